From an optimization exercise on the open Yosys and OpenROAD flow, aimed at small area; shortcuts taken in it are not production practice.
Where RTL was checked, it was by simulation tests only, not by an equivalence proof against the original.
Order is by start time. A run may have started before the one above it ended, and the first run may already hold edits.
Not every run is shown, and edits may drop behaviour that the tests do not exercise.
For runs 1 to 6, 8 to 10, 16, 17, 19 and 28, only the layout was checked, not whether the RTL still works.
The flow treats the clock pin as an ideal source, which a real chip does not have.
Power figures rest on the tool's default switching activity, not on a simulated workload.

`flow/design.v`:
```
module firFilter(dataOut1,r_out,dataIn1,rIn1, clk, rst, enable);
input clk,rst,enable;
output [16-1:0]dataOut1;
output r_out;
input [16-1:0]dataIn1;
input rIn1;
reg mR, rR, a2R, a1R, oR;
reg [15:0] x, a2, a1, o;
reg [13:0] d;                
always @(posedge clk) begin
  if (rst) begin
    mR <= 1'b0; rR <= 1'b0; a2R <= 1'b0; a1R <= 1'b0; oR <= 1'b0;
  end else if (enable) begin
    mR  <= rIn1;
    rR  <= mR;
    a2R <= rR & mR;
    a1R <= a2R & mR;
    oR  <= a1R & mR;
  end
end
always @(posedge clk) begin
  if (enable) begin
    x  <= dataIn1;
    d  <= x[13:0];
    a2 <= {d, 2'b00} + x + {x[14:0], 1'b0};
    a1 <= a2 + {x[14:0], 1'b0};
    o  <= a1 + x;
  end
end
assign r_out = oR;
assign dataOut1 = o;
endmodule
```
`flow/constraint.sdc`:
```
create_clock -name core_clock -period 4.0 [get_ports {clk}]
set_input_delay 0.8000 -clock core_clock [delete_from_list [all_inputs] [get_ports {clk}]]
set_output_delay 0.8000 -clock core_clock [all_outputs]
set_load 0.01 [all_outputs]
```
`flow/run.sh`:
```
#!/bin/bash
# synth_recipe.tcl (not shown) runs the flow's synth.tcl, then flattens the netlist and writes it again
# the make line also repeats each setting of config.mk as NAME=value (left out here)
make -C /OpenROAD-flow-scripts/flow DESIGN_CONFIG=/design/flow/config.mk WORK_HOME=/design/flow/orfs CLKGATE_MAP_FILE= SYNTH_SCRIPT=/design/flow/synth_recipe.tcl finish
```
`flow/config.mk`:
```
export PLATFORM = sky130hd
export DESIGN_NAME = firFilter
export DESIGN_NICKNAME = firFilter
export VERILOG_FILES = /design/flow/design.v
export SDC_FILE = /design/flow/constraint.sdc
export NUM_CORES = 4
export LEC_CHECK = 0
export CAP_MARGIN = 20
export CORE_MARGIN = 2
export CORE_UTILIZATION = 40
export SLEW_MARGIN = 20
```
==> load_flow_metrics.sql, run 1 <==
INSERT INTO impl_metrics (metric_group, metric, value, unit) VALUES
('cts', 'tritoncts_num_sinks', '82', ''),
('synth', 'synthArstFlopShare', '0', ''),
('drt', 'dr.first_iter.drc_count', '93', ''),
('cts', 'post_cts_buffers', '0', ''),
('drt', 'drt_wl_total', '8300', 'um'),
('floorplanning', 'placement_rows', '40', ''),
('cts', 'ctsRootBufferMaster', 'sky130_fd_sc_hd__clkbuf_16', ''),
('cts', 'cts_made_buffers', '9', ''),
('pwr', 'power.static_leakage', '0.00214', 'uW'),
('grt', 'antenna_found_initial', '0', ''),
('cts', 'cts-htree-levels', '3', ''),
('synth', 'synth_top_area_cell', 'sky130_fd_sc_hd__edfxtp_1', ''),
('cts', 'cts-root-to-sink-buffers', '2', ''),
('synth', 'synth_compound_gate_area_share', '0.157', ''),
('drt', 'avgRoutedWirePerCell', '14.1', 'um'),
('drt', 'firstDrtPassIters', '4', ''),
('cts', 'cts_repair_resize_count', '0', ''),
('cts', 'clk-insertion-delay-late', '0.34', 'ns'),
('place', 'dp_hpwl', '5990', 'um'),
('synth', 'synth-main-ff-cell', 'sky130_fd_sc_hd__edfxtp_1', ''),
('floorplanning', 'fp.coreArea', '12000', 'um^2'),
('sta', 'final.setup_skew', '0.00853', 'ns'),
('synth', 'mappedNetlistNets', '476', ''),
('pwr', 'clockPowerShare', '0.209', ''),
('grt', 'pin_count_of_the_biggest_net_entering_global_routing', '86', ''),
('drt', 'antenna_violating_nets_post_route', '0', ''),
('critical_path', 'worst_ep_required_time', '4.08', 'ns'),
('grt', 'vias_in_the_first_global_route', '3195', ''),
('pwr', 'swShare', '0.337', ''),
('cells_and_area', 'postLayoutCellArea', '5710', 'um^2'),
('drt', 'route.vias.total', '3220', ''),
('sta', 'setup_repair_after_global_routing_missed_its_margin', 'no', ''),
('synth', 'yosysWarningCount', '1', ''),
('drt', 'drc', '0', ''),
('pwr', 'combinationalPowerShare', '0.438', ''),
('sta', 'final_max_slew_viol_count', '0', ''),
('critical_path', 'setup.worst_path.end_class', 'register', ''),
('run', 'maxCapViolations', '0', ''),
('critical_path', 'worstPathArrival', '3.07', 'ns'),
('cts', 'path_clk_slew', '0.06', 'ns'),
('synth', 'syn_area_per_cell', '12.4', 'um^2'),
('cells_and_area', 'insertedDiodeCount', '0', ''),
('critical_path', 'critPathKind', 'register to register', ''),
('pwr', 'power.switching', '1300', 'uW'),
('synth', 'synthAdderAreaFrac', '0.175', ''),
('synth', 'synth_sequential_area_ratio', '0.492', ''),
('outcome', 'outcome', 'timing/DRC/antenna clean', ''),
('worst_hold_path', 'hp-class', 'register to register', ''),
('synth', 'synthXorXnorAreaFrac', '0.0643', ''),
('floorplanning', 'ioPinCount', '37', ''),
('drt', 'detail_route.vias_per_cell', '5.47', ''),
('sta', 'clock.fmax', '0.335', 'GHz'),
('floorplanning', 'fp.dieArea', '13200', 'um^2'),
('critical_path', 'start_kind', 'register', ''),
('cells_and_area', 'num-nets-final', '516', ''),
('synth', 'synth_top_family_by_area', 'adder cells', ''),
('synth', 'netlist.area_leader.share', '0.471', ''),
('sta', 'layout_worst_path_cycle_share', '0.745', ''),
('grt', 'global_route_wire_length_before_repair', '14000', 'um'),
('synth', 'muxShareOfSynthArea', '0.00408', ''),
('sta', 'setup_total_negative_slack', '0', 'ns'),
('sta', 'timing.max_slew.rel_slack', '0.316', ''),
('synth', 'synth.ff_latch_count', '82', ''),
('synth', 'synth_cell_type_count', '57', ''),
('cells_and_area', 'drive_gt1_frac', '0.0701', ''),
('pwr', 'cell_internal_pwr', '2550', 'uW'),
('synth', 'count_of_flip_flops_with_a_built_in_enable_after_synthesis', '77', ''),
('synth', 'post_synthesis_simple_gate_area_fraction', '0.0898', ''),
('pwr', 'max-vdd-ir-drop', '0.225', 'mV'),
('place', 'placed_cell_area', '5420', 'um^2'),
('grt', 'overflow', '0', '');
-- cells by family after synthesis --
group,count (synthesis)
AOI/OAI and AO/OA,105
muxes,2
adders and majority gates,59
xor gates and xnor gates,36
and+or+nand+nor,91
DFF,82
buffers and inverters,22
-- flip-flops by register name, indices dropped and copies added, names as in the netlist --
| register | flops |
|---|---|
| a2R | 1 |
| rR | 1 |
| a2 | 16 |
| o | 16 |
| x | 16 |
| a1R | 1 |
| oR | 1 |
| a1 | 16 |
| d | 13 |
| mR | 1 |
-- placed cells by master (no fill, tap or decap), types with 3 or more instances in the layout --
cell / count
sky130_fd_sc_hd__fa_1: 16
sky130_fd_sc_hd__a211o_1: 3
sky130_fd_sc_hd__a21o_1: 9
sky130_fd_sc_hd__a211oi_1: 5
sky130_fd_sc_hd__o21ai_0: 8
sky130_fd_sc_hd__dfxtp_1: 5
sky130_fd_sc_hd__o211ai_1: 3
sky130_fd_sc_hd__clkbuf_16: 10
sky130_fd_sc_hd__inv_1: 15
sky130_fd_sc_hd__ha_1: 43
sky130_fd_sc_hd__nor2_1: 23
sky130_fd_sc_hd__xor2_1: 13
sky130_fd_sc_hd__o21a_1: 4
sky130_fd_sc_hd__a31oi_1: 5
sky130_fd_sc_hd__a21oi_1: 30
sky130_fd_sc_hd__nand2b_1: 8
sky130_fd_sc_hd__o21ai_1: 4
sky130_fd_sc_hd__nor3_1: 12
sky130_fd_sc_hd__edfxtp_1: 77
sky130_fd_sc_hd__clkdlybuf4s50_1: 35
sky130_fd_sc_hd__nand2_1: 18
sky130_fd_sc_hd__o31ai_1: 3
sky130_fd_sc_hd__nand3_1: 15
sky130_fd_sc_hd__a21oi_2: 3
sky130_fd_sc_hd__xnor2_1: 23
sky130_fd_sc_hd__nand4_1: 3
-- stage by stage --
| stage | cells | setup slack [ns] | hold WS [ns] | util | total power, uW |
|---|---|---|---|---|---|
| 2_1_floorplan | 397 | 1.28 | 0.441 | - | 2640 |
| 3_3_place_gp | 573 | 1.10 | 0.458 | 0.451 | 3010 |
| 3_5_place_dp | 573 | 1.04 | 0.473 | 0.451 | 3050 |
| 4_1_cts | 589 | 1.02 | 0.483 | 0.475 | 3870 |
| 5_1_grt | 589 | 0.901 | 0.497 | 0.475 | 4140 |
| 6_report | 589 | 1.02 | 0.479 | 0.475 | 3850 |
-- power by group through the flow --
| stage | Sequential [uW] | Clock (uW) | Combinational (uW) |
|---|---|---|---|
| finish | 1360 | 806 | 1690 |
| global placement | 1380 | 0 | 1630 |
| detailed placement | 1380 | 0 | 1670 |
| global route | 1380 | 868 | 1890 |
| floorplan | 1400 | 0 | 1240 |
| CTS | 1360 | 829 | 1680 |
-- routing by layer --
layer / track usage / share of wire / up-vias
met5: 0 / 0 / -
li1: - / - / 1591
met2: 0.215 / 0.46 / 77
met3: 0.0337 / 0.041 / 25
met1: 0.173 / 0.47 / 1527
met4: 0.0755 / 0.033 / 0
-- cell usage after synthesis, types with 3 or more instances --
| cell | number |
|---|---|
| sky130_fd_sc_hd__a211oi_1 | 5 |
| sky130_fd_sc_hd__o21ai_0 | 8 |
| sky130_fd_sc_hd__o211ai_1 | 3 |
| sky130_fd_sc_hd__nor2_1 | 23 |
| sky130_fd_sc_hd__edfxtp_1 | 77 |
| sky130_fd_sc_hd__a21oi_2 | 3 |
| sky130_fd_sc_hd__nor3_1 | 12 |
| sky130_fd_sc_hd__fa_1 | 16 |
| sky130_fd_sc_hd__nand4_1 | 3 |
| sky130_fd_sc_hd__a21o_1 | 9 |
| sky130_fd_sc_hd__buf_2 | 4 |
| sky130_fd_sc_hd__ha_1 | 43 |
| sky130_fd_sc_hd__xor2_1 | 13 |
| sky130_fd_sc_hd__nand3_1 | 15 |
| sky130_fd_sc_hd__a31oi_1 | 5 |
| sky130_fd_sc_hd__inv_1 | 15 |
| sky130_fd_sc_hd__xnor2_1 | 23 |
| sky130_fd_sc_hd__nand2b_1 | 8 |
| sky130_fd_sc_hd__o31ai_1 | 3 |
| sky130_fd_sc_hd__a211o_1 | 3 |
| sky130_fd_sc_hd__clkbuf_1 | 3 |
| sky130_fd_sc_hd__o21ai_1 | 4 |
| sky130_fd_sc_hd__nand2_1 | 18 |
| sky130_fd_sc_hd__a21oi_1 | 30 |
| sky130_fd_sc_hd__dfxtp_1 | 5 |
| sky130_fd_sc_hd__o21a_1 | 4 |
-- path summary, 6_finish.rpt --
kind / from / slack, ns / endpoint / cells after the start
worst max-delay path: x[1] / 1.02 / a2[14] / 9
worst min-delay path: a1R / 0.48 / a1R / 2
worst max register to register: x[1] / 1.02 / a2[14] / 9
worst min register to register: a1R / 0.48 / a1R / 2
-- final cells by class --
class / count / area [um^2]
Timing Repair Buffer: 36 / 358
Tap cell: 147 / 184
Multi-Input combinational cell: 293 / 2400
Clock inverter: 2 / 10.0
Clock buffer: 14 / 285
Sequential cell: 82 / 2410
Inverter: 15 / 56.3
Fill cell: 1096 / 6300
-- worst max-delay path, cell delays in order, from the launching register on --
cell                       delay, ns
sky130_fd_sc_hd__edfxtp_1       0.54
sky130_fd_sc_hd__fa_1           0.59
sky130_fd_sc_hd__ha_1           0.21
sky130_fd_sc_hd__inv_1          0.07
sky130_fd_sc_hd__fa_1           0.40
sky130_fd_sc_hd__nand2b_1       0.19
sky130_fd_sc_hd__a21oi_1        0.29
sky130_fd_sc_hd__o41ai_2        0.14
sky130_fd_sc_hd__a31oi_1        0.21
sky130_fd_sc_hd__xor2_1         0.08
==> run 2: changes to the inputs <==
--- a/flow/config.mk
+++ b/flow/config.mk
@@ -5,6 +5,7 @@
 export SDC_FILE = /design/flow/constraint.sdc
 export NUM_CORES = 4
 export LEC_CHECK = 0
+export ABC_AREA = 1
 export CAP_MARGIN = 20
 export CORE_MARGIN = 2
 export CORE_UTILIZATION = 40
==> run 2 against run 1 <==
Compared with the run above: largest power group unchanged; routed wire length rose by 11%; power shrank 0.38%; critical path depth increased by 1; still clean.
==> load_flow_metrics.sql, run 2 <==
INSERT INTO impl_metrics (metric_group, metric, value, unit) VALUES
('floorplanning', 'die-width', '119', 'um'),
('sta', 'finalSetupViolCount', '0', ''),
('grt', 'global_route.usage.total', '0.148', ''),
('floorplanning', 'initial_utilization', '0.413', ''),
('synth', 'synthArstFlopShare', '0', ''),
('synth', 'mappedNetlistNets', '670', ''),
('critical_path', 'critPathMaxFanout', '7', ''),
('critical_path', 'worst_r2r_startpoint', 'x[1]', ''),
('synth', 'synth_cell_type_count', '24', ''),
('sta', 'final.min_clock_period', '2.59', 'ns'),
('place', 'placed_cell_area', '5830', 'um^2'),
('synth', 'synth_top_cells_by_area', 'sky130_fd_sc_hd__edfxtp_1 (44%), sky130_fd_sc_hd__nand2_1 (15%), sky130_fd_sc_hd__ha_1 (10%)', ''),
('synth', 'synth-main-ff-cell', 'sky130_fd_sc_hd__edfxtp_1', ''),
('critical_path', 'critPathBufInv', '2', ''),
('worst_hold_path', 'hp-class', 'register to register', ''),
('sta', 'setup_total_negative_slack', '0', 'ns'),
('critical_path', 'crit_path_max_incr_delay', '0.59', 'ns'),
('cts', 'hold_buffers', '0', ''),
('cts', 'ctsRootBufferMaster', 'sky130_fd_sc_hd__clkbuf_16', ''),
('run', 'maxCapViolations', '0', ''),
('drt', 'drc', '0', ''),
('synth', 'syn-cell-area', '5260', 'um^2'),
('synth', 'synth.ff_latch_count', '82', ''),
('floorplanning', 'ioPinCount', '37', ''),
('synth', 'netlist.area_leader.share', '0.440', ''),
('grt', 'pin_count_of_the_biggest_net_entering_global_routing', '84', ''),
('critical_path', 'reg2reg_depth', '10', ''),
('sta', 'final.setup_skew', '0.00335', 'ns'),
('synth', 'ys_top_cells_by_count', 'sky130_fd_sc_hd__nand2_1 (206), sky130_fd_sc_hd__inv_1 (100), sky130_fd_sc_hd__edfxtp_1 (77)', ''),
('cts', 'cts-root-to-sink-buffers', '2', ''),
('critical_path', 'setup.worst_path.end_class', 'register', ''),
('cells_and_area', 'syn_to_final_growth', '17.5', '%'),
('cells_and_area', 'final_common_cell', 'sky130_fd_sc_hd__nand2_1', ''),
('critical_path', 'cpMostUsedCell', 'sky130_fd_sc_hd__nand3_1', ''),
('place', 'dp_hpwl', '7130', 'um'),
('cts', 'tritoncts', 'done', ''),
('cts', 'tritoncts_num_sinks', '82', ''),
('synth', 'syn_area_per_cell', '8.89', 'um^2'),
('drt', 'route.vias.total', '3783', ''),
('sta', 'worstMarginPinSlew', '1.00', 'ns'),
('sta', 'final-hold-violation-count', '0', ''),
('grt', 'vias_in_the_first_global_route', '3846', ''),
('cts', 'post_cts_buffers', '0', ''),
('sta', 'final_max_slew_viol_count', '0', ''),
('drt', 'drt_wl_total', '9200', 'um'),
('synth', 'count_of_flip_flops_with_a_built_in_enable_after_synthesis', '77', ''),
('worst_hold_path', 'min-delay-start', 'rR', ''),
('drt', 'antenna_violating_nets_post_route', '0', ''),
('pwr', 'max-vdd-ir-drop', '0.231', 'mV'),
('critical_path', 'setup.reg_to_reg.worst_slack', '1.41', 'ns'),
('outcome', 'outcome', 'timing/DRC/antenna clean', ''),
('cells_and_area', 'insertedDiodeCount', '0', ''),
('cts', 'clk-insertion-delay-late', '0.34', 'ns'),
('cts', 'path_clk_slew', '0.06', 'ns'),
('critical_path', 'worst_ep_required_time', '4.10', 'ns'),
('floorplanning', 'fp.dieArea', '14100', 'um^2'),
('critical_path', 'capturing_point_of_the_worst_reg2reg_path', 'a2[14]', ''),
('drt', 'firstDrtPassIters', '4', ''),
('critical_path', 'cp_cell_sequence', 'fa_1 > ha_1 > inv_1 > fa_1 > inv_1 > nand3_1 > nand3_1 > nand3_1 > nand4_1 > nand2_1', ''),
('synth', 'synth_sequential_area_ratio', '0.459', ''),
('worst_hold_path', 'timing.hold.worst_path_depth', '2', ''),
('critical_path', 'start_kind', 'register', ''),
('grt', 'overflow', '0', ''),
('sta', 'setup_repair_after_global_routing_missed_its_margin', 'no', ''),
('cells_and_area', 'num-nets-final', '717', ''),
('cells_and_area', 'postLayoutCellArea', '6180', 'um^2'),
('floorplanning', 'fp.coreArea', '12700', 'um^2'),
('drt', 'avgRoutedWirePerCell', '11.3', 'um'),
('grt', 'global_route_wire_length_before_repair', '16500', 'um'),
('floorplanning', 'placement_rows', '41', ''),
('critical_path', 'critPathSlowestCell', 'sky130_fd_sc_hd__fa_1', ''),
('grt', 'antenna_found_initial', '0', ''),
('critical_path', 'critPathKind', 'register to register', ''),
('cells_and_area', 'drive_gt1_frac', '0.0435', ''),
('synth', 'synth.most_common_cell', 'sky130_fd_sc_hd__nand2_1', ''),
('sta', 'layout_worst_path_cycle_share', '0.647', ''),
('sta', 'timing.max_slew.rel_slack', '0.331', ''),
('cts', 'cts-htree-levels', '3', ''),
('worst_hold_path', 'hold-path-endpoint', 'rR', ''),
('critical_path', 'critPathTopFamily', 'adder cells', ''),
('critical_path', 'critical_path_cell_count', '10', ''),
('cells_and_area', 'final_cell_mix', 'sky130_fd_sc_hd__nand2_1 (206), sky130_fd_sc_hd__inv_1 (100), sky130_fd_sc_hd__edfxtp_1 (77), sky130_fd_sc_hd__ha_1 (43), sky130_fd_sc_hd__clkdlybuf4s50_1 (35)', ''),
('pwr', 'power.static_leakage', '0.00295', 'uW'),
('drt', 'detail_route.vias_per_cell', '4.64', ''),
('synth', 'synth_top_area_cell', 'sky130_fd_sc_hd__edfxtp_1', ''),
('cts', 'cts_made_buffers', '9', ''),
('synth', 'yosysWarningCount', '1', ''),
('synth', 'synthesis.instances', '591', ''),
('critical_path', 'worstPathArrival', '2.69', 'ns'),
('cts', 'cts_repair_resize_count', '0', ''),
('place', 'place.gp.congestion', '0.864', ''),
('floorplanning', 'die_h', '119', 'um'),
('place', 'buffer_ports.inserted', '36', ''),
('sta', 'clock.fmax', '0.386', 'GHz'),
('drt', 'dr.first_iter.drc_count', '124', ''),
('pwr', 'pwr_density_cell', '621', 'nW/um^2');
[run 2: cell types whose count changed in the layout (fill, tap and decap cells not counted), moves of 5 or more]
cell / before / now
sky130_fd_sc_hd__nand2_1: 18 / 206
sky130_fd_sc_hd__inv_1: 15 / 100
sky130_fd_sc_hd__nand3_1: 15 / 34
sky130_fd_sc_hd__xnor2_1: 23 / 8
sky130_fd_sc_hd__nor3_1: 12 / 3
sky130_fd_sc_hd__a21o_1: 9 / 1
sky130_fd_sc_hd__o21ai_0: 8 / 0
sky130_fd_sc_hd__nand2b_1: 8 / 1
sky130_fd_sc_hd__nor2_1: 23 / 30
sky130_fd_sc_hd__a211oi_1: 5 / 0
sky130_fd_sc_hd__a31oi_1: 5 / 0
[run 2: power by group]
| part | switching [uW] | internal, uW | total [uW] |
|---|---|---|---|
| Sequential | 83.2 | 1240 | 1330 |
| Clock | 326 | 588 | 914 |
| Combinational | 939 | 657 | 1600 |
| Total | 1350 | 2490 | 3840 |
[run 2: worst max path at each step]
stage	start	to	slack (ns)
2_1_floorplan	x[1]	a2[14]	1.61
6_report	x[1]	a2[14]	1.41
3_5_place_dp	x[1]	a2[14]	1.40
5_1_grt	x[1]	a2[14]	1.25
3_3_place_gp	x[1]	a2[14]	1.47
4_1_cts	x[1]	a2[14]	1.39
[run 2: final cells by class]
class | instances | area (um^2)
inverters | 101 | 379
repair buffers | 36 | 358
multi-input cells | 408 | 2460
well taps | 172 | 215
clock inverters | 1 | 5.00
clock buffers | 15 | 343
flip-flops and latches | 82 | 2410
fillers | 1251 | 6550
[run 2: cell families (layout without fill, tap and decap cells)]
logic type,Yosys count,in the layout,synth area share
AO/OA/AOI/OAI,32,32,0.0329
flip-flops,82,82,0.459
buffers and inverters,101,153,0.0721
adder cells (fa/ha/maj),59,59,0.163
XOR/XNOR,25,25,0.0417
AND/OR/NAND/NOR,292,292,0.231
[run 2: tightest hold or removal path, stage by stage (launching register included)]
cell	delay (ns)
sky130_fd_sc_hd__dfxtp_1	0.31
sky130_fd_sc_hd__nand2_1	0.06
sky130_fd_sc_hd__a21oi_1	0.05
[run 2: stage by stage]
step           setup slack, ns  hold slack (ns)  cells  utilization  total power, uW
2_1_floorplan             1.61            0.434    591            -             2520
3_3_place_gp              1.47            0.452    799        0.458             2920
3_5_place_dp              1.40            0.462    799        0.458             2950
4_1_cts                   1.39            0.472    815        0.485             3870
5_1_grt                   1.25            0.500    815        0.485             4190
6_report                  1.41            0.467    815        0.485             3840
[run 2: per-layer routing]
layer  up-vias  track usage  part of all wire
li1       1999            -                 -
met1      1703        0.171              0.45
met2        64        0.252              0.48
met3        17       0.0343             0.041
met4         0       0.0804             0.029
met5         -            0                 0
==> run 3: changes to the inputs <==
==> flow/design.v (replaced) <==
module FA (
  input a,
  input b,
  input ci,
  output s,
  output co
);
  assign s = a ^ b ^ ci;
  assign co = (a & b) | (a & ci) | (b & ci);
endmodule
module HA (
  input a,
  input b,
  output s,
  output co
);
  assign s = a ^ b;
  assign co = a & b;
endmodule
module firFilter(dataOut1,r_out,dataIn1,rIn1, clk, rst, enable);
input clk,rst,enable;
output [16-1:0]dataOut1;
output r_out;
input [16-1:0]dataIn1;
input rIn1;
localparam L = 8;
reg mR, rR, a2R, a1R, oR;
reg [15:0] x, a2, a1, o;     
reg [13:0] d;                
reg c2, c1, co;              
always @(posedge clk) begin
  if (rst) begin
    mR <= 1'b0; rR <= 1'b0; a2R <= 1'b0; a1R <= 1'b0; oR <= 1'b0;
  end else if (enable) begin
    mR  <= rIn1;
    rR  <= mR;
    a2R <= rR & mR;
    a1R <= a2R & mR;
    oR  <= a1R & mR;
  end
end
wire [15:0] s3;              
wire [15:0] k3;              
wire [15:0] a2n;
wire [15:0] a2c;             
genvar i;
generate
  for (i = 2; i <= 14; i = i + 1) begin : csa
    FA u (.a(d[i-2]), .b(x[i-1]), .ci(x[i]), .s(s3[i]), .co(k3[i+1]));
  end
endgenerate
assign s3[15] = d[13] ^ x[14] ^ x[15];
assign a2n[0] = x[0];
HA a2h1 (.a(x[1]), .b(x[0]), .s(a2n[1]), .co(a2c[1]));
HA a2h2 (.a(s3[2]), .b(a2c[1]), .s(a2n[2]), .co(a2c[2]));
generate
  for (i = 3; i < L; i = i + 1) begin : a2lo
    FA u (.a(s3[i]), .b(k3[i]), .ci(a2c[i-1]), .s(a2n[i]), .co(a2c[i]));
  end
endgenerate
HA a2hL (.a(s3[L]), .b(k3[L]), .s(a2n[L]), .co(a2c[L]));
generate
  for (i = L + 1; i <= 14; i = i + 1) begin : a2hi
    FA u (.a(s3[i]), .b(k3[i]), .ci(a2c[i-1]), .s(a2n[i]), .co(a2c[i]));
  end
endgenerate
assign a2n[15] = s3[15] ^ k3[15] ^ a2c[14];
wire [15:0] a1n;
wire [15:0] a1c;
assign a1n[0] = a2[0];
HA a1h1 (.a(a2[1]), .b(x[0]), .s(a1n[1]), .co(a1c[1]));
generate
  for (i = 2; i < L; i = i + 1) begin : a1lo
    FA u (.a(a2[i]), .b(x[i-1]), .ci(a1c[i-1]), .s(a1n[i]), .co(a1c[i]));
  end
endgenerate
FA a1fL (.a(a2[L]), .b(x[L-1]), .ci(c2), .s(a1n[L]), .co(a1c[L]));
generate
  for (i = L + 1; i <= 14; i = i + 1) begin : a1hi
    FA u (.a(a2[i]), .b(x[i-1]), .ci(a1c[i-1]), .s(a1n[i]), .co(a1c[i]));
  end
endgenerate
assign a1n[15] = a2[15] ^ x[14] ^ a1c[14];
wire [15:0] on;
wire [15:0] oc;
HA oh0 (.a(a1[0]), .b(x[0]), .s(on[0]), .co(oc[0]));
generate
  for (i = 1; i < L; i = i + 1) begin : olo
    FA u (.a(a1[i]), .b(x[i]), .ci(oc[i-1]), .s(on[i]), .co(oc[i]));
  end
endgenerate
FA ofL (.a(a1[L]), .b(x[L]), .ci(c1), .s(on[L]), .co(oc[L]));
generate
  for (i = L + 1; i <= 14; i = i + 1) begin : ohi
    FA u (.a(a1[i]), .b(x[i]), .ci(oc[i-1]), .s(on[i]), .co(oc[i]));
  end
endgenerate
assign on[15] = a1[15] ^ x[15] ^ oc[14];
always @(posedge clk) begin
  if (enable) begin
    x  <= dataIn1;
    d  <= x[13:0];
    a2 <= a2n;
    c2 <= a2c[L-1];
    a1 <= a1n;
    c1 <= a1c[L-1];
    o  <= on;
    co <= oc[L-1];
  end
end
wire [15:0] inc;             
assign inc[L] = co;
generate
  for (i = L; i <= 14; i = i + 1) begin : oinc
    HA u (.a(o[i]), .b(inc[i]), .s(dataOut1[i]), .co(inc[i+1]));
  end
endgenerate
assign dataOut1[15] = o[15] ^ inc[15];
assign dataOut1[L-1:0] = o[L-1:0];
assign r_out = oR;
endmodule
==> flow/flow/run.sh (new file) <==
#!/bin/bash
# The standard layout, with two changes: the smallest buffer (buf_1) on
# every input and output port, and no dummy loads in the clock tree.
set -euo pipefail
export BUFFER_PORTS_ARGS="-buffer_cell sky130_fd_sc_hd__buf_1"
export CTS_ARGS="-sink_clustering_enable -repair_clock_nets -dont_use_dummy_load"
bash standard.sh finish > standard_finish.log 2>&1
==> flow/standard.sh (new file) <==
#!/bin/bash
# synth_recipe.tcl (not shown) runs the flow's synth.tcl, then flattens the netlist and writes it again
# the make line also repeats each setting of config.mk as NAME=value (left out here)
make -C /OpenROAD-flow-scripts/flow DESIGN_CONFIG=/design/flow/config.mk WORK_HOME=/design/flow/orfs CLKGATE_MAP_FILE= SYNTH_SCRIPT=/design/flow/synth_recipe.tcl "${@:-finish}"
--- a/flow/config.mk
+++ b/flow/config.mk
@@ -5,8 +5,9 @@
 export SDC_FILE = /design/flow/constraint.sdc
 export NUM_CORES = 4
 export LEC_CHECK = 0
-export ABC_AREA = 1
 export CAP_MARGIN = 20
 export CORE_MARGIN = 2
 export CORE_UTILIZATION = 40
 export SLEW_MARGIN = 20
+export SYNTH_HIERARCHICAL = 1
+export SYNTH_MINIMUM_KEEP_SIZE = 0
removed: flow/run.sh
==> run 3 against run 2 <==
Compared with the run above: die area fell by 25%; final cell count fell by 57%; count of clock-buffer cells in the layout fell by 6; synthesized area fell by 26%; utilization fell by 3.3 points; worst setup slack got worse by 1.3 ns; synthesized cell count fell by 70%.
==> load_flow_metrics.sql, run 3 <==
INSERT INTO impl_metrics (metric_group, metric, value, unit) VALUES
('outcome', 'outcome', 'timing/DRC/antenna clean', ''),
('synth', 'synth_top_area_cell', 'sky130_fd_sc_hd__edfxtp_1', ''),
('cts', 'cts_made_buffers', '9', ''),
('floorplanning', 'die-width', '103', 'um'),
('synth', 'synthesis.instances', '178', ''),
('cts', 'clk-insertion-delay-late', '0.35', 'ns'),
('cells_and_area', 'ff_latch_area', '2500', 'um^2'),
('pwr', 'power.static_leakage', '0.00150', 'uW'),
('floorplanning', 'initial_utilization', '0.406', ''),
('sta', 'layout_worst_path_cycle_share', '0.968', ''),
('grt', 'vias_in_the_first_global_route', '1656', ''),
('synth', 'synth_cell_type_count', '14', ''),
('place', 'dp_hpwl', '3270', 'um'),
('synth', 'netlist.area_leader.share', '0.616', ''),
('synth', 'synth_sequential_area_ratio', '0.642', ''),
('sta', 'setup_repair_after_global_routing_missed_its_margin', 'yes', ''),
('synth', 'count_of_flip_flops_with_a_built_in_enable_after_synthesis', '80', ''),
('sta', 'final.setup_skew', '0.0166', 'ns'),
('cells_and_area', 'syn_to_final_growth', '11.2', '%'),
('cells_and_area', 'final_cell_mix', 'sky130_fd_sc_hd__edfxtp_1 (80), sky130_fd_sc_hd__fa_1 (44), sky130_fd_sc_hd__buf_1 (35), sky130_fd_sc_hd__ha_1 (12), sky130_fd_sc_hd__clkbuf_8 (9)', ''),
('cells_and_area', 'multi_input_comb_area', '1350', 'um^2'),
('synth', 'mappedNetlistNets', '261', ''),
('synth', 'synth_top_family_by_area', 'adder cells', ''),
('grt', 'global_route.usage.total', '0.103', ''),
('cts', 'cts-root-to-sink-buffers', '2', ''),
('synth', 'synthXorXnorAreaFrac', '0.0215', ''),
('floorplanning', 'die_h', '103', 'um'),
('critical_path', 'worstPathArrival', '3.97', 'ns'),
('drt', 'drt_wl_total', '4550', 'um'),
('synth', 'synth.most_common_cell', 'sky130_fd_sc_hd__edfxtp_1', ''),
('cells_and_area', 'drive_gt1_frac', '0.109', ''),
('critical_path', 'worst_ep_required_time', '4.10', 'ns'),
('cts', 'tritoncts', 'done', ''),
('synth', 'synth_top_cells_by_area', 'sky130_fd_sc_hd__edfxtp_1 (62%), sky130_fd_sc_hd__fa_1 (26%), sky130_fd_sc_hd__ha_1 (3.9%)', ''),
('place', 'place.gp.congestion', '0.716', ''),
('synth', 'synth.ff_latch_count', '85', ''),
('cells_and_area', 'final_common_cell', 'sky130_fd_sc_hd__edfxtp_1', ''),
('drt', 'dr.first_iter.drc_count', '28', ''),
('cts', 'tritoncts_num_sinks', '85', ''),
('floorplanning', 'fp.coreArea', '9590', 'um^2'),
('drt', 'firstDrtPassIters', '4', ''),
('critical_path', 'cp_cell_sequence', 'fa_1 > ha_1 > fa_2 > fa_1 > fa_2 > fa_2 > fa_1 > fa_1 > xor2_1 > xnor2_1', ''),
('synth', 'post_synthesis_simple_gate_area_fraction', '0.0106', ''),
('sta', 'final-hold-violation-count', '0', ''),
('critical_path', 'critPathMaxFanout', '3', ''),
('critical_path', 'start_kind', 'register', ''),
('synth', 'synthAdderAreaFrac', '0.300', ''),
('grt', 'overflow', '0', ''),
('critical_path', 'crit_path_max_incr_delay', '0.48', 'ns'),
('cells_and_area', 'postLayoutCellArea', '4340', 'um^2'),
('critical_path', 'critPathSlowestCell', 'sky130_fd_sc_hd__fa_1', ''),
('synth', 'syn_area_per_cell', '21.9', 'um^2'),
('cells_and_area', 'insertedDiodeCount', '0', ''),
('synth', 'synthArstFlopShare', '0', ''),
('synth', 'syn-cell-area', '3900', 'um^2'),
('drt', 'detail_route.vias_per_cell', '4.35', ''),
('critical_path', 'critPathKind', 'register to register', ''),
('sta', 'final_max_slew_viol_count', '0', ''),
('worst_hold_path', 'hp-class', 'register to register', ''),
('cells_and_area', 'n_fill_cell', '827', ''),
('pwr', 'pwr_density_cell', '541', 'nW/um^2'),
('sta', 'hold_slack', '0.478', 'ns'),
('drt', 'route.vias.total', '1540', ''),
('synth', 'yosysWarningCount', '7', ''),
('drt', 'avgRoutedWirePerCell', '12.9', 'um'),
('floorplanning', 'fp.dieArea', '10600', 'um^2'),
('synth', 'synth-main-ff-cell', 'sky130_fd_sc_hd__edfxtp_1', ''),
('cts', 'ctsRootBufferMaster', 'sky130_fd_sc_hd__clkbuf_8', ''),
('place', 'placed_cell_area', '4180', 'um^2'),
('cts', 'path_clk_slew', '0.07', 'ns'),
('run', 'maxCapViolations', '0', ''),
('floorplanning', 'placement_rows', '36', ''),
('sta', 'clock.fmax', '0.258', 'GHz'),
('grt', 'antenna_found_initial', '0', ''),
('cells_and_area', 'num-nets-final', '306', ''),
('critical_path', 'cpMostUsedCell', 'sky130_fd_sc_hd__fa_1', ''),
('synth', 'muxShareOfSynthArea', '0.00513', ''),
('cts', 'cts-htree-levels', '3', ''),
('grt', 'pin_count_of_the_biggest_net_entering_global_routing', '42', ''),
('sta', 'final.min_clock_period', '3.87', 'ns'),
('sta', 'finalSetupViolCount', '0', ''),
('pwr', 'max-vdd-ir-drop', '0.179', 'mV'),
('synth', 'synth_compound_gate_area_share', '0.00385', ''),
('synth', 'ys_top_cells_by_count', 'sky130_fd_sc_hd__edfxtp_1 (80), sky130_fd_sc_hd__fa_1 (51), sky130_fd_sc_hd__ha_1 (12)', ''),
('critical_path', 'setup.worst_path.end_class', 'register', ''),
('place', 'buffer_ports.inserted', '36', ''),
('grt', 'global_route_wire_length_before_repair', '7840', 'um'),
('floorplanning', 'ioPinCount', '37', ''),
('sta', 'worstMarginPinSlew', '0.525', 'ns'),
('drt', 'drc', '0', ''),
('drt', 'antenna_violating_nets_post_route', '0', ''),
('sta', 'timing.max_slew.rel_slack', '0.650', '');
[run 3: cell types whose count changed after synthesis, moves of 6 or more]
cell | previous run | this run
sky130_fd_sc_hd__nand3_1 | 34 | 3
sky130_fd_sc_hd__inv_1 | 100 | 0
sky130_fd_sc_hd__buf_4 | 0 | 8
sky130_fd_sc_hd__nand4_1 | 6 | 0
sky130_fd_sc_hd__xor2_1 | 17 | 2
sky130_fd_sc_hd__ha_1 | 43 | 12
sky130_fd_sc_hd__nor2_1 | 30 | 2
sky130_fd_sc_hd__nand2_1 | 206 | 0
sky130_fd_sc_hd__a21oi_1 | 28 | 3
sky130_fd_sc_hd__fa_1 | 16 | 51
[run 3: worst paths after layout]
| path | slack [ns] | end | start | cells past startpoint |
|---|---|---|---|---|
| worst min-delay path | 0.48 | oR | oR | 2 |
| worst min register to register | 0.48 | oR | oR | 2 |
| worst max register to register | 0.13 | a2[15] | x[7] | 10 |
| worst max-delay path | 0.13 | a2[15] | x[7] | 10 |
[run 3: area by class of cell]
cell class	count	share of cell area
Tap cell	133	0.0384
Timing Repair Buffer	43	0.0450
Sequential cell	85	0.577
Clock buffer	9	0.0286
Multi-Input combinational cell	84	0.311
[run 3: critical path: cells and delay by family, from the launching register on]
| kind | cells | cell delay [ns] |
|---|---|---|
| adders and majority gates | 8 | 2.89 |
| DFF | 1 | 0.45 |
| xor gates and xnor gates | 2 | 0.28 |
[run 3: Yosys stat by module (local to each module, per instance)]
| module | flops+latches | times used | area, um^2 | cells inside |
|---|---|---|---|---|
| FA | 0 | 51 | 20.0 | 1 |
| firFilter | 85 | 1 | 2730 | 115 |
| HA | 0 | 12 | 12.5 | 1 |
[run 3: kinds of logic (layout without fill, tap and decap cells)]
kind of cell / count (synthesis) / in the layout
mux: 2 / 2
simple gates: 8 / 8
compound gates: 3 / 3
xor+xnor: 8 / 8
fa+ha+maj: 63 / 63
buf+inv: 9 / 52
flops: 85 / 85
[run 3: routing by layer]
| metal | global-route usage | up-vias | wire (um) |
|---|---|---|---|
| li1 | - | 714 | - |
| met1 | 0.148 | 780 | 2310 |
| met2 | 0.136 | 34 | 1870 |
| met3 | 0.0332 | 12 | 245 |
| met4 | 0.0646 | 0 | 126 |
| met5 | 0 | - | 0 |
[run 3: report_power, final]
| group | switching [uW] | leakage (uW) | total, uW | internal, uW |
|---|---|---|---|---|
| sequential | 109 | 0.000824 | 1380 | 1270 |
| clock | 256 | 0.0000647 | 457 | 201 |
| combinational | 260 | 0.000613 | 507 | 247 |
| total | 625 | 0.00150 | 2350 | 1720 |
[run 3: metrics by stage]
stage                     setup slack (ns)  utilization  total power, uW  setup TNS [ns]  std cells
after floorplan                     0.0327            -             1780               0        178
after global placement              0.0264        0.436             1900               0        344
after global routing              -0.00905        0.452             2550        -0.00905        354
final                                0.126        0.452             2350               0        354
after CTS                           0.0312        0.450             2390               0        354
after detailed placement           -0.0186        0.436             1920         -0.0186        344
[run 3: repair_timing]
item	CTS	global route
buffers inserted	1	0
gates cloned	0	0
gates resized for setup	1	7
pin swaps	0	1
endpoints found under the hold margin	0	0
endpoints found under the setup margin	1	3
hold buffers	0	0
==> run 4: changes to the inputs <==
==> flow/run.sh (new file) <==
#!/bin/bash
# synth_recipe.tcl (not shown) runs the flow's synth.tcl, then flattens the netlist and writes it again
# the make line also repeats each setting of config.mk as NAME=value (left out here)
make -C /OpenROAD-flow-scripts/flow DESIGN_CONFIG=/design/flow/config.mk WORK_HOME=/design/flow/orfs CLKGATE_MAP_FILE= SYNTH_SCRIPT=/design/flow/synth_recipe.tcl finish
removed: flow/flow/run.sh
removed: flow/standard.sh
==> run 4 against run 3 <==
Compared with the run above: worst setup slack improved by 0.0016 ns; synthesized cell count did not move; design area rose by 7.4%; via count fell by 1.2%; clock power rose by 55%; fmax barely moved; routed wire length fell by 1.3%; worst hold slack improved by 0.0016 ns; count of clock-buffer cells in the layout did not move.
==> load_flow_metrics.sql, run 4 <==
INSERT INTO impl_metrics (metric_group, metric, value, unit) VALUES
('drt', 'avgRoutedWirePerCell', '12.6', 'um'),
('sta', 'setup_total_negative_slack', '0', 'ns'),
('place', 'dp.cells', '342', ''),
('place', 'dp_hpwl', '3050', 'um'),
('synth', 'synth_top_area_cell', 'sky130_fd_sc_hd__edfxtp_1', ''),
('critical_path', 'cpMostUsedCell', 'sky130_fd_sc_hd__fa_1', ''),
('synth', 'yosysWarningCount', '7', ''),
('synth', 'synth.most_common_cell', 'sky130_fd_sc_hd__edfxtp_1', ''),
('cells_and_area', 'multi_input_comb_area', '1360', 'um^2'),
('cts', 'ctsRootBufferMaster', 'sky130_fd_sc_hd__clkbuf_8', ''),
('grt', 'overflow', '0', ''),
('synth', 'synthArstFlopShare', '0', ''),
('critical_path', 'worstPathArrival', '3.98', 'ns'),
('critical_path', 'cp_cell_sequence', 'buf_4 > fa_1 > fa_1 > fa_1 > fa_1 > fa_1 > fa_2 > fa_2 > xnor2_2 > xnor2_1', ''),
('cts', 'hold_buffers', '0', ''),
('floorplanning', 'fp.coreArea', '9590', 'um^2'),
('critical_path', 'critPathMaxFanout', '4', ''),
('cells_and_area', 'insertedDiodeCount', '0', ''),
('worst_hold_path', 'min-delay-start', 'oR', ''),
('synth', 'synth_cell_type_count', '14', ''),
('critical_path', 'setup.reg_to_reg.worst_slack', '0.13', 'ns'),
('cells_and_area', 'final_cell_mix', 'sky130_fd_sc_hd__edfxtp_1 (80), sky130_fd_sc_hd__fa_1 (44), sky130_fd_sc_hd__clkdlybuf4s50_1 (35), sky130_fd_sc_hd__ha_1 (12), sky130_fd_sc_hd__clkbuf_8 (9)', ''),
('drt', 'dr.first_iter.drc_count', '65', ''),
('pwr', 'power.static_leakage', '0.00165', 'uW'),
('sta', 'final.setup_skew', '0.0146', 'ns'),
('critical_path', 'start_kind', 'register', ''),
('sta', 'timing.final.ws_setup', '0.128', 'ns'),
('place', 'place.gp.congestion', '0.714', ''),
('synth', 'syn_area_per_cell', '21.9', 'um^2'),
('synth', 'count_of_flip_flops_with_a_built_in_enable_after_synthesis', '80', ''),
('sta', 'setup_repair_after_global_routing_missed_its_margin', 'no', ''),
('synth', 'synth.ff_latch_count', '85', ''),
('grt', 'vias_in_the_first_global_route', '1551', ''),
('cells_and_area', 'syn_to_final_growth', '19.5', '%'),
('grt', 'antenna_found_initial', '0', ''),
('cells_and_area', 'drive_gt1_frac', '0.124', ''),
('sta', 'final-hold-violation-count', '0', ''),
('cells_and_area', 'ff_latch_area', '2500', 'um^2'),
('sta', 'layout_worst_path_cycle_share', '0.968', ''),
('cts', 'cts-root-to-sink-buffers', '2', ''),
('critical_path', 'worst_ep_required_time', '4.10', 'ns'),
('cells_and_area', 'final_common_cell', 'sky130_fd_sc_hd__edfxtp_1', ''),
('cells_and_area', 'finish.cell_count_without_fillers', '358', ''),
('grt', 'pin_count_of_the_biggest_net_entering_global_routing', '89', ''),
('place', 'buffer_ports.inserted', '36', ''),
('sta', 'timing.max_slew.rel_slack', '0.302', ''),
('synth', 'synth_sequential_area_ratio', '0.642', ''),
('critical_path', 'reg2reg_depth', '10', ''),
('place', 'placed_cell_area', '4390', 'um^2'),
('grt', 'global_route.usage.total', '0.101', ''),
('synth', 'synth-main-ff-cell', 'sky130_fd_sc_hd__edfxtp_1', ''),
('drt', 'firstDrtPassIters', '4', ''),
('cells_and_area', 'num-nets-final', '304', ''),
('pwr', 'pwr_density_cell', '581', 'nW/um^2'),
('drt', 'detail_route.vias_per_cell', '4.25', ''),
('synth', 'synthesis.instances', '178', ''),
('critical_path', 'crit_path_max_incr_delay', '0.45', 'ns'),
('outcome', 'outcome', 'timing/DRC/antenna clean', ''),
('critical_path', 'setup.worst_path.end_class', 'register', ''),
('cells_and_area', 'n_fill_cell', '812', ''),
('sta', 'final_max_slew_viol_count', '0', ''),
('synth', 'synth_top_cells_by_area', 'sky130_fd_sc_hd__edfxtp_1 (62%), sky130_fd_sc_hd__fa_1 (26%), sky130_fd_sc_hd__ha_1 (3.9%)', ''),
('grt', 'global_route_wire_length_before_repair', '7710', 'um'),
('critical_path', 'worst_r2r_startpoint', 'x[8]', ''),
('drt', 'antenna_violating_nets_post_route', '0', ''),
('cts', 'path_clk_slew', '0.08', 'ns'),
('run', 'maxCapViolations', '0', ''),
('drt', 'route.vias.total', '1521', ''),
('synth', 'netlist.area_leader.share', '0.616', ''),
('cts', 'clk-insertion-delay-late', '0.35', 'ns'),
('critical_path', 'critPathSlowestCell', 'sky130_fd_sc_hd__edfxtp_1', ''),
('sta', 'clock.fmax', '0.258', 'GHz'),
('floorplanning', 'initial_utilization', '0.406', ''),
('worst_hold_path', 'hp-class', 'register to register', ''),
('sta', 'finalSetupViolCount', '0', ''),
('worst_hold_path', 'timing.hold.worst_path_depth', '2', ''),
('sta', 'worstMarginPinSlew', '1.05', 'ns'),
('drt', 'drc', '0', ''),
('cts', 'cts-htree-levels', '3', ''),
('cts', 'tritoncts_num_sinks', '85', ''),
('cells_and_area', 'postLayoutCellArea', '4660', 'um^2'),
('floorplanning', 'die-width', '103', 'um'),
('cts', 'tritoncts', 'done', ''),
('pwr', 'max-vdd-ir-drop', '0.189', 'mV'),
('synth', 'mappedNetlistNets', '261', ''),
('floorplanning', 'ioPinCount', '37', ''),
('critical_path', 'capturing_point_of_the_worst_reg2reg_path', 'o[15]', ''),
('critical_path', 'timing.critical_path.from', 'x[8]', ''),
('worst_hold_path', 'hold-path-endpoint', 'oR', ''),
('place', 'placement.setup.worst_slack', '-0.00635', 'ns'),
('critical_path', 'critPathKind', 'register to register', ''),
('drt', 'drt_wl_total', '4500', 'um'),
('cts', 'cts_made_buffers', '9', ''),
('floorplanning', 'die_h', '103', 'um'),
('floorplanning', 'fp.dieArea', '10600', 'um^2'),
('sta', 'hold_slack', '0.480', 'ns'),
('synth', 'ys_top_cells_by_count', 'sky130_fd_sc_hd__edfxtp_1 (80), sky130_fd_sc_hd__fa_1 (51), sky130_fd_sc_hd__ha_1 (12)', ''),
('sta', 'final.min_clock_period', '3.87', 'ns'),
('floorplanning', 'placement_rows', '36', ''),
('synth', 'syn-cell-area', '3900', 'um^2');
[run 4: logic make-up (layout without fill, tap and decap cells)]
group,Yosys count,count (layout),share of synthesized area
AOI/OAI and AO/OA,3,3,0.00385
xor gates and xnor gates,8,8,0.0215
adders and majority gates,63,63,0.300
buffers and inverters,9,56,0.0167
DFF,85,85,0.642
muxes,2,2,0.00513
and+or+nand+nor,8,8,0.0106
[run 4: how the worst max path moves through the flow]
stage | end | cells past startpoint
after floorplan | a2[15] | 10
after global placement | a2[15] | 10
after detailed placement | a2[15] | 10
after CTS | o[15] | 10
after global routing | a1[15] | 10
final | o[15] | 10
[run 4: per-module statistics from Yosys, one instance, submodules excluded]
module     flip-flops and latches  cells
FA                              0      1
HA                              0      1
firFilter                      85    115
[run 4: area by class of cell]
class | instances | share of cell area
Sequential cell | 85 | 0.537
Multi-Input combinational cell | 84 | 0.291
Timing Repair Buffer | 41 | 0.0857
Tap cell | 133 | 0.0357
Clock buffer | 9 | 0.0266
Clock inverter | 6 | 0.0239
[run 4: what timing repair did]
action,4_1_cts,5_1_grt
resized for setup,1,8
buffers inserted,0,1
setup endpoints to repair,1,3
pin swaps,0,1
gates cloned,0,0
[run 4: power breakdown]
part / internal, uW / total [uW] / switching [uW]
Sequential: 1270 / 1380 / 108
Combinational: 354 / 614 / 260
Clock: 413 / 709 / 297
[run 4: worst max-delay path, delay by kind of cell, from the launching register on]
family / cells / cell delay, ns
adder cells (fa/ha/maj): 7 / 2.73
XOR/XNOR: 2 / 0.26
flip-flops: 1 / 0.45
buffers and inverters: 1 / 0.19
[run 4: metal layers]
| metal | global-route usage | up-vias | wire, um |
|---|---|---|---|
| met2 | 0.125 | 37 | 1860 |
| met5 | 0 | - | 0 |
| met3 | 0.0366 | 8 | 242 |
| met1 | 0.156 | 760 | 2300 |
| met4 | 0.0492 | 0 | 90 |
| li1 | - | 716 | - |
[run 4: metrics by stage]
stage	total power, uW	util
floorplan	1780	-
global placement	2010	0.457
detailed placement	2020	0.457
CTS	2730	0.482
global route	2920	0.486
finish	2710	0.486
==> run 5: changes to the inputs <==
==> flow/flow/run.sh (new file) <==
#!/bin/bash
# The standard layout, with two changes: the smallest buffer (buf_1) on
# every input and output port, and no dummy loads in the clock tree.
set -euo pipefail
export BUFFER_PORTS_ARGS="-buffer_cell sky130_fd_sc_hd__buf_1"
export CTS_ARGS="-sink_clustering_enable -repair_clock_nets -dont_use_dummy_load -sink_clustering_size 30 -sink_clustering_max_diameter 80"
bash standard.sh finish > standard_finish.log 2>&1
==> flow/standard.sh (new file) <==
#!/bin/bash
# synth_recipe.tcl (not shown) runs the flow's synth.tcl, then flattens the netlist and writes it again
# the make line also repeats each setting of config.mk as NAME=value (left out here)
make -C /OpenROAD-flow-scripts/flow DESIGN_CONFIG=/design/flow/config.mk WORK_HOME=/design/flow/orfs CLKGATE_MAP_FILE= SYNTH_SCRIPT=/design/flow/synth_recipe.tcl "${@:-finish}"
removed: flow/run.sh
==> run 5 against run 4 <==
Compared with the run above: clock power shrank 36%; clock skew grew 0.0020 ns; worst hold slack lost 0.0016 ns; via count grew 1.2%; count of clock-buffer cells in the layout is the same; non-clock buffer count grew 2; worst setup slack lost 0.0016 ns; routed wire length grew 1.3%; power shrank 13%; critical path type unchanged.
==> load_flow_metrics.sql, run 5 <==
INSERT INTO impl_metrics (metric_group, metric, value, unit) VALUES
('outcome', 'outcome', 'timing/DRC/antenna clean', ''),
('sta', 'setup_repair_after_global_routing_missed_its_margin', 'yes', ''),
('cts', 'cts_made_buffers', '9', ''),
('critical_path', 'cp_cell_sequence', 'fa_1 > ha_1 > fa_2 > fa_1 > fa_2 > fa_2 > fa_1 > fa_1 > xor2_1 > xnor2_1', ''),
('synth', 'count_of_flip_flops_with_a_built_in_enable_after_synthesis', '80', ''),
('floorplanning', 'fp.dieArea', '10600', 'um^2'),
('sta', 'timing.final.ws_setup', '0.126', 'ns'),
('synth', 'synth_top_area_cell', 'sky130_fd_sc_hd__edfxtp_1', ''),
('floorplanning', 'fp.coreArea', '9590', 'um^2'),
('critical_path', 'critPathKind', 'register to register', ''),
('cells_and_area', 'insertedDiodeCount', '0', ''),
('critical_path', 'critical_path_cell_count', '10', ''),
('cts', 'path_clk_slew', '0.07', 'ns'),
('cells_and_area', 'syn_to_final_growth', '11.2', '%'),
('place', 'place.gp.congestion', '0.716', ''),
('critical_path', 'crit_path_max_incr_delay', '0.48', 'ns'),
('floorplanning', 'die_h', '103', 'um'),
('synth', 'synthesis.instances', '178', ''),
('critical_path', 'setup.reg_to_reg.worst_slack', '0.13', 'ns'),
('grt', 'vias_in_the_first_global_route', '1656', ''),
('cts', 'tritoncts_num_sinks', '85', ''),
('synth', 'ys_top_cells_by_count', 'sky130_fd_sc_hd__edfxtp_1 (80), sky130_fd_sc_hd__fa_1 (51), sky130_fd_sc_hd__ha_1 (12)', ''),
('cells_and_area', 'n_fill_cell', '827', ''),
('floorplanning', 'die-width', '103', 'um'),
('synth', 'yosysWarningCount', '7', ''),
('critical_path', 'setup.worst_path.end_class', 'register', ''),
('synth', 'synthArstFlopShare', '0', ''),
('pwr', 'power.static_leakage', '0.00150', 'uW'),
('synth', 'netlist.area_leader.share', '0.616', ''),
('cells_and_area', 'final_common_cell', 'sky130_fd_sc_hd__edfxtp_1', ''),
('place', 'placement.setup.worst_slack', '-0.0186', 'ns'),
('cells_and_area', 'num-nets-final', '306', ''),
('synth', 'mappedNetlistNets', '261', ''),
('cells_and_area', 'final_cell_mix', 'sky130_fd_sc_hd__edfxtp_1 (80), sky130_fd_sc_hd__fa_1 (44), sky130_fd_sc_hd__buf_1 (35), sky130_fd_sc_hd__ha_1 (12), sky130_fd_sc_hd__clkbuf_8 (9)', ''),
('floorplanning', 'placement_rows', '36', ''),
('sta', 'final-hold-violation-count', '0', ''),
('synth', 'synth_sequential_area_ratio', '0.642', ''),
('critical_path', 'worst_r2r_startpoint', 'x[7]', ''),
('synth', 'synth-main-ff-cell', 'sky130_fd_sc_hd__edfxtp_1', ''),
('critical_path', 'crit_end', 'a2[15]', ''),
('sta', 'final.min_clock_period', '3.87', 'ns'),
('pwr', 'power.total', '2350', 'uW'),
('worst_hold_path', 'min-delay-start', 'oR', ''),
('critical_path', 'critPathMaxFanout', '3', ''),
('sta', 'finalSetupViolCount', '0', ''),
('drt', 'detail_route.vias_per_cell', '4.35', ''),
('synth', 'synth.most_common_cell', 'sky130_fd_sc_hd__edfxtp_1', ''),
('synth', 'synth.ff_latch_count', '85', ''),
('grt', 'global_route_wire_length_before_repair', '7840', 'um'),
('pwr', 'pwr_density_cell', '541', 'nW/um^2'),
('sta', 'timing.max_slew.rel_slack', '0.650', ''),
('synth', 'synth_cell_type_count', '14', ''),
('cts', 'cts-htree-levels', '3', ''),
('grt', 'pin_count_of_the_biggest_net_entering_global_routing', '42', ''),
('critical_path', 'capturing_point_of_the_worst_reg2reg_path', 'a2[15]', ''),
('critical_path', 'timing.critical_path.from', 'x[7]', ''),
('place', 'dp_hpwl', '3270', 'um'),
('critical_path', 'worstPathArrival', '3.97', 'ns'),
('drt', 'route.vias.total', '1540', ''),
('critical_path', 'worst_ep_required_time', '4.10', 'ns'),
('critical_path', 'reg2reg_depth', '10', ''),
('floorplanning', 'initial_utilization', '0.406', ''),
('cells_and_area', 'drive_gt1_frac', '0.109', ''),
('sta', 'clock.fmax', '0.258', 'GHz'),
('sta', 'setup_total_negative_slack', '0', 'ns'),
('cts', 'cts-root-to-sink-buffers', '2', ''),
('critical_path', 'cpMostUsedCell', 'sky130_fd_sc_hd__fa_1', ''),
('drt', 'antenna_violating_nets_post_route', '0', ''),
('synth', 'synth_top_cells_by_area', 'sky130_fd_sc_hd__edfxtp_1 (62%), sky130_fd_sc_hd__fa_1 (26%), sky130_fd_sc_hd__ha_1 (3.9%)', ''),
('grt', 'antenna_found_initial', '0', ''),
('grt', 'overflow', '0', ''),
('drt', 'drt_wl_total', '4550', 'um'),
('critical_path', 'start_kind', 'register', ''),
('synth', 'syn-cell-area', '3900', 'um^2'),
('sta', 'layout_worst_path_cycle_share', '0.968', ''),
('drt', 'avgRoutedWirePerCell', '12.9', 'um'),
('critical_path', 'critPathBufInv', '0', ''),
('drt', 'dr.first_iter.drc_count', '28', ''),
('synth', 'syn_area_per_cell', '21.9', 'um^2'),
('sta', 'final_max_slew_viol_count', '0', ''),
('worst_hold_path', 'hp-class', 'register to register', ''),
('pwr', 'max-vdd-ir-drop', '0.179', 'mV'),
('drt', 'firstDrtPassIters', '4', ''),
('cts', 'tritoncts', 'done', ''),
('critical_path', 'critPathSlowestCell', 'sky130_fd_sc_hd__fa_1', ''),
('floorplanning', 'ioPinCount', '37', ''),
('critical_path', 'critPathTopFamily', 'adder cells', ''),
('sta', 'final.setup_skew', '0.0166', 'ns'),
('grt', 'global_route.usage.total', '0.103', ''),
('drt', 'drc', '0', ''),
('sta', 'worstMarginPinSlew', '0.525', 'ns'),
('cts', 'ctsRootBufferMaster', 'sky130_fd_sc_hd__clkbuf_8', ''),
('place', 'buffer_ports.inserted', '36', ''),
('cts', 'hold_buffers', '0', ''),
('run', 'maxCapViolations', '0', ''),
('cts', 'clk-insertion-delay-late', '0.35', 'ns');
## run 5: cell counts after synthesis
Identical to the previous run, type by type.
## run 5: cell families after synthesis
group                      share of synthesized area
buffers and inverters                         0.0167
DFF                                            0.642
and+or+nand+nor                               0.0106
adders and majority gates                      0.300
xor gates and xnor gates                      0.0215
AOI/OAI and AO/OA                            0.00385
muxes                                        0.00513
## run 5: worst min-delay path, stage by stage (launching register included)
cell and delay [ns]:
sky130_fd_sc_hd__dfxtp_1 0.31, sky130_fd_sc_hd__nand2b_1 0.06, sky130_fd_sc_hd__a21oi_1 0.05
## run 5: cell type report
class | count | area, um^2 | area share
flip-flops and latches | 85 | 2500 | 0.577
multi-input cells | 84 | 1350 | 0.311
repair buffers | 43 | 195 | 0.0450
well taps | 133 | 166 | 0.0384
clock buffers | 9 | 124 | 0.0286
## run 5: per-module statistics from Yosys, one instance, submodules excluded
module	cells inside	cell area [um^2]	times used	flip-flops and latches
firFilter	115	2730	1	85
FA	1	20.0	51	0
HA	1	12.5	12	0
## run 5: repair_timing
| item | 4_1_cts | 5_1_grt |
|---|---|---|
| endpoints found under the setup margin | 1 | 3 |
| setup buffers | 1 | 0 |
| pin swaps | 0 | 1 |
| resized for setup | 1 | 7 |
## run 5: worst min-delay path by stage
stage	cells past startpoint	endpoint	slack, ns
3_3_place_gp	2	oR	0.46
2_1_floorplan	2	a1R	0.44
4_1_cts	2	a1R	0.49
3_5_place_dp	2	oR	0.47
6_report	2	oR	0.48
5_1_grt	2	oR	0.50
## run 5: layer usage
metal	track usage	vias up	wire length [um]
met5	0	-	0
met4	0.0646	0	126
met3	0.0332	12	245
met2	0.136	34	1870
met1	0.148	780	2310
li1	-	714	-
## run 5: report_power, final
group | internal [uW] | switching [uW] | leakage (uW) | total, uW
registers | 1270 | 109 | 0.000824 | 1380
logic | 247 | 260 | 0.000613 | 507
clock network | 201 | 256 | 0.0000647 | 457
## run 5: metrics by stage
stage / cells / instance area [um^2] / hold slack [ns] / utilization
3_3_place_gp: 344 / 4180 / 0.457 / 0.436
4_1_cts: 354 / 4320 / 0.485 / 0.450
2_1_floorplan: 178 / 3900 / 0.440 / -
5_1_grt: 354 / 4340 / 0.502 / 0.452
3_5_place_dp: 344 / 4180 / 0.472 / 0.436
6_report: 354 / 4340 / 0.478 / 0.452
==> run 6: changes to the inputs <==
==> flow/flow/run.sh (replaced) <==
#!/bin/bash
# The standard layout, with two changes: the smallest buffer (buf_1) on
# every input and output port, and no dummy loads in the clock tree.
set -euo pipefail
export BUFFER_PORTS_ARGS="-buffer_cell sky130_fd_sc_hd__buf_1"
export CTS_ARGS="-sink_clustering_enable -repair_clock_nets -dont_use_dummy_load -sink_clustering_size 45 -sink_clustering_max_diameter 200 -buf_list sky130_fd_sc_hd__clkbuf_16"
bash standard.sh finish > standard_finish.log 2>&1
==> run 6 against run 5 <==
Compared with the run above: still clean; first-iteration DRC count is 7.1% higher; worst hold slack got worse by 0.0022 ns; sequential share of layout area is 1.4 points lower; critical path depth stayed put; sequential power barely moved; worst setup slack better by 0.044 ns; synthesized area unchanged; fmax grew 1.1%; final cell count unchanged; non-clock buffer count stayed put; largest cell class unchanged.
==> load_flow_metrics.sql, run 6 <==
INSERT INTO impl_metrics (metric_group, metric, value, unit) VALUES
('synth', 'synth_sequential_area_ratio', '0.642', ''),
('floorplanning', 'die_h', '103', 'um'),
('critical_path', 'critPathMaxFanout', '4', ''),
('cts', 'tritoncts', 'done', ''),
('critical_path', 'cpMostUsedCell', 'sky130_fd_sc_hd__fa_2', ''),
('critical_path', 'setup.reg_to_reg.worst_slack', '0.17', 'ns'),
('sta', 'setup_repair_after_global_routing_missed_its_margin', 'no', ''),
('pwr', 'power.static_leakage', '0.00155', 'uW'),
('place', 'dp.cells', '344', ''),
('cells_and_area', 'multi_input_comb_area', '1350', 'um^2'),
('critical_path', 'worstPathArrival', '3.90', 'ns'),
('sta', 'final-hold-violation-count', '0', ''),
('critical_path', 'setup.worst_path.end_class', 'register', ''),
('synth', 'synth_top_family_by_area', 'adder cells', ''),
('synth', 'synth.most_common_cell', 'sky130_fd_sc_hd__edfxtp_1', ''),
('synth', 'syn-cell-area', '3900', 'um^2'),
('cells_and_area', 'final_util', '0.463', ''),
('grt', 'global_route.usage.total', '0.105', ''),
('synth', 'synth_top_area_cell', 'sky130_fd_sc_hd__edfxtp_1', ''),
('critical_path', 'capturing_point_of_the_worst_reg2reg_path', 'a2[15]', ''),
('critical_path', 'timing.critical_path.from', 'x[8]', ''),
('critical_path', 'cp_cell_sequence', 'fa_1 > ha_1 > fa_2 > fa_2 > fa_2 > fa_2 > fa_1 > fa_1 > xor2_1 > xnor2_1', ''),
('drt', 'drt_wl_total', '4570', 'um'),
('cts', 'hold_buffers', '0', ''),
('floorplanning', 'placement_rows', '36', ''),
('pwr', 'power.switching', '649', 'uW'),
('cells_and_area', 'num-nets-final', '306', ''),
('pwr', 'swShare', '0.253', ''),
('cts', 'cts_made_buffers', '9', ''),
('place', 'placement.setup.worst_slack', '-0.0186', 'ns'),
('pwr', 'cell_internal_pwr', '1920', 'uW'),
('cells_and_area', 'syn_to_final_growth', '14.0', '%'),
('place', 'place.gp.congestion', '0.716', ''),
('sta', 'layout_worst_path_cycle_share', '0.958', ''),
('cells_and_area', 'ff_latch_area', '2500', 'um^2'),
('cts', 'ctsRootBufferMaster', 'sky130_fd_sc_hd__clkbuf_16', ''),
('worst_hold_path', 'timing.hold.worst_path_depth', '2', ''),
('sta', 'final_max_slew_viol_count', '0', ''),
('synth', 'synth_cell_type_count', '14', ''),
('cts', 'clk-insertion-delay-late', '0.33', 'ns'),
('cts', 'tritoncts_num_sinks', '85', ''),
('drt', 'avgRoutedWirePerCell', '12.9', 'um'),
('cells_and_area', 'n_fill_cell', '819', ''),
('floorplanning', 'fp.coreArea', '9590', 'um^2'),
('floorplanning', 'initial_utilization', '0.406', ''),
('grt', 'pin_count_of_the_biggest_net_entering_global_routing', '42', ''),
('synth', 'synthesis.instances', '178', ''),
('grt', 'overflow', '0', ''),
('place', 'dp_hpwl', '3270', 'um'),
('sta', 'final.setup_skew', '0.0104', 'ns'),
('synth', 'post_synthesis_simple_gate_area_fraction', '0.0106', ''),
('drt', 'firstDrtPassIters', '4', ''),
('critical_path', 'start_kind', 'register', ''),
('synth', 'netlist.area_leader.share', '0.616', ''),
('critical_path', 'critPathKind', 'register to register', ''),
('pwr', 'combinationalPowerShare', '0.197', ''),
('sta', 'timing.final.ws_setup', '0.170', 'ns'),
('synth', 'syn_area_per_cell', '21.9', 'um^2'),
('synth', 'ys_top_cells_by_count', 'sky130_fd_sc_hd__edfxtp_1 (80), sky130_fd_sc_hd__fa_1 (51), sky130_fd_sc_hd__ha_1 (12)', ''),
('critical_path', 'reg2reg_depth', '10', ''),
('pwr', 'max-vdd-ir-drop', '0.196', 'mV'),
('synth', 'synthArstFlopShare', '0', ''),
('sta', 'clock.fmax', '0.261', 'GHz'),
('cells_and_area', 'final_common_cell', 'sky130_fd_sc_hd__edfxtp_1', ''),
('cells_and_area', 'finish.cell_count_without_fillers', '354', ''),
('cells_and_area', 'drive_gt1_frac', '0.113', ''),
('drt', 'route.vias.total', '1543', ''),
('worst_hold_path', 'hp-class', 'register to register', ''),
('synth', 'synth_top_cells_by_area', 'sky130_fd_sc_hd__edfxtp_1 (62%), sky130_fd_sc_hd__fa_1 (26%), sky130_fd_sc_hd__ha_1 (3.9%)', ''),
('critical_path', 'worst_r2r_startpoint', 'x[8]', ''),
('synth', 'synth_compound_gate_area_share', '0.00385', ''),
('drt', 'drc', '0', ''),
('worst_hold_path', 'hold-path-endpoint', 'oR', ''),
('synth', 'synth-main-ff-cell', 'sky130_fd_sc_hd__edfxtp_1', ''),
('critical_path', 'crit_path_max_incr_delay', '0.47', 'ns'),
('drt', 'detail_route.vias_per_cell', '4.36', ''),
('sta', 'final.min_clock_period', '3.83', 'ns'),
('cells_and_area', 'insertedDiodeCount', '0', ''),
('synth', 'muxShareOfSynthArea', '0.00513', ''),
('synth', 'yosysWarningCount', '7', ''),
('critical_path', 'critPathTopFamily', 'adder cells', ''),
('drt', 'antenna_violating_nets_post_route', '0', ''),
('sta', 'worstMarginPinSlew', '0.524', 'ns'),
('synth', 'synthXorXnorAreaFrac', '0.0215', ''),
('outcome', 'outcome', 'timing/DRC/antenna clean', ''),
('critical_path', 'critPathSlowestCell', 'sky130_fd_sc_hd__edfxtp_1', ''),
('cells_and_area', 'final_cell_mix', 'sky130_fd_sc_hd__edfxtp_1 (80), sky130_fd_sc_hd__fa_1 (43), sky130_fd_sc_hd__buf_1 (35), sky130_fd_sc_hd__ha_1 (12), sky130_fd_sc_hd__clkbuf_16 (9)', ''),
('cts', 'cts-root-to-sink-buffers', '2', ''),
('synth', 'synthAdderAreaFrac', '0.300', ''),
('sta', 'timing.max_slew.rel_slack', '0.651', ''),
('grt', 'global_route_wire_length_before_repair', '7960', 'um'),
('floorplanning', 'fp.dieArea', '10600', 'um^2'),
('floorplanning', 'die-width', '103', 'um'),
('place', 'buffer_ports.inserted', '36', ''),
('place', 'placed_cell_area', '4180', 'um^2'),
('critical_path', 'critPathBufInv', '0', ''),
('synth', 'mappedNetlistNets', '261', ''),
('worst_hold_path', 'min-delay-start', 'oR', ''),
('critical_path', 'worst_ep_required_time', '4.07', 'ns'),
('run', 'maxCapViolations', '0', ''),
('sta', 'finalSetupViolCount', '0', ''),
('pwr', 'power.sequential.fraction', '0.540', ''),
('cts', 'path_clk_slew', '0.05', 'ns'),
('grt', 'antenna_found_initial', '0', ''),
('floorplanning', 'ioPinCount', '37', ''),
('drt', 'dr.first_iter.drc_count', '30', ''),
('cts', 'cts-htree-levels', '3', ''),
('grt', 'vias_in_the_first_global_route', '1674', ''),
('synth', 'count_of_flip_flops_with_a_built_in_enable_after_synthesis', '80', ''),
('pwr', 'pwr_density_cell', '578', 'nW/um^2'),
('pwr', 'clockPowerShare', '0.263', ''),
('cells_and_area', 'postLayoutCellArea', '4440', 'um^2'),
('synth', 'synth.ff_latch_count', '85', '');
==> run 6: cells by family after synthesis <==
group / Yosys count
AO/OA/AOI/OAI: 3
XOR/XNOR: 8
adder cells (fa/ha/maj): 63
buffers and inverters: 9
flip-flops: 85
multiplexers: 2
AND/OR/NAND/NOR: 8
==> run 6: area by class of cell <==
class | count | share of cell area
Sequential cell | 85 | 0.563
Multi-Input combinational cell | 84 | 0.304
Timing Repair Buffer | 43 | 0.0448
Clock buffer | 9 | 0.0507
Tap cell | 133 | 0.0374
==> run 6: worst max path at each step <==
stage | to | slack [ns] | cells after the start
finish | a2[15] | 0.17 | 10
global route | o[15] | 0.03 | 10
CTS | a2[15] | 0.03 | 10
detailed placement | a2[15] | -0.02 | 10
global placement | a2[15] | 0.03 | 10
floorplan | a2[15] | 0.03 | 10
==> run 6: power groups by stage <==
stage / Sequential [uW] / Clock, uW / Combinational [uW]
final: 1390 / 675 / 507
after global routing: 1420 / 733 / 630
after CTS: 1390 / 697 / 516
after detailed placement: 1410 / 0 / 511
after global placement: 1400 / 0 / 500
after floorplan: 1390 / 0 / 392
==> run 6: stage by stage <==
stage	hold slack, ns	total power, uW	setup TNS (ns)
floorplan	0.440	1780	0
global placement	0.457	1900	0
detailed placement	0.472	1920	-0.0186
CTS	0.482	2600	0
global route	0.499	2780	0
finish	0.476	2570	0
==> run 6: modules after synthesis (local to each module, per instance) <==
module | cells | cell area [um^2] | times used
firFilter | 115 | 2730 | 1
FA | 1 | 20.0 | 51
HA | 1 | 12.5 | 12
==> run 6: timing repair <==
action	in CTS	in global routing
buffers inserted	1	0
setup endpoints to repair	1	3
gates resized for setup	1	9
pin swaps	0	1
==> run 6: layer usage <==
layer	GRT usage	routed length (um)	vias up	part of all wire
met2	0.140	1920	33	0.42
met5	0	0	-	0
met1	0.149	2320	779	0.51
met3	0.0271	202	10	0.044
met4	0.0738	124	0	0.027
li1	-	-	721	-
==> run 6: worst min-delay path: stages, from the launching register on <==
cell and delay (ns):
sky130_fd_sc_hd__dfxtp_1 0.31, sky130_fd_sc_hd__nand2b_1 0.06, sky130_fd_sc_hd__a21oi_1 0.05
==> run 7: changes to the inputs <==
--- a/flow/design.v
+++ b/flow/design.v
@@ -24,19 +24,18 @@
 input [16-1:0]dataIn1;
 input rIn1;
 localparam L = 8;
-reg mR, rR, a2R, a1R, oR;
+reg mR;                      
+reg [2:0] n;                 
 reg [15:0] x, a2, a1, o;     
 reg [13:0] d;                
 reg c2, c1, co;              
 always @(posedge clk) begin
   if (rst) begin
-    mR <= 1'b0; rR <= 1'b0; a2R <= 1'b0; a1R <= 1'b0; oR <= 1'b0;
+    mR <= 1'b0;
+    n  <= 3'd0;
   end else if (enable) begin
-    mR  <= rIn1;
-    rR  <= mR;
-    a2R <= rR & mR;
-    a1R <= a2R & mR;
-    oR  <= a1R & mR;
+    mR <= rIn1;
+    n  <= !mR ? 3'd0 : n[2] ? 3'd4 : n + 3'd1;
   end
 end
 wire [15:0] s3;              
@@ -117,5 +116,5 @@
 endgenerate
 assign dataOut1[15] = o[15] ^ inc[15];
 assign dataOut1[L-1:0] = o[L-1:0];
-assign r_out = oR;
+assign r_out = n[2];
 endmodule
==> flow/flow/run.sh (replaced) <==
#!/bin/bash
# The standard layout, with two changes: the smallest buffer (buf_1) on
# every input and output port, and no dummy loads in the clock tree.
set -euo pipefail
export BUFFER_PORTS_ARGS="-buffer_cell sky130_fd_sc_hd__buf_1"
export CTS_ARGS="-sink_clustering_enable -repair_clock_nets -dont_use_dummy_load"
bash standard.sh finish > standard_finish.log 2>&1
==> run 7 against run 6 <==
Compared with the run above: critical path type unchanged; synthesized area down 0.42%; routed wire length increased by 4.9%; power shrank 9.2%; fmax shrank 1.1%; clock skew increased by 0.0093 ns; via count shrank 2.5%; worst setup slack got worse by 0.043 ns; die area shrank 0.40%; flip-flop and latch count fell by 1; design area decreased by 2.7%.
==> load_flow_metrics.sql, run 7 <==
INSERT INTO impl_metrics (metric_group, metric, value, unit) VALUES
('floorplanning', 'fp.coreArea', '9330', 'um^2'),
('cts', 'tritoncts', 'done', ''),
('critical_path', 'setup.reg_to_reg.worst_slack', '0.13', 'ns'),
('sta', 'final.setup_skew', '0.0197', 'ns'),
('synth', 'synth_sequential_area_ratio', '0.639', ''),
('sta', 'worstMarginPinSlew', '0.850', 'ns'),
('outcome', 'outcome', 'timing/DRC/antenna clean', ''),
('sta', 'setup_repair_after_global_routing_missed_its_margin', 'yes', ''),
('cells_and_area', 'final_common_cell', 'sky130_fd_sc_hd__edfxtp_1', ''),
('critical_path', 'setup.worst_path.end_class', 'register', ''),
('drt', 'avgRoutedWirePerCell', '13.7', 'um'),
('grt', 'global_route.usage.total', '0.110', ''),
('grt', 'pin_count_of_the_biggest_net_entering_global_routing', '66', ''),
('pwr', 'max-vdd-ir-drop', '0.179', 'mV'),
('critical_path', 'critPathSlowestCell', 'sky130_fd_sc_hd__fa_1', ''),
('critical_path', 'worst_ep_required_time', '4.09', 'ns'),
('critical_path', 'critPathTopFamily', 'adder cells', ''),
('pwr', 'power.static_leakage', '0.00151', 'uW'),
('grt', 'overflow', '0', ''),
('synth', 'netlist.area_leader.share', '0.619', ''),
('floorplanning', 'die-width', '103', 'um'),
('place', 'buffer_ports.inserted', '36', ''),
('place', 'dp.cells', '340', ''),
('sta', 'final.min_clock_period', '3.87', 'ns'),
('cts', 'cts_made_buffers', '9', ''),
('drt', 'antenna_violating_nets_post_route', '0', ''),
('floorplanning', 'ioPinCount', '37', ''),
('synth', 'synth.ff_latch_count', '84', ''),
('sta', 'final-hold-violation-count', '0', ''),
('cts', 'hold_buffers', '0', ''),
('floorplanning', 'fp.dieArea', '10500', 'um^2'),
('cells_and_area', 'final_util', '0.464', ''),
('cts', 'ctsRootBufferMaster', 'sky130_fd_sc_hd__clkbuf_8', ''),
('floorplanning', 'initial_utilization', '0.416', ''),
('critical_path', 'cp_cell_sequence', 'fa_1 > ha_1 > fa_1 > fa_2 > fa_1 > fa_2 > fa_2 > fa_1 > xor2_1 > xnor2_1', ''),
('synth', 'synth_cell_type_count', '16', ''),
('critical_path', 'critPathMaxFanout', '4', ''),
('cells_and_area', 'syn_to_final_growth', '11.4', '%'),
('synth', 'ys_top_cells_by_count', 'sky130_fd_sc_hd__edfxtp_1 (80), sky130_fd_sc_hd__fa_1 (51), sky130_fd_sc_hd__ha_1 (13)', ''),
('run', 'maxCapViolations', '0', ''),
('synth', 'syn_area_per_cell', '22.2', 'um^2'),
('cts', 'tritoncts_num_sinks', '84', ''),
('critical_path', 'critPathKind', 'register to register', ''),
('synth', 'synth-main-ff-cell', 'sky130_fd_sc_hd__edfxtp_1', ''),
('cells_and_area', 'insertedDiodeCount', '0', ''),
('cts', 'clk-insertion-delay-late', '0.35', 'ns'),
('synth', 'synth.most_common_cell', 'sky130_fd_sc_hd__edfxtp_1', ''),
('floorplanning', 'placement_rows', '35', ''),
('drt', 'detail_route.vias_per_cell', '4.30', ''),
('grt', 'global_route_wire_length_before_repair', '8270', 'um'),
('synth', 'synthArstFlopShare', '0', ''),
('sta', 'final_max_slew_viol_count', '0', ''),
('critical_path', 'worstPathArrival', '3.97', 'ns'),
('critical_path', 'critPathBufInv', '0', ''),
('drt', 'firstDrtPassIters', '3', ''),
('floorplanning', 'die_h', '103', 'um'),
('synth', 'count_of_flip_flops_with_a_built_in_enable_after_synthesis', '80', ''),
('sta', 'timing.max_slew.rel_slack', '0.434', ''),
('synth', 'yosysWarningCount', '7', ''),
('drt', 'route.vias.total', '1505', ''),
('pwr', 'pwr_density_cell', '539', 'nW/um^2'),
('cts', 'cts-root-to-sink-buffers', '2', ''),
('sta', 'hold_slack', '0.488', 'ns'),
('cells_and_area', 'drive_gt1_frac', '0.104', ''),
('cells_and_area', 'finish.cell_count_without_fillers', '350', ''),
('place', 'place.gp.congestion', '0.689', ''),
('drt', 'drt_wl_total', '4800', 'um'),
('place', 'placed_cell_area', '4180', 'um^2'),
('drt', 'dr.first_iter.drc_count', '95', ''),
('sta', 'layout_worst_path_cycle_share', '0.968', ''),
('critical_path', 'cpMostUsedCell', 'sky130_fd_sc_hd__fa_1', ''),
('cells_and_area', 'postLayoutCellArea', '4320', 'um^2'),
('critical_path', 'start_kind', 'register', ''),
('drt', 'drc', '0', ''),
('place', 'dp_hpwl', '3490', 'um'),
('cells_and_area', 'num-nets-final', '307', ''),
('grt', 'vias_in_the_first_global_route', '1648', ''),
('worst_hold_path', 'hp-class', 'register to register', ''),
('synth', 'mappedNetlistNets', '259', ''),
('cells_and_area', 'final_cell_mix', 'sky130_fd_sc_hd__edfxtp_1 (80), sky130_fd_sc_hd__fa_1 (47), sky130_fd_sc_hd__buf_1 (35), sky130_fd_sc_hd__ha_1 (13)', ''),
('synth', 'synth_top_cells_by_area', 'sky130_fd_sc_hd__edfxtp_1 (62%), sky130_fd_sc_hd__fa_1 (26%), sky130_fd_sc_hd__ha_1 (4.2%)', ''),
('critical_path', 'crit_path_max_incr_delay', '0.48', 'ns'),
('sta', 'clock.fmax', '0.258', 'GHz'),
('synth', 'synth_top_area_cell', 'sky130_fd_sc_hd__edfxtp_1', ''),
('grt', 'antenna_found_initial', '0', ''),
('cts', 'cts-htree-levels', '3', ''),
('synth', 'syn-cell-area', '3880', 'um^2'),
('cts', 'path_clk_slew', '0.07', 'ns'),
('synth', 'synthesis.instances', '175', ''),
('sta', 'finalSetupViolCount', '0', '');
[run 7: per-stage QoR]
stage                     setup TNS [ns]  worst slack [ns]  total power [uW]
after floorplan                        0            0.0327              1770
after CTS                              0            0.0158              2380
after global routing             -0.0114           -0.0114              2550
after detailed placement         -0.0370           -0.0370              1920
after global placement                 0            0.0295              1880
final                                  0             0.127              2330
[run 7: cell type report]
cell class	count	area [um^2]
repair buffers	45	206
fillers	822	5000
well taps	129	161
multi-input cells	83	1350
clock buffers	9	124
flip-flops and latches	84	2480
[run 7: logic make-up (layout without fill, tap and decap cells)]
family,count (synthesis),in the layout,share of synthesized area
flops,84,84,0.639
xor+xnor,8,8,0.0216
simple gates,7,7,0.0122
compound gates,3,3,0.00387
mux,1,1,0.00258
fa+ha+maj,64,64,0.305
buf+inv,8,54,0.0155
[run 7: report_power, final]
group / switching [uW] / internal [uW]
clock: 252 / 201
sequential: 102 / 1260
combinational: 264 / 249
[run 7: final timing paths]
| path | from | to | cells past startpoint |
|---|---|---|---|
| setup / recovery | x[7] | a2[15] | 10 |
| hold reg to reg | n[1] | n[1] | 2 |
| setup reg to reg | x[7] | a2[15] | 10 |
| hold / removal | n[1] | n[1] | 2 |
[run 7: repair_timing]
item,in CTS,in global routing
endpoints found under the setup margin,1,3
setup buffers,0,1
resized for setup,1,3
[run 7: tightest hold or removal path, stage by stage, from the launching register on]
cell and delay [ns]:
sky130_fd_sc_hd__dfxtp_1 0.32, sky130_fd_sc_hd__nand2b_1 0.07, sky130_fd_sc_hd__a21oi_1 0.06
[run 7: per-layer routing]
| layer | GRT usage | share of wire |
|---|---|---|
| met2 | 0.145 | 0.43 |
| met3 | 0.0359 | 0.045 |
| met1 | 0.164 | 0.50 |
| met5 | 0 | 0 |
| met4 | 0.0585 | 0.023 |
[run 7: modules after synthesis, one instance, submodules excluded]
| module | times used | area, um^2 |
|---|---|---|
| FA | 51 | 20.0 |
| HA | 12 | 12.5 |
| firFilter | 1 | 2710 |
==> run 8: changes to the inputs <==
--- a/flow/design.v
+++ b/flow/design.v
@@ -26,7 +26,9 @@
 localparam L = 8;
 reg mR;                      
 reg [2:0] n;                 
-reg [15:0] x, a2, a1, o;     
+reg [15:0] x, a1, o;         
+reg [15:2] a2;               
+wire [1:0] a2l = {d[1] ^ d[0], d[0]};
 reg [13:0] d;                
 reg c2, c1, co;              
 always @(posedge clk) begin
@@ -40,7 +42,7 @@
 end
 wire [15:0] s3;              
 wire [15:0] k3;              
-wire [15:0] a2n;
+wire [15:2] a2n;
 wire [15:0] a2c;             
 genvar i;
 generate
@@ -49,8 +51,7 @@
   end
 endgenerate
 assign s3[15] = d[13] ^ x[14] ^ x[15];
-assign a2n[0] = x[0];
-HA a2h1 (.a(x[1]), .b(x[0]), .s(a2n[1]), .co(a2c[1]));
+assign a2c[1] = x[1] & x[0];
 HA a2h2 (.a(s3[2]), .b(a2c[1]), .s(a2n[2]), .co(a2c[2]));
 generate
   for (i = 3; i < L; i = i + 1) begin : a2lo
@@ -66,8 +67,8 @@
 assign a2n[15] = s3[15] ^ k3[15] ^ a2c[14];
 wire [15:0] a1n;
 wire [15:0] a1c;
-assign a1n[0] = a2[0];
-HA a1h1 (.a(a2[1]), .b(x[0]), .s(a1n[1]), .co(a1c[1]));
+assign a1n[0] = a2l[0];
+HA a1h1 (.a(a2l[1]), .b(x[0]), .s(a1n[1]), .co(a1c[1]));
 generate
   for (i = 2; i < L; i = i + 1) begin : a1lo
     FA u (.a(a2[i]), .b(x[i-1]), .ci(a1c[i-1]), .s(a1n[i]), .co(a1c[i]));
--- a/flow/config.mk
+++ b/flow/config.mk
@@ -7,7 +7,8 @@
 export LEC_CHECK = 0
 export CAP_MARGIN = 20
 export CORE_MARGIN = 2
-export CORE_UTILIZATION = 40
+export CORE_UTILIZATION = 70
+export PLACE_DENSITY = 0.85
 export SLEW_MARGIN = 20
 export SYNTH_HIERARCHICAL = 1
 export SYNTH_MINIMUM_KEEP_SIZE = 0
==> run 8 against run 7 <==
Compared with the run above: still clean on timing, DRC and antenna; worst hold slack improved by 0.011 ns; clock power fell by 1%; final cell count down 17%; design area is 2.1% lower; global-route usage rose by 8.6 points; first-iteration DRC count down 7.4%; combinational power rose by 6.3%; non-clock buffer count decreased by 2; clock skew decreased by 0.0018 ns; critical path type unchanged; critical endpoint unchanged.
==> load_flow_metrics.sql, run 8 <==
INSERT INTO impl_metrics (metric_group, metric, value, unit) VALUES
('pwr', 'combinationalPowerShare', '0.231', ''),
('pwr', 'max-vdd-ir-drop', '0.336', 'mV'),
('cts', 'cts-root-to-sink-buffers', '2', ''),
('pwr', 'cell_internal_pwr', '1720', 'uW'),
('synth', 'synth_top_cells_by_area', 'sky130_fd_sc_hd__edfxtp_1 (62%), sky130_fd_sc_hd__fa_1 (26%), sky130_fd_sc_hd__ha_1 (3.9%)', ''),
('place', 'buffer_ports.inserted', '36', ''),
('run', 'maxCapViolations', '0', ''),
('sta', 'hold_slack', '0.499', 'ns'),
('pwr', 'pwr_density_cell', '557', 'nW/um^2'),
('sta', 'setup_repair_after_global_routing_missed_its_margin', 'no', ''),
('place', 'dp_hpwl', '3750', 'um'),
('floorplanning', 'die_h', '78.2', 'um'),
('cts', 'tritoncts_num_sinks', '83', ''),
('grt', 'global_route.usage.total', '0.197', ''),
('synth', 'synthesis.instances', '175', ''),
('drt', 'route.vias.total', '1567', ''),
('cts', 'tritoncts', 'done', ''),
('sta', 'finalSetupViolCount', '0', ''),
('sta', 'layout_worst_path_cycle_share', '0.970', ''),
('grt', 'vias_in_the_first_global_route', '1781', ''),
('grt', 'pin_count_of_the_biggest_net_entering_global_routing', '87', ''),
('grt', 'global_route_wire_length_before_repair', '8420', 'um'),
('synth', 'synth.ff_latch_count', '83', ''),
('drt', 'drc', '0', ''),
('sta', 'final.setup_skew', '0.0179', 'ns'),
('critical_path', 'worst_ep_required_time', '4.11', 'ns'),
('synth', 'synth-main-ff-cell', 'sky130_fd_sc_hd__edfxtp_1', ''),
('synth', 'count_of_flip_flops_with_a_built_in_enable_after_synthesis', '79', ''),
('drt', 'avgRoutedWirePerCell', '17.5', 'um'),
('cells_and_area', 'final_util', '0.783', ''),
('floorplanning', 'fp.dieArea', '6120', 'um^2'),
('synth', 'syn_area_per_cell', '22.0', 'um^2'),
('pwr', 'power.switching', '638', 'uW'),
('critical_path', 'critPathKind', 'register to register', ''),
('cells_and_area', 'n_fill_cell', '298', ''),
('critical_path', 'setup.worst_path.end_class', 'register', ''),
('sta', 'final-hold-violation-count', '0', ''),
('critical_path', 'capturing_point_of_the_worst_reg2reg_path', 'a2[15]', ''),
('critical_path', 'critPathMaxFanout', '3', ''),
('cts', 'path_clk_slew', '0.08', 'ns'),
('critical_path', 'crit_end', 'a2[15]', ''),
('critical_path', 'worst_r2r_startpoint', 'x[8]', ''),
('sta', 'timing.max_slew.rel_slack', '0.328', ''),
('pwr', 'swShare', '0.271', ''),
('cells_and_area', 'multi_input_comb_area', '1370', 'um^2'),
('cts', 'cts_made_buffers', '9', ''),
('critical_path', 'setup.reg_to_reg.worst_slack', '0.12', 'ns'),
('cts', 'hold_buffers', '0', ''),
('place', 'place.gp.congestion', '0.764', ''),
('cells_and_area', 'final_common_cell', 'sky130_fd_sc_hd__edfxtp_1', ''),
('cells_and_area', 'syn_to_final_growth', '9.77', '%'),
('cts', 'cts-htree-levels', '3', ''),
('synth', 'mappedNetlistNets', '258', ''),
('place', 'dp.cells', '280', ''),
('drt', 'antenna_violating_nets_post_route', '0', ''),
('drt', 'drt_wl_total', '5110', 'um'),
('synth', 'synth_sequential_area_ratio', '0.636', ''),
('floorplanning', 'ioPinCount', '37', ''),
('cells_and_area', 'final_cell_mix', 'sky130_fd_sc_hd__edfxtp_1 (79), sky130_fd_sc_hd__fa_1 (43), sky130_fd_sc_hd__buf_1 (35), sky130_fd_sc_hd__ha_1 (12), sky130_fd_sc_hd__clkbuf_8 (9)', ''),
('synth', 'syn-cell-area', '3850', 'um^2'),
('drt', 'detail_route.vias_per_cell', '5.38', ''),
('critical_path', 'start_kind', 'register', ''),
('synth', 'synth.most_common_cell', 'sky130_fd_sc_hd__edfxtp_1', ''),
('sta', 'final.min_clock_period', '3.88', 'ns'),
('synth', 'yosysWarningCount', '7', ''),
('sta', 'worstMarginPinSlew', '1.01', 'ns'),
('floorplanning', 'initial_utilization', '0.713', ''),
('pwr', 'power.sequential.fraction', '0.579', ''),
('floorplanning', 'placement_rows', '27', ''),
('cells_and_area', 'drive_gt1_frac', '0.119', ''),
('cells_and_area', 'layout_top_registers', 'a1 x16, o x16, x x16', ''),
('critical_path', 'timing.critical_path.from', 'x[8]', ''),
('floorplanning', 'fp.coreArea', '5410', 'um^2'),
('outcome', 'outcome', 'timing/DRC/antenna clean', ''),
('pwr', 'clockPowerShare', '0.190', ''),
('grt', 'antenna_found_initial', '0', ''),
('drt', 'firstDrtPassIters', '4', ''),
('grt', 'overflow', '0', ''),
('pwr', 'power.static_leakage', '0.00149', 'uW'),
('sta', 'final_max_slew_viol_count', '0', ''),
('cells_and_area', 'insertedDiodeCount', '0', ''),
('cells_and_area', 'num-nets-final', '304', ''),
('sta', 'setup_total_negative_slack', '0', 'ns'),
('synth', 'synth_cell_type_count', '17', ''),
('critical_path', 'worstPathArrival', '3.99', 'ns'),
('cells_and_area', 'ff_latch_area', '2450', 'um^2'),
('cts', 'clk-insertion-delay-late', '0.35', 'ns'),
('critical_path', 'reg2reg_depth', '11', ''),
('sta', 'clock.fmax', '0.258', 'GHz'),
('drt', 'dr.first_iter.drc_count', '88', ''),
('worst_hold_path', 'hp-class', 'register to register', ''),
('synth', 'ys_top_cells_by_count', 'sky130_fd_sc_hd__edfxtp_1 (79), sky130_fd_sc_hd__fa_1 (51), sky130_fd_sc_hd__ha_1 (12)', ''),
('cts', 'ctsRootBufferMaster', 'sky130_fd_sc_hd__clkbuf_8', ''),
('synth', 'synthArstFlopShare', '0', ''),
('floorplanning', 'die-width', '78.2', 'um'),
('cells_and_area', 'finish.cell_count_without_fillers', '291', ''),
('synth', 'netlist.area_leader.share', '0.615', ''),
('synth', 'synth_top_area_cell', 'sky130_fd_sc_hd__edfxtp_1', '');
## run 8: cell count changes after synthesis, sizes merged
cell | before | now
and2 | 0 | 1
edfxtp | 80 | 79
ha | 13 | 12
xor2 | 2 | 3
## run 8: critical path, cell delays in order (launching register included)
cell	delay [ns]
sky130_fd_sc_hd__edfxtp_1	0.41
sky130_fd_sc_hd__buf_4	0.16
sky130_fd_sc_hd__fa_1	0.44
sky130_fd_sc_hd__ha_1	0.22
sky130_fd_sc_hd__fa_1	0.38
sky130_fd_sc_hd__fa_2	0.35
sky130_fd_sc_hd__fa_2	0.35
sky130_fd_sc_hd__fa_2	0.35
sky130_fd_sc_hd__fa_2	0.35
sky130_fd_sc_hd__fa_2	0.38
sky130_fd_sc_hd__xor2_2	0.16
sky130_fd_sc_hd__xnor2_1	0.12
## run 8: worst min-delay path by stage
stage          start    to  slack, ns  cells after the start
3_5_place_dp    n[0]  n[0]       0.49                      2
3_3_place_gp    n[1]  n[1]       0.46                      2
6_report        n[0]  n[0]       0.50                      2
4_1_cts         n[0]  n[0]       0.50                      2
5_1_grt         n[0]  n[0]       0.51                      2
2_1_floorplan   n[1]  n[1]       0.45                      2
## run 8: what timing repair did
item | CTS | global route
pin swaps | 1 | 3
resized for setup | 3 | 7
setup buffers | 1 | 1
endpoints found under the setup margin | 3 | 3
hold endpoints to repair | 0 | 0
## run 8: layout make-up
cell class	count	share of cell area
clock buffers	9	0.0293
multi-input cells	84	0.324
well taps	72	0.0213
flip-flops and latches	83	0.580
repair buffers	43	0.0461
## run 8: routing by layer
metal  share of wire  up-vias  wire length (um)  track usage
li1                -      707                 -            -
met1            0.43      804              2210        0.272
met2            0.51       45              2590        0.303
met3           0.041       11               210       0.0483
met4           0.018        0                94       0.0947
met5               0        -                 0            0
## run 8: kinds of logic (layout without fill, tap and decap cells)
family | count (synthesis) | after routing | synth area share
muxes | 1 | 1 | 0.00260
and+or+nand+nor | 8 | 8 | 0.0140
buffers and inverters | 8 | 52 | 0.0156
adders and majority gates | 63 | 63 | 0.304
AOI/OAI and AO/OA | 3 | 3 | 0.00389
DFF | 83 | 83 | 0.636
xor gates and xnor gates | 9 | 9 | 0.0240
## run 8: power groups by stage
| stage | logic, uW | registers (uW) | clock network (uW) |
|---|---|---|---|
| floorplan | 393 | 1370 | 0 |
| global placement | 482 | 1370 | 0 |
| detailed placement | 545 | 1390 | 0 |
| CTS | 553 | 1370 | 457 |
| global route | 648 | 1390 | 486 |
| finish | 544 | 1360 | 448 |
## run 8: modules after synthesis, one instance, submodules excluded
module	area (um^2)	cells	flip-flops and latches
FA	20.0	1	0
HA	12.5	1	0
firFilter	2700	113	83
## run 8: stage by stage
stage	setup slack, ns	total power, uW	area [um^2]
after global routing	0.00127	2530	4230
after CTS	0.00323	2380	4200
after global placement	0.0455	1860	4060
after detailed placement	-0.0873	1930	4060
final	0.119	2360	4230
after floorplan	0.0327	1760	3850
==> run 9: changes to the inputs <==
--- a/flow/config.mk
+++ b/flow/config.mk
@@ -7,8 +7,7 @@
 export LEC_CHECK = 0
 export CAP_MARGIN = 20
 export CORE_MARGIN = 2
-export CORE_UTILIZATION = 70
-export PLACE_DENSITY = 0.85
+export CORE_UTILIZATION = 40
 export SLEW_MARGIN = 20
 export SYNTH_HIERARCHICAL = 1
 export SYNTH_MINIMUM_KEEP_SIZE = 0
==> run 9 against run 8 <==
Compared with the run above: register-to-register slack improved by 0.04 ns; sequential power barely moved; sequential share of layout area fell by 0.76 points; flip-flop and latch count did not move; design area rose by 1.3%; die area rose by 71%; worst setup slack improved by 0.038 ns; synthesized cell count did not move; largest cell class unchanged.
==> load_flow_metrics.sql, run 9 <==
INSERT INTO impl_metrics (metric_group, metric, value, unit) VALUES
('outcome', 'outcome', 'timing/DRC/antenna clean', ''),
('critical_path', 'worst_r2r_startpoint', 'x[7]', ''),
('grt', 'vias_in_the_first_global_route', '1527', ''),
('sta', 'setup_repair_after_global_routing_missed_its_margin', 'no', ''),
('floorplanning', 'ioPinCount', '37', ''),
('cells_and_area', 'num-nets-final', '302', ''),
('synth', 'count_of_flip_flops_with_a_built_in_enable_after_synthesis', '79', ''),
('synth', 'syn-cell-area', '3850', 'um^2'),
('floorplanning', 'fp.coreArea', '9280', 'um^2'),
('drt', 'firstDrtPassIters', '3', ''),
('synth', 'synthArstFlopShare', '0', ''),
('synth', 'mappedNetlistNets', '258', ''),
('cells_and_area', 'final_common_cell', 'sky130_fd_sc_hd__edfxtp_1', ''),
('drt', 'drt_wl_total', '4450', 'um'),
('cts', 'path_clk_slew', '0.06', 'ns'),
('critical_path', 'critPathSlowestCell', 'sky130_fd_sc_hd__fa_1', ''),
('floorplanning', 'die-width', '102', 'um'),
('floorplanning', 'die_h', '102', 'um'),
('synth', 'synth-main-ff-cell', 'sky130_fd_sc_hd__edfxtp_1', ''),
('sta', 'finalSetupViolCount', '0', ''),
('synth', 'synth_top_area_cell', 'sky130_fd_sc_hd__edfxtp_1', ''),
('cts', 'tritoncts', 'done', ''),
('synth', 'synth_cell_type_count', '17', ''),
('cells_and_area', 'layout_top_registers', 'a1 x16, o x16, x x16', ''),
('critical_path', 'worstPathArrival', '3.93', 'ns'),
('place', 'dp_hpwl', '3120', 'um'),
('sta', 'timing.max_slew.rel_slack', '0.298', ''),
('cells_and_area', 'final_util', '0.462', ''),
('cts', 'tritoncts_num_sinks', '83', ''),
('cts', 'ctsRootBufferMaster', 'sky130_fd_sc_hd__clkbuf_8', ''),
('cells_and_area', 'final_cell_mix', 'sky130_fd_sc_hd__edfxtp_1 (79), sky130_fd_sc_hd__fa_1 (43), sky130_fd_sc_hd__buf_1 (35), sky130_fd_sc_hd__ha_1 (12), sky130_fd_sc_hd__clkbuf_8 (9)', ''),
('drt', 'antenna_violating_nets_post_route', '0', ''),
('pwr', 'power.static_leakage', '0.00149', 'uW'),
('place', 'place.gp.congestion', '0.691', ''),
('worst_hold_path', 'min-delay-start', 'n[1]', ''),
('cts', 'cts-htree-levels', '3', ''),
('synth', 'netlist.area_leader.share', '0.615', ''),
('cells_and_area', 'ff_latch_area', '2450', 'um^2'),
('sta', 'layout_worst_path_cycle_share', '0.961', ''),
('synth', 'synth_sequential_area_ratio', '0.636', ''),
('sta', 'hold_slack', '0.503', 'ns'),
('sta', 'final.min_clock_period', '3.84', 'ns'),
('sta', 'setup_total_negative_slack', '0', 'ns'),
('synth', 'synthesis.instances', '175', ''),
('cells_and_area', 'insertedDiodeCount', '0', ''),
('synth', 'yosysWarningCount', '7', ''),
('cells_and_area', 'drive_gt1_frac', '0.111', ''),
('synth', 'ys_top_cells_by_count', 'sky130_fd_sc_hd__edfxtp_1 (79), sky130_fd_sc_hd__fa_1 (51), sky130_fd_sc_hd__ha_1 (12)', ''),
('critical_path', 'cpMostUsedCell', 'sky130_fd_sc_hd__fa_2', ''),
('drt', 'route.vias.total', '1493', ''),
('synth', 'syn_area_per_cell', '22.0', 'um^2'),
('worst_hold_path', 'hp-class', 'register to register', ''),
('synth', 'synth_top_cells_by_area', 'sky130_fd_sc_hd__edfxtp_1 (62%), sky130_fd_sc_hd__fa_1 (26%), sky130_fd_sc_hd__ha_1 (3.9%)', ''),
('floorplanning', 'initial_utilization', '0.415', ''),
('grt', 'global_route_wire_length_before_repair', '7420', 'um'),
('sta', 'worstMarginPinSlew', '1.05', 'ns'),
('drt', 'detail_route.vias_per_cell', '4.32', ''),
('drt', 'avgRoutedWirePerCell', '12.9', 'um'),
('grt', 'global_route.usage.total', '0.0984', ''),
('pwr', 'max-vdd-ir-drop', '0.159', 'mV'),
('cts', 'hold_buffers', '0', ''),
('drt', 'drc', '0', ''),
('critical_path', 'setup.worst_path.end_class', 'register', ''),
('synth', 'synth.ff_latch_count', '83', ''),
('drt', 'dr.first_iter.drc_count', '55', ''),
('pwr', 'pwr_density_cell', '541', 'nW/um^2'),
('sta', 'final.setup_skew', '0.0268', 'ns'),
('floorplanning', 'fp.dieArea', '10400', 'um^2'),
('critical_path', 'critPathMaxFanout', '3', ''),
('cts', 'cts-root-to-sink-buffers', '2', ''),
('cells_and_area', 'syn_to_final_growth', '11.2', '%'),
('cts', 'cts_made_buffers', '9', ''),
('critical_path', 'cp_cell_sequence', 'fa_1 > ha_1 > fa_2 > fa_2 > fa_1 > fa_2 > fa_2 > fa_1 > xor2_1 > xnor2_1', ''),
('place', 'buffer_ports.inserted', '36', ''),
('grt', 'overflow', '0', ''),
('sta', 'clock.fmax', '0.260', 'GHz'),
('synth', 'synth.most_common_cell', 'sky130_fd_sc_hd__edfxtp_1', ''),
('critical_path', 'worst_ep_required_time', '4.08', 'ns'),
('critical_path', 'crit_path_max_incr_delay', '0.49', 'ns'),
('sta', 'final-hold-violation-count', '0', ''),
('run', 'maxCapViolations', '0', ''),
('cts', 'clk-insertion-delay-late', '0.35', 'ns'),
('cells_and_area', 'n_fill_cell', '821', ''),
('grt', 'antenna_found_initial', '0', ''),
('critical_path', 'start_kind', 'register', ''),
('critical_path', 'timing.critical_path.from', 'x[7]', ''),
('floorplanning', 'placement_rows', '35', ''),
('critical_path', 'critPathKind', 'register to register', ''),
('sta', 'final_max_slew_viol_count', '0', ''),
('cells_and_area', 'multi_input_comb_area', '1370', 'um^2'),
('grt', 'pin_count_of_the_biggest_net_entering_global_routing', '87', '');
run 9: worst paths after layout:
path / end / slack (ns) / cells past startpoint
setup reg to reg: a2[15] / 0.16 / 10
hold reg to reg: n[1] / 0.50 / 2
hold / removal: n[1] / 0.50 / 2
setup / recovery: a2[15] / 0.16 / 10
run 9: critical path, delay by kind of cell, from the launching register on:
| kind | cells | cell delay (ns) |
|---|---|---|
| adder cells (fa/ha/maj) | 8 | 2.84 |
| flip-flops | 1 | 0.47 |
| XOR/XNOR | 2 | 0.28 |
run 9: layer usage:
| metal | up-vias | GRT usage | share of wire |
|---|---|---|---|
| li1 | 703 | - | - |
| met1 | 746 | 0.144 | 0.51 |
| met2 | 36 | 0.130 | 0.43 |
| met3 | 8 | 0.0349 | 0.049 |
| met4 | 0 | 0.0523 | 0.017 |
| met5 | - | 0 | 0 |
run 9: layout make-up:
type / count / share of cell area
clock buffer: 9 / 0.0289
sequential: 83 / 0.572
multi-input combinational: 84 / 0.320
tap: 129 / 0.0376
timing repair buffer: 41 / 0.0420
run 9: power by group:
group	total [uW]	leakage (uW)	switching (uW)	internal (uW)
Combinational	508	0.000615	257	251
Sequential	1360	0.000806	108	1250
Clock	451	0.0000647	250	201
Total	2320	0.00149	615	1710
run 9: Yosys stat by module (local to each module, per instance):
module / cell area [um^2] / copies in the design / cells inside
firFilter: 2700 / 1 / 113
FA: 20.0 / 51 / 1
HA: 12.5 / 11 / 1
run 9: metrics by stage:
step | total power (uW) | setup slack, ns | std cells | cell area [um^2]
6_report | 2320 | 0.157 | 346 | 4290
5_1_grt | 2520 | 0.0149 | 346 | 4290
4_1_cts | 2350 | 0.0405 | 345 | 4250
3_5_place_dp | 1890 | -0.0331 | 336 | 4130
3_3_place_gp | 1880 | 0.0289 | 336 | 4130
2_1_floorplan | 1760 | 0.0327 | 175 | 3850
run 9: kinds of logic (layout without fill, tap and decap cells):
logic type / count (synthesis) / in the layout / share of synthesized area
AO/OA/AOI/OAI: 3 / 3 / 0.00389
XOR/XNOR: 9 / 9 / 0.0240
adder cells (fa/ha/maj): 63 / 63 / 0.304
buffers and inverters: 8 / 50 / 0.0156
flip-flops: 83 / 83 / 0.636
multiplexers: 1 / 1 / 0.00260
AND/OR/NAND/NOR: 8 / 8 / 0.0140
run 9: timing repair:
| action | 4_1_cts | 5_1_grt |
|---|---|---|
| setup buffers | 0 | 1 |
| pin swaps | 1 | 1 |
| gates resized for setup | 2 | 8 |
| setup endpoints to repair | 1 | 3 |
==> run 10: changes to the inputs <==
--- a/flow/config.mk
+++ b/flow/config.mk
@@ -8,6 +8,7 @@
 export CAP_MARGIN = 20
 export CORE_MARGIN = 2
 export CORE_UTILIZATION = 40
+export GPL_TIMING_DRIVEN = 0
 export SLEW_MARGIN = 20
 export SYNTH_HIERARCHICAL = 1
 export SYNTH_MINIMUM_KEEP_SIZE = 0
==> run 10 against run 9 <==
Compared with the run above: register-to-register slack got worse by 0.03 ns; clock skew decreased by 0.0016 ns; via count up 3.5%; routed wire length is 1.8% higher; non-clock buffer count grew 9; count of clock-buffer cells in the layout unchanged; still clean on timing, DRC and antenna; highest routed layer unchanged.
==> load_flow_metrics.sql, run 10 <==
INSERT INTO impl_metrics (metric_group, metric, value, unit) VALUES
('outcome', 'outcome', 'timing/DRC/antenna clean', ''),
('place', 'dp.cells', '342', ''),
('pwr', 'max-vdd-ir-drop', '0.144', 'mV'),
('drt', 'drt_wl_total', '4530', 'um'),
('sta', 'layout_worst_path_cycle_share', '0.970', ''),
('grt', 'grt.met1_usage', '0.152', ''),
('cts', 'path_clk_slew', '0.08', 'ns'),
('cts', 'ctsRootBufferMaster', 'sky130_fd_sc_hd__clkbuf_8', ''),
('sta', 'timing.final.ws_setup', '0.122', 'ns'),
('grt', 'top_usage_layer', 'met1', ''),
('pwr', 'pwr_density_cell', '541', 'nW/um^2'),
('drt', 'dr.first_iter.drc_count', '73', ''),
('grt', 'global_route.usage.total', '0.101', ''),
('synth', 'synth_top_area_cell', 'sky130_fd_sc_hd__edfxtp_1', ''),
('cts', 'cts-htree-levels', '3', ''),
('sta', 'clock.fmax', '0.258', 'GHz'),
('sta', 'final_max_slew_viol_count', '0', ''),
('drt', 'detail_route.vias_per_cell', '4.35', ''),
('pwr', 'power.static_leakage', '0.00153', 'uW'),
('floorplanning', 'die_h', '102', 'um'),
('run', 'maxCapViolations', '0', ''),
('critical_path', 'critPathKind', 'register to register', ''),
('cts', 'clk-insertion-delay-late', '0.35', 'ns'),
('synth', 'synth-main-ff-cell', 'sky130_fd_sc_hd__edfxtp_1', ''),
('synth', 'netlist.area_leader.share', '0.615', ''),
('cts', 'cts-root-to-sink-buffers', '2', ''),
('synth', 'mappedNetlistNets', '258', ''),
('sta', 'worstMarginPinSlew', '0.661', 'ns'),
('synth', 'syn_area_per_cell', '22.0', 'um^2'),
('synth', 'synth.most_common_cell', 'sky130_fd_sc_hd__edfxtp_1', ''),
('cts', 'tritoncts_num_sinks', '83', ''),
('critical_path', 'setup.worst_path.end_class', 'register', ''),
('floorplanning', 'initial_utilization', '0.415', ''),
('cells_and_area', 'syn_to_final_growth', '13.4', '%'),
('synth', 'synthesis.instances', '175', ''),
('floorplanning', 'die-width', '102', 'um'),
('drt', 'antenna_violating_nets_post_route', '0', ''),
('cells_and_area', 'final_cell_mix', 'sky130_fd_sc_hd__edfxtp_1 (79), sky130_fd_sc_hd__fa_1 (44), sky130_fd_sc_hd__buf_1 (35), sky130_fd_sc_hd__ha_1 (12), sky130_fd_sc_hd__buf_4 (12)', ''),
('sta', 'timing.max_slew.rel_slack', '0.559', ''),
('synth', 'ys_top_cells_by_count', 'sky130_fd_sc_hd__edfxtp_1 (79), sky130_fd_sc_hd__fa_1 (51), sky130_fd_sc_hd__ha_1 (12)', ''),
('synth', 'synthArstFlopShare', '0', ''),
('grt', 'overflow', '0', ''),
('sta', 'finalSetupViolCount', '0', ''),
('critical_path', 'worstPathArrival', '3.98', 'ns'),
('place', 'dp_hpwl', '3250', 'um'),
('cts', 'tritoncts', 'done', ''),
('grt', 'global_route_wire_length_before_repair', '7680', 'um'),
('cells_and_area', 'finish.cell_count_without_fillers', '355', ''),
('grt', 'grtUsageMet2', '0.129', ''),
('grt', 'antenna_found_initial', '0', ''),
('cells_and_area', 'final_common_cell', 'sky130_fd_sc_hd__edfxtp_1', ''),
('drt', 'firstDrtPassIters', '4', ''),
('critical_path', 'critPathMaxFanout', '4', ''),
('sta', 'final.min_clock_period', '3.88', 'ns'),
('critical_path', 'start_kind', 'register', ''),
('synth', 'count_of_flip_flops_with_a_built_in_enable_after_synthesis', '79', ''),
('drt', 'avgRoutedWirePerCell', '12.8', 'um'),
('sta', 'final-hold-violation-count', '0', ''),
('sta', 'final.setup_skew', '0.0253', 'ns'),
('sta', 'setup_repair_after_global_routing_missed_its_margin', 'no', ''),
('drt', 'route.vias.total', '1546', ''),
('floorplanning', 'fp.dieArea', '10400', 'um^2'),
('worst_hold_path', 'hp-class', 'register to register', ''),
('grt', 'vias_in_the_first_global_route', '1570', ''),
('floorplanning', 'ioPinCount', '37', ''),
('cells_and_area', 'num-nets-final', '311', ''),
('cells_and_area', 'drive_gt1_frac', '0.137', ''),
('synth', 'synth.ff_latch_count', '83', ''),
('drt', 'drc', '0', ''),
('synth', 'synth_cell_type_count', '17', ''),
('floorplanning', 'placement_rows', '35', ''),
('grt', 'pin_count_of_the_biggest_net_entering_global_routing', '35', ''),
('critical_path', 'worst_ep_required_time', '4.10', 'ns'),
('cts', 'cts_made_buffers', '9', ''),
('synth', 'yosysWarningCount', '7', ''),
('cells_and_area', 'insertedDiodeCount', '0', ''),
('grt', 'groute.layer.met3.usage', '0.0356', ''),
('place', 'placement.setup.worst_slack', '-0.187', 'ns'),
('cells_and_area', 'layout_top_registers', 'a1 x16, o x16, x x16', ''),
('cts', 'hold_buffers', '0', ''),
('synth', 'synth_sequential_area_ratio', '0.636', ''),
('pwr', 'power.total', '2360', 'uW'),
('place', 'place.gp.congestion', '0.684', ''),
('synth', 'synth_top_cells_by_area', 'sky130_fd_sc_hd__edfxtp_1 (62%), sky130_fd_sc_hd__fa_1 (26%), sky130_fd_sc_hd__ha_1 (3.9%)', ''),
('place', 'buffer_ports.inserted', '36', ''),
('synth', 'syn-cell-area', '3850', 'um^2'),
('floorplanning', 'fp.coreArea', '9280', 'um^2');
[run 10: per-module statistics from Yosys (local to each module, per instance)]
module	cell area, um^2	cells	flip-flops and latches	copies in the design
HA	12.5	1	0	11
firFilter	2700	113	83	1
FA	20.0	1	0	51
[run 10: worst paths after layout]
path         from  slack [ns]    end  cells past startpoint
max          x[8]        0.12  o[15]                     10
max reg2reg  x[8]        0.12  o[15]                     10
min          n[1]        0.48   n[1]                      2
min reg2reg  n[1]        0.48   n[1]                      2
[run 10: kinds of logic (layout without fill, tap and decap cells)]
logic type	Yosys count	in the layout	share of synthesized area
AOI/OAI and AO/OA	3	3	0.00389
adders and majority gates	63	63	0.304
muxes	1	1	0.00260
DFF	83	83	0.636
and+or+nand+nor	8	8	0.0140
xor gates and xnor gates	9	9	0.0240
buffers and inverters	8	59	0.0156
[run 10: power by group]
group / internal [uW] / switching [uW]
sequential: 1250 / 109
clock: 202 / 254
combinational: 281 / 267
[run 10: through the flow]
| step | cell area (um^2) | hold slack [ns] | TNS [ns] | util |
|---|---|---|---|---|
| after floorplan | 3850 | 0.447 | 0 | - |
| after global placement | 4150 | 0.471 | -36.87 | 0.447 |
| after detailed placement | 4200 | 0.477 | -0.187 | 0.452 |
| after CTS | 4350 | 0.488 | 0 | 0.469 |
| after global routing | 4370 | 0.515 | 0 | 0.471 |
| final | 4370 | 0.481 | 0 | 0.471 |
[run 10: layout make-up]
cell class	count	area (um^2)
fill	837	4910
sequential	83	2450
multi-input combinational	84	1360
timing repair buffer	42	214
tap	129	161
clock buffer	9	124
buffer	8	60.1
[run 10: metal layers]
| layer | vias to the layer above | part of all wire |
|---|---|---|
| li1 | 724 | - |
| met4 | 0 | 0.015 |
| met5 | - | 0 |
| met1 | 778 | 0.51 |
| met3 | 6 | 0.054 |
| met2 | 38 | 0.42 |
[run 10: repair_timing]
action / 4_1_cts / 5_1_grt
resized for setup: 2 / 5
setup endpoints to repair: 1 / 3
setup buffers: 3 / 1
pin swaps: 0 / 1
[run 10: critical path: stages (launching register included)]
cell                       delay, ns
sky130_fd_sc_hd__edfxtp_1       0.47
sky130_fd_sc_hd__buf_4          0.20
sky130_fd_sc_hd__fa_1           0.41
sky130_fd_sc_hd__fa_2           0.36
sky130_fd_sc_hd__fa_1           0.39
sky130_fd_sc_hd__fa_2           0.36
sky130_fd_sc_hd__fa_1           0.39
sky130_fd_sc_hd__fa_1           0.40
sky130_fd_sc_hd__fa_1           0.39
sky130_fd_sc_hd__xnor2_1        0.20
sky130_fd_sc_hd__xnor2_1        0.08
==> run 11: changes to the inputs <==
--- a/flow/design.v
+++ b/flow/design.v
@@ -23,7 +23,7 @@
 output r_out;
 input [16-1:0]dataIn1;
 input rIn1;
-localparam L = 8;
+localparam L = 9;
 reg mR;                      
 reg [2:0] n;                 
 reg [15:0] x, a1, o;         
--- a/flow/config.mk
+++ b/flow/config.mk
@@ -8,7 +8,6 @@
 export CAP_MARGIN = 20
 export CORE_MARGIN = 2
 export CORE_UTILIZATION = 40
-export GPL_TIMING_DRIVEN = 0
 export SLEW_MARGIN = 20
 export SYNTH_HIERARCHICAL = 1
 export SYNTH_MINIMUM_KEEP_SIZE = 0
==> run 11 against run 10 <==
Compared with the run above: design area shrank 2.2%; via count fell by 1.4%; sequential power about the same; still clean on timing, DRC and antenna.
==> load_flow_metrics.sql, run 11 <==
INSERT INTO impl_metrics (metric_group, metric, value, unit) VALUES
('cells_and_area', 'n_fill_cell', '817', ''),
('worst_hold_path', 'timing.hold.worst_path_depth', '2', ''),
('drt', 'antenna_violating_nets_post_route', '0', ''),
('synth', 'synthArstFlopShare', '0', ''),
('drt', 'route.vias.total', '1525', ''),
('run', 'maxCapViolations', '0', ''),
('synth', 'synthesis.instances', '175', ''),
('cells_and_area', 'ff_latch_area', '2450', 'um^2'),
('cells_and_area', 'drive_gt1_frac', '0.100', ''),
('synth', 'synth_cell_type_count', '17', ''),
('place', 'buffer_ports.inserted', '36', ''),
('critical_path', 'critPathKind', 'register to register', ''),
('synth', 'syn_area_per_cell', '22.0', 'um^2'),
('grt', 'vias_in_the_first_global_route', '1548', ''),
('floorplanning', 'initial_utilization', '0.415', ''),
('sta', 'layout_worst_path_cycle_share', '0.970', ''),
('worst_hold_path', 'min-delay-start', 'n[1]', ''),
('sta', 'final.setup_skew', '0.0378', 'ns'),
('cts', 'clk-insertion-delay-late', '0.35', 'ns'),
('floorplanning', 'placement_rows', '35', ''),
('synth', 'synth.ff_latch_count', '83', ''),
('critical_path', 'start_kind', 'register', ''),
('grt', 'antenna_found_initial', '0', ''),
('critical_path', 'setup.reg_to_reg.worst_slack', '0.12', 'ns'),
('cells_and_area', 'syn_to_final_growth', '11.1', '%'),
('synth', 'synth_top_cells_by_area', 'sky130_fd_sc_hd__edfxtp_1 (62%), sky130_fd_sc_hd__fa_1 (27%), sky130_fd_sc_hd__ha_1 (3.6%)', ''),
('grt', 'overflow', '0', ''),
('critical_path', 'setup.worst_path.end_class', 'register', ''),
('sta', 'final-hold-violation-count', '0', ''),
('synth', 'synth-main-ff-cell', 'sky130_fd_sc_hd__edfxtp_1', ''),
('synth', 'synth_top_area_cell', 'sky130_fd_sc_hd__edfxtp_1', ''),
('cells_and_area', 'final_cell_mix', 'sky130_fd_sc_hd__edfxtp_1 (79), sky130_fd_sc_hd__fa_1 (47), sky130_fd_sc_hd__buf_1 (35), sky130_fd_sc_hd__ha_1 (11), sky130_fd_sc_hd__clkbuf_8 (9)', ''),
('synth', 'synth_sequential_area_ratio', '0.637', ''),
('cells_and_area', 'final_common_cell', 'sky130_fd_sc_hd__edfxtp_1', ''),
('floorplanning', 'fp.coreArea', '9280', 'um^2'),
('cells_and_area', 'final_util', '0.461', ''),
('synth', 'mappedNetlistNets', '257', ''),
('place', 'dp_hpwl', '3210', 'um'),
('cts', 'cts-root-to-sink-buffers', '2', ''),
('grt', 'pin_count_of_the_biggest_net_entering_global_routing', '55', ''),
('floorplanning', 'die_h', '102', 'um'),
('place', 'placement.setup.worst_slack', '-0.0449', 'ns'),
('synth', 'count_of_flip_flops_with_a_built_in_enable_after_synthesis', '79', ''),
('cts', 'path_clk_slew', '0.09', 'ns'),
('sta', 'setup_total_negative_slack', '0', 'ns'),
('cts', 'ctsRootBufferMaster', 'sky130_fd_sc_hd__clkbuf_8', ''),
('sta', 'worstMarginPinSlew', '0.697', 'ns'),
('floorplanning', 'ioPinCount', '37', ''),
('worst_hold_path', 'hold-path-endpoint', 'n[1]', ''),
('drt', 'firstDrtPassIters', '2', ''),
('synth', 'synth.most_common_cell', 'sky130_fd_sc_hd__edfxtp_1', ''),
('critical_path', 'worstPathArrival', '3.96', 'ns'),
('critical_path', 'reg2reg_depth', '9', ''),
('cts', 'tritoncts', 'done', ''),
('synth', 'yosysWarningCount', '7', ''),
('synth', 'syn-cell-area', '3850', 'um^2'),
('cells_and_area', 'multi_input_comb_area', '1340', 'um^2'),
('synth', 'ys_top_cells_by_count', 'sky130_fd_sc_hd__edfxtp_1 (79), sky130_fd_sc_hd__fa_1 (51), sky130_fd_sc_hd__ha_1 (11)', ''),
('drt', 'dr.first_iter.drc_count', '23', ''),
('cells_and_area', 'insertedDiodeCount', '0', ''),
('grt', 'global_route.usage.total', '0.100', ''),
('cells_and_area', 'num-nets-final', '303', ''),
('worst_hold_path', 'hp-class', 'register to register', ''),
('cells_and_area', 'postLayoutCellArea', '4280', 'um^2'),
('pwr', 'power.static_leakage', '0.00149', 'uW'),
('sta', 'timing.final.ws_setup', '0.119', 'ns'),
('drt', 'drc', '0', ''),
('grt', 'global_route_wire_length_before_repair', '7620', 'um'),
('sta', 'timing.max_slew.rel_slack', '0.535', ''),
('sta', 'hold_slack', '0.479', 'ns'),
('cts', 'tritoncts_num_sinks', '83', ''),
('drt', 'detail_route.vias_per_cell', '4.38', ''),
('cts', 'cts_made_buffers', '9', ''),
('floorplanning', 'die-width', '102', 'um'),
('floorplanning', 'fp.dieArea', '10400', 'um^2'),
('sta', 'final.min_clock_period', '3.88', 'ns'),
('critical_path', 'capturing_point_of_the_worst_reg2reg_path', 'o[8]', ''),
('critical_path', 'worst_r2r_startpoint', 'x[0]', ''),
('critical_path', 'critPathMaxFanout', '2', ''),
('cells_and_area', 'layout_top_registers', 'a1 x16, o x16, x x16', ''),
('sta', 'clock.fmax', '0.258', 'GHz'),
('pwr', 'pwr_density_cell', '540', 'nW/um^2'),
('outcome', 'outcome', 'timing/DRC/antenna clean', ''),
('critical_path', 'worst_ep_required_time', '4.07', 'ns'),
('synth', 'netlist.area_leader.share', '0.616', ''),
('place', 'placed_cell_area', '4140', 'um^2'),
('pwr', 'max-vdd-ir-drop', '0.157', 'mV'),
('cts', 'cts-htree-levels', '3', ''),
('sta', 'finalSetupViolCount', '0', ''),
('sta', 'final_max_slew_viol_count', '0', ''),
('drt', 'drt_wl_total', '4440', 'um'),
('place', 'place.gp.congestion', '0.681', ''),
('drt', 'avgRoutedWirePerCell', '12.8', 'um'),
('sta', 'setup_repair_after_global_routing_missed_its_margin', 'no', '');
[run 11: worst max-delay path by stage]
stage	from	end	slack, ns
5_1_grt	d[0]	a1[8]	0.006
4_1_cts	x[0]	o[8]	0.04
2_1_floorplan	x[0]	o[8]	0.07
6_report	x[0]	o[8]	0.12
3_3_place_gp	x[0]	o[8]	0.03
3_5_place_dp	x[0]	o[8]	-0.04
[run 11: through the flow]
stage	power, uW	std cells
2_1_floorplan	1760	175
3_3_place_gp	1880	338
3_5_place_dp	1900	338
4_1_cts	2350	348
5_1_grt	2500	348
6_report	2310	348
[run 11: report_power, final]
group / total [uW] / internal (uW) / switching (uW)
Sequential: 1360 / 1250 / 106
Clock: 454 / 201 / 253
Combinational: 498 / 242 / 256
Total: 2310 / 1700 / 616
[run 11: what timing repair did]
action | 4_1_cts | 5_1_grt
setup endpoints to repair | 2 | 2
gates resized for setup | 2 | 2
hold buffers | 0 | 0
cloned | 0 | 0
setup buffers | 1 | 0
[run 11: cell type report]
| cell class | count | area share |
|---|---|---|
| clock buffer | 9 | 0.0290 |
| multi-input combinational | 83 | 0.313 |
| tap | 129 | 0.0377 |
| sequential | 83 | 0.573 |
| timing repair buffer | 44 | 0.0465 |
[run 11: per-layer routing]
| layer | global-route usage | up-vias | part of all wire |
|---|---|---|---|
| met5 | 0 | - | 0 |
| met4 | 0.0585 | 0 | 0.019 |
| met3 | 0.0321 | 8 | 0.051 |
| met2 | 0.133 | 33 | 0.43 |
| met1 | 0.145 | 779 | 0.50 |
| li1 | - | 705 | - |
[run 11: per-module statistics from Yosys (local to each module, per instance)]
module     cells  flip-flops and latches  area, um^2  copies in the design
firFilter    114                      83        2700                     1
FA             1                       0        20.0                    51
HA             1                       0        12.5                    10
[run 11: cells by family after synthesis]
family | Yosys count | synth area share
and+or+nand+nor | 8 | 0.0140
xor gates and xnor gates | 9 | 0.0240
DFF | 83 | 0.637
AOI/OAI and AO/OA | 3 | 0.00390
muxes | 1 | 0.00260
adders and majority gates | 62 | 0.301
buffers and inverters | 9 | 0.0175
[run 11: critical path: stages (launching register included)]
cell and delay (ns):
sky130_fd_sc_hd__edfxtp_1 0.40, sky130_fd_sc_hd__ha_1 0.21, sky130_fd_sc_hd__fa_2 0.34, sky130_fd_sc_hd__fa_2 0.35, sky130_fd_sc_hd__fa_2 0.34, sky130_fd_sc_hd__fa_1 0.38
sky130_fd_sc_hd__fa_1 0.39, sky130_fd_sc_hd__fa_1 0.39, sky130_fd_sc_hd__fa_2 0.36, sky130_fd_sc_hd__fa_1 0.45
==> run 12: changes to the inputs <==
--- a/flow/design.v
+++ b/flow/design.v
@@ -37,7 +37,7 @@
     n  <= 3'd0;
   end else if (enable) begin
     mR <= rIn1;
-    n  <= !mR ? 3'd0 : n[2] ? 3'd4 : n + 3'd1;
+    n  <= {mR & n[1] & ~n[0], mR & (n[1] | n[0]), mR & ~n[1]};
   end
 end
 wire [15:0] s3;              
==> run 12 against run 11 <==
Compared with the run above: sequential power is essentially flat; utilization shrank 0.067 points; first-iteration DRC count grew 100%; register-to-register slack lost 0.02 ns; power grew 1.0%; highest routed layer unchanged; critical path depth is the same; routed wire length grew 9.6%.
==> load_flow_metrics.sql, run 12 <==
INSERT INTO impl_metrics (metric_group, metric, value, unit) VALUES
('outcome', 'outcome', 'timing/DRC/antenna clean', ''),
('cts', 'tritoncts_num_sinks', '83', ''),
('cts', 'hold_buffers', '0', ''),
('synth', 'synth-main-ff-cell', 'sky130_fd_sc_hd__edfxtp_1', ''),
('grt', 'global_route.usage.total', '0.106', ''),
('critical_path', 'reg2reg_depth', '9', ''),
('synth', 'ys_top_cells_by_count', 'sky130_fd_sc_hd__edfxtp_1 (79), sky130_fd_sc_hd__fa_1 (51), sky130_fd_sc_hd__ha_1 (10)', ''),
('synth', 'synthesis.instances', '174', ''),
('grt', 'vias_in_the_first_global_route', '1638', ''),
('drt', 'antenna_violating_nets_post_route', '0', ''),
('worst_hold_path', 'timing.hold.worst_path_depth', '2', ''),
('cells_and_area', 'layout_top_registers', 'a1 x16, o x16, x x16', ''),
('cts', 'tritoncts', 'done', ''),
('grt', 'overflow', '0', ''),
('cells_and_area', 'final_common_cell', 'sky130_fd_sc_hd__edfxtp_1', ''),
('worst_hold_path', 'hold-path-endpoint', 'n[2]', ''),
('sta', 'setup_repair_after_global_routing_missed_its_margin', 'no', ''),
('critical_path', 'start_kind', 'register', ''),
('cells_and_area', 'final_cell_mix', 'sky130_fd_sc_hd__edfxtp_1 (79), sky130_fd_sc_hd__fa_1 (46), sky130_fd_sc_hd__buf_1 (35), sky130_fd_sc_hd__ha_1 (10)', ''),
('critical_path', 'critPathKind', 'register to register', ''),
('worst_hold_path', 'min-delay-start', 'n[2]', ''),
('place', 'buffer_ports.inserted', '36', ''),
('cells_and_area', 'drive_gt1_frac', '0.110', ''),
('pwr', 'power.static_leakage', '0.00148', 'uW'),
('drt', 'dr.first_iter.drc_count', '46', ''),
('drt', 'drt_wl_total', '4870', 'um'),
('pwr', 'max-vdd-ir-drop', '0.218', 'mV'),
('place', 'place.gp.congestion', '0.722', ''),
('floorplanning', 'fp.dieArea', '10400', 'um^2'),
('grt', 'antenna_found_initial', '0', ''),
('place', 'dp_hpwl', '3540', 'um'),
('cts', 'cts-root-to-sink-buffers', '2', ''),
('pwr', 'power.total', '2330', 'uW'),
('cts', 'clk-insertion-delay-late', '0.34', 'ns'),
('grt', 'global_route_wire_length_before_repair', '8080', 'um'),
('synth', 'count_of_flip_flops_with_a_built_in_enable_after_synthesis', '79', ''),
('cells_and_area', 'insertedDiodeCount', '0', ''),
('drt', 'avgRoutedWirePerCell', '14.0', 'um'),
('synth', 'synth_top_family_by_area', 'adder cells', ''),
('cts', 'cts-htree-levels', '3', ''),
('run', 'maxCapViolations', '0', ''),
('floorplanning', 'die_h', '102', 'um'),
('floorplanning', 'fp.coreArea', '9280', 'um^2'),
('place', 'placed_cell_area', '4130', 'um^2'),
('synth', 'netlist.area_leader.share', '0.619', ''),
('critical_path', 'capturing_point_of_the_worst_reg2reg_path', 'o[8]', ''),
('sta', 'setup_total_negative_slack', '0', 'ns'),
('floorplanning', 'initial_utilization', '0.413', ''),
('synth', 'yosysWarningCount', '7', ''),
('sta', 'final-hold-violation-count', '0', ''),
('synth', 'synth_sequential_area_ratio', '0.640', ''),
('cts', 'cts_made_buffers', '9', ''),
('cts', 'path_clk_slew', '0.09', 'ns'),
('sta', 'final.min_clock_period', '3.90', 'ns'),
('critical_path', 'worst_r2r_startpoint', 'x[0]', ''),
('worst_hold_path', 'hp-class', 'register to register', ''),
('grt', 'pin_count_of_the_biggest_net_entering_global_routing', '45', ''),
('sta', 'clock.fmax', '0.257', 'GHz'),
('synth', 'synth.most_common_cell', 'sky130_fd_sc_hd__edfxtp_1', ''),
('critical_path', 'setup.reg_to_reg.worst_slack', '0.10', 'ns'),
('cells_and_area', 'num-nets-final', '302', ''),
('sta', 'final_max_slew_viol_count', '0', ''),
('drt', 'detail_route.vias_per_cell', '4.40', ''),
('synth', 'post_synthesis_simple_gate_area_fraction', '0.0131', ''),
('floorplanning', 'ioPinCount', '37', ''),
('floorplanning', 'die-width', '102', 'um'),
('cts', 'ctsRootBufferMaster', 'sky130_fd_sc_hd__clkbuf_8', ''),
('critical_path', 'worst_ep_required_time', '4.09', 'ns'),
('synth', 'synthXorXnorAreaFrac', '0.0242', ''),
('drt', 'route.vias.total', '1532', ''),
('drt', 'firstDrtPassIters', '4', ''),
('synth', 'synth.ff_latch_count', '83', ''),
('floorplanning', 'placement_rows', '35', ''),
('synth', 'mappedNetlistNets', '255', ''),
('synth', 'synth_cell_type_count', '17', ''),
('critical_path', 'setup.worst_path.end_class', 'register', ''),
('synth', 'syn-cell-area', '3830', 'um^2'),
('synth', 'synth_top_cells_by_area', 'sky130_fd_sc_hd__edfxtp_1 (62%), sky130_fd_sc_hd__fa_1 (27%), sky130_fd_sc_hd__ha_1 (3.3%)', ''),
('sta', 'finalSetupViolCount', '0', ''),
('synth', 'muxShareOfSynthArea', '0.00261', ''),
('critical_path', 'critPathMaxFanout', '2', ''),
('synth', 'synth_compound_gate_area_share', '0.00392', ''),
('cells_and_area', 'postLayoutCellArea', '4270', 'um^2'),
('synth', 'syn_area_per_cell', '22.0', 'um^2'),
('synth', 'synthAdderAreaFrac', '0.299', ''),
('synth', 'synthArstFlopShare', '0', ''),
('sta', 'timing.max_slew.rel_slack', '0.623', ''),
('sta', 'final.setup_skew', '0.0219', 'ns'),
('sta', 'layout_worst_path_cycle_share', '0.974', ''),
('sta', 'worstMarginPinSlew', '0.566', 'ns'),
('pwr', 'pwr_density_cell', '547', 'nW/um^2'),
('synth', 'synth_top_area_cell', 'sky130_fd_sc_hd__edfxtp_1', ''),
('critical_path', 'worstPathArrival', '3.99', 'ns'),
('drt', 'drc', '0', ''),
('cells_and_area', 'syn_to_final_growth', '11.4', '%');
-- run 12: worst max-delay path by stage --
stage / end / depth (start not counted) / start / slack (ns)
after global routing: o[8] / 9 / x[0] / 0.02
after floorplan: o[8] / 9 / x[0] / 0.07
final: o[8] / 9 / x[0] / 0.10
after global placement: o[8] / 9 / x[0] / 0.05
after detailed placement: o[8] / 9 / x[0] / -0.03
after CTS: o[8] / 9 / x[0] / 0.01
-- run 12: critical path, cell delays in order (launching register included) --
cell	delay, ns
sky130_fd_sc_hd__edfxtp_1	0.41
sky130_fd_sc_hd__ha_1	0.21
sky130_fd_sc_hd__fa_2	0.34
sky130_fd_sc_hd__fa_2	0.34
sky130_fd_sc_hd__fa_1	0.38
sky130_fd_sc_hd__fa_1	0.38
sky130_fd_sc_hd__fa_1	0.40
sky130_fd_sc_hd__fa_2	0.36
sky130_fd_sc_hd__fa_1	0.39
sky130_fd_sc_hd__fa_1	0.43
-- run 12: per-stage QoR --
| stage | util | std cells | hold WS [ns] | worst slack [ns] |
|---|---|---|---|---|
| 3_5_place_dp | 0.444 | 338 | 0.479 | -0.0302 |
| 2_1_floorplan | - | 174 | 0.447 | 0.0684 |
| 3_3_place_gp | 0.444 | 338 | 0.465 | 0.0495 |
| 4_1_cts | 0.459 | 348 | 0.491 | 0.0116 |
| 5_1_grt | 0.460 | 348 | 0.511 | 0.0199 |
| 6_report | 0.460 | 348 | 0.484 | 0.103 |
-- run 12: final cells by class --
type / count / area (um^2)
multi-input combinational: 82 / 1330
clock buffer: 9 / 124
timing repair buffer: 45 / 206
sequential: 83 / 2450
fill: 823 / 5010
tap: 129 / 161
-- run 12: routing by layer --
layer	up-vias	global-route usage	wire length [um]
met2	38	0.150	2170
met1	781	0.150	2370
met4	0	0.0503	93
met5	-	0	0
li1	703	-	-
met3	10	0.0363	233
-- run 12: power breakdown --
group	internal, uW	switching [uW]	total, uW
registers	1250	107	1360
clock network	201	248	449
logic	255	271	526
total	1710	625	2330
-- run 12: cells by family after synthesis --
logic type | after synthesis
simple gates | 8
compound gates | 3
mux | 1
buf+inv | 9
fa+ha+maj | 61
xor+xnor | 9
flops | 83
-- run 12: per-module statistics from Yosys, one instance, submodules excluded --
| module | flops+latches | times used |
|---|---|---|
| firFilter | 83 | 1 |
| HA | 0 | 10 |
| FA | 0 | 51 |
-- run 12: what timing repair did --
action / CTS / global route
setup endpoints to repair: 2 / 4
endpoints found under the hold margin: 0 / 0
buffers inserted: 1 / 0
gates resized for setup: 1 / 4
==> run 13: changes to the inputs <==
--- a/flow/config.mk
+++ b/flow/config.mk
@@ -5,9 +5,9 @@
 export SDC_FILE = /design/flow/constraint.sdc
 export NUM_CORES = 4
 export LEC_CHECK = 0
-export CAP_MARGIN = 20
+export CAP_MARGIN = 5
 export CORE_MARGIN = 2
 export CORE_UTILIZATION = 40
-export SLEW_MARGIN = 20
+export SLEW_MARGIN = 5
 export SYNTH_HIERARCHICAL = 1
 export SYNTH_MINIMUM_KEEP_SIZE = 0
==> run 13 against run 12 <==
Compared with the run above: combinational power hardly changed; largest power group unchanged; design area unchanged; critical path type unchanged; register-to-register slack about the same; die area is the same; worst setup slack unchanged; synthesized area stayed put; highest routed layer unchanged; global-route usage stayed put; sequential power about the same; fmax unchanged; via count stayed put; final cell count unchanged.
==> load_flow_metrics.sql, run 13 <==
INSERT INTO impl_metrics (metric_group, metric, value, unit) VALUES
('sta', 'setup_repair_after_global_routing_missed_its_margin', 'no', ''),
('drt', 'detail_route.vias_per_cell', '4.40', ''),
('synth', 'synth_cell_type_count', '17', ''),
('synth', 'mappedNetlistNets', '255', ''),
('floorplanning', 'die-width', '102', 'um'),
('critical_path', 'worst_ep_required_time', '4.09', 'ns'),
('critical_path', 'cp_cell_sequence', 'ha_1 > fa_2 > fa_2 > fa_1 > fa_1 > fa_1 > fa_2 > fa_1 > fa_1', ''),
('cts', 'tritoncts', 'done', ''),
('pwr', 'power.static_leakage', '0.00148', 'uW'),
('cells_and_area', 'final_common_cell', 'sky130_fd_sc_hd__edfxtp_1', ''),
('synth', 'synth.ff_latch_count', '83', ''),
('grt', 'global_route.usage.total', '0.106', ''),
('sta', 'final_max_slew_viol_count', '0', ''),
('sta', 'finalSetupViolCount', '0', ''),
('critical_path', 'start_kind', 'register', ''),
('drt', 'avgRoutedWirePerCell', '14.0', 'um'),
('critical_path', 'critPathMaxFanout', '2', ''),
('synth', 'synth_top_area_cell', 'sky130_fd_sc_hd__edfxtp_1', ''),
('critical_path', 'cpMostUsedCell', 'sky130_fd_sc_hd__fa_1', ''),
('sta', 'clock.fmax', '0.257', 'GHz'),
('cts', 'hold_buffers', '0', ''),
('cells_and_area', 'insertedDiodeCount', '0', ''),
('synth', 'count_of_flip_flops_with_a_built_in_enable_after_synthesis', '79', ''),
('cts', 'cts_made_buffers', '9', ''),
('cells_and_area', 'final_cell_mix', 'sky130_fd_sc_hd__edfxtp_1 (79), sky130_fd_sc_hd__fa_1 (46), sky130_fd_sc_hd__buf_1 (35), sky130_fd_sc_hd__ha_1 (10)', ''),
('floorplanning', 'die_h', '102', 'um'),
('critical_path', 'crit_path_max_incr_delay', '0.43', 'ns'),
('pwr', 'pwr_density_cell', '547', 'nW/um^2'),
('cts', 'ctsRootBufferMaster', 'sky130_fd_sc_hd__clkbuf_8', ''),
('cells_and_area', 'layout_top_registers', 'a1 x16, o x16, x x16', ''),
('synth', 'synth_top_cells_by_area', 'sky130_fd_sc_hd__edfxtp_1 (62%), sky130_fd_sc_hd__fa_1 (27%), sky130_fd_sc_hd__ha_1 (3.3%)', ''),
('grt', 'overflow', '0', ''),
('synth', 'synthesis.instances', '174', ''),
('cells_and_area', 'num-nets-final', '302', ''),
('critical_path', 'worstPathArrival', '3.99', 'ns'),
('cells_and_area', 'drive_gt1_frac', '0.110', ''),
('grt', 'antenna_found_initial', '0', ''),
('drt', 'drc', '0', ''),
('floorplanning', 'fp.dieArea', '10400', 'um^2'),
('synth', 'syn-cell-area', '3830', 'um^2'),
('run', 'maxCapViolations', '0', ''),
('sta', 'layout_worst_path_cycle_share', '0.974', ''),
('cts', 'cts-root-to-sink-buffers', '2', ''),
('cts', 'path_clk_slew', '0.09', 'ns'),
('drt', 'drt_wl_total', '4870', 'um'),
('synth', 'ys_top_cells_by_count', 'sky130_fd_sc_hd__edfxtp_1 (79), sky130_fd_sc_hd__fa_1 (51), sky130_fd_sc_hd__ha_1 (10)', ''),
('sta', 'hold_slack', '0.484', 'ns'),
('critical_path', 'critPathKind', 'register to register', ''),
('synth', 'synthArstFlopShare', '0', ''),
('place', 'place.gp.congestion', '0.722', ''),
('cts', 'tritoncts_num_sinks', '83', ''),
('place', 'buffer_ports.inserted', '36', ''),
('synth', 'netlist.area_leader.share', '0.619', ''),
('cts', 'clk-insertion-delay-late', '0.34', 'ns'),
('sta', 'timing.max_slew.rel_slack', '0.623', ''),
('synth', 'yosysWarningCount', '7', ''),
('sta', 'final-hold-violation-count', '0', ''),
('floorplanning', 'fp.coreArea', '9280', 'um^2'),
('drt', 'dr.first_iter.drc_count', '46', ''),
('sta', 'setup_total_negative_slack', '0', 'ns'),
('drt', 'firstDrtPassIters', '4', ''),
('place', 'dp_hpwl', '3540', 'um'),
('sta', 'final.min_clock_period', '3.90', 'ns'),
('cts', 'cts-htree-levels', '3', ''),
('grt', 'global_route_wire_length_before_repair', '8080', 'um'),
('floorplanning', 'ioPinCount', '37', ''),
('grt', 'vias_in_the_first_global_route', '1638', ''),
('synth', 'synth_sequential_area_ratio', '0.640', ''),
('worst_hold_path', 'hp-class', 'register to register', ''),
('cells_and_area', 'syn_to_final_growth', '11.4', '%'),
('critical_path', 'setup.worst_path.end_class', 'register', ''),
('pwr', 'max-vdd-ir-drop', '0.218', 'mV'),
('critical_path', 'critPathSlowestCell', 'sky130_fd_sc_hd__fa_1', ''),
('sta', 'final.setup_skew', '0.0219', 'ns'),
('grt', 'pin_count_of_the_biggest_net_entering_global_routing', '45', ''),
('outcome', 'outcome', 'timing/DRC/antenna clean', ''),
('floorplanning', 'placement_rows', '35', ''),
('synth', 'syn_area_per_cell', '22.0', 'um^2'),
('synth', 'synth.most_common_cell', 'sky130_fd_sc_hd__edfxtp_1', ''),
('drt', 'antenna_violating_nets_post_route', '0', ''),
('drt', 'route.vias.total', '1532', ''),
('synth', 'synth-main-ff-cell', 'sky130_fd_sc_hd__edfxtp_1', ''),
('sta', 'worstMarginPinSlew', '0.566', 'ns'),
('floorplanning', 'initial_utilization', '0.413', '');
-- run 13: cell counts in the layout (fill, tap and decap cells not counted) --
No cell type changed its count.
-- run 13: timing repair --
action / CTS / global route
resized for setup: 1 / 4
buffers inserted: 1 / 0
gates cloned: 0 / 0
endpoints found under the setup margin: 2 / 4
-- run 13: per-module statistics from Yosys (local to each module, per instance) --
module,area [um^2],cells inside,flops+latches,copies in the design
HA,12.5,1,0,10
firFilter,2690,113,83,1
FA,20.0,1,0,51
-- run 13: cell type report --
cell class	count	area, um^2
Clock buffer	9	124
Fill cell	823	5010
Multi-Input combinational cell	82	1330
Sequential cell	83	2450
Tap cell	129	161
Timing Repair Buffer	45	206
-- run 13: per-stage QoR --
stage | worst slack (ns) | utilization | std cells | power (uW) | cell area, um^2
final | 0.103 | 0.460 | 348 | 2330 | 4270
after global routing | 0.0199 | 0.460 | 348 | 2530 | 4270
after CTS | 0.0116 | 0.459 | 348 | 2390 | 4260
after detailed placement | -0.0302 | 0.444 | 338 | 1920 | 4130
after global placement | 0.0495 | 0.444 | 338 | 1900 | 4130
after floorplan | 0.0684 | - | 174 | 1760 | 3830
-- run 13: final timing paths --
kind,from,endpoint,slack [ns],cells past startpoint
worst min register to register,n[2],n[2],0.48,2
worst min-delay path,n[2],n[2],0.48,2
worst max register to register,x[0],o[8],0.10,9
worst max-delay path,x[0],o[8],0.10,9
-- run 13: kinds of logic after synthesis --
family	count (synthesis)	synth area share
flops	83	0.640
buf+inv	9	0.0176
fa+ha+maj	61	0.299
compound gates	3	0.00392
xor+xnor	9	0.0242
mux	1	0.00261
simple gates	8	0.0131
-- run 13: metal layers --
metal | vias up | global-route usage | part of all wire
li1 | 703 | - | -
met1 | 781 | 0.150 | 0.49
met2 | 38 | 0.150 | 0.45
met3 | 10 | 0.0363 | 0.048
met4 | 0 | 0.0503 | 0.019
met5 | - | 0 | 0
-- run 13: worst max-delay path: cells and delay by family (launching register included) --
family	cells	cell delay (ns)
flip-flops	1	0.41
adder cells (fa/ha/maj)	9	3.23
-- run 13: power by group --
group / switching (uW) / leakage [uW] / internal [uW]
combinational: 271 / 0.000609 / 255
sequential: 107 / 0.000806 / 1250
clock: 248 / 0.0000647 / 201
==> run 14: changes to the inputs <==
--- a/flow/config.mk
+++ b/flow/config.mk
@@ -5,9 +5,9 @@
 export SDC_FILE = /design/flow/constraint.sdc
 export NUM_CORES = 4
 export LEC_CHECK = 0
-export CAP_MARGIN = 5
+export CAP_MARGIN = 0
 export CORE_MARGIN = 2
 export CORE_UTILIZATION = 40
-export SLEW_MARGIN = 5
+export SLEW_MARGIN = 0
 export SYNTH_HIERARCHICAL = 1
 export SYNTH_MINIMUM_KEEP_SIZE = 0
==> run 14 against run 13 <==
Compared with the run above: critical path depth unchanged; critical path type unchanged; power unchanged; global-route usage unchanged; flip-flop and latch count unchanged; still clean; design area stayed put; highest routed layer unchanged; sequential share of layout area unchanged.
==> load_flow_metrics.sql, run 14 <==
INSERT INTO impl_metrics (metric_group, metric, value, unit) VALUES
('grt', 'overflow', '0', ''),
('cells_and_area', 'layout_top_registers', 'a1 x16, o x16, x x16', ''),
('critical_path', 'setup.worst_path.end_class', 'register', ''),
('sta', 'setup_repair_after_global_routing_missed_its_margin', 'no', ''),
('place', 'placed_cell_area', '4130', 'um^2'),
('synth', 'netlist.area_leader.share', '0.619', ''),
('synth', 'synth.most_common_cell', 'sky130_fd_sc_hd__edfxtp_1', ''),
('cts', 'cts_made_buffers', '9', ''),
('place', 'buffer_ports.inserted', '36', ''),
('pwr', 'power.static_leakage', '0.00148', 'uW'),
('sta', 'final.setup_skew', '0.0219', 'ns'),
('place', 'place.gp.congestion', '0.722', ''),
('sta', 'final.min_clock_period', '3.90', 'ns'),
('sta', 'timing.max_slew.rel_slack', '0.623', ''),
('sta', 'setup_total_negative_slack', '0', 'ns'),
('drt', 'drc', '0', ''),
('synth', 'synth_top_cells_by_area', 'sky130_fd_sc_hd__edfxtp_1 (62%), sky130_fd_sc_hd__fa_1 (27%), sky130_fd_sc_hd__ha_1 (3.3%)', ''),
('sta', 'hold_slack', '0.484', 'ns'),
('grt', 'antenna_found_initial', '0', ''),
('synth', 'synth-main-ff-cell', 'sky130_fd_sc_hd__edfxtp_1', ''),
('synth', 'yosysWarningCount', '7', ''),
('run', 'maxCapViolations', '0', ''),
('grt', 'vias_in_the_first_global_route', '1638', ''),
('cts', 'cts-root-to-sink-buffers', '2', ''),
('critical_path', 'start_kind', 'register', ''),
('critical_path', 'critPathMaxFanout', '2', ''),
('cells_and_area', 'insertedDiodeCount', '0', ''),
('critical_path', 'cpMostUsedCell', 'sky130_fd_sc_hd__fa_1', ''),
('sta', 'worstMarginPinSlew', '0.566', 'ns'),
('sta', 'finalSetupViolCount', '0', ''),
('grt', 'global_route.usage.total', '0.106', ''),
('synth', 'synthArstFlopShare', '0', ''),
('floorplanning', 'placement_rows', '35', ''),
('cells_and_area', 'postLayoutCellArea', '4270', 'um^2'),
('floorplanning', 'fp.dieArea', '10400', 'um^2'),
('floorplanning', 'fp.coreArea', '9280', 'um^2'),
('cts', 'path_clk_slew', '0.09', 'ns'),
('cts', 'tritoncts_num_sinks', '83', ''),
('cells_and_area', 'syn_to_final_growth', '11.4', '%'),
('critical_path', 'critPathTopFamily', 'adder cells', ''),
('critical_path', 'cp_cell_sequence', 'ha_1 > fa_2 > fa_2 > fa_1 > fa_1 > fa_1 > fa_2 > fa_1 > fa_1', ''),
('pwr', 'max-vdd-ir-drop', '0.218', 'mV'),
('critical_path', 'worst_ep_required_time', '4.09', 'ns'),
('floorplanning', 'ioPinCount', '37', ''),
('worst_hold_path', 'hp-class', 'register to register', ''),
('drt', 'dr.first_iter.drc_count', '46', ''),
('critical_path', 'critPathKind', 'register to register', ''),
('floorplanning', 'die_h', '102', 'um'),
('floorplanning', 'die-width', '102', 'um'),
('drt', 'firstDrtPassIters', '4', ''),
('pwr', 'pwr_density_cell', '547', 'nW/um^2'),
('synth', 'count_of_flip_flops_with_a_built_in_enable_after_synthesis', '79', ''),
('cells_and_area', 'num-nets-final', '302', ''),
('drt', 'avgRoutedWirePerCell', '14.0', 'um'),
('cts', 'clk-insertion-delay-late', '0.34', 'ns'),
('cells_and_area', 'final_cell_mix', 'sky130_fd_sc_hd__edfxtp_1 (79), sky130_fd_sc_hd__fa_1 (46), sky130_fd_sc_hd__buf_1 (35), sky130_fd_sc_hd__ha_1 (10)', ''),
('drt', 'antenna_violating_nets_post_route', '0', ''),
('critical_path', 'worstPathArrival', '3.99', 'ns'),
('cts', 'cts-htree-levels', '3', ''),
('synth', 'syn_area_per_cell', '22.0', 'um^2'),
('synth', 'synthesis.instances', '174', ''),
('drt', 'drt_wl_total', '4870', 'um'),
('sta', 'clock.fmax', '0.257', 'GHz'),
('outcome', 'outcome', 'timing/DRC/antenna clean', ''),
('cts', 'tritoncts', 'done', ''),
('cts', 'ctsRootBufferMaster', 'sky130_fd_sc_hd__clkbuf_8', ''),
('sta', 'layout_worst_path_cycle_share', '0.974', ''),
('cells_and_area', 'drive_gt1_frac', '0.110', ''),
('place', 'dp_hpwl', '3540', 'um'),
('critical_path', 'critPathBufInv', '0', ''),
('cells_and_area', 'final_common_cell', 'sky130_fd_sc_hd__edfxtp_1', ''),
('critical_path', 'critPathSlowestCell', 'sky130_fd_sc_hd__fa_1', ''),
('critical_path', 'crit_path_max_incr_delay', '0.43', 'ns'),
('sta', 'final-hold-violation-count', '0', ''),
('grt', 'global_route_wire_length_before_repair', '8080', 'um'),
('synth', 'synth_cell_type_count', '17', ''),
('synth', 'synth_top_area_cell', 'sky130_fd_sc_hd__edfxtp_1', ''),
('sta', 'final_max_slew_viol_count', '0', ''),
('drt', 'detail_route.vias_per_cell', '4.40', ''),
('drt', 'route.vias.total', '1532', ''),
('synth', 'syn-cell-area', '3830', 'um^2'),
('grt', 'pin_count_of_the_biggest_net_entering_global_routing', '45', ''),
('floorplanning', 'initial_utilization', '0.413', ''),
('synth', 'ys_top_cells_by_count', 'sky130_fd_sc_hd__edfxtp_1 (79), sky130_fd_sc_hd__fa_1 (51), sky130_fd_sc_hd__ha_1 (10)', ''),
('synth', 'synth.ff_latch_count', '83', ''),
('synth', 'synth_sequential_area_ratio', '0.640', ''),
('synth', 'mappedNetlistNets', '255', '');
run 14: cell counts after synthesis:
No cell type changed its count.
run 14: final timing paths:
kind,from,endpoint,slack [ns],cells past startpoint
hold / removal,n[2],n[2],0.48,2
setup / recovery,x[0],o[8],0.10,9
hold reg to reg,n[2],n[2],0.48,2
setup reg to reg,x[0],o[8],0.10,9
run 14: cells by family after synthesis:
| logic type | share of synthesized area |
|---|---|
| AO/OA/AOI/OAI | 0.00392 |
| XOR/XNOR | 0.0242 |
| adder cells (fa/ha/maj) | 0.299 |
| buffers and inverters | 0.0176 |
| flip-flops | 0.640 |
| multiplexers | 0.00261 |
| AND/OR/NAND/NOR | 0.0131 |
run 14: worst reg2reg max path, cell delays in order, from the launching register on:
cell                       delay (ns)
sky130_fd_sc_hd__edfxtp_1        0.41
sky130_fd_sc_hd__ha_1            0.21
sky130_fd_sc_hd__fa_2            0.34
sky130_fd_sc_hd__fa_2            0.34
sky130_fd_sc_hd__fa_1            0.38
sky130_fd_sc_hd__fa_1            0.38
sky130_fd_sc_hd__fa_1            0.40
sky130_fd_sc_hd__fa_2            0.36
sky130_fd_sc_hd__fa_1            0.39
sky130_fd_sc_hd__fa_1            0.43
run 14: what timing repair did:
action / 4_1_cts / 5_1_grt
setup endpoints to repair: 2 / 4
resized for setup: 1 / 4
setup buffers: 1 / 0
hold buffers: 0 / 0
run 14: layer usage:
metal / vias to the layer above / wire length [um] / GRT usage
li1: 703 / - / -
met3: 10 / 233 / 0.0363
met4: 0 / 93 / 0.0503
met1: 781 / 2370 / 0.150
met5: - / 0 / 0
met2: 38 / 2170 / 0.150
run 14: modules after synthesis, one instance, submodules excluded:
| module | cell area, um^2 | copies in the design |
|---|---|---|
| firFilter | 2690 | 1 |
| FA | 20.0 | 51 |
| HA | 12.5 | 10 |
run 14: area by class of cell:
type	instances	area, um^2
clock buffer	9	124
fill	823	5010
tap	129	161
sequential	83	2450
timing repair buffer	45	206
multi-input combinational	82	1330
run 14: report_power, final:
group,total [uW],internal [uW],switching [uW]
clock network,449,201,248
registers,1360,1250,107
logic,526,255,271
total,2330,1710,625
run 14: metrics by stage:
stage | power (uW) | setup WS (ns) | utilization | std cells
final | 2330 | 0.103 | 0.460 | 348
after global routing | 2530 | 0.0199 | 0.460 | 348
after CTS | 2390 | 0.0116 | 0.459 | 348
after detailed placement | 1920 | -0.0302 | 0.444 | 338
after global placement | 1900 | 0.0495 | 0.444 | 338
after floorplan | 1760 | 0.0684 | - | 174
==> run 15: changes to the inputs <==
==> flow/flow/run.sh (replaced) <==
#!/bin/bash
# The standard layout, with three changes: the smallest buffer (buf_1) on
# every input and output port, no dummy loads in the clock tree, and the clock
# tree's leaf buffers downsized where the flip-flop clock-pin slew allows.
set -euo pipefail
export BUFFER_PORTS_ARGS="-buffer_cell sky130_fd_sc_hd__buf_1"
export CTS_ARGS="-sink_clustering_enable -repair_clock_nets -dont_use_dummy_load"
export POST_CTS_TCL="$(pwd)/flow/downsize_clk.tcl"
bash standard.sh finish > standard_finish.log 2>&1
==> flow/flow/downsize_clk.tcl (new file) <==
estimate_parasitics -placement
proc clk_pin_slew_max {} {
  set worst 0.0
  foreach p [get_pins -hierarchical */CLK] {
    foreach prop {slew_max_rise slew_max_fall} {
      set s [get_property $p $prop]
      if {$s > $worst} { set worst $s }
    }
  }
  return $worst
}
set slew_limit 0.112
set setup0 [sta::worst_slack_cmd max]
set hold0 [sta::worst_slack_cmd min]
puts "clock downsizing: start slew [clk_pin_slew_max] setup $setup0 hold $hold0"
set sizes {sky130_fd_sc_hd__clkbuf_1 sky130_fd_sc_hd__clkbuf_2 sky130_fd_sc_hd__clkbuf_4 sky130_fd_sc_hd__clkbuf_8 sky130_fd_sc_hd__clkbuf_16}
foreach inst [get_cells clkbuf_*_f_clk] {
  set name [get_full_name $inst]
  set orig [get_property $inst ref_name]
  set idx [lsearch $sizes $orig]
  if {$idx < 0} { continue }
  set best $orig
  for {set i [expr {$idx - 1}]} {$i >= 0} {incr i -1} {
    set cand [lindex $sizes $i]
    replace_cell $inst $cand
    estimate_parasitics -placement
    set sl [clk_pin_slew_max]
    set su [sta::worst_slack_cmd max]
    set ho [sta::worst_slack_cmd min]
    puts "clock downsizing: try $name $cand slew $sl setup $su hold $ho"
    if {$sl <= $slew_limit && $su >= -20e-12 && $ho >= 50e-12} {
      set best $cand
    } else {
      break
    }
  }
  replace_cell $inst $best
  estimate_parasitics -placement
  puts "clock downsizing: $name $orig -> $best"
}
puts "clock downsizing: end slew [clk_pin_slew_max] setup [sta::worst_slack_cmd max] hold [sta::worst_slack_cmd min]"
detailed_placement
check_placement
--- a/flow/config.mk
+++ b/flow/config.mk
@@ -5,9 +5,9 @@
 export SDC_FILE = /design/flow/constraint.sdc
 export NUM_CORES = 4
 export LEC_CHECK = 0
-export CAP_MARGIN = 0
+export CAP_MARGIN = 20
 export CORE_MARGIN = 2
 export CORE_UTILIZATION = 40
-export SLEW_MARGIN = 0
+export SLEW_MARGIN = 20
 export SYNTH_HIERARCHICAL = 1
 export SYNTH_MINIMUM_KEEP_SIZE = 0
==> run 15 against run 14 <==
Compared with the run above: still clean on timing, DRC and antenna; flip-flop and latch count unchanged; design area down 0.53%; critical path depth is 1 higher; synthesized area stayed put; worst hold slack improved by 0.0047 ns; sequential share of layout area grew 0.30 points; power shrank 2.1%; final cell count unchanged; sequential power about the same; critical path type unchanged; largest power group unchanged.
==> load_flow_metrics.sql, run 15 <==
INSERT INTO impl_metrics (metric_group, metric, value, unit) VALUES
('synth', 'synth.ff_latch_count', '83', ''),
('pwr', 'combinationalPowerShare', '0.230', ''),
('sta', 'timing.max_slew.rel_slack', '0.623', ''),
('sta', 'hold_slack', '0.489', 'ns'),
('drt', 'dr.first_iter.drc_count', '44', ''),
('synth', 'syn_area_per_cell', '22.0', 'um^2'),
('synth', 'synth_cell_type_count', '17', ''),
('cells_and_area', 'n_fill_cell', '827', ''),
('floorplanning', 'die_h', '102', 'um'),
('worst_hold_path', 'hp-class', 'register to register', ''),
('sta', 'finalSetupViolCount', '0', ''),
('cells_and_area', 'layout_top_registers', 'a1 x16, o x16, x x16', ''),
('critical_path', 'critPathBufInv', '2', ''),
('sta', 'setup_repair_after_global_routing_missed_its_margin', 'no', ''),
('synth', 'synthArstFlopShare', '0', ''),
('sta', 'layout_worst_path_cycle_share', '0.966', ''),
('grt', 'pin_count_of_the_biggest_net_entering_global_routing', '45', ''),
('synth', 'synth_top_cells_by_area', 'sky130_fd_sc_hd__edfxtp_1 (62%), sky130_fd_sc_hd__fa_1 (27%), sky130_fd_sc_hd__ha_1 (3.3%)', ''),
('cts', 'clk-insertion-delay-late', '0.35', 'ns'),
('place', 'placement.setup.worst_slack', '-0.0302', 'ns'),
('drt', 'avgRoutedWirePerCell', '13.9', 'um'),
('synth', 'ys_top_cells_by_count', 'sky130_fd_sc_hd__edfxtp_1 (79), sky130_fd_sc_hd__fa_1 (51), sky130_fd_sc_hd__ha_1 (10)', ''),
('pwr', 'power.total', '2280', 'uW'),
('cells_and_area', 'num-nets-final', '302', ''),
('drt', 'antenna_violating_nets_post_route', '0', ''),
('sta', 'clock.fmax', '0.259', 'GHz'),
('run', 'maxCapViolations', '0', ''),
('synth', 'synthesis.instances', '174', ''),
('drt', 'firstDrtPassIters', '3', ''),
('cts', 'path_clk_slew', '0.10', 'ns'),
('floorplanning', 'initial_utilization', '0.413', ''),
('grt', 'grtUsageMet2', '0.150', ''),
('place', 'dp_hpwl', '3540', 'um'),
('pwr', 'clockPowerShare', '0.175', ''),
('cts', 'tritoncts', 'done', ''),
('grt', 'global_route_wire_length_before_repair', '8080', 'um'),
('synth', 'synth.most_common_cell', 'sky130_fd_sc_hd__edfxtp_1', ''),
('grt', 'grt.met1_usage', '0.150', ''),
('synth', 'netlist.area_leader.share', '0.619', ''),
('cells_and_area', 'drive_gt1_frac', '0.114', ''),
('floorplanning', 'placement_rows', '35', ''),
('critical_path', 'worstPathArrival', '3.92', 'ns'),
('cells_and_area', 'final_util', '0.458', ''),
('sta', 'timing.final.ws_setup', '0.138', 'ns'),
('floorplanning', 'ioPinCount', '37', ''),
('sta', 'final.setup_skew', '0.0331', 'ns'),
('grt', 'antenna_found_initial', '0', ''),
('grt', 'vias_in_the_first_global_route', '1638', ''),
('place', 'dp.cells', '338', ''),
('synth', 'count_of_flip_flops_with_a_built_in_enable_after_synthesis', '79', ''),
('drt', 'drt_wl_total', '4850', 'um'),
('grt', 'overflow', '0', ''),
('critical_path', 'critPathTopFamily', 'adder cells', ''),
('drt', 'detail_route.vias_per_cell', '4.42', ''),
('critical_path', 'cpMostUsedCell', 'sky130_fd_sc_hd__fa_1', ''),
('critical_path', 'cp_cell_sequence', 'buf_4 > buf_4 > ha_1 > fa_1 > fa_1 > fa_1 > fa_2 > fa_1 > fa_2 > fa_1', ''),
('critical_path', 'critPathMaxFanout', '3', ''),
('synth', 'synth-main-ff-cell', 'sky130_fd_sc_hd__edfxtp_1', ''),
('pwr', 'swShare', '0.270', ''),
('pwr', 'pwr_density_cell', '538', 'nW/um^2'),
('sta', 'final_max_slew_viol_count', '0', ''),
('synth', 'synth_top_area_cell', 'sky130_fd_sc_hd__edfxtp_1', ''),
('sta', 'final.min_clock_period', '3.86', 'ns'),
('floorplanning', 'fp.coreArea', '9280', 'um^2'),
('drt', 'route.vias.total', '1537', ''),
('critical_path', 'start_kind', 'register', ''),
('cells_and_area', 'insertedDiodeCount', '0', ''),
('cells_and_area', 'syn_to_final_growth', '10.8', '%'),
('grt', 'top_usage_layer', 'met1', ''),
('grt', 'groute.layer.met3.usage', '0.0363', ''),
('floorplanning', 'fp.dieArea', '10400', 'um^2'),
('critical_path', 'worst_ep_required_time', '4.06', 'ns'),
('pwr', 'power.static_leakage', '0.00147', 'uW'),
('cells_and_area', 'final_common_cell', 'sky130_fd_sc_hd__edfxtp_1', ''),
('drt', 'drc', '0', ''),
('synth', 'synth_sequential_area_ratio', '0.640', ''),
('sta', 'worstMarginPinSlew', '0.565', 'ns'),
('synth', 'mappedNetlistNets', '255', ''),
('pwr', 'max-vdd-ir-drop', '0.217', 'mV'),
('synth', 'yosysWarningCount', '7', ''),
('floorplanning', 'die-width', '102', 'um'),
('place', 'buffer_ports.inserted', '36', ''),
('cts', 'tritoncts_num_sinks', '83', ''),
('pwr', 'power.switching', '618', 'uW'),
('pwr', 'power.sequential.fraction', '0.595', ''),
('synth', 'syn-cell-area', '3830', 'um^2'),
('sta', 'final-hold-violation-count', '0', ''),
('outcome', 'outcome', 'timing/DRC/antenna clean', ''),
('critical_path', 'setup.worst_path.end_class', 'register', ''),
('place', 'place.gp.congestion', '0.722', ''),
('critical_path', 'crit_path_max_incr_delay', '0.43', 'ns'),
('cells_and_area', 'finish.cell_count_without_fillers', '348', ''),
('cells_and_area', 'final_cell_mix', 'sky130_fd_sc_hd__edfxtp_1 (79), sky130_fd_sc_hd__fa_1 (45), sky130_fd_sc_hd__buf_1 (35), sky130_fd_sc_hd__ha_1 (10), sky130_fd_sc_hd__buf_4 (9)', ''),
('critical_path', 'critPathSlowestCell', 'sky130_fd_sc_hd__fa_1', ''),
('grt', 'global_route.usage.total', '0.106', ''),
('critical_path', 'critPathKind', 'register to register', ''),
('pwr', 'cell_internal_pwr', '1670', 'uW');
[run 15: logic make-up after synthesis]
kind of cell,Yosys count,synth area share
flops,83,0.640
simple gates,8,0.0131
xor+xnor,9,0.0242
fa+ha+maj,61,0.299
compound gates,3,0.00392
buf+inv,9,0.0176
mux,1,0.00261
[run 15: routing by layer]
| metal | share of wire | vias up | routed length, um |
|---|---|---|---|
| met4 | 0.022 | 0 | 105 |
| met5 | 0 | - | 0 |
| met2 | 0.45 | 38 | 2180 |
| li1 | - | 705 | - |
| met1 | 0.48 | 783 | 2330 |
| met3 | 0.048 | 11 | 232 |
[run 15: power groups by stage]
stage                     registers, uW  logic, uW  clock network [uW]
after detailed placement           1380        539                   0
after global placement             1380        517                   0
after global routing               1390        640                 451
final                              1360        527                 399
after floorplan                    1370        396                   0
[run 15: per-module statistics from Yosys, one instance, submodules excluded]
| module | flip-flops and latches | cell area [um^2] |
|---|---|---|
| FA | 0 | 20.0 |
| HA | 0 | 12.5 |
| firFilter | 83 | 2690 |
[run 15: final cells by class]
class	instances	area, um^2	area share
Sequential cell	83	2450	0.577
Timing Repair Buffer	45	206	0.0486
Multi-Input combinational cell	82	1330	0.313
Tap cell	129	161	0.0380
Clock buffer	9	98.8	0.0233
[run 15: worst paths after layout]
check / from / slack (ns) / to / cells past startpoint
hold reg to reg: n[2] / 0.49 / n[2] / 2
setup reg to reg: x[0] / 0.14 / a1[8] / 10
hold / removal: n[2] / 0.49 / n[2] / 2
setup / recovery: x[0] / 0.14 / a1[8] / 10
[run 15: metrics by stage]
stage               setup TNS (ns)  instance area (um^2)
floorplan                        0                  3830
global placement                 0                  4130
detailed placement         -0.0302                  4130
global route                     0                  4250
finish                           0                  4250
[run 15: worst reg2reg max path: stages (launching register included)]
cell	delay [ns]
sky130_fd_sc_hd__edfxtp_1	0.41
sky130_fd_sc_hd__buf_4	0.15
sky130_fd_sc_hd__buf_4	0.13
sky130_fd_sc_hd__ha_1	0.18
sky130_fd_sc_hd__fa_1	0.40
sky130_fd_sc_hd__fa_1	0.39
sky130_fd_sc_hd__fa_1	0.39
sky130_fd_sc_hd__fa_2	0.35
sky130_fd_sc_hd__fa_1	0.40
sky130_fd_sc_hd__fa_2	0.36
sky130_fd_sc_hd__fa_1	0.43
==> run 16: changes to the inputs <==
--- a/flow/design.v
+++ b/flow/design.v
@@ -23,7 +23,7 @@
 output r_out;
 input [16-1:0]dataIn1;
 input rIn1;
-localparam L = 9;
+localparam L = 8;
 reg mR;                      
 reg [2:0] n;                 
 reg [15:0] x, a1, o;         
==> run 16 against run 15 <==
Compared with the run above: design area grew 0.68%; utilization grew 0.31 points; synthesized cell count is the same; highest routed layer unchanged.
==> load_flow_metrics.sql, run 16 <==
INSERT INTO impl_metrics (metric_group, metric, value, unit) VALUES
('outcome', 'outcome', 'timing/DRC/antenna clean', ''),
('critical_path', 'worstPathArrival', '3.99', 'ns'),
('synth', 'synth_cell_type_count', '17', ''),
('sta', 'final_max_slew_viol_count', '0', ''),
('place', 'buffer_ports.inserted', '36', ''),
('cells_and_area', 'postLayoutCellArea', '4280', 'um^2'),
('synth', 'mappedNetlistNets', '256', ''),
('drt', 'dr.first_iter.drc_count', '48', ''),
('critical_path', 'critPathSlowestCell', 'sky130_fd_sc_hd__edfxtp_1', ''),
('sta', 'timing.max_slew.rel_slack', '0.745', ''),
('critical_path', 'setup.worst_path.end_class', 'register', ''),
('sta', 'setup_total_negative_slack', '0', 'ns'),
('critical_path', 'critPathKind', 'register to register', ''),
('cts', 'tritoncts', 'done', ''),
('grt', 'overflow', '0', ''),
('pwr', 'power.total', '2270', 'uW'),
('cells_and_area', 'multi_input_comb_area', '1360', 'um^2'),
('critical_path', 'cpMostUsedCell', 'sky130_fd_sc_hd__fa_2', ''),
('floorplanning', 'fp.dieArea', '10400', 'um^2'),
('drt', 'antenna_violating_nets_post_route', '0', ''),
('sta', 'finalSetupViolCount', '0', ''),
('pwr', 'pwr_density_cell', '532', 'nW/um^2'),
('floorplanning', 'placement_rows', '35', ''),
('cts', 'path_clk_slew', '0.10', 'ns'),
('place', 'dp_hpwl', '3220', 'um'),
('synth', 'synthArstFlopShare', '0', ''),
('grt', 'antenna_found_initial', '0', ''),
('place', 'dp.cells', '337', ''),
('critical_path', 'crit_path_max_incr_delay', '0.44', 'ns'),
('sta', 'worstMarginPinSlew', '0.383', 'ns'),
('sta', 'clock.fmax', '0.257', 'GHz'),
('sta', 'final.min_clock_period', '3.89', 'ns'),
('synth', 'synth_top_area_cell', 'sky130_fd_sc_hd__edfxtp_1', ''),
('sta', 'final.setup_skew', '0.0291', 'ns'),
('cells_and_area', 'num-nets-final', '304', ''),
('drt', 'firstDrtPassIters', '3', ''),
('sta', 'final-hold-violation-count', '0', ''),
('sta', 'layout_worst_path_cycle_share', '0.971', ''),
('cells_and_area', 'finish.cell_count_without_fillers', '349', ''),
('critical_path', 'critPathMaxFanout', '4', ''),
('synth', 'yosysWarningCount', '7', ''),
('critical_path', 'setup.reg_to_reg.worst_slack', '0.11', 'ns'),
('synth', 'syn-cell-area', '3840', 'um^2'),
('cells_and_area', 'insertedDiodeCount', '0', ''),
('floorplanning', 'fp.coreArea', '9280', 'um^2'),
('critical_path', 'worst_ep_required_time', '4.10', 'ns'),
('grt', 'vias_in_the_first_global_route', '1576', ''),
('synth', 'synth.most_common_cell', 'sky130_fd_sc_hd__edfxtp_1', ''),
('cells_and_area', 'ff_latch_area', '2450', 'um^2'),
('critical_path', 'worst_r2r_startpoint', 'x[8]', ''),
('cells_and_area', 'drive_gt1_frac', '0.136', ''),
('synth', 'syn_area_per_cell', '22.1', 'um^2'),
('worst_hold_path', 'hp-class', 'register to register', ''),
('synth', 'synth_top_cells_by_area', 'sky130_fd_sc_hd__edfxtp_1 (62%), sky130_fd_sc_hd__fa_1 (27%), sky130_fd_sc_hd__ha_1 (3.6%)', ''),
('synth', 'netlist.area_leader.share', '0.618', ''),
('synth', 'synth-main-ff-cell', 'sky130_fd_sc_hd__edfxtp_1', ''),
('synth', 'count_of_flip_flops_with_a_built_in_enable_after_synthesis', '79', ''),
('synth', 'synth.ff_latch_count', '83', ''),
('floorplanning', 'die-width', '102', 'um'),
('drt', 'drc', '0', ''),
('grt', 'pin_count_of_the_biggest_net_entering_global_routing', '32', ''),
('critical_path', 'crit_end', 'a2[15]', ''),
('critical_path', 'start_kind', 'register', ''),
('cts', 'tritoncts_num_sinks', '83', ''),
('place', 'place.gp.congestion', '0.663', ''),
('pwr', 'power.static_leakage', '0.00148', 'uW'),
('grt', 'global_route_wire_length_before_repair', '7490', 'um'),
('drt', 'route.vias.total', '1510', ''),
('place', 'placed_cell_area', '4120', 'um^2'),
('cells_and_area', 'final_cell_mix', 'sky130_fd_sc_hd__edfxtp_1 (79), sky130_fd_sc_hd__fa_1 (42), sky130_fd_sc_hd__buf_1 (35), sky130_fd_sc_hd__ha_1 (11)', ''),
('grt', 'global_route.usage.total', '0.0994', ''),
('synth', 'synth_sequential_area_ratio', '0.639', ''),
('cts', 'clk-insertion-delay-late', '0.34', 'ns'),
('floorplanning', 'die_h', '102', 'um'),
('run', 'maxCapViolations', '0', ''),
('drt', 'detail_route.vias_per_cell', '4.33', ''),
('critical_path', 'cp_cell_sequence', 'buf_4 > fa_1 > ha_1 > fa_1 > fa_2 > fa_2 > fa_2 > fa_2 > fa_2 > xor2_1 > xnor2_1', ''),
('critical_path', 'reg2reg_depth', '11', ''),
('critical_path', 'timing.critical_path.from', 'x[8]', ''),
('drt', 'drt_wl_total', '4420', 'um'),
('cells_and_area', 'layout_top_registers', 'a1 x16, o x16, x x16', ''),
('floorplanning', 'initial_utilization', '0.413', ''),
('cells_and_area', 'final_util', '0.461', ''),
('critical_path', 'capturing_point_of_the_worst_reg2reg_path', 'a2[15]', ''),
('cells_and_area', 'final_common_cell', 'sky130_fd_sc_hd__edfxtp_1', ''),
('pwr', 'max-vdd-ir-drop', '0.155', 'mV'),
('synth', 'synthesis.instances', '174', ''),
('synth', 'ys_top_cells_by_count', 'sky130_fd_sc_hd__edfxtp_1 (79), sky130_fd_sc_hd__fa_1 (51), sky130_fd_sc_hd__ha_1 (11)', ''),
('cells_and_area', 'n_fill_cell', '823', ''),
('drt', 'avgRoutedWirePerCell', '12.7', 'um'),
('floorplanning', 'ioPinCount', '37', ''),
('cells_and_area', 'syn_to_final_growth', '11.4', '%');
==> run 16: cell count changes after synthesis <==
cell / delta
sky130_fd_sc_hd__buf_4: -1
sky130_fd_sc_hd__ha_1: +1
==> run 16: cell families after synthesis <==
| group | synth area share |
|---|---|
| flops | 0.639 |
| compound gates | 0.00391 |
| simple gates | 0.0130 |
| xor+xnor | 0.0241 |
| mux | 0.00261 |
| fa+ha+maj | 0.302 |
| buf+inv | 0.0156 |
==> run 16: critical path, delay by kind of cell, from the launching register on <==
family / cells / cell delay [ns]
XOR/XNOR: 2 / 0.28
adder cells (fa/ha/maj): 8 / 2.77
buffers and inverters: 1 / 0.16
flip-flops: 1 / 0.44
==> run 16: metal layers <==
metal  track usage  part of all wire  up-vias
met5             0                 0        -
met4        0.0492             0.015        0
met3        0.0349             0.050        6
met2         0.136              0.43       33
met1         0.142              0.51      763
li1              -                 -      708
==> run 16: area by class of cell <==
cell class	count	share of cell area
flip-flops and latches	83	0.573
clock buffers	9	0.0217
multi-input cells	83	0.319
well taps	129	0.0377
repair buffers	45	0.0483
==> run 16: modules after synthesis (local to each module, per instance) <==
module / flops+latches / cells / times used / area (um^2)
firFilter: 83 / 112 / 1 / 2680
HA: 0 / 1 / 11 / 12.5
FA: 0 / 1 / 51 / 20.0
==> run 16: worst min-delay path by stage <==
stage / cells past startpoint / from / end
5_1_grt: 2 / n[0] / n[0]
3_5_place_dp: 2 / n[0] / n[0]
2_1_floorplan: 2 / n[0] / n[0]
6_report: 2 / n[1] / n[2]
3_3_place_gp: 2 / n[2] / n[2]
==> run 16: power by group <==
| part | total (uW) | internal [uW] | switching, uW |
|---|---|---|---|
| clock | 391 | 149 | 242 |
| sequential | 1360 | 1250 | 108 |
| combinational | 523 | 262 | 261 |
==> run 16: through the flow <==
stage | hold slack (ns) | setup slack, ns
6_report | 0.490 | 0.115
3_5_place_dp | 0.482 | -0.0474
3_3_place_gp | 0.462 | 0.0197
5_1_grt | 0.516 | -0.00164
2_1_floorplan | 0.447 | 0.0327
==> run 17: changes to the inputs <==
--- a/flow/design.v
+++ b/flow/design.v
@@ -23,7 +23,7 @@
 output r_out;
 input [16-1:0]dataIn1;
 input rIn1;
-localparam L = 8;
+localparam L = 10;
 reg mR;                      
 reg [2:0] n;                 
 reg [15:0] x, a1, o;         
==> run 17 against run 16 <==
Compared with the run above: now fails the layout checks on negative setup slack; design area grew 0.56%; synthesized area shrank 0.26%; routed wire length grew 7.0%.
==> load_flow_metrics.sql, run 17 <==
INSERT INTO impl_metrics (metric_group, metric, value, unit) VALUES
('synth', 'synthesis.instances', '174', ''),
('synth', 'synth_cell_type_count', '17', ''),
('drt', 'dr.first_iter.drc_count', '50', ''),
('cells_and_area', 'insertedDiodeCount', '0', ''),
('place', 'place.gp.congestion', '0.718', ''),
('cells_and_area', 'syn_to_final_growth', '12.3', '%'),
('grt', 'pin_count_of_the_biggest_net_entering_global_routing', '68', ''),
('sta', 'worstMarginPinSlew', '0.873', 'ns'),
('sta', 'final-hold-violation-count', '0', ''),
('cells_and_area', 'final_common_cell', 'sky130_fd_sc_hd__edfxtp_1', ''),
('place', 'buffer_ports.inserted', '36', ''),
('critical_path', 'setup.reg_to_reg.worst_slack', '-0.05', 'ns'),
('floorplanning', 'ioPinCount', '37', ''),
('drt', 'drc', '0', ''),
('floorplanning', 'fp.coreArea', '9280', 'um^2'),
('floorplanning', 'initial_utilization', '0.412', ''),
('grt', 'global_route_wire_length_before_repair', '7940', 'um'),
('drt', 'route.vias.total', '1524', ''),
('drt', 'detail_route.vias_per_cell', '4.40', ''),
('synth', 'syn-cell-area', '3830', 'um^2'),
('synth', 'yosysWarningCount', '7', ''),
('outcome', 'outcome', 'complete, but fails checks', ''),
('floorplanning', 'placement_rows', '35', ''),
('drt', 'avgRoutedWirePerCell', '13.7', 'um'),
('critical_path', 'worst_ep_required_time', '4.08', 'ns'),
('critical_path', 'worstPathArrival', '4.13', 'ns'),
('sta', 'final.min_clock_period', '4.05', 'ns'),
('synth', 'synthArstFlopShare', '0', ''),
('critical_path', 'setup.worst_path.end_class', 'register', ''),
('synth', 'synth-main-ff-cell', 'sky130_fd_sc_hd__edfxtp_1', ''),
('sta', 'final.setup_skew', '0.0281', 'ns'),
('sta', 'timing.final.ws_setup', '-0.0549', 'ns'),
('synth', 'synth_sequential_area_ratio', '0.641', ''),
('sta', 'timing.max_slew.rel_slack', '0.418', ''),
('grt', 'overflow', '0', ''),
('sta', 'setup_repair_after_global_routing_missed_its_margin', 'yes', ''),
('pwr', 'max-vdd-ir-drop', '0.190', 'mV'),
('synth', 'synth_top_area_cell', 'sky130_fd_sc_hd__edfxtp_1', ''),
('cts', 'tritoncts', 'done', ''),
('run', 'maxCapViolations', '0', ''),
('drt', 'firstDrtPassIters', '4', ''),
('floorplanning', 'die_h', '102', 'um'),
('drt', 'antenna_violating_nets_post_route', '0', ''),
('cts', 'clk-insertion-delay-late', '0.35', 'ns'),
('critical_path', 'critPathMaxFanout', '2', ''),
('cts', 'path_clk_slew', '0.09', 'ns'),
('synth', 'syn_area_per_cell', '22.0', 'um^2'),
('cells_and_area', 'num-nets-final', '299', ''),
('cts', 'tritoncts_num_sinks', '83', ''),
('synth', 'netlist.area_leader.share', '0.620', ''),
('sta', 'setup_total_negative_slack', '-0.0549', 'ns'),
('pwr', 'power.static_leakage', '0.00144', 'uW'),
('synth', 'synth_top_cells_by_area', 'sky130_fd_sc_hd__edfxtp_1 (62%), sky130_fd_sc_hd__fa_1 (27%), sky130_fd_sc_hd__ha_1 (2.9%)', ''),
('outcome', 'check-failures', 'negative setup slack', ''),
('floorplanning', 'fp.dieArea', '10400', 'um^2'),
('synth', 'ys_top_cells_by_count', 'sky130_fd_sc_hd__edfxtp_1 (79), sky130_fd_sc_hd__fa_1 (51), sky130_fd_sc_hd__buf_4 (10)', ''),
('drt', 'drt_wl_total', '4720', 'um'),
('cells_and_area', 'drive_gt1_frac', '0.198', ''),
('worst_hold_path', 'hp-class', 'register to register', ''),
('critical_path', 'start_kind', 'register', ''),
('grt', 'antenna_found_initial', '0', ''),
('place', 'dp_hpwl', '3450', 'um'),
('synth', 'count_of_flip_flops_with_a_built_in_enable_after_synthesis', '79', ''),
('floorplanning', 'die-width', '102', 'um'),
('sta', 'final_max_slew_viol_count', '0', ''),
('cells_and_area', 'final_cell_mix', 'sky130_fd_sc_hd__edfxtp_1 (79), sky130_fd_sc_hd__buf_1 (35), sky130_fd_sc_hd__fa_1 (29), sky130_fd_sc_hd__fa_2 (22), sky130_fd_sc_hd__clkbuf_8 (9)', ''),
('critical_path', 'critPathKind', 'register to register', ''),
('synth', 'synth.most_common_cell', 'sky130_fd_sc_hd__edfxtp_1', ''),
('sta', 'hold_slack', '0.479', 'ns'),
('sta', 'clock.fmax', '0.247', 'GHz'),
('sta', 'finalSetupViolCount', '1', ''),
('synth', 'mappedNetlistNets', '254', ''),
('grt', 'vias_in_the_first_global_route', '1592', ''),
('cells_and_area', 'layout_top_registers', 'a1 x16, o x16, x x16', ''),
('synth', 'synth.ff_latch_count', '83', ''),
('sta', 'layout_worst_path_cycle_share', '1.01', ''),
('grt', 'global_route.usage.total', '0.105', ''),
('place', 'dp.cells', '337', ''),
('pwr', 'pwr_density_cell', '546', 'nW/um^2'),
('cells_and_area', 'finish.cell_count_without_fillers', '346', '');
## run 17: cell count changes after synthesis
cell and delta:
sky130_fd_sc_hd__buf_4 +2, sky130_fd_sc_hd__ha_1 -2
## run 17: per-module statistics from Yosys, one instance, submodules excluded
| module | flops+latches | cells inside |
|---|---|---|
| HA | 0 | 1 |
| FA | 0 | 1 |
| firFilter | 83 | 114 |
## run 17: kinds of logic after synthesis
family,after synthesis,synth area share
fa+ha+maj,60,0.296
simple gates,8,0.0131
mux,1,0.00261
buf+inv,10,0.0196
compound gates,3,0.00392
xor+xnor,9,0.0242
flops,83,0.641
## run 17: layout make-up
type,count,area [um^2]
fillers,818,4980
flip-flops and latches,83,2450
multi-input cells,81,1360
repair buffers,44,199
well taps,129,161
clock buffers,9,124
## run 17: power breakdown
group	switching [uW]	total, uW	internal [uW]
registers	112	1370	1250
clock network	255	456	201
logic	267	526	260
total	633	2350	1710
## run 17: worst paths after layout
kind	cells after the start	startpoint	end
max	10	x[0]	o[9]
min	2	n[2]	n[2]
max reg2reg	10	x[0]	o[9]
min reg2reg	2	n[2]	n[2]
## run 17: critical path, cell delays in order, from the launching register on
cell                       delay, ns
sky130_fd_sc_hd__edfxtp_1       0.40
sky130_fd_sc_hd__ha_2           0.19
sky130_fd_sc_hd__fa_2           0.34
sky130_fd_sc_hd__fa_2           0.35
sky130_fd_sc_hd__fa_2           0.35
sky130_fd_sc_hd__fa_2           0.35
sky130_fd_sc_hd__fa_2           0.35
sky130_fd_sc_hd__fa_2           0.35
sky130_fd_sc_hd__fa_2           0.36
sky130_fd_sc_hd__fa_2           0.35
sky130_fd_sc_hd__fa_2           0.40
## run 17: stage by stage
stage	cell area [um^2]	setup slack (ns)	utilization	power (uW)
global route	4300	-0.164	0.463	2540
floorplan	3870	0.0136	-	1780
global placement	4160	-0.0611	0.448	1900
detailed placement	4160	-0.0871	0.448	1930
finish	4300	-0.0549	0.463	2350
## run 17: routing by layer
| metal | wire length (um) | up-vias | global-route usage |
|---|---|---|---|
| li1 | - | 695 | - |
| met1 | 2230 | 772 | 0.154 |
| met2 | 2100 | 45 | 0.143 |
| met3 | 264 | 12 | 0.0294 |
| met4 | 128 | 0 | 0.0585 |
| met5 | 0 | - | 0 |
==> run 18: changes to the inputs <==
--- a/flow/design.v
+++ b/flow/design.v
@@ -23,7 +23,7 @@
 output r_out;
 input [16-1:0]dataIn1;
 input rIn1;
-localparam L = 10;
+localparam L = 9;
 reg mR;                      
 reg [2:0] n;                 
 reg [15:0] x, a1, o;         
==> run 18 against run 17 <==
Compared with the run above: the run now finishes clean; first-iteration DRC count decreased by 12%; clock skew increased by 0.0050 ns; non-clock buffer count increased by 1; sequential power about the same; flip-flop and latch count unchanged; sequential share of layout area increased by 0.71 points; global-route usage increased by 0.11 points.
==> load_flow_metrics.sql, run 18 <==
INSERT INTO impl_metrics (metric_group, metric, value, unit) VALUES
('critical_path', 'worst_ep_required_time', '4.06', 'ns'),
('place', 'place.gp.congestion', '0.722', ''),
('pwr', 'power.switching', '618', 'uW'),
('grt', 'antenna_found_initial', '0', ''),
('pwr', 'power.sequential.fraction', '0.595', ''),
('synth', 'synth.most_common_cell', 'sky130_fd_sc_hd__edfxtp_1', ''),
('pwr', 'cell_internal_pwr', '1670', 'uW'),
('synth', 'syn-cell-area', '3830', 'um^2'),
('cells_and_area', 'layout_top_registers', 'a1 x16, o x16, x x16', ''),
('cts', 'clk-insertion-delay-late', '0.35', 'ns'),
('critical_path', 'worst_r2r_startpoint', 'x[0]', ''),
('sta', 'timing.max_slew.rel_slack', '0.623', ''),
('drt', 'avgRoutedWirePerCell', '13.9', 'um'),
('place', 'dp_hpwl', '3540', 'um'),
('critical_path', 'capturing_point_of_the_worst_reg2reg_path', 'a1[8]', ''),
('pwr', 'max-vdd-ir-drop', '0.217', 'mV'),
('synth', 'synthesis.instances', '174', ''),
('cts', 'path_clk_slew', '0.10', 'ns'),
('cts', 'tritoncts_num_sinks', '83', ''),
('synth', 'synth_cell_type_count', '17', ''),
('drt', 'antenna_violating_nets_post_route', '0', ''),
('synth', 'synthArstFlopShare', '0', ''),
('pwr', 'power.static_leakage', '0.00147', 'uW'),
('synth', 'synth.ff_latch_count', '83', ''),
('place', 'placed_cell_area', '4130', 'um^2'),
('floorplanning', 'fp.dieArea', '10400', 'um^2'),
('synth', 'mappedNetlistNets', '255', ''),
('critical_path', 'critPathMaxFanout', '3', ''),
('outcome', 'outcome', 'timing/DRC/antenna clean', ''),
('place', 'placement.setup.worst_slack', '-0.0302', 'ns'),
('cts', 'tritoncts', 'done', ''),
('sta', 'final.setup_skew', '0.0331', 'ns'),
('cells_and_area', 'final_cell_mix', 'sky130_fd_sc_hd__edfxtp_1 (79), sky130_fd_sc_hd__fa_1 (45), sky130_fd_sc_hd__buf_1 (35), sky130_fd_sc_hd__ha_1 (10), sky130_fd_sc_hd__buf_4 (9)', ''),
('drt', 'firstDrtPassIters', '3', ''),
('drt', 'drt_wl_total', '4850', 'um'),
('critical_path', 'reg2reg_depth', '10', ''),
('sta', 'clock.fmax', '0.259', 'GHz'),
('critical_path', 'setup.reg_to_reg.worst_slack', '0.14', 'ns'),
('grt', 'global_route.usage.total', '0.106', ''),
('cells_and_area', 'num-nets-final', '302', ''),
('cells_and_area', 'insertedDiodeCount', '0', ''),
('grt', 'global_route_wire_length_before_repair', '8080', 'um'),
('sta', 'final-hold-violation-count', '0', ''),
('sta', 'layout_worst_path_cycle_share', '0.966', ''),
('worst_hold_path', 'min-delay-start', 'n[2]', ''),
('cells_and_area', 'drive_gt1_frac', '0.114', ''),
('sta', 'setup_repair_after_global_routing_missed_its_margin', 'no', ''),
('critical_path', 'setup.worst_path.end_class', 'register', ''),
('synth', 'yosysWarningCount', '7', ''),
('worst_hold_path', 'hp-class', 'register to register', ''),
('pwr', 'clockPowerShare', '0.175', ''),
('worst_hold_path', 'hold-path-endpoint', 'n[2]', ''),
('floorplanning', 'die-width', '102', 'um'),
('grt', 'vias_in_the_first_global_route', '1638', ''),
('grt', 'overflow', '0', ''),
('floorplanning', 'initial_utilization', '0.413', ''),
('pwr', 'power.total', '2280', 'uW'),
('sta', 'final.min_clock_period', '3.86', 'ns'),
('critical_path', 'start_kind', 'register', ''),
('sta', 'timing.final.ws_setup', '0.138', 'ns'),
('synth', 'ys_top_cells_by_count', 'sky130_fd_sc_hd__edfxtp_1 (79), sky130_fd_sc_hd__fa_1 (51), sky130_fd_sc_hd__ha_1 (10)', ''),
('cells_and_area', 'final_common_cell', 'sky130_fd_sc_hd__edfxtp_1', ''),
('drt', 'route.vias.total', '1537', ''),
('synth', 'synth-main-ff-cell', 'sky130_fd_sc_hd__edfxtp_1', ''),
('place', 'buffer_ports.inserted', '36', ''),
('sta', 'finalSetupViolCount', '0', ''),
('sta', 'final_max_slew_viol_count', '0', ''),
('drt', 'drc', '0', ''),
('synth', 'count_of_flip_flops_with_a_built_in_enable_after_synthesis', '79', ''),
('synth', 'synth_top_area_cell', 'sky130_fd_sc_hd__edfxtp_1', ''),
('cells_and_area', 'syn_to_final_growth', '10.8', '%'),
('synth', 'syn_area_per_cell', '22.0', 'um^2'),
('floorplanning', 'die_h', '102', 'um'),
('run', 'maxCapViolations', '0', ''),
('drt', 'dr.first_iter.drc_count', '44', ''),
('cells_and_area', 'postLayoutCellArea', '4250', 'um^2'),
('sta', 'hold_slack', '0.489', 'ns'),
('sta', 'worstMarginPinSlew', '0.565', 'ns'),
('floorplanning', 'fp.coreArea', '9280', 'um^2'),
('pwr', 'combinationalPowerShare', '0.230', ''),
('floorplanning', 'placement_rows', '35', ''),
('worst_hold_path', 'timing.hold.worst_path_depth', '2', ''),
('pwr', 'swShare', '0.270', ''),
('synth', 'netlist.area_leader.share', '0.619', ''),
('drt', 'detail_route.vias_per_cell', '4.42', ''),
('floorplanning', 'ioPinCount', '37', ''),
('pwr', 'pwr_density_cell', '538', 'nW/um^2'),
('critical_path', 'worstPathArrival', '3.92', 'ns'),
('grt', 'pin_count_of_the_biggest_net_entering_global_routing', '45', ''),
('synth', 'synth_top_cells_by_area', 'sky130_fd_sc_hd__edfxtp_1 (62%), sky130_fd_sc_hd__fa_1 (27%), sky130_fd_sc_hd__ha_1 (3.3%)', ''),
('synth', 'synth_sequential_area_ratio', '0.640', ''),
('critical_path', 'critPathKind', 'register to register', '');
[run 18: changes by cell type after synthesis]
cell and change:
sky130_fd_sc_hd__ha_1 +1, sky130_fd_sc_hd__buf_4 -1
[run 18: power groups by stage]
| stage | logic [uW] | registers, uW | clock network (uW) |
|---|---|---|---|
| 6_report | 527 | 1360 | 399 |
| 5_1_grt | 640 | 1390 | 451 |
| 3_5_place_dp | 539 | 1380 | 0 |
| 3_3_place_gp | 517 | 1380 | 0 |
| 2_1_floorplan | 396 | 1370 | 0 |
[run 18: modules after synthesis, one instance, submodules excluded]
module,times used,flops+latches,cells,cell area [um^2]
firFilter,1,83,113,2690
HA,10,0,1,12.5
FA,51,0,1,20.0
[run 18: per-layer routing]
layer / up-vias / global-route usage / wire, um
met5: - / 0 / 0
met4: 0 / 0.0503 / 105
met3: 11 / 0.0363 / 232
met2: 38 / 0.150 / 2180
met1: 783 / 0.150 / 2330
li1: 705 / - / -
[run 18: area by class of cell]
| class | count | area (um^2) |
|---|---|---|
| fill | 827 | 5040 |
| sequential | 83 | 2450 |
| multi-input combinational | 82 | 1330 |
| timing repair buffer | 45 | 206 |
| tap | 129 | 161 |
| clock buffer | 9 | 98.8 |
[run 18: worst max path at each step]
stage	from	endpoint	slack (ns)	depth (start not counted)
2_1_floorplan	x[0]	o[8]	0.07	9
3_3_place_gp	x[0]	o[8]	0.05	9
3_5_place_dp	x[0]	o[8]	-0.03	9
5_1_grt	d[0]	a1[8]	0.02	9
6_report	x[0]	a1[8]	0.14	10
[run 18: per-stage QoR]
stage,TNS [ns],cells,util
finish,0,348,0.458
detailed placement,-0.0302,338,0.444
global placement,0,338,0.444
floorplan,0,174,-
global route,0,348,0.458
[run 18: critical path, cell delays in order (launching register included)]
cell and delay, ns:
sky130_fd_sc_hd__edfxtp_1 0.41, sky130_fd_sc_hd__buf_4 0.15, sky130_fd_sc_hd__buf_4 0.13, sky130_fd_sc_hd__ha_1 0.18, sky130_fd_sc_hd__fa_1 0.40, sky130_fd_sc_hd__fa_1 0.39
sky130_fd_sc_hd__fa_1 0.39, sky130_fd_sc_hd__fa_2 0.35, sky130_fd_sc_hd__fa_1 0.40, sky130_fd_sc_hd__fa_2 0.36, sky130_fd_sc_hd__fa_1 0.43
[run 18: cell families after synthesis]
group / count (synthesis) / synth area share
flops: 83 / 0.640
simple gates: 8 / 0.0131
buf+inv: 9 / 0.0176
xor+xnor: 9 / 0.0242
mux: 1 / 0.00261
compound gates: 3 / 0.00392
fa+ha+maj: 61 / 0.299
==> run 19: changes to the inputs <==
--- a/flow/design.v
+++ b/flow/design.v
@@ -55,13 +55,13 @@
 HA a2h2 (.a(s3[2]), .b(a2c[1]), .s(a2n[2]), .co(a2c[2]));
 generate
   for (i = 3; i < L; i = i + 1) begin : a2lo
-    FA u (.a(s3[i]), .b(k3[i]), .ci(a2c[i-1]), .s(a2n[i]), .co(a2c[i]));
+    FA u (.a(s3[i]), .b(a2c[i-1]), .ci(k3[i]), .s(a2n[i]), .co(a2c[i]));
   end
 endgenerate
 HA a2hL (.a(s3[L]), .b(k3[L]), .s(a2n[L]), .co(a2c[L]));
 generate
   for (i = L + 1; i <= 14; i = i + 1) begin : a2hi
-    FA u (.a(s3[i]), .b(k3[i]), .ci(a2c[i-1]), .s(a2n[i]), .co(a2c[i]));
+    FA u (.a(s3[i]), .b(a2c[i-1]), .ci(k3[i]), .s(a2n[i]), .co(a2c[i]));
   end
 endgenerate
 assign a2n[15] = s3[15] ^ k3[15] ^ a2c[14];
@@ -71,13 +71,13 @@
 HA a1h1 (.a(a2l[1]), .b(x[0]), .s(a1n[1]), .co(a1c[1]));
 generate
   for (i = 2; i < L; i = i + 1) begin : a1lo
-    FA u (.a(a2[i]), .b(x[i-1]), .ci(a1c[i-1]), .s(a1n[i]), .co(a1c[i]));
+    FA u (.a(a2[i]), .b(a1c[i-1]), .ci(x[i-1]), .s(a1n[i]), .co(a1c[i]));
   end
 endgenerate
-FA a1fL (.a(a2[L]), .b(x[L-1]), .ci(c2), .s(a1n[L]), .co(a1c[L]));
+FA a1fL (.a(a2[L]), .b(c2), .ci(x[L-1]), .s(a1n[L]), .co(a1c[L]));
 generate
   for (i = L + 1; i <= 14; i = i + 1) begin : a1hi
-    FA u (.a(a2[i]), .b(x[i-1]), .ci(a1c[i-1]), .s(a1n[i]), .co(a1c[i]));
+    FA u (.a(a2[i]), .b(a1c[i-1]), .ci(x[i-1]), .s(a1n[i]), .co(a1c[i]));
   end
 endgenerate
 assign a1n[15] = a2[15] ^ x[14] ^ a1c[14];
@@ -86,13 +86,13 @@
 HA oh0 (.a(a1[0]), .b(x[0]), .s(on[0]), .co(oc[0]));
 generate
   for (i = 1; i < L; i = i + 1) begin : olo
-    FA u (.a(a1[i]), .b(x[i]), .ci(oc[i-1]), .s(on[i]), .co(oc[i]));
+    FA u (.a(a1[i]), .b(oc[i-1]), .ci(x[i]), .s(on[i]), .co(oc[i]));
   end
 endgenerate
-FA ofL (.a(a1[L]), .b(x[L]), .ci(c1), .s(on[L]), .co(oc[L]));
+FA ofL (.a(a1[L]), .b(c1), .ci(x[L]), .s(on[L]), .co(oc[L]));
 generate
   for (i = L + 1; i <= 14; i = i + 1) begin : ohi
-    FA u (.a(a1[i]), .b(x[i]), .ci(oc[i-1]), .s(on[i]), .co(oc[i]));
+    FA u (.a(a1[i]), .b(oc[i-1]), .ci(x[i]), .s(on[i]), .co(oc[i]));
   end
 endgenerate
 assign on[15] = a1[15] ^ x[15] ^ oc[14];
==> run 19 against run 18 <==
Compared with the run above: clock power increased by 5%; fmax down 1.9%; first-iteration DRC count decreased by 4.5%; register-to-register slack worse by 0.08 ns; critical path type unchanged; worst setup slack got worse by 0.076 ns; utilization increased by 0.58 points; power grew 2.2%; synthesized area unchanged; clock skew down 0.0081 ns; count of clock-buffer cells in the layout did not move; die area unchanged.
==> load_flow_metrics.sql, run 19 <==
INSERT INTO impl_metrics (metric_group, metric, value, unit) VALUES
('floorplanning', 'fp.coreArea', '9280', 'um^2'),
('sta', 'timing.max_slew.rel_slack', '0.299', ''),
('grt', 'grtUsageMet2', '0.158', ''),
('pwr', 'pwr_density_cell', '543', 'nW/um^2'),
('drt', 'drt_wl_total', '4920', 'um'),
('cts', 'tritoncts_num_sinks', '83', ''),
('pwr', 'clockPowerShare', '0.179', ''),
('floorplanning', 'die_h', '102', 'um'),
('synth', 'synthArstFlopShare', '0', ''),
('grt', 'top_usage_layer', 'met2', ''),
('floorplanning', 'ioPinCount', '37', ''),
('pwr', 'power.switching', '639', 'uW'),
('critical_path', 'crit_path_max_incr_delay', '0.45', 'ns'),
('synth', 'yosysWarningCount', '7', ''),
('drt', 'antenna_violating_nets_post_route', '0', ''),
('critical_path', 'capturing_point_of_the_worst_reg2reg_path', 'o[8]', ''),
('sta', 'clock.fmax', '0.254', 'GHz'),
('critical_path', 'critPathKind', 'register to register', ''),
('grt', 'pin_count_of_the_biggest_net_entering_global_routing', '87', ''),
('cts', 'tritoncts', 'done', ''),
('synth', 'synth_top_area_cell', 'sky130_fd_sc_hd__edfxtp_1', ''),
('critical_path', 'start_kind', 'register', ''),
('drt', 'route.vias.total', '1550', ''),
('drt', 'avgRoutedWirePerCell', '14.0', 'um'),
('worst_hold_path', 'hp-class', 'register to register', ''),
('place', 'placement.setup.worst_slack', '-0.127', 'ns'),
('synth', 'netlist.area_leader.share', '0.619', ''),
('grt', 'groute.layer.met3.usage', '0.0445', ''),
('critical_path', 'setup.worst_path.end_class', 'register', ''),
('pwr', 'cell_internal_pwr', '1700', 'uW'),
('grt', 'overflow', '0', ''),
('sta', 'final_max_slew_viol_count', '0', ''),
('pwr', 'power.sequential.fraction', '0.581', ''),
('cells_and_area', 'layout_top_registers', 'a1 x16, o x16, x x16', ''),
('place', 'buffer_ports.inserted', '36', ''),
('synth', 'post_synthesis_simple_gate_area_fraction', '0.0131', ''),
('pwr', 'power.static_leakage', '0.00147', 'uW'),
('worst_hold_path', 'timing.hold.worst_path_depth', '2', ''),
('critical_path', 'worst_r2r_startpoint', 'x[0]', ''),
('cells_and_area', 'n_fill_cell', '802', ''),
('worst_hold_path', 'min-delay-start', 'n[2]', ''),
('cells_and_area', 'final_common_cell', 'sky130_fd_sc_hd__edfxtp_1', ''),
('critical_path', 'reg2reg_depth', '9', ''),
('critical_path', 'cp_cell_sequence', 'ha_2 > fa_2 > fa_2 > fa_2 > fa_2 > fa_2 > fa_2 > fa_2 > fa_1', ''),
('grt', 'global_route.usage.total', '0.111', ''),
('place', 'dp_hpwl', '3400', 'um'),
('grt', 'grt.met1_usage', '0.150', ''),
('floorplanning', 'initial_utilization', '0.413', ''),
('cells_and_area', 'finish.cell_count_without_fillers', '351', ''),
('synth', 'synthesis.instances', '174', ''),
('drt', 'dr.first_iter.drc_count', '42', ''),
('floorplanning', 'fp.dieArea', '10400', 'um^2'),
('cts', 'path_clk_slew', '0.08', 'ns'),
('critical_path', 'cpMostUsedCell', 'sky130_fd_sc_hd__fa_2', ''),
('critical_path', 'critPathSlowestCell', 'sky130_fd_sc_hd__fa_1', ''),
('synth', 'synth.ff_latch_count', '83', ''),
('drt', 'detail_route.vias_per_cell', '4.42', ''),
('sta', 'layout_worst_path_cycle_share', '0.984', ''),
('synth', 'synthAdderAreaFrac', '0.299', ''),
('sta', 'worstMarginPinSlew', '1.05', 'ns'),
('critical_path', 'worst_ep_required_time', '4.08', 'ns'),
('floorplanning', 'placement_rows', '35', ''),
('critical_path', 'worstPathArrival', '4.02', 'ns'),
('critical_path', 'critPathMaxFanout', '2', ''),
('cells_and_area', 'drive_gt1_frac', '0.171', ''),
('place', 'dp.cells', '341', ''),
('synth', 'synth_top_cells_by_area', 'sky130_fd_sc_hd__edfxtp_1 (62%), sky130_fd_sc_hd__fa_1 (27%), sky130_fd_sc_hd__ha_1 (3.3%)', ''),
('synth', 'synth.most_common_cell', 'sky130_fd_sc_hd__edfxtp_1', ''),
('sta', 'setup_repair_after_global_routing_missed_its_margin', 'yes', ''),
('sta', 'timing.final.ws_setup', '0.0620', 'ns'),
('worst_hold_path', 'hold-path-endpoint', 'n[2]', ''),
('synth', 'syn-cell-area', '3830', 'um^2'),
('floorplanning', 'die-width', '102', 'um'),
('drt', 'firstDrtPassIters', '4', ''),
('cells_and_area', 'final_cell_mix', 'sky130_fd_sc_hd__edfxtp_1 (79), sky130_fd_sc_hd__fa_1 (36), sky130_fd_sc_hd__buf_1 (35), sky130_fd_sc_hd__fa_2 (15), sky130_fd_sc_hd__buf_4 (13)', ''),
('cts', 'clk-insertion-delay-late', '0.35', 'ns'),
('synth', 'synth_cell_type_count', '17', ''),
('run', 'maxCapViolations', '0', ''),
('pwr', 'combinationalPowerShare', '0.240', ''),
('pwr', 'swShare', '0.274', ''),
('synth', 'synth_top_family_by_area', 'adder cells', ''),
('cells_and_area', 'num-nets-final', '305', ''),
('grt', 'global_route_wire_length_before_repair', '8270', 'um'),
('critical_path', 'setup.reg_to_reg.worst_slack', '0.06', 'ns'),
('sta', 'final.min_clock_period', '3.94', 'ns'),
('outcome', 'outcome', 'timing/DRC/antenna clean', ''),
('grt', 'vias_in_the_first_global_route', '1662', ''),
('sta', 'final.setup_skew', '0.0250', 'ns'),
('place', 'place.gp.congestion', '0.696', ''),
('pwr', 'max-vdd-ir-drop', '0.181', 'mV'),
('synth', 'synth-main-ff-cell', 'sky130_fd_sc_hd__edfxtp_1', ''),
('sta', 'final-hold-violation-count', '0', ''),
('cells_and_area', 'insertedDiodeCount', '0', ''),
('synth', 'muxShareOfSynthArea', '0.00261', ''),
('synth', 'synthXorXnorAreaFrac', '0.0242', ''),
('synth', 'count_of_flip_flops_with_a_built_in_enable_after_synthesis', '79', ''),
('drt', 'drc', '0', ''),
('synth', 'mappedNetlistNets', '255', ''),
('synth', 'synth_compound_gate_area_share', '0.00392', ''),
('cells_and_area', 'syn_to_final_growth', '12.2', '%'),
('synth', 'ys_top_cells_by_count', 'sky130_fd_sc_hd__edfxtp_1 (79), sky130_fd_sc_hd__fa_1 (51), sky130_fd_sc_hd__ha_1 (10)', ''),
('synth', 'syn_area_per_cell', '22.0', 'um^2'),
('sta', 'finalSetupViolCount', '0', ''),
('synth', 'synth_sequential_area_ratio', '0.640', ''),
('grt', 'antenna_found_initial', '0', '');
run 19: cell counts after synthesis:
No cell type changed its count.
run 19: per-stage QoR:
step	utilization	instance area [um^2]	hold slack [ns]	setup TNS, ns	total power, uW
detailed placement	0.449	4160	0.469	-0.309	1960
global route	0.463	4300	0.508	-0.0385	2530
floorplan	-	3850	0.447	0	1790
global placement	0.449	4160	0.465	-0.180	1930
finish	0.463	4300	0.479	0	2330
run 19: worst max-delay path: cells and delay by family, from the launching register on:
family	cells	cell delay [ns]
DFF	1	0.43
adders and majority gates	9	3.25
run 19: cell families (layout without fill, tap and decap cells):
| kind of cell | after synthesis | count (layout) |
|---|---|---|
| flops | 83 | 83 |
| fa+ha+maj | 61 | 61 |
| xor+xnor | 9 | 9 |
| buf+inv | 9 | 57 |
| simple gates | 8 | 8 |
| compound gates | 3 | 3 |
| mux | 1 | 1 |
run 19: worst max path at each step:
stage | startpoint | to | slack [ns] | depth (start not counted)
floorplan | x[0] | o[8] | 0.008 | 9
global placement | x[0] | o[8] | -0.11 | 9
detailed placement | x[0] | o[8] | -0.13 | 9
global route | x[0] | o[8] | -0.04 | 9
finish | x[0] | o[8] | 0.06 | 9
run 19: routing by layer:
layer	wire (um)	vias to the layer above
met5	0	-
met4	103	0
met3	264	9
met2	2250	35
met1	2300	797
li1	-	709
run 19: layout make-up:
| cell class | instances | area [um^2] | area share |
|---|---|---|---|
| Tap cell | 129 | 161 | 0.0375 |
| Clock buffer | 9 | 105 | 0.0244 |
| Multi-Input combinational cell | 82 | 1350 | 0.315 |
| Timing Repair Buffer | 48 | 229 | 0.0532 |
| Sequential cell | 83 | 2450 | 0.570 |
run 19: power groups by stage:
| stage | logic [uW] | clock network [uW] | registers, uW |
|---|---|---|---|
| after floorplan | 421 | 0 | 1370 |
| after global placement | 558 | 0 | 1380 |
| after detailed placement | 575 | 0 | 1380 |
| after global routing | 678 | 466 | 1390 |
| final | 561 | 418 | 1360 |
run 19: Yosys stat by module, one instance, submodules excluded:
module / times used / area, um^2
firFilter: 1 / 2690
HA: 10 / 12.5
FA: 51 / 20.0
==> run 20: changes to the inputs <==
--- a/flow/design.v
+++ b/flow/design.v
@@ -55,13 +55,13 @@
 HA a2h2 (.a(s3[2]), .b(a2c[1]), .s(a2n[2]), .co(a2c[2]));
 generate
   for (i = 3; i < L; i = i + 1) begin : a2lo
-    FA u (.a(s3[i]), .b(a2c[i-1]), .ci(k3[i]), .s(a2n[i]), .co(a2c[i]));
+    FA u (.a(s3[i]), .b(k3[i]), .ci(a2c[i-1]), .s(a2n[i]), .co(a2c[i]));
   end
 endgenerate
 HA a2hL (.a(s3[L]), .b(k3[L]), .s(a2n[L]), .co(a2c[L]));
 generate
   for (i = L + 1; i <= 14; i = i + 1) begin : a2hi
-    FA u (.a(s3[i]), .b(a2c[i-1]), .ci(k3[i]), .s(a2n[i]), .co(a2c[i]));
+    FA u (.a(s3[i]), .b(k3[i]), .ci(a2c[i-1]), .s(a2n[i]), .co(a2c[i]));
   end
 endgenerate
 assign a2n[15] = s3[15] ^ k3[15] ^ a2c[14];
@@ -71,13 +71,13 @@
 HA a1h1 (.a(a2l[1]), .b(x[0]), .s(a1n[1]), .co(a1c[1]));
 generate
   for (i = 2; i < L; i = i + 1) begin : a1lo
-    FA u (.a(a2[i]), .b(a1c[i-1]), .ci(x[i-1]), .s(a1n[i]), .co(a1c[i]));
+    FA u (.a(a2[i]), .b(x[i-1]), .ci(a1c[i-1]), .s(a1n[i]), .co(a1c[i]));
   end
 endgenerate
-FA a1fL (.a(a2[L]), .b(c2), .ci(x[L-1]), .s(a1n[L]), .co(a1c[L]));
+FA a1fL (.a(a2[L]), .b(x[L-1]), .ci(c2), .s(a1n[L]), .co(a1c[L]));
 generate
   for (i = L + 1; i <= 14; i = i + 1) begin : a1hi
-    FA u (.a(a2[i]), .b(a1c[i-1]), .ci(x[i-1]), .s(a1n[i]), .co(a1c[i]));
+    FA u (.a(a2[i]), .b(x[i-1]), .ci(a1c[i-1]), .s(a1n[i]), .co(a1c[i]));
   end
 endgenerate
 assign a1n[15] = a2[15] ^ x[14] ^ a1c[14];
@@ -86,13 +86,13 @@
 HA oh0 (.a(a1[0]), .b(x[0]), .s(on[0]), .co(oc[0]));
 generate
   for (i = 1; i < L; i = i + 1) begin : olo
-    FA u (.a(a1[i]), .b(oc[i-1]), .ci(x[i]), .s(on[i]), .co(oc[i]));
+    FA u (.a(a1[i]), .b(x[i]), .ci(oc[i-1]), .s(on[i]), .co(oc[i]));
   end
 endgenerate
-FA ofL (.a(a1[L]), .b(c1), .ci(x[L]), .s(on[L]), .co(oc[L]));
+FA ofL (.a(a1[L]), .b(x[L]), .ci(c1), .s(on[L]), .co(oc[L]));
 generate
   for (i = L + 1; i <= 14; i = i + 1) begin : ohi
-    FA u (.a(a1[i]), .b(oc[i-1]), .ci(x[i]), .s(on[i]), .co(oc[i]));
+    FA u (.a(a1[i]), .b(x[i]), .ci(oc[i-1]), .s(on[i]), .co(oc[i]));
   end
 endgenerate
 assign on[15] = a1[15] ^ x[15] ^ oc[14];
--- a/flow/config.mk
+++ b/flow/config.mk
@@ -8,6 +8,7 @@
 export CAP_MARGIN = 20
 export CORE_MARGIN = 2
 export CORE_UTILIZATION = 40
+export PLACE_DENSITY = 0.45
 export SLEW_MARGIN = 20
 export SYNTH_HIERARCHICAL = 1
 export SYNTH_MINIMUM_KEEP_SIZE = 0
==> run 20 against run 19 <==
Compared with the run above: combinational power is 4.3% lower; synthesized cell count unchanged; global-route usage grew 0.88 points; fmax up 1.4%; clock skew is 0.00092 ns lower; largest cell class unchanged.
==> load_flow_metrics.sql, run 20 <==
INSERT INTO impl_metrics (metric_group, metric, value, unit) VALUES
('drt', 'dr_wl_met2', '2520', 'um'),
('sta', 'final_max_slew_viol_count', '0', ''),
('synth', 'mappedNetlistNets', '255', ''),
('place', 'buffer_ports.inserted', '36', ''),
('pwr', 'power.static_leakage', '0.00147', 'uW'),
('synth', 'post_synthesis_simple_gate_area_fraction', '0.0131', ''),
('sta', 'setup_repair_after_global_routing_missed_its_margin', 'no', ''),
('floorplanning', 'fp.dieArea', '10400', 'um^2'),
('pwr', 'max-vdd-ir-drop', '0.160', 'mV'),
('synth', 'synthAdderAreaFrac', '0.299', ''),
('floorplanning', 'placement_rows', '35', ''),
('grt', 'antenna_found_initial', '0', ''),
('cts', 'tritoncts', 'done', ''),
('critical_path', 'worst_r2r_startpoint', 'x[1]', ''),
('critical_path', 'worstPathArrival', '3.98', 'ns'),
('cells_and_area', 'ff_latch_area', '2450', 'um^2'),
('synth', 'muxShareOfSynthArea', '0.00261', ''),
('place', 'place.gp.congestion', '0.710', ''),
('sta', 'worstMarginPinSlew', '1.08', 'ns'),
('floorplanning', 'die-width', '102', 'um'),
('worst_hold_path', 'timing.hold.worst_path_depth', '2', ''),
('synth', 'synth.ff_latch_count', '83', ''),
('drt', 'antenna_violating_nets_post_route', '0', ''),
('drt', 'firstDrtPassIters', '4', ''),
('critical_path', 'setup.reg_to_reg.worst_slack', '0.12', 'ns'),
('drt', 'drc', '0', ''),
('critical_path', 'worst_ep_required_time', '4.09', 'ns'),
('sta', 'setup_total_negative_slack', '0', 'ns'),
('worst_hold_path', 'min-delay-start', 'n[2]', ''),
('worst_hold_path', 'hp-class', 'register to register', ''),
('cells_and_area', 'drive_gt1_frac', '0.105', ''),
('synth', 'synth_top_cells_by_area', 'sky130_fd_sc_hd__edfxtp_1 (62%), sky130_fd_sc_hd__fa_1 (27%), sky130_fd_sc_hd__ha_1 (3.3%)', ''),
('critical_path', 'capturing_point_of_the_worst_reg2reg_path', 'a2[8]', ''),
('drt', 'detail_route.vias_per_cell', '4.48', ''),
('grt', 'global_route_wire_length_before_repair', '8990', 'um'),
('floorplanning', 'ioPinCount', '37', ''),
('synth', 'synthesis.instances', '174', ''),
('drt', 'drt_wl_total', '5290', 'um'),
('synth', 'ys_top_cells_by_count', 'sky130_fd_sc_hd__edfxtp_1 (79), sky130_fd_sc_hd__fa_1 (51), sky130_fd_sc_hd__ha_1 (10)', ''),
('cts', 'clk-insertion-delay-late', '0.34', 'ns'),
('cts', 'path_clk_slew', '0.10', 'ns'),
('synth', 'synth_top_area_cell', 'sky130_fd_sc_hd__edfxtp_1', ''),
('synth', 'syn-cell-area', '3830', 'um^2'),
('synth', 'synth.most_common_cell', 'sky130_fd_sc_hd__edfxtp_1', ''),
('critical_path', 'critPathMaxFanout', '3', ''),
('floorplanning', 'initial_utilization', '0.413', ''),
('sta', 'timing.max_slew.rel_slack', '0.278', ''),
('synth', 'synth_sequential_area_ratio', '0.640', ''),
('grt', 'global_route.usage.total', '0.119', ''),
('cells_and_area', 'syn_to_final_growth', '10.7', '%'),
('cells_and_area', 'n_fill_cell', '827', ''),
('drt', 'avgRoutedWirePerCell', '15.2', 'um'),
('floorplanning', 'fp.coreArea', '9280', 'um^2'),
('drt', 'detail_route.wirelength.met1', '2460', 'um'),
('critical_path', 'setup.worst_path.end_class', 'register', ''),
('synth', 'synth_top_family_by_area', 'adder cells', ''),
('floorplanning', 'die_h', '102', 'um'),
('cells_and_area', 'num-nets-final', '302', ''),
('synth', 'count_of_flip_flops_with_a_built_in_enable_after_synthesis', '79', ''),
('sta', 'final.setup_skew', '0.0241', 'ns'),
('cts', 'tritoncts_num_sinks', '83', ''),
('worst_hold_path', 'hold-path-endpoint', 'n[2]', ''),
('grt', 'overflow', '0', ''),
('critical_path', 'start_kind', 'register', ''),
('cells_and_area', 'multi_input_comb_area', '1320', 'um^2'),
('synth', 'synthXorXnorAreaFrac', '0.0242', ''),
('cells_and_area', 'final_common_cell', 'sky130_fd_sc_hd__edfxtp_1', ''),
('pwr', 'pwr_density_cell', '544', 'nW/um^2'),
('place', 'dp_hpwl', '3770', 'um'),
('sta', 'clock.fmax', '0.257', 'GHz'),
('synth', 'yosysWarningCount', '7', ''),
('grt', 'pin_count_of_the_biggest_net_entering_global_routing', '87', ''),
('cells_and_area', 'final_cell_mix', 'sky130_fd_sc_hd__edfxtp_1 (79), sky130_fd_sc_hd__fa_1 (47), sky130_fd_sc_hd__buf_1 (35), sky130_fd_sc_hd__ha_1 (10), sky130_fd_sc_hd__buf_4 (10)', ''),
('drt', 'dr.first_iter.drc_count', '73', ''),
('cells_and_area', 'insertedDiodeCount', '0', ''),
('synth', 'synthArstFlopShare', '0', ''),
('critical_path', 'reg2reg_depth', '8', ''),
('synth', 'synth-main-ff-cell', 'sky130_fd_sc_hd__edfxtp_1', ''),
('critical_path', 'critPathKind', 'register to register', ''),
('sta', 'finalSetupViolCount', '0', ''),
('cells_and_area', 'layout_top_registers', 'a1 x16, o x16, x x16', ''),
('drt', 'route.top_layer_used', 'met4', ''),
('synth', 'syn_area_per_cell', '22.0', 'um^2'),
('outcome', 'outcome', 'timing/DRC/antenna clean', ''),
('synth', 'netlist.area_leader.share', '0.619', ''),
('sta', 'hold_slack', '0.487', 'ns'),
('synth', 'synth_compound_gate_area_share', '0.00392', ''),
('synth', 'synth_cell_type_count', '17', ''),
('sta', 'final-hold-violation-count', '0', ''),
('drt', 'amount_of_wire_on_met3_after_detailed_routing', '219', 'um'),
('drt', 'route.vias.total', '1560', ''),
('grt', 'vias_in_the_first_global_route', '1743', ''),
('sta', 'layout_worst_path_cycle_share', '0.971', ''),
('sta', 'final.min_clock_period', '3.88', 'ns'),
('run', 'maxCapViolations', '0', '');
==> run 20: cell counts after synthesis <==
No cell type changed its count.
==> run 20: critical path, stage by stage (launching register included) <==
cell and delay [ns]:
sky130_fd_sc_hd__edfxtp_1 0.49, sky130_fd_sc_hd__fa_1 0.50, sky130_fd_sc_hd__ha_1 0.23, sky130_fd_sc_hd__fa_1 0.41, sky130_fd_sc_hd__fa_1 0.40, sky130_fd_sc_hd__fa_1 0.39, sky130_fd_sc_hd__fa_1 0.40, sky130_fd_sc_hd__fa_1 0.39
sky130_fd_sc_hd__fa_1 0.43
==> run 20: logic make-up (layout without fill, tap and decap cells) <==
kind of cell,after synthesis,after routing
AND/OR/NAND/NOR,8,8
adder cells (fa/ha/maj),61,61
XOR/XNOR,9,9
AO/OA/AOI/OAI,3,3
multiplexers,1,1
buffers and inverters,9,54
flip-flops,83,83
==> run 20: per-module statistics from Yosys, one instance, submodules excluded <==
| module | cells inside | copies in the design | flip-flops and latches |
|---|---|---|---|
| FA | 1 | 51 | 0 |
| HA | 1 | 10 | 0 |
| firFilter | 113 | 1 | 83 |
==> run 20: layer usage <==
metal  up-vias  GRT usage
li1        704          -
met1       812      0.169
met2        35      0.172
met3         9     0.0308
met4         0     0.0615
met5         -          0
==> run 20: through the flow <==
step | total power [uW] | instance area [um^2] | cells | utilization | setup WS [ns]
after detailed placement | 1950 | 4120 | 337 | 0.444 | -0.0316
final | 2310 | 4240 | 348 | 0.457 | 0.116
after floorplan | 1760 | 3830 | 174 | - | 0.0684
after global routing | 2500 | 4240 | 348 | 0.457 | 0.0133
after global placement | 1930 | 4120 | 337 | 0.444 | 0.00252
==> run 20: power by group <==
group	internal (uW)	switching (uW)
Combinational	256	280
Clock	160	250
Sequential	1250	110
==> run 20: layout make-up <==
| type | instances | area share |
|---|---|---|
| multi-input combinational | 82 | 0.312 |
| tap | 129 | 0.0380 |
| timing repair buffer | 45 | 0.0487 |
| clock buffer | 9 | 0.0233 |
| sequential | 83 | 0.578 |
==> run 20: worst max path at each step <==
stage          depth (start not counted)  from  endpoint  slack, ns
2_1_floorplan                          9  x[0]      o[8]       0.07
3_3_place_gp                           9  x[0]      o[8]      0.003
3_5_place_dp                           9  x[0]      o[8]      -0.03
5_1_grt                                9  x[0]      o[8]       0.01
6_report                               8  x[1]     a2[8]       0.12
==> run 21: changes to the inputs <==
--- a/flow/config.mk
+++ b/flow/config.mk
@@ -8,7 +8,7 @@
 export CAP_MARGIN = 20
 export CORE_MARGIN = 2
 export CORE_UTILIZATION = 40
-export PLACE_DENSITY = 0.45
+export PLACE_DENSITY = 0.9
 export SLEW_MARGIN = 20
 export SYNTH_HIERARCHICAL = 1
 export SYNTH_MINIMUM_KEEP_SIZE = 0
==> run 21 against run 20 <==
Compared with the run above: via count fell by 0.90%; non-clock buffer count unchanged; fmax fell by 0.12%; flip-flop and latch count unchanged; clock power is 5.4% lower; utilization is essentially flat; final cell count stayed put; global-route usage decreased by 1.0 points; routed wire length shrank 6.4%; count of clock-buffer cells in the layout is the same; sequential power about the same; critical endpoint unchanged; largest cell class unchanged; largest power group unchanged.
==> load_flow_metrics.sql, run 21 <==
INSERT INTO impl_metrics (metric_group, metric, value, unit) VALUES
('outcome', 'outcome', 'timing/DRC/antenna clean', ''),
('synth', 'synth_sequential_area_ratio', '0.640', ''),
('sta', 'clock.fmax', '0.257', 'GHz'),
('grt', 'pin_count_of_the_biggest_net_entering_global_routing', '87', ''),
('critical_path', 'critPathBufInv', '1', ''),
('sta', 'timing.max_slew.rel_slack', '0.303', ''),
('drt', 'firstDrtPassIters', '4', ''),
('sta', 'final.min_clock_period', '3.89', 'ns'),
('sta', 'worstMarginPinSlew', '1.05', 'ns'),
('cells_and_area', 'finish.cell_count_without_fillers', '348', ''),
('critical_path', 'worst_ep_required_time', '4.07', 'ns'),
('cells_and_area', 'final_common_cell', 'sky130_fd_sc_hd__edfxtp_1', ''),
('worst_hold_path', 'timing.hold.worst_path_depth', '2', ''),
('synth', 'yosysWarningCount', '7', ''),
('cells_and_area', 'drive_gt1_frac', '0.123', ''),
('grt', 'overflow', '0', ''),
('cells_and_area', 'n_fill_cell', '818', ''),
('floorplanning', 'placement_rows', '35', ''),
('grt', 'global_route_wire_length_before_repair', '8300', 'um'),
('critical_path', 'cpMostUsedCell', 'sky130_fd_sc_hd__fa_1', ''),
('cells_and_area', 'syn_to_final_growth', '10.8', '%'),
('critical_path', 'reg2reg_depth', '9', ''),
('pwr', 'power.total', '2290', 'uW'),
('drt', 'avgRoutedWirePerCell', '14.2', 'um'),
('synth', 'synth.most_common_cell', 'sky130_fd_sc_hd__edfxtp_1', ''),
('cells_and_area', 'ff_latch_area', '2450', 'um^2'),
('pwr', 'power.static_leakage', '0.00146', 'uW'),
('drt', 'drc', '0', ''),
('sta', 'final-hold-violation-count', '0', ''),
('cts', 'clk-insertion-delay-late', '0.34', 'ns'),
('grt', 'antenna_found_initial', '0', ''),
('worst_hold_path', 'min-delay-start', 'n[2]', ''),
('synth', 'synth.ff_latch_count', '83', ''),
('cells_and_area', 'layout_top_registers', 'a1 x16, o x16, x x16', ''),
('place', 'dp_hpwl', '3600', 'um'),
('critical_path', 'start_kind', 'register', ''),
('cts', 'tritoncts', 'done', ''),
('floorplanning', 'fp.dieArea', '10400', 'um^2'),
('synth', 'synth_cell_type_count', '17', ''),
('drt', 'drt_wl_total', '4950', 'um'),
('synth', 'mappedNetlistNets', '255', ''),
('critical_path', 'cp_cell_sequence', 'buf_4 > fa_1 > ha_1 > fa_1 > fa_2 > fa_1 > fa_1 > fa_1 > fa_1', ''),
('cts', 'path_clk_slew', '0.10', 'ns'),
('synth', 'syn_area_per_cell', '22.0', 'um^2'),
('critical_path', 'critPathKind', 'register to register', ''),
('pwr', 'pwr_density_cell', '538', 'nW/um^2'),
('sta', 'final_max_slew_viol_count', '0', ''),
('synth', 'synth_top_cells_by_area', 'sky130_fd_sc_hd__edfxtp_1 (62%), sky130_fd_sc_hd__fa_1 (27%), sky130_fd_sc_hd__ha_1 (3.3%)', ''),
('grt', 'vias_in_the_first_global_route', '1718', ''),
('synth', 'count_of_flip_flops_with_a_built_in_enable_after_synthesis', '79', ''),
('pwr', 'max-vdd-ir-drop', '0.211', 'mV'),
('synth', 'syn-cell-area', '3830', 'um^2'),
('synth', 'synth_top_area_cell', 'sky130_fd_sc_hd__edfxtp_1', ''),
('critical_path', 'crit_path_max_incr_delay', '0.45', 'ns'),
('sta', 'finalSetupViolCount', '0', ''),
('place', 'place.gp.congestion', '0.739', ''),
('drt', 'route.vias.total', '1546', ''),
('place', 'buffer_ports.inserted', '36', ''),
('critical_path', 'setup.worst_path.end_class', 'register', ''),
('critical_path', 'critPathMaxFanout', '2', ''),
('drt', 'antenna_violating_nets_post_route', '0', ''),
('cells_and_area', 'final_cell_mix', 'sky130_fd_sc_hd__edfxtp_1 (79), sky130_fd_sc_hd__fa_1 (43), sky130_fd_sc_hd__buf_1 (35), sky130_fd_sc_hd__ha_1 (10), sky130_fd_sc_hd__buf_4 (10)', ''),
('synth', 'ys_top_cells_by_count', 'sky130_fd_sc_hd__edfxtp_1 (79), sky130_fd_sc_hd__fa_1 (51), sky130_fd_sc_hd__ha_1 (10)', ''),
('sta', 'layout_worst_path_cycle_share', '0.972', ''),
('synth', 'synthesis.instances', '174', ''),
('floorplanning', 'ioPinCount', '37', ''),
('floorplanning', 'die-width', '102', 'um'),
('floorplanning', 'initial_utilization', '0.413', ''),
('cts', 'tritoncts_num_sinks', '83', ''),
('cells_and_area', 'multi_input_comb_area', '1330', 'um^2'),
('grt', 'global_route.usage.total', '0.109', ''),
('critical_path', 'critPathSlowestCell', 'sky130_fd_sc_hd__fa_1', ''),
('critical_path', 'setup.reg_to_reg.worst_slack', '0.11', 'ns'),
('synth', 'netlist.area_leader.share', '0.619', ''),
('run', 'maxCapViolations', '0', ''),
('critical_path', 'worst_r2r_startpoint', 'x[1]', ''),
('sta', 'final.setup_skew', '0.0324', 'ns'),
('critical_path', 'capturing_point_of_the_worst_reg2reg_path', 'a2[8]', ''),
('synth', 'synth-main-ff-cell', 'sky130_fd_sc_hd__edfxtp_1', ''),
('drt', 'detail_route.vias_per_cell', '4.44', ''),
('cells_and_area', 'insertedDiodeCount', '0', ''),
('place', 'dp.cells', '335', ''),
('critical_path', 'worstPathArrival', '3.96', 'ns'),
('floorplanning', 'fp.coreArea', '9280', 'um^2'),
('sta', 'setup_repair_after_global_routing_missed_its_margin', 'no', ''),
('cells_and_area', 'num-nets-final', '302', ''),
('worst_hold_path', 'hold-path-endpoint', 'n[2]', ''),
('worst_hold_path', 'hp-class', 'register to register', ''),
('drt', 'dr.first_iter.drc_count', '102', ''),
('critical_path', 'critPathTopFamily', 'adder cells', ''),
('synth', 'synthArstFlopShare', '0', ''),
('floorplanning', 'die_h', '102', 'um');
-- run 21: area by class of cell --
type,count,area share
sequential,83,0.577
multi-input combinational,82,0.314
tap,129,0.0380
timing repair buffer,45,0.0486
clock buffer,9,0.0218
-- run 21: cells by family (layout without fill, tap and decap cells) --
logic type,Yosys count,after routing,share of synthesized area
buf+inv,9,54,0.0176
simple gates,8,8,0.0131
compound gates,3,3,0.00392
mux,1,1,0.00261
fa+ha+maj,61,61,0.299
xor+xnor,9,9,0.0242
flops,83,83,0.640
-- run 21: stage by stage --
step                      setup slack (ns)  area (um^2)  hold WS [ns]  TNS (ns)   util
after floorplan                     0.0684         3830         0.447         0      -
after global routing                0.0269         4250         0.534         0  0.457
after detailed placement           -0.0759         4100         0.478    -0.122  0.442
final                                0.111         4250         0.485         0  0.457
after global placement              0.0478         4100         0.462         0  0.442
-- run 21: tightest hold or removal path, cell delays in order (launching register included) --
cell and delay, ns:
sky130_fd_sc_hd__dfxtp_1 0.33, sky130_fd_sc_hd__nand2b_1 0.06, sky130_fd_sc_hd__a21oi_1 0.06
-- run 21: modules after synthesis, one instance, submodules excluded --
| module | area, um^2 | flip-flops and latches | cells inside | copies in the design |
|---|---|---|---|---|
| firFilter | 2690 | 83 | 113 | 1 |
| FA | 20.0 | 0 | 1 | 51 |
| HA | 12.5 | 0 | 1 | 10 |
-- run 21: metal layers --
| metal | part of all wire | track usage | routed length [um] |
|---|---|---|---|
| met3 | 0.033 | 0.0246 | 165 |
| met5 | 0 | 0 | 0 |
| met1 | 0.45 | 0.151 | 2230 |
| met2 | 0.50 | 0.168 | 2490 |
| met4 | 0.014 | 0.0492 | 70 |
-- run 21: worst max path at each step --
stage | startpoint | endpoint | slack (ns) | cells past startpoint
global route | x[1] | a2[8] | 0.03 | 9
finish | x[1] | a2[8] | 0.11 | 9
floorplan | x[0] | o[8] | 0.07 | 9
detailed placement | x[0] | o[8] | -0.08 | 9
global placement | x[0] | o[8] | 0.05 | 9
-- run 21: where the power goes --
part / internal (uW) / switching, uW / leakage, uW
sequential: 1250 / 111 / 0.000806
combinational: 257 / 277 / 0.000606
clock: 149 / 239 / 0.0000518
==> run 22: changes to the inputs <==
--- a/flow/config.mk
+++ b/flow/config.mk
@@ -7,8 +7,8 @@
 export LEC_CHECK = 0
 export CAP_MARGIN = 20
 export CORE_MARGIN = 2
-export CORE_UTILIZATION = 40
-export PLACE_DENSITY = 0.9
+export CORE_UTILIZATION = 60
+export PLACE_DENSITY = 0.75
 export SLEW_MARGIN = 20
 export SYNTH_HIERARCHICAL = 1
 export SYNTH_MINIMUM_KEEP_SIZE = 0
==> run 22 against run 21 <==
Compared with the run above: count of clock-buffer cells in the layout stayed put; still clean on timing, DRC and antenna; die area is 32% lower; largest power group unchanged; routed wire length is 2.4% higher; clock skew is 0.0080 ns higher; global-route usage is 6.6 points higher.
==> load_flow_metrics.sql, run 22 <==
INSERT INTO impl_metrics (metric_group, metric, value, unit) VALUES
('synth', 'synth.most_common_cell', 'sky130_fd_sc_hd__edfxtp_1', ''),
('sta', 'layout_worst_path_cycle_share', '0.966', ''),
('worst_hold_path', 'timing.hold.worst_path_depth', '2', ''),
('place', 'dp.cells', '286', ''),
('floorplanning', 'fp.dieArea', '7050', 'um^2'),
('sta', 'final.min_clock_period', '3.86', 'ns'),
('cells_and_area', 'n_fill_cell', '437', ''),
('synth', 'netlist.area_leader.share', '0.619', ''),
('pwr', 'power.sequential.fraction', '0.594', ''),
('synth', 'synth_top_area_cell', 'sky130_fd_sc_hd__edfxtp_1', ''),
('pwr', 'cell_internal_pwr', '1660', 'uW'),
('critical_path', 'critPathSlowestCell', 'sky130_fd_sc_hd__fa_1', ''),
('critical_path', 'start_kind', 'register', ''),
('pwr', 'swShare', '0.277', ''),
('sta', 'final-hold-violation-count', '0', ''),
('pwr', 'pwr_density_cell', '551', 'nW/um^2'),
('drt', 'dr.first_iter.drc_count', '57', ''),
('drt', 'drc', '0', ''),
('grt', 'global_route.usage.total', '0.175', ''),
('critical_path', 'worstPathArrival', '3.96', 'ns'),
('floorplanning', 'die-width', '83.9', 'um'),
('run', 'maxCapViolations', '0', ''),
('cells_and_area', 'multi_input_comb_area', '1330', 'um^2'),
('cells_and_area', 'finish.cell_count_without_fillers', '295', ''),
('sta', 'worstMarginPinSlew', '0.426', 'ns'),
('sta', 'timing.final.ws_setup', '0.137', 'ns'),
('drt', 'avgRoutedWirePerCell', '17.2', 'um'),
('pwr', 'clockPowerShare', '0.169', ''),
('drt', 'detail_route.vias_per_cell', '5.30', ''),
('pwr', 'power.switching', '635', 'uW'),
('place', 'buffer_ports.inserted', '36', ''),
('grt', 'antenna_found_initial', '0', ''),
('floorplanning', 'die_h', '83.9', 'um'),
('synth', 'count_of_flip_flops_with_a_built_in_enable_after_synthesis', '79', ''),
('critical_path', 'cp_cell_sequence', 'ha_1 > fa_2 > fa_2 > fa_2 > fa_1 > fa_1 > fa_1 > fa_1 > fa_1', ''),
('sta', 'hold_slack', '0.509', 'ns'),
('critical_path', 'cpMostUsedCell', 'sky130_fd_sc_hd__fa_1', ''),
('drt', 'antenna_violating_nets_post_route', '0', ''),
('critical_path', 'worst_r2r_startpoint', 'x[0]', ''),
('critical_path', 'worst_ep_required_time', '4.09', 'ns'),
('cts', 'tritoncts', 'done', ''),
('place', 'dp_hpwl', '3820', 'um'),
('synth', 'synthArstFlopShare', '0', ''),
('synth', 'ys_top_cells_by_count', 'sky130_fd_sc_hd__edfxtp_1 (79), sky130_fd_sc_hd__fa_1 (51), sky130_fd_sc_hd__ha_1 (10)', ''),
('sta', 'setup_total_negative_slack', '0', 'ns'),
('grt', 'overflow', '0', ''),
('sta', 'final_max_slew_viol_count', '0', ''),
('critical_path', 'setup.worst_path.end_class', 'register', ''),
('synth', 'synth.ff_latch_count', '83', ''),
('drt', 'firstDrtPassIters', '4', ''),
('critical_path', 'critical_path_cell_count', '9', ''),
('floorplanning', 'ioPinCount', '37', ''),
('synth', 'synth_sequential_area_ratio', '0.640', ''),
('critical_path', 'setup.reg_to_reg.worst_slack', '0.14', 'ns'),
('critical_path', 'capturing_point_of_the_worst_reg2reg_path', 'o[8]', ''),
('synth', 'synth_cell_type_count', '17', ''),
('synth', 'syn_area_per_cell', '22.0', 'um^2'),
('cells_and_area', 'syn_to_final_growth', '8.68', '%'),
('critical_path', 'critPathKind', 'register to register', ''),
('cells_and_area', 'final_common_cell', 'sky130_fd_sc_hd__edfxtp_1', ''),
('cells_and_area', 'insertedDiodeCount', '0', ''),
('cts', 'tritoncts_num_sinks', '83', ''),
('cells_and_area', 'drive_gt1_frac', '0.106', ''),
('cts', 'clk-insertion-delay-late', '0.35', 'ns'),
('grt', 'vias_in_the_first_global_route', '1836', ''),
('pwr', 'combinationalPowerShare', '0.237', ''),
('critical_path', 'critPathTopFamily', 'adder cells', ''),
('synth', 'mappedNetlistNets', '255', ''),
('cells_and_area', 'ff_latch_area', '2450', 'um^2'),
('drt', 'drt_wl_total', '5070', 'um'),
('sta', 'timing.max_slew.rel_slack', '0.716', ''),
('worst_hold_path', 'hp-class', 'register to register', ''),
('critical_path', 'timing.critical_path.from', 'x[0]', ''),
('critical_path', 'critPathMaxFanout', '2', ''),
('critical_path', 'critPathBufInv', '0', ''),
('place', 'place.gp.congestion', '0.730', ''),
('floorplanning', 'initial_utilization', '0.611', ''),
('drt', 'route.vias.total', '1564', ''),
('sta', 'final.setup_skew', '0.0404', 'ns'),
('grt', 'global_route_wire_length_before_repair', '8960', 'um'),
('critical_path', 'crit_path_max_incr_delay', '0.44', 'ns'),
('cells_and_area', 'final_cell_mix', 'sky130_fd_sc_hd__edfxtp_1 (79), sky130_fd_sc_hd__fa_1 (46), sky130_fd_sc_hd__buf_1 (35), sky130_fd_sc_hd__ha_1 (10), sky130_fd_sc_hd__buf_4 (8)', ''),
('synth', 'synthesis.instances', '174', ''),
('pwr', 'power.static_leakage', '0.00146', 'uW'),
('synth', 'synth-main-ff-cell', 'sky130_fd_sc_hd__edfxtp_1', ''),
('cts', 'path_clk_slew', '0.10', 'ns'),
('floorplanning', 'placement_rows', '29', ''),
('critical_path', 'reg2reg_depth', '9', ''),
('cells_and_area', 'layout_top_registers', 'a1 x16, o x16, x x16', ''),
('sta', 'finalSetupViolCount', '0', ''),
('cells_and_area', 'num-nets-final', '301', ''),
('place', 'placement.setup.worst_slack', '-0.0965', 'ns'),
('grt', 'pin_count_of_the_biggest_net_entering_global_routing', '35', ''),
('synth', 'syn-cell-area', '3830', 'um^2'),
('outcome', 'outcome', 'timing/DRC/antenna clean', ''),
('floorplanning', 'fp.coreArea', '6280', 'um^2'),
('pwr', 'max-vdd-ir-drop', '0.310', 'mV'),
('sta', 'setup_repair_after_global_routing_missed_its_margin', 'no', ''),
('critical_path', 'crit_end', 'o[8]', ''),
('synth', 'synth_top_cells_by_area', 'sky130_fd_sc_hd__edfxtp_1 (62%), sky130_fd_sc_hd__fa_1 (27%), sky130_fd_sc_hd__ha_1 (3.3%)', ''),
('synth', 'yosysWarningCount', '7', ''),
('sta', 'clock.fmax', '0.259', 'GHz');
[run 22: cell count changes in the layout (fill, tap and decap cells not counted), sizes merged]
cell    before  now
buf         45   43
clkbuf       9   10
[run 22: modules after synthesis, one instance, submodules excluded]
module,times used,flops+latches,area [um^2]
firFilter,1,83,2690
FA,51,0,20.0
HA,10,0,12.5
[run 22: worst min path at each step]
stage / start / end
floorplan: n[0] / n[0]
global placement: n[2] / n[2]
detailed placement: n[1] / n[2]
global route: n[0] / n[0]
finish: n[0] / n[0]
[run 22: kinds of logic (layout without fill, tap and decap cells)]
group,count (synthesis),after routing,share of synthesized area
xor+xnor,9,9,0.0242
fa+ha+maj,61,61,0.299
buf+inv,9,53,0.0176
compound gates,3,3,0.00392
mux,1,1,0.00261
flops,83,83,0.640
simple gates,8,8,0.0131
[run 22: power groups by stage]
| stage | Sequential (uW) | Clock (uW) | Combinational, uW |
|---|---|---|---|
| 2_1_floorplan | 1370 | 0 | 396 |
| 3_3_place_gp | 1380 | 0 | 509 |
| 5_1_grt | 1400 | 438 | 642 |
| 3_5_place_dp | 1390 | 0 | 556 |
| 6_report | 1360 | 387 | 545 |
[run 22: layout make-up]
type                       instances  share of cell area
tap                               77              0.0231
clock buffer                       9              0.0222
timing repair buffer              44              0.0477
sequential                        83               0.589
multi-input combinational         82               0.318
[run 22: worst min-delay path, stage by stage (launching register included)]
cell and delay (ns):
sky130_fd_sc_hd__dfxtp_1 0.33, sky130_fd_sc_hd__nand2b_1 0.07, sky130_fd_sc_hd__a21oi_1 0.06
[run 22: per-layer routing]
metal  vias to the layer above  share of wire  GRT usage
met1                       824           0.39      0.217
li1                        704              -          -
met2                        30           0.56      0.290
met4                         0          0.013     0.0528
met3                         6          0.038     0.0653
met5                         -              0          0
[run 22: stage by stage]
step                      power (uW)  cell area, um^2   util
after global placement          1890             4060  0.647
final                           2300             4170  0.664
after detailed placement        1950             4060  0.647
after floorplan                 1760             3830      -
after global routing            2480             4170  0.664
==> run 23: changes to the inputs <==
--- a/flow/config.mk
+++ b/flow/config.mk
@@ -7,7 +7,7 @@
 export LEC_CHECK = 0
 export CAP_MARGIN = 20
 export CORE_MARGIN = 2
-export CORE_UTILIZATION = 60
+export CORE_UTILIZATION = 40
 export PLACE_DENSITY = 0.75
 export SLEW_MARGIN = 20
 export SYNTH_HIERARCHICAL = 1
==> run 23 against run 22 <==
Compared with the run above: register-to-register slack lost 0.03 ns; routed wire length decreased by 8.7%; still clean on timing, DRC and antenna; global-route usage shrank 7.1 points; largest cell class unchanged; sequential power is essentially flat; critical path depth unchanged; die area is 47% higher; worst setup slack got worse by 0.033 ns; utilization decreased by 21 points.
==> load_flow_metrics.sql, run 23 <==
INSERT INTO impl_metrics (metric_group, metric, value, unit) VALUES
('outcome', 'outcome', 'timing/DRC/antenna clean', ''),
('cells_and_area', 'drive_gt1_frac', '0.0917', ''),
('critical_path', 'start_kind', 'register', ''),
('sta', 'final-hold-violation-count', '0', ''),
('synth', 'synthArstFlopShare', '0', ''),
('synth', 'synth_cell_type_count', '17', ''),
('critical_path', 'worst_ep_required_time', '4.11', 'ns'),
('sta', 'final.setup_skew', '0.0347', 'ns'),
('synth', 'netlist.area_leader.share', '0.619', ''),
('floorplanning', 'die_h', '102', 'um'),
('synth', 'syn-cell-area', '3830', 'um^2'),
('cts', 'clk-insertion-delay-late', '0.35', 'ns'),
('sta', 'timing.max_slew.rel_slack', '0.302', ''),
('floorplanning', 'die-width', '102', 'um'),
('synth', 'synth-main-ff-cell', 'sky130_fd_sc_hd__edfxtp_1', ''),
('cts', 'tritoncts_num_sinks', '83', ''),
('cells_and_area', 'syn_to_final_growth', '10.3', '%'),
('critical_path', 'worstPathArrival', '4.01', 'ns'),
('grt', 'grt.met1_usage', '0.141', ''),
('sta', 'finalSetupViolCount', '0', ''),
('grt', 'overflow', '0', ''),
('place', 'buffer_ports.inserted', '36', ''),
('drt', 'route.vias.total', '1554', ''),
('cells_and_area', 'n_fill_cell', '844', ''),
('synth', 'synthXorXnorAreaFrac', '0.0242', ''),
('sta', 'final_max_slew_viol_count', '0', ''),
('synth', 'synth.most_common_cell', 'sky130_fd_sc_hd__edfxtp_1', ''),
('worst_hold_path', 'hp-class', 'register to register', ''),
('floorplanning', 'ioPinCount', '37', ''),
('synth', 'synth_top_area_cell', 'sky130_fd_sc_hd__edfxtp_1', ''),
('cells_and_area', 'ff_latch_area', '2450', 'um^2'),
('cells_and_area', 'final_cell_mix', 'sky130_fd_sc_hd__edfxtp_1 (79), sky130_fd_sc_hd__fa_1 (49), sky130_fd_sc_hd__buf_1 (35), sky130_fd_sc_hd__ha_1 (10), sky130_fd_sc_hd__buf_4 (9)', ''),
('sta', 'worstMarginPinSlew', '1.05', 'ns'),
('grt', 'global_route.usage.total', '0.104', ''),
('sta', 'layout_worst_path_cycle_share', '0.974', ''),
('run', 'maxCapViolations', '0', ''),
('sta', 'setup_repair_after_global_routing_missed_its_margin', 'no', ''),
('drt', 'firstDrtPassIters', '4', ''),
('sta', 'clock.fmax', '0.257', 'GHz'),
('grt', 'antenna_found_initial', '0', ''),
('grt', 'top_usage_layer', 'met2', ''),
('floorplanning', 'placement_rows', '35', ''),
('critical_path', 'critPathMaxFanout', '2', ''),
('place', 'place.gp.congestion', '0.713', ''),
('synth', 'count_of_flip_flops_with_a_built_in_enable_after_synthesis', '79', ''),
('drt', 'detail_route.vias_per_cell', '4.48', ''),
('synth', 'synthesis.instances', '174', ''),
('synth', 'syn_area_per_cell', '22.0', 'um^2'),
('synth', 'synth_sequential_area_ratio', '0.640', ''),
('place', 'dp.cells', '335', ''),
('drt', 'drt_wl_total', '4630', 'um'),
('place', 'dp_hpwl', '3300', 'um'),
('floorplanning', 'fp.dieArea', '10400', 'um^2'),
('cells_and_area', 'layout_top_registers', 'a1 x16, o x16, x x16', ''),
('cts', 'path_clk_slew', '0.11', 'ns'),
('drt', 'dr.first_iter.drc_count', '82', ''),
('cells_and_area', 'num-nets-final', '301', ''),
('cells_and_area', 'multi_input_comb_area', '1320', 'um^2'),
('cells_and_area', 'final_common_cell', 'sky130_fd_sc_hd__edfxtp_1', ''),
('drt', 'drc', '0', ''),
('critical_path', 'critPathKind', 'register to register', ''),
('sta', 'setup_total_negative_slack', '0', 'ns'),
('synth', 'yosysWarningCount', '7', ''),
('cells_and_area', 'finish.cell_count_without_fillers', '347', ''),
('critical_path', 'setup.worst_path.end_class', 'register', ''),
('drt', 'avgRoutedWirePerCell', '13.4', 'um'),
('floorplanning', 'fp.coreArea', '9280', 'um^2'),
('synth', 'mappedNetlistNets', '255', ''),
('synth', 'synthAdderAreaFrac', '0.299', ''),
('critical_path', 'setup.reg_to_reg.worst_slack', '0.10', 'ns'),
('pwr', 'pwr_density_cell', '539', 'nW/um^2'),
('pwr', 'power.static_leakage', '0.00147', 'uW'),
('synth', 'muxShareOfSynthArea', '0.00261', ''),
('grt', 'pin_count_of_the_biggest_net_entering_global_routing', '87', ''),
('place', 'placement.setup.worst_slack', '-0.00872', 'ns'),
('floorplanning', 'initial_utilization', '0.413', ''),
('drt', 'antenna_violating_nets_post_route', '0', ''),
('cts', 'tritoncts', 'done', ''),
('grt', 'vias_in_the_first_global_route', '1663', ''),
('grt', 'global_route_wire_length_before_repair', '7850', 'um'),
('grt', 'groute.layer.met3.usage', '0.0267', ''),
('synth', 'post_synthesis_simple_gate_area_fraction', '0.0131', ''),
('grt', 'grtUsageMet2', '0.152', ''),
('synth', 'synth_compound_gate_area_share', '0.00392', ''),
('synth', 'synth_top_family_by_area', 'adder cells', ''),
('cells_and_area', 'insertedDiodeCount', '0', ''),
('synth', 'synth_top_cells_by_area', 'sky130_fd_sc_hd__edfxtp_1 (62%), sky130_fd_sc_hd__fa_1 (27%), sky130_fd_sc_hd__ha_1 (3.3%)', ''),
('sta', 'final.min_clock_period', '3.90', 'ns'),
('pwr', 'max-vdd-ir-drop', '0.180', 'mV'),
('synth', 'synth.ff_latch_count', '83', ''),
('sta', 'timing.final.ws_setup', '0.104', 'ns'),
('synth', 'ys_top_cells_by_count', 'sky130_fd_sc_hd__edfxtp_1 (79), sky130_fd_sc_hd__fa_1 (51), sky130_fd_sc_hd__ha_1 (10)', '');
[run 23: cell counts after synthesis]
Identical to the previous run, type by type.
[run 23: cells by family (layout without fill, tap and decap cells)]
group | Yosys count | in the layout
multiplexers | 1 | 1
XOR/XNOR | 9 | 9
AND/OR/NAND/NOR | 8 | 8
flip-flops | 83 | 83
AO/OA/AOI/OAI | 3 | 3
buffers and inverters | 9 | 53
adder cells (fa/ha/maj) | 61 | 61
[run 23: per-module statistics from Yosys (local to each module, per instance)]
module     copies in the design  cells  flip-flops and latches  cell area, um^2
HA                           10      1                       0             12.5
FA                           51      1                       0             20.0
firFilter                     1    113                      83             2690
[run 23: per-layer routing]
| metal | routed length, um | share of wire | vias up |
|---|---|---|---|
| met5 | 0 | 0 | - |
| met4 | 127 | 0.027 | 0 |
| met3 | 187 | 0.040 | 10 |
| met2 | 2180 | 0.47 | 33 |
| met1 | 2130 | 0.46 | 811 |
| li1 | - | - | 700 |
[run 23: path summary, 6_finish.rpt]
kind,from,end,cells after the start
worst min register to register,n[2],n[2],2
worst min-delay path,n[2],n[2],2
worst max-delay path,x[0],o[8],9
worst max register to register,x[0],o[8],9
[run 23: final cells by class]
cell class / count / share of cell area
Clock buffer: 9 / 0.0228
Multi-Input combinational cell: 82 / 0.312
Timing Repair Buffer: 44 / 0.0471
Sequential cell: 83 / 0.580
Tap cell: 129 / 0.0382
[run 23: through the flow]
| step | power [uW] | util | cell area, um^2 | hold slack [ns] |
|---|---|---|---|---|
| after floorplan | 1760 | - | 3830 | 0.447 |
| after global placement | 1860 | 0.442 | 4100 | 0.463 |
| after detailed placement | 1920 | 0.442 | 4100 | 0.476 |
| after global routing | 2460 | 0.455 | 4230 | 0.505 |
| final | 2280 | 0.455 | 4230 | 0.486 |
[run 23: power by group]
part / switching (uW) / total, uW / internal, uW
clock: 244 / 398 / 154
combinational: 272 / 521 / 249
sequential: 106 / 1360 / 1250
total: 622 / 2280 / 1660
[run 23: worst max-delay path, stage by stage, from the launching register on]
cell and delay (ns):
sky130_fd_sc_hd__edfxtp_1 0.40, sky130_fd_sc_hd__ha_1 0.21, sky130_fd_sc_hd__fa_1 0.38, sky130_fd_sc_hd__fa_1 0.40
sky130_fd_sc_hd__fa_2 0.36, sky130_fd_sc_hd__fa_2 0.34, sky130_fd_sc_hd__fa_1 0.39, sky130_fd_sc_hd__fa_1 0.39
sky130_fd_sc_hd__fa_1 0.39, sky130_fd_sc_hd__fa_1 0.42
==> run 24: changes to the inputs <==
--- a/flow/flow/run.sh
+++ b/flow/flow/run.sh
@@ -6,4 +6,5 @@
 export BUFFER_PORTS_ARGS="-buffer_cell sky130_fd_sc_hd__buf_1"
 export CTS_ARGS="-sink_clustering_enable -repair_clock_nets -dont_use_dummy_load"
 export POST_CTS_TCL="$(pwd)/flow/downsize_clk.tcl"
+export SETUP_MOVE_SEQUENCE="unbuffer,sizeup,swap"
 bash standard.sh finish > standard_finish.log 2>&1
==> run 24 against run 23 <==
Compared with the run above: die area is the same; design area shrank 0.36%; worst hold slack is essentially flat; combinational power is essentially flat; clock skew grew 0.0025 ns; sequential share of layout area grew 0.21 points; synthesized area is the same; synthesized cell count is the same; clock power is essentially flat; power shrank 0.12%; critical endpoint unchanged; largest cell class unchanged; highest routed layer unchanged.
==> load_flow_metrics.sql, run 24 <==
INSERT INTO impl_metrics (metric_group, metric, value, unit) VALUES
('pwr', 'power.switching', '620', 'uW'),
('sta', 'hold_slack', '0.485', 'ns'),
('cells_and_area', 'layout_top_registers', 'a1 x16, o x16, x x16', ''),
('floorplanning', 'die-width', '102', 'um'),
('grt', 'global_route_wire_length_before_repair', '7830', 'um'),
('pwr', 'pwr_density_cell', '540', 'nW/um^2'),
('sta', 'final_max_slew_viol_count', '0', ''),
('synth', 'synth.ff_latch_count', '83', ''),
('synth', 'syn-cell-area', '3830', 'um^2'),
('cells_and_area', 'final_util', '0.454', ''),
('critical_path', 'critPathSlowestCell', 'sky130_fd_sc_hd__fa_1', ''),
('critical_path', 'critPathBufInv', '0', ''),
('pwr', 'combinationalPowerShare', '0.228', ''),
('grt', 'global_route.usage.total', '0.103', ''),
('place', 'buffer_ports.inserted', '36', ''),
('synth', 'count_of_flip_flops_with_a_built_in_enable_after_synthesis', '79', ''),
('place', 'place.gp.congestion', '0.713', ''),
('synth', 'synthesis.instances', '174', ''),
('sta', 'finalSetupViolCount', '0', ''),
('synth', 'yosysWarningCount', '7', ''),
('synth', 'synthArstFlopShare', '0', ''),
('drt', 'dr_wl_met2', '2180', 'um'),
('critical_path', 'cp_cell_sequence', 'ha_1 > fa_1 > fa_2 > fa_2 > fa_2 > fa_1 > fa_1 > fa_1 > fa_1', ''),
('floorplanning', 'fp.coreArea', '9280', 'um^2'),
('drt', 'route.top_layer_used', 'met4', ''),
('critical_path', 'critPathKind', 'register to register', ''),
('pwr', 'max-vdd-ir-drop', '0.178', 'mV'),
('sta', 'setup_repair_after_global_routing_missed_its_margin', 'no', ''),
('pwr', 'power.static_leakage', '0.00145', 'uW'),
('critical_path', 'start_kind', 'register', ''),
('synth', 'synth_cell_type_count', '17', ''),
('critical_path', 'critPathTopFamily', 'adder cells', ''),
('drt', 'avgRoutedWirePerCell', '13.3', 'um'),
('synth', 'synth-main-ff-cell', 'sky130_fd_sc_hd__edfxtp_1', ''),
('drt', 'amount_of_wire_on_met3_after_detailed_routing', '162', 'um'),
('synth', 'mappedNetlistNets', '255', ''),
('sta', 'layout_worst_path_cycle_share', '0.967', ''),
('synth', 'synth_sequential_area_ratio', '0.640', ''),
('floorplanning', 'ioPinCount', '37', ''),
('cells_and_area', 'syn_to_final_growth', '9.89', '%'),
('cts', 'tritoncts', 'done', ''),
('floorplanning', 'fp.dieArea', '10400', 'um^2'),
('sta', 'setup_total_negative_slack', '0', 'ns'),
('pwr', 'swShare', '0.272', ''),
('drt', 'detail_route.vias_per_cell', '4.46', ''),
('place', 'placed_cell_area', '4100', 'um^2'),
('sta', 'final-hold-violation-count', '0', ''),
('cells_and_area', 'drive_gt1_frac', '0.0930', ''),
('critical_path', 'worst_ep_required_time', '4.11', 'ns'),
('outcome', 'outcome', 'timing/DRC/antenna clean', ''),
('critical_path', 'critPathMaxFanout', '2', ''),
('floorplanning', 'placement_rows', '35', ''),
('drt', 'detail_route.wirelength.met1', '2110', 'um'),
('drt', 'firstDrtPassIters', '4', ''),
('synth', 'synth.most_common_cell', 'sky130_fd_sc_hd__edfxtp_1', ''),
('synth', 'syn_area_per_cell', '22.0', 'um^2'),
('critical_path', 'cpMostUsedCell', 'sky130_fd_sc_hd__fa_1', ''),
('critical_path', 'reg2reg_depth', '9', ''),
('synth', 'netlist.area_leader.share', '0.619', ''),
('drt', 'dr.first_iter.drc_count', '67', ''),
('critical_path', 'worstPathArrival', '3.98', 'ns'),
('synth', 'synth_top_cells_by_area', 'sky130_fd_sc_hd__edfxtp_1 (62%), sky130_fd_sc_hd__fa_1 (27%), sky130_fd_sc_hd__ha_1 (3.3%)', ''),
('cells_and_area', 'final_cell_mix', 'sky130_fd_sc_hd__edfxtp_1 (79), sky130_fd_sc_hd__fa_1 (46), sky130_fd_sc_hd__buf_1 (35), sky130_fd_sc_hd__ha_1 (10), sky130_fd_sc_hd__buf_4 (6)', ''),
('worst_hold_path', 'hp-class', 'register to register', ''),
('critical_path', 'critical_path_cell_count', '9', ''),
('floorplanning', 'die_h', '102', 'um'),
('synth', 'synth_top_area_cell', 'sky130_fd_sc_hd__edfxtp_1', ''),
('cts', 'tritoncts_num_sinks', '83', ''),
('grt', 'overflow', '0', ''),
('cts', 'clk-insertion-delay-late', '0.35', 'ns'),
('sta', 'final.setup_skew', '0.0372', 'ns'),
('pwr', 'power.sequential.fraction', '0.598', ''),
('pwr', 'cell_internal_pwr', '1660', 'uW'),
('cts', 'path_clk_slew', '0.10', 'ns'),
('sta', 'timing.max_slew.rel_slack', '0.297', ''),
('drt', 'route.vias.total', '1534', ''),
('drt', 'drc', '0', ''),
('cells_and_area', 'final_common_cell', 'sky130_fd_sc_hd__edfxtp_1', ''),
('place', 'dp_hpwl', '3300', 'um'),
('sta', 'clock.fmax', '0.259', 'GHz'),
('grt', 'vias_in_the_first_global_route', '1658', ''),
('pwr', 'clockPowerShare', '0.174', ''),
('critical_path', 'setup.reg_to_reg.worst_slack', '0.13', 'ns'),
('drt', 'antenna_violating_nets_post_route', '0', ''),
('sta', 'final.min_clock_period', '3.87', 'ns'),
('cells_and_area', 'postLayoutCellArea', '4210', 'um^2'),
('worst_hold_path', 'timing.hold.worst_path_depth', '2', ''),
('synth', 'ys_top_cells_by_count', 'sky130_fd_sc_hd__edfxtp_1 (79), sky130_fd_sc_hd__fa_1 (51), sky130_fd_sc_hd__ha_1 (10)', ''),
('critical_path', 'crit_path_max_incr_delay', '0.42', 'ns'),
('cells_and_area', 'num-nets-final', '298', ''),
('sta', 'worstMarginPinSlew', '1.05', 'ns'),
('drt', 'drt_wl_total', '4570', 'um'),
('floorplanning', 'initial_utilization', '0.413', ''),
('critical_path', 'setup.worst_path.end_class', 'register', ''),
('run', 'maxCapViolations', '0', ''),
('grt', 'pin_count_of_the_biggest_net_entering_global_routing', '87', ''),
('grt', 'antenna_found_initial', '0', ''),
('cells_and_area', 'insertedDiodeCount', '0', '');
run 24: worst paths after layout:
| check | startpoint | to |
|---|---|---|
| setup / recovery | x[0] | o[8] |
| hold / removal | n[2] | n[2] |
| setup reg to reg | x[0] | o[8] |
| hold reg to reg | n[2] | n[2] |
run 24: modules after synthesis, one instance, submodules excluded:
module / flip-flops and latches / cell area (um^2) / times used
firFilter: 83 / 2690 / 1
FA: 0 / 20.0 / 51
HA: 0 / 12.5 / 10
run 24: power groups by stage:
stage | clock, uW | combinational (uW) | sequential (uW)
6_report | 396 | 519 | 1360
5_1_grt | 452 | 616 | 1390
3_5_place_dp | 0 | 535 | 1390
3_3_place_gp | 0 | 485 | 1380
2_1_floorplan | 0 | 396 | 1370
run 24: worst min-delay path, delay by kind of cell (launching register included):
kind,cells,cell delay (ns)
compound gates,1,0.06
flops,1,0.31
simple gates,1,0.07
run 24: cells by family after synthesis:
kind of cell | synth area share
multiplexers | 0.00261
adder cells (fa/ha/maj) | 0.299
buffers and inverters | 0.0176
AND/OR/NAND/NOR | 0.0131
AO/OA/AOI/OAI | 0.00392
XOR/XNOR | 0.0242
flip-flops | 0.640
run 24: layout make-up:
cell class	instances	area, um^2
clock buffers	9	96.3
fillers	845	5070
multi-input cells	82	1330
flip-flops and latches	83	2450
well taps	129	161
repair buffers	41	176
run 24: metrics by stage:
step                      power [uW]  instances  setup slack [ns]
after global routing            2460        344            0.0253
after floorplan                 1760        174            0.0684
final                           2270        344             0.132
after global placement          1860        335            0.0308
after detailed placement        1920        335          -0.00872
run 24: routing by layer:
metal	global-route usage	vias up
met5	0	-
met4	0.0615	0
met3	0.0267	8
met2	0.152	33
met1	0.141	800
li1	-	693
==> run 25: changes to the inputs <==
--- a/flow/flow/run.sh
+++ b/flow/flow/run.sh
@@ -6,5 +6,5 @@
 export BUFFER_PORTS_ARGS="-buffer_cell sky130_fd_sc_hd__buf_1"
 export CTS_ARGS="-sink_clustering_enable -repair_clock_nets -dont_use_dummy_load"
 export POST_CTS_TCL="$(pwd)/flow/downsize_clk.tcl"
-export SETUP_MOVE_SEQUENCE="unbuffer,sizeup,swap"
+export RECOVER_POWER=100
 bash standard.sh finish > standard_finish.log 2>&1
==> run 25 against run 24 <==
Compared with the run above: now fails the layout checks on max-capacitance violations, max-slew violations; count of clock-buffer cells in the layout unchanged; design area about the same; clock skew about the same; via count up 0.78%; flip-flop and latch count unchanged; worst hold slack about the same; routed wire length up 0.94%; final cell count up 0.87%; die area unchanged; largest cell class unchanged.
==> load_flow_metrics.sql, run 25 <==
INSERT INTO impl_metrics (metric_group, metric, value, unit) VALUES
('outcome', 'outcome', 'complete, but fails checks', ''),
('outcome', 'check-failures', 'max-capacitance violations, max-slew violations', ''),
('drt', 'drt_wl_total', '4610', 'um'),
('floorplanning', 'fp.dieArea', '10400', 'um^2'),
('cells_and_area', 'layout_top_registers', 'a1 x16, o x16, x x16', ''),
('drt', 'avgRoutedWirePerCell', '13.3', 'um'),
('drt', 'antenna_violating_nets_post_route', '0', ''),
('pwr', 'max-vdd-ir-drop', '0.179', 'mV'),
('critical_path', 'setup.worst_path.end_class', 'register', ''),
('critical_path', 'setup.reg_to_reg.worst_slack', '0.10', 'ns'),
('drt', 'dr.first_iter.drc_count', '83', ''),
('synth', 'synth.ff_latch_count', '83', ''),
('drt', 'drc', '0', ''),
('critical_path', 'critPathMaxFanout', '2', ''),
('synth', 'syn-cell-area', '3830', 'um^2'),
('cells_and_area', 'syn_to_final_growth', '9.82', '%'),
('grt', 'antenna_found_initial', '0', ''),
('cells_and_area', 'n_fill_cell', '850', ''),
('place', 'place.gp.congestion', '0.713', ''),
('grt', 'pin_count_of_the_biggest_net_entering_global_routing', '87', ''),
('cts', 'path_clk_slew', '0.10', 'ns'),
('floorplanning', 'initial_utilization', '0.413', ''),
('sta', 'layout_worst_path_cycle_share', '0.974', ''),
('place', 'dp.cells', '335', ''),
('cells_and_area', 'insertedDiodeCount', '0', ''),
('sta', 'setup_total_negative_slack', '0', 'ns'),
('sta', 'final-hold-violation-count', '0', ''),
('floorplanning', 'die_h', '102', 'um'),
('grt', 'vias_in_the_first_global_route', '1663', ''),
('synth', 'synth_top_area_cell', 'sky130_fd_sc_hd__edfxtp_1', ''),
('synth', 'synth.most_common_cell', 'sky130_fd_sc_hd__edfxtp_1', ''),
('cells_and_area', 'drive_gt1_frac', '0.0734', ''),
('drt', 'route.vias.total', '1546', ''),
('cells_and_area', 'postLayoutCellArea', '4210', 'um^2'),
('cells_and_area', 'num-nets-final', '301', ''),
('critical_path', 'reg2reg_depth', '9', ''),
('grt', 'global_route.usage.total', '0.104', ''),
('cells_and_area', 'final_common_cell', 'sky130_fd_sc_hd__edfxtp_1', ''),
('place', 'buffer_ports.inserted', '36', ''),
('synth', 'yosysWarningCount', '7', ''),
('floorplanning', 'ioPinCount', '37', ''),
('worst_hold_path', 'hp-class', 'register to register', ''),
('synth', 'synthArstFlopShare', '0', ''),
('synth', 'synth_sequential_area_ratio', '0.640', ''),
('synth', 'synth-main-ff-cell', 'sky130_fd_sc_hd__edfxtp_1', ''),
('floorplanning', 'fp.coreArea', '9280', 'um^2'),
('synth', 'syn_area_per_cell', '22.0', 'um^2'),
('cts', 'tritoncts', 'done', ''),
('cells_and_area', 'finish.cell_count_without_fillers', '347', ''),
('critical_path', 'worst_ep_required_time', '4.11', 'ns'),
('synth', 'synth_cell_type_count', '17', ''),
('sta', 'worstMarginPinSlew', '2.05', 'ns'),
('sta', 'final.min_clock_period', '3.90', 'ns'),
('critical_path', 'start_kind', 'register', ''),
('pwr', 'pwr_density_cell', '540', 'nW/um^2'),
('cts', 'tritoncts_num_sinks', '83', ''),
('critical_path', 'critPathKind', 'register to register', ''),
('worst_hold_path', 'min-delay-start', 'n[2]', ''),
('floorplanning', 'die-width', '102', 'um'),
('synth', 'synthesis.instances', '174', ''),
('synth', 'mappedNetlistNets', '255', ''),
('pwr', 'power.static_leakage', '0.00145', 'uW'),
('grt', 'overflow', '0', ''),
('sta', 'finalSetupViolCount', '0', ''),
('sta', 'final_max_slew_viol_count', '87', ''),
('drt', 'firstDrtPassIters', '4', ''),
('pwr', 'power.total', '2270', 'uW'),
('floorplanning', 'placement_rows', '35', ''),
('critical_path', 'worstPathArrival', '4.00', 'ns'),
('synth', 'count_of_flip_flops_with_a_built_in_enable_after_synthesis', '79', ''),
('critical_path', 'capturing_point_of_the_worst_reg2reg_path', 'o[8]', ''),
('critical_path', 'timing.critical_path.from', 'x[0]', ''),
('synth', 'synth_top_cells_by_area', 'sky130_fd_sc_hd__edfxtp_1 (62%), sky130_fd_sc_hd__fa_1 (27%), sky130_fd_sc_hd__ha_1 (3.3%)', ''),
('grt', 'global_route_wire_length_before_repair', '7850', 'um'),
('drt', 'detail_route.vias_per_cell', '4.46', ''),
('cells_and_area', 'final_cell_mix', 'sky130_fd_sc_hd__edfxtp_1 (79), sky130_fd_sc_hd__fa_1 (49), sky130_fd_sc_hd__buf_1 (35), sky130_fd_sc_hd__ha_1 (10)', ''),
('cts', 'clk-insertion-delay-late', '0.35', 'ns'),
('sta', 'setup_repair_after_global_routing_missed_its_margin', 'no', ''),
('synth', 'netlist.area_leader.share', '0.619', ''),
('sta', 'final.setup_skew', '0.0371', 'ns'),
('synth', 'ys_top_cells_by_count', 'sky130_fd_sc_hd__edfxtp_1 (79), sky130_fd_sc_hd__fa_1 (51), sky130_fd_sc_hd__ha_1 (10)', ''),
('critical_path', 'worst_r2r_startpoint', 'x[0]', ''),
('sta', 'timing.max_slew.rel_slack', '-0.369', ''),
('worst_hold_path', 'hold-path-endpoint', 'n[2]', ''),
('sta', 'hold_slack', '0.486', 'ns'),
('sta', 'clock.fmax', '0.257', 'GHz'),
('place', 'dp_hpwl', '3300', 'um'),
('run', 'maxCapViolations', '1', ''),
('worst_hold_path', 'timing.hold.worst_path_depth', '2', ''),
('place', 'placed_cell_area', '4100', 'um^2');
run 25: cell counts after synthesis:
Identical to the previous run, type by type.
run 25: worst max path at each step:
stage | end | cells after the start
finish | o[8] | 9
global route | o[8] | 9
detailed placement | o[8] | 9
global placement | o[8] | 9
floorplan | o[8] | 9
run 25: cell families after synthesis:
family                     Yosys count  synth area share
AOI/OAI and AO/OA                    3           0.00392
DFF                                 83             0.640
xor gates and xnor gates             9            0.0242
adders and majority gates           61             0.299
and+or+nand+nor                      8            0.0131
buffers and inverters                9            0.0176
muxes                                1           0.00261
run 25: critical path, stage by stage (launching register included):
cell                       delay, ns
sky130_fd_sc_hd__edfxtp_1       0.40
sky130_fd_sc_hd__ha_1           0.21
sky130_fd_sc_hd__fa_1           0.38
sky130_fd_sc_hd__fa_1           0.40
sky130_fd_sc_hd__fa_2           0.36
sky130_fd_sc_hd__fa_2           0.34
sky130_fd_sc_hd__fa_1           0.39
sky130_fd_sc_hd__fa_1           0.39
sky130_fd_sc_hd__fa_1           0.39
sky130_fd_sc_hd__fa_1           0.42
run 25: report_power, final:
group | switching (uW) | internal (uW)
registers | 106 | 1250
logic | 271 | 246
clock network | 242 | 154
total | 619 | 1650
run 25: metal layers:
layer / part of all wire / vias up / wire (um) / GRT usage
li1: - / 699 / - / -
met4: 0.025 / 0 / 117 / 0.0615
met5: 0 / - / 0 / 0
met3: 0.035 / 8 / 162 / 0.0267
met1: 0.47 / 806 / 2160 / 0.141
met2: 0.47 / 33 / 2170 / 0.152
run 25: per-stage QoR:
| step | setup slack [ns] | util |
|---|---|---|
| 2_1_floorplan | 0.0684 | - |
| 3_3_place_gp | 0.0308 | 0.442 |
| 3_5_place_dp | -0.00872 | 0.442 |
| 5_1_grt | 0.0118 | 0.454 |
| 6_report | 0.103 | 0.454 |
run 25: Yosys stat by module, one instance, submodules excluded:
module	times used	cell area, um^2	flops+latches	cells
firFilter	1	2690	83	113
FA	51	20.0	0	1
HA	10	12.5	0	1
run 25: final cells by class:
type | instances | area [um^2] | area share
sequential | 83 | 2450 | 0.582
tap | 129 | 161 | 0.0383
clock buffer | 9 | 96.3 | 0.0229
multi-input combinational | 82 | 1320 | 0.313
timing repair buffer | 44 | 181 | 0.0431
==> run 26: changes to the inputs <==
--- a/flow/flow/run.sh
+++ b/flow/flow/run.sh
@@ -6,5 +6,6 @@
 export BUFFER_PORTS_ARGS="-buffer_cell sky130_fd_sc_hd__buf_1"
 export CTS_ARGS="-sink_clustering_enable -repair_clock_nets -dont_use_dummy_load"
 export POST_CTS_TCL="$(pwd)/flow/downsize_clk.tcl"
-export RECOVER_POWER=100
+export SETUP_MOVE_SEQUENCE="unbuffer,sizeup,swap"
+export GPL_KEEP_OVERFLOW=0
 bash standard.sh finish > standard_finish.log 2>&1
==> run 26 against run 25 <==
Compared with the run above: the run now finishes clean; via count down 1.6%; count of clock-buffer cells in the layout unchanged; combinational power up 2%; critical path depth unchanged; clock skew fell by 0.0091 ns; largest power group unchanged; clock power grew 2%; fmax shrank 0.26%; synthesized cell count unchanged; power rose by 1.0%; largest cell class unchanged; first-iteration DRC count fell by 51%.
==> load_flow_metrics.sql, run 26 <==
INSERT INTO impl_metrics (metric_group, metric, value, unit) VALUES
('critical_path', 'critPathKind', 'register to register', ''),
('floorplanning', 'die_h', '102', 'um'),
('pwr', 'combinationalPowerShare', '0.229', ''),
('grt', 'grtUsageMet2', '0.170', ''),
('sta', 'final.setup_skew', '0.0280', 'ns'),
('critical_path', 'setup.worst_path.end_class', 'register', ''),
('place', 'buffer_ports.inserted', '36', ''),
('cts', 'path_clk_slew', '0.10', 'ns'),
('drt', 'detail_route.vias_per_cell', '4.46', ''),
('sta', 'worstMarginPinSlew', '0.478', 'ns'),
('floorplanning', 'placement_rows', '35', ''),
('cells_and_area', 'multi_input_comb_area', '1330', 'um^2'),
('cells_and_area', 'insertedDiodeCount', '0', ''),
('pwr', 'max-vdd-ir-drop', '0.184', 'mV'),
('critical_path', 'worst_r2r_startpoint', 'x[0]', ''),
('grt', 'global_route_wire_length_before_repair', '8330', 'um'),
('pwr', 'power.sequential.fraction', '0.596', ''),
('grt', 'overflow', '0', ''),
('synth', 'synth_sequential_area_ratio', '0.640', ''),
('floorplanning', 'fp.dieArea', '10400', 'um^2'),
('outcome', 'outcome', 'timing/DRC/antenna clean', ''),
('synth', 'synthArstFlopShare', '0', ''),
('grt', 'top_usage_layer', 'met2', ''),
('floorplanning', 'die-width', '102', 'um'),
('drt', 'antenna_violating_nets_post_route', '0', ''),
('cells_and_area', 'ff_latch_area', '2450', 'um^2'),
('cts', 'tritoncts_num_sinks', '83', ''),
('sta', 'hold_slack', '0.498', 'ns'),
('sta', 'final.min_clock_period', '3.91', 'ns'),
('sta', 'timing.max_slew.rel_slack', '0.682', ''),
('drt', 'avgRoutedWirePerCell', '14.4', 'um'),
('floorplanning', 'ioPinCount', '37', ''),
('cells_and_area', 'n_fill_cell', '831', ''),
('critical_path', 'critPathMaxFanout', '4', ''),
('synth', 'yosysWarningCount', '7', ''),
('pwr', 'power.static_leakage', '0.00144', 'uW'),
('worst_hold_path', 'hp-class', 'register to register', ''),
('grt', 'pin_count_of_the_biggest_net_entering_global_routing', '38', ''),
('worst_hold_path', 'min-delay-start', 'n[2]', ''),
('sta', 'timing.final.ws_setup', '0.0934', 'ns'),
('critical_path', 'setup.reg_to_reg.worst_slack', '0.09', 'ns'),
('sta', 'clock.fmax', '0.256', 'GHz'),
('synth', 'mappedNetlistNets', '255', ''),
('sta', 'setup_total_negative_slack', '0', 'ns'),
('cells_and_area', 'final_common_cell', 'sky130_fd_sc_hd__edfxtp_1', ''),
('grt', 'global_route.usage.total', '0.110', ''),
('floorplanning', 'fp.coreArea', '9280', 'um^2'),
('sta', 'final-hold-violation-count', '0', ''),
('synth', 'count_of_flip_flops_with_a_built_in_enable_after_synthesis', '79', ''),
('cells_and_area', 'num-nets-final', '295', ''),
('drt', 'dr.first_iter.drc_count', '41', ''),
('drt', 'route.vias.total', '1521', ''),
('synth', 'netlist.area_leader.share', '0.619', ''),
('cells_and_area', 'final_cell_mix', 'sky130_fd_sc_hd__edfxtp_1 (79), sky130_fd_sc_hd__fa_1 (44), sky130_fd_sc_hd__buf_1 (35), sky130_fd_sc_hd__ha_1 (9), sky130_fd_sc_hd__fa_2 (7)', ''),
('sta', 'final_max_slew_viol_count', '0', ''),
('cells_and_area', 'final_util', '0.455', ''),
('cts', 'clk-insertion-delay-late', '0.35', 'ns'),
('worst_hold_path', 'timing.hold.worst_path_depth', '2', ''),
('pwr', 'clockPowerShare', '0.175', ''),
('drt', 'drt_wl_total', '4900', 'um'),
('pwr', 'cell_internal_pwr', '1670', 'uW'),
('cells_and_area', 'layout_top_registers', 'a1 x16, o x16, x x16', ''),
('pwr', 'power.total', '2300', 'uW'),
('critical_path', 'capturing_point_of_the_worst_reg2reg_path', 'o[8]', ''),
('synth', 'synth_top_cells_by_area', 'sky130_fd_sc_hd__edfxtp_1 (62%), sky130_fd_sc_hd__fa_1 (27%), sky130_fd_sc_hd__ha_1 (3.3%)', ''),
('synth', 'synthesis.instances', '174', ''),
('grt', 'antenna_found_initial', '0', ''),
('place', 'dp_hpwl', '3670', 'um'),
('place', 'place.gp.congestion', '0.695', ''),
('cts', 'tritoncts', 'done', ''),
('cells_and_area', 'drive_gt1_frac', '0.0943', ''),
('synth', 'syn_area_per_cell', '22.0', 'um^2'),
('critical_path', 'reg2reg_depth', '9', ''),
('synth', 'synth_top_area_cell', 'sky130_fd_sc_hd__edfxtp_1', ''),
('synth', 'synth-main-ff-cell', 'sky130_fd_sc_hd__edfxtp_1', ''),
('place', 'placement.setup.worst_slack', '-0.102', 'ns'),
('grt', 'groute.layer.met3.usage', '0.0369', ''),
('floorplanning', 'initial_utilization', '0.413', ''),
('synth', 'syn-cell-area', '3830', 'um^2'),
('worst_hold_path', 'hold-path-endpoint', 'n[2]', ''),
('synth', 'synth.ff_latch_count', '83', ''),
('drt', 'firstDrtPassIters', '4', ''),
('drt', 'drc', '0', ''),
('pwr', 'swShare', '0.275', ''),
('pwr', 'pwr_density_cell', '544', 'nW/um^2'),
('critical_path', 'timing.critical_path.from', 'x[0]', ''),
('synth', 'ys_top_cells_by_count', 'sky130_fd_sc_hd__edfxtp_1 (79), sky130_fd_sc_hd__fa_1 (51), sky130_fd_sc_hd__ha_1 (10)', ''),
('sta', 'layout_worst_path_cycle_share', '0.977', ''),
('critical_path', 'worst_ep_required_time', '4.10', 'ns'),
('sta', 'finalSetupViolCount', '0', ''),
('cells_and_area', 'syn_to_final_growth', '10.2', '%'),
('synth', 'synth_cell_type_count', '17', ''),
('pwr', 'power.switching', '632', 'uW'),
('critical_path', 'worstPathArrival', '4.01', 'ns'),
('grt', 'vias_in_the_first_global_route', '1752', ''),
('grt', 'grt.met1_usage', '0.141', ''),
('critical_path', 'start_kind', 'register', ''),
('synth', 'synth.most_common_cell', 'sky130_fd_sc_hd__edfxtp_1', ''),
('run', 'maxCapViolations', '0', '');
## run 26: cell families (layout without fill, tap and decap cells)
kind of cell    count (synthesis)  in the layout  share of synthesized area
flops                          83             83                      0.640
fa+ha+maj                      61             61                      0.299
xor+xnor                        9              9                     0.0242
buf+inv                         9             47                     0.0176
simple gates                    8              8                     0.0131
compound gates                  3              3                    0.00392
mux                             1              1                    0.00261
## run 26: worst max-delay path: stages, from the launching register on
cell and delay [ns]:
sky130_fd_sc_hd__edfxtp_1 0.45, sky130_fd_sc_hd__ha_2 0.21, sky130_fd_sc_hd__fa_1 0.38, sky130_fd_sc_hd__fa_2 0.35, sky130_fd_sc_hd__fa_2 0.36, sky130_fd_sc_hd__fa_2 0.35, sky130_fd_sc_hd__fa_2 0.35, sky130_fd_sc_hd__fa_1 0.38
sky130_fd_sc_hd__fa_1 0.39, sky130_fd_sc_hd__fa_1 0.44
## run 26: per-stage QoR
stage | cells | cell area (um^2)
after global routing | 341 | 4220
after floorplan | 174 | 3830
final | 341 | 4220
after detailed placement | 332 | 4100
after global placement | 330 | 4060
## run 26: worst max path at each step
stage | to | cells past startpoint
finish | o[8] | 9
global route | o[8] | 9
detailed placement | o[8] | 9
global placement | mR | 3
floorplan | o[8] | 9
## run 26: per-module statistics from Yosys, one instance, submodules excluded
module	cells	cell area [um^2]	flip-flops and latches	copies in the design
firFilter	113	2690	83	1
FA	1	20.0	0	51
HA	1	12.5	0	10
## run 26: cell type report
class	count	share of cell area
multi-input cells	82	0.316
well taps	129	0.0382
repair buffers	38	0.0418
clock buffers	9	0.0234
flip-flops and latches	83	0.581
## run 26: layer usage
layer	routed length, um	share of wire
met1	2140	0.44
met2	2460	0.50
met5	0	0
met3	227	0.046
met4	74	0.015
## run 26: power groups by stage
stage	logic, uW	registers, uW	clock network [uW]
after floorplan	396	1370	0
after global placement	473	1390	0
after detailed placement	533	1390	0
after global routing	631	1400	452
final	527	1370	402
==> run 27: changes to the inputs <==
==> flow/flow/run.sh (replaced) <==
#!/bin/bash
# The standard layout, with four changes: the smallest buffer (buf_1) on
# every input and output port, no dummy loads in the clock tree, the clock
# tree's leaf buffers downsized where the flip-flop clock-pin slew allows, and
# setup repair limited to resizing and pin swaps (no new buffers).
set -euo pipefail
export BUFFER_PORTS_ARGS="-buffer_cell sky130_fd_sc_hd__buf_1"
export CTS_ARGS="-sink_clustering_enable -repair_clock_nets -dont_use_dummy_load"
export POST_CTS_TCL="$(pwd)/flow/downsize_clk.tcl"
export SETUP_MOVE_SEQUENCE="unbuffer,sizeup,swap"
bash standard.sh finish > standard_finish.log 2>&1
==> run 27 against run 26 <==
Compared with the run above: still clean on timing, DRC and antenna; sequential share of layout area is 0.14 points higher; die area stayed put; global-route usage is 0.61 points lower; synthesized cell count stayed put; clock skew is 0.0092 ns higher; non-clock buffer count is 3 higher.
==> load_flow_metrics.sql, run 27 <==
INSERT INTO impl_metrics (metric_group, metric, value, unit) VALUES
('sta', 'worstMarginPinSlew', '1.05', 'ns'),
('place', 'placed_cell_area', '4100', 'um^2'),
('critical_path', 'critPathTopFamily', 'adder cells', ''),
('critical_path', 'setup.worst_path.end_class', 'register', ''),
('floorplanning', 'ioPinCount', '37', ''),
('drt', 'antenna_violating_nets_post_route', '0', ''),
('pwr', 'power.static_leakage', '0.00145', 'uW'),
('sta', 'final.setup_skew', '0.0372', 'ns'),
('grt', 'antenna_found_initial', '0', ''),
('critical_path', 'cpMostUsedCell', 'sky130_fd_sc_hd__fa_1', ''),
('sta', 'finalSetupViolCount', '0', ''),
('critical_path', 'critPathSlowestCell', 'sky130_fd_sc_hd__fa_1', ''),
('synth', 'synthArstFlopShare', '0', ''),
('critical_path', 'worst_ep_required_time', '4.11', 'ns'),
('critical_path', 'critPathMaxFanout', '2', ''),
('cts', 'tritoncts', 'done', ''),
('pwr', 'pwr_density_cell', '540', 'nW/um^2'),
('drt', 'firstDrtPassIters', '4', ''),
('cells_and_area', 'final_common_cell', 'sky130_fd_sc_hd__edfxtp_1', ''),
('cells_and_area', 'layout_top_registers', 'a1 x16, o x16, x x16', ''),
('synth', 'count_of_flip_flops_with_a_built_in_enable_after_synthesis', '79', ''),
('run', 'maxCapViolations', '0', ''),
('drt', 'avgRoutedWirePerCell', '13.3', 'um'),
('cts', 'path_clk_slew', '0.10', 'ns'),
('synth', 'synth_sequential_area_ratio', '0.640', ''),
('floorplanning', 'fp.coreArea', '9280', 'um^2'),
('synth', 'syn-cell-area', '3830', 'um^2'),
('synth', 'netlist.area_leader.share', '0.619', ''),
('cts', 'clk-insertion-delay-late', '0.35', 'ns'),
('outcome', 'outcome', 'timing/DRC/antenna clean', ''),
('floorplanning', 'die_h', '102', 'um'),
('synth', 'synth.ff_latch_count', '83', ''),
('cts', 'tritoncts_num_sinks', '83', ''),
('drt', 'detail_route.vias_per_cell', '4.46', ''),
('cells_and_area', 'num-nets-final', '298', ''),
('critical_path', 'critPathBufInv', '0', ''),
('cells_and_area', 'postLayoutCellArea', '4210', 'um^2'),
('place', 'dp.cells', '335', ''),
('sta', 'clock.fmax', '0.259', 'GHz'),
('critical_path', 'critPathKind', 'register to register', ''),
('grt', 'global_route.usage.total', '0.103', ''),
('place', 'dp_hpwl', '3300', 'um'),
('grt', 'global_route_wire_length_before_repair', '7830', 'um'),
('synth', 'ys_top_cells_by_count', 'sky130_fd_sc_hd__edfxtp_1 (79), sky130_fd_sc_hd__fa_1 (51), sky130_fd_sc_hd__ha_1 (10)', ''),
('pwr', 'power.total', '2270', 'uW'),
('drt', 'dr.first_iter.drc_count', '67', ''),
('synth', 'synth.most_common_cell', 'sky130_fd_sc_hd__edfxtp_1', ''),
('synth', 'synthesis.instances', '174', ''),
('sta', 'final_max_slew_viol_count', '0', ''),
('synth', 'synth_top_cells_by_area', 'sky130_fd_sc_hd__edfxtp_1 (62%), sky130_fd_sc_hd__fa_1 (27%), sky130_fd_sc_hd__ha_1 (3.3%)', ''),
('synth', 'mappedNetlistNets', '255', ''),
('cells_and_area', 'syn_to_final_growth', '9.89', '%'),
('floorplanning', 'fp.dieArea', '10400', 'um^2'),
('synth', 'yosysWarningCount', '7', ''),
('sta', 'final.min_clock_period', '3.87', 'ns'),
('cells_and_area', 'finish.cell_count_without_fillers', '344', ''),
('grt', 'pin_count_of_the_biggest_net_entering_global_routing', '87', ''),
('worst_hold_path', 'hp-class', 'register to register', ''),
('sta', 'layout_worst_path_cycle_share', '0.967', ''),
('grt', 'vias_in_the_first_global_route', '1658', ''),
('critical_path', 'crit_path_max_incr_delay', '0.42', 'ns'),
('critical_path', 'worstPathArrival', '3.98', 'ns'),
('pwr', 'max-vdd-ir-drop', '0.178', 'mV'),
('critical_path', 'start_kind', 'register', ''),
('cells_and_area', 'final_cell_mix', 'sky130_fd_sc_hd__edfxtp_1 (79), sky130_fd_sc_hd__fa_1 (46), sky130_fd_sc_hd__buf_1 (35), sky130_fd_sc_hd__ha_1 (10), sky130_fd_sc_hd__buf_4 (6)', ''),
('place', 'buffer_ports.inserted', '36', ''),
('sta', 'setup_repair_after_global_routing_missed_its_margin', 'no', ''),
('drt', 'route.vias.total', '1534', ''),
('grt', 'overflow', '0', ''),
('floorplanning', 'placement_rows', '35', ''),
('cells_and_area', 'insertedDiodeCount', '0', ''),
('sta', 'final-hold-violation-count', '0', ''),
('synth', 'synth-main-ff-cell', 'sky130_fd_sc_hd__edfxtp_1', ''),
('synth', 'syn_area_per_cell', '22.0', 'um^2'),
('cells_and_area', 'drive_gt1_frac', '0.0930', ''),
('critical_path', 'cp_cell_sequence', 'ha_1 > fa_1 > fa_2 > fa_2 > fa_2 > fa_1 > fa_1 > fa_1 > fa_1', ''),
('place', 'place.gp.congestion', '0.713', ''),
('floorplanning', 'initial_utilization', '0.413', ''),
('drt', 'drc', '0', ''),
('floorplanning', 'die-width', '102', 'um'),
('synth', 'synth_cell_type_count', '17', ''),
('sta', 'timing.max_slew.rel_slack', '0.297', ''),
('drt', 'drt_wl_total', '4570', 'um'),
('synth', 'synth_top_area_cell', 'sky130_fd_sc_hd__edfxtp_1', '');
-- run 27: cell counts after synthesis --
No cell type changed its count.
-- run 27: final cells by class --
type                            count  area (um^2)
Fill cell                         845         5070
Sequential cell                    83         2450
Multi-Input combinational cell     82         1330
Timing Repair Buffer               41          176
Tap cell                          129          161
Clock buffer                        9         96.3
-- run 27: metrics by stage --
step                       util  setup WS [ns]  hold slack, ns   TNS, ns
final                     0.454          0.132           0.485         0
after global routing      0.454         0.0253           0.505         0
after detailed placement  0.442       -0.00872           0.476  -0.00872
after global placement    0.442         0.0308           0.463         0
after floorplan               -         0.0684           0.447         0
-- run 27: per-layer routing --
layer,vias up,GRT usage,wire [um]
li1,693,-,-
met1,800,0.141,2110
met2,33,0.152,2180
met3,8,0.0267,162
met4,0,0.0615,117
met5,-,0,0
-- run 27: Yosys stat by module (local to each module, per instance) --
module / flops+latches / copies in the design / area, um^2 / cells inside
HA: 0 / 10 / 12.5 / 1
FA: 0 / 51 / 20.0 / 1
firFilter: 83 / 1 / 2690 / 113
-- run 27: path summary, 6_finish.rpt --
kind,startpoint,end,slack (ns),cells after the start
min reg2reg,n[2],n[2],0.49,2
min,n[2],n[2],0.49,2
max reg2reg,x[0],o[8],0.13,9
max,x[0],o[8],0.13,9
-- run 27: report_power, final --
part           internal (uW)  leakage, uW  total (uW)  switching [uW]
clock network            155    0.0000539         396             242
logic                    248     0.000590         519             271
registers               1250     0.000806        1360             107
-- run 27: cells by family (layout without fill, tap and decap cells) --
kind of cell,Yosys count,in the layout,synth area share
xor gates and xnor gates,9,9,0.0242
buffers and inverters,9,50,0.0176
and+or+nand+nor,8,8,0.0131
DFF,83,83,0.640
AOI/OAI and AO/OA,3,3,0.00392
adders and majority gates,61,61,0.299
muxes,1,1,0.00261
-- run 27: worst reg2reg max path, delay by kind of cell (launching register included) --
family	cells	cell delay [ns]
flops	1	0.41
fa+ha+maj	9	3.24
==> run 28: changes to the inputs <==
--- a/flow/design.v
+++ b/flow/design.v
@@ -23,7 +23,7 @@
 output r_out;
 input [16-1:0]dataIn1;
 input rIn1;
-localparam L = 9;
+localparam L = 8;
 reg mR;                      
 reg [2:0] n;                 
 reg [15:0] x, a1, o;         
==> run 28 against run 27 <==
Compared with the run above: critical path depth rose by 1; combinational power grew 2%; die area grew 0.12%; register-to-register slack about the same; fmax increased by 0.16%; clock power fell by 2%; power up 0.10%; via count about the same; clock skew hardly changed; critical endpoint is now a1[15]; largest cell class unchanged.
==> load_flow_metrics.sql, run 28 <==
INSERT INTO impl_metrics (metric_group, metric, value, unit) VALUES
('grt', 'global_route_wire_length_before_repair', '8130', 'um'),
('drt', 'route.vias.total', '1535', ''),
('synth', 'synth-main-ff-cell', 'sky130_fd_sc_hd__edfxtp_1', ''),
('place', 'place.gp.congestion', '0.730', ''),
('worst_hold_path', 'hp-class', 'register to register', ''),
('synth', 'mappedNetlistNets', '256', ''),
('synth', 'count_of_flip_flops_with_a_built_in_enable_after_synthesis', '79', ''),
('grt', 'overflow', '0', ''),
('floorplanning', 'die-width', '102', 'um'),
('sta', 'final.min_clock_period', '3.86', 'ns'),
('critical_path', 'worstPathArrival', '3.94', 'ns'),
('drt', 'detail_route.wirelength.met1', '2150', 'um'),
('sta', 'timing.final.ws_setup', '0.138', 'ns'),
('place', 'dp.cells', '336', ''),
('critical_path', 'setup.worst_path.end_class', 'register', ''),
('grt', 'pin_count_of_the_biggest_net_entering_global_routing', '87', ''),
('critical_path', 'critPathKind', 'register to register', ''),
('synth', 'synth_cell_type_count', '17', ''),
('critical_path', 'crit_path_max_incr_delay', '0.44', 'ns'),
('synth', 'synth.ff_latch_count', '83', ''),
('pwr', 'max-vdd-ir-drop', '0.240', 'mV'),
('pwr', 'power.total', '2280', 'uW'),
('pwr', 'pwr_density_cell', '538', 'nW/um^2'),
('cts', 'clk-insertion-delay-late', '0.35', 'ns'),
('drt', 'route.top_layer_used', 'met4', ''),
('place', 'buffer_ports.inserted', '36', ''),
('drt', 'dr.first_iter.drc_count', '123', ''),
('drt', 'antenna_violating_nets_post_route', '0', ''),
('place', 'placement.setup.worst_slack', '-0.0110', 'ns'),
('drt', 'firstDrtPassIters', '4', ''),
('sta', 'setup_repair_after_global_routing_missed_its_margin', 'no', ''),
('outcome', 'outcome', 'timing/DRC/antenna clean', ''),
('sta', 'clock.fmax', '0.259', 'GHz'),
('synth', 'synth_sequential_area_ratio', '0.639', ''),
('floorplanning', 'initial_utilization', '0.413', ''),
('critical_path', 'start_kind', 'register', ''),
('grt', 'vias_in_the_first_global_route', '1760', ''),
('cells_and_area', 'layout_top_registers', 'a1 x16, o x16, x x16', ''),
('cells_and_area', 'final_common_cell', 'sky130_fd_sc_hd__edfxtp_1', ''),
('synth', 'synthArstFlopShare', '0', ''),
('drt', 'drc', '0', ''),
('floorplanning', 'placement_rows', '35', ''),
('worst_hold_path', 'min-delay-start', 'n[2]', ''),
('critical_path', 'critPathTopFamily', 'adder cells', ''),
('cells_and_area', 'drive_gt1_frac', '0.102', ''),
('synth', 'syn-cell-area', '3840', 'um^2'),
('grt', 'antenna_found_initial', '0', ''),
('synth', 'syn_area_per_cell', '22.1', 'um^2'),
('cells_and_area', 'syn_to_final_growth', '10.2', '%'),
('floorplanning', 'fp.coreArea', '9280', 'um^2'),
('synth', 'synth_top_cells_by_area', 'sky130_fd_sc_hd__edfxtp_1 (62%), sky130_fd_sc_hd__fa_1 (27%), sky130_fd_sc_hd__ha_1 (3.6%)', ''),
('synth', 'yosysWarningCount', '7', ''),
('place', 'dp_hpwl', '3280', 'um'),
('drt', 'dr_wl_met2', '2150', 'um'),
('drt', 'drt_wl_total', '4620', 'um'),
('sta', 'worstMarginPinSlew', '1.03', 'ns'),
('sta', 'timing.max_slew.rel_slack', '0.312', ''),
('cells_and_area', 'num-nets-final', '300', ''),
('sta', 'finalSetupViolCount', '0', ''),
('cells_and_area', 'insertedDiodeCount', '0', ''),
('floorplanning', 'die_h', '102', 'um'),
('cells_and_area', 'n_fill_cell', '827', ''),
('sta', 'final_max_slew_viol_count', '0', ''),
('critical_path', 'timing.critical_path.from', 'x[7]', ''),
('cts', 'tritoncts_num_sinks', '83', ''),
('synth', 'synthesis.instances', '174', ''),
('cells_and_area', 'final_cell_mix', 'sky130_fd_sc_hd__edfxtp_1 (79), sky130_fd_sc_hd__fa_1 (45), sky130_fd_sc_hd__buf_1 (35), sky130_fd_sc_hd__ha_1 (11)', ''),
('drt', 'amount_of_wire_on_met3_after_detailed_routing', '256', 'um'),
('pwr', 'power.static_leakage', '0.00146', 'uW'),
('sta', 'final-hold-violation-count', '0', ''),
('critical_path', 'cp_cell_sequence', 'buf_4 > fa_1 > fa_1 > fa_1 > fa_1 > fa_1 > fa_1 > fa_2 > xnor2_2 > xnor2_1', ''),
('sta', 'setup_total_negative_slack', '0', 'ns'),
('critical_path', 'critPathBufInv', '1', ''),
('floorplanning', 'ioPinCount', '37', ''),
('drt', 'avgRoutedWirePerCell', '13.4', 'um'),
('synth', 'ys_top_cells_by_count', 'sky130_fd_sc_hd__edfxtp_1 (79), sky130_fd_sc_hd__fa_1 (51), sky130_fd_sc_hd__ha_1 (11)', ''),
('synth', 'synth.most_common_cell', 'sky130_fd_sc_hd__edfxtp_1', ''),
('grt', 'global_route.usage.total', '0.105', ''),
('critical_path', 'worst_ep_required_time', '4.08', 'ns'),
('cts', 'tritoncts', 'done', ''),
('critical_path', 'worst_r2r_startpoint', 'x[7]', ''),
('sta', 'final.setup_skew', '0.0376', 'ns'),
('cells_and_area', 'finish.cell_count_without_fillers', '345', ''),
('run', 'maxCapViolations', '0', ''),
('floorplanning', 'fp.dieArea', '10400', 'um^2'),
('cts', 'path_clk_slew', '0.11', 'ns'),
('critical_path', 'critPathMaxFanout', '3', ''),
('synth', 'netlist.area_leader.share', '0.618', ''),
('sta', 'layout_worst_path_cycle_share', '0.965', ''),
('drt', 'detail_route.vias_per_cell', '4.45', ''),
('synth', 'synth_top_area_cell', 'sky130_fd_sc_hd__edfxtp_1', ''),
('critical_path', 'critPathSlowestCell', 'sky130_fd_sc_hd__edfxtp_1', ''),
('critical_path', 'cpMostUsedCell', 'sky130_fd_sc_hd__fa_1', '');
-- run 28: changes by cell type after synthesis --
cell / delta
sky130_fd_sc_hd__ha_1: +1
sky130_fd_sc_hd__buf_4: -1
-- run 28: report_power, final --
group	total, uW	switching, uW	leakage [uW]	internal (uW)
Sequential	1360	107	0.000806	1250
Combinational	529	272	0.000604	257
Clock	389	240	0.0000518	149
Total	2280	619	0.00146	1660
-- run 28: path summary, 6_finish.rpt --
path / slack (ns) / depth (start not counted) / endpoint
worst max register to register: 0.14 / 10 / a1[15]
worst min register to register: 0.48 / 2 / n[2]
worst min-delay path: 0.48 / 2 / n[2]
worst max-delay path: 0.14 / 10 / a1[15]
-- run 28: per-stage QoR --
step / hold WS (ns) / utilization / area [um^2]
finish: 0.484 / 0.456 / 4230
global route: 0.516 / 0.456 / 4230
detailed placement: 0.479 / 0.443 / 4120
global placement: 0.463 / 0.443 / 4120
floorplan: 0.447 / - / 3840
-- run 28: per-layer routing --
layer	up-vias	GRT usage
li1	701	-
met1	793	0.148
met2	37	0.149
met3	4	0.0335
met4	0	0.0554
met5	-	0
-- run 28: kinds of logic after synthesis --
logic type / count (synthesis) / synth area share
compound gates: 3 / 0.00391
flops: 83 / 0.639
fa+ha+maj: 62 / 0.302
mux: 1 / 0.00261
buf+inv: 8 / 0.0156
xor+xnor: 9 / 0.0241
simple gates: 8 / 0.0130
-- run 28: final cells by class --
class | instances | area, um^2 | share of cell area
Clock buffer | 9 | 92.6 | 0.0219
Multi-Input combinational cell | 83 | 1350 | 0.319
Sequential cell | 83 | 2450 | 0.580
Tap cell | 129 | 161 | 0.0381
Timing Repair Buffer | 41 | 176 | 0.0417
-- run 28: worst reg2reg max path, stage by stage, from the launching register on --
cell and delay [ns]:
sky130_fd_sc_hd__edfxtp_1 0.44, sky130_fd_sc_hd__buf_4 0.19, sky130_fd_sc_hd__fa_1 0.41, sky130_fd_sc_hd__fa_1 0.39
sky130_fd_sc_hd__fa_1 0.39, sky130_fd_sc_hd__fa_1 0.39, sky130_fd_sc_hd__fa_1 0.39, sky130_fd_sc_hd__fa_1 0.40
sky130_fd_sc_hd__fa_2 0.36, sky130_fd_sc_hd__xnor2_2 0.14, sky130_fd_sc_hd__xnor2_1 0.12
-- run 28: Yosys stat by module, one instance, submodules excluded --
module | times used | area [um^2]
firFilter | 1 | 2680
HA | 11 | 12.5
FA | 51 | 20.0
==> run 29: changes to the inputs <==
--- a/flow/design.v
+++ b/flow/design.v
@@ -23,13 +23,13 @@
 output r_out;
 input [16-1:0]dataIn1;
 input rIn1;
-localparam L = 8;
+localparam L = 9;
 reg mR;                      
 reg [2:0] n;                 
 reg [15:0] x, a1, o;         
+reg [13:0] d;                
 reg [15:2] a2;               
 wire [1:0] a2l = {d[1] ^ d[0], d[0]};
-reg [13:0] d;                
 reg c2, c1, co;              
 always @(posedge clk) begin
   if (rst) begin
@@ -40,10 +40,10 @@
     n  <= {mR & n[1] & ~n[0], mR & (n[1] | n[0]), mR & ~n[1]};
   end
 end
-wire [15:0] s3;              
-wire [15:0] k3;              
+wire [15:2] s3;              
+wire [15:3] k3;              
 wire [15:2] a2n;
-wire [15:0] a2c;             
+wire [14:1] a2c;             
 genvar i;
 generate
   for (i = 2; i <= 14; i = i + 1) begin : csa
@@ -66,7 +66,7 @@
 endgenerate
 assign a2n[15] = s3[15] ^ k3[15] ^ a2c[14];
 wire [15:0] a1n;
-wire [15:0] a1c;
+wire [14:1] a1c;
 assign a1n[0] = a2l[0];
 HA a1h1 (.a(a2l[1]), .b(x[0]), .s(a1n[1]), .co(a1c[1]));
 generate
@@ -82,7 +82,7 @@
 endgenerate
 assign a1n[15] = a2[15] ^ x[14] ^ a1c[14];
 wire [15:0] on;
-wire [15:0] oc;
+wire [14:0] oc;
 HA oh0 (.a(a1[0]), .b(x[0]), .s(on[0]), .co(oc[0]));
 generate
   for (i = 1; i < L; i = i + 1) begin : olo
@@ -108,7 +108,7 @@
     co <= oc[L-1];
   end
 end
-wire [15:0] inc;             
+wire [15:L] inc;             
 assign inc[L] = co;
 generate
   for (i = L; i <= 14; i = i + 1) begin : oinc
==> run 29 against run 28 <==
Compared with the run above: via count hardly changed; largest power group unchanged; fmax decreased by 0.16%; highest routed layer unchanged; sequential share of layout area rose by 0.26 points; worst hold slack gained 0.0018 ns; routed wire length down 1.1%.
==> load_flow_metrics.sql, run 29 <==
INSERT INTO impl_metrics (metric_group, metric, value, unit) VALUES
('synth', 'syn-cell-area', '3830', 'um^2'),
('synth', 'ys_top_cells_by_count', 'sky130_fd_sc_hd__edfxtp_1 (79), sky130_fd_sc_hd__fa_1 (51), sky130_fd_sc_hd__ha_1 (10)', ''),
('cells_and_area', 'final_cell_mix', 'sky130_fd_sc_hd__edfxtp_1 (79), sky130_fd_sc_hd__fa_1 (46), sky130_fd_sc_hd__buf_1 (35), sky130_fd_sc_hd__ha_1 (10), sky130_fd_sc_hd__buf_4 (6)', ''),
('grt', 'antenna_found_initial', '0', ''),
('cells_and_area', 'n_fill_cell', '845', ''),
('critical_path', 'start_kind', 'register', ''),
('pwr', 'max-vdd-ir-drop', '0.178', 'mV'),
('place', 'dp_hpwl', '3300', 'um'),
('drt', 'antenna_violating_nets_post_route', '0', ''),
('floorplanning', 'fp.coreArea', '9280', 'um^2'),
('floorplanning', 'fp.dieArea', '10400', 'um^2'),
('synth', 'synthArstFlopShare', '0', ''),
('synth', 'post_synthesis_simple_gate_area_fraction', '0.0131', ''),
('floorplanning', 'die_h', '102', 'um'),
('synth', 'synth-main-ff-cell', 'sky130_fd_sc_hd__edfxtp_1', ''),
('drt', 'dr.first_iter.drc_count', '67', ''),
('sta', 'finalSetupViolCount', '0', ''),
('outcome', 'outcome', 'timing/DRC/antenna clean', ''),
('place', 'place.gp.congestion', '0.713', ''),
('synth', 'yosysWarningCount', '7', ''),
('cts', 'path_clk_slew', '0.10', 'ns'),
('sta', 'clock.fmax', '0.259', 'GHz'),
('synth', 'count_of_flip_flops_with_a_built_in_enable_after_synthesis', '79', ''),
('synth', 'synth_compound_gate_area_share', '0.00392', ''),
('cells_and_area', 'ff_latch_area', '2450', 'um^2'),
('sta', 'final.setup_skew', '0.0372', 'ns'),
('drt', 'avgRoutedWirePerCell', '13.3', 'um'),
('drt', 'detail_route.vias_per_cell', '4.46', ''),
('drt', 'drt_wl_total', '4570', 'um'),
('cts', 'tritoncts', 'done', ''),
('synth', 'synthXorXnorAreaFrac', '0.0242', ''),
('critical_path', 'critPathKind', 'register to register', ''),
('cells_and_area', 'final_util', '0.454', ''),
('floorplanning', 'die-width', '102', 'um'),
('synth', 'mappedNetlistNets', '255', ''),
('grt', 'pin_count_of_the_biggest_net_entering_global_routing', '87', ''),
('synth', 'netlist.area_leader.share', '0.619', ''),
('run', 'maxCapViolations', '0', ''),
('cells_and_area', 'drive_gt1_frac', '0.0930', ''),
('pwr', 'power.total', '2270', 'uW'),
('place', 'placement.setup.worst_slack', '-0.00872', 'ns'),
('synth', 'synth_cell_type_count', '17', ''),
('synth', 'synth_top_family_by_area', 'adder cells', ''),
('floorplanning', 'placement_rows', '35', ''),
('sta', 'final_max_slew_viol_count', '0', ''),
('synth', 'muxShareOfSynthArea', '0.00261', ''),
('cells_and_area', 'num-nets-final', '298', ''),
('sta', 'worstMarginPinSlew', '1.05', 'ns'),
('cts', 'tritoncts_num_sinks', '83', ''),
('pwr', 'pwr_density_cell', '540', 'nW/um^2'),
('sta', 'layout_worst_path_cycle_share', '0.967', ''),
('sta', 'timing.max_slew.rel_slack', '0.297', ''),
('critical_path', 'setup.worst_path.end_class', 'register', ''),
('sta', 'timing.final.ws_setup', '0.132', 'ns'),
('floorplanning', 'ioPinCount', '37', ''),
('worst_hold_path', 'hp-class', 'register to register', ''),
('synth', 'synth_top_area_cell', 'sky130_fd_sc_hd__edfxtp_1', ''),
('sta', 'setup_total_negative_slack', '0', 'ns'),
('sta', 'final.min_clock_period', '3.87', 'ns'),
('floorplanning', 'initial_utilization', '0.413', ''),
('cells_and_area', 'finish.cell_count_without_fillers', '344', ''),
('synth', 'synth.most_common_cell', 'sky130_fd_sc_hd__edfxtp_1', ''),
('critical_path', 'worstPathArrival', '3.98', 'ns'),
('critical_path', 'worst_ep_required_time', '4.11', 'ns'),
('synth', 'synth_sequential_area_ratio', '0.640', ''),
('synth', 'synthAdderAreaFrac', '0.299', ''),
('pwr', 'power.static_leakage', '0.00145', 'uW'),
('grt', 'vias_in_the_first_global_route', '1658', ''),
('critical_path', 'reg2reg_depth', '9', ''),
('synth', 'synthesis.instances', '174', ''),
('drt', 'firstDrtPassIters', '4', ''),
('synth', 'synth.ff_latch_count', '83', ''),
('critical_path', 'critPathMaxFanout', '2', ''),
('cells_and_area', 'multi_input_comb_area', '1330', 'um^2'),
('cells_and_area', 'final_common_cell', 'sky130_fd_sc_hd__edfxtp_1', ''),
('grt', 'global_route_wire_length_before_repair', '7830', 'um'),
('worst_hold_path', 'timing.hold.worst_path_depth', '2', ''),
('sta', 'setup_repair_after_global_routing_missed_its_margin', 'no', ''),
('sta', 'final-hold-violation-count', '0', ''),
('place', 'buffer_ports.inserted', '36', ''),
('grt', 'overflow', '0', ''),
('synth', 'syn_area_per_cell', '22.0', 'um^2'),
('grt', 'global_route.usage.total', '0.103', ''),
('drt', 'drc', '0', ''),
('cells_and_area', 'syn_to_final_growth', '9.89', '%'),
('cells_and_area', 'insertedDiodeCount', '0', ''),
('cts', 'clk-insertion-delay-late', '0.35', 'ns'),
('cells_and_area', 'layout_top_registers', 'a1 x16, o x16, x x16', ''),
('drt', 'route.vias.total', '1534', ''),
('place', 'dp.cells', '335', ''),
('synth', 'synth_top_cells_by_area', 'sky130_fd_sc_hd__edfxtp_1 (62%), sky130_fd_sc_hd__fa_1 (27%), sky130_fd_sc_hd__ha_1 (3.3%)', '');
## run 29: logic make-up (layout without fill, tap and decap cells)
logic type                 Yosys count  after routing
buffers and inverters                9             50
DFF                                 83             83
muxes                                1              1
AOI/OAI and AO/OA                    3              3
and+or+nand+nor                      8              8
xor gates and xnor gates             9              9
adders and majority gates           61             61
## run 29: cell type report
| class | instances | area share |
|---|---|---|
| repair buffers | 41 | 0.0419 |
| clock buffers | 9 | 0.0229 |
| well taps | 129 | 0.0383 |
| flip-flops and latches | 83 | 0.582 |
| multi-input cells | 82 | 0.315 |
## run 29: critical path: stages, from the launching register on
cell	delay (ns)
sky130_fd_sc_hd__edfxtp_1	0.41
sky130_fd_sc_hd__ha_1	0.21
sky130_fd_sc_hd__fa_1	0.39
sky130_fd_sc_hd__fa_2	0.35
sky130_fd_sc_hd__fa_2	0.35
sky130_fd_sc_hd__fa_2	0.34
sky130_fd_sc_hd__fa_1	0.39
sky130_fd_sc_hd__fa_1	0.39
sky130_fd_sc_hd__fa_1	0.39
sky130_fd_sc_hd__fa_1	0.42
## run 29: final timing paths
path	start	endpoint	slack [ns]
setup / recovery	x[0]	o[8]	0.13
hold / removal	n[2]	n[2]	0.49
setup reg to reg	x[0]	o[8]	0.13
hold reg to reg	n[2]	n[2]	0.49
## run 29: report_power, final
group	internal [uW]	total, uW	switching, uW
clock network	155	396	242
logic	248	519	271
registers	1250	1360	107
total	1660	2270	620
## run 29: metal layers
layer  vias up  track usage  share of wire
met5         -            0              0
met4         0       0.0615          0.026
met3         8       0.0267          0.035
met2        33        0.152           0.48
met1       800        0.141           0.46
li1        693            -              -
## run 29: per-module statistics from Yosys, one instance, submodules excluded
module     cell area (um^2)  cells
FA                     20.0      1
HA                     12.5      1
firFilter              2690    113
## run 29: metrics by stage
stage               instance area, um^2  hold slack (ns)
floorplan                          3830            0.447
detailed placement                 4100            0.476
global route                       4210            0.505
finish                             4210            0.485
global placement                   4100            0.463
==> run 30: changes to the inputs <==
--- a/flow/design.v
+++ b/flow/design.v
@@ -68,7 +68,8 @@
 wire [15:0] a1n;
 wire [14:1] a1c;
 assign a1n[0] = a2l[0];
-HA a1h1 (.a(a2l[1]), .b(x[0]), .s(a1n[1]), .co(a1c[1]));
+assign a1n[1] = a2l[1] ^ x[0];
+assign a1c[1] = a2l[1] & x[0];
 generate
   for (i = 2; i < L; i = i + 1) begin : a1lo
     FA u (.a(a2[i]), .b(x[i-1]), .ci(a1c[i-1]), .s(a1n[i]), .co(a1c[i]));
@@ -83,7 +84,8 @@
 assign a1n[15] = a2[15] ^ x[14] ^ a1c[14];
 wire [15:0] on;
 wire [14:0] oc;
-HA oh0 (.a(a1[0]), .b(x[0]), .s(on[0]), .co(oc[0]));
+assign on[0] = a1[0] ^ x[0];
+assign oc[0] = a1[0] & x[0];
 generate
   for (i = 1; i < L; i = i + 1) begin : olo
     FA u (.a(a1[i]), .b(x[i]), .ci(oc[i-1]), .s(on[i]), .co(oc[i]));
==> run 30 against run 29 <==
Compared with the run above: still clean; final cell count is the same; critical path depth is the same; non-clock buffer count is the same; power is essentially flat; worst hold slack lost 0.0054 ns; utilization shrank 0.067 points; flip-flop and latch count is the same; sequential power is essentially flat; clock skew shrank 0.0070 ns; global-route usage grew 0.30 points; combinational power is essentially flat; synthesized cell count is the same; critical path type unchanged; largest cell class unchanged; highest routed layer unchanged.
==> load_flow_metrics.sql, run 30 <==
INSERT INTO impl_metrics (metric_group, metric, value, unit) VALUES
('drt', 'amount_of_wire_on_met3_after_detailed_routing', '211', 'um'),
('synth', 'synth_sequential_area_ratio', '0.640', ''),
('grt', 'overflow', '0', ''),
('drt', 'antenna_violating_nets_post_route', '0', ''),
('grt', 'vias_in_the_first_global_route', '1698', ''),
('drt', 'detail_route.wirelength.met1', '2180', 'um'),
('grt', 'antenna_found_initial', '0', ''),
('cells_and_area', 'final_common_cell', 'sky130_fd_sc_hd__edfxtp_1', ''),
('floorplanning', 'die-width', '102', 'um'),
('sta', 'worstMarginPinSlew', '1.04', 'ns'),
('cells_and_area', 'final_util', '0.453', ''),
('synth', 'synthesis.instances', '174', ''),
('cells_and_area', 'drive_gt1_frac', '0.0884', ''),
('place', 'placement.setup.worst_slack', '-0.0918', 'ns'),
('pwr', 'power.static_leakage', '0.00145', 'uW'),
('drt', 'route.top_layer_used', 'met4', ''),
('sta', 'final-hold-violation-count', '0', ''),
('sta', 'timing.final.ws_setup', '0.108', 'ns'),
('synth', 'yosysWarningCount', '7', ''),
('critical_path', 'critPathKind', 'register to register', ''),
('sta', 'finalSetupViolCount', '0', ''),
('floorplanning', 'placement_rows', '35', ''),
('drt', 'firstDrtPassIters', '4', ''),
('pwr', 'combinationalPowerShare', '0.229', ''),
('pwr', 'clockPowerShare', '0.173', ''),
('drt', 'drt_wl_total', '4620', 'um'),
('pwr', 'power.switching', '623', 'uW'),
('critical_path', 'worstPathArrival', '3.99', 'ns'),
('sta', 'setup_repair_after_global_routing_missed_its_margin', 'no', ''),
('pwr', 'swShare', '0.274', ''),
('critical_path', 'start_kind', 'register', ''),
('pwr', 'power.sequential.fraction', '0.598', ''),
('synth', 'ys_top_cells_by_count', 'sky130_fd_sc_hd__edfxtp_1 (79), sky130_fd_sc_hd__fa_1 (51), sky130_fd_sc_hd__ha_1 (10)', ''),
('critical_path', 'worst_ep_required_time', '4.10', 'ns'),
('pwr', 'pwr_density_cell', '540', 'nW/um^2'),
('cells_and_area', 'syn_to_final_growth', '9.73', '%'),
('sta', 'timing.max_slew.rel_slack', '0.306', ''),
('grt', 'global_route.usage.total', '0.106', ''),
('synth', 'synthArstFlopShare', '0', ''),
('synth', 'count_of_flip_flops_with_a_built_in_enable_after_synthesis', '79', ''),
('pwr', 'power.total', '2270', 'uW'),
('synth', 'synth_top_cells_by_area', 'sky130_fd_sc_hd__edfxtp_1 (62%), sky130_fd_sc_hd__fa_1 (27%), sky130_fd_sc_hd__ha_1 (3.3%)', ''),
('place', 'buffer_ports.inserted', '36', ''),
('synth', 'mappedNetlistNets', '255', ''),
('sta', 'layout_worst_path_cycle_share', '0.973', ''),
('cells_and_area', 'layout_top_registers', 'a1 x16, o x16, x x16', ''),
('run', 'maxCapViolations', '0', ''),
('drt', 'avgRoutedWirePerCell', '13.4', 'um'),
('synth', 'synth.most_common_cell', 'sky130_fd_sc_hd__edfxtp_1', ''),
('cts', 'clk-insertion-delay-late', '0.34', 'ns'),
('cts', 'tritoncts', 'done', ''),
('place', 'place.gp.congestion', '0.716', ''),
('critical_path', 'reg2reg_depth', '9', ''),
('floorplanning', 'initial_utilization', '0.413', ''),
('floorplanning', 'fp.dieArea', '10400', 'um^2'),
('synth', 'syn_area_per_cell', '22.0', 'um^2'),
('grt', 'global_route_wire_length_before_repair', '8180', 'um'),
('sta', 'final_max_slew_viol_count', '0', ''),
('drt', 'dr_wl_met2', '2150', 'um'),
('synth', 'syn-cell-area', '3830', 'um^2'),
('cts', 'tritoncts_num_sinks', '83', ''),
('pwr', 'max-vdd-ir-drop', '0.171', 'mV'),
('critical_path', 'setup.worst_path.end_class', 'register', ''),
('cells_and_area', 'num-nets-final', '298', ''),
('outcome', 'outcome', 'timing/DRC/antenna clean', ''),
('cells_and_area', 'n_fill_cell', '822', ''),
('pwr', 'cell_internal_pwr', '1650', 'uW'),
('synth', 'synth-main-ff-cell', 'sky130_fd_sc_hd__edfxtp_1', ''),
('worst_hold_path', 'hp-class', 'register to register', ''),
('floorplanning', 'ioPinCount', '37', ''),
('drt', 'route.vias.total', '1517', ''),
('drt', 'detail_route.vias_per_cell', '4.41', ''),
('cells_and_area', 'final_cell_mix', 'sky130_fd_sc_hd__edfxtp_1 (79), sky130_fd_sc_hd__fa_1 (47), sky130_fd_sc_hd__buf_1 (35), sky130_fd_sc_hd__ha_1 (10), sky130_fd_sc_hd__buf_4 (6)', ''),
('synth', 'synth_cell_type_count', '17', ''),
('synth', 'netlist.area_leader.share', '0.619', ''),
('synth', 'synth.ff_latch_count', '83', ''),
('sta', 'clock.fmax', '0.257', 'GHz'),
('grt', 'pin_count_of_the_biggest_net_entering_global_routing', '87', ''),
('drt', 'drc', '0', ''),
('drt', 'dr.first_iter.drc_count', '107', ''),
('sta', 'final.setup_skew', '0.0302', 'ns'),
('worst_hold_path', 'timing.hold.worst_path_depth', '2', ''),
('cts', 'path_clk_slew', '0.11', 'ns'),
('place', 'dp_hpwl', '3280', 'um'),
('floorplanning', 'fp.coreArea', '9280', 'um^2'),
('cells_and_area', 'insertedDiodeCount', '0', ''),
('critical_path', 'critPathMaxFanout', '2', ''),
('sta', 'final.min_clock_period', '3.89', 'ns'),
('synth', 'synth_top_area_cell', 'sky130_fd_sc_hd__edfxtp_1', ''),
('floorplanning', 'die_h', '102', 'um');
[run 30: power by group through the flow]
stage	Combinational, uW	Sequential (uW)	Clock [uW]
floorplan	396	1370	0
finish	520	1360	394
global route	631	1390	443
global placement	486	1380	0
detailed placement	537	1390	0
[run 30: final cells by class]
type	instances	area, um^2	area share
sequential	83	2450	0.583
multi-input combinational	82	1320	0.315
timing repair buffer	41	176	0.0419
tap	129	161	0.0384
clock buffer	9	92.6	0.0220
[run 30: per-layer routing]
metal	track usage	vias to the layer above
met2	0.150	36
met3	0.0260	7
met5	0	-
met4	0.0585	0
li1	-	695
met1	0.153	779
[run 30: logic make-up after synthesis]
family,synth area share
AOI/OAI and AO/OA,0.00392
DFF,0.640
muxes,0.00261
buffers and inverters,0.0176
and+or+nand+nor,0.0131
adders and majority gates,0.299
xor gates and xnor gates,0.0242
[run 30: Yosys stat by module (local to each module, per instance)]
module | cells inside | flops+latches
firFilter | 115 | 83
FA | 1 | 0
HA | 1 | 0
[run 30: through the flow]
step           instance area (um^2)  setup TNS (ns)  cells  hold slack [ns]
6_report                       4210               0    344            0.480
5_1_grt                        4210               0    344            0.521
3_5_place_dp                   4100         -0.0918    335            0.475
3_3_place_gp                   4100               0    335            0.463
2_1_floorplan                  3830               0    174            0.447
[run 30: worst max-delay path: stages (launching register included)]
cell and delay, ns:
sky130_fd_sc_hd__edfxtp_1 0.41, sky130_fd_sc_hd__ha_1 0.22, sky130_fd_sc_hd__fa_1 0.39, sky130_fd_sc_hd__fa_2 0.35, sky130_fd_sc_hd__fa_2 0.35, sky130_fd_sc_hd__fa_2 0.35
sky130_fd_sc_hd__fa_2 0.35, sky130_fd_sc_hd__fa_1 0.38, sky130_fd_sc_hd__fa_1 0.39, sky130_fd_sc_hd__fa_1 0.45
[run 30: worst paths after layout]
path | to | startpoint | slack [ns]
max reg2reg | o[8] | x[0] | 0.11
max | o[8] | x[0] | 0.11
min reg2reg | n[2] | n[2] | 0.48
min | n[2] | n[2] | 0.48

==> re-timing with driven ports <==
Ports are ideal in the flow. The routed layouts listed here were re-timed in OpenROAD. Step 1 assumes that a clkbuf_16 drives the clock port and a buf_2 every other input. Step 2 times the ports against the registers' clock, not the clock port: input delays grow and output delays shrink by t, the midpoint of the rising clock arrivals with the driver on. Slacks: no drivers / after step 1 / after step 2; pairs: no drivers / after step 1.
run	shift t [ns]	setup slack, ns	slew at the worst register clock pin (ns)	worst slew at a driven data input, ns
run 1	0.370	1.019 / 1.019 / 1.019	0.06 / 0.06	0.03
run 2	0.375	1.411 / 1.411 / 1.411	0.06 / 0.06	0.04
run 3	0.371	0.126 / 0.126 / 0.126	0.08 / 0.08	0.03
run 4	0.377	0.128 / 0.128 / 0.128	0.09 / 0.09	0.03
run 5	0.371	0.126 / 0.126 / 0.126	0.08 / 0.08	0.03
run 6	0.356	0.170 / 0.170 / 0.170	0.06 / 0.06	0.03
run 7	0.365	0.127 / 0.127 / 0.127	0.08 / 0.08	0.04
run 8	0.366	0.119 / 0.119 / 0.119	0.08 / 0.08	0.03
run 9	0.369	0.157 / 0.157 / 0.157	0.10 / 0.10	0.03
run 10	0.364	0.122 / 0.122 / 0.122	0.09 / 0.09	0.03
run 11	0.359	0.119 / 0.119 / 0.119	0.09 / 0.09	0.03
run 12	0.357	0.103 / 0.103 / 0.103	0.09 / 0.09	0.04
run 13	0.357	0.103 / 0.103 / 0.103	0.09 / 0.09	0.04
run 14	0.357	0.103 / 0.103 / 0.103	0.09 / 0.09	0.04
run 15	0.361	0.138 / 0.138 / 0.138	0.11 / 0.11	0.04
run 16	0.354	0.115 / 0.115 / 0.115	0.10 / 0.10	0.03
run 17	0.367	-0.055 / -0.055 / -0.055	0.09 / 0.09	0.03
run 18	0.361	0.138 / 0.138 / 0.138	0.11 / 0.11	0.04
run 19	0.368	0.062 / 0.062 / 0.062	0.09 / 0.09	0.04
run 20	0.358	0.116 / 0.116 / 0.116	0.10 / 0.10	0.03
run 21	0.352	0.111 / 0.111 / 0.111	0.11 / 0.11	0.04
run 22	0.363	0.137 / 0.137 / 0.137	0.11 / 0.11	0.03
run 23	0.365	0.104 / 0.104 / 0.104	0.11 / 0.11	0.04
run 24	0.363	0.132 / 0.132 / 0.132	0.11 / 0.11	0.04
run 25	0.363	0.103 / 0.103 / 0.103	0.11 / 0.11	0.04
run 26	0.361	0.093 / 0.093 / 0.093	0.10 / 0.10	0.04
run 27	0.363	0.132 / 0.132 / 0.132	0.11 / 0.11	0.04
run 28	0.358	0.138 / 0.138 / 0.138	0.11 / 0.11	0.03
run 29	0.363	0.132 / 0.132 / 0.132	0.11 / 0.11	0.04
run 30	0.357	0.108 / 0.108 / 0.108	0.11 / 0.11	0.03
